What follows belongs to an exercise in optimizing a design on an open flow for small area, a short achievable clock period and few clock cycles; a production flow would make more cautious choices. RTL that was checked went through simulation tests only; none was proved equivalent to the original. Runs are listed by start time; runs that overlapped did not see each other's results, and the first one shown may already differ from the original design. Not every run is shown, and edits may drop behaviour that the tests do not exercise. For runs 1, 3 to 7, 11, 12, 14, 19 to 23 and 25, only the layout was checked, not whether the RTL still works. Power is estimated from default activity; no workload was simulated.

## flow/run.sh

```bash
#!/bin/bash
# synth_recipe.tcl (not shown) runs the flow's synth.tcl, then flattens the netlist and writes it again
# the make line also repeats each setting of config.mk as NAME=value (left out here)
make -C /OpenROAD-flow-scripts/flow DESIGN_CONFIG=/design/flow/config.mk WORK_HOME=/design/flow/orfs CLKGATE_MAP_FILE= SYNTH_SCRIPT=/design/flow/synth_recipe.tcl finish
```

## flow/config.mk

```make
export PLATFORM = sky130hd
export DESIGN_NAME = alu
export DESIGN_NICKNAME = alu
export VERILOG_FILES = /design/flow/design.v
export SDC_FILE = /design/flow/constraint.sdc
export NUM_CORES = 4
export LEC_CHECK = 0
export CAP_MARGIN = 20
export CORE_MARGIN = 2
export CORE_UTILIZATION = 40
export SLEW_MARGIN = 20
```

## flow/constraint.sdc

```tcl
create_clock -name core_clock -period 9.0 [get_ports {i_clk}]
set_input_delay 1.8000 -clock core_clock [delete_from_list [all_inputs] [get_ports {i_clk}]]
set_output_delay 1.8000 -clock core_clock [all_outputs]
set_load 0.01 [all_outputs]
```

## flow/design.v

```verilog
module alu #(
    parameter INT_W  = 4,
    parameter FRAC_W = 6,
    parameter INST_W = 4,
    parameter DATA_W = INT_W + FRAC_W
)(
    input                     i_clk,
    input                     i_rst_n,
    input                     i_valid,
    input signed [DATA_W-1:0] i_data_a,
    input signed [DATA_W-1:0] i_data_b,
    input        [INST_W-1:0] i_inst,
    output                    o_valid,
    output       [DATA_W-1:0] o_data
);  
parameter INST_SIGN_ADD = 4'b0000;
parameter INST_SIGN_SUB = 4'b0001;
parameter INST_SIGN_MUL = 4'b0010;
parameter INST_MAC = 4'b0011;
parameter INST_TANH = 4'b0100;
parameter INST_ORN = 4'b0101;
parameter INST_CLZ = 4'b0110;
parameter INST_CTZ = 4'b0111;
parameter INST_CPOP = 4'b1000;
parameter INST_ROL = 4'b1001;
parameter TANH_INTERS_1_X = 10'sb11_1010_0000;  
parameter TANH_INTERS_2_X = 10'sb11_1110_0000;  
parameter TANH_INTERS_3_X = 10'sb00_0010_0000;  
parameter TANH_INTERS_4_X = 10'sb00_0110_0000;  
parameter TANH_INTERS_1_Y = 10'sb11_1100_0000;  
parameter TANH_INTERS_2_Y = 10'sb11_1110_0000;  
parameter TANH_INTERS_3_Y = 10'sb00_0010_0000;  
parameter TANH_INTERS_4_Y = 10'sb00_0100_0000;  
reg i_valid_w, i_valid_r;
reg signed [DATA_W-1:0] o_data_w, o_data_r;
reg signed o_valid_w, o_valid_r;
reg signed [DATA_W-1:0] input_a, input_b;
wire signed [3*DATA_W-1:0] mul_data_w, mul_data_rounded;
wire signed [DATA_W-1:0] mul_data_final;
integer i;
wire signed [3*DATA_W-1:0] mac_w, mac_round;
wire signed [DATA_W-1:0] mac_final;
assign mul_data_w = i_data_a * i_data_b;
assign mul_data_rounded = (mul_data_w[5])? (mul_data_w+'sb100_0000)>>>6: (mul_data_w)>>>6; 
assign mul_data_final = (mul_data_rounded>10'sb01_1111_1111)? (10'sb01_1111_1111): 
                            ((mul_data_rounded<10'sb10_0000_0000)? 10'sb10_0000_0000:mul_data_rounded[9:0]);
assign mac_w = $signed((o_data_r+'sb0)<<<6) + $signed(input_a)*$signed(input_b);
assign mac_round = (mac_w[5])? (mac_w+'sb100_0000)>>>6: (mac_w)>>>6; 
assign mac_final = (mac_round>10'sb01_1111_1111)? (10'sb01_1111_1111): 
                            ((mac_round<10'sb10_0000_0000)? 10'sb10_0000_0000:mac_round[9:0]);
assign o_valid = o_valid_r;
assign o_data = o_data_r;
always@(*) begin
    i_valid_w = i_valid;
    o_data_w = o_data_r;
    o_valid_w = o_valid_r;
    if(o_valid_r) begin
        o_valid_w = 0;
    end
    if(i_valid_r) begin
        case(i_inst)
            INST_SIGN_ADD: begin
                if(i_data_a + i_data_b + 'sb0 > 10'sb01_1111_1111) begin  
                    o_data_w = 10'sb01_1111_1111;
                end
                else if (i_data_a + i_data_b + 'sb0 < 10'sb10_0000_0000) begin
                    o_data_w = 10'sb10_0000_0000;
                end
                else begin
                    o_data_w = i_data_a + i_data_b;
                end
                o_valid_w = 1;
            end
            INST_SIGN_SUB: begin
                if(i_data_a - i_data_b + 'sb0 > 10'sb01_1111_1111) begin  
                    o_data_w = 10'sb01_1111_1111;
                end
                else if (i_data_a - i_data_b + 'sb0 < 10'sb10_0000_0000) begin
                    o_data_w = 10'sb10_0000_0000;
                end
                else begin
                    o_data_w = i_data_a - i_data_b;
                end
                o_valid_w = 1;
            end
            INST_SIGN_MUL: begin
                o_data_w = mul_data_final;
                o_valid_w = 1;
            end
            INST_MAC: begin
                o_data_w = mac_final;
                o_valid_w = 1;
            end
            INST_TANH: begin
                if(i_data_a <= TANH_INTERS_1_X) begin
                    o_data_w = TANH_INTERS_1_Y;
                end
                else if(i_data_a > TANH_INTERS_1_X && i_data_a <= TANH_INTERS_2_X) begin
                    o_data_w = i_data_a[0]? ((i_data_a >>> 1) - 'sd16 + 'sd1):((i_data_a >>> 1) - 'sd16);
                end
                else if(i_data_a > TANH_INTERS_2_X && i_data_a <= TANH_INTERS_3_X) begin
                    o_data_w = i_data_a;
                end
                else if(i_data_a > TANH_INTERS_3_X && i_data_a <= TANH_INTERS_4_X) begin
                    o_data_w = i_data_a[0]? ((i_data_a >>> 1) + 'sd16 + 'sd1):((i_data_a >>> 1) + 'sd16);
                end
                else begin  
                    o_data_w = TANH_INTERS_4_Y;
                end
                o_valid_w = 1;
            end
            INST_ORN: begin
                o_data_w = i_data_a | ~i_data_b;
                o_valid_w = 1;
            end
            INST_CLZ: begin
                if(i_data_a[9] == 1) o_data_w = 0;
                else if(i_data_a[8] == 1) o_data_w = 1;
                else if(i_data_a[7] == 1) o_data_w = 2;
                else if(i_data_a[6] == 1) o_data_w = 3;
                else if(i_data_a[5] == 1) o_data_w = 4;
                else if(i_data_a[4] == 1) o_data_w = 5;
                else if(i_data_a[3] == 1) o_data_w = 6;
                else if(i_data_a[2] == 1) o_data_w = 7;
                else if(i_data_a[1] == 1) o_data_w = 8;
                else if(i_data_a[0] == 1) o_data_w = 9;
                else o_data_w = 10;
                o_valid_w = 1;
            end
            INST_CTZ: begin
                if(i_data_a[0] == 1) o_data_w = 0;
                else if(i_data_a[1] == 1) o_data_w = 1;
                else if(i_data_a[2] == 1) o_data_w = 2;
                else if(i_data_a[3] == 1) o_data_w = 3;
                else if(i_data_a[4] == 1) o_data_w = 4;
                else if(i_data_a[5] == 1) o_data_w = 5;
                else if(i_data_a[6] == 1) o_data_w = 6;
                else if(i_data_a[7] == 1) o_data_w = 7;
                else if(i_data_a[8] == 1) o_data_w = 8;
                else if(i_data_a[9] == 1) o_data_w = 9;
                else o_data_w = 10;
                o_valid_w = 1;
            end
            INST_CPOP: begin
                o_data_w = ((i_data_a[0]+i_data_a[1])+(i_data_a[2]+i_data_a[3]))+
                    (i_data_a[4]+i_data_a[5])+
                    ((i_data_a[6]+i_data_a[7])+(i_data_a[8]+i_data_a[9]));
                o_valid_w = 1;
            end
            INST_ROL: begin
                for(i=0; i<DATA_W; i=i+1) begin
                    o_data_w[i] = i_data_a[(i-i_data_b+DATA_W)%DATA_W];
                end
                o_valid_w = 1;
            end
            default: begin
            end
        endcase
    end
end
always@(posedge i_clk or negedge i_rst_n) begin
    if (!i_rst_n) begin
        o_data_r <= 0;
        o_valid_r <= 0;
        i_valid_r <= 0;
        input_a <= 0;
        input_b <= 0;
    end else begin
        o_data_r <= o_data_w;
        o_valid_r <= o_valid_w;
        i_valid_r <= i_valid_w;
        input_a <= i_data_a;
        input_b <= i_data_b;
    end
end
endmodule
```

==> out/results.txt, run 1 <==
Final Cycle Share - 97.3%
DR DRC count - 0
PwrDens - 345 nW/µm²
Crit end category - register
Simple-gate area share of the yosys netlist - 22.9%
Clock transition at path regs - 60 ps
Largest net degree at the start of global routing - 57
Final Cell Area - 28,200 µm²
Bufs on Longest Clock Path - 2
Worst slack at placement - -6.04 ps
Number of max-cap violations - 0
Peak supply drop - 361 µV
Synth Area in Adders - 24.1%
Post-synthesis cell area - 26,100 µm²
Critical Path End - o_data_r[5]
Fin worst setup slack - 243 ps
Mapped Avg Cell Area - 7.37 µm²
Req. time, crit path - 9170 ps
Status - no timing/DRC/antenna violations
Smallest hold slack - 711 ps
Row Count - 93
Final wirelength - 91,600 µm
CP Class - primary input to register
Most common cell after layout, fill and taps aside - nand2_1
Worst r2r src - input_a[9]
CTS sink cnt - 32
# nets final - 3,980
Worst Setup SP - i_data_a[9]
Final setup fails - 0
First-pass GRT wire length - 145,000 µm
Most frequent cells in the layout - nand2_1, nor2_1, inv_1
Post-layout minimum cycle time - 8760 ps
Synth Area in XOR/XNOR - 10.7%
Ports - 38
Final Skew - 8.82 ps
GR Overflow Total - 0
CTS Hold Bufs - 0
First-pass detailed-route iteration total - 7
Share of layout cells above drive strength 1 - 8.67%
Compound-Gate Fraction of Synth Area - 29.4%
TritonCTS Buffers - 5
Final ANT Viol Nets - 0
P_leak - 11.7 nW
Reg-to-reg slack, setup - 1540 ps
Die Y - 259 µm
Fmax - 114 MHz
Area grow syn2layout - 8.15%
Max Slew Vio Count - 0
Synthesized instance count - 3,538
Post-route total power - 9.74 mW
Fin. Hold Viols - 0
Primary FF master, synth - dfrtp_1
Clk Latency, worst-skew pair - 290 ps
Post-synth EDFFs - 0
Startpoint types - primary input
Synthesis Warnings - 1
Hpwl dp - 73,100 µm
Share of synthesized registers carrying an async set or reset - 100%
Starting density of the core - 40.5%
Port Buffer Count - 37
Detailed-route via count - 27,500
H-Tree Level Count - 2
GPL Wtd Cong - 1.02
Slew at the pin closest to its max-slew limit - 919 ps
Vias/cell - 6.21
Crit path DAT - 8930 ps
Reg2reg path depth - 23
Overall global routing resource usage - 26.7%
Cell Area, Placed - 28,000 µm²
Reg2Reg Capture Point - o_data_r[8]
Routed WL per cell - 20.7 µm
Die footprint - 67,300 µm²
Post-layout util - 43.8%
Post-synth cell types - 123
Main combinational cell family by area after synthesis - compound AO/OA/AOI/OAI gates
Total core area - 64,500 µm²
Die width - 259 µm
Post-synthesis mux area share - 2.93%
CTS tree - yes
Slew headroom - 38.3%
Worst-path maximum fanout - 8
Worst Hold Class - register to register
Antenna violations before repair - 0
Clock Tree Root - clkbuf_16
Number of synthesized register bits - 32
Vias in the first global route - 25,400
Seq/Total Area, Yosys - 3.07%
Initial drt markers - 2,866
==> worst max-delay path: stages <==
cell	delay, ps
clkdlybuf4s50_1	540
buf_4	180
nand2_1	100
inv_1	140
fa_1	450
buf_4	180
fa_1	530
fa_1	440
fa_1	520
fa_1	520
ha_1	320
inv_1	130
o21bai_1	110
a21o_1	220
a21oi_1	180
nor2b_2	90
a211oi_4	290
mux2i_1	120
a31oi_1	150
o2111ai_1	130
a2111oi_2	480
a31oi_1	180
a211oi_1	430
a311oi_1	90
a2111o_1	400
a32o_1	210
==> layout make-up <==
| type | count | area, µm² |
|---|---|---|
| Multi-Input combinational cell | 3054 | 23500 |
| Clock buffer | 8 | 146 |
| Timing Repair Buffer | 205 | 1630 |
| Sequential cell | 32 | 801 |
| Fill cell | 6680 | 36200 |
| Tap cell | 855 | 1070 |
| Antenna cell | 1 | 2.50 |
| Inverter | 276 | 1040 |
==> worst min path at each step <==
stage	startpoint	endpoint	slack [ps]	cells after the start
finish	o_data_r[1]	o_data_r[1]	710	2
global route	o_data_r[1]	o_data_r[1]	730	2
CTS	o_data_r[1]	o_data_r[1]	700	2
detailed placement	o_data_r[1]	o_data_r[1]	690	2
global placement	o_data_r[1]	o_data_r[1]	700	2
floorplan	o_data_r[1]	o_data_r[1]	580	2
==> where the power goes <==
part	switching (mW)	internal [mW]	leakage (nW)
Combinational	5.52	3.80	11.3
Clock	0.0635	0.110	0.0712
Sequential	0.0816	0.170	0.378
Total	5.66	4.08	11.7
==> stage by stage <==
step	cells	setup TNS [ps]
global route	4430	-37.6
detailed placement	4421	-6.04
CTS	4429	0
global placement	4421	0
floorplan	3538	0
finish	4431	0
==> state kept, by name, indices dropped and copies added (netlist names) <==
register   cells
input_a       10
input_b       10
o_data_r      10
i_valid_r      1
o_valid_r      1
==> layer usage <==
metal | vias to the layer above | share of wire, % | track usage (%)
li1 | 12900 | - | -
met3 | 153 | 8.0 | 3.22
met1 | 13200 | 45 | 38.1
met2 | 1197 | 45 | 42.5
met5 | - | 0 | 0
met4 | 0 | 2.7 | 6.80
==> cells in the mapped netlist (34+ instances only) <==
library cell / instances / area share (%)
nand2_1: 331 / 4.8
nor2_1: 290 / 4.2
inv_1: 260 / 3.7
xnor2_1: 217 / 7.3
a21oi_1: 213 / 4.1
fa_1: 203 / 16
ha_1: 176 / 8.4
o21ai_0: 169 / 3.2
nor3_1: 115 / 2.2
nand3_1: 110 / 2.1
clkbuf_1: 108 / 1.6
xor2_1: 87 / 2.9
and2_1: 78 / 1.9
o211ai_1: 61 / 1.8
mux2i_1: 55 / 2.1
a31oi_1: 51 / 1.2
nand2b_1: 41 / 0.98
a211oi_1: 39 / 1.1
a21o_1: 39 / 1.1
buf_2: 38 / 0.73
and3_1: 37 / 0.89
nand4_1: 37 / 0.89
o21ai_1: 35 / 0.67
or3_1: 35 / 0.84
nor4_1: 34 / 0.82
==> cell families after synthesis <==
logic type,count (synthesis)
AND/OR/NAND/NOR,1224
AO/OA/AOI/OAI,1068
buffers and inverters,452
adder cells (fa/ha/maj),380
XOR/XNOR,312
multiplexers,70
flip-flops,32
==> repair_timing <==
| action | CTS | global route |
|---|---|---|
| resized for setup | 0 | 9 |
| setup endpoints to repair | 0 | 5 |
| buffers inserted | 0 | 1 |
==> run 2, diff against run 1 <==
==> flow/design.v (replaced) <==
module alu #(
    parameter INT_W  = 4,
    parameter FRAC_W = 6,
    parameter INST_W = 4,
    parameter DATA_W = INT_W + FRAC_W
)(
    input                     i_clk,
    input                     i_rst_n,
    input                     i_valid,
    input signed [DATA_W-1:0] i_data_a,
    input signed [DATA_W-1:0] i_data_b,
    input        [INST_W-1:0] i_inst,
    output                    o_valid,
    output       [DATA_W-1:0] o_data
);
reg              o_valid_r;
reg signed [9:0] o_data_r;
wire signed [9:0] a = i_data_a;
wire signed [9:0] b = i_data_b;
wire              is_sub = i_inst[0];
wire signed [10:0] addsub = {a[9], a} + (is_sub ? ~{b[9], b} : {b[9], b}) + is_sub;
wire        [9:0] addsub_sat = (addsub[10] != addsub[9]) ? {addsub[10], {9{~addsub[10]}}} : addsub[9:0];
wire              is_mac = i_inst[0];
wire signed [19:0] prod = a * b;
wire signed [19:0] macsum = prod + {{4{o_data_r[9] & is_mac}}, o_data_r & {10{is_mac}}, 6'b100000};
wire signed [13:0] rnd = macsum[19:6];
wire        [9:0] mul_sat = (rnd > 14'sd511) ? 10'h1ff : (rnd < -14'sd512) ? 10'h200 : rnd[9:0];
wire signed [9:0] half = (a + 10'sd1) >>> 1;
reg         [9:0] tanh;
always @(*) begin
    if (a <= -10'sd96)      tanh = -10'sd64;
    else if (a <= -10'sd32) tanh = half - 10'sd16;
    else if (a <= 10'sd32)  tanh = a;
    else if (a <= 10'sd96)  tanh = half + 10'sd16;
    else                    tanh = 10'sd64;
end
reg [3:0] clz, ctz;
integer k;
always @(*) begin
    clz = 4'd10;
    for (k = 0; k < 10; k = k + 1) if (a[k]) clz = 9 - k;
    ctz = 4'd10;
    for (k = 9; k >= 0; k = k - 1) if (a[k]) ctz = k;
end
wire [3:0] cpop = a[0] + a[1] + a[2] + a[3] + a[4] + a[5] + a[6] + a[7] + a[8] + a[9];
wire [19:0] rol2 = {a, a} << b[3:0];
wire [9:0]  rol  = rol2[19:10];
reg [9:0] result;
always @(*) begin
    case (i_inst)
        4'd0, 4'd1: result = addsub_sat;
        4'd2, 4'd3: result = mul_sat;
        4'd4:       result = tanh;
        4'd5:       result = a | ~b;
        4'd6:       result = {6'd0, clz};
        4'd7:       result = {6'd0, ctz};
        4'd8:       result = {6'd0, cpop};
        default:    result = rol;
    endcase
end
always @(posedge i_clk or negedge i_rst_n) begin
    if (!i_rst_n) begin
        o_valid_r <= 1'b0;
        o_data_r  <= 10'd0;
    end else begin
        o_valid_r <= i_valid;
        if (i_valid) o_data_r <= result;
    end
end
assign o_valid = o_valid_r;
assign o_data  = o_data_r;
endmodule
==> run 2 against run 1 <==
Still clean. Non-clock buffer count fell by 147. Core utilization is 0.95 points higher. Critical path depth shrank 7. First-iteration DRC count decreased by 82%. Combinational power is 66% lower. Global-route usage is 4.9 points lower. Largest power group unchanged.
==> out/results.txt, run 2 <==
Post-layout minimum cycle time - 8230 ps (-530 ps)
Primary FF master, synth - dfrtp_1
Crit path DAT - 8340 ps (-590 ps)
Largest net degree at the start of global routing - 23 (-60%)
Most common cell after layout, fill and taps aside - inv_1
Die Y - 140 µm (-46%)
CTS Hold Bufs - 0 (unchanged)
Register bank with the most flops - o_data_r
P_leak - 3.75 nW (-68%)
Regs by FF count - o_data_r (10), o_valid_r (1)
Synthesized instance count - 910 (-74%)
First-pass GRT wire length - 34,100 µm (-77%)
Postcts setup bufs - 0 (unchanged)
Worst-path maximum fanout - 11 (+3)
Synth Area in XOR/XNOR - 5.11% (-5.6 points)
Met3 Usage GRT - 2.51% (-0.71 points)
Met1 global-route usage - 31.9% (-6.1 points)
Area leader, netlist - fa_1
Cell Area, Placed - 7980 µm² (-72%)
Seq/Total Area, Yosys - 3.74% (+0.67 points)
# nets final - 1,122 (-72%)
Port Buffer Count - 37 (unchanged)
Share of layout cells above drive strength 1 - 7.14% (-1.5 points)
Fin. Hold Viols - 0 (unchanged)
Hold Startpoint - o_data_r[9]
GR Overflow Total - 0 (unchanged)
Post-synthesis mux area share - 3.86% (+0.93 points)
GPL Wtd Cong - 1.00 (-1.4%)
Bufs on Longest Clock Path - 2 (unchanged)
Synthesis Warnings - 1 (unchanged)
Crit end category - register
Peak supply drop - 402 µV (+11%)
Routed WL per cell - 18.4 µm (-11%)
Status - no timing/DRC/antenna violations
Top post-synthesis cells by area - fa_1, ha_1, inv_1
Area grow syn2layout - 9.44%
Share of synthesized registers carrying an async set or reset - 100% (unchanged)
Fmax - 122 MHz (+6.4%)
Vias/cell - 5.62 (-9.6%)
GR peak layer - met2
Final ANT Viol Nets - 0 (unchanged)
Synth Area in Adders - 39.8% (+16 points)
Detailed-route via count - 6,481 (-76%)
Clock Tree Root - clkbuf_16
Max Slew Vio Count - 0 (unchanged)
Mapped Avg Cell Area - 8.09 µm² (+9.8%)
Main combinational cell family by area after synthesis - adder cells
Clk Latency, worst-skew pair - 240 ps (-50 ps)
Post-synth cell types - 83 (-33%)
PwrDens - 411 nW/µm² (+19%)
TritonCTS Buffers - 3 (-2)
DR DRC count - 0 (unchanged)
CP Class - primary input to register
Worst Hold Class - register to register
Reg2reg path depth - 18 (-22%)
Post_cts resized - 0 (unchanged)
Max reg flops - 10
Number of synthesized register bits - 11 (-66%)
Compound-Gate Fraction of Synth Area - 18.0% (-11 points)
First-pass detailed-route iteration total - 5 (-2)
Initial drt markers - 515 (-82%)
Final wirelength - 21,200 µm (-77%)
Number of max-cap violations - 0 (unchanged)
Final Skew - 7.98 ps (-0.841 ps)
Overall global routing resource usage - 21.8% (-4.9 points)
Worst Setup SP - i_data_a[9]
Die width - 140 µm (-46%)
Top-area cell type share of the netlist area - 29.6% (+14 points)
Req. time, crit path - 9110 ps (-60 ps)
Setup TNS - 0 ps (unchanged)
Startpoint types - primary input
Ports - 38 (unchanged)
Slew at the pin closest to its max-slew limit - 828 ps (-90.5 ps)
Post-synth EDFFs - 0 (unchanged)
Die footprint - 19,500 µm² (-71%)
RSZ-0062 raised after global routing - false
Antenna diodes - 0 (-1)
Slew headroom - 43.3% (+5.0 points)
Row Count - 49 (-47%)
CTS tree - yes
Top post-synthesis cells by count - inv_1, fa_1, nand2_1, ha_1, nor2_1
CTS sink cnt - 11 (-66%)
Critical Path End - o_data_r[7]
GRT met2 Usage - 35.1% (-7.4 points)
Vias in the first global route - 6,312 (-75%)
Post-synthesis cell area - 7370 µm² (-72%)
H-Tree Level Count - 1 (-1)
Total core area - 18,000 µm² (-72%)
Simple-gate area share of the yosys netlist - 17.7% (-5.2 points)
Most frequent cells in the layout - inv_1, fa_1, nand2_1
Reg2Reg Capture Point - o_data_r[7]
Final Cycle Share - 91.4% (-5.9 points)
Count leader, synth - inv_1
Hpwl dp - 17,800 µm (-76%)
Worst r2r src - o_data_r[3]
Final setup fails - 0 (unchanged)
Clock transition at path regs - 50 ps (about the same)
Antenna violations before repair - 0 (unchanged)
Post-route total power - 3.31 mW (-66%)
Reg-to-reg slack, setup - 3670 ps (+2130 ps)
Final Cell Area - 8060 µm² (-71%)
Starting density of the core - 40.9% (+0.39 points)
==> run 2: per-stage QoR <==
step	worst slack, ps	cells	hold WS, ps	util (%)
after floorplan	1120	910	562	-
after global placement	555	1150	542	44.3
after detailed placement	553	1150	532	44.3
after CTS	793	1154	549	44.7
after global routing	344	1154	568	44.7
final	773	1154	545	44.7
==> run 2: power by group <==
group	switching (mW)	leakage [nW]	internal [mW]
clock	0.0253	0.0382	0.0598
sequential	0.0309	0.127	0.0730
combinational	1.85	3.58	1.27
==> run 2: critical path, stage by stage <==
cell and delay [ps]:
clkdlybuf4s50_1 830, nand2_1 310, fa_1 820, fa_1 480
inv_1 80, fa_1 430, fa_1 540, inv_1 50
fa_1 520, inv_1 50, ha_1 430, nand2_1 130
nor3_1 340, nand4_1 250, a211o_1 360, a21oi_1 260
nor2b_1 180, a2111oi_2 360, nor3_2 80
==> run 2: area by class of cell <==
cell class,count,area [µm²]
Clock buffer,4,78.8
Multi-Input combinational cell,673,6220
Fill cell,1851,9960
Timing Repair Buffer,58,528
Inverter,179,672
Tap cell,229,287
Sequential cell,11,275
==> run 2: worst min path at each step <==
stage	cells past startpoint	slack, ps	to
3_3_place_gp	1	540	o_data_r[9]
2_1_floorplan	1	560	o_data_r[9]
5_1_grt	1	570	o_data_r[9]
4_1_cts	1	550	o_data_r[9]
6_report	1	550	o_data_r[9]
3_5_place_dp	1	530	o_data_r[9]
==> run 2: cell families after synthesis <==
kind of cell	after synthesis
flip-flops	11
buffers and inverters	226
AO/OA/AOI/OAI	182
adder cells (fa/ha/maj)	169
AND/OR/NAND/NOR	258
multiplexers	21
XOR/XNOR	43
==> run 2: per-layer routing <==
layer | wire (µm) | vias up
met1 | 9470 | 3159
met2 | 9810 | 280
met4 | 383 | 0
met5 | 0 | -
met3 | 1580 | 28
li1 | - | 3014
Testbench counts for the RTL of run 2, summed over its fixed seeds: cycles 24,000.
==> run 3, diff against run 2 <==
==> flow/design.v (replaced) <==
module alu #(
    parameter INT_W  = 4,
    parameter FRAC_W = 6,
    parameter INST_W = 4,
    parameter DATA_W = INT_W + FRAC_W
)(
    input                     i_clk,
    input                     i_rst_n,
    input                     i_valid,
    input signed [DATA_W-1:0] i_data_a,
    input signed [DATA_W-1:0] i_data_b,
    input        [INST_W-1:0] i_inst,
    output                    o_valid,
    output       [DATA_W-1:0] o_data
);
wire signed [9:0] a = i_data_a;
wire signed [9:0] b = i_data_b;
wire               is_sub = i_inst[0];
wire signed [10:0] addsub = {a[9], a} + (is_sub ? ~{b[9], b} : {b[9], b}) + is_sub;
wire         [9:0] addsub_sat = (addsub[10] != addsub[9]) ? {addsub[10], {9{~addsub[10]}}} : addsub[9:0];
wire signed [9:0] half = (a + 10'sd1) >>> 1;
reg         [9:0] tanh;
always @(*) begin
    if (a <= -10'sd96)      tanh = -10'sd64;
    else if (a <= -10'sd32) tanh = half - 10'sd16;
    else if (a <= 10'sd32)  tanh = a;
    else if (a <= 10'sd96)  tanh = half + 10'sd16;
    else                    tanh = 10'sd64;
end
reg [3:0] clz, ctz;
integer k;
always @(*) begin
    clz = 4'd10;
    for (k = 0; k < 10; k = k + 1) if (a[k]) clz = 9 - k;
    ctz = 4'd10;
    for (k = 9; k >= 0; k = k - 1) if (a[k]) ctz = k;
end
wire [3:0] cpop = a[0] + a[1] + a[2] + a[3] + a[4] + a[5] + a[6] + a[7] + a[8] + a[9];
wire [19:0] rol2 = {a, a} << b[3:0];
wire [9:0]  rol  = rol2[19:10];
reg [9:0] simple;
always @(*) begin
    case (i_inst)
        4'd0, 4'd1: simple = addsub_sat;
        4'd4:       simple = tanh;
        4'd5:       simple = a | ~b;
        4'd6:       simple = {6'd0, clz};
        4'd7:       simple = {6'd0, ctz};
        4'd8:       simple = {6'd0, cpop};
        default:    simple = rol;
    endcase
end
wire ts1 = (a[1] & b[8]) ^ (a[2] & b[7]);
wire tc2 = (a[1] & b[8]) & (a[2] & b[7]);
wire ts3 = (a[2] & b[8]) ^ (a[3] & b[7]) ^ (a[4] & b[6]);
wire tc4 = ((a[2] & b[8]) & (a[3] & b[7])) | ((a[2] & b[8]) & (a[4] & b[6])) | ((a[3] & b[7]) & (a[4] & b[6]));
wire ts5 = (a[0] & b[5]) ^ (a[1] & b[4]);
wire tc6 = (a[0] & b[5]) & (a[1] & b[4]);
wire ts7 = (a[0] & b[6]) ^ (a[1] & b[5]) ^ (a[2] & b[4]);
wire tc8 = ((a[0] & b[6]) & (a[1] & b[5])) | ((a[0] & b[6]) & (a[2] & b[4])) | ((a[1] & b[5]) & (a[2] & b[4]));
wire ts9 = (a[0] & b[7]) ^ (a[1] & b[6]) ^ (a[2] & b[5]);
wire tc10 = ((a[0] & b[7]) & (a[1] & b[6])) | ((a[0] & b[7]) & (a[2] & b[5])) | ((a[1] & b[6]) & (a[2] & b[5]));
wire ts11 = (a[3] & b[4]) ^ (a[4] & b[3]);
wire tc12 = (a[3] & b[4]) & (a[4] & b[3]);
wire ts13 = (a[0] & b[8]) ^ (a[1] & b[7]) ^ (a[2] & b[6]);
wire tc14 = ((a[0] & b[8]) & (a[1] & b[7])) | ((a[0] & b[8]) & (a[2] & b[6])) | ((a[1] & b[7]) & (a[2] & b[6]));
wire ts15 = (a[3] & b[5]) ^ (a[4] & b[4]) ^ (a[5] & b[3]);
wire tc16 = ((a[3] & b[5]) & (a[4] & b[4])) | ((a[3] & b[5]) & (a[5] & b[3])) | ((a[4] & b[4]) & (a[5] & b[3]));
wire ts17 = (a[6] & b[2]) ^ (a[7] & b[1]);
wire tc18 = (a[6] & b[2]) & (a[7] & b[1]);
wire ts19 = (a[3] & b[6]) ^ (a[4] & b[5]) ^ (a[5] & b[4]);
wire tc20 = ((a[3] & b[6]) & (a[4] & b[5])) | ((a[3] & b[6]) & (a[5] & b[4])) | ((a[4] & b[5]) & (a[5] & b[4]));
wire ts21 = (a[6] & b[3]) ^ (a[7] & b[2]) ^ (a[8] & b[1]);
wire tc22 = ((a[6] & b[3]) & (a[7] & b[2])) | ((a[6] & b[3]) & (a[8] & b[1])) | ((a[7] & b[2]) & (a[8] & b[1]));
wire ts23 = ~(a[9] & b[0]) ^ ~(a[0] & b[9]) ^ ts1;
wire tc24 = (~(a[9] & b[0]) & ~(a[0] & b[9])) | (~(a[9] & b[0]) & ts1) | (~(a[0] & b[9]) & ts1);
wire ts25 = (a[5] & b[5]) ^ (a[6] & b[4]) ^ (a[7] & b[3]);
wire tc26 = ((a[5] & b[5]) & (a[6] & b[4])) | ((a[5] & b[5]) & (a[7] & b[3])) | ((a[6] & b[4]) & (a[7] & b[3]));
wire ts27 = (a[8] & b[2]) ^ ~(a[9] & b[1]) ^ ~(a[1] & b[9]);
wire tc28 = ((a[8] & b[2]) & ~(a[9] & b[1])) | ((a[8] & b[2]) & ~(a[1] & b[9])) | (~(a[9] & b[1]) & ~(a[1] & b[9]));
wire ts29 = 1'b1 ^ tc2 ^ ts3;
wire tc30 = (1'b1 & tc2) | (1'b1 & ts3) | (tc2 & ts3);
wire ts31 = (a[3] & b[8]) ^ (a[4] & b[7]) ^ (a[5] & b[6]);
wire tc32 = ((a[3] & b[8]) & (a[4] & b[7])) | ((a[3] & b[8]) & (a[5] & b[6])) | ((a[4] & b[7]) & (a[5] & b[6]));
wire ts33 = (a[6] & b[5]) ^ (a[7] & b[4]) ^ (a[8] & b[3]);
wire tc34 = ((a[6] & b[5]) & (a[7] & b[4])) | ((a[6] & b[5]) & (a[8] & b[3])) | ((a[7] & b[4]) & (a[8] & b[3]));
wire ts35 = ~(a[9] & b[2]) ^ ~(a[2] & b[9]) ^ tc4;
wire tc36 = (~(a[9] & b[2]) & ~(a[2] & b[9])) | (~(a[9] & b[2]) & tc4) | (~(a[2] & b[9]) & tc4);
wire ts37 = (a[4] & b[8]) ^ (a[5] & b[7]) ^ (a[6] & b[6]);
wire tc38 = ((a[4] & b[8]) & (a[5] & b[7])) | ((a[4] & b[8]) & (a[6] & b[6])) | ((a[5] & b[7]) & (a[6] & b[6]));
wire ts39 = (a[7] & b[5]) ^ (a[8] & b[4]) ^ ~(a[9] & b[3]);
wire tc40 = ((a[7] & b[5]) & (a[8] & b[4])) | ((a[7] & b[5]) & ~(a[9] & b[3])) | ((a[8] & b[4]) & ~(a[9] & b[3]));
wire ts41 = (a[5] & b[8]) ^ (a[6] & b[7]) ^ (a[7] & b[6]);
wire tc42 = ((a[5] & b[8]) & (a[6] & b[7])) | ((a[5] & b[8]) & (a[7] & b[6])) | ((a[6] & b[7]) & (a[7] & b[6]));
wire ts43 = (a[0] & b[4]) ^ (a[1] & b[3]);
wire tc44 = (a[0] & b[4]) & (a[1] & b[3]);
wire ts45 = (a[2] & b[3]) ^ (a[3] & b[2]) ^ (a[4] & b[1]);
wire tc46 = ((a[2] & b[3]) & (a[3] & b[2])) | ((a[2] & b[3]) & (a[4] & b[1])) | ((a[3] & b[2]) & (a[4] & b[1]));
wire ts47 = (a[5] & b[0]) ^ 1'b1;
wire tc48 = (a[5] & b[0]) & 1'b1;
wire ts49 = (a[3] & b[3]) ^ (a[4] & b[2]) ^ (a[5] & b[1]);
wire tc50 = ((a[3] & b[3]) & (a[4] & b[2])) | ((a[3] & b[3]) & (a[5] & b[1])) | ((a[4] & b[2]) & (a[5] & b[1]));
wire ts51 = (a[6] & b[0]) ^ tc6 ^ ts7;
wire tc52 = ((a[6] & b[0]) & tc6) | ((a[6] & b[0]) & ts7) | (tc6 & ts7);
wire ts53 = (a[5] & b[2]) ^ (a[6] & b[1]) ^ (a[7] & b[0]);
wire tc54 = ((a[5] & b[2]) & (a[6] & b[1])) | ((a[5] & b[2]) & (a[7] & b[0])) | ((a[6] & b[1]) & (a[7] & b[0]));
wire ts55 = tc8 ^ ts9 ^ ts11;
wire tc56 = (tc8 & ts9) | (tc8 & ts11) | (ts9 & ts11);
wire ts57 = (a[8] & b[0]) ^ tc10 ^ tc12;
wire tc58 = ((a[8] & b[0]) & tc10) | ((a[8] & b[0]) & tc12) | (tc10 & tc12);
wire ts59 = ts13 ^ ts15 ^ ts17;
wire tc60 = (ts13 & ts15) | (ts13 & ts17) | (ts15 & ts17);
wire ts61 = tc14 ^ tc16 ^ tc18;
wire tc62 = (tc14 & tc16) | (tc14 & tc18) | (tc16 & tc18);
wire ts63 = ts19 ^ ts21 ^ ts23;
wire tc64 = (ts19 & ts21) | (ts19 & ts23) | (ts21 & ts23);
wire ts65 = tc20 ^ tc22 ^ tc24;
wire tc66 = (tc20 & tc22) | (tc20 & tc24) | (tc22 & tc24);
wire ts67 = ts25 ^ ts27 ^ ts29;
wire tc68 = (ts25 & ts27) | (ts25 & ts29) | (ts27 & ts29);
wire ts69 = tc26 ^ tc28 ^ tc30;
wire tc70 = (tc26 & tc28) | (tc26 & tc30) | (tc28 & tc30);
wire ts71 = ts31 ^ ts33 ^ ts35;
wire tc72 = (ts31 & ts33) | (ts31 & ts35) | (ts33 & ts35);
wire ts73 = ~(a[3] & b[9]) ^ tc32 ^ tc34;
wire tc74 = (~(a[3] & b[9]) & tc32) | (~(a[3] & b[9]) & tc34) | (tc32 & tc34);
wire ts75 = tc36 ^ ts37 ^ ts39;
wire tc76 = (tc36 & ts37) | (tc36 & ts39) | (ts37 & ts39);
wire ts77 = (a[8] & b[5]) ^ ~(a[9] & b[4]) ^ ~(a[4] & b[9]);
wire tc78 = ((a[8] & b[5]) & ~(a[9] & b[4])) | ((a[8] & b[5]) & ~(a[4] & b[9])) | (~(a[9] & b[4]) & ~(a[4] & b[9]));
wire ts79 = tc38 ^ tc40 ^ ts41;
wire tc80 = (tc38 & tc40) | (tc38 & ts41) | (tc40 & ts41);
wire ts81 = (a[6] & b[8]) ^ (a[7] & b[7]) ^ (a[8] & b[6]);
wire tc82 = ((a[6] & b[8]) & (a[7] & b[7])) | ((a[6] & b[8]) & (a[8] & b[6])) | ((a[7] & b[7]) & (a[8] & b[6]));
wire ts83 = ~(a[9] & b[5]) ^ ~(a[5] & b[9]) ^ tc42;
wire tc84 = (~(a[9] & b[5]) & ~(a[5] & b[9])) | (~(a[9] & b[5]) & tc42) | (~(a[5] & b[9]) & tc42);
wire ts85 = (a[7] & b[8]) ^ (a[8] & b[7]) ^ ~(a[9] & b[6]);
wire tc86 = ((a[7] & b[8]) & (a[8] & b[7])) | ((a[7] & b[8]) & ~(a[9] & b[6])) | ((a[8] & b[7]) & ~(a[9] & b[6]));
wire ts87 = ~(a[6] & b[9]) ^ 1'b1;
wire tc88 = ~(a[6] & b[9]) & 1'b1;
wire ts89 = (a[8] & b[8]) ^ ~(a[9] & b[7]) ^ ~(a[7] & b[9]);
wire tc90 = ((a[8] & b[8]) & ~(a[9] & b[7])) | ((a[8] & b[8]) & ~(a[7] & b[9])) | (~(a[9] & b[7]) & ~(a[7] & b[9]));
wire ts91 = (a[0] & b[3]) ^ (a[1] & b[2]);
wire tc92 = (a[0] & b[3]) & (a[1] & b[2]);
wire ts93 = (a[2] & b[2]) ^ (a[3] & b[1]) ^ (a[4] & b[0]);
wire tc94 = ((a[2] & b[2]) & (a[3] & b[1])) | ((a[2] & b[2]) & (a[4] & b[0])) | ((a[3] & b[1]) & (a[4] & b[0]));
wire ts95 = ts5 ^ tc44 ^ ts45;
wire tc96 = (ts5 & tc44) | (ts5 & ts45) | (tc44 & ts45);
wire ts97 = tc46 ^ tc48 ^ ts49;
wire tc98 = (tc46 & tc48) | (tc46 & ts49) | (tc48 & ts49);
wire ts99 = tc50 ^ tc52 ^ ts53;
wire tc100 = (tc50 & tc52) | (tc50 & ts53) | (tc52 & ts53);
wire ts101 = tc54 ^ tc56 ^ ts57;
wire tc102 = (tc54 & tc56) | (tc54 & ts57) | (tc56 & ts57);
wire ts103 = tc58 ^ tc60 ^ ts61;
wire tc104 = (tc58 & tc60) | (tc58 & ts61) | (tc60 & ts61);
wire ts105 = tc62 ^ tc64 ^ ts65;
wire tc106 = (tc62 & tc64) | (tc62 & ts65) | (tc64 & ts65);
wire ts107 = tc66 ^ tc68 ^ ts69;
wire tc108 = (tc66 & tc68) | (tc66 & ts69) | (tc68 & ts69);
wire ts109 = tc70 ^ tc72 ^ ts73;
wire tc110 = (tc70 & tc72) | (tc70 & ts73) | (tc72 & ts73);
wire ts111 = tc74 ^ tc76 ^ ts77;
wire tc112 = (tc74 & tc76) | (tc74 & ts77) | (tc76 & ts77);
wire ts113 = tc78 ^ tc80 ^ ts81;
wire tc114 = (tc78 & tc80) | (tc78 & ts81) | (tc80 & ts81);
wire ts115 = tc82 ^ tc84 ^ ts85;
wire tc116 = (tc82 & tc84) | (tc82 & ts85) | (tc84 & ts85);
wire ts117 = 1'b1 ^ tc86 ^ tc88;
wire tc118 = (1'b1 & tc86) | (1'b1 & tc88) | (tc86 & tc88);
wire ts119 = ~(a[9] & b[8]) ^ ~(a[8] & b[9]) ^ 1'b1;
wire tc120 = (~(a[9] & b[8]) & ~(a[8] & b[9])) | (~(a[9] & b[8]) & 1'b1) | (~(a[8] & b[9]) & 1'b1);
wire ts121 = (a[0] & b[2]) ^ (a[1] & b[1]);
wire tc122 = (a[0] & b[2]) & (a[1] & b[1]);
wire ts123 = (a[2] & b[1]) ^ (a[3] & b[0]) ^ ts91;
wire tc124 = ((a[2] & b[1]) & (a[3] & b[0])) | ((a[2] & b[1]) & ts91) | ((a[3] & b[0]) & ts91);
wire ts125 = ts43 ^ tc92 ^ ts93;
wire tc126 = (ts43 & tc92) | (ts43 & ts93) | (tc92 & ts93);
wire ts127 = ts47 ^ tc94 ^ ts95;
wire tc128 = (ts47 & tc94) | (ts47 & ts95) | (tc94 & ts95);
wire ts129 = ts51 ^ tc96 ^ ts97;
wire tc130 = (ts51 & tc96) | (ts51 & ts97) | (tc96 & ts97);
wire ts131 = ts55 ^ tc98 ^ ts99;
wire tc132 = (ts55 & tc98) | (ts55 & ts99) | (tc98 & ts99);
wire ts133 = ts59 ^ tc100 ^ ts101;
wire tc134 = (ts59 & tc100) | (ts59 & ts101) | (tc100 & ts101);
wire ts135 = ts63 ^ tc102 ^ ts103;
wire tc136 = (ts63 & tc102) | (ts63 & ts103) | (tc102 & ts103);
wire ts137 = ts67 ^ tc104 ^ ts105;
wire tc138 = (ts67 & tc104) | (ts67 & ts105) | (tc104 & ts105);
wire ts139 = ts71 ^ tc106 ^ ts107;
wire tc140 = (ts71 & tc106) | (ts71 & ts107) | (tc106 & ts107);
wire ts141 = ts75 ^ tc108 ^ ts109;
wire tc142 = (ts75 & tc108) | (ts75 & ts109) | (tc108 & ts109);
wire ts143 = ts79 ^ tc110 ^ ts111;
wire tc144 = (ts79 & tc110) | (ts79 & ts111) | (tc110 & ts111);
wire ts145 = ts83 ^ tc112 ^ ts113;
wire tc146 = (ts83 & tc112) | (ts83 & ts113) | (tc112 & ts113);
wire ts147 = ts87 ^ tc114 ^ ts115;
wire tc148 = (ts87 & tc114) | (ts87 & ts115) | (tc114 & ts115);
wire ts149 = ts89 ^ tc116 ^ ts117;
wire tc150 = (ts89 & tc116) | (ts89 & ts117) | (tc116 & ts117);
wire ts151 = tc90 ^ tc118 ^ ts119;
wire tc152 = (tc90 & tc118) | (tc90 & ts119) | (tc118 & ts119);
wire ts153 = (a[9] & b[9]) ^ 1'b1 ^ tc120;
wire tc154 = ((a[9] & b[9]) & 1'b1) | ((a[9] & b[9]) & tc120) | (1'b1 & tc120);
wire [19:0] row0 = {tc154, tc152, tc150, tc148, tc146, tc144, tc142, tc140, tc138, tc136, tc134, tc132, tc130, tc128, tc126, tc124, tc122, (a[2] & b[0]), (a[0] & b[1]), (a[0] & b[0])};
wire [19:0] row1 = {1'b0, ts153, ts151, ts149, ts147, ts145, ts143, ts141, ts139, ts137, ts135, ts133, ts131, ts129, ts127, ts125, ts123, ts121, (a[1] & b[0]), 1'b0};
wire [6:0] lo = row0[5:0] + row1[5:0];
reg        o_valid_r;
reg  [9:0] acc_r;
reg [13:0] r0_r, r1_r;
reg        c6_r;
reg  [9:0] simple_r;
reg        is_mul_r, is_mac_r;
always @(posedge i_clk or negedge i_rst_n) begin
    if (!i_rst_n) begin
        o_valid_r <= 1'b0;
        acc_r     <= 10'd0;
    end else begin
        o_valid_r <= i_valid;
        if (o_valid_r) acc_r <= o_data;
    end
end
always @(posedge i_clk) begin
    r0_r     <= row0[19:6];
    r1_r     <= row1[19:6];
    c6_r     <= lo[6];
    simple_r <= simple;
    is_mul_r <= (i_inst[3:1] == 3'b001);
    is_mac_r <= i_inst[0];
end
wire [13:0] accrow = {4'b0000, ~(acc_r[9] & is_mac_r), acc_r[8:0] & {9{is_mac_r}}};
wire [13:0] xs = r0_r ^ r1_r ^ accrow;
wire [13:0] xc = (r0_r & r1_r) | (r0_r & accrow) | (r1_r & accrow);
wire [14:0] sum = {xs, 1'b1} + {xc[12:0], 1'b0, c6_r};
wire [13:0] S = sum[14:1];
wire        ovf = ~(&S[13:9] | ~|S[13:9]);
wire  [9:0] mul_sat = ovf ? {S[13], {9{~S[13]}}} : S[9:0];
assign o_valid = o_valid_r;
assign o_data  = is_mul_r ? mul_sat : simple_r;
endmodule
--- a/flow/config.mk
+++ b/flow/config.mk
@@ -9,3 +9,4 @@
 export CORE_MARGIN = 2
 export CORE_UTILIZATION = 40
+export SETUP_SLACK_MARGIN = 4
 export SLEW_MARGIN = 20
==> run 3 against run 2 <==
Register-to-register slack improved by 1800 ps. Sequential power rose to 3.2 times the previous value. Hold slack lost 13 ps. Highest routed layer unchanged. Core utilization rose by 5.4 points.
==> out/results.txt, run 3 <==
Status - no timing/DRC/antenna violations
DR DRC count - 0 (unchanged)
Cell Area, Placed - 7760 µm² (-2.8%)
Final wirelength - 20,500 µm (-3.5%)
Clock transition at path regs - 70 ps (+20 ps)
Initial drt markers - 631 (+23%)
CP Class - register to output port
Overall global routing resource usage - 22.6% (+0.79 points)
Total core area - 17,400 µm² (-3.7%)
Vias in the first global route - 6,304 (-0.13%)
Antenna violations before repair - 0 (unchanged)
Met1 global-route usage - 30.9% (-1.1 points)
CP top delay family - simple AND/OR/NAND/NOR gates
Slowest stage cell, crit path - or4_4
Die footprint - 19,000 µm² (-2.9%)
Top post-synthesis cells by area - fa_1, dfxtp_1, ha_1
TritonCTS Buffers - 5 (+2)
Fin. Hold Viols - 0 (unchanged)
Vias/cell - 5.53 (-1.6%)
Most frequent cells in the layout - inv_1, nand2_1, fa_1
Top-area cell type share of the netlist area - 22.7% (-6.9 points)
Post-layout minimum cycle time - 5480 ps (-2740 ps)
Synthesized instance count - 874 (-4.0%)
PwrDens - 283 nW/µm² (-31%)
Worst-path maximum fanout - 6 (-5)
Antenna diodes - 0 (unchanged)
Primary FF master, synth - dfxtp_1
Clk Latency, worst-skew pair - 300 ps (+60 ps)
Final Cycle Share - 60.9% (-30 points)
CTS sink cnt - 51 (+40)
CP bufs+invs - 6 (+2)
Largest net degree at the start of global routing - 33 (+43%)
Req. time, crit path - 7200 ps (-1910 ps)
GR Overflow Total - 0 (unchanged)
Regs by FF count - r0_r (14), r1_r (13)
Clock Tree Root - clkbuf_16
Routed WL per cell - 18.0 µm (-2.2%)
GPL Wtd Cong - 0.909 (-9.3%)
First-pass GRT wire length - 33,100 µm (-3.1%)
Area leader, netlist - fa_1
RSZ-0062 raised after global routing - true
GR peak layer - met2
Row Count - 48 (-2.0%)
Final Cell Area - 8700 µm² (+7.9%)
GRT met2 Usage - 36.7% (+1.6 points)
Largest stage delay, worst path - 580 ps (-250 ps)
Crit-path cells - buf_6, and2_4, fa_1, inv_2, ha_4, buf_6, inv_2, o21ai_1, a21oi_2, and3b_1, or4_4, nor3_4, buf_6, o21ai_2, a21oi_2, buf_2
CTS Hold Bufs - 0 (unchanged)
Crit path DAT - 3680 ps (-4660 ps)
Ports - 38 (unchanged)
Final ANT Viol Nets - 0 (unchanged)
Post-synthesis cell area - 7150 µm² (-3.0%)
Post-synth EDFFs - 0 (unchanged)
Fmax - 182 MHz (+50%)
Hpwl dp - 14,400 µm (-19%)
Detailed-route via count - 6,297 (-2.8%)
Die Y - 138 µm (-1.4%)
# nets final - 1,068 (-4.8%)
H-Tree Level Count - 2 (+1)
Mapped Avg Cell Area - 8.18 µm² (+1.0%)
CTS tree - yes
Top post-synthesis cells by count - inv_1, nand2_1, fa_1, nor2_1, and2_1
Setup TNS - 0 ps (unchanged)
Worst Hold Class - register to register
Area grow syn2layout - 21.7%
Count leader, synth - inv_1
Peak supply drop - 271 µV (-33%)
Final Skew - 8.02 ps (+0.0445 ps)
Reg-to-reg slack, setup - 5500 ps (+1830 ps)
P_leak - 3.93 nW (+4.9%)
Seq/Total Area, Yosys - 15.1% (+11 points)
Register bank with the most flops - r0_r
Port Buffer Count - 37 (unchanged)
Slew headroom - 23.9% (-19 points)
Synthesis Warnings - 1 (unchanged)
Most common cell after layout, fill and taps aside - inv_1
Crit end category - output port
Starting density of the core - 41.2% (+0.32 points)
First-pass detailed-route iteration total - 5 (unchanged)
Met3 Usage GRT - 2.65% (+0.14 points)
Slew at the pin closest to its max-slew limit - 1130 ps (+303 ps)
Number of max-cap violations - 0 (unchanged)
Share of layout cells above drive strength 1 - 18.4% (+11 points)
Post-synth cell types - 74 (-11%)
Die width - 138 µm (-1.4%)
Share of synthesized registers carrying an async set or reset - 21.6% (-78 points)
Startpoint types - register
Most Frequent Cell on Critical Path - buf_6
Number of synthesized register bits - 51 (+40)
Bufs on Longest Clock Path - 2 (unchanged)
Max Slew Vio Count - 0 (unchanged)
Max reg flops - 14 (+4)
Final setup fails - 0 (unchanged)
-- run 3: through the flow --
stage          power (mW)  instances  hold slack (ps)  setup slack (ps)  util, %
6_report             2.46       1139              532              3520     50.1
5_1_grt              2.66       1139              562              3380     50.1
4_1_cts              2.20       1131              532              3510     48.4
3_5_place_dp         1.68       1101              514              2880     44.7
3_3_place_gp         1.68       1101              512              2970     44.7
2_1_floorplan        1.38        874              472              3990        -
-- run 3: cell type report --
| type | instances | area, µm² |
|---|---|---|
| fill | 1671 | 8660 |
| multi-input combinational | 634 | 5810 |
| sequential | 51 | 1080 |
| timing repair buffer | 80 | 803 |
| inverter | 141 | 551 |
| tap | 225 | 282 |
| clock buffer | 5 | 125 |
| clock inverter | 3 | 47.5 |
-- run 3: final timing paths --
check	from	end	cells past startpoint
worst min register to register	acc_r[5]	acc_r[5]	2
max in group asynchronous	i_rst_n	acc_r[7]	1
worst max register to register	is_mac_r	acc_r[6]	14
worst max-delay path	is_mac_r	o_data[1]	16
worst min-delay path	acc_r[5]	acc_r[5]	2
min in group asynchronous	i_rst_n	acc_r[0]	1
-- run 3: what timing repair did --
item / in CTS / in global routing
pin swaps: 26 / 40
endpoints found under the setup margin: 20 / 20
resized for setup: 129 / 62
buffers inserted: 19 / 8
cloned: 3 / 0
-- run 3: worst register-to-register path, cell delays in order (launching register included) --
cell and delay [ps]:
dfxtp_4 410, nand2_2 60, fa_1 480, inv_1 60, ha_4 240, a211oi_4 260
a211oi_2 130, buf_4 160, nand4b_1 180, o2111a_2 190, or4_4 560, o21ai_4 170
buf_4 130, nand3_1 180, o21ai_1 210
-- run 3: where the power goes --
part           internal [mW]  total (mW)  switching, mW  leakage (nW)
Sequential             0.301       0.332         0.0307         0.467
Clock                  0.133       0.223         0.0905        0.0844
Combinational          0.869        1.91           1.04          3.38
-- run 3: cells by family after synthesis --
| group | count (synthesis) | share of synthesized area, % |
|---|---|---|
| buffers and inverters | 189 | 10.0 |
| AND/OR/NAND/NOR | 256 | 17.1 |
| multiplexers | 16 | 3.22 |
| adder cells (fa/ha/maj) | 130 | 31.2 |
| AO/OA/AOI/OAI | 194 | 18.7 |
| XOR/XNOR | 38 | 4.66 |
| flip-flops | 51 | 15.1 |
-- run 3: layer usage --
layer  vias to the layer above  wire, µm
met5                         -         0
met4                         0       662
met3                        54      1130
met2                       226      9390
met1                      3065      9330
li1                       2952         -
==> run 4, diff against run 3 <==
--- a/flow/config.mk
+++ b/flow/config.mk
@@ -9,4 +9,3 @@
 export CORE_MARGIN = 2
 export CORE_UTILIZATION = 40
-export SETUP_SLACK_MARGIN = 4
 export SLEW_MARGIN = 20
==> run 4 against run 3 <==
Still clean. Cell area is 9.0% lower. Register-to-register slack worse by 410 ps. Wire length is 8.1% lower. Hold slack better by 7.4 ps. Critical path type unchanged. Largest cell class unchanged.
==> out/results.txt, run 4 <==
Synthesis Warnings - 1 (unchanged)
Top post-synthesis cells by count - inv_1, nand2_1, fa_1, nor2_1, and2_1
PwrDens - 239 nW/µm² (-16%)
Final setup fails - 0 (unchanged)
Area grow syn2layout - 10.8%
Clock transition at path regs - 70 ps (about the same)
Most common cell after layout, fill and taps aside - inv_1
Status - no timing/DRC/antenna violations
Hpwl dp - 14,400 µm (+0.15%)
Met1 global-route usage - 29.9% (-0.92 points)
P_leak - 3.66 nW (-7.0%)
First-pass detailed-route iteration total - 5 (unchanged)
Final Cell Area - 7920 µm² (-9.0%)
Final Cycle Share - 72.1% (+11 points)
Max reg flops - 14 (unchanged)
Slowest stage cell, crit path - clkdlybuf4s50_1
Peak supply drop - 163 µV (-40%)
Crit-path cells - nand2_1, fa_1, inv_1, ha_1, a211oi_1, a211oi_1, a31o_1, a2111oi_0, o22ai_1, nor3_1, o21ai_1, a21oi_1, clkdlybuf4s50_1
Fin worst setup slack - 2510 ps (-1010 ps)
GPL Wtd Cong - 0.910 (+0.20%)
GR peak layer - met2
H-Tree Level Count - 2 (unchanged)
Most Frequent Cell on Critical Path - a211oi_1
Post-synthesis cell area - 7150 µm² (unchanged)
CTS Hold Bufs - 0 (unchanged)
Mapped Avg Cell Area - 8.18 µm² (unchanged)
Area leader, netlist - fa_1
Startpoint types - register
Initial drt markers - 520 (-18%)
Primary FF master, synth - dfxtp_1
TritonCTS Buffers - 5 (unchanged)
Clock Tree Root - clkbuf_16
Slew at the pin closest to its max-slew limit - 1000 ps (-131 ps)
Die footprint - 19,000 µm² (unchanged)
RSZ-0062 raised after global routing - false
Req. time, crit path - 7200 ps (about the same)
Seq/Total Area, Yosys - 15.1% (unchanged)
Cell Area, Placed - 7730 µm² (-0.35%)
# nets final - 1,041 (-2.5%)
GRT met2 Usage - 35.5% (-1.2 points)
Ports - 38 (unchanged)
Crit end category - output port
GR Overflow Total - 0 (unchanged)
Top-area cell type share of the netlist area - 22.7% (unchanged)
Setup TNS - 0 ps (unchanged)
Post-synth EDFFs - 0 (unchanged)
Reg2reg path depth - 12 (-2)
Post_cts resized - 0 (-100%)
Worst-path maximum fanout - 10 (+4)
Fin. Hold Viols - 0 (unchanged)
Met3 Usage GRT - 1.88% (-0.77 points)
Most frequent cells in the layout - inv_1, nand2_1, fa_1
Post-route total power - 1.89 mW (-23%)
Worst hold path depth - 2 (unchanged)
Detailed-route via count - 5,991 (-4.9%)
CP Class - register to output port
Share of layout cells above drive strength 1 - 5.30% (-13 points)
Final wirelength - 18,800 µm (-8.1%)
Max Slew Vio Count - 0 (unchanged)
Fmax - 154 MHz (-16%)
Bufs on Longest Clock Path - 2 (unchanged)
Synthesized instance count - 874 (unchanged)
Total core area - 17,400 µm² (unchanged)
Slew headroom - 32.8% (+8.8 points)
Die Y - 138 µm (unchanged)
Post-synth cell types - 74 (unchanged)
Worst Hold Class - register to register
Vias in the first global route - 6,052 (-4.0%)
Number of synthesized register bits - 51 (unchanged)
First-pass GRT wire length - 31,700 µm (-4.3%)
CTS tree - yes
Postcts setup bufs - 0 (-19)
Antenna diodes - 0 (unchanged)
Largest stage delay, worst path - 550 ps (-30 ps)
Number of max-cap violations - 0 (unchanged)
Smallest hold slack - 540 ps (+7.43 ps)
CTS sink cnt - 51 (unchanged)
Starting density of the core - 41.2% (unchanged)
Top post-synthesis cells by area - fa_1, dfxtp_1, ha_1
Count leader, synth - inv_1
Worst slack at placement - 2740 ps (-145 ps)
Largest net degree at the start of global routing - 33 (unchanged)
Clk Latency, worst-skew pair - 290 ps (about the same)
Post-layout minimum cycle time - 6490 ps (+1010 ps)
Share of synthesized registers carrying an async set or reset - 21.6% (unchanged)
Crit path DAT - 4690 ps (+1010 ps)
Die width - 138 µm (unchanged)
Port Buffer Count - 37 (unchanged)
Row Count - 48 (unchanged)
Vias/cell - 5.39 (-2.5%)
Overall global routing resource usage - 21.4% (-1.2 points)
DR DRC count - 0 (unchanged)
Antenna violations before repair - 0 (unchanged)
Final Skew - 7.28 ps (-0.744 ps)
Final ANT Viol Nets - 0 (unchanged)
Routed WL per cell - 16.9 µm (-5.9%)
Regs by FF count - r0_r (14), r1_r (13)
Register bank with the most flops - r0_r
-- run 4: cell counts after synthesis --
Identical to the previous run, type by type.
-- run 4: cell families after synthesis --
logic type | after synthesis | synth area share (%)
xor gates and xnor gates | 38 | 4.66
muxes | 16 | 3.22
DFF | 51 | 15.1
adders and majority gates | 130 | 31.2
and+or+nand+nor | 256 | 17.1
buffers and inverters | 189 | 10.0
AOI/OAI and AO/OA | 194 | 18.7
-- run 4: worst max-delay path, delay by kind of cell (launching register included) --
family | cells | cell delay, ps
buffers and inverters | 2 | 590
DFF | 1 | 540
and+or+nand+nor | 2 | 600
adders and majority gates | 2 | 860
AOI/OAI and AO/OA | 7 | 1790
-- run 4: area by class of cell --
class,count,area (µm²)
inverter,141,529
fill,1738,9440
clock buffer,6,150
clock inverter,2,36.3
multi-input combinational,634,5360
sequential,51,1080
tap,225,282
timing repair buffer,53,490
-- run 4: final timing paths --
check                         start   endpoint  slack, ps
max reg2reg                is_mac_r   acc_r[4]       5090
max in group asynchronous   i_rst_n   acc_r[6]       6800
min in group asynchronous   i_rst_n  o_valid_r       1850
min reg2reg                acc_r[2]   acc_r[2]        540
min                        acc_r[2]   acc_r[2]        540
max                        is_mac_r  o_data[7]       2510
-- run 4: power by group --
part           internal, mW  switching, mW  leakage [nW]
sequential            0.302         0.0321         0.467
clock                 0.148         0.0868        0.0925
combinational         0.552          0.770          3.10
-- run 4: metal layers --
| layer | vias up | share of wire (%) |
|---|---|---|
| li1 | 2889 | - |
| met1 | 2869 | 46 |
| met2 | 201 | 47 |
| met3 | 32 | 4.9 |
| met4 | 0 | 1.8 |
| met5 | - | 0 |
-- run 4: metrics by stage --
stage | util (%) | cells
final | 45.6 | 1112
after global routing | 45.6 | 1112
after CTS | 45.6 | 1112
after detailed placement | 44.6 | 1104
after global placement | 44.6 | 1104
after floorplan | - | 874
==> run 5, diff against run 4 <==
--- a/flow/config.mk
+++ b/flow/config.mk
@@ -8,4 +8,5 @@
 export CAP_MARGIN = 20
 export CORE_MARGIN = 2
-export CORE_UTILIZATION = 40
+export CORE_UTILIZATION = 60
+export SETUP_SLACK_MARGIN = 5
 export SLEW_MARGIN = 20
==> run 5 against run 4 <==
Core utilization up 40 points. Clock skew rose by 4.7 ps. Area after synthesis unchanged. Power grew 49%. Synthesized cell count unchanged. Flip-flop and latch count stayed put. Sequential share of layout area fell by 2.7 points. Register-to-register slack worse by 50 ps. Via count up 21%. Non-clock buffer count increased by 96. Count of clock-buffer cells in the layout down 1.
==> out/results.txt, run 5 <==
Final setup fails - 0 (unchanged)
Die Y - 113 µm (-18%)
CTS Hold Bufs - 0 (unchanged)
Worst slack at placement - 3100 ps (+367 ps)
Area grow syn2layout - 38.7%
Slew at the pin closest to its max-slew limit - 1300 ps (+301 ps)
Share of synthesized registers carrying an async set or reset - 21.6% (unchanged)
Vias/cell - 6.44 (+20%)
CTS sink cnt - 51 (unchanged)
Final Skew - 12.0 ps (+4.69 ps)
Bufs on Longest Clock Path - 2 (unchanged)
Top-area cell type share of the netlist area - 22.7% (unchanged)
Post-route insts no fill - 1,126 (+1.3%)
P_leak - 4.46 nW (+22%)
Worst-path maximum fanout - 6 (-4)
Post-synth EDFFs - 0 (unchanged)
Placed cells - 1,016 (-8.0%)
Die footprint - 12,800 µm² (-32%)
Reg-to-reg slack, setup - 5040 ps (-50 ps)
Peak supply drop - 246 µV (+51%)
Clk Latency, worst-skew pair - 290 ps (about the same)
Register bank with the most flops - r0_r
DR DRC count - 0 (unchanged)
Regs by FF count - r0_r (14), r1_r (13)
Worst Hold Class - register to register
Post-synth cell types - 74 (unchanged)
CP Class - register to output port
Synthesized instance count - 874 (unchanged)
Antenna violations before repair - 0 (unchanged)
Top post-synthesis cells by area - fa_1, dfxtp_1, ha_1
Number of synthesized register bits - 51 (unchanged)
Slowest stage cell, crit path - or4_4
Post-layout util - 86.1% (+40 points)
Post-synthesis cell area - 7150 µm² (unchanged)
Slew headroom - 12.4% (-20 points)
Final wirelength - 25,400 µm (+35%)
Number of max-cap violations - 0 (unchanged)
Primary FF master, synth - dfxtp_1
Clock Tree Root - clkbuf_16
Most frequent cells in the layout - inv_1, nand2_1, buf_4
GR Overflow Total - 0 (unchanged)
Fin worst setup slack - 3210 ps (+700 ps)
Worst Setup SP - is_mac_r
Max reg flops - 14 (unchanged)
Area leader, netlist - fa_1
H-Tree Level Count - 2 (unchanged)
Hpwl dp - 15,500 µm (+7.3%)
Antenna diodes - 0 (unchanged)
Startpoint types - register
Post-route total power - 2.82 mW (+49%)
TritonCTS Buffers - 5 (unchanged)
Fin. Hold Viols - 0 (unchanged)
Vias in the first global route - 7,192 (+19%)
Most common cell after layout, fill and taps aside - inv_1
Reg2reg path depth - 15 (+3)
WHS Endpoint - acc_r[9]
Final ANT Viol Nets - 0 (unchanged)
Routed WL per cell - 22.5 µm (+33%)
Ports - 38 (unchanged)
Crit-path cells - buf_6, nand2_4, fa_1, buf_4, nand4b_1, a211oi_2, a31o_1, a211oi_2, or4_4, nor3_4, buf_6, buf_4, o21ai_2, a21oi_2, buf_2
Seq/Total Area, Yosys - 15.1% (unchanged)
CP bufs+invs - 5 (+3)
GPL Wtd Cong - 0.972 (+6.8%)
Fmax - 173 MHz (+12%)
Reg2Reg Capture Point - acc_r[6]
Fill cell total of the finished layout - 603 (-65%)
Status - no timing/DRC/antenna violations
Worst r2r src - is_mac_r
Post-layout minimum cycle time - 5790 ps (-700 ps)
Top post-synthesis cells by count - inv_1, nand2_1, fa_1, nor2_1, and2_1
Final Cycle Share - 64.3% (-7.8 points)
Clock transition at path regs - 70 ps (about the same)
Mapped Avg Cell Area - 8.18 µm² (unchanged)
First-pass GRT wire length - 38,400 µm (+21%)
# nets final - 1,137 (+9.2%)
First-pass detailed-route iteration total - 25 (+20)
Largest stage delay, worst path - 550 ps (about the same)
Req. time, crit path - 7200 ps (about the same)
Initial drt markers - 835 (+61%)
Port Buffer Count - 37 (unchanged)
Largest net degree at the start of global routing - 22 (-33%)
Overall global routing resource usage - 38.5% (+17 points)
Row Count - 39 (-19%)
Starting density of the core - 62.1% (+21 points)
Setup TNS - 0 ps (unchanged)
Crit path DAT - 3990 ps (-700 ps)
Worst hold path depth - 1 (-1)
Share of layout cells above drive strength 1 - 36.0% (+31 points)
Max Slew Vio Count - 0 (unchanged)
CP top delay family - simple AND/OR/NAND/NOR gates
Synthesis Warnings - 1 (unchanged)
RSZ-0062 raised after global routing - true
PwrDens - 284 nW/µm² (+19%)
CTS tree - yes
Count leader, synth - inv_1
Total core area - 11,500 µm² (-34%)
Die width - 113 µm (-18%)
Detailed-route via count - 7,250 (+21%)
Crit end category - output port
Hold Startpoint - acc_r[9]
run 5: cell type report:
class                   instances  area [µm²]  share of cell area (%)
multi-input cells             634        6260                    63.1
inverters                     141         573                    5.78
repair buffers                149        1660                    16.7
flip-flops and latches         51        1080                    10.9
clock inverters                 3        43.8                   0.442
well taps                     143         179                    1.80
clock buffers                   5         125                    1.26
run 5: worst max-delay path by stage:
stage	end	cells past startpoint	slack, ps
5_1_grt	o_data[1]	16	3140
6_report	o_data[1]	15	3210
3_3_place_gp	simple_r[1]	16	3140
2_1_floorplan	o_data[4]	14	4080
3_5_place_dp	o_data[6]	13	3100
4_1_cts	o_data[3]	15	3450
run 5: kinds of logic (layout without fill, tap and decap cells):
kind of cell | Yosys count | after routing | share of synthesized area, %
xor+xnor | 38 | 38 | 4.66
flops | 51 | 51 | 15.1
buf+inv | 189 | 298 | 10.0
fa+ha+maj | 130 | 130 | 31.2
compound gates | 194 | 194 | 18.7
mux | 16 | 16 | 3.22
simple gates | 256 | 256 | 17.1
run 5: metrics by stage:
| stage | hold WS (ps) | cell area (µm²) |
|---|---|---|
| after floorplan | 473 | 7690 |
| after global placement | 508 | 7870 |
| after detailed placement | 504 | 7870 |
| after CTS | 523 | 9480 |
| after global routing | 537 | 9920 |
| final | 532 | 9920 |
run 5: what timing repair did:
item,CTS,global route
buffers inserted,72,22
endpoints found under the setup margin,46,35
pin swaps,54,57
gates cloned,8,0
gates resized for setup,311,67
run 5: worst register-to-register path: cells and delay by family (launching register included):
family / cells / cell delay, ps
adder cells (fa/ha/maj): 1 / 500
AO/OA/AOI/OAI: 5 / 1210
buffers and inverters: 5 / 700
flip-flops: 1 / 400
AND/OR/NAND/NOR: 4 / 1030
run 5: routing by layer:
layer	track usage, %	vias up	part of all wire (%)
met2	65.0	522	48
met5	0	-	0
met3	5.03	151	9.8
met4	19.8	0	6.5
met1	48.6	3482	36
li1	-	3095	-
run 5: power breakdown:
group	internal, mW	leakage, nW	switching (mW)	total [mW]
sequential	0.301	0.467	0.0332	0.335
clock	0.131	0.0838	0.0882	0.219
combinational	1.02	3.91	1.24	2.26
==> run 6, diff against run 5 <==
--- a/flow/config.mk
+++ b/flow/config.mk
@@ -6,7 +6,8 @@
 export NUM_CORES = 4
 export LEC_CHECK = 0
+export ABC_CLOCK_PERIOD_IN_PS = 2500
 export CAP_MARGIN = 20
 export CORE_MARGIN = 2
-export CORE_UTILIZATION = 60
-export SETUP_SLACK_MARGIN = 5
+export CORE_UTILIZATION = 40
+export SETUP_SLACK_MARGIN = 4
 export SLEW_MARGIN = 20
==> run 6 against run 5 <==
Still clean. Clock skew is 3.9 ps lower. Global-route usage is 16 points lower. Power is 13% lower. Critical path depth is 1 higher. Count of clock-buffer cells in the layout stayed put. Hold slack better by 0.56 ps. Non-clock buffer count is 69 lower. Via count is 13% lower. Sequential power hardly changed. Clock power is 2% higher. Area after synthesis stayed put. Combinational power is 15% lower. Largest power group unchanged. Highest routed layer unchanged.
==> out/results.txt, run 6 <==
Worst hold path depth - 2 (+1)
Slew headroom - 23.9% (+12 points)
Total core area - 17,400 µm² (+51%)
RSZ-0062 raised after global routing - true
PwrDens - 283 nW/µm² (-0.37%)
Number of synthesized register bits - 51 (unchanged)
Req. time, crit path - 7200 ps (about the same)
Setup TNS - 0 ps (unchanged)
Crit path DAT - 3680 ps (-310 ps)
CTS tree - yes
First-pass GRT wire length - 33,100 µm (-14%)
Fin. Hold Viols - 0 (unchanged)
Placed cells - 1,101 (+8.4%)
Die width - 138 µm (+22%)
Bufs on Longest Clock Path - 2 (unchanged)
Post-route insts no fill - 1,139 (+1.2%)
TritonCTS Buffers - 5 (unchanged)
Post-synth cell types - 74 (unchanged)
Final ANT Viol Nets - 0 (unchanged)
Synthesized instance count - 874 (unchanged)
Worst Setup SP - is_mac_r
Top post-synthesis cells by area - fa_1, dfxtp_1, ha_1
Antenna diodes - 0 (unchanged)
Overall global routing resource usage - 22.6% (-16 points)
Most frequent cells in the layout - inv_1, nand2_1, fa_1
Worst Hold Class - register to register
Hold Startpoint - acc_r[5]
Detailed-route via count - 6,297 (-13%)
Final Skew - 8.02 ps (-3.94 ps)
WHS Endpoint - acc_r[5]
DR DRC count - 0 (unchanged)
Seq/Total Area, Yosys - 15.1% (unchanged)
GPL Wtd Cong - 0.909 (-6.5%)
Top post-synthesis cells by count - inv_1, nand2_1, fa_1, nor2_1, and2_1
Final setup fails - 0 (unchanged)
Final wirelength - 20,500 µm (-19%)
Vias/cell - 5.53 (-14%)
CTS sink cnt - 51 (unchanged)
Primary FF master, synth - dfxtp_1
Row Count - 48 (+23%)
Area leader, netlist - fa_1
Share of synthesized registers carrying an async set or reset - 21.6% (unchanged)
Fmax - 182 MHz (+5.6%)
Reg2reg path depth - 14 (-1)
Clk Latency, worst-skew pair - 300 ps (about the same)
Die Y - 138 µm (+22%)
Starting density of the core - 41.2% (-21 points)
Final Cycle Share - 60.9% (-3.4 points)
P_leak - 3.93 nW (-12%)
Vias in the first global route - 6,304 (-12%)
Hpwl dp - 14,400 µm (-6.9%)
Synthesis Warnings - 1 (unchanged)
Reg2Reg Capture Point - acc_r[6]
Port Buffer Count - 37 (unchanged)
Slew at the pin closest to its max-slew limit - 1130 ps (-170 ps)
Count leader, synth - inv_1
CP Class - register to output port
Worst r2r src - is_mac_r
Post-synthesis cell area - 7150 µm² (unchanged)
H-Tree Level Count - 2 (unchanged)
Worst-path maximum fanout - 6 (unchanged)
# nets final - 1,068 (-6.1%)
Crit end category - output port
Top-area cell type share of the netlist area - 22.7% (unchanged)
Post-layout minimum cycle time - 5480 ps (-307 ps)
Most common cell after layout, fill and taps aside - inv_1
Routed WL per cell - 18.0 µm (-20%)
Initial drt markers - 631 (-24%)
Reg-to-reg slack, setup - 5500 ps (+460 ps)
Antenna violations before repair - 0 (unchanged)
Post-synth EDFFs - 0 (unchanged)
Mapped Avg Cell Area - 8.18 µm² (unchanged)
Startpoint types - register
Register bank with the most flops - r0_r
GR Overflow Total - 0 (unchanged)
Max reg flops - 14 (unchanged)
Clock transition at path regs - 70 ps (about the same)
First-pass detailed-route iteration total - 5 (-80%)
Peak supply drop - 271 µV (+10%)
Regs by FF count - r0_r (14), r1_r (13)
Ports - 38 (unchanged)
Area grow syn2layout - 21.7%
Number of max-cap violations - 0 (unchanged)
CTS Hold Bufs - 0 (unchanged)
Clock Tree Root - clkbuf_16
Status - no timing/DRC/antenna violations
Max Slew Vio Count - 0 (unchanged)
Die footprint - 19,000 µm² (+48%)
Share of layout cells above drive strength 1 - 18.4% (-18 points)
Largest net degree at the start of global routing - 33 (+50%)
[run 6: cells by family (layout without fill, tap and decap cells)]
kind of cell | after synthesis | after routing | synth area share, %
adder cells (fa/ha/maj) | 130 | 130 | 31.2
flip-flops | 51 | 51 | 15.1
multiplexers | 16 | 16 | 3.22
AND/OR/NAND/NOR | 256 | 256 | 17.1
buffers and inverters | 189 | 229 | 10.0
AO/OA/AOI/OAI | 194 | 194 | 18.7
XOR/XNOR | 38 | 38 | 4.66
[run 6: per-stage QoR]
stage | total power, mW | cell area, µm² | setup WS, ps | util, % | hold WS (ps)
after floorplan | 1.38 | 7210 | 3990 | - | 472
after global placement | 1.68 | 7760 | 2970 | 44.7 | 512
after detailed placement | 1.68 | 7760 | 2880 | 44.7 | 514
after CTS | 2.20 | 8400 | 3510 | 48.4 | 532
after global routing | 2.66 | 8700 | 3380 | 50.1 | 562
final | 2.46 | 8700 | 3520 | 50.1 | 532
[run 6: worst max path at each step]
stage | endpoint | slack (ps) | cells past startpoint
2_1_floorplan | simple_r[1] | 3990 | 15
3_3_place_gp | simple_r[1] | 2970 | 15
3_5_place_dp | simple_r[1] | 2880 | 15
4_1_cts | o_data[1] | 3510 | 15
5_1_grt | o_data[3] | 3380 | 14
6_report | o_data[1] | 3520 | 16
[run 6: report_power, final]
part | switching [mW] | leakage (nW) | internal, mW | total (mW)
combinational | 1.04 | 3.38 | 0.869 | 1.91
clock | 0.0905 | 0.0844 | 0.133 | 0.223
sequential | 0.0307 | 0.467 | 0.301 | 0.332
total | 1.16 | 3.93 | 1.30 | 2.46
[run 6: critical path, stage by stage (launching register included)]
cell and delay, ps:
dfxtp_4 390, buf_6 140, and2_4 160, fa_1 500
inv_2 50, ha_4 280, buf_6 100, inv_2 40
o21ai_1 190, a21oi_2 80, and3b_1 190, or4_4 580
nor3_4 200, buf_6 160, o21ai_2 70, a21oi_2 120
buf_2 140
[run 6: area by class of cell]
| type | count | area [µm²] |
|---|---|---|
| Clock buffer | 5 | 125 |
| Inverter | 141 | 551 |
| Tap cell | 225 | 282 |
| Timing Repair Buffer | 80 | 803 |
| Sequential cell | 51 | 1080 |
| Fill cell | 1671 | 8660 |
| Multi-Input combinational cell | 634 | 5810 |
| Clock inverter | 3 | 47.5 |
[run 6: routing by layer]
layer	track usage (%)	routed length [µm]	vias up
met5	0	0	-
met1	30.9	9330	3065
met2	36.7	9390	226
li1	-	-	2952
met3	2.65	1130	54
met4	8.59	662	0
[run 6: repair_timing]
action | 4_1_cts | 5_1_grt
resized for setup | 129 | 62
pin swaps | 26 | 40
cloned | 3 | 0
setup buffers | 19 | 8
setup endpoints to repair | 20 | 20
--- run 7: outline of the changes from run 6 ---
flow/design.v: 242 -> 240 lines; modules unchanged: 0
  alu: edited, 242 -> 240 lines, shown in part
==> module alu, changes in run 7, first 39 of 368 lines <==
@@ -16,7 +16,8 @@
 wire signed [9:0] a = i_data_a;
 wire signed [9:0] b = i_data_b;
-wire               is_sub = i_inst[0];
-wire signed [10:0] addsub = {a[9], a} + (is_sub ? ~{b[9], b} : {b[9], b}) + is_sub;
-wire         [9:0] addsub_sat = (addsub[10] != addsub[9]) ? {addsub[10], {9{~addsub[10]}}} : addsub[9:0];
+wire is_addsub = (i_inst[3:1] == 3'b000);
+wire is_mul    = (i_inst[3:1] == 3'b001);
+wire is_sub    = (i_inst == 4'd1);
+wire is_mac    = (i_inst == 4'd3);
 wire signed [9:0] half = (a + 10'sd1) >>> 1;
 reg         [9:0] tanh;
@@ -36,77 +37,87 @@
     for (k = 9; k >= 0; k = k - 1) if (a[k]) ctz = k;
 end
-wire [3:0] cpop = a[0] + a[1] + a[2] + a[3] + a[4] + a[5] + a[6] + a[7] + a[8] + a[9];
+wire p_s0 = a[0] ^ a[1] ^ a[2], p_c0 = (a[0] & a[1]) | (a[0] & a[2]) | (a[1] & a[2]);
+wire p_s1 = a[3] ^ a[4] ^ a[5], p_c1 = (a[3] & a[4]) | (a[3] & a[5]) | (a[4] & a[5]);
+wire p_s2 = a[6] ^ a[7] ^ a[8], p_c2 = (a[6] & a[7]) | (a[6] & a[8]) | (a[7] & a[8]);
+wire p_s3 = p_s0 ^ p_s1 ^ p_s2, p_c3 = (p_s0 & p_s1) | (p_s0 & p_s2) | (p_s1 & p_s2);
+wire p_s4 = p_c0 ^ p_c1 ^ p_c2, p_c4 = (p_c0 & p_c1) | (p_c0 & p_c2) | (p_c1 & p_c2);
+wire p_c5 = p_s3 & a[9];
+wire p_c6 = (p_s4 & p_c3) | (p_s4 & p_c5) | (p_c3 & p_c5);
+wire [3:0] cpop = {p_c4 & p_c6, p_c4 ^ p_c6, p_s4 ^ p_c3 ^ p_c5, p_s3 ^ a[9]};
 wire [19:0] rol2 = {a, a} << b[3:0];
 wire [9:0]  rol  = rol2[19:10];
-reg [9:0] simple;
+reg [9:0] x;
 always @(*) begin
     case (i_inst)
-        4'd0, 4'd1: simple = addsub_sat;
-        4'd4:       simple = tanh;
-        4'd5:       simple = a | ~b;
-        4'd6:       simple = {6'd0, clz};
-        4'd7:       simple = {6'd0, ctz};
-        4'd8:       simple = {6'd0, cpop};
-        default:    simple = rol;
+        4'd0:    x = b;
+        4'd1:    x = ~b;
--- a/flow/config.mk
+++ b/flow/config.mk
@@ -6,5 +6,4 @@
 export NUM_CORES = 4
 export LEC_CHECK = 0
-export ABC_CLOCK_PERIOD_IN_PS = 2500
 export CAP_MARGIN = 20
 export CORE_MARGIN = 2
==> run 7 against run 6 <==
Power increased by 4.4%. Non-clock buffer count up 17. Sequential power decreased by 26%. Largest power group unchanged. Wire length rose by 4.9%. Critical endpoint is now x_r[2]. Flip-flop and latch count fell by 13. Critical path type is now primary input to register. Maximum frequency up 6.1%. Area after synthesis decreased by 8.8%. First-iteration DRC count fell by 11%. Worst setup slack improved by 310 ps. Synthesized cell count is 11% lower.
==> out/results.txt, run 7 <==
Reg-to-reg slack, setup - 5550 ps (+50 ps)
Mapped Avg Cell Area - 8.40 µm² (+2.7%)
Final ANT Viol Nets - 0 (unchanged)
Crit-path cells - buf_8, buf_12, fa_1, inv_2, fa_1, inv_1, ha_2, fa_2, ha_4, mux2_4, a21oi_2, nor2_1, a221o_1, a311oi_1, a21oi_1, a311o_1
Worst hold path depth - 1 (-1)
Bufs on Longest Clock Path - 2 (unchanged)
Synthesis Warnings - 1 (unchanged)
P_leak - 3.78 nW (-3.8%)
Clock Tree Root - clkbuf_16
Slew at the pin closest to its max-slew limit - 834 ps (-297 ps)
Number of synthesized register bits - 38 (-25%)
Share of synthesized registers carrying an async set or reset - 28.9% (+7.4 points)
Post-synthesis cell area - 6520 µm² (-8.8%)
Largest stage delay, worst path - 540 ps (-40 ps)
Final Cycle Share - 57.4% (-3.5 points)
RSZ-0062 raised after global routing - true
Ports - 38 (unchanged)
Met1 global-route usage - 34.9% (+4.1 points)
Clock transition at path regs - 60 ps (about the same)
Post-route insts no fill - 1,038 (-8.9%)
Die Y - 132 µm (-4.4%)
Top post-synthesis cells by area - fa_1, dfxtp_1, ha_1
Worst Hold Class - register to register
Most frequent cells in the layout - nand2_1, inv_1, fa_1
Post-synth cell types - 77 (+4.1%)
PwrDens - 306 nW/µm² (+8.3%)
Largest net degree at the start of global routing - 36 (+9.1%)
Post-synth EDFFs - 0 (unchanged)
Regs by FF count - r0_r (13), r1_r (13), x_r (10)
Port Buffer Count - 37 (unchanged)
Placed cells - 984 (-11%)
TritonCTS Buffers - 5 (unchanged)
CP bufs+invs - 4 (-2)
CP Class - primary input to register
Slew headroom - 44.2% (+20 points)
Overall global routing resource usage - 24.8% (+2.2 points)
Crit end category - register
Reg2reg path depth - 12 (-2)
Number of max-cap violations - 0 (unchanged)
Detailed-route via count - 6,172 (-2.0%)
Antenna diodes - 0 (unchanged)
Die width - 132 µm (-4.4%)
Crit path DAT - 5330 ps (+1650 ps)
Hold Startpoint - x_r[6]
Top post-synthesis cells by count - nand2_1, inv_1, fa_1, and3_1, clkbuf_1
Slowest stage cell, crit path - fa_1
Startpoint types - primary input
Final wirelength - 21,500 µm (+4.9%)
Met3 Usage GRT - 2.66% (+0.013 points)
Fin. Hold Viols - 0 (unchanged)
Seq/Total Area, Yosys - 12.5% (-2.5 points)
Antenna violations before repair - 0 (unchanged)
Vias in the first global route - 6,260 (-0.70%)
Area grow syn2layout - 28.7%
Status - no timing/DRC/antenna violations
Share of layout cells above drive strength 1 - 21.0% (+2.7 points)
Synthesized instance count - 776 (-11%)
Peak supply drop - 408 µV (+50%)
GR Overflow Total - 0 (unchanged)
First-pass detailed-route iteration total - 6 (+1)
CTS sink cnt - 38 (-25%)
Vias/cell - 5.95 (+7.6%)
Worst r2r src - x_r[2]
Most Frequent Cell on Critical Path - fa_1
Reg2Reg Capture Point - x_r[6]
Primary FF master, synth - dfxtp_1
GRT met2 Usage - 40.2% (+3.5 points)
Routed WL per cell - 20.7 µm (+15%)
Starting density of the core - 41.0% (-0.16 points)
Req. time, crit path - 9160 ps (+1960 ps)
Final setup fails - 0 (unchanged)
Row Count - 46 (-4.2%)
GR peak layer - met2
Area leader, netlist - fa_1
CP top delay family - adder cells
Final Skew - 3.38 ps (-4.64 ps)
Clk Latency, worst-skew pair - 280 ps (-20 ps)
Hpwl dp - 14,300 µm (-0.78%)
H-Tree Level Count - 2 (unchanged)
Initial drt markers - 560 (-11%)
Post-layout minimum cycle time - 5170 ps (-314 ps)
WHS Endpoint - x_r[6]
Fmax - 193 MHz (+6.1%)
First-pass GRT wire length - 34,300 µm (+3.9%)
CTS Hold Bufs - 0 (unchanged)
GPL Wtd Cong - 0.984 (+8.3%)
Total core area - 15,900 µm² (-8.5%)
Top-area cell type share of the netlist area - 25.5% (+2.8 points)
# nets final - 969 (-9.3%)
Worst-path maximum fanout - 2 (-4)
CTS tree - yes
Setup TNS - 0 ps (unchanged)
Most common cell after layout, fill and taps aside - nand2_1
Count leader, synth - nand2_1
DR DRC count - 0 (unchanged)
Die footprint - 17,300 µm² (-8.6%)
Max Slew Vio Count - 0 (unchanged)
run 7: changes by cell type in the layout (fill, tap and decap cells not counted), moves of 30 or more:
| cell | previous run | this run |
|---|---|---|
| inv_1 | 125 | 81 |
| nor2_1 | 60 | 30 |
| and2_1 | 56 | 12 |
| and3_1 | 1 | 57 |
run 7: repair_timing:
action | 4_1_cts | 5_1_grt
endpoints found under the setup margin | 35 | 15
cloned | 11 | 1
buffers inserted | 22 | 12
pin swaps | 24 | 29
gates resized for setup | 169 | 44
run 7: layout make-up:
| type | count | area (µm²) |
|---|---|---|
| Fill cell | 1431 | 7500 |
| Multi-Input combinational cell | 593 | 5550 |
| Timing Repair Buffer | 97 | 1220 |
| Sequential cell | 38 | 818 |
| Inverter | 86 | 334 |
| Tap cell | 216 | 270 |
| Clock buffer | 5 | 125 |
| Clock inverter | 3 | 68.8 |
run 7: cell families after synthesis:
| family | synth area share, % |
|---|---|
| flip-flops | 12.5 |
| AO/OA/AOI/OAI | 16.5 |
| buffers and inverters | 8.83 |
| adder cells (fa/ha/maj) | 32.8 |
| multiplexers | 5.49 |
| AND/OR/NAND/NOR | 21.1 |
| XOR/XNOR | 2.82 |
run 7: worst max-delay path by stage:
stage,startpoint,to,slack (ps),cells after the start
after global placement,i_inst[2],r1_r[6],2900,13
after CTS,i_data_a[3],x_r[2],3790,16
final,i_data_a[8],x_r[2],3830,16
after detailed placement,i_inst[2],r1_r[6],2740,13
after floorplan,i_data_a[2],x_r[2],3890,16
after global routing,i_data_a[8],x_r[2],3740,16
run 7: report_power, final:
part	internal, mW	switching (mW)
clock	0.159	0.0682
combinational	1.03	1.06
sequential	0.209	0.0376
total	1.40	1.17
run 7: worst register-to-register path, cell delays in order, from the launching register on:
cell and delay [ps]:
dfrtp_1 410, fa_1 540, ha_4 230, o21ai_4 220
a22oi_2 180, a221oi_4 290, mux4_2 580, nand3_4 140
buf_12 130, nand2_8 70, buf_4 160, a2111oi_2 310
a211o_1 140
run 7: per-stage QoR:
step	setup slack [ps]	total power [mW]	utilization, %	cell area [µm²]	hold WS (ps)
after detailed placement	2740	1.59	44.5	7070	554
after floorplan	3890	1.15	-	6590	502
after global routing	3740	2.73	52.8	8390	566
final	3830	2.57	52.8	8390	551
after global placement	2900	1.56	44.5	7070	548
after CTS	3790	2.13	50.7	8050	566
run 7: per-layer routing:
layer	vias to the layer above	part of all wire [%]	wire, µm
met3	55	8.1	1750
met4	0	3.1	670
met1	3048	42	9080
met5	-	0	0
li1	2738	-	-
met2	331	47	10000
==> run 8, diff against run 7 <==
==> flow/design.v (replaced) <==
module alu #(
    parameter INT_W  = 4,
    parameter FRAC_W = 6,
    parameter INST_W = 4,
    parameter DATA_W = INT_W + FRAC_W
)(
    input                     i_clk,
    input                     i_rst_n,
    input                     i_valid,
    input signed [DATA_W-1:0] i_data_a,
    input signed [DATA_W-1:0] i_data_b,
    input        [INST_W-1:0] i_inst,
    output                    o_valid,
    output       [DATA_W-1:0] o_data
);
wire signed [9:0] a = i_data_a;
wire signed [9:0] b = i_data_b;
wire is_addsub = (i_inst[3:1] == 3'b000);
wire is_mul    = (i_inst[3:1] == 3'b001);
wire is_sub    = (i_inst == 4'd1);
wire is_mac    = (i_inst == 4'd3);
wire is_tanh   = (i_inst == 4'd4);
wire t_r1 = (a <= -10'sd96);
wire t_r2 = !t_r1 && (a <= -10'sd32);
wire t_r5 = (a > 10'sd96);
wire t_r4 = !t_r5 && (a > 10'sd32);
wire t_r3 = !(t_r1 || t_r2 || t_r4 || t_r5);
wire [9:0] tanh_x = t_r1 ? -10'sd64 : t_r2 ? -10'sd16 : t_r4 ? 10'sd16 : t_r5 ? 10'sd64 : 10'sd0;
reg [3:0] clz, ctz;
integer k;
always @(*) begin
    clz = 4'd10;
    for (k = 0; k < 10; k = k + 1) if (a[k]) clz = 9 - k;
    ctz = 4'd10;
    for (k = 9; k >= 0; k = k - 1) if (a[k]) ctz = k;
end
wire [3:0] cpop = a[0] + a[1] + a[2] + a[3] + a[4] + a[5] + a[6] + a[7] + a[8] + a[9];
wire [9:0] rol_1 = b[0] ? {a[8:0], a[9]} : a;
wire [9:0] rol_2 = b[1] ? {rol_1[7:0], rol_1[9:8]} : rol_1;
wire [9:0] rol_4 = b[2] ? {rol_2[5:0], rol_2[9:6]} : rol_2;
wire [9:0] rol   = b[3] ? {rol_4[1:0], rol_4[9:2]} : rol_4;
reg [9:0] x;
always @(*) begin
    case (i_inst)
        4'd0:    x = b;
        4'd1:    x = ~b;
        4'd4:    x = tanh_x;
        4'd5:    x = a | ~b;
        4'd6:    x = {6'd0, clz};
        4'd7:    x = {6'd0, ctz};
        4'd8:    x = {6'd0, cpop};
        4'd9:    x = rol;
        default: x = 10'd0;
    endcase
end
wire [9:0] m = {b[9:7] & {3{is_mul}}, (b[6] & is_mul) | is_addsub | (is_tanh & t_r3),
                (b[5] & is_mul) | (is_tanh & (t_r2 | t_r4)), b[4:0] & {5{is_mul}}};
wire ts1 = ~(a[0] & m[9]) ^ (a[1] & m[8]);
wire tc2 = ~(a[0] & m[9]) & (a[1] & m[8]);
wire ts3 = 1'b1 ^ ~(a[1] & m[9]) ^ (a[2] & m[8]);
wire tc4 = (1'b1 & ~(a[1] & m[9])) | (1'b1 & (a[2] & m[8])) | (~(a[1] & m[9]) & (a[2] & m[8]));
wire ts5 = 1'b1 ^ (a[1] & m[4]);
wire tc6 = 1'b1 & (a[1] & m[4]);
wire ts7 = (a[2] & m[4]) ^ (a[3] & m[3]) ^ (a[4] & m[2]);
wire tc8 = ((a[2] & m[4]) & (a[3] & m[3])) | ((a[2] & m[4]) & (a[4] & m[2])) | ((a[3] & m[3]) & (a[4] & m[2]));
wire ts9 = (a[0] & m[7]) ^ (a[3] & m[4]) ^ (a[4] & m[3]);
wire tc10 = ((a[0] & m[7]) & (a[3] & m[4])) | ((a[0] & m[7]) & (a[4] & m[3])) | ((a[3] & m[4]) & (a[4] & m[3]));
wire ts11 = (a[5] & m[2]) ^ (a[6] & m[1]);
wire tc12 = (a[5] & m[2]) & (a[6] & m[1]);
wire ts13 = (a[0] & m[8]) ^ (a[1] & m[7]) ^ (a[4] & m[4]);
wire tc14 = ((a[0] & m[8]) & (a[1] & m[7])) | ((a[0] & m[8]) & (a[4] & m[4])) | ((a[1] & m[7]) & (a[4] & m[4]));
wire ts15 = (a[5] & m[3]) ^ (a[6] & m[2]) ^ (a[7] & m[1]);
wire tc16 = ((a[5] & m[3]) & (a[6] & m[2])) | ((a[5] & m[3]) & (a[7] & m[1])) | ((a[6] & m[2]) & (a[7] & m[1]));
wire ts17 = (a[8] & m[0]) ^ (a[2] & m[6]);
wire tc18 = (a[8] & m[0]) & (a[2] & m[6]);
wire ts19 = (a[2] & m[7]) ^ (a[5] & m[4]) ^ (a[6] & m[3]);
wire tc20 = ((a[2] & m[7]) & (a[5] & m[4])) | ((a[2] & m[7]) & (a[6] & m[3])) | ((a[5] & m[4]) & (a[6] & m[3]));
wire ts21 = (a[7] & m[2]) ^ (a[8] & m[1]) ^ ~(a[9] & m[0]);
wire tc22 = ((a[7] & m[2]) & (a[8] & m[1])) | ((a[7] & m[2]) & ~(a[9] & m[0])) | ((a[8] & m[1]) & ~(a[9] & m[0]));
wire ts23 = ts1 ^ (a[3] & m[6]) ^ (a[4] & m[5]);
wire tc24 = (ts1 & (a[3] & m[6])) | (ts1 & (a[4] & m[5])) | ((a[3] & m[6]) & (a[4] & m[5]));
wire ts25 = (a[3] & m[7]) ^ (a[6] & m[4]) ^ (a[7] & m[3]);
wire tc26 = ((a[3] & m[7]) & (a[6] & m[4])) | ((a[3] & m[7]) & (a[7] & m[3])) | ((a[6] & m[4]) & (a[7] & m[3]));
wire ts27 = (a[8] & m[2]) ^ ~(a[9] & m[1]) ^ tc2;
wire tc28 = ((a[8] & m[2]) & ~(a[9] & m[1])) | ((a[8] & m[2]) & tc2) | (~(a[9] & m[1]) & tc2);
wire ts29 = ts3 ^ (a[4] & m[6]) ^ (a[5] & m[5]);
wire tc30 = (ts3 & (a[4] & m[6])) | (ts3 & (a[5] & m[5])) | ((a[4] & m[6]) & (a[5] & m[5]));
wire ts31 = ~(a[2] & m[9]) ^ (a[3] & m[8]) ^ (a[4] & m[7]);
wire tc32 = (~(a[2] & m[9]) & (a[3] & m[8])) | (~(a[2] & m[9]) & (a[4] & m[7])) | ((a[3] & m[8]) & (a[4] & m[7]));
wire ts33 = (a[7] & m[4]) ^ (a[8] & m[3]) ^ ~(a[9] & m[2]);
wire tc34 = ((a[7] & m[4]) & (a[8] & m[3])) | ((a[7] & m[4]) & ~(a[9] & m[2])) | ((a[8] & m[3]) & ~(a[9] & m[2]));
wire ts35 = tc4 ^ (a[5] & m[6]) ^ (a[6] & m[5]);
wire tc36 = (tc4 & (a[5] & m[6])) | (tc4 & (a[6] & m[5])) | ((a[5] & m[6]) & (a[6] & m[5]));
wire ts37 = ~(a[3] & m[9]) ^ (a[4] & m[8]) ^ (a[5] & m[7]);
wire tc38 = (~(a[3] & m[9]) & (a[4] & m[8])) | (~(a[3] & m[9]) & (a[5] & m[7])) | ((a[4] & m[8]) & (a[5] & m[7]));
wire ts39 = (a[8] & m[4]) ^ ~(a[9] & m[3]) ^ (a[6] & m[6]);
wire tc40 = ((a[8] & m[4]) & ~(a[9] & m[3])) | ((a[8] & m[4]) & (a[6] & m[6])) | (~(a[9] & m[3]) & (a[6] & m[6]));
wire ts41 = ~(a[4] & m[9]) ^ (a[5] & m[8]) ^ (a[6] & m[7]);
wire tc42 = (~(a[4] & m[9]) & (a[5] & m[8])) | (~(a[4] & m[9]) & (a[6] & m[7])) | ((a[5] & m[8]) & (a[6] & m[7]));
wire ts43 = (a[0] & m[4]) ^ (a[1] & m[3]);
wire tc44 = (a[0] & m[4]) & (a[1] & m[3]);
wire ts45 = (a[2] & m[3]) ^ (a[3] & m[2]) ^ (a[4] & m[1]);
wire tc46 = ((a[2] & m[3]) & (a[3] & m[2])) | ((a[2] & m[3]) & (a[4] & m[1])) | ((a[3] & m[2]) & (a[4] & m[1]));
wire ts47 = (a[5] & m[0]) ^ ts5;
wire tc48 = (a[5] & m[0]) & ts5;
wire ts49 = (a[5] & m[1]) ^ (a[6] & m[0]) ^ tc6;
wire tc50 = ((a[5] & m[1]) & (a[6] & m[0])) | ((a[5] & m[1]) & tc6) | ((a[6] & m[0]) & tc6);
wire ts51 = ts7 ^ (a[0] & m[6]) ^ (a[1] & m[5]);
wire tc52 = (ts7 & (a[0] & m[6])) | (ts7 & (a[1] & m[5])) | ((a[0] & m[6]) & (a[1] & m[5]));
wire ts53 = (a[7] & m[0]) ^ ts11 ^ tc8;
wire tc54 = ((a[7] & m[0]) & ts11) | ((a[7] & m[0]) & tc8) | (ts11 & tc8);
wire ts55 = ts9 ^ (a[1] & m[6]) ^ (a[2] & m[5]);
wire tc56 = (ts9 & (a[1] & m[6])) | (ts9 & (a[2] & m[5])) | ((a[1] & m[6]) & (a[2] & m[5]));
wire ts57 = tc12 ^ tc10 ^ ts13;
wire tc58 = (tc12 & tc10) | (tc12 & ts13) | (tc10 & ts13);
wire ts59 = ts15 ^ (a[3] & m[5]) ^ ts17;
wire tc60 = (ts15 & (a[3] & m[5])) | (ts15 & ts17) | ((a[3] & m[5]) & ts17);
wire ts61 = tc14 ^ tc16 ^ ts19;
wire tc62 = (tc14 & tc16) | (tc14 & ts19) | (tc16 & ts19);
wire ts63 = ts21 ^ tc18 ^ ts23;
wire tc64 = (ts21 & tc18) | (ts21 & ts23) | (tc18 & ts23);
wire ts65 = tc20 ^ tc22 ^ ts25;
wire tc66 = (tc20 & tc22) | (tc20 & ts25) | (tc22 & ts25);
wire ts67 = ts27 ^ tc24 ^ ts29;
wire tc68 = (ts27 & tc24) | (ts27 & ts29) | (tc24 & ts29);
wire ts69 = tc26 ^ ts31 ^ ts33;
wire tc70 = (tc26 & ts31) | (tc26 & ts33) | (ts31 & ts33);
wire ts71 = tc28 ^ tc30 ^ ts35;
wire tc72 = (tc28 & tc30) | (tc28 & ts35) | (tc30 & ts35);
wire ts73 = tc32 ^ tc34 ^ ts37;
wire tc74 = (tc32 & tc34) | (tc32 & ts37) | (tc34 & ts37);
wire ts75 = (a[7] & m[5]) ^ tc36 ^ ts39;
wire tc76 = ((a[7] & m[5]) & tc36) | ((a[7] & m[5]) & ts39) | (tc36 & ts39);
wire ts77 = ~(a[9] & m[4]) ^ tc38 ^ ts41;
wire tc78 = (~(a[9] & m[4]) & tc38) | (~(a[9] & m[4]) & ts41) | (tc38 & ts41);
wire ts79 = (a[7] & m[6]) ^ (a[8] & m[5]) ^ tc40;
wire tc80 = ((a[7] & m[6]) & (a[8] & m[5])) | ((a[7] & m[6]) & tc40) | ((a[8] & m[5]) & tc40);
wire ts81 = ~(a[5] & m[9]) ^ (a[6] & m[8]) ^ (a[7] & m[7]);
wire tc82 = (~(a[5] & m[9]) & (a[6] & m[8])) | (~(a[5] & m[9]) & (a[7] & m[7])) | ((a[6] & m[8]) & (a[7] & m[7]));
wire ts83 = tc42 ^ (a[8] & m[6]) ^ ~(a[9] & m[5]);
wire tc84 = (tc42 & (a[8] & m[6])) | (tc42 & ~(a[9] & m[5])) | ((a[8] & m[6]) & ~(a[9] & m[5]));
wire ts85 = ~(a[6] & m[9]) ^ (a[7] & m[8]) ^ (a[8] & m[7]);
wire tc86 = (~(a[6] & m[9]) & (a[7] & m[8])) | (~(a[6] & m[9]) & (a[8] & m[7])) | ((a[7] & m[8]) & (a[8] & m[7]));
wire ts87 = (a[0] & m[3]) ^ (a[1] & m[2]);
wire tc88 = (a[0] & m[3]) & (a[1] & m[2]);
wire ts89 = (a[2] & m[2]) ^ (a[3] & m[1]) ^ (a[4] & m[0]);
wire tc90 = ((a[2] & m[2]) & (a[3] & m[1])) | ((a[2] & m[2]) & (a[4] & m[0])) | ((a[3] & m[1]) & (a[4] & m[0]));
wire ts91 = tc44 ^ ts45 ^ (a[0] & m[5]);
wire tc92 = (tc44 & ts45) | (tc44 & (a[0] & m[5])) | (ts45 & (a[0] & m[5]));
wire ts93 = tc46 ^ tc48 ^ ts49;
wire tc94 = (tc46 & tc48) | (tc46 & ts49) | (tc48 & ts49);
wire ts95 = tc50 ^ ts53 ^ tc52;
wire tc96 = (tc50 & ts53) | (tc50 & tc52) | (ts53 & tc52);
wire ts97 = tc54 ^ ts57 ^ tc56;
wire tc98 = (tc54 & ts57) | (tc54 & tc56) | (ts57 & tc56);
wire ts99 = tc58 ^ ts61 ^ tc60;
wire tc100 = (tc58 & ts61) | (tc58 & tc60) | (ts61 & tc60);
wire ts101 = tc62 ^ ts65 ^ tc64;
wire tc102 = (tc62 & ts65) | (tc62 & tc64) | (ts65 & tc64);
wire ts103 = tc66 ^ ts69 ^ tc68;
wire tc104 = (tc66 & ts69) | (tc66 & tc68) | (ts69 & tc68);
wire ts105 = tc70 ^ ts73 ^ tc72;
wire tc106 = (tc70 & ts73) | (tc70 & tc72) | (ts73 & tc72);
wire ts107 = tc74 ^ ts77 ^ tc76;
wire tc108 = (tc74 & ts77) | (tc74 & tc76) | (ts77 & tc76);
wire ts109 = ts81 ^ tc78 ^ ts83;
wire tc110 = (ts81 & tc78) | (ts81 & ts83) | (tc78 & ts83);
wire ts111 = tc82 ^ ts85 ^ ~(a[9] & m[6]);
wire tc112 = (tc82 & ts85) | (tc82 & ~(a[9] & m[6])) | (ts85 & ~(a[9] & m[6]));
wire ts113 = ~(a[7] & m[9]) ^ (a[8] & m[8]) ^ ~(a[9] & m[7]);
wire tc114 = (~(a[7] & m[9]) & (a[8] & m[8])) | (~(a[7] & m[9]) & ~(a[9] & m[7])) | ((a[8] & m[8]) & ~(a[9] & m[7]));
wire ts115 = (a[0] & m[2]) ^ (a[1] & m[1]);
wire tc116 = (a[0] & m[2]) & (a[1] & m[1]);
wire ts117 = (a[2] & m[1]) ^ (a[3] & m[0]) ^ ts87;
wire tc118 = ((a[2] & m[1]) & (a[3] & m[0])) | ((a[2] & m[1]) & ts87) | ((a[3] & m[0]) & ts87);
wire ts119 = tc88 ^ ts43 ^ ts89;
wire tc120 = (tc88 & ts43) | (tc88 & ts89) | (ts43 & ts89);
wire ts121 = tc90 ^ ts47 ^ ts91;
wire tc122 = (tc90 & ts47) | (tc90 & ts91) | (ts47 & ts91);
wire ts123 = tc92 ^ ts51 ^ ts93;
wire tc124 = (tc92 & ts51) | (tc92 & ts93) | (ts51 & ts93);
wire ts125 = ts55 ^ tc94 ^ ts95;
wire tc126 = (ts55 & tc94) | (ts55 & ts95) | (tc94 & ts95);
wire ts127 = ts59 ^ tc96 ^ ts97;
wire tc128 = (ts59 & tc96) | (ts59 & ts97) | (tc96 & ts97);
wire ts129 = tc98 ^ ts63 ^ ts99;
wire tc130 = (tc98 & ts63) | (tc98 & ts99) | (ts63 & ts99);
wire ts131 = ts67 ^ tc100 ^ ts101;
wire tc132 = (ts67 & tc100) | (ts67 & ts101) | (tc100 & ts101);
wire ts133 = ts71 ^ tc102 ^ ts103;
wire tc134 = (ts71 & tc102) | (ts71 & ts103) | (tc102 & ts103);
wire ts135 = ts75 ^ tc104 ^ ts105;
wire tc136 = (ts75 & tc104) | (ts75 & ts105) | (tc104 & ts105);
wire ts137 = ts79 ^ tc106 ^ ts107;
wire tc138 = (ts79 & tc106) | (ts79 & ts107) | (tc106 & ts107);
wire ts139 = tc80 ^ ts109 ^ tc108;
wire tc140 = (tc80 & ts109) | (tc80 & tc108) | (ts109 & tc108);
wire ts141 = tc84 ^ ts111 ^ tc110;
wire tc142 = (tc84 & ts111) | (tc84 & tc110) | (ts111 & tc110);
wire ts143 = tc86 ^ ts113 ^ tc112;
wire tc144 = (tc86 & ts113) | (tc86 & tc112) | (ts113 & tc112);
wire ts145 = ~(a[8] & m[9]) ^ ~(a[9] & m[8]) ^ tc114;
wire tc146 = (~(a[8] & m[9]) & ~(a[9] & m[8])) | (~(a[8] & m[9]) & tc114) | (~(a[9] & m[8]) & tc114);
wire [19:0] row0 = {1'b1, (a[9] & m[9]), tc144, tc142, tc140, tc138, tc136, tc134, tc132, tc130, tc128, tc126, tc124, tc122, tc120, tc118, tc116, (a[2] & m[0]), (a[0] & m[1]), (a[0] & m[0])};
wire [19:0] row1 = {1'b0, tc146, ts145, ts143, ts141, ts139, ts137, ts135, ts133, ts131, ts129, ts127, ts125, ts123, ts121, ts119, ts117, ts115, (a[1] & m[0]), 1'b0};
wire [6:0] lo = row0[5:0] + row1[5:0];
reg        o_valid_r;
reg  [9:0] x_r;
reg [13:0] r0_r, r1_r;
reg        c6_r;
always @(posedge i_clk or negedge i_rst_n) begin
    if (!i_rst_n) begin
        o_valid_r <= 1'b0;
        x_r       <= 10'd0;
    end else begin
        o_valid_r <= i_valid;
        if (i_valid && !is_mac) x_r <= x;
        else if (o_valid_r)     x_r <= o_data;
    end
end
always @(posedge i_clk) begin
    r0_r <= row0[19:6];
    r1_r <= row1[19:6];
    c6_r <= lo[6] | is_sub;
end
wire [13:0] xrow = {{4{x_r[9]}}, x_r};
wire [13:0] xs = r0_r ^ r1_r ^ xrow;
wire [13:0] xc = (r0_r & r1_r) | (r0_r & xrow) | (r1_r & xrow);
wire [14:0] sum = {xs, 1'b1} + {xc[12:0], 1'b0, c6_r};
wire [13:0] S = sum[14:1];
wire        ovf = ~(&S[13:9] | ~|S[13:9]);
assign o_valid = o_valid_r;
assign o_data  = ovf ? {S[13], {9{~S[13]}}} : S[9:0];
endmodule
==> run 8 against run 7 <==
Clock power decreased by 8%. First-iteration DRC count decreased by 23%. Power is 23% higher. Sequential share of layout area rose by 0.65 points. Wire length is 9.6% lower. Worst setup slack worse by 18 ps. Core utilization grew 3.4 points. Cell area fell by 6.2%. Highest routed layer unchanged.
==> out/results.txt, run 8 <==
Status - no timing/DRC/antenna violations
Crit end category - output port
Overall global routing resource usage - 25.5% (+0.77 points)
Antenna diodes - 0 (unchanged)
Fill cell total of the finished layout - 1,214 (-15%)
Fin. Hold Viols - 0 (unchanged)
Clock Tree Root - clkbuf_16
Fmax - 193 MHz (-0.35%)
Most common cell after layout, fill and taps aside - inv_1
CTS tree - yes
Seq/Total Area, Yosys - 14.1% (+1.6 points)
Clock transition at path regs - 50 ps (about the same)
Req. time, crit path - 7200 ps (-1960 ps)
Top post-synthesis cells by area - fa_1, dfxtp_1, ha_1
Routed WL per cell - 20.7 µm (-0.30%)
Number of max-cap violations - 0 (unchanged)
Share of synthesized registers carrying an async set or reset - 28.9% (unchanged)
P_leak - 3.61 nW (-4.7%)
Smallest hold slack - 610 ps (+58.4 ps)
Final setup fails - 0 (unchanged)
Met3 Usage GRT - 2.84% (+0.18 points)
Final wirelength - 19,400 µm (-9.6%)
Final ANT Viol Nets - 0 (unchanged)
Regs by FF count - r0_r (13), r1_r (13), x_r (10)
Crit path DAT - 3390 ps (-1940 ps)
Top post-synthesis cells by count - inv_1, nand2_1, fa_1, clkbuf_1, and3_1
Worst-path maximum fanout - 3 (+1)
Placed cells - 855 (-13%)
Share of layout cells above drive strength 1 - 29.7% (+8.7 points)
Port Buffer Count - 37 (unchanged)
DR DRC count - 0 (unchanged)
TritonCTS Buffers - 5 (unchanged)
Number of synthesized register bits - 38 (unchanged)
Post-synth cell types - 60 (-22%)
Initial drt markers - 434 (-23%)
Worst Hold Class - register to register
# nets final - 899 (-7.2%)
Clk Latency, worst-skew pair - 280 ps (about the same)
Startpoint types - register
Vias in the first global route - 5,457 (-13%)
Most frequent cells in the layout - inv_1, nand2_1, fa_1
GR peak layer - met2
Primary FF master, synth - dfxtp_1
CTS sink cnt - 38 (unchanged)
Antenna violations before repair - 0 (unchanged)
Largest net degree at the start of global routing - 24 (-33%)
GR Overflow Total - 0 (unchanged)
Met1 global-route usage - 34.2% (-0.72 points)
Final Cycle Share - 57.6% (+0.20 points)
Peak supply drop - 295 µV (-28%)
Row Count - 43 (-6.5%)
First-pass GRT wire length - 29,800 µm (-13%)
Ports - 38 (unchanged)
Setup TNS - 0 ps (unchanged)
Max Slew Vio Count - 0 (unchanged)
Post-synthesis cell area - 5780 µm² (-11%)
Area leader, netlist - fa_1
Die footprint - 15,400 µm² (-11%)
CTS Hold Bufs - 0 (unchanged)
Vias/cell - 5.70 (-4.2%)
Hpwl dp - 13,200 µm (-7.4%)
Die Y - 124 µm (-5.7%)
Post-synth EDFFs - 0 (unchanged)
CP Class - register to output port
Post-layout minimum cycle time - 5190 ps (+18.0 ps)
Count leader, synth - inv_1
Slew at the pin closest to its max-slew limit - 811 ps (-22.9 ps)
GRT met2 Usage - 44.1% (+3.9 points)
Starting density of the core - 41.3% (+0.26 points)
First-pass detailed-route iteration total - 5 (-1)
Slew headroom - 45.7% (+1.5 points)
RSZ-0062 raised after global routing - true
Mapped Avg Cell Area - 8.59 µm² (+2.3%)
Top-area cell type share of the netlist area - 28.8% (+3.3 points)
Die width - 124 µm (-5.7%)
PwrDens - 401 nW/µm² (+31%)
Post-route insts no fill - 941 (-9.3%)
Bufs on Longest Clock Path - 2 (unchanged)
Synthesized instance count - 672 (-13%)
GPL Wtd Cong - 0.888 (-9.8%)
Total core area - 14,000 µm² (-12%)
Synthesis Warnings - 1 (unchanged)
Detailed-route via count - 5,359 (-13%)
H-Tree Level Count - 2 (unchanged)
Post-route total power - 3.16 mW (+23%)
Area grow syn2layout - 36.2%
Final Skew - 7.09 ps (+3.71 ps)
-- run 8: changes by cell type after synthesis, sizes merged, moves of 7 or more --
cell    before  now
mux2i       20    8
buf         15    3
a21oi       44   30
and3        57   36
ha          38   29
inv         86   96
nand3       22   13
nand2       92   84
o21ai       44   19
clkbuf      45   38
-- run 8: per-layer routing --
layer | up-vias | routed length [µm]
met5 | - | 0
met4 | 0 | 345
li1 | 2427 | -
met2 | 208 | 9720
met1 | 2696 | 8160
met3 | 28 | 1220
-- run 8: timing repair --
| item | CTS | global route |
|---|---|---|
| buffers inserted | 45 | 27 |
| endpoints found under the setup margin | 39 | 24 |
| pin swaps | 39 | 44 |
| resized for setup | 206 | 72 |
| cloned | 5 | 1 |
-- run 8: report_power, final --
group          internal (mW)  switching, mW  total, mW
clock                  0.144         0.0640      0.208
combinational           1.40           1.29       2.69
sequential             0.217         0.0406      0.258
total                   1.76           1.40       3.16
-- run 8: logic make-up (layout without fill, tap and decap cells) --
kind of cell | after synthesis | count (layout) | share of synthesized area [%]
DFF | 38 | 38 | 14.1
adders and majority gates | 112 | 112 | 35.1
buffers and inverters | 137 | 223 | 8.93
AOI/OAI and AO/OA | 125 | 126 | 14.9
and+or+nand+nor | 220 | 222 | 18.6
muxes | 23 | 23 | 5.87
xor gates and xnor gates | 17 | 17 | 2.58
-- run 8: per-stage QoR --
step	utilization, %	instance area (µm²)	worst slack (ps)
final	56.2	7870	3810
after global routing	56.2	7870	3730
after CTS	52.4	7330	3900
after detailed placement	44.9	6280	2330
after global placement	44.9	6280	2300
after floorplan	-	5800	3990
-- run 8: layout make-up --
cell class / count / area (µm²) / area share [%]
flip-flops and latches: 38 / 818 / 10.4
clock buffers: 8 / 189 / 2.40
multi-input cells: 500 / 5050 / 64.2
inverters: 96 / 378 / 4.80
repair buffers: 119 / 1210 / 15.3
well taps: 180 / 225 / 2.86
-- run 8: final timing paths --
| check | start | end | slack (ps) | cells after the start |
|---|---|---|---|---|
| max in group asynchronous | i_rst_n | x_r[9] | 6670 | 1 |
| max | x_r[0] | o_data[7] | 3810 | 14 |
| min reg2reg | o_valid_r | x_r[0] | 610 | 1 |
| max reg2reg | x_r[7] | x_r[2] | 5360 | 16 |
| min | o_valid_r | x_r[0] | 610 | 1 |
| min in group asynchronous | i_rst_n | x_r[5] | 1900 | 1 |
-- run 8: critical path: stages, from the launching register on --
cell and delay [ps]:
dfrtp_1 400, fa_2 640, ha_4 160, a21o_1 150
nand4_1 150, a21oi_2 280, a211oi_4 70, xor2_2 190
buf_4 150, buf_6 110, o41ai_4 370, buf_4 180
nand2_2 40, nand2_1 80, buf_2 130
Testbench counts for the RTL of run 8, summed over its fixed seeds: cycles 24,000.
==> run 9, diff against run 8 <==
--- a/flow/config.mk
+++ b/flow/config.mk
@@ -9,4 +9,4 @@
 export CORE_MARGIN = 2
 export CORE_UTILIZATION = 40
-export SETUP_SLACK_MARGIN = 4
+export SETUP_SLACK_MARGIN = 2.5
 export SLEW_MARGIN = 20
==> run 9 against run 8 <==
Highest routed layer unchanged. Flip-flop and latch count stayed put. Critical path depth up 2. Still clean on timing, DRC and antenna. Register-to-register slack worse by 50 ps. Critical path type is now primary input to register. Area after synthesis unchanged. Sequential power hardly changed. Clock skew is essentially flat. Non-clock buffer count fell by 76. Final cell count decreased by 8.4%. Clock power is 4% higher. Sequential share of layout area grew 2.2 points.
==> out/results.txt, run 9 <==
DR DRC count - 0 (unchanged)
Worst Setup SP - i_data_a[5]
Final setup fails - 0 (unchanged)
Overall global routing resource usage - 23.2% (-2.3 points)
Post-synthesis cell area - 5780 µm² (unchanged)
Startpoint types - primary input
CTS Hold Bufs - 0 (unchanged)
Share of layout cells above drive strength 1 - 5.72% (-24 points)
Status - no timing/DRC/antenna violations
Synth Area in XOR/XNOR - 2.58% (unchanged)
Slew headroom - 35.9% (-9.8 points)
RSZ-0062 raised after global routing - false
Clock Tree Root - clkbuf_16
P_leak - 3.05 nW (-15%)
Fin. Hold Viols - 0 (unchanged)
Vias/cell - 5.63 (-1.2%)
Mapped Avg Cell Area - 8.59 µm² (unchanged)
Most frequent cells in the layout - inv_1, nand2_1, fa_1
Cell Area, Placed - 6260 µm² (-0.34%)
Simple-gate area share of the yosys netlist - 18.6% (unchanged)
Synthesized instance count - 672 (unchanged)
Reg2Reg Capture Point - x_r[7]
First-pass detailed-route iteration total - 8 (+3)
Final Skew - 7.00 ps (-0.0911 ps)
Req. time, crit path - 9150 ps (+1950 ps)
Die footprint - 15,400 µm² (unchanged)
Crit end category - register
Starting density of the core - 41.3% (unchanged)
Worst Hold Class - register to register
Top post-synthesis cells by count - inv_1, nand2_1, fa_1, clkbuf_1, and3_1
TritonCTS Buffers - 5 (unchanged)
Total core area - 14,000 µm² (unchanged)
Hold Startpoint - o_valid_r
WHS Endpoint - x_r[0]
H-Tree Level Count - 2 (unchanged)
Vias in the first global route - 4,903 (-10%)
Final ANT Viol Nets - 0 (unchanged)
Largest net degree at the start of global routing - 43 (+79%)
# nets final - 820 (-8.8%)
Ports - 38 (unchanged)
Count leader, synth - inv_1
Initial drt markers - 401 (-7.6%)
Die width - 124 µm (unchanged)
Area grow syn2layout - 11.8%
Seq/Total Area, Yosys - 14.1% (unchanged)
Main combinational cell family by area after synthesis - adder cells
Worst-path maximum fanout - 17 (+14)
Post-synth EDFFs - 0 (unchanged)
Routed WL per cell - 19.5 µm (-5.7%)
CTS sink cnt - 38 (unchanged)
Peak supply drop - 198 µV (-33%)
Number of max-cap violations - 0 (unchanged)
Synthesis Warnings - 1 (unchanged)
Number of synthesized register bits - 38 (unchanged)
Worst r2r src - x_r[1]
Reg2reg path depth - 10 (-6)
Final Cell Area - 6450 µm² (-18%)
Slew at the pin closest to its max-slew limit - 958 ps (+147 ps)
Post-synthesis mux area share - 5.87% (unchanged)
Setup TNS - 0 ps (unchanged)
Reg-to-reg slack, setup - 5310 ps (-50 ps)
Detailed-route via count - 4,852 (-9.5%)
GPL Wtd Cong - 0.948 (+6.7%)
CP Class - primary input to register
Clock transition at path regs - 60 ps (about the same)
CTS tree - yes
Post-layout minimum cycle time - 6240 ps (+1060 ps)
Row Count - 43 (unchanged)
Hpwl dp - 13,100 µm (-0.88%)
GR Overflow Total - 0 (unchanged)
Compound-Gate Fraction of Synth Area - 14.9% (unchanged)
Top-area cell type share of the netlist area - 28.8% (unchanged)
Final Cycle Share - 69.4% (+12 points)
Fill cell total of the finished layout - 1,395 (+15%)
Bufs on Longest Clock Path - 2 (unchanged)
Antenna diodes - 0 (unchanged)
Regs by FF count - r0_r (13), r1_r (13), x_r (10)
PwrDens - 294 nW/µm² (-27%)
Antenna violations before repair - 0 (unchanged)
Post-route total power - 1.90 mW (-40%)
Die Y - 124 µm (unchanged)
Most common cell after layout, fill and taps aside - inv_1
Top post-synthesis cells by area - fa_1, dfxtp_1, ha_1
Max Slew Vio Count - 0 (unchanged)
First-pass GRT wire length - 27,100 µm (-9.0%)
Fmax - 160 MHz (-17%)
Primary FF master, synth - dfxtp_1
Port Buffer Count - 37 (unchanged)
Post-synth cell types - 60 (unchanged)
Synth Area in Adders - 35.1% (unchanged)
Final wirelength - 16,800 µm (-14%)
Clk Latency, worst-skew pair - 280 ps (about the same)
Crit path DAT - 6400 ps (+3010 ps)
Worst hold path depth - 1 (unchanged)
Area leader, netlist - fa_1
Share of synthesized registers carrying an async set or reset - 28.9% (unchanged)
==> run 9: cell counts after synthesis <==
Identical to the previous run, type by type.
==> run 9: metal layers <==
| metal | vias to the layer above | GRT usage (%) | wire length [µm] |
|---|---|---|---|
| met5 | - | 0 | 0 |
| met4 | 0 | 4.42 | 216 |
| met3 | 21 | 2.38 | 1060 |
| met2 | 173 | 36.4 | 7470 |
| met1 | 2397 | 34.8 | 8050 |
| li1 | 2261 | - | - |
==> run 9: worst max-delay path by stage <==
stage | end | slack, ps | cells past startpoint
after floorplan | r1_r[6] | 3710 | 16
after global placement | r1_r[6] | 2520 | 16
after detailed placement | r1_r[6] | 2460 | 16
after CTS | r1_r[6] | 2750 | 16
after global routing | r1_r[6] | 2530 | 16
final | r1_r[6] | 2760 | 16
==> run 9: area by class of cell <==
| class | count | area [µm²] | area share (%) |
|---|---|---|---|
| repair buffers | 43 | 418 | 6.47 |
| inverters | 96 | 360 | 5.58 |
| well taps | 180 | 225 | 3.49 |
| clock inverters | 2 | 38.8 | 0.601 |
| clock buffers | 6 | 150 | 2.33 |
| multi-input cells | 497 | 4450 | 68.9 |
| flip-flops and latches | 38 | 816 | 12.6 |
==> run 9: kinds of logic after synthesis <==
kind of cell             Yosys count
XOR/XNOR                          17
AO/OA/AOI/OAI                    125
flip-flops                        38
buffers and inverters            137
multiplexers                      23
adder cells (fa/ha/maj)          112
AND/OR/NAND/NOR                  220
==> run 9: repair_timing <==
item | in CTS | in global routing
setup buffers | 0 | 0
setup endpoints to repair | 0 | 1
gates resized for setup | 0 | 1
==> run 9: critical path, stage by stage <==
cell,delay [ps]
clkdlybuf4s50_1,970
inv_1,270
a211o_1,350
nor2_1,150
a31oi_1,50
o21ai_0,150
nand2b_1,70
a21oi_1,530
nand2_1,160
fa_1,530
inv_1,50
fa_1,340
inv_1,70
fa_1,400
inv_1,80
fa_1,410
==> run 9: per-stage QoR <==
step / util (%) / worst slack, ps / hold WS (ps) / cells
CTS: 46.1 / 2750 / 541 / 862
detailed placement: 44.8 / 2460 / 533 / 854
floorplan: - / 3710 / 547 / 672
global placement: 44.8 / 2520 / 538 / 854
finish: 46.1 / 2760 / 544 / 862
global route: 46.1 / 2530 / 582 / 862
==> run 9: report_power, final <==
group          switching, mW  internal (mW)  leakage (nW)
Combinational          0.786          0.640          2.60
Sequential            0.0410          0.216         0.359
Clock                 0.0684          0.148        0.0922
==> run 10, diff against run 9 <==
--- a/flow/config.mk
+++ b/flow/config.mk
@@ -9,4 +9,4 @@
 export CORE_MARGIN = 2
 export CORE_UTILIZATION = 40
-export SETUP_SLACK_MARGIN = 2.5
+export SETUP_SLACK_MARGIN = 4.5
 export SLEW_MARGIN = 20
==> run 10 against run 9 <==
Clock skew increased by 1.8 ps. Still clean on timing, DRC and antenna. Sequential share of layout area decreased by 2.9 points. Critical path type is now register to output port. Clock power decreased by 22%. Final cell count increased by 13%. Count of clock-buffer cells in the layout increased by 1. Synthesized cell count unchanged. Area after synthesis unchanged. Maximum frequency increased by 20%.
==> out/results.txt, run 10 <==
Status - no timing/DRC/antenna violations
Share of synthesized registers carrying an async set or reset - 28.9% (unchanged)
Seq/Total Area, Yosys - 14.1% (unchanged)
Clk Latency, worst-skew pair - 280 ps (about the same)
Slew headroom - 46.6% (+11 points)
CP Class - register to output port
Fill cell total of the finished layout - 1,139 (-18%)
Crit end category - output port
Largest stage delay, worst path - 530 ps (-440 ps)
CP top delay family - compound AO/OA/AOI/OAI gates
Detailed-route via count - 5,672 (+17%)
Final Skew - 8.78 ps (+1.78 ps)
Vias in the first global route - 5,692 (+16%)
Number of synthesized register bits - 38 (unchanged)
# nets final - 931 (+14%)
Max Slew Vio Count - 0 (unchanged)
RSZ-0062 raised after global routing - true
Crit path DAT - 3390 ps (-3010 ps)
Worst-path maximum fanout - 3 (-14)
Vias/cell - 5.83 (+3.6%)
PwrDens - 360 nW/µm² (+22%)
Area leader, netlist - fa_1
Crit-path cells - fa_1, ha_4, o21ai_4, a221oi_4, a31oi_4, o21bai_4, xnor2_2, buf_4, o41ai_4, buf_4, buf_6, a21oi_4, inv_2, buf_2
Synthesis Warnings - 1 (unchanged)
CTS tree - yes
Mapped Avg Cell Area - 8.59 µm² (unchanged)
H-Tree Level Count - 2 (unchanged)
GPL Wtd Cong - 0.982 (+3.6%)
Final ANT Viol Nets - 0 (unchanged)
Regs by FF count - r0_r (13), r1_r (13), x_r (10)
Primary FF master, synth - dfxtp_1
Post-synthesis cell area - 5780 µm² (unchanged)
Post-synth cell types - 60 (unchanged)
Post-layout util - 59.8% (+14 points)
TritonCTS Buffers - 5 (unchanged)
Smallest hold slack - 575 ps (+30.2 ps)
Ports - 38 (unchanged)
CP bufs+invs - 5 (unchanged)
Final wirelength - 20,100 µm (+20%)
Clock transition at path regs - 60 ps (about the same)
Post-route total power - 3.01 mW (+58%)
Die width - 124 µm (unchanged)
Largest net degree at the start of global routing - 25 (-42%)
Total core area - 14,000 µm² (unchanged)
Startpoint types - register
First-pass GRT wire length - 30,400 µm (+12%)
Final Cycle Share - 57.7% (-12 points)
DR DRC count - 0 (unchanged)
First-pass detailed-route iteration total - 8 (unchanged)
Setup TNS - 0 ps (unchanged)
Overall global routing resource usage - 26.2% (+3.0 points)
Top post-synthesis cells by count - inv_1, nand2_1, fa_1, clkbuf_1, and3_1
Clock Tree Root - clkbuf_16
Row Count - 43 (unchanged)
GR Overflow Total - 0 (unchanged)
Fmax - 193 MHz (+20%)
Worst slack at placement - 2680 ps (+225 ps)
Die footprint - 15,400 µm² (unchanged)
Number of max-cap violations - 0 (unchanged)
Port Buffer Count - 37 (unchanged)
Share of layout cells above drive strength 1 - 41.1% (+35 points)
Top post-synthesis cells by area - fa_1, dfxtp_1, ha_1
P_leak - 3.79 nW (+24%)
Most Frequent Cell on Critical Path - buf_4
Routed WL per cell - 20.7 µm (+6.1%)
Antenna diodes - 0 (unchanged)
Post-layout minimum cycle time - 5190 ps (-1050 ps)
Bufs on Longest Clock Path - 2 (unchanged)
Count leader, synth - inv_1
Slew at the pin closest to its max-slew limit - 798 ps (-160 ps)
Peak supply drop - 333 µV (+68%)
Initial drt markers - 600 (+50%)
Top-area cell type share of the netlist area - 28.8% (unchanged)
Antenna violations before repair - 0 (unchanged)
Starting density of the core - 41.3% (unchanged)
Slowest stage cell, crit path - fa_1
Worst Hold Class - register to register
Die Y - 124 µm (unchanged)
Area grow syn2layout - 44.8%
Fin. Hold Viols - 0 (unchanged)
Req. time, crit path - 7200 ps (-1950 ps)
Fin worst setup slack - 3810 ps (+1050 ps)
CTS sink cnt - 38 (unchanged)
CTS Hold Bufs - 0 (unchanged)
Most frequent cells in the layout - nand2_1, buf_4, inv_1
Hpwl dp - 12,900 µm (-1.2%)
Final setup fails - 0 (unchanged)
Synthesized instance count - 672 (unchanged)
Post-synth EDFFs - 0 (unchanged)
==> run 10: cell types whose count changed in the layout (fill, tap and decap cells not counted), moves of 15 or more <==
cell | previous run | this run
inv_1 | 96 | 67
inv_2 | 0 | 24
buf_4 | 6 | 71
and2_4 | 0 | 15
fa_1 | 83 | 55
and2_1 | 21 | 5
clkdlybuf4s50_1 | 36 | 9
buf_6 | 0 | 41
fa_2 | 0 | 28
ha_1 | 29 | 14
==> run 10: cells by family after synthesis <==
kind of cell,after synthesis,share of synthesized area (%)
AND/OR/NAND/NOR,220,18.6
buffers and inverters,137,8.93
flip-flops,38,14.1
multiplexers,23,5.87
adder cells (fa/ha/maj),112,35.1
XOR/XNOR,17,2.58
AO/OA/AOI/OAI,125,14.9
==> run 10: final timing paths <==
path                       startpoint        end  slack [ps]  cells after the start
min in group asynchronous     i_rst_n  o_valid_r        1900                      1
hold / removal              o_valid_r     x_r[0]         570                      1
setup / recovery               x_r[2]  o_data[5]        3810                     14
hold reg to reg             o_valid_r     x_r[0]         570                      1
max in group asynchronous     i_rst_n     x_r[9]        6680                      1
setup reg to reg               x_r[1]     x_r[7]        5350                     15
==> run 10: metrics by stage <==
| stage | area, µm² | std cells |
|---|---|---|
| final | 8360 | 973 |
| after global routing | 8360 | 973 |
| after CTS | 7910 | 952 |
| after detailed placement | 6540 | 858 |
| after global placement | 6540 | 858 |
| after floorplan | 6200 | 672 |
==> run 10: per-layer routing <==
metal / share of wire [%] / vias up / global-route usage, %
met1: 40 / 2777 / 34.7
li1: - / 2492 / -
met2: 47 / 327 / 43.2
met5: 0 / - / 0
met3: 8.5 / 76 / 4.12
met4: 3.7 / 0 / 9.90
==> run 10: repair_timing <==
item | 4_1_cts | 5_1_grt
resized for setup | 244 | 80
endpoints found under the setup margin | 40 | 36
cloned | 7 | 0
buffers inserted | 79 | 21
pin swaps | 70 | 57
==> run 10: layout make-up <==
cell class              instances  area, µm²  area share, %
multi-input cells             500       5260           62.9
repair buffers                151       1530           18.3
flip-flops and latches         38        818           9.79
inverters                      96        380           4.55
well taps                     180        225           2.69
clock buffers                   7        143           1.71
clock inverters                 1       5.00         0.0599
==> run 10: power breakdown <==
part           switching [mW]  total, mW  leakage (nW)  internal (mW)
Clock                  0.0594      0.169        0.0739          0.109
Combinational            1.30       2.58          3.36           1.29
Sequential             0.0428      0.260         0.356          0.217
==> run 11, diff against run 10 <==
==> flow/design.v (replaced) <==
module alu #(
    parameter INT_W  = 4,
    parameter FRAC_W = 6,
    parameter INST_W = 4,
    parameter DATA_W = INT_W + FRAC_W
)(
    input                     i_clk,
    input                     i_rst_n,
    input                     i_valid,
    input signed [DATA_W-1:0] i_data_a,
    input signed [DATA_W-1:0] i_data_b,
    input        [INST_W-1:0] i_inst,
    output                    o_valid,
    output       [DATA_W-1:0] o_data
);
wire signed [9:0] a = i_data_a;
wire signed [9:0] b = i_data_b;
wire is_addsub = (i_inst[3:1] == 3'b000);
wire is_mul    = (i_inst[3:1] == 3'b001);
wire is_sub    = (i_inst == 4'd1);
wire is_mac    = (i_inst == 4'd3);
wire is_tanh   = (i_inst == 4'd4);
wire t_r1 = (a <= -10'sd96);
wire t_r2 = !t_r1 && (a <= -10'sd32);
wire t_r5 = (a > 10'sd96);
wire t_r4 = !t_r5 && (a > 10'sd32);
wire t_r3 = !(t_r1 || t_r2 || t_r4 || t_r5);
wire [9:0] tanh_x = t_r1 ? -10'sd64 : t_r2 ? -10'sd16 : t_r4 ? 10'sd16 : t_r5 ? 10'sd64 : 10'sd0;
reg [3:0] clz, ctz;
integer k;
always @(*) begin
    clz = 4'd10;
    for (k = 0; k < 10; k = k + 1) if (a[k]) clz = 9 - k;
    ctz = 4'd10;
    for (k = 9; k >= 0; k = k - 1) if (a[k]) ctz = k;
end
wire [3:0] cpop = a[0] + a[1] + a[2] + a[3] + a[4] + a[5] + a[6] + a[7] + a[8] + a[9];
wire [9:0] rol_1 = b[0] ? {a[8:0], a[9]} : a;
wire [9:0] rol_2 = b[1] ? {rol_1[7:0], rol_1[9:8]} : rol_1;
wire [9:0] rol_4 = b[2] ? {rol_2[5:0], rol_2[9:6]} : rol_2;
wire [9:0] rol   = b[3] ? {rol_4[1:0], rol_4[9:2]} : rol_4;
reg [9:0] x;
always @(*) begin
    case (i_inst)
        4'd0:    x = b;
        4'd1:    x = ~b;
        4'd4:    x = tanh_x;
        4'd5:    x = a | ~b;
        4'd6:    x = {6'd0, clz};
        4'd7:    x = {6'd0, ctz};
        4'd8:    x = {6'd0, cpop};
        4'd9:    x = rol;
        default: x = 10'd0;
    endcase
end
wire [9:0] m = {b[9:7] & {3{is_mul}}, (b[6] & is_mul) | is_addsub | (is_tanh & t_r3),
                (b[5] & is_mul) | (is_tanh & (t_r2 | t_r4)), b[4:0] & {5{is_mul}}};
wire ts1, tc2;
alu_ha u_ts1 (.x(~(a[0] & m[9])), .y((a[1] & m[8])), .s(ts1), .c(tc2));
wire ts3, tc4;
alu_fa u_ts3 (.x(1'b1), .y(~(a[1] & m[9])), .z((a[2] & m[8])), .s(ts3), .c(tc4));
wire ts5, tc6;
alu_ha u_ts5 (.x(1'b1), .y((a[1] & m[4])), .s(ts5), .c(tc6));
wire ts7, tc8;
alu_fa u_ts7 (.x((a[2] & m[4])), .y((a[3] & m[3])), .z((a[4] & m[2])), .s(ts7), .c(tc8));
wire ts9, tc10;
alu_fa u_ts9 (.x((a[0] & m[7])), .y((a[3] & m[4])), .z((a[4] & m[3])), .s(ts9), .c(tc10));
wire ts11, tc12;
alu_ha u_ts11 (.x((a[5] & m[2])), .y((a[6] & m[1])), .s(ts11), .c(tc12));
wire ts13, tc14;
alu_fa u_ts13 (.x((a[0] & m[8])), .y((a[1] & m[7])), .z((a[4] & m[4])), .s(ts13), .c(tc14));
wire ts15, tc16;
alu_fa u_ts15 (.x((a[5] & m[3])), .y((a[6] & m[2])), .z((a[7] & m[1])), .s(ts15), .c(tc16));
wire ts17, tc18;
alu_ha u_ts17 (.x((a[8] & m[0])), .y((a[2] & m[6])), .s(ts17), .c(tc18));
wire ts19, tc20;
alu_fa u_ts19 (.x((a[2] & m[7])), .y((a[5] & m[4])), .z((a[6] & m[3])), .s(ts19), .c(tc20));
wire ts21, tc22;
alu_fa u_ts21 (.x((a[7] & m[2])), .y((a[8] & m[1])), .z(~(a[9] & m[0])), .s(ts21), .c(tc22));
wire ts23, tc24;
alu_fa u_ts23 (.x(ts1), .y((a[3] & m[6])), .z((a[4] & m[5])), .s(ts23), .c(tc24));
wire ts25, tc26;
alu_fa u_ts25 (.x((a[3] & m[7])), .y((a[6] & m[4])), .z((a[7] & m[3])), .s(ts25), .c(tc26));
wire ts27, tc28;
alu_fa u_ts27 (.x((a[8] & m[2])), .y(~(a[9] & m[1])), .z(tc2), .s(ts27), .c(tc28));
wire ts29, tc30;
alu_fa u_ts29 (.x(ts3), .y((a[4] & m[6])), .z((a[5] & m[5])), .s(ts29), .c(tc30));
wire ts31, tc32;
alu_fa u_ts31 (.x(~(a[2] & m[9])), .y((a[3] & m[8])), .z((a[4] & m[7])), .s(ts31), .c(tc32));
wire ts33, tc34;
alu_fa u_ts33 (.x((a[7] & m[4])), .y((a[8] & m[3])), .z(~(a[9] & m[2])), .s(ts33), .c(tc34));
wire ts35, tc36;
alu_fa u_ts35 (.x(tc4), .y((a[5] & m[6])), .z((a[6] & m[5])), .s(ts35), .c(tc36));
wire ts37, tc38;
alu_fa u_ts37 (.x(~(a[3] & m[9])), .y((a[4] & m[8])), .z((a[5] & m[7])), .s(ts37), .c(tc38));
wire ts39, tc40;
alu_fa u_ts39 (.x((a[8] & m[4])), .y(~(a[9] & m[3])), .z((a[6] & m[6])), .s(ts39), .c(tc40));
wire ts41, tc42;
alu_fa u_ts41 (.x(~(a[4] & m[9])), .y((a[5] & m[8])), .z((a[6] & m[7])), .s(ts41), .c(tc42));
wire ts43, tc44;
alu_ha u_ts43 (.x((a[0] & m[4])), .y((a[1] & m[3])), .s(ts43), .c(tc44));
wire ts45, tc46;
alu_fa u_ts45 (.x((a[2] & m[3])), .y((a[3] & m[2])), .z((a[4] & m[1])), .s(ts45), .c(tc46));
wire ts47, tc48;
alu_ha u_ts47 (.x((a[5] & m[0])), .y(ts5), .s(ts47), .c(tc48));
wire ts49, tc50;
alu_fa u_ts49 (.x((a[5] & m[1])), .y((a[6] & m[0])), .z(tc6), .s(ts49), .c(tc50));
wire ts51, tc52;
alu_fa u_ts51 (.x(ts7), .y((a[0] & m[6])), .z((a[1] & m[5])), .s(ts51), .c(tc52));
wire ts53, tc54;
alu_fa u_ts53 (.x((a[7] & m[0])), .y(ts11), .z(tc8), .s(ts53), .c(tc54));
wire ts55, tc56;
alu_fa u_ts55 (.x(ts9), .y((a[1] & m[6])), .z((a[2] & m[5])), .s(ts55), .c(tc56));
wire ts57, tc58;
alu_fa u_ts57 (.x(tc12), .y(tc10), .z(ts13), .s(ts57), .c(tc58));
wire ts59, tc60;
alu_fa u_ts59 (.x(ts15), .y((a[3] & m[5])), .z(ts17), .s(ts59), .c(tc60));
wire ts61, tc62;
alu_fa u_ts61 (.x(tc14), .y(tc16), .z(ts19), .s(ts61), .c(tc62));
wire ts63, tc64;
alu_fa u_ts63 (.x(ts21), .y(tc18), .z(ts23), .s(ts63), .c(tc64));
wire ts65, tc66;
alu_fa u_ts65 (.x(tc20), .y(tc22), .z(ts25), .s(ts65), .c(tc66));
wire ts67, tc68;
alu_fa u_ts67 (.x(ts27), .y(tc24), .z(ts29), .s(ts67), .c(tc68));
wire ts69, tc70;
alu_fa u_ts69 (.x(tc26), .y(ts31), .z(ts33), .s(ts69), .c(tc70));
wire ts71, tc72;
alu_fa u_ts71 (.x(tc28), .y(tc30), .z(ts35), .s(ts71), .c(tc72));
wire ts73, tc74;
alu_fa u_ts73 (.x(tc32), .y(tc34), .z(ts37), .s(ts73), .c(tc74));
wire ts75, tc76;
alu_fa u_ts75 (.x((a[7] & m[5])), .y(tc36), .z(ts39), .s(ts75), .c(tc76));
wire ts77, tc78;
alu_fa u_ts77 (.x(~(a[9] & m[4])), .y(tc38), .z(ts41), .s(ts77), .c(tc78));
wire ts79, tc80;
alu_fa u_ts79 (.x((a[7] & m[6])), .y((a[8] & m[5])), .z(tc40), .s(ts79), .c(tc80));
wire ts81, tc82;
alu_fa u_ts81 (.x(~(a[5] & m[9])), .y((a[6] & m[8])), .z((a[7] & m[7])), .s(ts81), .c(tc82));
wire ts83, tc84;
alu_fa u_ts83 (.x(tc42), .y((a[8] & m[6])), .z(~(a[9] & m[5])), .s(ts83), .c(tc84));
wire ts85, tc86;
alu_fa u_ts85 (.x(~(a[6] & m[9])), .y((a[7] & m[8])), .z((a[8] & m[7])), .s(ts85), .c(tc86));
wire ts87, tc88;
alu_ha u_ts87 (.x((a[0] & m[3])), .y((a[1] & m[2])), .s(ts87), .c(tc88));
wire ts89, tc90;
alu_fa u_ts89 (.x((a[2] & m[2])), .y((a[3] & m[1])), .z((a[4] & m[0])), .s(ts89), .c(tc90));
wire ts91, tc92;
alu_fa u_ts91 (.x(tc44), .y(ts45), .z((a[0] & m[5])), .s(ts91), .c(tc92));
wire ts93, tc94;
alu_fa u_ts93 (.x(tc46), .y(tc48), .z(ts49), .s(ts93), .c(tc94));
wire ts95, tc96;
alu_fa u_ts95 (.x(tc50), .y(ts53), .z(tc52), .s(ts95), .c(tc96));
wire ts97, tc98;
alu_fa u_ts97 (.x(tc54), .y(ts57), .z(tc56), .s(ts97), .c(tc98));
wire ts99, tc100;
alu_fa u_ts99 (.x(tc58), .y(ts61), .z(tc60), .s(ts99), .c(tc100));
wire ts101, tc102;
alu_fa u_ts101 (.x(tc62), .y(ts65), .z(tc64), .s(ts101), .c(tc102));
wire ts103, tc104;
alu_fa u_ts103 (.x(tc66), .y(ts69), .z(tc68), .s(ts103), .c(tc104));
wire ts105, tc106;
alu_fa u_ts105 (.x(tc70), .y(ts73), .z(tc72), .s(ts105), .c(tc106));
wire ts107, tc108;
alu_fa u_ts107 (.x(tc74), .y(ts77), .z(tc76), .s(ts107), .c(tc108));
wire ts109, tc110;
alu_fa u_ts109 (.x(ts81), .y(tc78), .z(ts83), .s(ts109), .c(tc110));
wire ts111, tc112;
alu_fa u_ts111 (.x(tc82), .y(ts85), .z(~(a[9] & m[6])), .s(ts111), .c(tc112));
wire ts113, tc114;
alu_fa u_ts113 (.x(~(a[7] & m[9])), .y((a[8] & m[8])), .z(~(a[9] & m[7])), .s(ts113), .c(tc114));
wire ts115, tc116;
alu_ha u_ts115 (.x((a[0] & m[2])), .y((a[1] & m[1])), .s(ts115), .c(tc116));
wire ts117, tc118;
alu_fa u_ts117 (.x((a[2] & m[1])), .y((a[3] & m[0])), .z(ts87), .s(ts117), .c(tc118));
wire ts119, tc120;
alu_fa u_ts119 (.x(tc88), .y(ts43), .z(ts89), .s(ts119), .c(tc120));
wire ts121, tc122;
alu_fa u_ts121 (.x(tc90), .y(ts47), .z(ts91), .s(ts121), .c(tc122));
wire ts123, tc124;
alu_fa u_ts123 (.x(tc92), .y(ts51), .z(ts93), .s(ts123), .c(tc124));
wire ts125, tc126;
alu_fa u_ts125 (.x(ts55), .y(tc94), .z(ts95), .s(ts125), .c(tc126));
wire ts127, tc128;
alu_fa u_ts127 (.x(ts59), .y(tc96), .z(ts97), .s(ts127), .c(tc128));
wire ts129, tc130;
alu_fa u_ts129 (.x(tc98), .y(ts63), .z(ts99), .s(ts129), .c(tc130));
wire ts131, tc132;
alu_fa u_ts131 (.x(ts67), .y(tc100), .z(ts101), .s(ts131), .c(tc132));
wire ts133, tc134;
alu_fa u_ts133 (.x(ts71), .y(tc102), .z(ts103), .s(ts133), .c(tc134));
wire ts135, tc136;
alu_fa u_ts135 (.x(ts75), .y(tc104), .z(ts105), .s(ts135), .c(tc136));
wire ts137, tc138;
alu_fa u_ts137 (.x(ts79), .y(tc106), .z(ts107), .s(ts137), .c(tc138));
wire ts139, tc140;
alu_fa u_ts139 (.x(tc80), .y(ts109), .z(tc108), .s(ts139), .c(tc140));
wire ts141, tc142;
alu_fa u_ts141 (.x(tc84), .y(ts111), .z(tc110), .s(ts141), .c(tc142));
wire ts143, tc144;
alu_fa u_ts143 (.x(tc86), .y(ts113), .z(tc112), .s(ts143), .c(tc144));
wire ts145, tc146;
alu_fa u_ts145 (.x(~(a[8] & m[9])), .y(~(a[9] & m[8])), .z(tc114), .s(ts145), .c(tc146));
wire [19:0] row0 = {1'b1, (a[9] & m[9]), tc144, tc142, tc140, tc138, tc136, tc134, tc132, tc130, tc128, tc126, tc124, tc122, tc120, tc118, tc116, (a[2] & m[0]), (a[0] & m[1]), (a[0] & m[0])};
wire [19:0] row1 = {1'b0, tc146, ts145, ts143, ts141, ts139, ts137, ts135, ts133, ts131, ts129, ts127, ts125, ts123, ts121, ts119, ts117, ts115, (a[1] & m[0]), 1'b0};
wire [6:0] lo = row0[5:0] + row1[5:0];
reg        o_valid_r;
reg  [9:0] x_r;
reg [13:0] r0_r, r1_r;
reg        c6_r;
always @(posedge i_clk or negedge i_rst_n) begin
    if (!i_rst_n) begin
        o_valid_r <= 1'b0;
        x_r       <= 10'd0;
    end else begin
        o_valid_r <= i_valid;
        if (i_valid && !is_mac) x_r <= x;
        else if (o_valid_r)     x_r <= o_data;
    end
end
always @(posedge i_clk) begin
    r0_r <= row0[19:6];
    r1_r <= row1[19:6];
    c6_r <= lo[6] | is_sub;
end
wire [13:0] xrow = {{4{x_r[9]}}, x_r};
wire [13:0] xs = r0_r ^ r1_r ^ xrow;
wire [13:0] xc = (r0_r & r1_r) | (r0_r & xrow) | (r1_r & xrow);
wire [14:0] sum = {xs, 1'b1} + {xc[12:0], 1'b0, c6_r};
wire [13:0] S = sum[14:1];
wire        ovf = ~(&S[13:9] | ~|S[13:9]);
assign o_valid = o_valid_r;
assign o_data  = ovf ? {S[13], {9{~S[13]}}} : S[9:0];
endmodule
module alu_fa (input x, input y, input z, output s, output c);
assign s = x ^ y ^ z;
assign c = (x & y) | (x & z) | (y & z);
endmodule
module alu_ha (input x, input y, output s, output c);
assign s = x ^ y;
assign c = x & y;
endmodule
--- a/flow/config.mk
+++ b/flow/config.mk
@@ -9,4 +9,6 @@
 export CORE_MARGIN = 2
 export CORE_UTILIZATION = 40
-export SETUP_SLACK_MARGIN = 4.5
+export SETUP_SLACK_MARGIN = 4
 export SLEW_MARGIN = 20
+export SYNTH_HIERARCHICAL = 1
+export SYNTH_MINIMUM_KEEP_SIZE = 0
==> run 11 against run 10 <==
Critical path depth decreased by 1. Global-route usage is 1.6 points lower. Critical path type unchanged. Final cell count decreased by 13%. Clock skew decreased by 3.6 ps. Register-to-register slack better by 120 ps. First-iteration DRC count shrank 37%.
==> out/results.txt, run 11 <==
Synthesized instance count - 606 (-9.8%)
Worst slack at placement - 2520 ps (-163 ps)
Post-route total power - 2.76 mW (-8.2%)
GR Overflow Total - 0 (unchanged)
Largest stage delay, worst path - 590 ps (+60 ps)
Clock Tree Root - clkbuf_16
DR DRC count - 0 (unchanged)
CP bufs+invs - 4 (-1)
H-Tree Level Count - 2 (unchanged)
Mapped Avg Cell Area - 9.40 µm² (+9.4%)
Total core area - 13,900 µm² (-0.77%)
CP Class - register to output port
Overall global routing resource usage - 24.6% (-1.6 points)
Share of layout cells above drive strength 1 - 29.0% (-12 points)
Final setup fails - 0 (unchanged)
Peak supply drop - 342 µV (+2.6%)
Reg power frac - 9.1% (+0.5 points)
Worst Hold Class - register to register
GPL Wtd Cong - 0.910 (-7.3%)
Post-synth EDFFs - 0 (unchanged)
Switching power - 1.28 mW (-8.8%)
Crit-path cells - fa_1, ha_4, and3_4, a2111oi_4, o21ai_2, a311o_1, xnor2_4, buf_12, o31ai_4, buf_4, buf_12, a21oi_4, buf_6
RSZ-0062 raised after global routing - true
Final wirelength - 18,200 µm (-9.4%)
Final Cycle Share - 58.8% (+1.1 points)
Vias in the first global route - 5,324 (-6.5%)
Most Frequent Cell on Critical Path - buf_12
Slew at the pin closest to its max-slew limit - 774 ps (-23.9 ps)
Bufs on Longest Clock Path - 2 (unchanged)
Req. time, crit path - 7200 ps (about the same)
Fmax - 189 MHz (-1.9%)
Routed WL per cell - 21.5 µm (+3.8%)
Top post-synthesis cells by area - fa_1, dfxtp_1, and3_1
Most common cell after layout, fill and taps aside - fa_1
Post-synth cell types - 68 (+13%)
Count leader, synth - fa_1
CTS sink cnt - 38 (unchanged)
First-pass GRT wire length - 28,600 µm (-5.9%)
Final Skew - 5.15 ps (-3.63 ps)
Final ANT Viol Nets - 0 (unchanged)
Reg-to-reg slack, setup - 5470 ps (+120 ps)
Slowest stage cell, crit path - fa_1
Area grow syn2layout - 29.8%
PwrDens - 374 nW/µm² (+3.8%)
CP top delay family - compound AO/OA/AOI/OAI gates
CTS Hold Bufs - 0 (unchanged)
Fin worst setup slack - 3710 ps (-101 ps)
Detailed-route via count - 5,131 (-9.5%)
Max Slew Vio Count - 0 (unchanged)
Startpoint types - register
Fin. Hold Viols - 0 (unchanged)
Hpwl dp - 12,700 µm (-1.9%)
Initial drt markers - 381 (-37%)
Primary FF master, synth - dfxtp_1
TritonCTS Buffers - 5 (unchanged)
Slew headroom - 48.2% (+1.6 points)
Antenna diodes - 0 (unchanged)
Post-synthesis cell area - 5700 µm² (-1.3%)
Synthesis Warnings - 7 (+6)
Die Y - 123 µm (-0.64%)
CTS tree - yes
# nets final - 809 (-13%)
P_leak - 3.30 nW (-13%)
Crit end category - output port
Die width - 123 µm (-0.64%)
Die footprint - 15,200 µm² (-1.3%)
Most frequent cells in the layout - fa_1, and3_1, nand2_1
First-pass detailed-route iteration total - 5 (-3)
Number of max-cap violations - 0 (unchanged)
Regs by FF count - r0_r (13), r1_r (13), x_r (10)
Vias/cell - 6.04 (+3.6%)
Comb power frac - 82.4% (-3.4 points)
Seq/Total Area, Yosys - 14.3% (+0.19 points)
Smallest hold slack - 549 ps (-25.6 ps)
Starting density of the core - 41.1% (-0.23 points)
Largest net degree at the start of global routing - 36 (+44%)
Setup TNS - 0 ps (unchanged)
Antenna violations before repair - 1 (+1)
Crit path DAT - 3490 ps (+100 ps)
Ports - 38 (unchanged)
Sw frac - 46.1% (-0.31 points)
Row Count - 43 (unchanged)
Worst-path maximum fanout - 6 (+3)
Post-layout minimum cycle time - 5290 ps (+101 ps)
Clock transition at path regs - 60 ps (about the same)
Clk Latency, worst-skew pair - 280 ps (about the same)
Top-area cell type share of the netlist area - 29.5% (+0.74 points)
Share of synthesized registers carrying an async set or reset - 28.9% (unchanged)
Status - no timing/DRC/antenna violations
Area leader, netlist - fa_1
Internal - 1.49 mW (-7.6%)
Number of synthesized register bits - 38 (unchanged)
Clk pwr share - 8.5% (+2.9 points)
Port Buffer Count - 37 (unchanged)
Top post-synthesis cells by count - fa_1, and3_1, nand2_1, clkbuf_1, a21oi_1
## run 11: cell types whose count changed after synthesis, moves of 4 or more
cell / delta
inv_1: -69
and3_1: +29
nand2_1: -27
and2_1: -14
o22ai_1: -9
a211oi_1: -6
a21oi_1: +6
nand2b_1: -5
o22a_1: +5
nor2b_1: +4
nor4_1: -4
o211ai_2: +4
xnor2_1: -4
## run 11: cell families after synthesis
logic type	count (synthesis)	share of synthesized area [%]
simple gates	215	19.5
compound gates	129	16.2
fa+ha+maj	113	35.9
buf+inv	73	5.12
flops	38	14.3
mux	24	6.56
xor+xnor	13	2.33
other cells	1	0.0658
## run 11: metrics by stage
step / utilization, % / instance area [µm²] / std cells
floorplan: - / 5800 / 607
global placement: 44.9 / 6230 / 785
detailed placement: 44.9 / 6230 / 785
CTS: 50.7 / 7040 / 832
global route: 53.3 / 7400 / 850
finish: 53.3 / 7400 / 850
## run 11: layout make-up
type	count	area [µm²]
clock buffers	6	139
clock inverters	2	60.1
fillers	1195	6480
inverters	27	118
multi-input cells	497	5050
flip-flops and latches	38	817
well taps	180	225
repair buffers	100	985
## run 11: what timing repair did
| item | in CTS | in global routing |
|---|---|---|
| setup endpoints to repair | 36 | 26 |
| gates cloned | 5 | 0 |
| resized for setup | 171 | 60 |
| pin swaps | 27 | 39 |
| buffers inserted | 34 | 18 |
## run 11: tightest hold or removal path: stages, from the launching register on
cell and delay, ps:
dfrtp_1 370, a21oi_1 90, o211ai_2 50
## run 11: routing by layer
metal | vias to the layer above | global-route usage (%) | wire (µm)
li1 | 2285 | - | -
met1 | 2579 | 32.5 | 7400
met2 | 221 | 42.1 | 9030
met3 | 46 | 3.37 | 1330
met4 | 0 | 7.32 | 467
met5 | - | 0 | 0
## run 11: worst paths after layout
path                               from   endpoint  depth (start not counted)
worst max-delay path             x_r[3]  o_data[6]                         13
worst min-delay path             x_r[0]     x_r[0]                          2
worst max register to register   x_r[3]     x_r[8]                         13
worst min register to register   x_r[0]     x_r[0]                          2
max in group asynchronous       i_rst_n     x_r[9]                          1
min in group asynchronous       i_rst_n     x_r[5]                          1
## run 11: power by group through the flow
stage | combinational (mW) | sequential, mW | clock, mW
floorplan | 1.02 | 0.244 | 0
global route | 2.44 | 0.256 | 0.246
detailed placement | 1.49 | 0.256 | 0
global placement | 1.45 | 0.255 | 0
finish | 2.28 | 0.251 | 0.235
CTS | 2.01 | 0.251 | 0.237
## run 11: per-module statistics from Yosys, one instance, submodules excluded
module / area (µm²) / flip-flops and latches
alu: 4300 / 38
alu_fa: 20.0 / 0
alu_ha: 12.5 / 0
==> run 12, diff against run 11 <==
--- a/flow/config.mk
+++ b/flow/config.mk
@@ -9,5 +9,5 @@
 export CORE_MARGIN = 2
 export CORE_UTILIZATION = 40
-export SETUP_SLACK_MARGIN = 4
+export SETUP_SLACK_MARGIN = 2.5
 export SLEW_MARGIN = 20
 export SYNTH_HIERARCHICAL = 1
==> run 12 against run 11 <==
Register-to-register slack got worse by 430 ps. Count of clock-buffer cells in the layout down 1. Power fell by 31%. Maximum frequency is 17% lower.
==> out/results.txt, run 12 <==
H-Tree Level Count - 2 (unchanged)
Worst-path maximum fanout - 15 (+9)
# nets final - 753 (-6.9%)
Total core area - 13,900 µm² (unchanged)
Area leader, netlist - fa_1
Most common cell after layout, fill and taps aside - fa_1
Slew at the pin closest to its max-slew limit - 1090 ps (+317 ps)
Top post-synthesis cells by area - fa_1, dfxtp_1, and3_1
Synth Area in Adders - 35.9% (unchanged)
Slowest stage cell, crit path - clkdlybuf4s50_1
Main combinational cell family by area after synthesis - adder cells
Primary FF master, synth - dfxtp_1
GR Overflow Total - 0 (unchanged)
First-pass GRT wire length - 27,800 µm (-3.0%)
Multi-input logic area - 4610 µm² (-8.8%)
Clk pwr share - 9.2% (+0.7 points)
GRT met2 Usage - 41.0% (-1.0 points)
Count leader, synth - fa_1
Clock transition at path regs - 60 ps (about the same)
Number of max-cap violations - 0 (unchanged)
Final Cycle Share - 70.9% (+12 points)
Worst r2r src - x_r[2]
Final Skew - 6.02 ps (+0.868 ps)
Comb power frac - 77.6% (-4.8 points)
CTS tree - yes
Crit end category - register
Synthesized instance count - 606 (unchanged)
Slew headroom - 27.0% (-21 points)
Antenna violations before repair - 1 (unchanged)
Largest net degree at the start of global routing - 70 (+94%)
Die footprint - 15,200 µm² (unchanged)
Bufs on Longest Clock Path - 2 (unchanged)
Reg2Reg Capture Point - x_r[7]
Clock Tree Root - clkbuf_16
Row Count - 43 (unchanged)
Simple-gate area share of the yosys netlist - 19.5% (unchanged)
First-pass detailed-route iteration total - 7 (+2)
GPL Wtd Cong - 0.978 (+7.4%)
CP Class - primary input to register
Synthesis Warnings - 7 (unchanged)
Final setup fails - 0 (unchanged)
Post-layout minimum cycle time - 6380 ps (+1090 ps)
Final wirelength - 17,200 µm (-5.9%)
Die width - 123 µm (unchanged)
Top-area cell type share of the netlist area - 29.5% (unchanged)
Reg-to-reg slack, setup - 5040 ps (-430 ps)
Starting density of the core - 41.1% (unchanged)
Antenna diodes - 0 (unchanged)
Top post-synthesis cells by count - fa_1, and3_1, nand2_1, clkbuf_1, a21oi_1
Vias in the first global route - 5,087 (-4.5%)
DR DRC count - 0 (unchanged)
Startpoint types - primary input
Reg power frac - 13.1% (+4.0 points)
Met3 Usage GRT - 3.46% (+0.092 points)
Hpwl dp - 12,700 µm (about the same)
Internal - 0.984 mW (-34%)
RSZ-0062 raised after global routing - true
Req. time, crit path - 9160 ps (+1960 ps)
Met1 global-route usage - 31.8% (-0.75 points)
Seq/Total Area, Yosys - 14.3% (unchanged)
Detailed-route via count - 4,804 (-6.4%)
Clk Latency, worst-skew pair - 290 ps (about the same)
Smallest hold slack - 546 ps (-3.04 ps)
Die Y - 123 µm (unchanged)
CTS Hold Bufs - 0 (unchanged)
TritonCTS Buffers - 5 (unchanged)
Critical Path End - x_r[1]
P_leak - 2.89 nW (-12%)
Reg2reg path depth - 10 (-3)
Post-synthesis mux area share - 6.56% (unchanged)
Area occupied by registers - 816 µm² (-0.15%)
Crit-path cells - clkdlybuf4s50_1, inv_1, fa_1, fa_1, fa_1, inv_1, ha_1, fa_1, mux2_2, a21oi_1, nor2_1, a221oi_1, a21oi_1, a21oi_1, o211ai_2
Initial drt markers - 420 (+10%)
Fmax - 157 MHz (-17%)
Routed WL per cell - 21.6 µm (+0.75%)
Share of synthesized registers carrying an async set or reset - 28.9% (unchanged)
Post-synth cell types - 68 (unchanged)
Crit path DAT - 6540 ps (+3050 ps)
Fill cell total of the finished layout - 1,303 (+9.0%)
Ports - 38 (unchanged)
Most Frequent Cell on Critical Path - fa_1
Fin. Hold Viols - 0 (unchanged)
Share of layout cells above drive strength 1 - 8.79% (-20 points)
Peak supply drop - 165 µV (-52%)
Number of synthesized register bits - 38 (unchanged)
Vias/cell - 6.05 (+0.23%)
Mapped Avg Cell Area - 9.40 µm² (unchanged)
Area grow syn2layout - 11.1%
GR peak layer - met2
Final ANT Viol Nets - 0 (unchanged)
Worst Hold Class - register to register
Synth Area in XOR/XNOR - 2.33% (unchanged)
PwrDens - 302 nW/µm² (-19%)
Largest stage delay, worst path - 870 ps (+280 ps)
CTS sink cnt - 38 (unchanged)
Switching power - 0.927 mW (-27%)
Compound-Gate Fraction of Synth Area - 16.2% (unchanged)
Overall global routing resource usage - 24.0% (-0.63 points)
Setup TNS - 0 ps (unchanged)
Sw frac - 48.5% (+2.4 points)
Port Buffer Count - 37 (unchanged)
Worst Setup SP - i_data_a[1]
Post-synth EDFFs - 0 (unchanged)
Regs by FF count - r0_r (13), r1_r (13), x_r (10)
Status - no timing/DRC/antenna violations
Post-synthesis cell area - 5700 µm² (unchanged)
Most frequent cells in the layout - fa_1, and3_1, nand2_1
Max Slew Vio Count - 0 (unchanged)
[run 12: cell count changes in the layout (fill, tap and decap cells not counted), moves of 8 or more]
cell	delta
buf_4	-42
buf_6	-11
ha_1	+10
buf_2	-10
fa_2	-8
clkdlybuf4s50_1	+24
o21ai_0	+8
fa_1	+8
[run 12: Yosys stat by module (local to each module, per instance)]
module  times used  cells inside  flip-flops and latches  area [µm²]
alu              1           533                      38        4300
alu_ha           8             1                       0        12.5
alu_fa          65             1                       0        20.0
[run 12: kinds of logic after synthesis]
logic type                 Yosys count
and+or+nand+nor                    215
AOI/OAI and AO/OA                  129
adders and majority gates          113
buffers and inverters               73
DFF                                 38
muxes                               24
xor gates and xnor gates            13
other                                1
[run 12: worst max-delay path, delay by kind of cell]
| family | cells | cell delay [ps] |
|---|---|---|
| adders and majority gates | 5 | 2190 |
| buffers and inverters | 3 | 1200 |
| AOI/OAI and AO/OA | 5 | 1000 |
| muxes | 1 | 270 |
| and+or+nand+nor | 1 | 70 |
[run 12: metrics by stage]
step           instances  setup slack (ps)  util (%)  total power [mW]  area, µm²
2_1_floorplan        607              3440         -              1.26       5700
3_3_place_gp         786              2340      44.5              1.70       6170
3_5_place_dp         786              2150      44.5              1.73       6170
4_1_cts              794              2680      45.6              1.92       6320
5_1_grt              794              2390      45.6              2.09       6330
6_report             794              2620      45.6              1.91       6330
[run 12: how the worst min path moves through the flow]
stage          startpoint  endpoint  slack [ps]  depth (start not counted)
2_1_floorplan      x_r[1]    x_r[1]         510                          2
3_3_place_gp       x_r[2]    x_r[2]         540                          2
3_5_place_dp       x_r[1]    x_r[1]         540                          2
4_1_cts            x_r[1]    x_r[1]         560                          2
5_1_grt            x_r[1]    x_r[1]         590                          2
6_report           x_r[1]    x_r[1]         550                          2
[run 12: cell type report]
type                       count  share of cell area (%)
multi-input combinational    496                    72.8
sequential                    38                    12.9
timing repair buffer          45                    6.88
inverter                      27                    1.60
clock inverter                 3                   0.336
tap                          180                    3.56
clock buffer                   5                    1.98
[run 12: repair_timing]
| action | 4_1_cts | 5_1_grt |
|---|---|---|
| resized for setup | 1 | 3 |
| endpoints found under the setup margin | 4 | 11 |
| setup buffers | 0 | 0 |
[run 12: layer usage]
layer	routed length (µm)	part of all wire (%)
met3	1060	6.2
met5	0	0
met1	7430	43
met2	8320	48
met4	344	2.0
[run 12: power groups by stage]
stage          clock network, mW  registers, mW  logic [mW]
2_1_floorplan                  0          0.244        1.02
3_3_place_gp                   0          0.254        1.45
3_5_place_dp                   0          0.255        1.48
4_1_cts                    0.180          0.251        1.48
5_1_grt                    0.186          0.258        1.65
6_report                   0.176          0.251        1.48
==> run 13, diff against run 12 <==
==> flow/design.v: back to that of run 8 <==
==> flow/flow/run.sh (new file) <==
#!/bin/bash
# The standard layout, except that the input and output ports are buffered
# with buf_2 cells (buffer_ports otherwise picks a slow delay buffer).
set -euo pipefail
bash standard.sh "BUFFER_PORTS_ARGS=-buffer_cell sky130_fd_sc_hd__buf_2" finish > standard_flow.log 2>&1
==> flow/standard.sh (new file) <==
#!/bin/bash
# synth_recipe.tcl (not shown) runs the flow's synth.tcl, then flattens the netlist and writes it again
# the make line also repeats each setting of config.mk as NAME=value (left out here)
make -C /OpenROAD-flow-scripts/flow DESIGN_CONFIG=/design/flow/config.mk WORK_HOME=/design/flow/orfs CLKGATE_MAP_FILE= SYNTH_SCRIPT=/design/flow/synth_recipe.tcl "${@:-finish}"
--- a/flow/config.mk
+++ b/flow/config.mk
@@ -11,4 +11,2 @@
 export SETUP_SLACK_MARGIN = 2.5
 export SLEW_MARGIN = 20
-export SYNTH_HIERARCHICAL = 1
-export SYNTH_MINIMUM_KEEP_SIZE = 0
removed: flow/run.sh
==> run 13 against run 12 <==
Final cell count up 7.9%. Wire length down 6.2%. Flip-flop and latch count unchanged. Highest routed layer unchanged. Cell area down 2.0%.
==> out/results.txt, run 13 <==
Status - no timing/DRC/antenna violations
Count leader, synth - inv_1
Reg-to-reg slack, setup - 5190 ps (+150 ps)
Primary FF master, synth - dfxtp_1
Final Cycle Share - 63.7% (-7.2 points)
DR DRC count - 0 (unchanged)
Fmax - 175 MHz (+11%)
Area leader, netlist - fa_1
Final wirelength - 16,100 µm (-6.2%)
Hpwl dp - 12,600 µm (-1.1%)
GR Overflow Total - 0 (unchanged)
Most common cell after layout, fill and taps aside - inv_1
Fill cell total of the finished layout - 1,413 (+8.4%)
Post-synth cell types - 60 (-12%)
Met1 WL - 7410 µm (-0.36%)
Vias in the first global route - 4,893 (-3.8%)
Hold Startpoint - o_valid_r
Worst hold path depth - 1 (-1)
TritonCTS Buffers - 5 (unchanged)
Bufs on Longest Clock Path - 2 (unchanged)
Detailed-route via count - 4,852 (+1.0%)
Seq/Total Area, Yosys - 14.1% (-0.19 points)
Starting density of the core - 41.3% (+0.23 points)
Most Frequent Cell on Critical Path - a21oi_1
Largest net degree at the start of global routing - 49 (-30%)
Slew at the pin closest to its max-slew limit - 953 ps (-138 ps)
Postcts setup bufs - 0 (unchanged)
PwrDens - 282 nW/µm² (-6.6%)
Reg2reg path depth - 10 (unchanged)
WHS Endpoint - x_r[0]
Setup TNS - 0 ps (unchanged)
First-pass GRT wire length - 26,400 µm (-4.9%)
Overall global routing resource usage - 22.4% (-1.6 points)
Most frequent cells in the layout - inv_1, nand2_1, fa_1
Post-layout minimum cycle time - 5730 ps (-651 ps)
Comb power frac - 73.8% (-3.8 points)
Row Count - 43 (unchanged)
Crit path DAT - 3930 ps (-2610 ps)
Crit end category - output port
Mapped Avg Cell Area - 8.59 µm² (-8.6%)
Die width - 124 µm (+0.64%)
CTS Hold Bufs - 0 (unchanged)
H-Tree Level Count - 2 (unchanged)
Crit-path cells - fa_1, ha_1, a21oi_1, o21ai_0, o21a_1, a311oi_1, xnor2_1, o41ai_4, a21oi_1, inv_1, buf_2
Port Buffer Count - 37 (unchanged)
Slew headroom - 36.3% (+9.2 points)
Post-synth EDFFs - 0 (unchanged)
Synthesized instance count - 672 (+11%)
Slowest stage cell, crit path - xnor2_1
Top sig layer - met4
P_leak - 3.00 nW (+3.7%)
Clock transition at path regs - 60 ps (about the same)
Post_cts resized - 0 (-1)
Final ANT Viol Nets - 0 (unchanged)
Final Skew - 9.80 ps (+3.78 ps)
Fin. Hold Viols - 0 (unchanged)
Post-synthesis cell area - 5780 µm² (+1.3%)
Met2 WL - 7470 µm (-10%)
Worst-path maximum fanout - 10 (-5)
Total core area - 14,000 µm² (+0.78%)
Smallest hold slack - 537 ps (-9.34 ps)
CTS tree - yes
Antenna violations before repair - 0 (-1)
Worst r2r src - x_r[9]
Synthesis Warnings - 1 (-6)
Antenna diodes - 0 (unchanged)
Startpoint types - register
Sw frac - 51.9% (+3.4 points)
Area grow syn2layout - 7.47%
GPL Wtd Cong - 1.00 (+2.3%)
Vias/cell - 5.66 (-6.4%)
First-pass detailed-route iteration total - 5 (-2)
Regs by FF count - r0_r (13), r1_r (13), x_r (10)
Initial drt markers - 502 (+20%)
Die Y - 124 µm (+0.64%)
Share of synthesized registers carrying an async set or reset - 28.9% (unchanged)
Peak supply drop - 195 µV (+18%)
Clk Latency, worst-skew pair - 280 ps (about the same)
Max Slew Vio Count - 0 (unchanged)
Clock Tree Root - clkbuf_16
Top post-synthesis cells by count - inv_1, nand2_1, fa_1, clkbuf_1, and3_1
RSZ-0062 raised after global routing - false
Share of layout cells above drive strength 1 - 10.3% (+1.5 points)
Ports - 38 (unchanged)
Worst slack at placement - 3250 ps (+1100 ps)
Routed WL per cell - 18.8 µm (-13%)
Top-area cell type share of the netlist area - 28.8% (-0.74 points)
CTS sink cnt - 38 (unchanged)
Worst Hold Class - register to register
Largest stage delay, worst path - 750 ps (-120 ps)
Clk pwr share - 11.2% (+2.0 points)
Reg power frac - 15.0% (+1.9 points)
Internal - 0.842 mW (-14%)
# nets final - 815 (+8.2%)
Number of synthesized register bits - 38 (unchanged)
Switching power - 0.908 mW (-2.1%)
Final setup fails - 0 (unchanged)
Die footprint - 15,400 µm² (+1.3%)
Req. time, crit path - 7200 ps (-1960 ps)
Top post-synthesis cells by area - fa_1, dfxtp_1, ha_1
Reg2Reg Capture Point - x_r[2]
CP Class - register to output port
DR WL met3 - 1010 µm (-5.0%)
Number of max-cap violations - 0 (unchanged)
Fin worst setup slack - 3270 ps (+651 ps)
[run 13: cell count changes after synthesis, sizes merged, moves of 4 or more]
| cell | previous run | this run |
|---|---|---|
| a211oi | 0 | 6 |
| a21oi | 37 | 30 |
| and2 | 7 | 21 |
| and3 | 66 | 36 |
| buf | 7 | 3 |
| inv | 27 | 96 |
| nand2 | 57 | 84 |
| nand2b | 5 | 10 |
| nor2b | 6 | 2 |
| nor4 | 2 | 6 |
| o21ai | 26 | 19 |
| o22a | 5 | 0 |
| o22ai | 1 | 10 |
[run 13: worst max path at each step]
stage                start   endpoint  slack (ps)  depth (start not counted)
6_report            x_r[9]  o_data[5]        3270                         11
5_1_grt             x_r[9]  o_data[5]        2980                         11
4_1_cts             x_r[9]  o_data[5]        3260                         11
3_5_place_dp   i_data_a[7]     x_r[2]        3250                         15
3_3_place_gp   i_data_a[7]     x_r[2]        3260                         15
2_1_floorplan  i_data_a[6]    r1_r[6]        3710                         16
[run 13: metal layers]
metal | vias to the layer above | global-route usage, %
met4 | 0 | 4.14
met1 | 2388 | 32.8
met3 | 21 | 2.20
li1 | 2250 | -
met2 | 193 | 36.3
met5 | - | 0
[run 13: area by class of cell]
class / count / area, µm² / area share, %
Multi-Input combinational cell: 497 / 4450 / 71.6
Sequential cell: 38 / 816 / 13.1
Inverter: 96 / 360 / 5.81
Tap cell: 180 / 225 / 3.63
Timing Repair Buffer: 38 / 193 / 3.10
Clock buffer: 6 / 129 / 2.08
Clock inverter: 2 / 37.5 / 0.605
[run 13: cells by family (layout without fill, tap and decap cells)]
group,after synthesis,count (layout),share of synthesized area [%]
xor+xnor,17,17,2.58
compound gates,125,125,14.9
fa+ha+maj,112,112,35.1
buf+inv,137,142,8.93
simple gates,220,220,18.6
mux,23,23,5.87
flops,38,38,14.1
[run 13: critical path, delay by kind of cell, from the launching register on]
kind | cells | cell delay [ps]
AOI/OAI and AO/OA | 6 | 1220
adders and majority gates | 2 | 940
xor gates and xnor gates | 1 | 750
DFF | 1 | 510
buffers and inverters | 2 | 210
[run 13: stage by stage]
stage	instance area [µm²]	instances	utilization [%]	power, mW
final	6210	857	44.4	1.75
after global routing	6210	857	44.4	1.93
after CTS	6210	857	44.4	1.76
after detailed placement	6040	849	43.2	1.56
after global placement	6040	849	43.2	1.53
after floorplan	5780	672	-	1.16
[run 13: power by group through the flow]
stage	sequential, mW	clock (mW)	combinational, mW
after global routing	0.268	0.205	1.45
after CTS	0.264	0.199	1.30
final	0.262	0.196	1.29
after floorplan	0.248	0	0.911
after detailed placement	0.267	0	1.29
after global placement	0.267	0	1.26
Testbench counts for the RTL of run 13, summed over its fixed seeds: cycles 24,000.
==> run 14, diff against run 13 <==
==> flow/design.v: back to that of run 11 <==
--- a/flow/config.mk
+++ b/flow/config.mk
@@ -11,2 +11,4 @@
 export SETUP_SLACK_MARGIN = 2.5
 export SLEW_MARGIN = 20
+export SYNTH_HIERARCHICAL = 1
+export SYNTH_MINIMUM_KEEP_SIZE = 0
==> run 14 against run 13 <==
Core utilization shrank 0.40 points. Global-route usage is 0.68 points higher. Non-clock buffer count is 1 higher. Count of clock-buffer cells in the layout increased by 1. Sequential power fell by 4%.
==> out/results.txt, run 14 <==
Status - no timing/DRC/antenna violations
Placed cells - 780 (-8.1%)
Fin. Hold Viols - 0 (unchanged)
Crit-path cells - buf_2, nor2_1, a41oi_1, a31o_2, nor3b_1, a31o_2, a21oi_1, nor2_1, fa_1, fa_1, fa_1, fa_1
Primary FF master, synth - dfxtp_1
Post-synth cell types - 68 (+13%)
Top post-synthesis cells by area - fa_1, dfxtp_1, and3_1
Largest stage delay, worst path - 630 ps (-120 ps)
CTS Hold Bufs - 0 (unchanged)
Number of max-cap violations - 0 (unchanged)
Top post-synthesis cells by count - fa_1, and3_1, nand2_1, clkbuf_1, a21oi_1
PwrDens - 292 nW/µm² (+3.5%)
Hpwl dp - 12,600 µm (+0.49%)
Crit end category - register
Setup TNS - 0 ps (unchanged)
Share of synthesized registers carrying an async set or reset - 28.9% (unchanged)
Synthesized instance count - 606 (-9.8%)
Final ANT Viol Nets - 0 (unchanged)
Peak supply drop - 140 µV (-28%)
Total core area - 13,900 µm² (-0.77%)
Initial drt markers - 487 (-3.0%)
Final Cycle Share - 65.0% (+1.3 points)
Post-synth EDFFs - 0 (unchanged)
Post-route insts no fill - 788 (-8.1%)
RSZ-0062 raised after global routing - false
Final Skew - 13.1 ps (+3.31 ps)
Most Frequent Cell on Critical Path - fa_1
# nets final - 747 (-8.3%)
Vias/cell - 5.89 (+4.0%)
Clock Tree Root - clkbuf_16
Worst Hold Class - register to register
Vias in the first global route - 4,845 (-0.98%)
Antenna diodes - 0 (unchanged)
GR Overflow Total - 0 (unchanged)
Regs by FF count - r0_r (13), r1_r (13), x_r (10)
Most frequent cells in the layout - fa_1, and3_1, nand2_1
Fill cell total of the finished layout - 1,353 (-4.2%)
Crit path DAT - 6010 ps (+2080 ps)
Post-synthesis cell area - 5700 µm² (-1.3%)
First-pass GRT wire length - 26,600 µm (+0.76%)
Area grow syn2layout - 7.09%
Ports - 38 (unchanged)
Number of synthesized register bits - 38 (unchanged)
Slew at the pin closest to its max-slew limit - 831 ps (-121 ps)
Count leader, synth - fa_1
H-Tree Level Count - 2 (unchanged)
Worst-path maximum fanout - 20 (+10)
Post-layout minimum cycle time - 5850 ps (+119 ps)
CTS tree - yes
Top-area cell type share of the netlist area - 29.5% (+0.74 points)
Final setup fails - 0 (unchanged)
GPL Wtd Cong - 0.959 (-4.1%)
Postcts setup bufs - 0 (unchanged)
Antenna violations before repair - 0 (unchanged)
Final wirelength - 16,400 µm (+1.9%)
Post-route total power - 1.78 mW (+1.8%)
Share of layout cells above drive strength 1 - 13.5% (+3.1 points)
Synthesis Warnings - 7 (+6)
Bufs on Longest Clock Path - 2 (unchanged)
Row Count - 43 (unchanged)
CP Class - primary input to register
Slowest stage cell, crit path - a21oi_1
P_leak - 2.85 nW (-4.9%)
Mapped Avg Cell Area - 9.40 µm² (+9.4%)
Area leader, netlist - fa_1
Worst slack at placement - 2890 ps (-352 ps)
Fmax - 171 MHz (-2.0%)
Largest net degree at the start of global routing - 71 (+45%)
Routed WL per cell - 20.8 µm (+11%)
Die width - 123 µm (-0.64%)
Overall global routing resource usage - 23.1% (+0.68 points)
Most common cell after layout, fill and taps aside - fa_1
Worst r2r src - x_r[2]
Post_cts resized - 0 (unchanged)
Die Y - 123 µm (-0.64%)
Starting density of the core - 41.1% (-0.23 points)
DR DRC count - 0 (unchanged)
First-pass detailed-route iteration total - 5 (unchanged)
Die footprint - 15,200 µm² (-1.3%)
Slew headroom - 44.4% (+8.1 points)
Worst Setup SP - i_data_a[2]
TritonCTS Buffers - 5 (unchanged)
Clk Latency, worst-skew pair - 290 ps (about the same)
Seq/Total Area, Yosys - 14.3% (+0.19 points)
Detailed-route via count - 4,641 (-4.3%)
CTS sink cnt - 38 (unchanged)
Startpoint types - primary input
Hold Startpoint - x_r[2]
Clock transition at path regs - 70 ps (about the same)
Req. time, crit path - 9160 ps (+1960 ps)
Port Buffer Count - 37 (unchanged)
Max Slew Vio Count - 0 (unchanged)
Fin worst setup slack - 3150 ps (-119 ps)
run 14: cell count changes after synthesis, moves of 5 or more:
cell and change:
inv_1 -69, and3_1 +29, nand2_1 -27, and2_1 -14, o22ai_1 -9, a211oi_1 -6, a21oi_1 +6, nand2b_1 -5
o22a_1 +5
run 14: kinds of logic (layout without fill, tap and decap cells):
family | after synthesis | after routing | synth area share (%)
buf+inv | 73 | 74 | 5.12
flops | 38 | 38 | 14.3
compound gates | 129 | 129 | 16.2
mux | 24 | 24 | 6.56
xor+xnor | 13 | 13 | 2.33
fa+ha+maj | 113 | 113 | 35.9
other cells | 1 | 2 | 0.0658
simple gates | 215 | 215 | 19.5
run 14: worst max-delay path, delay by kind of cell:
family,cells,cell delay (ps)
adder cells (fa/ha/maj),4,1900
AO/OA/AOI/OAI,4,1590
AND/OR/NAND/NOR,3,400
buffers and inverters,1,310
run 14: worst paths after layout:
path                                end  slack (ps)  depth (start not counted)
worst max-delay path            r1_r[5]        3150                         12
worst min-delay path             x_r[2]         560                          2
worst max register to register   x_r[7]        5100                         10
worst min register to register   x_r[2]         560                          2
max in group asynchronous        x_r[5]        7390                          1
min in group asynchronous        x_r[0]        1380                          1
run 14: layout make-up:
class | count | area [µm²] | area share [%]
Sequential cell | 38 | 816 | 13.4
Timing Repair Buffer | 39 | 200 | 3.28
Clock buffer | 7 | 154 | 2.52
Clock inverter | 1 | 6.26 | 0.103
Multi-Input combinational cell | 496 | 4600 | 75.4
Tap cell | 180 | 225 | 3.69
Inverter | 27 | 101 | 1.66
run 14: where the power goes:
group / total [mW] / internal, mW / switching, mW
Clock: 0.190 / 0.120 / 0.0698
Combinational: 1.34 / 0.528 / 0.813
Sequential: 0.251 / 0.215 / 0.0364
run 14: per-module statistics from Yosys (local to each module, per instance):
module / copies in the design / flip-flops and latches
alu_ha: 8 / 0
alu: 1 / 38
alu_fa: 65 / 0
run 14: per-layer routing:
layer	global-route usage [%]	vias up	wire, µm
met4	5.26	0	200
met3	3.27	14	1040
met2	38.6	174	7890
met1	31.7	2306	7280
li1	-	2147	-
met5	0	-	0
run 14: per-stage QoR:
stage / hold WS (ps) / util [%] / cell area (µm²)
6_report: 562 / 44.0 / 6100
5_1_grt: 586 / 44.0 / 6100
4_1_cts: 565 / 44.0 / 6100
3_5_place_dp: 552 / 42.8 / 5940
3_3_place_gp: 535 / 42.8 / 5940
2_1_floorplan: 509 / - / 5700
==> run 15, diff against run 14 <==
==> flow/design.v: back to that of run 8 <==
--- a/flow/config.mk
+++ b/flow/config.mk
@@ -9,6 +9,4 @@
 export CORE_MARGIN = 2
 export CORE_UTILIZATION = 40
-export SETUP_SLACK_MARGIN = 2.5
+export SETUP_SLACK_MARGIN = 3.5
 export SLEW_MARGIN = 20
-export SYNTH_HIERARCHICAL = 1
-export SYNTH_MINIMUM_KEEP_SIZE = 0
==> run 15 against run 14 <==
Combinational power is 19% higher. Clock power is 3% higher. Synthesized cell count is 11% higher. Count of clock-buffer cells in the layout is 1 lower. First-iteration DRC count is 10% higher. Register-to-register slack better by 460 ps. Final cell count is 9.6% higher. Area after synthesis is 1.3% higher. Via count is 5.9% higher.
==> out/results.txt, run 15 <==
Status - no timing/DRC/antenna violations
PwrDens - 318 nW/µm² (+8.9%)
Clock Tree Root - clkbuf_16
Largest net degree at the start of global routing - 49 (-31%)
TritonCTS Buffers - 5 (unchanged)
Post-synth cell types - 60 (-12%)
Regs by FF count - r0_r (13), r1_r (13), x_r (10)
Synth Area in Adders - 35.1% (-0.82 points)
Share of layout cells above drive strength 1 - 14.5% (+0.99 points)
Worst Hold Class - register to register
Worst r2r src - x_r[9]
RSZ-0062 raised after global routing - true
Max Slew Vio Count - 0 (unchanged)
Share of synthesized registers carrying an async set or reset - 28.9% (unchanged)
Worst hold path depth - 1 (-1)
Final Cell Area - 6430 µm² (+5.4%)
Die width - 124 µm (+0.64%)
Main combinational cell family by area after synthesis - adder cells
Hold Startpoint - o_valid_r
CTS tree - yes
Synth Area in XOR/XNOR - 2.58% (+0.25 points)
Cell Area, Placed - 6040 µm² (+1.6%)
Number of synthesized register bits - 38 (unchanged)
Slew headroom - 35.0% (-9.4 points)
Fin. Hold Viols - 0 (unchanged)
Vias in the first global route - 4,910 (+1.3%)
GR Overflow Total - 0 (unchanged)
Most common cell after layout, fill and taps aside - inv_1
GPL Wtd Cong - 1.00 (+4.3%)
Final wirelength - 16,300 µm (-0.77%)
Reg2Reg Capture Point - x_r[3]
Overall global routing resource usage - 22.4% (-0.70 points)
Clock transition at path regs - 60 ps (about the same)
Post-synth EDFFs - 0 (unchanged)
Top post-synthesis cells by count - inv_1, nand2_1, fa_1, clkbuf_1, and3_1
Slew at the pin closest to its max-slew limit - 971 ps (+140 ps)
Post-synthesis mux area share - 5.87% (-0.69 points)
Simple-gate area share of the yosys netlist - 18.6% (-0.97 points)
Startpoint types - register
P_leak - 3.05 nW (+7.2%)
Number of max-cap violations - 0 (unchanged)
Top-area cell type share of the netlist area - 28.8% (-0.74 points)
Final setup fails - 0 (unchanged)
Detailed-route via count - 4,916 (+5.9%)
Row Count - 43 (unchanged)
Total core area - 14,000 µm² (+0.78%)
Most frequent cells in the layout - inv_1, nand2_1, fa_1
Final Skew - 11.5 ps (-1.66 ps)
Req. time, crit path - 7200 ps (-1960 ps)
Reg2reg path depth - 11 (+1)
Bufs on Longest Clock Path - 2 (unchanged)
Vias/cell - 5.69 (-3.4%)
First-pass detailed-route iteration total - 5 (unchanged)
Final Cycle Share - 59.8% (-5.2 points)
Clk Latency, worst-skew pair - 280 ps (about the same)
Reg-to-reg slack, setup - 5560 ps (+460 ps)
Die footprint - 15,400 µm² (+1.3%)
Antenna diodes - 0 (unchanged)
Top post-synthesis cells by area - fa_1, dfxtp_1, ha_1
Crit end category - output port
Primary FF master, synth - dfxtp_1
Compound-Gate Fraction of Synth Area - 14.9% (-1.3 points)
Area leader, netlist - fa_1
Post-synthesis cell area - 5780 µm² (+1.3%)
First-pass GRT wire length - 26,400 µm (-0.86%)
Area grow syn2layout - 11.4%
Die Y - 124 µm (+0.64%)
Initial drt markers - 536 (+10%)
Synthesis Warnings - 1 (-6)
Antenna violations before repair - 0 (unchanged)
Worst-path maximum fanout - 4 (-80%)
Crit path DAT - 3580 ps (-2430 ps)
# nets final - 822 (+10%)
CP Class - register to output port
Peak supply drop - 211 µV (+51%)
Port Buffer Count - 37 (unchanged)
Fmax - 186 MHz (+8.7%)
CTS sink cnt - 38 (unchanged)
Ports - 38 (unchanged)
Final ANT Viol Nets - 0 (unchanged)
Starting density of the core - 41.3% (+0.23 points)
Post-layout minimum cycle time - 5380 ps (-466 ps)
Setup TNS - 0 ps (unchanged)
Routed WL per cell - 18.8 µm (-9.5%)
H-Tree Level Count - 2 (unchanged)
WHS Endpoint - x_r[0]
Hpwl dp - 12,600 µm (-0.48%)
Count leader, synth - inv_1
Synthesized instance count - 672 (+11%)
DR DRC count - 0 (unchanged)
Mapped Avg Cell Area - 8.59 µm² (-8.6%)
Seq/Total Area, Yosys - 14.1% (-0.19 points)
run 15: cell count changes in the layout (fill, tap and decap cells not counted), moves of 9 or more:
cell	previous run	this run
a21oi_1	36	26
inv_1	27	96
and2_1	7	21
and3_1	65	36
o22ai_1	1	10
nand2_1	57	84
run 15: layout make-up:
class	instances	area, µm²
Multi-Input combinational cell	497	4610
Tap cell	180	225
Inverter	96	360
Clock buffer	6	129
Timing Repair Buffer	45	259
Fill cell	1368	7550
Clock inverter	2	37.5
Sequential cell	38	817
run 15: cells by family after synthesis:
| group | after synthesis |
|---|---|
| AOI/OAI and AO/OA | 125 |
| xor gates and xnor gates | 17 |
| adders and majority gates | 112 |
| buffers and inverters | 137 |
| DFF | 38 |
| muxes | 23 |
| and+or+nand+nor | 220 |
run 15: layer usage:
metal,routed length (µm),up-vias,track usage (%)
met5,0,-,0
met4,289,0,5.13
met3,891,30,2.34
met2,7520,184,35.8
met1,7590,2435,32.7
li1,-,2267,-
run 15: worst max-delay path, cell delays in order (launching register included):
cell      delay [ps]
dfrtp_1          420
fa_1             510
ha_4             320
o21ai_2           70
a221oi_2         360
a31oi_2          210
buf_4            180
a21oi_2          160
xnor2_2          140
o41a_1           480
o21ai_2          260
buf_2            180
run 15: timing repair:
action / 4_1_cts / 5_1_grt
endpoints found under the setup margin: 8 / 21
pin swaps: 1 / 10
gates cloned: 0 / 0
resized for setup: 3 / 32
buffers inserted: 2 / 5
hold buffers: 0 / 0
run 15: worst max-delay path by stage:
stage | cells after the start | endpoint | startpoint
global route | 13 | o_data[3] | x_r[2]
CTS | 10 | o_data[6] | x_r[6]
global placement | 15 | x_r[2] | i_data_a[7]
detailed placement | 15 | x_r[2] | i_data_a[7]
finish | 11 | o_data[6] | x_r[2]
floorplan | 16 | r1_r[6] | i_data_a[6]
run 15: per-stage QoR:
| stage | power (mW) | std cells | setup slack [ps] | util (%) | hold slack, ps |
|---|---|---|---|---|---|
| floorplan | 1.16 | 672 | 3710 | - | 547 |
| global placement | 1.53 | 849 | 3260 | 43.2 | 527 |
| detailed placement | 1.56 | 849 | 3250 | 43.2 | 529 |
| CTS | 1.82 | 859 | 3490 | 44.6 | 538 |
| global route | 2.21 | 864 | 3450 | 46.0 | 572 |
| finish | 2.04 | 864 | 3620 | 46.0 | 534 |
run 15: report_power, final:
part | switching (mW) | internal, mW
combinational | 0.920 | 0.666
sequential | 0.0459 | 0.216
clock | 0.0649 | 0.131
total | 1.03 | 1.01
Testbench counts for the RTL of run 15, summed over its fixed seeds: cycles 24,000.
==> run 16, diff against run 15 <==
--- a/flow/config.mk
+++ b/flow/config.mk
@@ -9,4 +9,4 @@
 export CORE_MARGIN = 2
 export CORE_UTILIZATION = 40
-export SETUP_SLACK_MARGIN = 3.5
+export SETUP_SLACK_MARGIN = 4.5
 export SLEW_MARGIN = 20
==> run 16 against run 15 <==
Count of clock-buffer cells in the layout increased by 1. Flip-flop and latch count unchanged. Register-to-register slack worse by 230 ps. Largest cell class unchanged. Critical path depth is 2 higher. Die area unchanged. Core utilization grew 12 points. Still clean. Largest power group unchanged. Power increased by 44%.
==> out/results.txt, run 16 <==
Regs by FF count - r0_r (13), r1_r (13), x_r (10)
PwrDens - 362 nW/µm² (+14%)
Multi-input logic area - 5220 µm² (+13%)
First-pass detailed-route iteration total - 5 (unchanged)
Clk pwr share - 7.5% (-2.1 points)
Placed cells - 848 (-0.12%)
CTS sink cnt - 38 (unchanged)
Final wirelength - 20,100 µm (+24%)
Synthesized instance count - 672 (unchanged)
Worst-path maximum fanout - 4 (unchanged)
Post-layout minimum cycle time - 5220 ps (-163 ps)
Number of synthesized register bits - 38 (unchanged)
CP Class - register to output port
Hpwl dp - 13,600 µm (+8.4%)
Area occupied by registers - 817 µm² (unchanged)
Sw frac - 45.7% (-4.7 points)
Internal - 1.60 mW (+58%)
Most frequent cells in the layout - nand2_1, inv_1, buf_4
Final Skew - 7.09 ps (-4.37 ps)
Post-synth EDFFs - 0 (unchanged)
Bufs on Longest Clock Path - 2 (unchanged)
Top post-synthesis cells by count - inv_1, nand2_1, fa_1, clkbuf_1, and3_1
First-pass GRT wire length - 31,400 µm (+19%)
Routed WL per cell - 21.1 µm (+12%)
Port Buffer Count - 37 (unchanged)
Die Y - 124 µm (unchanged)
GPL Wtd Cong - 0.988 (-1.2%)
TritonCTS Buffers - 5 (unchanged)
Slew at the pin closest to its max-slew limit - 779 ps (-192 ps)
Area leader, netlist - fa_1
Share of synthesized registers carrying an async set or reset - 28.9% (unchanged)
Total core area - 14,000 µm² (unchanged)
Reg2reg path depth - 14 (+3)
CP Depth - 13 (+2)
# nets final - 912 (+11%)
Crit-path cells - fa_1, ha_4, o21ai_4, a221oi_4, a31oi_4, o21bai_2, xnor2_2, buf_6, buf_12, o41ai_4, nand2_1, nand2_1, buf_2
Die footprint - 15,400 µm² (unchanged)
H-Tree Level Count - 2 (unchanged)
Cell Area, Placed - 6280 µm² (+3.9%)
Antenna diodes - 0 (unchanged)
Fin. Hold Viols - 0 (unchanged)
Worst Hold Class - register to register
Max Slew Vio Count - 0 (unchanged)
Status - no timing/DRC/antenna violations
Clock transition at path regs - 60 ps (about the same)
Seq/Total Area, Yosys - 14.1% (unchanged)
Peak supply drop - 358 µV (+70%)
Area grow syn2layout - 40.7%
Final setup fails - 0 (unchanged)
DR DRC count - 0 (unchanged)
Vias in the first global route - 5,764 (+17%)
Share of layout cells above drive strength 1 - 39.4% (+25 points)
Most common cell after layout, fill and taps aside - nand2_1
Antenna violations before repair - 0 (unchanged)
RSZ-0062 raised after global routing - true
Fin worst setup slack - 3780 ps (+163 ps)
GR Overflow Total - 0 (unchanged)
Overall global routing resource usage - 27.3% (+4.9 points)
Switching power - 1.35 mW (+31%)
Primary FF master, synth - dfxtp_1
Mapped Avg Cell Area - 8.59 µm² (unchanged)
Most Frequent Cell on Critical Path - nand2_1
P_leak - 3.69 nW (+21%)
Fmax - 192 MHz (+3.1%)
Starting density of the core - 41.3% (unchanged)
Final ANT Viol Nets - 0 (unchanged)
Slowest stage cell, crit path - fa_1
Crit path DAT - 3420 ps (-160 ps)
Reg power frac - 8.8% (-4.0 points)
Ports - 38 (unchanged)
Largest net degree at the start of global routing - 31 (-37%)
Detailed-route via count - 5,517 (+12%)
Worst slack at placement - 3200 ps (-42.7 ps)
Final Cell Area - 8130 µm² (+26%)
Vias/cell - 5.78 (+1.6%)
CTS Hold Bufs - 0 (unchanged)
Setup TNS - 0 ps (unchanged)
Die width - 124 µm (unchanged)
Row Count - 43 (unchanged)
Post-synthesis cell area - 5780 µm² (unchanged)
CP top delay family - compound AO/OA/AOI/OAI gates
Final Cycle Share - 58.0% (-1.8 points)
Top-area cell type share of the netlist area - 28.8% (unchanged)
Number of max-cap violations - 0 (unchanged)
Req. time, crit path - 7200 ps (about the same)
Fill cell total of the finished layout - 1,186 (-13%)
Clk Latency, worst-skew pair - 280 ps (about the same)
Clock Tree Root - clkbuf_16
Largest stage delay, worst path - 530 ps (+20 ps)
Synthesis Warnings - 1 (unchanged)
Crit end category - output port
Post-synth cell types - 60 (unchanged)
Top post-synthesis cells by area - fa_1, dfxtp_1, ha_1
Count leader, synth - inv_1
Startpoint types - register
CTS tree - yes
Slew headroom - 47.9% (+13 points)
Comb power frac - 83.7% (+6.1 points)
Initial drt markers - 553 (+3.2%)
Worst hold path depth - 1 (unchanged)
CP bufs+invs - 3 (+1)
Post-route insts no fill - 954 (+10%)
## run 16: metrics by stage
stage	utilization, %	total power, mW	hold slack [ps]
3_5_place_dp	44.9	1.71	564
4_1_cts	55.7	2.65	572
3_3_place_gp	44.9	1.67	548
2_1_floorplan	-	1.29	529
5_1_grt	58.1	3.13	611
6_report	58.1	2.94	568
## run 16: area by class of cell
class | count | share of cell area [%]
clock buffer | 7 | 2.02
clock inverter | 1 | 0.370
inverter | 96 | 4.73
multi-input combinational | 503 | 64.3
sequential | 38 | 10.1
tap | 180 | 2.77
timing repair buffer | 129 | 15.8
## run 16: path summary, 6_finish.rpt
path / start / slack (ps) / end
setup / recovery: x_r[3] / 3780 / o_data[7]
hold / removal: o_valid_r / 570 / x_r[0]
setup reg to reg: x_r[3] / 5330 / x_r[3]
hold reg to reg: o_valid_r / 570 / x_r[0]
max in group asynchronous: i_rst_n / 7380 / x_r[9]
min in group asynchronous: i_rst_n / 1390 / x_r[8]
## run 16: metal layers
metal / wire [µm] / vias up / global-route usage [%]
met5: 0 / - / 0
met3: 1500 / 40 / 5.68
li1: - / 2461 / -
met2: 9860 / 261 / 46.2
met4: 520 / 0 / 9.69
met1: 8250 / 2755 / 34.4
## run 16: timing repair
action,in CTS,in global routing
gates cloned,8,0
pin swaps,69,48
buffers inserted,73,17
resized for setup,150,53
endpoints found under the setup margin,38,32
## run 16: cell families (layout without fill, tap and decap cells)
| logic type | Yosys count | in the layout | share of synthesized area [%] |
|---|---|---|---|
| buffers and inverters | 137 | 233 | 8.93 |
| and+or+nand+nor | 220 | 225 | 18.6 |
| AOI/OAI and AO/OA | 125 | 126 | 14.9 |
| DFF | 38 | 38 | 14.1 |
| adders and majority gates | 112 | 112 | 35.1 |
| xor gates and xnor gates | 17 | 17 | 2.58 |
| muxes | 23 | 23 | 5.87 |
## run 16: power groups by stage
stage               Sequential [mW]  Combinational (mW)  Clock (mW)
floorplan                     0.247                1.05           0
global placement              0.262                1.41           0
detailed placement            0.263                1.45           0
CTS                           0.260                2.17       0.223
global route                  0.265                2.63       0.233
finish                        0.260                2.46       0.220
==> run 17, diff against run 16 <==
--- a/flow/config.mk
+++ b/flow/config.mk
@@ -6,7 +6,8 @@
 export NUM_CORES = 4
 export LEC_CHECK = 0
+export ABC_AREA = 1
 export CAP_MARGIN = 20
 export CORE_MARGIN = 2
 export CORE_UTILIZATION = 40
-export SETUP_SLACK_MARGIN = 4.5
+export SETUP_SLACK_MARGIN = 3.5
 export SLEW_MARGIN = 20
==> run 17 against run 16 <==
Critical path type is now primary input to register. Non-clock buffer count is 92 lower. Still clean. Sequential power down 2%. Combinational power is 39% lower.
==> out/results.txt, run 17 <==
Overall global routing resource usage - 21.6% (-5.6 points)
Cell Area, Placed - 6270 µm² (-0.14%)
Area grow syn2layout - 8.29%
Peak supply drop - 180 µV (-50%)
Post-layout minimum cycle time - 5340 ps (+123 ps)
Worst-path maximum fanout - 15 (+11)
PwrDens - 301 nW/µm² (-17%)
RSZ-0062 raised after global routing - false
TritonCTS Buffers - 5 (unchanged)
Top post-synthesis cells by count - nand2_1, inv_1, nor2_1, fa_1, nand3_1
Fill cell total of the finished layout - 1,567 (+32%)
Smallest hold slack - 562 ps (-6.03 ps)
Ports - 38 (unchanged)
GPL Wtd Cong - 0.972 (-1.6%)
Synthesis Warnings - 1 (unchanged)
Clk Latency, worst-skew pair - 280 ps (about the same)
Final wirelength - 16,700 µm (-17%)
Most common cell after layout, fill and taps aside - nand2_1
Final ANT Viol Nets - 0 (unchanged)
Slew at the pin closest to its max-slew limit - 793 ps (+13.6 ps)
Area leader, netlist - fa_1
Final setup fails - 0 (unchanged)
Die width - 126 µm (+1.5%)
Vias in the first global route - 5,334 (-7.5%)
Status - no timing/DRC/antenna violations
Die Y - 126 µm (+1.5%)
Total core area - 14,500 µm² (+3.9%)
P_leak - 3.39 nW (-8.4%)
Hpwl dp - 13,900 µm (+1.9%)
Post-synth cell types - 39 (-35%)
Die footprint - 15,900 µm² (+3.1%)
Top-area cell type share of the netlist area - 27.9% (-0.89 points)
Antenna diodes - 0 (unchanged)
Bufs on Longest Clock Path - 2 (unchanged)
Startpoint types - primary input
Clock transition at path regs - 60 ps (about the same)
Antenna violations before repair - 0 (unchanged)
First-pass detailed-route iteration total - 5 (unchanged)
Fin. Hold Viols - 0 (unchanged)
Regs by FF count - r0_r (13), r1_r (13), x_r (10)
Final Cycle Share - 59.4% (+1.4 points)
Fin worst setup slack - 3660 ps (-123 ps)
Seq/Total Area, Yosys - 13.7% (-0.44 points)
Post-layout util - 44.4% (-14 points)
Post_cts resized - 0 (-100%)
Largest net degree at the start of global routing - 22 (-29%)
Number of synthesized register bits - 38 (unchanged)
Detailed-route via count - 5,296 (-4.0%)
GR Overflow Total - 0 (unchanged)
Vias/cell - 5.08 (-12%)
First-pass GRT wire length - 27,500 µm (-13%)
Mapped Avg Cell Area - 7.15 µm² (-17%)
Primary FF master, synth - dfxtp_1
Number of max-cap violations - 0 (unchanged)
Count leader, synth - nand2_1
Slew headroom - 47.1% (-0.72 points)
H-Tree Level Count - 2 (unchanged)
Setup TNS - 0 ps (unchanged)
Worst Hold Class - register to register
Synthesized instance count - 834 (+24%)
Final Skew - 5.79 ps (-1.29 ps)
Crit end category - register
CP Class - primary input to register
Routed WL per cell - 16.0 µm (-24%)
Max Slew Vio Count - 0 (unchanged)
CTS sink cnt - 38 (unchanged)
Post-synth EDFFs - 0 (unchanged)
Final Cell Area - 6450 µm² (-21%)
Crit path DAT - 5510 ps (+2090 ps)
Port Buffer Count - 37 (unchanged)
Req. time, crit path - 9170 ps (+1970 ps)
Row Count - 44 (+2.3%)
Initial drt markers - 277 (-50%)
CTS tree - yes
Fmax - 187 MHz (-2.3%)
Starting density of the core - 41.0% (-0.28 points)
# nets final - 996 (+9.2%)
CTS Hold Bufs - 0 (unchanged)
Share of layout cells above drive strength 1 - 13.4% (-26 points)
Share of synthesized registers carrying an async set or reset - 28.9% (unchanged)
Most frequent cells in the layout - nand2_1, inv_1, nor2_1
Clock Tree Root - clkbuf_16
Post-synthesis cell area - 5960 µm² (+3.2%)
DR DRC count - 0 (unchanged)
Postcts setup bufs - 0 (-100%)
Top post-synthesis cells by area - fa_1, nand2_1, inv_1
Worst slack at placement - 3450 ps (+247 ps)
==> run 17: final timing paths <==
check | start | to | slack, ps | cells past startpoint
min in group asynchronous | i_rst_n | o_valid_r | 1390 | 1
max in group asynchronous | i_rst_n | x_r[4] | 7380 | 1
min reg2reg | x_r[5] | x_r[5] | 560 | 2
max | i_data_a[5] | x_r[2] | 3660 | 16
min | x_r[5] | x_r[5] | 560 | 2
max reg2reg | x_r[9] | x_r[7] | 6250 | 15
==> run 17: metrics by stage <==
stage / std cells / power, mW
final: 1042 / 1.95
after global routing: 1042 / 2.16
after CTS: 1042 / 1.97
after detailed placement: 1034 / 1.76
after global placement: 1034 / 1.74
after floorplan: 834 / 1.40
==> run 17: layout make-up <==
cell class                      count  area, µm²  area share, %
Multi-Input combinational cell    608       4410           68.3
Clock buffer                        7        175           2.71
Sequential cell                    38        816           12.6
Timing Repair Buffer               37        185           2.87
Tap cell                          184        230           3.57
Clock inverter                      1       8.76          0.136
Inverter                          167        629           9.75
==> run 17: metal layers <==
metal	wire [µm]	GRT usage (%)
met3	1010	3.31
met5	0	0
met4	226	5.11
met2	7710	35.5
met1	7770	30.2
==> run 17: power breakdown <==
group | leakage, nW | total (mW) | switching, mW | internal (mW)
combinational | 2.94 | 1.49 | 0.927 | 0.558
sequential | 0.354 | 0.256 | 0.0383 | 0.218
clock | 0.0904 | 0.203 | 0.0666 | 0.137
total | 3.39 | 1.95 | 1.03 | 0.913
==> run 17: logic make-up (layout without fill, tap and decap cells) <==
group | count (synthesis) | count (layout) | synth area share, %
XOR/XNOR | 9 | 9 | 1.32
AND/OR/NAND/NOR | 392 | 392 | 29.0
multiplexers | 2 | 2 | 0.336
buffers and inverters | 188 | 212 | 12.3
flip-flops | 38 | 38 | 13.7
adder cells (fa/ha/maj) | 112 | 112 | 34.0
AO/OA/AOI/OAI | 93 | 93 | 9.41
==> run 17: worst max-delay path, cell delays in order <==
cell,delay (ps)
buf_2,290
inv_1,270
fa_1,610
fa_1,430
fa_1,430
inv_1,60
ha_1,170
inv_1,60
fa_1,370
or2_2,300
nand3_1,80
nand4_1,90
nor2_1,130
nand2_1,120
a21oi_1,210
a21oi_2,80
==> run 18, diff against run 17 <==
--- a/flow/config.mk
+++ b/flow/config.mk
@@ -6,8 +6,7 @@
 export NUM_CORES = 4
 export LEC_CHECK = 0
-export ABC_AREA = 1
 export CAP_MARGIN = 20
 export CORE_MARGIN = 2
 export CORE_UTILIZATION = 40
-export SETUP_SLACK_MARGIN = 3.5
+export SETUP_SLACK_MARGIN = 3.0
 export SLEW_MARGIN = 20
==> run 18 against run 17 <==
Area after synthesis shrank 3.1%. Largest power group unchanged. Global-route usage is 0.74 points higher. Still clean. Sequential share of layout area up 0.49 points.
==> out/results.txt, run 18 <==
Die Y - 124 µm (-1.5%)
Switching power - 0.910 mW (-12%)
Max Slew Vio Count - 0 (unchanged)
Post_cts resized - 0 (unchanged)
Synthesis Warnings - 1 (unchanged)
CP Class - register to output port
PwrDens - 283 nW/µm² (-6.2%)
Worst-path maximum fanout - 7 (-8)
Antenna violations before repair - 0 (unchanged)
Number of max-cap violations - 0 (unchanged)
Synth Area in Adders - 35.1% (+1.1 points)
Fmax - 179 MHz (-4.5%)
Port Buffer Count - 37 (unchanged)
Most Frequent Cell on Critical Path - a21oi_1
Reg power frac - 14.9% (+1.7 points)
# nets final - 815 (-18%)
Setup TNS - 0 ps (unchanged)
DR DRC count - 0 (unchanged)
Primary FF master, synth - dfxtp_1
Reg2reg path depth - 10 (-5)
Share of synthesized registers carrying an async set or reset - 28.9% (unchanged)
Row Count - 43 (-2.3%)
Clock Tree Root - clkbuf_16
Worst Setup SP - x_r[9]
Worst hold path depth - 1 (-1)
Internal - 0.847 mW (-7.3%)
Peak supply drop - 202 µV (+12%)
Clock transition at path regs - 60 ps (about the same)
Crit path DAT - 3800 ps (-1710 ps)
Fin. Hold Viols - 0 (unchanged)
Post-route total power - 1.76 mW (-9.7%)
Clk Latency, worst-skew pair - 280 ps (about the same)
Top post-synthesis cells by area - fa_1, dfxtp_1, ha_1
Vias in the first global route - 4,893 (-8.3%)
Most frequent cells in the layout - inv_1, nand2_1, fa_1
Starting density of the core - 41.3% (+0.28 points)
Post-synth EDFFs - 0 (unchanged)
Total core area - 14,000 µm² (-3.8%)
Clk pwr share - 11.1% (+0.6 points)
Worst r2r src - x_r[6]
Number of synthesized register bits - 38 (unchanged)
First-pass detailed-route iteration total - 5 (unchanged)
Most common cell after layout, fill and taps aside - inv_1
Post-layout minimum cycle time - 5600 ps (+254 ps)
Count leader, synth - inv_1
Detailed-route via count - 4,910 (-7.3%)
Regs by FF count - r0_r (13), r1_r (13), x_r (10)
Die footprint - 15,400 µm² (-3.0%)
Startpoint types - register
GR Overflow Total - 0 (unchanged)
Final ANT Viol Nets - 0 (unchanged)
Reg-to-reg slack, setup - 5420 ps (-830 ps)
Die width - 124 µm (-1.5%)
First-pass GRT wire length - 26,400 µm (-3.8%)
Antenna diodes - 0 (unchanged)
RSZ-0062 raised after global routing - false
Worst Hold Class - register to register
Area leader, netlist - fa_1
Postcts setup bufs - 0 (unchanged)
Comb power frac - 73.9% (-2.5 points)
Ports - 38 (unchanged)
Post-synth cell types - 60 (+54%)
Final wirelength - 16,000 µm (-4.0%)
Final setup fails - 0 (unchanged)
Top post-synthesis cells by count - inv_1, nand2_1, fa_1, clkbuf_1, and3_1
Post-synthesis mux area share - 5.87% (+5.5 points)
Reg2Reg Capture Point - x_r[2]
Main combinational cell family by area after synthesis - adder cells
Synth Area in XOR/XNOR - 2.58% (+1.3 points)
TritonCTS Buffers - 5 (unchanged)
Req. time, crit path - 7200 ps (-1970 ps)
Sw frac - 51.8% (-1.3 points)
Crit end category - output port
Area grow syn2layout - 7.60%
CTS sink cnt - 38 (unchanged)
Slew at the pin closest to its max-slew limit - 918 ps (+125 ps)
Post-layout util - 44.4% (about the same)
P_leak - 3.00 nW (-11%)
GPL Wtd Cong - 1.00 (+2.8%)
Crit-path cells - fa_1, ha_1, a21oi_1, o21ai_0, o21a_1, a311oi_1, xnor2_2, a31oi_1, a21oi_1, inv_1, buf_2
Initial drt markers - 601 (+120%)
Top-area cell type share of the netlist area - 28.8% (+0.89 points)
Hpwl dp - 12,600 µm (-9.5%)
Bufs on Longest Clock Path - 2 (unchanged)
Routed WL per cell - 18.7 µm (+17%)
Post-synthesis cell area - 5780 µm² (-3.1%)
Slew headroom - 38.6% (-8.5 points)
Final Cycle Share - 62.2% (+2.8 points)
Share of layout cells above drive strength 1 - 10.5% (-2.9 points)
CTS tree - yes
Largest net degree at the start of global routing - 49 (+120%)
CTS Hold Bufs - 0 (unchanged)
Slowest stage cell, crit path - a31oi_1
Status - no timing/DRC/antenna violations
Final Skew - 9.30 ps (+3.50 ps)
Vias/cell - 5.73 (+13%)
Seq/Total Area, Yosys - 14.1% (+0.44 points)
Mapped Avg Cell Area - 8.59 µm² (+20%)
Synthesized instance count - 672 (-19%)
H-Tree Level Count - 2 (unchanged)
Largest stage delay, worst path - 590 ps (-20 ps)
Overall global routing resource usage - 22.4% (+0.74 points)
Critical Path End - o_data[5]
Simple-gate area share of the yosys netlist - 18.6% (-10 points)
Compound-Gate Fraction of Synth Area - 14.9% (+5.5 points)
[run 18: changes by cell type after synthesis, sizes merged, moves of 10 or more]
| cell | before | now |
|---|---|---|
| nand2 | 217 | 84 |
| inv | 166 | 96 |
| nor2 | 99 | 29 |
| nand3 | 58 | 13 |
| and3 | 0 | 36 |
| clkbuf | 5 | 38 |
| and2 | 0 | 21 |
| a21oi | 45 | 30 |
| buf | 16 | 3 |
| nand2b | 0 | 10 |
| o22ai | 0 | 10 |
[run 18: cells by family after synthesis]
family | count (synthesis)
buffers and inverters | 137
AND/OR/NAND/NOR | 220
AO/OA/AOI/OAI | 125
adder cells (fa/ha/maj) | 112
flip-flops | 38
multiplexers | 23
XOR/XNOR | 17
[run 18: final cells by class]
type | count | area [µm²]
fillers | 1410 | 7770
multi-input cells | 497 | 4450
flip-flops and latches | 38 | 816
inverters | 96 | 360
well taps | 180 | 225
repair buffers | 38 | 193
clock buffers | 6 | 129
clock inverters | 2 | 37.5
[run 18: how the worst min path moves through the flow]
stage                          from  endpoint  slack [ps]
after floorplan           o_valid_r    x_r[0]         550
after global placement    o_valid_r    x_r[0]         530
after detailed placement  o_valid_r    x_r[0]         530
after CTS                 o_valid_r    x_r[0]         540
after global routing      o_valid_r    x_r[0]         570
final                     o_valid_r    x_r[0]         530
[run 18: per-layer routing]
metal,GRT usage [%],wire (µm),up-vias
met5,0,0,-
met4,4.14,209,0
met3,2.20,797,23
met2,36.3,7430,183
met1,32.8,7590,2453
li1,-,-,2251
[run 18: power groups by stage]
stage / sequential, mW / clock [mW] / combinational (mW)
detailed placement: 0.267 / 0 / 1.29
floorplan: 0.248 / 0 / 0.911
CTS: 0.264 / 0.199 / 1.30
finish: 0.262 / 0.195 / 1.30
global route: 0.268 / 0.205 / 1.46
global placement: 0.267 / 0 / 1.26
[run 18: critical path, delay by kind of cell (launching register included)]
kind	cells	cell delay (ps)
xor+xnor	1	240
fa+ha+maj	2	910
compound gates	6	1630
buf+inv	2	210
flops	1	510
[run 18: through the flow]
| stage | hold WS [ps] | setup WS [ps] | cell area [µm²] | instances |
|---|---|---|---|---|
| final | 532 | 3400 | 6210 | 857 |
| after CTS | 538 | 3260 | 6210 | 857 |
| after global placement | 527 | 3260 | 6040 | 849 |
| after global routing | 572 | 3120 | 6210 | 857 |
| after detailed placement | 529 | 3250 | 6040 | 849 |
| after floorplan | 547 | 3710 | 5780 | 672 |
--- run 19: outline of the changes from run 18 ---
flow/design.v: 234 -> 243 lines; modules unchanged: 0
  alu: edited, 234 -> 243 lines, shown in part
==> module alu, changes in run 19, first 43 of 346 lines <==
@@ -16,9 +16,10 @@
 wire signed [9:0] a = i_data_a;
 wire signed [9:0] b = i_data_b;
-wire is_addsub = (i_inst[3:1] == 3'b000);
-wire is_mul    = (i_inst[3:1] == 3'b001);
-wire is_sub    = (i_inst == 4'd1);
-wire is_mac    = (i_inst == 4'd3);
-wire is_tanh   = (i_inst == 4'd4);
+wire s_mul  = (i_inst[3:1] == 3'b001);
+wire s_add  = (i_inst[3:1] == 3'b000);
+wire is_sub = (i_inst == 4'd1);
+wire is_mac = (i_inst == 4'd3);
+wire s_tanh = (i_inst == 4'd4);
+wire s_cpop = (i_inst == 4'd8);
 wire t_r1 = (a <= -10'sd96);
 wire t_r2 = !t_r1 && (a <= -10'sd32);
@@ -35,5 +36,7 @@
     for (k = 9; k >= 0; k = k - 1) if (a[k]) ctz = k;
 end
-wire [3:0] cpop = a[0] + a[1] + a[2] + a[3] + a[4] + a[5] + a[6] + a[7] + a[8] + a[9];
+wire [1:0] cp0 = a[0] + a[1] + a[2];
+wire [1:0] cp1 = a[3] + a[4] + a[5];
+wire [1:0] cp2 = a[6] + a[7] + a[8];
 wire [9:0] rol_1 = b[0] ? {a[8:0], a[9]} : a;
 wire [9:0] rol_2 = b[1] ? {rol_1[7:0], rol_1[9:8]} : rol_1;
@@ -49,164 +52,170 @@
         4'd6:    x = {6'd0, clz};
         4'd7:    x = {6'd0, ctz};
-        4'd8:    x = {6'd0, cpop};
+        4'd8:    x = {8'd0, cp2};
         4'd9:    x = rol;
         default: x = 10'd0;
     endcase
 end
-wire [9:0] m = {b[9:7] & {3{is_mul}}, (b[6] & is_mul) | is_addsub | (is_tanh & t_r3),
-                (b[5] & is_mul) | (is_tanh & (t_r2 | t_r4)), b[4:0] & {5{is_mul}}};
-wire ts1 = ~(a[0] & m[9]) ^ (a[1] & m[8]);
-wire tc2 = ~(a[0] & m[9]) & (a[1] & m[8]);
-wire ts3 = 1'b1 ^ ~(a[1] & m[9]) ^ (a[2] & m[8]);
-wire tc4 = (1'b1 & ~(a[1] & m[9])) | (1'b1 & (a[2] & m[8])) | (~(a[1] & m[9]) & (a[2] & m[8]));
-wire ts5 = 1'b1 ^ (a[1] & m[4]);
-wire tc6 = 1'b1 & (a[1] & m[4]);
-wire ts7 = (a[2] & m[4]) ^ (a[3] & m[3]) ^ (a[4] & m[2]);
--- a/flow/config.mk
+++ b/flow/config.mk
@@ -6,7 +6,8 @@
 export NUM_CORES = 4
 export LEC_CHECK = 0
+export ABC_AREA = 1
 export CAP_MARGIN = 20
 export CORE_MARGIN = 2
 export CORE_UTILIZATION = 40
-export SETUP_SLACK_MARGIN = 3.0
+export SETUP_SLACK_MARGIN = 3.5
 export SLEW_MARGIN = 20
==> run 19 against run 18 <==
Maximum frequency rose by 18%. Non-clock buffer count unchanged. Largest cell class unchanged. Flip-flop and latch count grew 1. Wire length rose by 7.9%. Cell area increased by 6.0%. First-iteration DRC count decreased by 40%. Global-route usage decreased by 0.058 points.
==> out/results.txt, run 19 <==
Status - no timing/DRC/antenna violations
Post-synthesis cell area - 6170 µm² (+6.8%)
Worst-path maximum fanout - 9 (+2)
Slew at the pin closest to its max-slew limit - 737 ps (-181 ps)
Regs by FF count - p_r (14), q_r (13), x_r (10)
Slew headroom - 50.9% (+12 points)
Post_cts resized - 0 (unchanged)
Antenna diodes - 0 (unchanged)
Port Buffer Count - 37 (unchanged)
Bufs on Longest Clock Path - 2 (unchanged)
Req. time, crit path - 7200 ps (about the same)
Most common cell after layout, fill and taps aside - nand2_1
Area grow syn2layout - 6.86%
Initial drt markers - 363 (-40%)
Startpoint types - register
Fmax - 212 MHz (+18%)
Crit end category - output port
Top post-synthesis cells by area - fa_1, nand2_1, inv_1
Post-synth EDFFs - 0 (unchanged)
Max Slew Vio Count - 0 (unchanged)
Primary FF master, synth - dfxtp_1
Top post-synthesis cells by count - nand2_1, inv_1, fa_1, nand3_1, nor2_1
Post-route insts no fill - 1,083 (+26%)
Fill cell total of the finished layout - 1,598 (+13%)
Most frequent cells in the layout - nand2_1, inv_1, fa_1
CTS tree - yes
Register bank with the most flops - p_r
Final wirelength - 17,300 µm (+7.9%)
Routed WL per cell - 16.0 µm (-15%)
First-pass detailed-route iteration total - 7 (+2)
PwrDens - 206 nW/µm² (-27%)
Final setup fails - 0 (unchanged)
CTS sink cnt - 39 (+2.6%)
Post-layout util - 43.5% (-0.92 points)
Detailed-route via count - 5,525 (+13%)
Number of max-cap violations - 0 (unchanged)
Die Y - 128 µm (+3.2%)
Top-area cell type share of the netlist area - 26.0% (-2.8 points)
Placed cells - 1,075 (+27%)
Cell Area, Placed - 6440 µm² (+6.6%)
Reg-to-reg slack, setup - 6260 ps (+840 ps)
Die footprint - 16,400 µm² (+6.5%)
Hpwl dp - 13,800 µm (+9.7%)
Vias in the first global route - 5,518 (+13%)
Peak supply drop - 132 µV (-35%)
Postcts setup bufs - 0 (unchanged)
Post-layout minimum cycle time - 4730 ps (-870 ps)
Count leader, synth - nand2_1
Ports - 38 (unchanged)
Smallest hold slack - 561 ps (+29.1 ps)
Crit path DAT - 2930 ps (-870 ps)
# nets final - 1,026 (+26%)
Clock Tree Root - clkbuf_16
Vias/cell - 5.10 (-11%)
Setup TNS - 0 ps (unchanged)
Overall global routing resource usage - 22.3% (-0.058 points)
GPL Wtd Cong - 0.978 (-2.2%)
GR Overflow Total - 0 (unchanged)
Antenna violations before repair - 1 (+1)
Fin. Hold Viols - 0 (unchanged)
Area occupied by registers - 836 µm² (+2.5%)
Final ANT Viol Nets - 0 (unchanged)
Final Skew - 13.5 ps (+4.17 ps)
CTS Hold Bufs - 0 (unchanged)
TritonCTS Buffers - 5 (unchanged)
Max reg flops - 14
Seq/Total Area, Yosys - 13.6% (-0.57 points)
Final Cell Area - 6590 µm² (+6.0%)
Clk Latency, worst-skew pair - 290 ps (about the same)
Post-synth cell types - 47 (-22%)
Worst Hold Class - register to register
Largest net degree at the start of global routing - 23 (-53%)
Starting density of the core - 40.7% (-0.58 points)
Number of synthesized register bits - 39 (+2.6%)
Synthesized instance count - 884 (+32%)
Area leader, netlist - fa_1
Row Count - 45 (+4.7%)
CP Class - register to output port
Total core area - 15,100 µm² (+8.3%)
DR DRC count - 0 (unchanged)
Clock transition at path regs - 60 ps (about the same)
RSZ-0062 raised after global routing - false
Share of layout cells above drive strength 1 - 12.6% (+2.1 points)
Die width - 128 µm (+3.2%)
H-Tree Level Count - 2 (unchanged)
Final Cycle Share - 52.5% (-9.7 points)
Share of synthesized registers carrying an async set or reset - 28.2% (-0.74 points)
Mapped Avg Cell Area - 6.98 µm² (-19%)
First-pass GRT wire length - 28,700 µm (+8.8%)
P_leak - 3.58 nW (+19%)
Multi-input logic area - 4520 µm² (+1.4%)
Synthesis Warnings - 1 (unchanged)
-- run 19: layout make-up --
type                            count  share of cell area [%]
Clock buffer                        7                    2.16
Tap cell                          188                    3.57
Clock inverter                      1                  0.0760
Sequential cell                    39                    12.7
Multi-Input combinational cell    635                    68.6
Timing Repair Buffer               38                    2.92
Inverter                          175                    10.0
-- run 19: worst paths after layout --
kind                          from   endpoint  cells past startpoint
hold reg to reg             x_r[3]     x_r[3]                      2
hold / removal              x_r[3]     x_r[3]                      2
min in group asynchronous  i_rst_n     x_r[5]                      1
setup / recovery            x_r[9]  o_data[5]                     14
setup reg to reg            x_r[9]     x_r[6]                     15
max in group asynchronous  i_rst_n     x_r[8]                      1
-- run 19: cell families (layout without fill, tap and decap cells) --
| kind of cell | after synthesis | in the layout | synth area share (%) |
|---|---|---|---|
| AND/OR/NAND/NOR | 426 | 426 | 30.6 |
| XOR/XNOR | 10 | 10 | 1.42 |
| flip-flops | 39 | 39 | 13.6 |
| AO/OA/AOI/OAI | 93 | 93 | 10.0 |
| multiplexers | 1 | 1 | 0.162 |
| buffers and inverters | 210 | 221 | 13.2 |
| adder cells (fa/ha/maj) | 105 | 105 | 31.0 |
-- run 19: worst max-delay path, stage by stage, from the launching register on --
cell,delay (ps)
dfrtp_1,500
fa_1,520
ha_1,370
nand2_1,100
inv_1,80
nand2_1,70
nor2_1,120
nand2_2,70
nand3_1,60
nand2_1,50
nand2_1,100
nand4_1,110
nand2_2,240
nand2_2,120
buf_2,150
-- run 19: power breakdown --
group | internal, mW | switching (mW) | total, mW | leakage, nW
clock network | 0.110 | 0.0685 | 0.178 | 0.0739
logic | 0.356 | 0.581 | 0.938 | 3.15
registers | 0.210 | 0.0308 | 0.241 | 0.358
-- run 19: layer usage --
metal	wire [µm]	GRT usage (%)
met1	8140	31.4
met2	7570	35.6
met3	1150	3.05
met4	435	7.30
met5	8	0
-- run 19: per-stage QoR --
step	worst slack [ps]	total power, mW
floorplan	4410	0.952
global placement	4420	1.18
detailed placement	4380	1.19
CTS	4250	1.37
global route	4030	1.50
finish	4270	1.36
==> run 20, diff against run 19 <==
--- a/flow/config.mk
+++ b/flow/config.mk
@@ -6,5 +6,4 @@
 export NUM_CORES = 4
 export LEC_CHECK = 0
-export ABC_AREA = 1
 export CAP_MARGIN = 20
 export CORE_MARGIN = 2
==> run 20 against run 19 <==
Still clean on timing, DRC and antenna. Sequential share of layout area up 0.32 points. Wire length down 3.5%. Critical path depth down 4. Maximum frequency down 12%. First-iteration DRC count up 7.2%. Combinational power down 26%. Non-clock buffer count up 6. Cell area down 2.3%. Count of clock-buffer cells in the layout unchanged. Critical path type unchanged. Critical endpoint is now o_data[6]. Largest cell class unchanged.
==> out/results.txt, run 20 <==
Status - no timing/DRC/antenna violations
Detailed-route via count - 5,004 (-9.4%)
Clock Tree Root - clkbuf_16
Post-layout minimum cycle time - 5360 ps (+628 ps)
Max reg flops - 14 (unchanged)
Overall global routing resource usage - 21.5% (-0.80 points)
Post-route total power - 1.10 mW (-19%)
Ports - 38 (unchanged)
Final Skew - 8.50 ps (-4.96 ps)
Mapped Avg Cell Area - 8.66 µm² (+24%)
Crit end category - output port
Final Cell Area - 6440 µm² (-2.3%)
RSZ-0062 raised after global routing - true
WHS Endpoint - x_r[0]
Slew headroom - 44.5% (-6.3 points)
Worst-path maximum fanout - 5 (-4)
Startpoint types - register
Share of layout cells above drive strength 1 - 14.2% (+1.5 points)
TritonCTS Buffers - 5 (unchanged)
Most frequent cells in the layout - nand2_1, fa_1, inv_1
Post-layout util - 44.5% (+0.97 points)
Req. time, crit path - 7200 ps (about the same)
CTS tree - yes
DR DRC count - 0 (unchanged)
Slew at the pin closest to its max-slew limit - 829 ps (+92.0 ps)
Area occupied by registers - 837 µm² (+0.15%)
Smallest hold slack - 546 ps (-15.7 ps)
Clock transition at path regs - 60 ps (about the same)
Post-synth cell types - 65 (+38%)
Largest net degree at the start of global routing - 27 (+17%)
# nets final - 816 (-20%)
Share of synthesized registers carrying an async set or reset - 28.2% (unchanged)
Hold Startpoint - x_r[0]
Crit path DAT - 3560 ps (+630 ps)
Bufs on Longest Clock Path - 2 (unchanged)
CP Class - register to output port
Vias in the first global route - 5,182 (-6.1%)
Die footprint - 15,800 µm² (-4.0%)
Area leader, netlist - fa_1
Multi-input logic area - 4700 µm² (+4.0%)
Top post-synthesis cells by area - fa_1, dfxtp_1, and2_1
Seq/Total Area, Yosys - 14.1% (+0.58 points)
Most common cell after layout, fill and taps aside - nand2_1
Top post-synthesis cells by count - nand2_1, fa_1, inv_1, and2_1, nor2_1
PwrDens - 171 nW/µm² (-17%)
Fill cell total of the finished layout - 1,438 (-10%)
Die width - 126 µm (-2.0%)
Regs by FF count - p_r (14), q_r (13), x_r (10)
Total core area - 14,500 µm² (-4.4%)
Clk Latency, worst-skew pair - 290 ps (about the same)
Reg2reg path depth - 12 (-3)
Post-synthesis cell area - 5910 µm² (-4.1%)
Synthesized instance count - 683 (-23%)
GR Overflow Total - 0 (unchanged)
Worst r2r src - x_r[4]
Final setup fails - 0 (unchanged)
Max Slew Vio Count - 0 (unchanged)
Reg-to-reg slack, setup - 5370 ps (-890 ps)
Final Cycle Share - 59.5% (+7.0 points)
Post-synth EDFFs - 0 (unchanged)
Count leader, synth - nand2_1
Primary FF master, synth - dfxtp_1
Routed WL per cell - 19.2 µm (+20%)
Top-area cell type share of the netlist area - 27.1% (+1.1 points)
Row Count - 44 (-2.2%)
Worst hold path depth - 2 (unchanged)
Setup TNS - 0 ps (unchanged)
Antenna diodes - 0 (unchanged)
GPL Wtd Cong - 0.938 (-4.1%)
CTS sink cnt - 39 (unchanged)
Post-route insts no fill - 869 (-20%)
Vias/cell - 5.76 (+13%)
H-Tree Level Count - 2 (unchanged)
Number of max-cap violations - 0 (unchanged)
Fin. Hold Viols - 0 (unchanged)
Placed cells - 854 (-21%)
Peak supply drop - 72.5 µV (-45%)
P_leak - 2.88 nW (-20%)
Synthesis Warnings - 1 (unchanged)
Register bank with the most flops - p_r
First-pass detailed-route iteration total - 5 (-2)
Hpwl dp - 12,500 µm (-9.5%)
First-pass GRT wire length - 27,400 µm (-4.7%)
Number of synthesized register bits - 39 (unchanged)
Die Y - 126 µm (-2.0%)
Port Buffer Count - 37 (unchanged)
Final wirelength - 16,700 µm (-3.5%)
Fin worst setup slack - 3640 ps (-628 ps)
Reg2Reg Capture Point - x_r[1]
Final ANT Viol Nets - 0 (unchanged)
CTS Hold Bufs - 0 (unchanged)
Initial drt markers - 389 (+7.2%)
Worst slack at placement - 3600 ps (-782 ps)
Cell Area, Placed - 6120 µm² (-5.0%)
Worst Hold Class - register to register
Fmax - 187 MHz (-12%)
Antenna violations before repair - 0 (-1)
Area grow syn2layout - 8.86%
Starting density of the core - 40.8% (+0.14 points)
[run 20: logic make-up (layout without fill, tap and decap cells)]
logic type / Yosys count / count (layout) / synth area share, %
AO/OA/AOI/OAI: 138 / 138 / 16.8
XOR/XNOR: 12 / 12 / 1.78
adder cells (fa/ha/maj): 105 / 105 / 32.4
buffers and inverters: 123 / 125 / 8.14
flip-flops: 39 / 39 / 14.1
multiplexers: 23 / 23 / 7.17
AND/OR/NAND/NOR: 243 / 243 / 19.6
[run 20: worst max path at each step]
stage	cells past startpoint	slack, ps	to	start
after floorplan	10	4070	p_r[6]	i_data_b[3]
after global placement	11	3780	o_data[0]	x_r[4]
after detailed placement	11	3600	o_data[1]	x_r[3]
after CTS	12	3510	o_data[7]	x_r[9]
after global routing	11	3480	o_data[7]	x_r[1]
final	10	3640	o_data[6]	x_r[4]
[run 20: timing repair]
item | in CTS | in global routing
resized for setup | 3 | 18
buffers inserted | 0 | 7
endpoints found under the setup margin | 9 | 9
pin swaps | 0 | 4
[run 20: critical path, cell delays in order (launching register included)]
cell	delay, ps
dfrtp_1	400
fa_1	550
ha_2	310
and2_4	170
a221oi_4	310
a21oi_4	120
o21a_1	240
or3_4	420
a2111oi_2	380
o22a_2	240
buf_2	130
[run 20: area by class of cell]
class	instances	share of cell area [%]
Multi-Input combinational cell	521	73.0
Sequential cell	39	13.0
Inverter	73	4.26
Timing Repair Buffer	44	3.69
Tap cell	184	3.58
Clock buffer	7	2.37
Clock inverter	1	0.117
[run 20: power breakdown]
part / switching [mW] / leakage [nW] / total [mW] / internal [mW]
clock: 0.0669 / 0.0761 / 0.185 / 0.118
combinational: 0.406 / 2.43 / 0.694 / 0.288
sequential: 0.0219 / 0.372 / 0.222 / 0.201
[run 20: layer usage]
metal	wire length (µm)	vias to the layer above	GRT usage (%)
met5	0	-	0
met4	312	0	6.86
met1	7440	2473	29.9
met2	7840	207	35.3
met3	1100	31	2.48
li1	-	2293	-
==> run 21, diff against run 20 <==
--- a/flow/config.mk
+++ b/flow/config.mk
@@ -6,7 +6,8 @@
 export NUM_CORES = 4
 export LEC_CHECK = 0
+export ABC_AREA = 1
 export CAP_MARGIN = 20
 export CORE_MARGIN = 2
 export CORE_UTILIZATION = 40
-export SETUP_SLACK_MARGIN = 3.5
+export SETUP_SLACK_MARGIN = 4.5
 export SLEW_MARGIN = 20
==> run 21 against run 20 <==
Power increased by 66%. Area after synthesis is 4.3% higher. Register-to-register slack improved by 890 ps. Wire length rose by 9.2%. Count of clock-buffer cells in the layout decreased by 1. Worst setup slack improved by 800 ps. Critical path type unchanged. Still clean. Clock skew shrank 4.1 ps. Critical path depth increased by 2. Largest power group unchanged. Combinational power up 100%. Sequential share of layout area is 1.4 points lower. Synthesized cell count grew 29%. Clock power down 7%.
==> out/results.txt, run 21 <==
Status - no timing/DRC/antenna violations
Fill cell total of the finished layout - 1,529 (+6.3%)
Die footprint - 16,400 µm² (+4.1%)
Synthesized instance count - 884 (+29%)
Vias/cell - 5.13 (-11%)
Final Skew - 4.36 ps (-4.14 ps)
Req. time, crit path - 7200 ps (about the same)
Peak supply drop - 168 µV (+130%)
Seq/Total Area, Yosys - 13.6% (-0.58 points)
Max reg flops - 14 (unchanged)
CTS Hold Bufs - 0 (unchanged)
Fin. Hold Viols - 0 (unchanged)
Share of layout cells above drive strength 1 - 21.6% (+7.4 points)
Reg2reg path depth - 14 (+2)
Fmax - 220 MHz (+18%)
Post-layout util - 47.5% (+3.0 points)
Startpoint types - register
Die Y - 128 µm (+2.0%)
Clock Tree Root - clkbuf_16
Reg2Reg Capture Point - x_r[6]
Register bank with the most flops - p_r
Number of synthesized register bits - 39 (unchanged)
Smallest hold slack - 547 ps (+1.23 ps)
Vias in the first global route - 5,638 (+8.8%)
Crit path DAT - 2750 ps (-810 ps)
H-Tree Level Count - 2 (unchanged)
Internal - 0.955 mW (+57%)
Fin worst setup slack - 4450 ps (+801 ps)
Setup TNS - 0 ps (unchanged)
Routed WL per cell - 16.5 µm (-14%)
Row Count - 45 (+2.3%)
Final ANT Viol Nets - 0 (unchanged)
Worst hold path depth - 2 (unchanged)
Area leader, netlist - fa_1
Top post-synthesis cells by area - fa_1, nand2_1, inv_1
Final setup fails - 0 (unchanged)
Slew headroom - 49.3% (+4.8 points)
Share of synthesized registers carrying an async set or reset - 28.2% (unchanged)
Antenna violations before repair - 1 (+1)
Reg power frac - 13.1% (-7.1 points)
Clk pwr share - 9.4% (-7.4 points)
Top-area cell type share of the netlist area - 26.0% (-1.1 points)
Hold Startpoint - x_r[2]
CP Class - register to output port
Post-synth EDFFs - 0 (unchanged)
Final Cycle Share - 50.6% (-8.9 points)
Most frequent cells in the layout - nand2_1, inv_1, fa_1
RSZ-0062 raised after global routing - true
Switching power - 0.868 mW (+75%)
Worst Setup SP - x_r[4]
Largest net degree at the start of global routing - 23 (-15%)
CTS sink cnt - 39 (unchanged)
Sw frac - 47.6% (+2.7 points)
Reg-to-reg slack, setup - 6260 ps (+890 ps)
Primary FF master, synth - dfxtp_1
Synthesis Warnings - 1 (unchanged)
Port Buffer Count - 37 (unchanged)
Final wirelength - 18,200 µm (+9.2%)
Number of max-cap violations - 0 (unchanged)
GR Overflow Total - 0 (unchanged)
Overall global routing resource usage - 23.2% (+1.7 points)
Die width - 128 µm (+2.0%)
# nets final - 1,049 (+29%)
Bufs on Longest Clock Path - 2 (unchanged)
CTS tree - yes
Final Cell Area - 7200 µm² (+12%)
Comb power frac - 77.5% (+15 points)
Detailed-route via count - 5,675 (+13%)
Top post-synthesis cells by count - nand2_1, inv_1, fa_1, nand3_1, nor2_1
Crit end category - output port
Regs by FF count - p_r (14), q_r (13), x_r (10)
Clk Latency, worst-skew pair - 280 ps (about the same)
Mapped Avg Cell Area - 6.98 µm² (-19%)
Count leader, synth - nand2_1
First-pass GRT wire length - 29,800 µm (+8.9%)
Initial drt markers - 448 (+15%)
DR DRC count - 0 (unchanged)
GPL Wtd Cong - 0.964 (+2.7%)
TritonCTS Buffers - 5 (unchanged)
Slew at the pin closest to its max-slew limit - 760 ps (-68.8 ps)
Total core area - 15,100 µm² (+4.6%)
Area grow syn2layout - 16.7%
Worst r2r src - x_r[4]
Ports - 38 (unchanged)
Max Slew Vio Count - 0 (unchanged)
Most common cell after layout, fill and taps aside - nand2_1
Cell Area, Placed - 6440 µm² (+5.2%)
Worst Hold Class - register to register
Post-layout minimum cycle time - 4550 ps (-801 ps)
Post-synthesis cell area - 6170 µm² (+4.3%)
Hpwl dp - 13,900 µm (+11%)
Worst-path maximum fanout - 4 (-1)
Post-synth cell types - 47 (-28%)
PwrDens - 253 nW/µm² (+48%)
Starting density of the core - 40.7% (-0.14 points)
Critical Path End - o_data[6]
Worst slack at placement - 4350 ps (+744 ps)
Clock transition at path regs - 60 ps (about the same)
First-pass detailed-route iteration total - 5 (unchanged)
Antenna diodes - 0 (unchanged)
P_leak - 3.76 nW (+31%)
-- run 21: cell types whose count changed in the layout (fill, tap and decap cells not counted), sizes merged, moves of 12 or more --
| cell | before | now |
|---|---|---|
| inv | 73 | 174 |
| and2 | 58 | 0 |
| nand2 | 93 | 282 |
| nand3 | 6 | 72 |
| buf | 44 | 56 |
| mux4 | 15 | 0 |
-- run 21: worst min-delay path by stage --
stage,slack (ps),end
global route,580,x_r[5]
finish,550,x_r[2]
global placement,540,x_r[4]
detailed placement,550,x_r[1]
floorplan,530,x_r[1]
CTS,550,x_r[5]
-- run 21: cell type report --
| cell class | instances | area (µm²) | share of cell area, % |
|---|---|---|---|
| clock buffers | 6 | 129 | 1.79 |
| repair buffers | 59 | 418 | 5.81 |
| well taps | 188 | 235 | 3.27 |
| clock inverters | 2 | 12.5 | 0.174 |
| multi-input cells | 637 | 4900 | 68.1 |
| inverters | 175 | 662 | 9.20 |
| flip-flops and latches | 39 | 837 | 11.6 |
-- run 21: logic make-up (layout without fill, tap and decap cells) --
logic type      after synthesis  count (layout)  synth area share [%]
mux                           1               1                 0.162
xor+xnor                     10              10                  1.42
buf+inv                     210             242                  13.2
fa+ha+maj                   105             105                  31.0
flops                        39              39                  13.6
compound gates               93              93                  10.0
simple gates                426             428                  30.6
-- run 21: power by group through the flow --
| stage | Combinational [mW] | Clock, mW | Sequential [mW] |
|---|---|---|---|
| global route | 1.55 | 0.181 | 0.245 |
| detailed placement | 0.942 | 0 | 0.245 |
| CTS | 1.34 | 0.175 | 0.239 |
| finish | 1.41 | 0.172 | 0.239 |
| floorplan | 0.714 | 0 | 0.239 |
| global placement | 0.934 | 0 | 0.245 |
-- run 21: metrics by stage --
step           cells  total power, mW
2_1_floorplan    884            0.952
3_3_place_gp    1075             1.18
3_5_place_dp    1075             1.19
4_1_cts         1102             1.76
5_1_grt         1106             1.98
6_report        1106             1.82
-- run 21: timing repair --
action,in CTS,in global routing
pin swaps,40,25
setup endpoints to repair,9,10
cloned,2,0
endpoints found under the hold margin,0,0
resized for setup,70,23
setup buffers,17,4
-- run 21: critical path, cell delays in order, from the launching register on --
cell and delay, ps:
dfrtp_1 400, fa_1 520, ha_4 320, nand2_2 70, nor2_2 180, nand3_2 100
nand3_1 90, nand2_1 60, nand2_2 70, nand4_1 220, nand2_2 220, nand2_2 80
buf_6 120
-- run 21: per-layer routing --
layer  up-vias  routed length (µm)  GRT usage, %
met2       199                8400          38.5
met5         -                  10             0
met1      2664                8240          32.3
met3        27                1260          3.09
met4         2                 310          5.37
li1       2783                   -             -
==> run 22, diff against run 21 <==
--- a/flow/config.mk
+++ b/flow/config.mk
@@ -10,4 +10,4 @@
 export CORE_MARGIN = 2
 export CORE_UTILIZATION = 40
-export SETUP_SLACK_MARGIN = 4.5
+export SETUP_SLACK_MARGIN = 4.0
 export SLEW_MARGIN = 20
==> run 22 against run 21 <==
Combinational power decreased by 33%. First-iteration DRC count decreased by 19%. Area after synthesis unchanged. Core utilization decreased by 4.0 points. Maximum frequency decreased by 3.7%. Power decreased by 26%. Clock skew increased by 9.1 ps. Count of clock-buffer cells in the layout increased by 1. Critical path type unchanged.
==> out/results.txt, run 22 <==
Post_cts resized - 0 (-100%)
Synthesized instance count - 884 (unchanged)
GRT met2 Usage - 35.6% (-2.9 points)
Count leader, synth - nand2_1
Top post-synthesis cells by count - nand2_1, inv_1, fa_1, nand3_1, nor2_1
Most frequent cells in the layout - nand2_1, inv_1, fa_1
Register bank with the most flops - p_r
CTS sink cnt - 39 (unchanged)
First-pass detailed-route iteration total - 7 (+2)
Post-route total power - 1.36 mW (-26%)
Port Buffer Count - 37 (unchanged)
Final Skew - 13.5 ps (+9.10 ps)
GR peak layer - met2
Antenna violations before repair - 1 (unchanged)
Slew headroom - 50.9% (+1.5 points)
Starting density of the core - 40.7% (unchanged)
Overall global routing resource usage - 22.3% (-0.89 points)
Seq/Total Area, Yosys - 13.6% (unchanged)
Hpwl dp - 13,800 µm (-0.84%)
Fmax - 212 MHz (-3.7%)
Vias in the first global route - 5,518 (-2.1%)
Top-area cell type share of the netlist area - 26.0% (unchanged)
# nets final - 1,026 (-2.2%)
Die footprint - 16,400 µm² (unchanged)
Die Y - 128 µm (unchanged)
Total core area - 15,100 µm² (unchanged)
CTS Hold Bufs - 0 (unchanged)
Bufs on Longest Clock Path - 2 (unchanged)
Post-synth cell types - 47 (unchanged)
Clock Tree Root - clkbuf_16
Ports - 38 (unchanged)
Max Slew Vio Count - 0 (unchanged)
Number of max-cap violations - 0 (unchanged)
Final ANT Viol Nets - 0 (unchanged)
H-Tree Level Count - 2 (unchanged)
Largest net degree at the start of global routing - 23 (unchanged)
Share of layout cells above drive strength 1 - 12.6% (-8.9 points)
Slew at the pin closest to its max-slew limit - 737 ps (-23.1 ps)
PwrDens - 206 nW/µm² (-19%)
Hold Startpoint - x_r[3]
Crit path DAT - 2930 ps (+180 ps)
Peak supply drop - 132 µV (-21%)
Setup TNS - 0 ps (unchanged)
Crit end category - output port
Postcts setup bufs - 0 (-17)
Max reg flops - 14 (unchanged)
Clock transition at path regs - 60 ps (about the same)
TritonCTS Buffers - 5 (unchanged)
Final wirelength - 17,300 µm (-5.1%)
Worst-path maximum fanout - 9 (+5)
DR DRC count - 0 (unchanged)
Final Cycle Share - 52.5% (+1.9 points)
Final setup fails - 0 (unchanged)
Worst r2r src - x_r[9]
Clk Latency, worst-skew pair - 290 ps (about the same)
Initial drt markers - 363 (-19%)
GPL Wtd Cong - 0.978 (+1.5%)
Post-layout util - 43.5% (-4.0 points)
CP Class - register to output port
CTS tree - yes
Most common cell after layout, fill and taps aside - nand2_1
Detailed-route via count - 5,525 (-2.6%)
Die width - 128 µm (unchanged)
Smallest hold slack - 561 ps (+14.5 ps)
Regs by FF count - p_r (14), q_r (13), x_r (10)
Mapped Avg Cell Area - 6.98 µm² (unchanged)
RSZ-0062 raised after global routing - false
Worst Hold Class - register to register
First-pass GRT wire length - 28,700 µm (-3.7%)
Req. time, crit path - 7200 ps (about the same)
Fin. Hold Viols - 0 (unchanged)
Synthesis Warnings - 1 (unchanged)
Row Count - 45 (unchanged)
Primary FF master, synth - dfxtp_1
Post-layout minimum cycle time - 4730 ps (+173 ps)
Top post-synthesis cells by area - fa_1, nand2_1, inv_1
Number of synthesized register bits - 39 (unchanged)
Area leader, netlist - fa_1
Share of synthesized registers carrying an async set or reset - 28.2% (unchanged)
Post-synth EDFFs - 0 (unchanged)
Area grow syn2layout - 6.86%
Met3 Usage GRT - 3.05% (-0.042 points)
Antenna diodes - 0 (unchanged)
Startpoint types - register
Met1 global-route usage - 31.4% (-0.96 points)
Status - no timing/DRC/antenna violations
Worst Setup SP - x_r[9]
GR Overflow Total - 0 (unchanged)
Routed WL per cell - 16.0 µm (-3.1%)
P_leak - 3.58 nW (-4.8%)
Post-synthesis cell area - 6170 µm² (unchanged)
Vias/cell - 5.10 (-0.58%)
run 22: path summary, 6_finish.rpt:
path	endpoint	slack [ps]	depth (start not counted)
setup / recovery	o_data[5]	4270	14
hold / removal	x_r[3]	560	2
setup reg to reg	x_r[6]	6260	15
hold reg to reg	x_r[3]	560	2
max in group asynchronous	x_r[8]	7400	1
min in group asynchronous	x_r[5]	1370	1
run 22: kinds of logic after synthesis:
logic type / synth area share (%)
flops: 13.6
xor+xnor: 1.42
fa+ha+maj: 31.0
mux: 0.162
compound gates: 10.0
buf+inv: 13.2
simple gates: 30.6
run 22: layer usage:
| layer | vias up | routed length [µm] |
|---|---|---|
| met2 | 192 | 7570 |
| met3 | 36 | 1150 |
| li1 | 2739 | - |
| met1 | 2556 | 8140 |
| met5 | - | 8 |
| met4 | 2 | 435 |
run 22: report_power, final:
group / switching (mW) / internal (mW)
clock: 0.0685 / 0.110
combinational: 0.581 / 0.356
sequential: 0.0308 / 0.210
total: 0.681 / 0.676
run 22: final cells by class:
type,count,area [µm²]
sequential,39,836
clock inverter,1,5.00
tap,188,235
fill,1598,8560
timing repair buffer,38,193
multi-input combinational,635,4520
inverter,175,659
clock buffer,7,143
run 22: critical path: stages, from the launching register on:
cell and delay, ps:
dfrtp_1 500, fa_1 520, ha_1 370, nand2_1 100, inv_1 80, nand2_1 70, nor2_1 120, nand2_2 70
nand3_1 60, nand2_1 50, nand2_1 100, nand4_1 110, nand2_2 240, nand2_2 120, buf_2 150
run 22: per-stage QoR:
| stage | std cells | instance area (µm²) | setup slack, ps |
|---|---|---|---|
| 2_1_floorplan | 884 | 6170 | 4410 |
| 3_3_place_gp | 1075 | 6440 | 4420 |
| 3_5_place_dp | 1075 | 6440 | 4380 |
| 4_1_cts | 1083 | 6590 | 4250 |
| 5_1_grt | 1083 | 6590 | 4030 |
| 6_report | 1083 | 6590 | 4270 |
==> run 23, diff against run 22 <==
--- a/flow/config.mk
+++ b/flow/config.mk
@@ -10,4 +10,6 @@
 export CORE_MARGIN = 2
 export CORE_UTILIZATION = 40
-export SETUP_SLACK_MARGIN = 4.0
+export CTS_CLUSTER_DIAMETER = 300
+export CTS_CLUSTER_SIZE = 60
+export SETUP_SLACK_MARGIN = 3.5
 export SLEW_MARGIN = 20
==> run 23 against run 22 <==
Cell area stayed put. Combinational power hardly changed. Die area did not move. Worst setup slack did not move. Sequential share of layout area is the same. First-iteration DRC count is the same. Power unchanged. Count of clock-buffer cells in the layout did not move. Area after synthesis is the same. Clock skew stayed put. Sequential power about the same.
==> out/results.txt, run 23 <==
Status - no timing/DRC/antenna violations
Routed WL per cell - 16.0 µm (unchanged)
Clock transition at path regs - 60 ps (about the same)
Die width - 128 µm (unchanged)
# nets final - 1,026 (unchanged)
RSZ-0062 raised after global routing - false
Top-area cell type share of the netlist area - 26.0% (unchanged)
Final Cell Area - 6590 µm² (unchanged)
Number of max-cap violations - 0 (unchanged)
Die Y - 128 µm (unchanged)
Bufs on Longest Clock Path - 2 (unchanged)
Synthesis Warnings - 1 (unchanged)
Register bank with the most flops - p_r
Worst r2r src - x_r[9]
Total core area - 15,100 µm² (unchanged)
Max reg flops - 14 (unchanged)
Final ANT Viol Nets - 0 (unchanged)
Detailed-route via count - 5,525 (unchanged)
Post_cts resized - 0 (unchanged)
Post-synthesis cell area - 6170 µm² (unchanged)
Vias in the first global route - 5,518 (unchanged)
Largest net degree at the start of global routing - 23 (unchanged)
Fin. Hold Viols - 0 (unchanged)
Count leader, synth - nand2_1
Row Count - 45 (unchanged)
Fmax - 212 MHz (unchanged)
Top post-synthesis cells by count - nand2_1, inv_1, fa_1, nand3_1, nor2_1
Peak supply drop - 132 µV (unchanged)
Area leader, netlist - fa_1
P_leak - 3.58 nW (unchanged)
Number of synthesized register bits - 39 (unchanged)
Fin worst setup slack - 4270 ps (unchanged)
Crit-path cells - fa_1, ha_1, nand2_1, inv_1, nand2_1, nor2_1, nand2_2, nand3_1, nand2_1, nand2_1, nand4_1, nand2_2, nand2_2, buf_2
Req. time, crit path - 7200 ps (about the same)
Max Slew Vio Count - 0 (unchanged)
Postcts setup bufs - 0 (unchanged)
Post-layout util - 43.5% (unchanged)
Regs by FF count - p_r (14), q_r (13), x_r (10)
Share of layout cells above drive strength 1 - 12.6% (unchanged)
PwrDens - 206 nW/µm² (unchanged)
CTS sink cnt - 39 (unchanged)
Seq/Total Area, Yosys - 13.6% (unchanged)
Die footprint - 16,400 µm² (unchanged)
Final wirelength - 17,300 µm (unchanged)
First-pass GRT wire length - 28,700 µm (unchanged)
Reg2Reg Capture Point - x_r[6]
Mapped Avg Cell Area - 6.98 µm² (unchanged)
Hold Startpoint - x_r[3]
Reg2reg path depth - 15 (unchanged)
Antenna violations before repair - 1 (unchanged)
Slowest stage cell, crit path - fa_1
Vias/cell - 5.10 (unchanged)
Crit path DAT - 2930 ps (about the same)
Most common cell after layout, fill and taps aside - nand2_1
Clk Latency, worst-skew pair - 290 ps (about the same)
Reg-to-reg slack, setup - 6260 ps (about the same)
Primary FF master, synth - dfxtp_1
Overall global routing resource usage - 22.3% (unchanged)
Area occupied by registers - 836 µm² (unchanged)
Final Cycle Share - 52.5% (unchanged)
Crit end category - output port
Placed cells - 1,075 (unchanged)
Most Frequent Cell on Critical Path - nand2_1
Worst hold path depth - 2 (unchanged)
H-Tree Level Count - 2 (unchanged)
Final Skew - 13.5 ps (unchanged)
Fill cell total of the finished layout - 1,598 (unchanged)
Slew headroom - 50.9% (unchanged)
Initial drt markers - 363 (unchanged)
Startpoint types - register
Share of synthesized registers carrying an async set or reset - 28.2% (unchanged)
Port Buffer Count - 37 (unchanged)
Antenna diodes - 0 (unchanged)
Post-route insts no fill - 1,083 (unchanged)
CP Class - register to output port
Ports - 38 (unchanged)
CTS Hold Bufs - 0 (unchanged)
Setup TNS - 0 ps (unchanged)
Post-synth cell types - 47 (unchanged)
Hpwl dp - 13,800 µm (unchanged)
CP Depth - 14 (unchanged)
Clock Tree Root - clkbuf_16
Final setup fails - 0 (unchanged)
Worst-path maximum fanout - 9 (unchanged)
Worst slack at placement - 4380 ps (unchanged)
GPL Wtd Cong - 0.978 (unchanged)
CP bufs+invs - 2 (unchanged)
Multi-input logic area - 4520 µm² (unchanged)
WHS Endpoint - x_r[3]
CP top delay family - simple AND/OR/NAND/NOR gates
Area grow syn2layout - 6.86% (unchanged)
Synthesized instance count - 884 (unchanged)
Post-synth EDFFs - 0 (unchanged)
Starting density of the core - 40.7% (unchanged)
Worst Hold Class - register to register
TritonCTS Buffers - 5 (unchanged)
Cell Area, Placed - 6440 µm² (unchanged)
Most frequent cells in the layout - nand2_1, inv_1, fa_1
Post-layout minimum cycle time - 4730 ps (unchanged)
First-pass detailed-route iteration total - 7 (unchanged)
Slew at the pin closest to its max-slew limit - 737 ps (unchanged)
Top post-synthesis cells by area - fa_1, nand2_1, inv_1
Largest stage delay, worst path - 520 ps (about the same)
CTS tree - yes
GR Overflow Total - 0 (unchanged)
DR DRC count - 0 (unchanged)
run 23: worst min-delay path, stage by stage, from the launching register on:
cell,delay (ps)
dfrtp_1,370
nor2_1,60
a21oi_2,90
run 23: final cells by class:
| type | count | share of cell area [%] |
|---|---|---|
| clock inverter | 1 | 0.0760 |
| sequential | 39 | 12.7 |
| clock buffer | 7 | 2.16 |
| tap | 188 | 3.57 |
| inverter | 175 | 10.0 |
| multi-input combinational | 635 | 68.6 |
| timing repair buffer | 38 | 2.92 |
run 23: kinds of logic (layout without fill, tap and decap cells):
| logic type | count (synthesis) | after routing | share of synthesized area (%) |
|---|---|---|---|
| compound gates | 93 | 93 | 10.0 |
| flops | 39 | 39 | 13.6 |
| mux | 1 | 1 | 0.162 |
| fa+ha+maj | 105 | 105 | 31.0 |
| simple gates | 426 | 426 | 30.6 |
| buf+inv | 210 | 221 | 13.2 |
| xor+xnor | 10 | 10 | 1.42 |
run 23: how the worst max path moves through the flow:
stage / start / to / slack (ps)
3_3_place_gp: i_data_a[5] / c_r / 4420
2_1_floorplan: i_data_a[0] / q_r[4] / 4410
3_5_place_dp: i_data_a[5] / c_r / 4380
4_1_cts: x_r[9] / o_data[5] / 4250
5_1_grt: x_r[9] / o_data[2] / 4030
6_report: x_r[9] / o_data[5] / 4270
run 23: stage by stage:
stage / hold WS, ps / power (mW)
after floorplan: 532 / 0.952
after global placement: 547 / 1.18
after detailed placement: 551 / 1.19
after CTS: 564 / 1.37
after global routing: 594 / 1.50
final: 561 / 1.36
run 23: metal layers:
layer  global-route usage [%]  up-vias  routed length, µm
li1                         -     2739                  -
met1                     31.4     2556               8140
met2                     35.6      192               7570
met3                     3.05       36               1150
met4                     7.30        2                435
met5                        0        -                  8
run 23: where the power goes:
| part | switching (mW) | internal [mW] | total, mW |
|---|---|---|---|
| clock | 0.0685 | 0.110 | 0.178 |
| sequential | 0.0308 | 0.210 | 0.241 |
| combinational | 0.581 | 0.356 | 0.938 |
==> run 24, diff against run 23 <==
--- a/flow/design.v
+++ b/flow/design.v
@@ -141,75 +141,84 @@
 wire ts83 = (a[8] & b[6]) ^ ~(a[9] & b[5]) ^ tc42;
 wire tc84 = ((a[8] & b[6]) & ~(a[9] & b[5])) | ((a[8] & b[6]) & tc42) | (~(a[9] & b[5]) & tc42);
-wire ts85 = ~(a[6] & b[9]) ^ (a[7] & b[8]) ^ (a[8] & b[7]);
-wire tc86 = (~(a[6] & b[9]) & (a[7] & b[8])) | (~(a[6] & b[9]) & (a[8] & b[7])) | ((a[7] & b[8]) & (a[8] & b[7]));
-wire ts87 = (a[0] & b[3]) ^ (a[1] & b[2]);
-wire tc88 = (a[0] & b[3]) & (a[1] & b[2]);
-wire ts89 = (a[2] & b[2]) ^ (a[3] & b[1]) ^ (a[4] & b[0]);
-wire tc90 = ((a[2] & b[2]) & (a[3] & b[1])) | ((a[2] & b[2]) & (a[4] & b[0])) | ((a[3] & b[1]) & (a[4] & b[0]));
-wire ts91 = tc44 ^ ts5 ^ ts47;
-wire tc92 = (tc44 & ts5) | (tc44 & ts47) | (ts5 & ts47);
-wire ts93 = tc48 ^ tc46 ^ ts49;
-wire tc94 = (tc48 & tc46) | (tc48 & ts49) | (tc46 & ts49);
-wire ts95 = tc50 ^ ts53 ^ tc52;
-wire tc96 = (tc50 & ts53) | (tc50 & tc52) | (ts53 & tc52);
-wire ts97 = tc54 ^ ts57 ^ tc56;
-wire tc98 = (tc54 & ts57) | (tc54 & tc56) | (ts57 & tc56);
-wire ts99 = tc58 ^ tc60 ^ ts61;
-wire tc100 = (tc58 & tc60) | (tc58 & ts61) | (tc60 & ts61);
-wire ts101 = tc62 ^ ts65 ^ tc64;
-wire tc102 = (tc62 & ts65) | (tc62 & tc64) | (ts65 & tc64);
-wire ts103 = tc66 ^ ts69 ^ ts71;
-wire tc104 = (tc66 & ts69) | (tc66 & ts71) | (ts69 & ts71);
-wire ts105 = tc70 ^ ts73 ^ tc72;
-wire tc106 = (tc70 & ts73) | (tc70 & tc72) | (ts73 & tc72);
-wire ts107 = ts77 ^ tc74 ^ ts79;
-wire tc108 = (ts77 & tc74) | (ts77 & ts79) | (tc74 & ts79);
-wire ts109 = tc78 ^ ts81 ^ tc80;
-wire tc110 = (tc78 & ts81) | (tc78 & tc80) | (ts81 & tc80);
-wire ts111 = ~(a[9] & b[6]) ^ tc82 ^ ts85;
-wire tc112 = (~(a[9] & b[6]) & tc82) | (~(a[9] & b[6]) & ts85) | (tc82 & ts85);
-wire ts113 = ~(a[7] & b[9]) ^ (a[8] & b[8]) ^ ~(a[9] & b[7]);
-wire tc114 = (~(a[7] & b[9]) & (a[8] & b[8])) | (~(a[7] & b[9]) & ~(a[9] & b[7])) | ((a[8] & b[8]) & ~(a[9] & b[7]));
-wire ts115 = (a[0] & b[2]) ^ (a[1] & b[1]);
-wire tc116 = (a[0] & b[2]) & (a[1] & b[1]);
-wire ts117 = (a[2] & b[1]) ^ (a[3] & b[0]) ^ ts87;
-wire tc118 = ((a[2] & b[1]) & (a[3] & b[0])) | ((a[2] & b[1]) & ts87) | ((a[3] & b[0]) & ts87);
-wire ts119 = tc88 ^ ts43 ^ ts89;
-wire tc120 = (tc88 & ts43) | (tc88 & ts89) | (ts43 & ts89);
-wire ts121 = tc90 ^ ts45 ^ ts91;
-wire tc122 = (tc90 & ts45) | (tc90 & ts91) | (ts45 & ts91);
-wire ts123 = tc92 ^ ts51 ^ ts93;
-wire tc124 = (tc92 & ts51) | (tc92 & ts93) | (ts51 & ts93);
-wire ts125 = tc94 ^ ts55 ^ ts95;
-wire tc126 = (tc94 & ts55) | (tc94 & ts95) | (ts55 & ts95);
-wire ts127 = ts59 ^ tc96 ^ ts97;
-wire tc128 = (ts59 & tc96) | (ts59 & ts97) | (tc96 & ts97);
-wire ts129 = ts63 ^ tc98 ^ ts99;
-wire tc130 = (ts63 & tc98) | (ts63 & ts99) | (tc98 & ts99);
-wire ts131 = tc100 ^ ts67 ^ ts101;
-wire tc132 = (tc100 & ts67) | (tc100 & ts101) | (ts67 & ts101);
-wire ts133 = tc68 ^ tc102 ^ ts103;
-wire tc134 = (tc68 & tc102) | (tc68 & ts103) | (tc102 & ts103);
-wire ts135 = ts75 ^ ts105 ^ tc104;
-wire tc136 = (ts75 & ts105) | (ts75 & tc104) | (ts105 & tc104);
-wire ts137 = tc76 ^ ts107 ^ tc106;
-wire tc138 = (tc76 & ts107) | (tc76 & tc106) | (ts107 & tc106);
-wire ts139 = ts83 ^ ts109 ^ tc108;
-wire tc140 = (ts83 & ts109) | (ts83 & tc108) | (ts109 & tc108);
-wire ts141 = tc84 ^ ts111 ^ tc110;
-wire tc142 = (tc84 & ts111) | (tc84 & tc110) | (ts111 & tc110);
-wire ts143 = tc86 ^ ts113 ^ tc112;
-wire tc144 = (tc86 & ts113) | (tc86 & tc112) | (ts113 & tc112);
-wire ts145 = ~(a[8] & b[9]) ^ ~(a[9] & b[8]) ^ tc114;
-wire tc146 = (~(a[8] & b[9]) & ~(a[9] & b[8])) | (~(a[8] & b[9]) & tc114) | (~(a[9] & b[8]) & tc114);
-wire [19:0] row0 = {1'b1, (a[9] & b[9]), tc144, tc142, tc140, tc138, tc136, tc134, tc132, tc130, tc128, tc126, tc124, tc122, tc120, tc118, tc116, (a[2] & b[0]), (a[0] & b[1]), (a[0] & b[0])};
-wire [19:0] row1 = {1'b0, tc146, ts145, ts143, ts141, ts139, ts137, ts135, ts133, ts131, ts129, ts127, ts125, ts123, ts121, ts119, ts117, ts115, (a[1] & b[0]), 1'b0};
+wire ts85 = 1'b1 ^ ~(a[6] & b[9]) ^ (a[7] & b[8]);
+wire tc86 = (1'b1 & ~(a[6] & b[9])) | (1'b1 & (a[7] & b[8])) | (~(a[6] & b[9]) & (a[7] & b[8]));
+wire ts87 = (a[8] & b[7]) ^ ~(a[9] & b[6]);
+wire tc88 = (a[8] & b[7]) & ~(a[9] & b[6]);
+wire ts89 = 1'b1 ^ ~(a[7] & b[9]) ^ (a[8] & b[8]);
+wire tc90 = (1'b1 & ~(a[7] & b[9])) | (1'b1 & (a[8] & b[8])) | (~(a[7] & b[9]) & (a[8] & b[8]));
+wire ts91 = (a[0] & b[3]) ^ (a[1] & b[2]);
+wire tc92 = (a[0] & b[3]) & (a[1] & b[2]);
+wire ts93 = (a[2] & b[2]) ^ (a[3] & b[1]) ^ (a[4] & b[0]);
+wire tc94 = ((a[2] & b[2]) & (a[3] & b[1])) | ((a[2] & b[2]) & (a[4] & b[0])) | ((a[3] & b[1]) & (a[4] & b[0]));
+wire ts95 = tc44 ^ ts5 ^ ts47;
+wire tc96 = (tc44 & ts5) | (tc44 & ts47) | (ts5 & ts47);
+wire ts97 = tc48 ^ tc46 ^ ts49;
+wire tc98 = (tc48 & tc46) | (tc48 & ts49) | (tc46 & ts49);
+wire ts99 = tc50 ^ ts53 ^ tc52;
+wire tc100 = (tc50 & ts53) | (tc50 & tc52) | (ts53 & tc52);
+wire ts101 = tc54 ^ ts57 ^ tc56;
+wire tc102 = (tc54 & ts57) | (tc54 & tc56) | (ts57 & tc56);
+wire ts103 = tc58 ^ tc60 ^ ts61;
+wire tc104 = (tc58 & tc60) | (tc58 & ts61) | (tc60 & ts61);
+wire ts105 = tc62 ^ ts65 ^ tc64;
+wire tc106 = (tc62 & ts65) | (tc62 & tc64) | (ts65 & tc64);
+wire ts107 = tc66 ^ ts69 ^ ts71;
+wire tc108 = (tc66 & ts69) | (tc66 & ts71) | (ts69 & ts71);
+wire ts109 = tc70 ^ ts73 ^ tc72;
+wire tc110 = (tc70 & ts73) | (tc70 & tc72) | (ts73 & tc72);
+wire ts111 = ts77 ^ tc74 ^ ts79;
+wire tc112 = (ts77 & tc74) | (ts77 & ts79) | (tc74 & ts79);
+wire ts113 = tc78 ^ ts81 ^ tc80;
+wire tc114 = (tc78 & ts81) | (tc78 & tc80) | (ts81 & tc80);
+wire ts115 = ts87 ^ tc82 ^ ts85;
+wire tc116 = (ts87 & tc82) | (ts87 & ts85) | (tc82 & ts85);
+wire ts117 = ~(a[9] & b[7]) ^ tc88 ^ tc86;
+wire tc118 = (~(a[9] & b[7]) & tc88) | (~(a[9] & b[7]) & tc86) | (tc88 & tc86);
+wire ts119 = 1'b1 ^ ~(a[8] & b[9]) ^ ~(a[9] & b[8]);
+wire tc120 = (1'b1 & ~(a[8] & b[9])) | (1'b1 & ~(a[9] & b[8])) | (~(a[8] & b[9]) & ~(a[9] & b[8]));
+wire ts121 = (a[0] & b[2]) ^ (a[1] & b[1]);
+wire tc122 = (a[0] & b[2]) & (a[1] & b[1]);
+wire ts123 = (a[2] & b[1]) ^ (a[3] & b[0]) ^ ts91;
+wire tc124 = ((a[2] & b[1]) & (a[3] & b[0])) | ((a[2] & b[1]) & ts91) | ((a[3] & b[0]) & ts91);
+wire ts125 = tc92 ^ ts43 ^ ts93;
+wire tc126 = (tc92 & ts43) | (tc92 & ts93) | (ts43 & ts93);
+wire ts127 = tc94 ^ ts45 ^ ts95;
+wire tc128 = (tc94 & ts45) | (tc94 & ts95) | (ts45 & ts95);
+wire ts129 = tc96 ^ ts51 ^ ts97;
+wire tc130 = (tc96 & ts51) | (tc96 & ts97) | (ts51 & ts97);
+wire ts131 = tc98 ^ ts55 ^ ts99;
+wire tc132 = (tc98 & ts55) | (tc98 & ts99) | (ts55 & ts99);
+wire ts133 = ts59 ^ tc100 ^ ts101;
+wire tc134 = (ts59 & tc100) | (ts59 & ts101) | (tc100 & ts101);
+wire ts135 = ts63 ^ tc102 ^ ts103;
+wire tc136 = (ts63 & tc102) | (ts63 & ts103) | (tc102 & ts103);
+wire ts137 = tc104 ^ ts67 ^ ts105;
+wire tc138 = (tc104 & ts67) | (tc104 & ts105) | (ts67 & ts105);
+wire ts139 = tc68 ^ tc106 ^ ts107;
+wire tc140 = (tc68 & tc106) | (tc68 & ts107) | (tc106 & ts107);
+wire ts141 = ts75 ^ ts109 ^ tc108;
+wire tc142 = (ts75 & ts109) | (ts75 & tc108) | (ts109 & tc108);
+wire ts143 = tc76 ^ ts111 ^ tc110;
+wire tc144 = (tc76 & ts111) | (tc76 & tc110) | (ts111 & tc110);
+wire ts145 = ts83 ^ ts113 ^ tc112;
+wire tc146 = (ts83 & ts113) | (ts83 & tc112) | (ts113 & tc112);
+wire ts147 = tc84 ^ ts115 ^ tc114;
+wire tc148 = (tc84 & ts115) | (tc84 & tc114) | (ts115 & tc114);
+wire ts149 = ts89 ^ tc116 ^ ts117;
+wire tc150 = (ts89 & tc116) | (ts89 & ts117) | (tc116 & ts117);
+wire ts151 = tc90 ^ ts119 ^ tc118;
+wire tc152 = (tc90 & ts119) | (tc90 & tc118) | (ts119 & tc118);
+wire ts153 = 1'b1 ^ (a[9] & b[9]) ^ tc120;
+wire tc154 = (1'b1 & (a[9] & b[9])) | (1'b1 & tc120) | ((a[9] & b[9]) & tc120);
+wire [19:0] row0 = {tc154, tc152, tc150, tc148, tc146, tc144, tc142, tc140, tc138, tc136, tc134, tc132, tc130, tc128, tc126, tc124, tc122, (a[2] & b[0]), (a[0] & b[1]), (a[0] & b[0])};
+wire [19:0] row1 = {1'b0, ts153, ts151, ts149, ts147, ts145, ts143, ts141, ts139, ts137, ts135, ts133, ts131, ts129, ts127, ts125, ts123, ts121, (a[1] & b[0]), 1'b0};
 wire [6:0] lo = row0[5:0] + row1[5:0];
 wire s_a  = s_add | (s_tanh & t_r3);
 wire s_ah = s_tanh & (t_r2 | t_r4);
-wire [13:0] a_ext  = {{4{a[9]}}, a};
-wire [13:0] ah_ext = {{5{a[9]}}, a[9:1]};
+wire [13:0] a_ext  = {4'b1111, ~a[9], a[8:0]};
+wire [13:0] ah_ext = {4'b1111, ~a[9], a[9:1]};
+wire        s_none = !(s_mul | s_a | s_ah);
 wire [13:0] p = ({14{s_mul}} & row0[19:6]) | ({14{s_a}} & a_ext) | ({14{s_ah}} & ah_ext)
-              | ({14{s_cpop}} & {12'd0, cp0});
+              | ({14{s_none}} & {5'b11111, 7'd0, cp0 & {2{s_cpop}}});
 wire [13:0] q = ({14{s_mul}} & row1[19:6]) | ({14{s_cpop}} & {12'd0, cp1});
 wire        c = s_mul ? lo[6] : (is_sub | (s_ah & a[0]) | (s_cpop & a[9]));
@@ -233,5 +242,5 @@
     c_r <= c;
 end
-wire [13:0] xrow = {{4{x_r[9]}}, x_r};
+wire [13:0] xrow = {4'b0000, ~x_r[9], x_r[8:0]};
 wire [13:0] xs = p_r ^ q_r ^ xrow;
 wire [13:0] xc = (p_r & q_r) | (p_r & xrow) | (q_r & xrow);
--- a/flow/config.mk
+++ b/flow/config.mk
@@ -10,6 +10,4 @@
 export CORE_MARGIN = 2
 export CORE_UTILIZATION = 40
-export CTS_CLUSTER_DIAMETER = 300
-export CTS_CLUSTER_SIZE = 60
 export SETUP_SLACK_MARGIN = 3.5
 export SLEW_MARGIN = 20
==> run 24 against run 23 <==
Still clean. Clock skew shrank 7.9 ps. Hold slack is essentially flat. Maximum frequency grew 0.56%. Die area shrank 2.3%. Clock power grew 8%. Worst setup slack gained 26 ps. Wire length shrank 1.2%. Combinational power shrank 21%. First-iteration DRC count grew 16%. Critical endpoint is now o_data[8].
==> out/results.txt, run 24 <==
Status - no timing/DRC/antenna violations
Mapped Avg Cell Area - 6.73 µm² (-3.5%)
Comb power frac - 63.8% (-5.3 points)
Req. time, crit path - 7200 ps (about the same)
Post-synth cell types - 35 (-26%)
Clk Latency, worst-skew pair - 280 ps (about the same)
Row Count - 44 (-2.2%)
Setup TNS - 0 ps (unchanged)
Reg power frac - 19.6% (+1.8 points)
Max Slew Vio Count - 0 (unchanged)
Post-synth EDFFs - 0 (unchanged)
Synthesis Warnings - 1 (unchanged)
Slew headroom - 46.9% (-4.0 points)
Top post-synthesis cells by count - nand2_1, inv_1, fa_1, nand3_1, nor2_1
Worst-path maximum fanout - 9 (unchanged)
Area grow syn2layout - 7.38%
Initial drt markers - 421 (+16%)
Clock transition at path regs - 60 ps (about the same)
Seq/Total Area, Yosys - 13.9% (+0.32 points)
Hpwl dp - 13,600 µm (-0.84%)
Overall global routing resource usage - 22.4% (+0.051 points)
Regs by FF count - p_r (14), q_r (13), x_r (10)
Post_cts resized - 0 (unchanged)
Detailed-route via count - 5,541 (+0.29%)
Final wirelength - 17,100 µm (-1.2%)
Number of synthesized register bits - 39 (unchanged)
GR Overflow Total - 0 (unchanged)
Crit end category - output port
Number of max-cap violations - 0 (unchanged)
Top post-synthesis cells by area - fa_1, nand2_1, inv_1
Total core area - 14,600 µm² (-3.3%)
Primary FF master, synth - dfxtp_1
Port Buffer Count - 37 (unchanged)
Starting density of the core - 41.1% (+0.41 points)
CTS sink cnt - 39 (unchanged)
Worst Setup SP - x_r[7]
Clk pwr share - 16.6% (+3.5 points)
Internal - 0.600 mW (-11%)
First-pass GRT wire length - 28,600 µm (-0.38%)
Fill cell total of the finished layout - 1,555 (-2.7%)
Final ANT Viol Nets - 0 (unchanged)
Count leader, synth - nand2_1
Fmax - 213 MHz (+0.56%)
Die Y - 127 µm (-1.1%)
Post-layout minimum cycle time - 4700 ps (-26.3 ps)
Postcts setup bufs - 0 (unchanged)
Final Cycle Share - 52.2% (-0.29 points)
Die footprint - 16,100 µm² (-2.3%)
First-pass detailed-route iteration total - 6 (-1)
Final setup fails - 0 (unchanged)
Ports - 38 (unchanged)
Top-area cell type share of the netlist area - 25.3% (-0.71 points)
Routed WL per cell - 15.7 µm (-1.8%)
Share of layout cells above drive strength 1 - 7.51% (-5.1 points)
CP Class - register to output port
Area occupied by registers - 836 µm² (unchanged)
Antenna diodes - 0 (unchanged)
Share of synthesized registers carrying an async set or reset - 28.2% (unchanged)
Most frequent cells in the layout - nand2_1, inv_1, fa_1
Crit path DAT - 2900 ps (-30 ps)
Smallest hold slack - 561 ps (+0.0180 ps)
Fin. Hold Viols - 0 (unchanged)
Peak supply drop - 96.8 µV (-27%)
Most common cell after layout, fill and taps aside - nand2_1
# nets final - 1,041 (+1.5%)
Die width - 127 µm (-1.1%)
Largest net degree at the start of global routing - 25 (+8.7%)
Sw frac - 48.6% (-1.6 points)
DR DRC count - 0 (unchanged)
Vias in the first global route - 5,393 (-2.3%)
Bufs on Longest Clock Path - 2 (unchanged)
Vias/cell - 5.08 (-0.35%)
Final Skew - 5.53 ps (-7.93 ps)
CTS Hold Bufs - 0 (unchanged)
P_leak - 3.63 nW (+1.3%)
Hold Startpoint - x_r[0]
GPL Wtd Cong - 0.902 (-7.8%)
Multi-input logic area - 4340 µm² (-3.9%)
CTS tree - yes
Synthesized instance count - 895 (+1.2%)
H-Tree Level Count - 2 (unchanged)
Max reg flops - 14 (unchanged)
Worst r2r src - x_r[7]
RSZ-0062 raised after global routing - false
Switching power - 0.566 mW (-17%)
TritonCTS Buffers - 5 (unchanged)
Slew at the pin closest to its max-slew limit - 792 ps (+55.0 ps)
Clock Tree Root - clkbuf_16
Register bank with the most flops - p_r
Startpoint types - register
Area leader, netlist - fa_1
PwrDens - 180 nW/µm² (-12%)
Worst Hold Class - register to register
Antenna violations before repair - 1 (unchanged)
Post-synthesis cell area - 6020 µm² (-2.3%)
[run 24: changes by cell type in the layout (fill, tap and decap cells not counted), moves of 4 or more]
cell	previous run	this run
nand2_2	34	7
nand2_1	243	268
inv_1	167	181
ha_1	25	33
nor2_1	49	57
a21oi_1	28	34
fa_1	80	76
nand3_1	70	66
nor2_2	6	2
o211ai_1	16	12
o21ai_0	20	24
[run 24: area by class of cell]
cell class | count | area share [%]
well taps | 184 | 3.56
repair buffers | 38 | 2.98
multi-input cells | 634 | 67.1
clock buffers | 6 | 2.32
flip-flops and latches | 39 | 12.9
inverters | 187 | 10.9
clock inverters | 2 | 0.213
[run 24: worst max-delay path: stages (launching register included)]
cell	delay (ps)
dfrtp_1	420
fa_1	490
ha_1	380
nand2_1	130
nor2_2	180
nand3_1	130
nand3_1	100
nand2_1	50
nand2_1	80
nand4_1	100
nand2_1	250
nand2_1	150
buf_2	160
[run 24: routing by layer]
layer  part of all wire (%)  GRT usage [%]  up-vias
met4                    1.8           5.82        2
met2                     45           35.9      192
met5                  0.064              0        -
li1                       -              -     2762
met3                    6.0           2.61       30
met1                     47           32.3     2555
[run 24: logic make-up (layout without fill, tap and decap cells)]
| group | after synthesis | in the layout | synth area share, % |
|---|---|---|---|
| buf+inv | 222 | 233 | 14.0 |
| fa+ha+maj | 109 | 109 | 32.1 |
| flops | 39 | 39 | 13.9 |
| mux | 1 | 1 | 0.166 |
| xor+xnor | 9 | 9 | 1.31 |
| compound gates | 95 | 95 | 9.68 |
| simple gates | 420 | 420 | 28.8 |
[run 24: metrics by stage]
step	total power, mW	util, %	setup WS [ps]	instances	instance area [µm²]
2_1_floorplan	0.767	-	4450	895	6020
5_1_grt	1.30	44.2	4060	1090	6470
3_3_place_gp	0.966	43.0	4400	1082	6300
3_5_place_dp	0.973	43.0	4370	1082	6300
4_1_cts	1.17	44.2	4270	1090	6470
6_report	1.17	44.2	4300	1090	6470
[run 24: path summary, 6_finish.rpt]
kind	end	slack, ps	cells after the start
setup / recovery	o_data[8]	4300	12
min in group asynchronous	x_r[0]	1380	1
hold reg to reg	x_r[0]	560	2
max in group asynchronous	x_r[8]	7400	1
setup reg to reg	x_r[5]	6200	13
hold / removal	x_r[0]	560	2
[run 24: power by group through the flow]
stage | clock, mW | sequential (mW) | combinational (mW)
after global placement | 0 | 0.233 | 0.732
after floorplan | 0 | 0.227 | 0.541
after global routing | 0.206 | 0.234 | 0.855
final | 0.193 | 0.229 | 0.744
after CTS | 0.197 | 0.230 | 0.744
after detailed placement | 0 | 0.233 | 0.740
Testbench counts for the RTL of run 24, summed over its fixed seeds: cycles 24,000.
==> run 25, diff against run 24 <==
--- a/flow/design.v
+++ b/flow/design.v
@@ -141,84 +141,75 @@
 wire ts83 = (a[8] & b[6]) ^ ~(a[9] & b[5]) ^ tc42;
 wire tc84 = ((a[8] & b[6]) & ~(a[9] & b[5])) | ((a[8] & b[6]) & tc42) | (~(a[9] & b[5]) & tc42);
-wire ts85 = 1'b1 ^ ~(a[6] & b[9]) ^ (a[7] & b[8]);
-wire tc86 = (1'b1 & ~(a[6] & b[9])) | (1'b1 & (a[7] & b[8])) | (~(a[6] & b[9]) & (a[7] & b[8]));
-wire ts87 = (a[8] & b[7]) ^ ~(a[9] & b[6]);
-wire tc88 = (a[8] & b[7]) & ~(a[9] & b[6]);
-wire ts89 = 1'b1 ^ ~(a[7] & b[9]) ^ (a[8] & b[8]);
-wire tc90 = (1'b1 & ~(a[7] & b[9])) | (1'b1 & (a[8] & b[8])) | (~(a[7] & b[9]) & (a[8] & b[8]));
-wire ts91 = (a[0] & b[3]) ^ (a[1] & b[2]);
-wire tc92 = (a[0] & b[3]) & (a[1] & b[2]);
-wire ts93 = (a[2] & b[2]) ^ (a[3] & b[1]) ^ (a[4] & b[0]);
-wire tc94 = ((a[2] & b[2]) & (a[3] & b[1])) | ((a[2] & b[2]) & (a[4] & b[0])) | ((a[3] & b[1]) & (a[4] & b[0]));
-wire ts95 = tc44 ^ ts5 ^ ts47;
-wire tc96 = (tc44 & ts5) | (tc44 & ts47) | (ts5 & ts47);
-wire ts97 = tc48 ^ tc46 ^ ts49;
-wire tc98 = (tc48 & tc46) | (tc48 & ts49) | (tc46 & ts49);
-wire ts99 = tc50 ^ ts53 ^ tc52;
-wire tc100 = (tc50 & ts53) | (tc50 & tc52) | (ts53 & tc52);
-wire ts101 = tc54 ^ ts57 ^ tc56;
-wire tc102 = (tc54 & ts57) | (tc54 & tc56) | (ts57 & tc56);
-wire ts103 = tc58 ^ tc60 ^ ts61;
-wire tc104 = (tc58 & tc60) | (tc58 & ts61) | (tc60 & ts61);
-wire ts105 = tc62 ^ ts65 ^ tc64;
-wire tc106 = (tc62 & ts65) | (tc62 & tc64) | (ts65 & tc64);
-wire ts107 = tc66 ^ ts69 ^ ts71;
-wire tc108 = (tc66 & ts69) | (tc66 & ts71) | (ts69 & ts71);
-wire ts109 = tc70 ^ ts73 ^ tc72;
-wire tc110 = (tc70 & ts73) | (tc70 & tc72) | (ts73 & tc72);
-wire ts111 = ts77 ^ tc74 ^ ts79;
-wire tc112 = (ts77 & tc74) | (ts77 & ts79) | (tc74 & ts79);
-wire ts113 = tc78 ^ ts81 ^ tc80;
-wire tc114 = (tc78 & ts81) | (tc78 & tc80) | (ts81 & tc80);
-wire ts115 = ts87 ^ tc82 ^ ts85;
-wire tc116 = (ts87 & tc82) | (ts87 & ts85) | (tc82 & ts85);
-wire ts117 = ~(a[9] & b[7]) ^ tc88 ^ tc86;
-wire tc118 = (~(a[9] & b[7]) & tc88) | (~(a[9] & b[7]) & tc86) | (tc88 & tc86);
-wire ts119 = 1'b1 ^ ~(a[8] & b[9]) ^ ~(a[9] & b[8]);
-wire tc120 = (1'b1 & ~(a[8] & b[9])) | (1'b1 & ~(a[9] & b[8])) | (~(a[8] & b[9]) & ~(a[9] & b[8]));
-wire ts121 = (a[0] & b[2]) ^ (a[1] & b[1]);
-wire tc122 = (a[0] & b[2]) & (a[1] & b[1]);
-wire ts123 = (a[2] & b[1]) ^ (a[3] & b[0]) ^ ts91;
-wire tc124 = ((a[2] & b[1]) & (a[3] & b[0])) | ((a[2] & b[1]) & ts91) | ((a[3] & b[0]) & ts91);
-wire ts125 = tc92 ^ ts43 ^ ts93;
-wire tc126 = (tc92 & ts43) | (tc92 & ts93) | (ts43 & ts93);
-wire ts127 = tc94 ^ ts45 ^ ts95;
-wire tc128 = (tc94 & ts45) | (tc94 & ts95) | (ts45 & ts95);
-wire ts129 = tc96 ^ ts51 ^ ts97;
-wire tc130 = (tc96 & ts51) | (tc96 & ts97) | (ts51 & ts97);
-wire ts131 = tc98 ^ ts55 ^ ts99;
-wire tc132 = (tc98 & ts55) | (tc98 & ts99) | (ts55 & ts99);
-wire ts133 = ts59 ^ tc100 ^ ts101;
-wire tc134 = (ts59 & tc100) | (ts59 & ts101) | (tc100 & ts101);
-wire ts135 = ts63 ^ tc102 ^ ts103;
-wire tc136 = (ts63 & tc102) | (ts63 & ts103) | (tc102 & ts103);
-wire ts137 = tc104 ^ ts67 ^ ts105;
-wire tc138 = (tc104 & ts67) | (tc104 & ts105) | (ts67 & ts105);
-wire ts139 = tc68 ^ tc106 ^ ts107;
-wire tc140 = (tc68 & tc106) | (tc68 & ts107) | (tc106 & ts107);
-wire ts141 = ts75 ^ ts109 ^ tc108;
-wire tc142 = (ts75 & ts109) | (ts75 & tc108) | (ts109 & tc108);
-wire ts143 = tc76 ^ ts111 ^ tc110;
-wire tc144 = (tc76 & ts111) | (tc76 & tc110) | (ts111 & tc110);
-wire ts145 = ts83 ^ ts113 ^ tc112;
-wire tc146 = (ts83 & ts113) | (ts83 & tc112) | (ts113 & tc112);
-wire ts147 = tc84 ^ ts115 ^ tc114;
-wire tc148 = (tc84 & ts115) | (tc84 & tc114) | (ts115 & tc114);
-wire ts149 = ts89 ^ tc116 ^ ts117;
-wire tc150 = (ts89 & tc116) | (ts89 & ts117) | (tc116 & ts117);
-wire ts151 = tc90 ^ ts119 ^ tc118;
-wire tc152 = (tc90 & ts119) | (tc90 & tc118) | (ts119 & tc118);
-wire ts153 = 1'b1 ^ (a[9] & b[9]) ^ tc120;
-wire tc154 = (1'b1 & (a[9] & b[9])) | (1'b1 & tc120) | ((a[9] & b[9]) & tc120);
-wire [19:0] row0 = {tc154, tc152, tc150, tc148, tc146, tc144, tc142, tc140, tc138, tc136, tc134, tc132, tc130, tc128, tc126, tc124, tc122, (a[2] & b[0]), (a[0] & b[1]), (a[0] & b[0])};
-wire [19:0] row1 = {1'b0, ts153, ts151, ts149, ts147, ts145, ts143, ts141, ts139, ts137, ts135, ts133, ts131, ts129, ts127, ts125, ts123, ts121, (a[1] & b[0]), 1'b0};
+wire ts85 = ~(a[6] & b[9]) ^ (a[7] & b[8]) ^ (a[8] & b[7]);
+wire tc86 = (~(a[6] & b[9]) & (a[7] & b[8])) | (~(a[6] & b[9]) & (a[8] & b[7])) | ((a[7] & b[8]) & (a[8] & b[7]));
+wire ts87 = (a[0] & b[3]) ^ (a[1] & b[2]);
+wire tc88 = (a[0] & b[3]) & (a[1] & b[2]);
+wire ts89 = (a[2] & b[2]) ^ (a[3] & b[1]) ^ (a[4] & b[0]);
+wire tc90 = ((a[2] & b[2]) & (a[3] & b[1])) | ((a[2] & b[2]) & (a[4] & b[0])) | ((a[3] & b[1]) & (a[4] & b[0]));
+wire ts91 = tc44 ^ ts5 ^ ts47;
+wire tc92 = (tc44 & ts5) | (tc44 & ts47) | (ts5 & ts47);
+wire ts93 = tc48 ^ tc46 ^ ts49;
+wire tc94 = (tc48 & tc46) | (tc48 & ts49) | (tc46 & ts49);
+wire ts95 = tc50 ^ ts53 ^ tc52;
+wire tc96 = (tc50 & ts53) | (tc50 & tc52) | (ts53 & tc52);
+wire ts97 = tc54 ^ ts57 ^ tc56;
+wire tc98 = (tc54 & ts57) | (tc54 & tc56) | (ts57 & tc56);
+wire ts99 = tc58 ^ tc60 ^ ts61;
+wire tc100 = (tc58 & tc60) | (tc58 & ts61) | (tc60 & ts61);
+wire ts101 = tc62 ^ ts65 ^ tc64;
+wire tc102 = (tc62 & ts65) | (tc62 & tc64) | (ts65 & tc64);
+wire ts103 = tc66 ^ ts69 ^ ts71;
+wire tc104 = (tc66 & ts69) | (tc66 & ts71) | (ts69 & ts71);
+wire ts105 = tc70 ^ ts73 ^ tc72;
+wire tc106 = (tc70 & ts73) | (tc70 & tc72) | (ts73 & tc72);
+wire ts107 = ts77 ^ tc74 ^ ts79;
+wire tc108 = (ts77 & tc74) | (ts77 & ts79) | (tc74 & ts79);
+wire ts109 = tc78 ^ ts81 ^ tc80;
+wire tc110 = (tc78 & ts81) | (tc78 & tc80) | (ts81 & tc80);
+wire ts111 = ~(a[9] & b[6]) ^ tc82 ^ ts85;
+wire tc112 = (~(a[9] & b[6]) & tc82) | (~(a[9] & b[6]) & ts85) | (tc82 & ts85);
+wire ts113 = ~(a[7] & b[9]) ^ (a[8] & b[8]) ^ ~(a[9] & b[7]);
+wire tc114 = (~(a[7] & b[9]) & (a[8] & b[8])) | (~(a[7] & b[9]) & ~(a[9] & b[7])) | ((a[8] & b[8]) & ~(a[9] & b[7]));
+wire ts115 = (a[0] & b[2]) ^ (a[1] & b[1]);
+wire tc116 = (a[0] & b[2]) & (a[1] & b[1]);
+wire ts117 = (a[2] & b[1]) ^ (a[3] & b[0]) ^ ts87;
+wire tc118 = ((a[2] & b[1]) & (a[3] & b[0])) | ((a[2] & b[1]) & ts87) | ((a[3] & b[0]) & ts87);
+wire ts119 = tc88 ^ ts43 ^ ts89;
+wire tc120 = (tc88 & ts43) | (tc88 & ts89) | (ts43 & ts89);
+wire ts121 = tc90 ^ ts45 ^ ts91;
+wire tc122 = (tc90 & ts45) | (tc90 & ts91) | (ts45 & ts91);
+wire ts123 = tc92 ^ ts51 ^ ts93;
+wire tc124 = (tc92 & ts51) | (tc92 & ts93) | (ts51 & ts93);
+wire ts125 = tc94 ^ ts55 ^ ts95;
+wire tc126 = (tc94 & ts55) | (tc94 & ts95) | (ts55 & ts95);
+wire ts127 = ts59 ^ tc96 ^ ts97;
+wire tc128 = (ts59 & tc96) | (ts59 & ts97) | (tc96 & ts97);
+wire ts129 = ts63 ^ tc98 ^ ts99;
+wire tc130 = (ts63 & tc98) | (ts63 & ts99) | (tc98 & ts99);
+wire ts131 = tc100 ^ ts67 ^ ts101;
+wire tc132 = (tc100 & ts67) | (tc100 & ts101) | (ts67 & ts101);
+wire ts133 = tc68 ^ tc102 ^ ts103;
+wire tc134 = (tc68 & tc102) | (tc68 & ts103) | (tc102 & ts103);
+wire ts135 = ts75 ^ ts105 ^ tc104;
+wire tc136 = (ts75 & ts105) | (ts75 & tc104) | (ts105 & tc104);
+wire ts137 = tc76 ^ ts107 ^ tc106;
+wire tc138 = (tc76 & ts107) | (tc76 & tc106) | (ts107 & tc106);
+wire ts139 = ts83 ^ ts109 ^ tc108;
+wire tc140 = (ts83 & ts109) | (ts83 & tc108) | (ts109 & tc108);
+wire ts141 = tc84 ^ ts111 ^ tc110;
+wire tc142 = (tc84 & ts111) | (tc84 & tc110) | (ts111 & tc110);
+wire ts143 = tc86 ^ ts113 ^ tc112;
+wire tc144 = (tc86 & ts113) | (tc86 & tc112) | (ts113 & tc112);
+wire ts145 = ~(a[8] & b[9]) ^ ~(a[9] & b[8]) ^ tc114;
+wire tc146 = (~(a[8] & b[9]) & ~(a[9] & b[8])) | (~(a[8] & b[9]) & tc114) | (~(a[9] & b[8]) & tc114);
+wire [19:0] row0 = {1'b1, (a[9] & b[9]), tc144, tc142, tc140, tc138, tc136, tc134, tc132, tc130, tc128, tc126, tc124, tc122, tc120, tc118, tc116, (a[2] & b[0]), (a[0] & b[1]), (a[0] & b[0])};
+wire [19:0] row1 = {1'b0, tc146, ts145, ts143, ts141, ts139, ts137, ts135, ts133, ts131, ts129, ts127, ts125, ts123, ts121, ts119, ts117, ts115, (a[1] & b[0]), 1'b0};
 wire [6:0] lo = row0[5:0] + row1[5:0];
 wire s_a  = s_add | (s_tanh & t_r3);
 wire s_ah = s_tanh & (t_r2 | t_r4);
-wire [13:0] a_ext  = {4'b1111, ~a[9], a[8:0]};
-wire [13:0] ah_ext = {4'b1111, ~a[9], a[9:1]};
-wire        s_none = !(s_mul | s_a | s_ah);
+wire [13:0] a_ext  = {{4{a[9]}}, a};
+wire [13:0] ah_ext = {{5{a[9]}}, a[9:1]};
 wire [13:0] p = ({14{s_mul}} & row0[19:6]) | ({14{s_a}} & a_ext) | ({14{s_ah}} & ah_ext)
-              | ({14{s_none}} & {5'b11111, 7'd0, cp0 & {2{s_cpop}}});
+              | ({14{s_cpop}} & {12'd0, cp0});
 wire [13:0] q = ({14{s_mul}} & row1[19:6]) | ({14{s_cpop}} & {12'd0, cp1});
 wire        c = s_mul ? lo[6] : (is_sub | (s_ah & a[0]) | (s_cpop & a[9]));
@@ -246,7 +237,8 @@
 wire [13:0] xc = (p_r & q_r) | (p_r & xrow) | (q_r & xrow);
 wire [14:0] sum = {xs, 1'b1} + {xc[12:0], 1'b0, c_r};
-wire [13:0] S = sum[14:1];
-wire        ovf = ~(&S[13:9] | ~|S[13:9]);
+wire [13:0] U = sum[14:1];
+wire        neg = U[13];                   
+wire        big = !U[13] && |U[12:10];      
 assign o_valid = o_valid_r;
-assign o_data  = ovf ? {S[13], {9{~S[13]}}} : S[9:0];
+assign o_data  = {neg | (!big & ~U[9]), {9{!neg}} & ({9{big}} | U[8:0])};
 endmodule
==> run 25 against run 24 <==
Combinational power down 8.6%. Critical path type unchanged. Cell area increased by 0.29%. Power decreased by 4.7%. Wire length down 1.6%.
==> out/results.txt, run 25 <==
Final Skew - 13.4 ps (+7.87 ps)
Initial drt markers - 540 (+28%)
Final setup fails - 0 (unchanged)
Die width - 127 µm (+0.19%)
Primary FF master, synth - dfxtp_1
Overall global routing resource usage - 22.0% (-0.37 points)
Synthesized instance count - 898 (+0.34%)
P_leak - 3.64 nW (+0.36%)
Post-synth cell types - 41 (+17%)
PwrDens - 171 nW/µm² (-5.0%)
Antenna violations before repair - 0 (-1)
Final ANT Viol Nets - 0 (unchanged)
Clock transition at path regs - 60 ps (about the same)
Status - no timing/DRC/antenna violations
Detailed-route via count - 5,532 (-0.16%)
Share of synthesized registers carrying an async set or reset - 28.2% (unchanged)
GPL Wtd Cong - 0.904 (+0.27%)
Share of layout cells above drive strength 1 - 7.15% (-0.35 points)
Routed WL per cell - 15.4 µm (-1.8%)
Post-synth EDFFs - 0 (unchanged)
Synthesis Warnings - 1 (unchanged)
Startpoint types - register
Starting density of the core - 41.3% (+0.16 points)
Number of synthesized register bits - 39 (unchanged)
GR Overflow Total - 0 (unchanged)
Setup TNS - 0 ps (unchanged)
Fill cell total of the finished layout - 1,576 (+1.4%)
Largest stage delay, worst path - 550 ps (+60 ps)
Row Count - 44 (unchanged)
Hold Startpoint - x_r[0]
Post_cts resized - 0 (unchanged)
Hpwl dp - 13,400 µm (-2.1%)
First-pass detailed-route iteration total - 5 (-1)
Slowest stage cell, crit path - fa_1
CTS tree - yes
Top post-synthesis cells by area - fa_1, nand2_1, inv_1
Max Slew Vio Count - 0 (unchanged)
Placed cells - 1,085 (+0.28%)
Fmax - 209 MHz (-1.7%)
Die Y - 127 µm (+0.19%)
Postcts setup bufs - 0 (unchanged)
Area grow syn2layout - 7.26%
Bufs on Longest Clock Path - 2 (unchanged)
# nets final - 1,040 (-0.096%)
Vias/cell - 5.06 (-0.44%)
Post-route insts no fill - 1,093 (+0.28%)
Reg2reg path depth - 15 (+2)
Count leader, synth - nand2_1
Regs by FF count - p_r (14), q_r (13), x_r (10)
Worst Hold Class - register to register
Register bank with the most flops - p_r
H-Tree Level Count - 2 (unchanged)
Fin. Hold Viols - 0 (unchanged)
Total core area - 14,600 µm² (unchanged)
Worst r2r src - x_r[9]
WHS Endpoint - x_r[0]
Final wirelength - 16,800 µm (-1.6%)
Final Cycle Share - 53.1% (+0.92 points)
Vias in the first global route - 5,525 (+2.4%)
Slew at the pin closest to its max-slew limit - 871 ps (+78.7 ps)
Seq/Total Area, Yosys - 13.8% (-0.055 points)
Most common cell after layout, fill and taps aside - nand2_1
Most frequent cells in the layout - nand2_1, inv_1, nand3_1
CTS Hold Bufs - 0 (unchanged)
Ports - 38 (unchanged)
Area occupied by registers - 836 µm² (unchanged)
Worst-path maximum fanout - 10 (+1)
Port Buffer Count - 37 (unchanged)
Req. time, crit path - 7200 ps (about the same)
Largest net degree at the start of global routing - 27 (+8.0%)
Multi-input logic area - 4320 µm² (-0.40%)
Area leader, netlist - fa_1
Reg-to-reg slack, setup - 6200 ps (about the same)
Post-synthesis cell area - 6050 µm² (+0.39%)
Worst hold path depth - 2 (unchanged)
Top post-synthesis cells by count - nand2_1, inv_1, nand3_1, fa_1, nor2_1
Max reg flops - 14 (unchanged)
Crit-path cells - fa_1, inv_1, ha_1, nand2_1, nor2_1, nand3_1, nand3_1, nand2_1, nand2_1, inv_1, nor2_4, nand3b_1, nand2_1, inv_1, buf_2
Slew headroom - 41.8% (-5.0 points)
CP Class - register to output port
Top-area cell type share of the netlist area - 25.5% (+0.23 points)
Crit path DAT - 2980 ps (+80 ps)
DR DRC count - 0 (unchanged)
Number of max-cap violations - 0 (unchanged)
First-pass GRT wire length - 28,300 µm (-1.3%)
Post-layout util - 44.3% (+0.13 points)
Post-layout minimum cycle time - 4780 ps (+82.4 ps)
CTS sink cnt - 39 (unchanged)
Peak supply drop - 79.3 µV (-18%)
Most Frequent Cell on Critical Path - nand2_1
Clk Latency, worst-skew pair - 290 ps (about the same)
Antenna diodes - 0 (unchanged)
Crit end category - output port
Clock Tree Root - clkbuf_16
RSZ-0062 raised after global routing - false
Mapped Avg Cell Area - 6.73 µm² (about the same)
Die footprint - 16,100 µm² (+0.38%)
TritonCTS Buffers - 5 (unchanged)
Reg2Reg Capture Point - x_r[9]
## run 25: cell families after synthesis
group / share of synthesized area [%]
AND/OR/NAND/NOR: 30.1
buffers and inverters: 14.7
adder cells (fa/ha/maj): 31.3
AO/OA/AOI/OAI: 8.84
flip-flops: 13.8
XOR/XNOR: 1.30
## run 25: routing by layer
metal	GRT usage [%]	part of all wire [%]	vias to the layer above	wire, µm
li1	-	-	2775	-
met1	30.1	46	2571	7740
met2	36.7	47	169	7860
met3	3.67	5.9	17	993
met4	5.11	1.4	0	235
met5	0	0	-	0
## run 25: critical path: cells and delay by family, from the launching register on
| family | cells | cell delay [ps] |
|---|---|---|
| adders and majority gates | 2 | 900 |
| buffers and inverters | 4 | 260 |
| and+or+nand+nor | 9 | 1110 |
| DFF | 1 | 430 |
## run 25: final cells by class
class                      count  share of cell area (%)
clock buffer                   6                    2.14
clock inverter                 2                   0.540
inverter                     196                    11.3
multi-input combinational    629                    66.7
sequential                    39                    12.9
tap                          184                    3.55
timing repair buffer          37                    2.86
## run 25: per-stage QoR
step	cell area [µm²]	worst slack (ps)	power, mW	hold slack (ps)
4_1_cts	6480	4180	1.12	540
3_5_place_dp	6310	4040	0.911	527
5_1_grt	6480	3950	1.24	595
2_1_floorplan	6050	4420	0.723	490
6_report	6480	4220	1.11	537
3_3_place_gp	6310	4140	0.904	549
## run 25: worst max-delay path by stage
stage	cells after the start	endpoint	startpoint	slack [ps]
3_3_place_gp	9	x_r[8]	i_inst[3]	4140
6_report	15	o_data[8]	x_r[9]	4220
2_1_floorplan	10	p_r[6]	i_data_b[3]	4420
5_1_grt	15	o_data[8]	x_r[9]	3950
3_5_place_dp	9	x_r[8]	i_inst[3]	4040
4_1_cts	15	o_data[8]	x_r[9]	4180
## run 25: power breakdown
group          total [mW]  internal (mW)  switching (mW)
sequential          0.228          0.203          0.0244
combinational       0.680          0.263           0.416
clock               0.204          0.138          0.0660
==> run 26, diff against run 25 <==
==> flow/design.v: back to that of run 24 <==
--- a/flow/config.mk
+++ b/flow/config.mk
@@ -9,5 +9,5 @@
 export CAP_MARGIN = 20
 export CORE_MARGIN = 2
-export CORE_UTILIZATION = 40
+export CORE_UTILIZATION = 55
 export SETUP_SLACK_MARGIN = 3.5
 export SLEW_MARGIN = 20
==> run 26 against run 25 <==
Still clean on timing, DRC and antenna. Sequential share of layout area rose by 0.26 points. Area after synthesis decreased by 0.39%. Cell area decreased by 2.0%. Clock power is 29% lower. Hold slack improved by 57 ps. Critical path depth decreased by 2. Critical path type unchanged.
==> out/results.txt, run 26 <==
Status - no timing/DRC/antenna violations
CP Class - register to output port
Bufs on Longest Clock Path - 2 (unchanged)
Share of layout cells above drive strength 1 - 7.40% (+0.24 points)
Met3 Usage GRT - 5.20% (+1.5 points)
Final ANT Viol Nets - 0 (unchanged)
Startpoint types - register
Most common cell after layout, fill and taps aside - nand2_1
Post-synth cell types - 35 (-15%)
RSZ-0062 raised after global routing - false
Top-area cell type share of the netlist area - 25.3% (-0.23 points)
Crit end category - output port
Largest net degree at the start of global routing - 25 (-7.4%)
Clock transition at path regs - 80 ps (+20 ps)
Number of max-cap violations - 0 (unchanged)
Antenna violations before repair - 0 (unchanged)
Number of synthesized register bits - 39 (unchanged)
Total core area - 10,700 µm² (-27%)
P_leak - 3.60 nW (-1.1%)
GRT met2 Usage - 50.3% (+14 points)
GPL Wtd Cong - 1.04 (+14%)
Fin. Hold Viols - 0 (unchanged)
Area grow syn2layout - 5.53%
Synthesis Warnings - 1 (unchanged)
Detailed-route via count - 5,841 (+5.6%)
Postcts setup bufs - 0 (unchanged)
Port Buffer Count - 37 (unchanged)
GR peak layer - met2
Post-route insts no fill - 1,046 (-4.3%)
Crit path DAT - 2990 ps (about the same)
Post_cts resized - 0 (unchanged)
Placed cells - 1,038 (-4.3%)
Fmax - 209 MHz (about the same)
Initial drt markers - 717 (+33%)
Post-layout minimum cycle time - 4790 ps (+2.54 ps)
Clock Tree Root - clkbuf_8
Final Cycle Share - 53.2% (about the same)
Share of synthesized registers carrying an async set or reset - 28.2% (unchanged)
Clk Latency, worst-skew pair - 300 ps (about the same)
GR Overflow Total - 0 (unchanged)
Starting density of the core - 56.0% (+15 points)
Antenna diodes - 0 (unchanged)
Slew headroom - 49.4% (+7.6 points)
First-pass detailed-route iteration total - 8 (+3)
Final setup fails - 0 (unchanged)
Peak supply drop - 131 µV (+65%)
Hpwl dp - 14,000 µm (+5.2%)
DR DRC count - 0 (unchanged)
Top post-synthesis cells by count - nand2_1, inv_1, fa_1, nand3_1, nor2_1
Slew at the pin closest to its max-slew limit - 755 ps (-115 ps)
Vias/cell - 5.58 (+10%)
Req. time, crit path - 7200 ps (about the same)
TritonCTS Buffers - 5 (unchanged)
Routed WL per cell - 16.7 µm (+8.7%)
Final Skew - 20.0 ps (+6.57 ps)
Regs by FF count - p_r (14), q_r (13), x_r (10)
Ports - 38 (unchanged)
Setup TNS - 0 ps (unchanged)
Post-synthesis cell area - 6020 µm² (-0.39%)
Final wirelength - 17,500 µm (+4.0%)
Synthesized instance count - 895 (-0.33%)
Die footprint - 11,800 µm² (-27%)
Register bank with the most flops - p_r
Max reg flops - 14 (unchanged)
PwrDens - 177 nW/µm² (+3.4%)
H-Tree Level Count - 2 (unchanged)
First-pass GRT wire length - 28,500 µm (+0.98%)
Met1 global-route usage - 45.3% (+15 points)
CTS tree - yes
Post-synth EDFFs - 0 (unchanged)
Vias in the first global route - 5,582 (+1.0%)
CTS sink cnt - 39 (unchanged)
Primary FF master, synth - dfxtp_1
Die width - 109 µm (-14%)
Most frequent cells in the layout - nand2_1, inv_1, fa_1
Die Y - 109 µm (-14%)
Top post-synthesis cells by area - fa_1, nand2_1, inv_1
Max Slew Vio Count - 0 (unchanged)
Mapped Avg Cell Area - 6.73 µm² (about the same)
Overall global routing resource usage - 31.6% (+9.6 points)
Count leader, synth - nand2_1
CTS Hold Bufs - 0 (unchanged)
Row Count - 38 (-14%)
Worst-path maximum fanout - 9 (-1)
Fill cell total of the finished layout - 1,053 (-33%)
Area leader, netlist - fa_1
Worst Hold Class - register to register
Post-route total power - 1.13 mW (+1.3%)
Seq/Total Area, Yosys - 13.9% (+0.055 points)
# nets final - 1,041 (+0.096%)
[run 26: final cells by class]
class | count | area [µm²] | area share (%)
clock buffer | 5 | 68.8 | 1.08
clock inverter | 3 | 38.8 | 0.610
inverter | 187 | 702 | 11.0
multi-input combinational | 634 | 4340 | 68.3
sequential | 39 | 836 | 13.2
tap | 140 | 175 | 2.76
timing repair buffer | 38 | 193 | 3.03
[run 26: path summary, 6_finish.rpt]
check,start,slack [ps],end,cells past startpoint
worst max register to register,x_r[9],6200,x_r[1],14
worst min-delay path,x_r[2],590,x_r[2],2
worst min register to register,x_r[2],590,x_r[2],2
worst max-delay path,x_r[9],4210,o_data[0],13
min in group asynchronous,i_rst_n,1360,x_r[0],1
max in group asynchronous,i_rst_n,7430,x_r[8],1
[run 26: cells by family after synthesis]
family | count (synthesis) | synth area share [%]
and+or+nand+nor | 420 | 28.8
adders and majority gates | 109 | 32.1
DFF | 39 | 13.9
AOI/OAI and AO/OA | 95 | 9.68
buffers and inverters | 222 | 14.0
muxes | 1 | 0.166
xor gates and xnor gates | 9 | 1.31
[run 26: worst max-delay path: stages, from the launching register on]
cell	delay (ps)
dfrtp_1	450
fa_1	550
inv_1	40
ha_1	360
nand2_1	100
nor2_1	150
nand3_1	130
nand3_1	80
nand2_1	50
nand2_1	90
nand4_1	90
nand2_1	270
nand2_1	170
buf_2	170
[run 26: through the flow]
stage / worst slack (ps) / area (µm²) / hold WS [ps] / util [%]
floorplan: 4450 / 6020 / 532 / -
global placement: 4440 / 6250 / 567 / 58.1
detailed placement: 4360 / 6250 / 582 / 58.1
CTS: 4240 / 6350 / 603 / 59.1
global route: 4030 / 6350 / 645 / 59.1
finish: 4210 / 6350 / 594 / 59.1
[run 26: per-layer routing]
| metal | up-vias | part of all wire (%) |
|---|---|---|
| met5 | - | 0 |
| met4 | 0 | 2.2 |
| met3 | 39 | 8.4 |
| met2 | 294 | 46 |
| met1 | 2747 | 44 |
| li1 | 2761 | - |
[run 26: power by group]
part | switching [mW] | internal [mW] | total (mW) | leakage, nW
Combinational | 0.472 | 0.273 | 0.745 | 3.19
Clock | 0.0632 | 0.0813 | 0.144 | 0.0556
Sequential | 0.0312 | 0.204 | 0.236 | 0.360
Total | 0.567 | 0.559 | 1.13 | 3.60
Testbench counts for the RTL of run 26, summed over its fixed seeds: cycles 24,000.
==> run 27, diff against run 26 <==
--- a/flow/config.mk
+++ b/flow/config.mk
@@ -9,5 +9,5 @@
 export CAP_MARGIN = 20
 export CORE_MARGIN = 2
-export CORE_UTILIZATION = 55
+export CORE_UTILIZATION = 30
 export SETUP_SLACK_MARGIN = 3.5
 export SLEW_MARGIN = 20
==> run 27 against run 26 <==
Non-clock buffer count unchanged. Synthesized cell count unchanged. Count of clock-buffer cells in the layout increased by 1. Global-route usage decreased by 14 points. Die area increased by 80%. Clock power increased by 33%. Sequential power decreased by 3%. Highest routed layer unchanged.
==> out/results.txt, run 27 <==
Post-synth EDFFs - 0 (unchanged)
Antenna diodes - 0 (unchanged)
GR Overflow Total - 0 (unchanged)
Register bank with the most flops - p_r
CTS tree - yes
Primary FF master, synth - dfxtp_1
Post-layout minimum cycle time - 4670 ps (-121 ps)
Starting density of the core - 30.7% (-25 points)
Count leader, synth - nand2_1
Fill cell total of the finished layout - 2,186 (+110%)
Fmax - 214 MHz (+2.6%)
Total core area - 19,600 µm² (+82%)
Smallest hold slack - 566 ps (-28.9 ps)
Multi-input logic area - 4340 µm² (unchanged)
Max Slew Vio Count - 0 (unchanged)
Crit end category - output port
Vias in the first global route - 5,658 (+1.4%)
Worst Setup SP - x_r[9]
Crit path DAT - 2870 ps (-120 ps)
Seq/Total Area, Yosys - 13.9% (unchanged)
Ports - 38 (unchanged)
Regs by FF count - p_r (14), q_r (13), x_r (10)
Area occupied by registers - 836 µm² (unchanged)
Synthesis Warnings - 1 (unchanged)
Area leader, netlist - fa_1
Vias/cell - 4.80 (-14%)
WHS Endpoint - x_r[1]
Reg2reg path depth - 13 (-1)
Detailed-route via count - 5,615 (-3.9%)
Postcts setup bufs - 0 (unchanged)
Number of synthesized register bits - 39 (unchanged)
Slew at the pin closest to its max-slew limit - 780 ps (+24.3 ps)
Startpoint types - register
Slew headroom - 47.7% (-1.8 points)
Worst hold path depth - 2 (unchanged)
Bufs on Longest Clock Path - 2 (unchanged)
Overall global routing resource usage - 17.3% (-14 points)
Final ANT Viol Nets - 0 (unchanged)
Clock transition at path regs - 60 ps (-20 ps)
Post-synth cell types - 35 (unchanged)
H-Tree Level Count - 2 (unchanged)
Antenna violations before repair - 0 (unchanged)
Setup TNS - 0 ps (unchanged)
CP Class - register to output port
Final Skew - 8.26 ps (-11.7 ps)
Reg2Reg Capture Point - x_r[7]
PwrDens - 178 nW/µm² (+0.29%)
First-pass detailed-route iteration total - 5 (-3)
Port Buffer Count - 37 (unchanged)
Worst-path maximum fanout - 9 (unchanged)
P_leak - 3.63 nW (+0.73%)
Share of layout cells above drive strength 1 - 7.51% (+0.11 points)
Most common cell after layout, fill and taps aside - nand2_1
CTS sink cnt - 39 (unchanged)
Worst slack at placement - 4360 ps (+2.16 ps)
Die footprint - 21,200 µm² (+80%)
Final wirelength - 17,500 µm (-0.24%)
Post-route total power - 1.17 mW (+3.6%)
Peak supply drop - 86.1 µV (-34%)
Final setup fails - 0 (unchanged)
Fin. Hold Viols - 0 (unchanged)
Hpwl dp - 14,100 µm (+0.14%)
Worst Hold Class - register to register
Worst r2r src - x_r[1]
Number of max-cap violations - 0 (unchanged)
Top post-synthesis cells by count - nand2_1, inv_1, fa_1, nand3_1, nor2_1
Hold Startpoint - x_r[1]
Most frequent cells in the layout - nand2_1, inv_1, fa_1
Area grow syn2layout - 9.06%
Reg-to-reg slack, setup - 6270 ps (+70 ps)
First-pass GRT wire length - 29,800 µm (+4.5%)
Final Cycle Share - 51.8% (-1.3 points)
Status - no timing/DRC/antenna violations
Max reg flops - 14 (unchanged)
Row Count - 51 (+34%)
Die Y - 146 µm (+34%)
Placed cells - 1,163 (+12%)
Clk Latency, worst-skew pair - 280 ps (-20 ps)
Top post-synthesis cells by area - fa_1, nand2_1, inv_1
Post_cts resized - 0 (unchanged)
Mapped Avg Cell Area - 6.73 µm² (unchanged)
Share of synthesized registers carrying an async set or reset - 28.2% (unchanged)
Synthesized instance count - 895 (unchanged)
Routed WL per cell - 14.9 µm (-11%)
RSZ-0062 raised after global routing - false
CTS Hold Bufs - 0 (unchanged)
Top-area cell type share of the netlist area - 25.3% (unchanged)
Req. time, crit path - 7200 ps (about the same)
Largest net degree at the start of global routing - 25 (unchanged)
Post-route insts no fill - 1,171 (+12%)
# nets final - 1,041 (unchanged)
Fin worst setup slack - 4330 ps (+121 ps)
Post-synthesis cell area - 6020 µm² (unchanged)
DR DRC count - 0 (unchanged)
TritonCTS Buffers - 5 (unchanged)
Die width - 146 µm (+34%)
GPL Wtd Cong - 0.935 (-9.7%)
Clock Tree Root - clkbuf_16
Initial drt markers - 432 (-40%)
run 27: cell counts after synthesis:
Identical to the previous run, type by type.
run 27: layer usage:
layer  GRT usage [%]  share of wire, %  vias up
li1                -                 -     2760
met1            24.9                46     2622
met2            27.3                44      221
met3            3.48               8.5       12
met4            3.04              0.86        0
met5               0                 0        -
run 27: final cells by class:
class	count	area share, %
Timing Repair Buffer	38	2.93
Clock buffer	6	2.29
Clock inverter	2	0.210
Inverter	187	10.7
Sequential cell	39	12.7
Tap cell	265	5.05
Multi-Input combinational cell	634	66.1
run 27: kinds of logic after synthesis:
group,Yosys count,share of synthesized area [%]
xor+xnor,9,1.31
compound gates,95,9.68
flops,39,13.9
mux,1,0.166
simple gates,420,28.8
buf+inv,222,14.0
fa+ha+maj,109,32.1
run 27: worst max-delay path by stage:
| stage | endpoint | depth (start not counted) |
|---|---|---|
| 2_1_floorplan | q_r[4] | 10 |
| 3_3_place_gp | x_r[1] | 10 |
| 3_5_place_dp | c_r | 13 |
| 4_1_cts | o_data[7] | 13 |
| 5_1_grt | o_data[8] | 15 |
| 6_report | o_data[8] | 13 |
run 27: worst max-delay path, stage by stage, from the launching register on:
cell	delay, ps
dfrtp_1	420
fa_1	550
inv_1	40
ha_1	340
nand2_1	90
nor2_1	150
nand3_1	120
nand3_1	100
nand2_1	50
nand2_1	80
nand4_1	90
nand2_1	250
nand2_1	160
buf_2	170
run 27: power by group:
part           internal [mW]  leakage [nW]  switching [mW]
clock network          0.120        0.0820          0.0726
logic                  0.275          3.19           0.469
registers              0.205         0.360          0.0251
run 27: stage by stage:
step / instance area (µm²) / util (%)
after floorplan: 6020 / -
after global placement: 6400 / 32.7
after detailed placement: 6400 / 32.7
after CTS: 6570 / 33.5
after global routing: 6570 / 33.5
final: 6570 / 33.5
==> run 28, diff against run 27 <==
--- a/flow/config.mk
+++ b/flow/config.mk
@@ -9,5 +9,5 @@
 export CAP_MARGIN = 20
 export CORE_MARGIN = 2
-export CORE_UTILIZATION = 30
-export SETUP_SLACK_MARGIN = 3.5
+export CORE_UTILIZATION = 40
+export SETUP_SLACK_MARGIN = 4.6
 export SLEW_MARGIN = 20
==> run 28 against run 27 <==
Worst setup slack better by 95 ps. Via count increased by 1.4%. Clock power is 8% higher. Synthesized cell count unchanged. Final cell count is 5.2% lower. Maximum frequency is 2.1% higher. Global-route usage is 5.0 points higher. Sequential power is essentially flat. Core utilization is 15 points higher. Die area down 24%. Register-to-register slack worse by 30 ps. Power grew 31%.
==> out/results.txt, run 28 <==
Status - no timing/DRC/antenna violations
TritonCTS Buffers - 5 (unchanged)
Ports - 38 (unchanged)
Count leader, synth - nand2_1
Final ANT Viol Nets - 0 (unchanged)
Crit path DAT - 2770 ps (-100 ps)
Mapped Avg Cell Area - 6.73 µm² (unchanged)
Sw frac - 45.8% (-2.8 points)
Top-area cell type share of the netlist area - 25.3% (unchanged)
Setup TNS - 0 ps (unchanged)
Fill cell total of the finished layout - 1,472 (-33%)
Top post-synthesis cells by area - fa_1, nand2_1, inv_1
Slew at the pin closest to its max-slew limit - 668 ps (-112 ps)
Port Buffer Count - 37 (unchanged)
Internal - 0.830 mW (+38%)
Vias/cell - 5.13 (+7.0%)
Antenna violations before repair - 1 (+1)
DR WL met3 - 978 µm (-34%)
Final setup fails - 0 (unchanged)
Post-synthesis cell area - 6020 µm² (unchanged)
Routed WL per cell - 15.8 µm (+6.0%)
Met2 WL - 8200 µm (+6.1%)
CTS sink cnt - 39 (unchanged)
Final Skew - 4.15 ps (-4.11 ps)
CTS tree - yes
Max reg flops - 14 (unchanged)
Worst hold path depth - 2 (unchanged)
Peak supply drop - 130 µV (+51%)
Number of synthesized register bits - 39 (unchanged)
Comb power frac - 71.5% (+7.7 points)
Register bank with the most flops - p_r
Multi-input logic area - 4690 µm² (+8.1%)
Fmax - 219 MHz (+2.1%)
Seq/Total Area, Yosys - 13.9% (unchanged)
Vias in the first global route - 5,446 (-3.7%)
Placed cells - 1,082 (-7.0%)
PwrDens - 217 nW/µm² (+22%)
Reg2reg path depth - 16 (+3)
Post-synth EDFFs - 0 (unchanged)
Top sig layer - met4
Clk Latency, worst-skew pair - 280 ps (about the same)
Post-layout util - 48.1% (+15 points)
Slew headroom - 55.3% (+7.6 points)
Clk pwr share - 13.6% (-2.9 points)
CTS Hold Bufs - 0 (unchanged)
Number of max-cap violations - 0 (unchanged)
GR Overflow Total - 0 (unchanged)
Clock transition at path regs - 60 ps (about the same)
Initial drt markers - 336 (-22%)
Worst Hold Class - register to register
Final Cell Area - 7040 µm² (+7.2%)
Area grow syn2layout - 17.0%
Worst-path maximum fanout - 4 (-5)
Reg power frac - 14.9% (-4.8 points)
Overall global routing resource usage - 22.3% (+5.0 points)
Post-layout minimum cycle time - 4570 ps (-95.4 ps)
Synthesized instance count - 895 (unchanged)
Hold Startpoint - x_r[3]
Clock Tree Root - clkbuf_16
Switching power - 0.701 mW (+24%)
Die Y - 127 µm (-13%)
Worst r2r src - x_r[6]
Primary FF master, synth - dfxtp_1
First-pass GRT wire length - 28,600 µm (-4.3%)
Regs by FF count - p_r (14), q_r (13), x_r (10)
Worst Setup SP - x_r[6]
Largest net degree at the start of global routing - 25 (unchanged)
Die width - 127 µm (-13%)
Starting density of the core - 41.1% (+10 points)
First-pass detailed-route iteration total - 5 (unchanged)
Hpwl dp - 13,400 µm (-4.7%)
Bufs on Longest Clock Path - 2 (unchanged)
Post-route insts no fill - 1,110 (-5.2%)
DR DRC count - 0 (unchanged)
Area leader, netlist - fa_1
Met1 WL - 8010 µm (-1.1%)
Final wirelength - 17,500 µm (+0.49%)
Most common cell after layout, fill and taps aside - nand2_1
Top post-synthesis cells by count - nand2_1, inv_1, fa_1, nand3_1, nor2_1
Detailed-route via count - 5,693 (+1.4%)
# nets final - 1,060 (+1.8%)
P_leak - 3.78 nW (+4.1%)
Share of synthesized registers carrying an async set or reset - 28.2% (unchanged)
Die footprint - 16,100 µm² (-24%)
Synthesis Warnings - 1 (unchanged)
Req. time, crit path - 7200 ps (about the same)
Most frequent cells in the layout - nand2_1, inv_1, fa_1
RSZ-0062 raised after global routing - true
Final Cycle Share - 50.8% (-1.1 points)
Startpoint types - register
Area occupied by registers - 836 µm² (unchanged)
Share of layout cells above drive strength 1 - 17.3% (+9.8 points)
CP Class - register to output port
GPL Wtd Cong - 0.914 (-2.3%)
Total core area - 14,600 µm² (-25%)
Row Count - 44 (-14%)
Fin. Hold Viols - 0 (unchanged)
H-Tree Level Count - 2 (unchanged)
Crit end category - output port
Post-synth cell types - 35 (unchanged)
Max Slew Vio Count - 0 (unchanged)
Cell Area, Placed - 6300 µm² (-1.6%)
-- run 28: cell counts after synthesis --
Identical to the previous run, type by type.
-- run 28: what timing repair did --
item	4_1_cts	5_1_grt
pin swaps	34	40
cloned	1	0
setup buffers	10	8
gates resized for setup	45	64
endpoints found under the setup margin	10	25
-- run 28: path summary, 6_finish.rpt --
path | endpoint | slack [ps]
max in group asynchronous | x_r[8] | 7400
min in group asynchronous | x_r[0] | 1380
max | o_data[3] | 4430
min | x_r[3] | 550
min reg2reg | x_r[3] | 550
max reg2reg | x_r[5] | 6240
-- run 28: worst max-delay path: stages (launching register included) --
cell	delay, ps
dfrtp_1	410
fa_1	510
ha_4	360
nand2_4	70
inv_2	60
nand2_1	80
nand2_2	90
nand2_2	70
nand3_2	70
nand2_1	50
nand2_1	80
nand4_1	220
nand2_2	220
nand2_2	80
buf_6	120
-- run 28: cell families after synthesis --
kind of cell             after synthesis  share of synthesized area (%)
adder cells (fa/ha/maj)              109                           32.1
multiplexers                           1                          0.166
AND/OR/NAND/NOR                      420                           28.8
buffers and inverters                222                           14.0
AO/OA/AOI/OAI                         95                           9.68
flip-flops                            39                           13.9
XOR/XNOR                               9                           1.31
-- run 28: layer usage --
layer / global-route usage [%] / up-vias
met5: 0 / -
met4: 5.37 / 0
met3: 3.33 / 32
met2: 36.6 / 192
met1: 31.3 / 2661
li1: - / 2808
-- run 28: area by class of cell --
| cell class | count | share of cell area (%) |
|---|---|---|
| Sequential cell | 39 | 11.9 |
| Timing Repair Buffer | 56 | 5.67 |
| Multi-Input combinational cell | 635 | 66.6 |
| Inverter | 187 | 10.1 |
| Tap cell | 184 | 3.27 |
| Antenna cell | 1 | 0.0355 |
| Clock inverter | 2 | 0.497 |
| Clock buffer | 6 | 1.97 |
-- run 28: power groups by stage --
stage                     clock network [mW]  registers, mW  logic [mW]
after floorplan                            0          0.227       0.541
after global placement                     0          0.233       0.731
after detailed placement                   0          0.234       0.737
after CTS                              0.212          0.228       0.914
after global routing                   0.218          0.232        1.21
final                                  0.208          0.229        1.09
-- run 28: per-stage QoR --
| step | setup WS [ps] | power (mW) | hold WS (ps) |
|---|---|---|---|
| 6_report | 4430 | 1.53 | 545 |
| 2_1_floorplan | 4600 | 0.768 | 532 |
| 3_3_place_gp | 4350 | 0.964 | 551 |
| 3_5_place_dp | 4270 | 0.970 | 553 |
| 5_1_grt | 4310 | 1.66 | 567 |
| 4_1_cts | 4480 | 1.35 | 550 |
==> run 29, diff against run 28 <==
--- a/flow/config.mk
+++ b/flow/config.mk
@@ -9,5 +9,5 @@
 export CAP_MARGIN = 20
 export CORE_MARGIN = 2
-export CORE_UTILIZATION = 40
-export SETUP_SLACK_MARGIN = 4.6
+export CORE_UTILIZATION = 30
+export SETUP_SLACK_MARGIN = 4.3
 export SLEW_MARGIN = 20
==> run 29 against run 28 <==
Still clean. Core utilization decreased by 13 points. Maximum frequency increased by 0.49%. Sequential share of layout area increased by 0.37 points. Wire length increased by 1.8%. Global-route usage decreased by 5.0 points. Final cell count increased by 6.4%. First-iteration DRC count increased by 15%. Area after synthesis unchanged. Critical endpoint is now o_data[1]. Largest power group unchanged. Highest routed layer unchanged.
==> out/results.txt, run 29 <==
Crit path DAT - 2750 ps (-20 ps)
Crit end category - output port
Synthesis Warnings - 1 (unchanged)
Clock Tree Root - clkbuf_16
Synth Area in Adders - 32.1% (unchanged)
Worst Hold Class - register to register
Vias in the first global route - 5,658 (+3.9%)
Synth Area in XOR/XNOR - 1.31% (unchanged)
Hpwl dp - 14,100 µm (+5.0%)
Post-synthesis cell area - 6020 µm² (unchanged)
Main combinational cell family by area after synthesis - adder cells
Seq/Total Area, Yosys - 13.9% (unchanged)
Top-area cell type share of the netlist area - 25.3% (unchanged)
Slowest stage cell, crit path - fa_1
Synthesized instance count - 895 (unchanged)
Fin. Hold Viols - 0 (unchanged)
Overall global routing resource usage - 17.3% (-5.0 points)
Post-route insts no fill - 1,181 (+6.4%)
Setup TNS - 0 ps (unchanged)
Most common cell after layout, fill and taps aside - nand2_1
Share of synthesized registers carrying an async set or reset - 28.2% (unchanged)
Starting density of the core - 30.7% (-10 points)
Clock transition at path regs - 60 ps (about the same)
Clk Latency, worst-skew pair - 280 ps (about the same)
Post-layout minimum cycle time - 4550 ps (-22.3 ps)
CP bufs+invs - 1 (-1)
Die width - 146 µm (+15%)
Die Y - 146 µm (+15%)
Top post-synthesis cells by area - fa_1, nand2_1, inv_1
Most frequent cells in the layout - nand2_1, inv_1, fa_1
Slew at the pin closest to its max-slew limit - 809 ps (+141 ps)
Antenna violations before repair - 0 (-1)
Final Skew - 6.00 ps (+1.85 ps)
Final ANT Viol Nets - 0 (unchanged)
RSZ-0062 raised after global routing - false
# nets final - 1,051 (-0.85%)
Fill cell total of the finished layout - 2,143 (+46%)
Total core area - 19,600 µm² (+34%)
Ports - 38 (unchanged)
Primary FF master, synth - dfxtp_1
DR DRC count - 0 (unchanged)
H-Tree Level Count - 2 (unchanged)
Register bank with the most flops - p_r
CTS sink cnt - 39 (unchanged)
Routed WL per cell - 15.1 µm (-4.4%)
Compound-Gate Fraction of Synth Area - 9.68% (unchanged)
Area grow syn2layout - 13.5%
Largest stage delay, worst path - 500 ps (about the same)
Simple-gate area share of the yosys netlist - 28.8% (unchanged)
GPL Wtd Cong - 0.935 (+2.4%)
Post-synth cell types - 35 (unchanged)
Number of synthesized register bits - 39 (unchanged)
Share of layout cells above drive strength 1 - 12.4% (-4.9 points)
Most Frequent Cell on Critical Path - nand2_1
Crit-path cells - fa_1, ha_4, nand2_1, nor2_1, nand3_1, nand3_1, nand2_1, nand2_1, nand4_1, nand2_2, nand2_2, buf_2
Placed cells - 1,163 (+7.5%)
Row Count - 51 (+16%)
CTS Hold Bufs - 0 (unchanged)
Antenna diodes - 0 (-1)
CTS tree - yes
Final Cycle Share - 50.5% (-0.25 points)
Detailed-route via count - 5,729 (+0.63%)
TritonCTS Buffers - 5 (unchanged)
Regs by FF count - p_r (14), q_r (13), x_r (10)
Final setup fails - 0 (unchanged)
CP Class - register to output port
Vias/cell - 4.85 (-5.4%)
Max Slew Vio Count - 0 (unchanged)
Mapped Avg Cell Area - 6.73 µm² (unchanged)
Post-synthesis mux area share - 0.166% (unchanged)
Worst-path maximum fanout - 4 (unchanged)
Final wirelength - 17,900 µm (+1.8%)
Req. time, crit path - 7200 ps (about the same)
Port Buffer Count - 37 (unchanged)
PwrDens - 196 nW/µm² (-9.9%)
Peak supply drop - 92.2 µV (-29%)
P_leak - 3.67 nW (-3.1%)
Startpoint types - register
Count leader, synth - nand2_1
Bufs on Longest Clock Path - 2 (unchanged)
Post-synth EDFFs - 0 (unchanged)
CP top delay family - simple AND/OR/NAND/NOR gates
First-pass GRT wire length - 29,800 µm (+4.4%)
Post-route total power - 1.34 mW (-13%)
Die footprint - 21,200 µm² (+32%)
Top post-synthesis cells by count - nand2_1, inv_1, fa_1, nand3_1, nor2_1
Status - no timing/DRC/antenna violations
Reg-to-reg slack, setup - 6270 ps (+30 ps)
First-pass detailed-route iteration total - 5 (unchanged)
Slew headroom - 45.7% (-9.6 points)
Number of max-cap violations - 0 (unchanged)
GR Overflow Total - 0 (unchanged)
Area leader, netlist - fa_1
Initial drt markers - 386 (+15%)
Max reg flops - 14 (unchanged)
Largest net degree at the start of global routing - 25 (unchanged)
Fmax - 220 MHz (+0.49%)
-- run 29: cell type report --
cell class / count / area (µm²) / area share [%]
multi-input combinational: 636 / 4540 / 66.3
sequential: 39 / 837 / 12.2
inverter: 187 / 704 / 10.3
tap: 265 / 332 / 4.85
timing repair buffer: 46 / 265 / 3.88
clock buffer: 6 / 150 / 2.20
clock inverter: 2 / 13.8 / 0.201
-- run 29: worst paths after layout --
| path | cells past startpoint | start | to |
|---|---|---|---|
| min in group asynchronous | 1 | i_rst_n | x_r[3] |
| hold reg to reg | 2 | x_r[3] | x_r[3] |
| setup / recovery | 12 | x_r[5] | o_data[1] |
| hold / removal | 2 | x_r[3] | x_r[3] |
| setup reg to reg | 14 | x_r[5] | x_r[7] |
| max in group asynchronous | 1 | i_rst_n | x_r[8] |
-- run 29: logic make-up after synthesis --
logic type | after synthesis
fa+ha+maj | 109
compound gates | 95
xor+xnor | 9
mux | 1
buf+inv | 222
flops | 39
simple gates | 420
-- run 29: metrics by stage --
stage	area, µm²	setup WS [ps]	hold slack, ps	util [%]
after floorplan	6020	4450	532	-
after global placement	6400	4380	547	32.7
after detailed placement	6400	4360	556	32.7
after CTS	6570	4310	570	33.5
after global routing	6840	4280	589	34.9
final	6840	4450	548	34.9
-- run 29: report_power, final --
| part | internal (mW) | total [mW] | leakage, nW | switching (mW) |
|---|---|---|---|---|
| Sequential | 0.205 | 0.229 | 0.360 | 0.0240 |
| Combinational | 0.383 | 0.918 | 3.22 | 0.535 |
| Clock | 0.120 | 0.192 | 0.0820 | 0.0723 |
| Total | 0.707 | 1.34 | 3.67 | 0.631 |
-- run 29: tightest hold or removal path, stage by stage, from the launching register on --
cell and delay [ps]:
dfrtp_1 360, nor2_1 60, a21oi_2 90
-- run 29: what timing repair did --
item / CTS / global route
resized for setup: 0 / 44
endpoints found under the setup margin: 0 / 9
buffers inserted: 0 / 8
-- run 29: routing by layer --
layer / global-route usage (%) / vias up / part of all wire, %
met5: 0 / - / 0
met1: 24.9 / 2682 / 46
met3: 3.48 / 21 / 8.3
met2: 27.3 / 240 / 44
met4: 3.04 / 0 / 1.0
li1: - / 2786 / -
==> run 30, diff against run 29 <==
--- a/flow/config.mk
+++ b/flow/config.mk
@@ -9,5 +9,6 @@
 export CAP_MARGIN = 20
 export CORE_MARGIN = 2
-export CORE_UTILIZATION = 30
+export CORE_UTILIZATION = 40
+export CTS_BUF_LIST = sky130_fd_sc_hd__clkbuf_4 sky130_fd_sc_hd__clkbuf_8
 export SETUP_SLACK_MARGIN = 4.3
 export SLEW_MARGIN = 20
==> run 30 against run 29 <==
Count of clock-buffer cells in the layout shrank 1. Clock skew is 1.0 ps higher. Final cell count decreased by 6.8%. Register-to-register slack worse by 100 ps. Critical path type unchanged. Flip-flop and latch count stayed put. Still clean. Via count down 1.4%. Largest power group unchanged.
==> out/results.txt, run 30 <==
Post-synth EDFFs - 0 (unchanged)
Req. time, crit path - 7200 ps (about the same)
Primary FF master, synth - dfxtp_1
Status - no timing/DRC/antenna violations
Mapped Avg Cell Area - 6.73 µm² (unchanged)
Post-layout minimum cycle time - 4660 ps (+113 ps)
Vias/cell - 5.13 (+5.7%)
Final Cell Area - 6800 µm² (-0.59%)
Initial drt markers - 424 (+9.8%)
Fin. Hold Viols - 0 (unchanged)
First-pass GRT wire length - 28,600 µm (-4.2%)
RSZ-0062 raised after global routing - true
Fill cell total of the finished layout - 1,502 (-30%)
Area grow syn2layout - 12.9%
Register bank with the most flops - p_r
Die Y - 127 µm (-13%)
Number of max-cap violations - 0 (unchanged)
Most frequent cells in the layout - nand2_1, inv_1, fa_1
CP Class - register to output port
Slew headroom - 47.0% (+1.3 points)
Synthesized instance count - 895 (unchanged)
Share of layout cells above drive strength 1 - 14.1% (+1.6 points)
Sw frac - 48.2% (+1.1 points)
Comb power frac - 72.3% (+3.7 points)
Post-synthesis cell area - 6020 µm² (unchanged)
Reg power frac - 16.7% (-0.4 points)
Overall global routing resource usage - 22.3% (+5.0 points)
Port Buffer Count - 37 (unchanged)
Internal - 0.706 mW (-0.10%)
Antenna diodes - 0 (unchanged)
Regs by FF count - p_r (14), q_r (13), x_r (10)
Top post-synthesis cells by area - fa_1, nand2_1, inv_1
CTS sink cnt - 39 (unchanged)
Die width - 127 µm (-13%)
Simple-gate area share of the yosys netlist - 28.8% (unchanged)
Top-area cell type share of the netlist area - 25.3% (unchanged)
Final Cycle Share - 51.8% (+1.3 points)
GR Overflow Total - 0 (unchanged)
Clk pwr share - 11.1% (-3.2 points)
Startpoint types - register
Detailed-route via count - 5,646 (-1.4%)
Hpwl dp - 13,600 µm (-3.0%)
Setup TNS - 0 ps (unchanged)
Bufs on Longest Clock Path - 2 (unchanged)
Most common cell after layout, fill and taps aside - nand2_1
Synthesis Warnings - 1 (unchanged)
Top post-synthesis cells by count - nand2_1, inv_1, fa_1, nand3_1, nor2_1
GPL Wtd Cong - 0.902 (-3.6%)
# nets final - 1,052 (+0.095%)
CTS tree - yes
Max reg flops - 14 (unchanged)
Post-synthesis mux area share - 0.166% (unchanged)
Count leader, synth - nand2_1
Clock transition at path regs - 90 ps (+30 ps)
Fmax - 215 MHz (-2.4%)
Final setup fails - 0 (unchanged)
Starting density of the core - 41.1% (+10 points)
PwrDens - 201 nW/µm² (+2.5%)
Synth Area in Adders - 32.1% (unchanged)
First-pass detailed-route iteration total - 5 (unchanged)
Seq/Total Area, Yosys - 13.9% (unchanged)
DR DRC count - 0 (unchanged)
Total core area - 14,600 µm² (-25%)
Post-synth cell types - 35 (unchanged)
Compound-Gate Fraction of Synth Area - 9.68% (unchanged)
P_leak - 3.68 nW (+0.44%)
Main combinational cell family by area after synthesis - adder cells
Switching power - 0.658 mW (+4.2%)
Vias in the first global route - 5,392 (-4.7%)
Ports - 38 (unchanged)
Area leader, netlist - fa_1
Number of synthesized register bits - 39 (unchanged)
Max Slew Vio Count - 0 (unchanged)
Die footprint - 16,100 µm² (-24%)
Slew at the pin closest to its max-slew limit - 789 ps (-19.6 ps)
TritonCTS Buffers - 5 (unchanged)
Final Skew - 7.05 ps (+1.05 ps)
Final wirelength - 17,600 µm (-1.1%)
H-Tree Level Count - 2 (unchanged)
Crit end category - output port
Worst Hold Class - register to register
Row Count - 44 (-14%)
Post-route total power - 1.36 mW (+1.9%)
Peak supply drop - 103 µV (+12%)
Final ANT Viol Nets - 0 (unchanged)
Share of synthesized registers carrying an async set or reset - 28.2% (unchanged)
Clk Latency, worst-skew pair - 290 ps (about the same)
CTS Hold Bufs - 0 (unchanged)
Synth Area in XOR/XNOR - 1.31% (unchanged)
Antenna violations before repair - 1 (+1)
Routed WL per cell - 16.0 µm (+6.0%)
Cell Area, Placed - 6300 µm² (-1.6%)
Crit path DAT - 2860 ps (+110 ps)
Worst-path maximum fanout - 5 (+1)
Largest net degree at the start of global routing - 25 (unchanged)
Clock Tree Root - clkbuf_8
-- run 30: changes by cell type in the layout (fill, tap and decap cells not counted), moves of 5 or more --
| cell | previous run | this run |
|---|---|---|
| nand2_4 | 3 | 8 |
| buf_6 | 0 | 5 |
| clkbuf_8 | 0 | 5 |
| nand2_1 | 253 | 242 |
| clkbuf_16 | 6 | 0 |
| buf_2 | 37 | 32 |
| nand2_2 | 22 | 28 |
-- run 30: worst max-delay path, stage by stage, from the launching register on --
cell,delay (ps)
dfrtp_1,430
fa_1,520
ha_4,350
nand2_4,60
inv_2,60
nand2_1,50
nor2_1,140
nand2_2,80
nand3_2,70
nand2_2,50
nand2_2,80
nand4_1,230
nand2_4,240
nand2_2,80
buf_6,120
-- run 30: layer usage --
metal	global-route usage, %	up-vias	part of all wire (%)
met5	0	-	0.062
met4	5.82	2	2.1
met3	2.61	35	5.4
met2	35.6	188	45
met1	32.4	2635	47
li1	-	2786	-
-- run 30: final timing paths --
check	start	end	slack, ps	cells after the start
max	x_r[7]	o_data[2]	4340	14
min	x_r[2]	x_r[2]	560	2
max reg2reg	x_r[7]	x_r[6]	6170	16
min reg2reg	x_r[2]	x_r[2]	560	2
max in group asynchronous	i_rst_n	x_r[8]	7410	1
min in group asynchronous	i_rst_n	x_r[2]	1370	1
-- run 30: per-stage QoR --
| stage | utilization (%) | cells | hold slack, ps | setup WS, ps |
|---|---|---|---|---|
| 2_1_floorplan | - | 895 | 532 | 4450 |
| 3_3_place_gp | 43.0 | 1082 | 550 | 4400 |
| 3_5_place_dp | 43.0 | 1082 | 556 | 4370 |
| 4_1_cts | 43.8 | 1090 | 575 | 4320 |
| 5_1_grt | 46.4 | 1101 | 584 | 4230 |
| 6_report | 46.4 | 1101 | 557 | 4340 |
-- run 30: area by class of cell --
class	count	area [µm²]	area share [%]
clock buffers	5	68.8	1.01
clock inverters	3	43.8	0.644
inverters	187	707	10.4
multi-input cells	636	4620	68.0
flip-flops and latches	39	837	12.3
well taps	184	230	3.39
repair buffers	47	292	4.29
-- run 30: logic make-up after synthesis --
| kind of cell | Yosys count |
|---|---|
| adders and majority gates | 109 |
| muxes | 1 |
| buffers and inverters | 222 |
| xor gates and xnor gates | 9 |
| AOI/OAI and AO/OA | 95 |
| DFF | 39 |
| and+or+nand+nor | 420 |
-- run 30: what timing repair did --
action / in CTS / in global routing
pin swaps: 0 / 35
setup endpoints to repair: 9 / 9
gates resized for setup: 1 / 70
buffers inserted: 0 / 9
cloned: 0 / 2
-- run 30: power groups by stage --
stage	registers, mW	logic, mW	clock network [mW]
CTS	0.229	0.744	0.154
global route	0.231	1.10	0.163
global placement	0.233	0.732	0
detailed placement	0.233	0.740	0
finish	0.227	0.986	0.151
floorplan	0.227	0.541	0
==> run 31, diff against run 30 <==
--- a/flow/config.mk
+++ b/flow/config.mk
@@ -10,5 +10,5 @@
 export CORE_MARGIN = 2
 export CORE_UTILIZATION = 40
-export CTS_BUF_LIST = sky130_fd_sc_hd__clkbuf_4 sky130_fd_sc_hd__clkbuf_8
+export CTS_BUF_LIST = sky130_fd_sc_hd__clkbuf_8
 export SETUP_SLACK_MARGIN = 4.3
 export SLEW_MARGIN = 20
==> run 31 against run 30 <==
Area after synthesis is the same. Largest power group unchanged. Hold slack is the same. Still clean on timing, DRC and antenna. Via count is the same.
==> out/results.txt, run 31 <==
Post-layout minimum cycle time - 4660 ps (unchanged)
Worst-path maximum fanout - 5 (unchanged)
CTS sink cnt - 39 (unchanged)
Final Skew - 7.05 ps (unchanged)
Req. time, crit path - 7200 ps (about the same)
Setup TNS - 0 ps (unchanged)
Reg-to-reg slack, setup - 6170 ps (about the same)
Hold Startpoint - x_r[2]
Fin. Hold Viols - 0 (unchanged)
Most common cell after layout, fill and taps aside - nand2_1
Vias in the first global route - 5,392 (unchanged)
Crit end category - output port
Worst r2r src - x_r[7]
CTS Hold Bufs - 0 (unchanged)
Number of synthesized register bits - 39 (unchanged)
Post-synth cell types - 35 (unchanged)
Starting density of the core - 41.1% (unchanged)
DR DRC count - 0 (unchanged)
Peak supply drop - 103 µV (unchanged)
Die footprint - 16,100 µm² (unchanged)
Area grow syn2layout - 12.9% (unchanged)
WHS Endpoint - x_r[2]
Hpwl dp - 13,600 µm (unchanged)
Fill cell total of the finished layout - 1,502 (unchanged)
Fmax - 215 MHz (unchanged)
Routed WL per cell - 16.0 µm (unchanged)
Clk Latency, worst-skew pair - 290 ps (about the same)
Area leader, netlist - fa_1
Final setup fails - 0 (unchanged)
Antenna diodes - 0 (unchanged)
Most frequent cells in the layout - nand2_1, inv_1, fa_1
Initial drt markers - 424 (unchanged)
Largest net degree at the start of global routing - 25 (unchanged)
Top-area cell type share of the netlist area - 25.3% (unchanged)
Fin worst setup slack - 4340 ps (unchanged)
Final wirelength - 17,600 µm (unchanged)
Synthesized instance count - 895 (unchanged)
Status - no timing/DRC/antenna violations
Top post-synthesis cells by area - fa_1, nand2_1, inv_1
Row Count - 44 (unchanged)
Final Cycle Share - 51.8% (unchanged)
Worst hold path depth - 2 (unchanged)
Post-synth EDFFs - 0 (unchanged)
Final Cell Area - 6800 µm² (unchanged)
Reg2Reg Capture Point - x_r[6]
Vias/cell - 5.13 (unchanged)
CP Class - register to output port
Bufs on Longest Clock Path - 2 (unchanged)
Reg2reg path depth - 16 (unchanged)
Total core area - 14,600 µm² (unchanged)
Worst slack at placement - 4370 ps (unchanged)
GR Overflow Total - 0 (unchanged)
Crit path DAT - 2860 ps (about the same)
Port Buffer Count - 37 (unchanged)
Slew headroom - 47.0% (unchanged)
Max reg flops - 14 (unchanged)
Synthesis Warnings - 1 (unchanged)
PwrDens - 201 nW/µm² (unchanged)
Register bank with the most flops - p_r
Cell Area, Placed - 6300 µm² (unchanged)
Overall global routing resource usage - 22.3% (unchanged)
Post-synthesis cell area - 6020 µm² (unchanged)
Startpoint types - register
Die width - 127 µm (unchanged)
Smallest hold slack - 557 ps (unchanged)
Seq/Total Area, Yosys - 13.9% (unchanged)
Detailed-route via count - 5,646 (unchanged)
RSZ-0062 raised after global routing - true
Ports - 38 (unchanged)
Share of synthesized registers carrying an async set or reset - 28.2% (unchanged)
Die Y - 127 µm (unchanged)
TritonCTS Buffers - 5 (unchanged)
Mapped Avg Cell Area - 6.73 µm² (unchanged)
Antenna violations before repair - 1 (unchanged)
H-Tree Level Count - 2 (unchanged)
Clock transition at path regs - 90 ps (about the same)
Max Slew Vio Count - 0 (unchanged)
P_leak - 3.68 nW (unchanged)
Final ANT Viol Nets - 0 (unchanged)
Top post-synthesis cells by count - nand2_1, inv_1, fa_1, nand3_1, nor2_1
First-pass detailed-route iteration total - 5 (unchanged)
# nets final - 1,052 (unchanged)
Worst Hold Class - register to register
Clock Tree Root - clkbuf_8
Slew at the pin closest to its max-slew limit - 789 ps (unchanged)
First-pass GRT wire length - 28,600 µm (unchanged)
Worst Setup SP - x_r[7]
Number of max-cap violations - 0 (unchanged)
Share of layout cells above drive strength 1 - 14.1% (unchanged)
CTS tree - yes
GPL Wtd Cong - 0.902 (unchanged)
Count leader, synth - nand2_1
Regs by FF count - p_r (14), q_r (13), x_r (10)
Primary FF master, synth - dfxtp_1
-- run 31: how the worst max path moves through the flow --
stage / endpoint / slack, ps / cells past startpoint
floorplan: q_r[4] / 4450 / 10
global placement: x_r[3] / 4400 / 10
detailed placement: x_r[7] / 4370 / 10
CTS: o_data[8] / 4320 / 15
global route: o_data[0] / 4230 / 14
finish: o_data[2] / 4340 / 14
-- run 31: per-layer routing --
metal | up-vias | track usage [%] | wire length (µm) | share of wire [%]
met1 | 2635 | 32.4 | 8300 | 47
li1 | 2786 | - | - | -
met2 | 188 | 35.6 | 8010 | 45
met5 | - | 0 | 11 | 0.062
met4 | 2 | 5.82 | 374 | 2.1
met3 | 35 | 2.61 | 950 | 5.4
-- run 31: kinds of logic after synthesis --
family / count (synthesis) / share of synthesized area (%)
XOR/XNOR: 9 / 1.31
multiplexers: 1 / 0.166
flip-flops: 39 / 13.9
adder cells (fa/ha/maj): 109 / 32.1
buffers and inverters: 222 / 14.0
AND/OR/NAND/NOR: 420 / 28.8
AO/OA/AOI/OAI: 95 / 9.68
-- run 31: area by class of cell --
| cell class | count | area (µm²) | share of cell area (%) |
|---|---|---|---|
| Timing Repair Buffer | 47 | 292 | 4.29 |
| Clock buffer | 5 | 68.8 | 1.01 |
| Sequential cell | 39 | 837 | 12.3 |
| Tap cell | 184 | 230 | 3.39 |
| Inverter | 187 | 707 | 10.4 |
| Multi-Input combinational cell | 636 | 4620 | 68.0 |
| Clock inverter | 3 | 43.8 | 0.644 |
-- run 31: timing repair --
| item | in CTS | in global routing |
|---|---|---|
| pin swaps | 0 | 35 |
| setup buffers | 0 | 9 |
| resized for setup | 1 | 70 |
| cloned | 0 | 2 |
| endpoints found under the hold margin | 0 | 0 |
| setup endpoints to repair | 9 | 9 |
-- run 31: power by group --
| part | switching [mW] | internal, mW |
|---|---|---|
| sequential | 0.0227 | 0.205 |
| clock | 0.0682 | 0.0827 |
| combinational | 0.567 | 0.419 |
-- run 31: worst max-delay path, stage by stage (launching register included) --
cell     delay, ps
dfrtp_1        430
fa_1           520
ha_4           350
nand2_4         60
inv_2           60
nand2_1         50
nor2_1         140
nand2_2         80
nand3_2         70
nand2_2         50
nand2_2         80
nand4_1        230
nand2_4        240
nand2_2         80
buf_6          120
-- run 31: metrics by stage --
stage	power [mW]	utilization, %	std cells
after floorplan	0.767	-	895
after global placement	0.966	43.0	1082
after detailed placement	0.973	43.0	1082
after CTS	1.13	43.8	1090
after global routing	1.49	46.4	1101
final	1.36	46.4	1101
==> run 32, diff against run 31 <==
--- a/flow/config.mk
+++ b/flow/config.mk
@@ -10,5 +10,4 @@
 export CORE_MARGIN = 2
 export CORE_UTILIZATION = 40
-export CTS_BUF_LIST = sky130_fd_sc_hd__clkbuf_8
 export SETUP_SLACK_MARGIN = 4.3
 export SLEW_MARGIN = 20
==> run 32 against run 31 <==
Count of clock-buffer cells in the layout up 1. Global-route usage about the same. Clock skew about the same. Worst setup slack better by 120 ps. Cell area down 2.0%. Sequential share of layout area up 0.24 points. Critical path type unchanged. Largest power group unchanged.
==> out/results.txt, run 32 <==
Number of max-cap violations - 0 (unchanged)
Max Slew Vio Count - 0 (unchanged)
Most frequent cells in the layout - nand2_1, inv_1, fa_1
Post-route total power - 1.28 mW (-6.0%)
Vias/cell - 5.14 (+0.25%)
# nets final - 1,045 (-0.67%)
Post-layout minimum cycle time - 4540 ps (-121 ps)
Fin worst setup slack - 4460 ps (+121 ps)
Regs by FF count - p_r (14), q_r (13), x_r (10)
Die footprint - 16,100 µm² (unchanged)
Bufs on Longest Clock Path - 2 (unchanged)
Startpoint types - register
Port Buffer Count - 37 (unchanged)
Area grow syn2layout - 10.6%
Most common cell after layout, fill and taps aside - nand2_1
CTS tree - yes
Crit end category - output port
Count leader, synth - nand2_1
Fill cell total of the finished layout - 1,519 (+1.1%)
Max reg flops - 14 (unchanged)
Seq/Total Area, Yosys - 13.9% (unchanged)
Worst Setup SP - x_r[6]
RSZ-0062 raised after global routing - true
GR Overflow Total - 0 (unchanged)
Setup TNS - 0 ps (unchanged)
Post-synthesis cell area - 6020 µm² (unchanged)
Row Count - 44 (unchanged)
DR DRC count - 0 (unchanged)
Post-route insts no fill - 1,094 (-0.64%)
Top-area cell type share of the netlist area - 25.3% (unchanged)
Vias in the first global route - 5,396 (+0.074%)
CTS sink cnt - 39 (unchanged)
Final ANT Viol Nets - 0 (unchanged)
Simple-gate area share of the yosys netlist - 28.8% (unchanged)
PwrDens - 193 nW/µm² (-4.0%)
Mapped Avg Cell Area - 6.73 µm² (unchanged)
Final Cycle Share - 50.4% (-1.3 points)
Number of synthesized register bits - 39 (unchanged)
Clk Latency, worst-skew pair - 280 ps (about the same)
Worst-path maximum fanout - 5 (unchanged)
Share of layout cells above drive strength 1 - 10.5% (-3.5 points)
TritonCTS Buffers - 5 (unchanged)
Share of synthesized registers carrying an async set or reset - 28.2% (unchanged)
Area leader, netlist - fa_1
Primary FF master, synth - dfxtp_1
Final setup fails - 0 (unchanged)
Initial drt markers - 427 (+0.71%)
Starting density of the core - 41.1% (unchanged)
Req. time, crit path - 7200 ps (about the same)
Fmax - 220 MHz (+2.7%)
Main combinational cell family by area after synthesis - adder cells
Worst r2r src - x_r[6]
Hold Startpoint - x_r[3]
GPL Wtd Cong - 0.902 (unchanged)
First-pass detailed-route iteration total - 5 (unchanged)
Hpwl dp - 13,600 µm (unchanged)
Ports - 38 (unchanged)
Antenna violations before repair - 1 (unchanged)
Slew headroom - 47.1% (+0.090 points)
Crit path DAT - 2740 ps (-120 ps)
Antenna diodes - 0 (unchanged)
Synthesized instance count - 895 (unchanged)
Post-synthesis mux area share - 0.166% (unchanged)
First-pass GRT wire length - 28,600 µm (+0.19%)
Top post-synthesis cells by area - fa_1, nand2_1, inv_1
Synth Area in Adders - 32.1% (unchanged)
Compound-Gate Fraction of Synth Area - 9.68% (unchanged)
Final Cell Area - 6660 µm² (-2.0%)
Clock transition at path regs - 60 ps (-30 ps)
P_leak - 3.65 nW (-0.77%)
Clock Tree Root - clkbuf_16
Largest net degree at the start of global routing - 25 (unchanged)
Total core area - 14,600 µm² (unchanged)
Fin. Hold Viols - 0 (unchanged)
Detailed-route via count - 5,624 (-0.39%)
Top post-synthesis cells by count - nand2_1, inv_1, fa_1, nand3_1, nor2_1
Status - no timing/DRC/antenna violations
CP Class - register to output port
Final wirelength - 17,300 µm (-1.8%)
Worst Hold Class - register to register
Register bank with the most flops - p_r
Peak supply drop - 97.7 µV (-5.4%)
Overall global routing resource usage - 22.4% (+0.045 points)
Slew at the pin closest to its max-slew limit - 788 ps (-1.34 ps)
Synth Area in XOR/XNOR - 1.31% (unchanged)
Post-synth EDFFs - 0 (unchanged)
Placed cells - 1,082 (unchanged)
Die Y - 127 µm (unchanged)
Worst slack at placement - 4370 ps (unchanged)
Final Skew - 6.99 ps (-0.0592 ps)
Routed WL per cell - 15.8 µm (-1.1%)
Die width - 127 µm (unchanged)
Synthesis Warnings - 1 (unchanged)
Cell Area, Placed - 6300 µm² (unchanged)
Post-synth cell types - 35 (unchanged)
H-Tree Level Count - 2 (unchanged)
run 32: cell type report:
type | count | area (µm²) | share of cell area [%]
sequential | 39 | 836 | 12.5
tap | 184 | 230 | 3.46
inverter | 187 | 704 | 10.6
clock buffer | 6 | 150 | 2.25
clock inverter | 2 | 13.8 | 0.207
timing repair buffer | 41 | 215 | 3.23
multi-input combinational | 635 | 4510 | 67.7
run 32: path summary, 6_finish.rpt:
kind | slack, ps | depth (start not counted) | to
worst max-delay path | 4460 | 14 | o_data[8]
worst max register to register | 6330 | 15 | x_r[8]
max in group asynchronous | 7390 | 1 | x_r[8]
worst min register to register | 550 | 2 | x_r[3]
worst min-delay path | 550 | 2 | x_r[3]
min in group asynchronous | 1390 | 1 | x_r[2]
run 32: power by group:
group	leakage, nW	total, mW	internal, mW	switching [mW]
combinational	3.21	0.861	0.345	0.516
clock	0.0820	0.193	0.120	0.0737
sequential	0.360	0.229	0.205	0.0241
run 32: critical path: stages (launching register included):
cell     delay (ps)
dfrtp_1         410
fa_1            590
ha_4            230
nand2_1          60
nand2_1          70
a21oi_2         200
nand3_1         100
nand2_1          60
nand2_1          70
nor2_1          140
nand2_2         110
nand2_4         110
nand2_1          50
nand2_1         100
buf_2           140
run 32: logic make-up (layout without fill, tap and decap cells):
kind of cell / after synthesis / in the layout
flip-flops: 39 / 39
multiplexers: 1 / 1
AO/OA/AOI/OAI: 95 / 95
buffers and inverters: 222 / 236
AND/OR/NAND/NOR: 420 / 421
XOR/XNOR: 9 / 9
adder cells (fa/ha/maj): 109 / 109
run 32: repair_timing:
item / in CTS / in global routing
gates cloned: 0 / 1
setup buffers: 0 / 3
pin swaps: 0 / 8
gates resized for setup: 1 / 32
endpoints found under the setup margin: 3 / 9
hold buffers: 0 / 0
run 32: through the flow:
| step | utilization [%] | hold slack [ps] |
|---|---|---|
| after global placement | 43.0 | 550 |
| after CTS | 44.2 | 570 |
| final | 45.5 | 552 |
| after global routing | 45.5 | 599 |
| after floorplan | - | 532 |
| after detailed placement | 43.0 | 556 |
run 32: metal layers:
metal	track usage, %	vias up	routed length [µm]
li1	-	2777	-
met3	2.61	38	1050
met1	32.4	2616	8080
met4	5.82	2	382
met5	0	-	11
met2	35.9	191	7810
==> run 33, diff against run 32 <==
==> flow/flow/run.sh (replaced) <==
#!/bin/bash
# The standard layout with two changes:
#  - the input and output ports are buffered with buf_2 cells (buffer_ports
#    otherwise picks a slow delay buffer);
#  - synthesis is the standard one except for ABC's mapping: the logic from
#    the registers to o_data keeps ORFS's area script (abc_area.script), the
#    logic from the inputs to the registers, which has timing to spare, is
#    mapped for area only (abc_s1.script). flow/abc_split.tcl replaces the
#    single abc call of ORFS's synth.tcl.
set -euo pipefail
W=$PWD
awk -v blk="$W/flow/abc_split.tcl" '{
  if ($0 == "  log_cmd abc {*}$abc_args") { while ((getline l < blk) > 0) print l; close(blk) }
  else print
}' "$FLOW_HOME/scripts/synth.tcl" > synth_split.tcl
grep -q 'ABC_S1' synth_split.tcl
sed "s#source \$::env(SCRIPTS_DIR)/synth.tcl#source $W/synth_split.tcl#" synth_recipe.tcl > synth_top.tcl
grep -q 'synth_split.tcl' synth_top.tcl
bash standard.sh "BUFFER_PORTS_ARGS=-buffer_cell sky130_fd_sc_hd__buf_2" \
  "SYNTH_SCRIPT=$W/synth_top.tcl" \
  "ABC_S1=$W/flow/abc_s1.script" \
  "ABC_S2=$FLOW_HOME/scripts/abc_area.script" \
  finish > standard_flow.log 2>&1
==> flow/flow/abc_s1.script (new file) <==
strash
dch
map -a
topo
stime -c
buffer -c
upsize -c
dnsize -c
==> flow/flow/abc_split.tcl (new file) <==
  # Map the logic in the cone of the outputs (from the registers to o_data)
  # and the rest (from the inputs to the registers) with separate ABC scripts.
  set abc_rest [lrange $abc_args 2 end]
  select -set s2 o:o_data {%ci*:-sky130_fd_sc_hd__dfxtp_1[D,CLK]:-sky130_fd_sc_hd__dfrtp_1[D,CLK,RESET_B]}
  select -set s1 * @s2 %d
  log_cmd abc -script $::env(ABC_S1) {*}$abc_rest @s1
  log_cmd abc -script $::env(ABC_S2) {*}$abc_rest @s2
  select -clear
==> run 33 against run 32 <==
Critical path depth stayed put. Power decreased by 1.7%. Synthesized cell count shrank 9.3%. Worst setup slack worse by 56 ps. Sequential power down 5%. Flip-flop and latch count did not move. First-iteration DRC count up 7.3%. Area after synthesis shrank 2.4%. Critical path type unchanged. Critical endpoint is now o_data[6].
==> out/results.txt, run 33 <==
Final ANT Viol Nets - 0 (unchanged)
Final Cycle Share - 51.1% (+0.63 points)
Clock Tree Root - clkbuf_16
Bufs on Longest Clock Path - 2 (unchanged)
Fmax - 218 MHz (-1.2%)
Most frequent cells in the layout - nand2_1, inv_1, nor2_1
Reg-to-reg slack, setup - 6060 ps (-270 ps)
Worst slack at placement - 4150 ps (-227 ps)
Placed cells - 1,005 (-7.1%)
Area leader, netlist - fa_1
Number of synthesized register bits - 39 (unchanged)
Hold Startpoint - x_r[5]
CTS tree - yes
Synthesized instance count - 812 (-9.3%)
Clk pwr share - 14.2% (-0.9 points)
Worst hold path depth - 2 (unchanged)
Row Count - 44 (unchanged)
Internal - 0.678 mW (+1.3%)
Post-synth cell types - 50 (+43%)
PwrDens - 187 nW/µm² (-3.1%)
Max reg flops - 14 (unchanged)
Worst Hold Class - register to register
Die width - 125 µm (-1.2%)
Antenna violations before repair - 0 (-1)
Port Buffer Count - 37 (unchanged)
Top post-synthesis cells by count - nand2_1, inv_1, nor2_1, fa_1, a21oi_1
Crit path DAT - 2800 ps (+60 ps)
# nets final - 986 (-5.6%)
First-pass GRT wire length - 29,300 µm (+2.3%)
Initial drt markers - 458 (+7.3%)
Worst-path maximum fanout - 5 (unchanged)
RSZ-0062 raised after global routing - true
Synthesis Warnings - 1 (unchanged)
Detailed-route via count - 5,568 (-1.0%)
Reg2Reg Capture Point - x_r[7]
Number of max-cap violations - 0 (unchanged)
Top-area cell type share of the netlist area - 25.9% (+0.62 points)
CP Class - register to output port
Post-layout minimum cycle time - 4600 ps (+56.3 ps)
WHS Endpoint - x_r[5]
H-Tree Level Count - 2 (unchanged)
Reg power frac - 17.2% (-0.6 points)
P_leak - 3.20 nW (-13%)
Hpwl dp - 14,400 µm (+5.6%)
Most common cell after layout, fill and taps aside - nand2_1
Worst Setup SP - x_r[2]
Top post-synthesis cells by area - fa_1, nand2_1, dfxtp_1
Startpoint types - register
Comb power frac - 68.5% (+1.4 points)
Post-synthesis cell area - 5880 µm² (-2.4%)
Final wirelength - 18,800 µm (+8.3%)
Largest net degree at the start of global routing - 22 (-12%)
GR Overflow Total - 0 (unchanged)
Clk Latency, worst-skew pair - 290 ps (about the same)
Count leader, synth - nand2_1
Area grow syn2layout - 15.0%
Max Slew Vio Count - 0 (unchanged)
GPL Wtd Cong - 0.931 (+3.2%)
Primary FF master, synth - dfxtp_1
Fin. Hold Viols - 0 (unchanged)
Slew headroom - 57.5% (+10 points)
Clock transition at path regs - 60 ps (about the same)
Ports - 38 (unchanged)
Post-route insts no fill - 1,035 (-5.4%)
CTS sink cnt - 39 (unchanged)
First-pass detailed-route iteration total - 5 (unchanged)
Seq/Total Area, Yosys - 14.2% (+0.34 points)
Routed WL per cell - 18.1 µm (+14%)
Req. time, crit path - 7200 ps (about the same)
Share of synthesized registers carrying an async set or reset - 28.2% (unchanged)
Switching power - 0.584 mW (-4.9%)
Peak supply drop - 81.5 µV (-17%)
Final setup fails - 0 (unchanged)
Vias/cell - 5.38 (+4.6%)
Setup TNS - 0 ps (unchanged)
Reg2reg path depth - 16 (+1)
Die footprint - 15,700 µm² (-2.3%)
Post-route total power - 1.26 mW (-1.7%)
Register bank with the most flops - p_r
Antenna diodes - 0 (unchanged)
Regs by FF count - p_r (14), q_r (13), x_r (10)
Final Skew - 9.47 ps (+2.47 ps)
Total core area - 14,400 µm² (-1.5%)
Share of layout cells above drive strength 1 - 18.4% (+7.9 points)
CTS Hold Bufs - 0 (unchanged)
Sw frac - 46.3% (-1.6 points)
DR DRC count - 0 (unchanged)
TritonCTS Buffers - 5 (unchanged)
Mapped Avg Cell Area - 7.24 µm² (+7.6%)
Worst r2r src - x_r[2]
Vias in the first global route - 5,464 (+1.3%)
Starting density of the core - 40.8% (-0.37 points)
Crit end category - output port
Slew at the pin closest to its max-slew limit - 634 ps (-154 ps)
Status - no timing/DRC/antenna violations
Post-synth EDFFs - 0 (unchanged)
Fin worst setup slack - 4400 ps (-56.3 ps)
Overall global routing resource usage - 23.7% (+1.4 points)
Die Y - 125 µm (-1.2%)
-- run 33: per-stage QoR --
stage	instance area, µm²	util [%]	hold WS [ps]
after CTS	6300	43.7	587
after global routing	6760	46.9	593
after detailed placement	6150	42.7	574
final	6760	46.9	561
after floorplan	5880	-	542
after global placement	6150	42.7	562
-- run 33: logic make-up (layout without fill, tap and decap cells) --
family	after synthesis	count (layout)	synth area share (%)
AOI/OAI and AO/OA	134	134	14.3
xor gates and xnor gates	9	9	1.34
adders and majority gates	109	109	32.9
buffers and inverters	169	206	11.5
DFF	39	39	14.2
muxes	2	2	0.341
and+or+nand+nor	350	352	25.5
-- run 33: worst max path at each step --
| stage | depth (start not counted) | end | slack, ps |
|---|---|---|---|
| after floorplan | 10 | q_r[5] | 4500 |
| after global placement | 13 | c_r | 4200 |
| after detailed placement | 12 | p_r[5] | 4150 |
| after CTS | 14 | o_data[1] | 4340 |
| after global routing | 16 | o_data[6] | 4270 |
| final | 14 | o_data[6] | 4400 |
-- run 33: critical path, stage by stage, from the launching register on --
cell     delay [ps]
dfrtp_1         400
fa_1            510
ha_4            330
nand2_4          70
nor2_2          100
nand2_1          60
nand2_2         100
nand2_2          70
nand3_1          60
nand2_1          60
nand2_2          90
nand4_1         220
nand2_4         240
nand2_4          60
buf_2           140
-- run 33: what timing repair did --
action,CTS,global route
buffers inserted,0,19
resized for setup,0,66
setup endpoints to repair,0,12
-- run 33: power groups by stage --
stage	sequential (mW)	combinational [mW]	clock [mW]
global route	0.221	0.952	0.190
floorplan	0.216	0.469	0
finish	0.217	0.865	0.180
global placement	0.222	0.645	0
detailed placement	0.222	0.652	0
CTS	0.219	0.657	0.183
-- run 33: per-layer routing --
metal | share of wire [%] | vias to the layer above | GRT usage (%)
met3 | 8.0 | 42 | 4.49
met2 | 46 | 243 | 38.3
met1 | 43 | 2650 | 31.9
met5 | 0 | - | 0
met4 | 3.1 | 0 | 8.63
li1 | - | 2633 | -
-- run 33: layout make-up --
class                           instances  area (µm²)
Clock inverter                          1        5.00
Fill cell                            1492        7660
Clock buffer                            7         143
Timing Repair inverter                  1        5.00
Tap cell                              184         230
Multi-Input combinational cell        606        4630
Sequential cell                        39         836
Inverter                              141         547
Timing Repair Buffer                   56         368
==> run 34, diff against run 33 <==
--- a/flow/config.mk
+++ b/flow/config.mk
@@ -10,4 +10,4 @@
 export CORE_MARGIN = 2
 export CORE_UTILIZATION = 40
-export SETUP_SLACK_MARGIN = 4.3
+export SETUP_SLACK_MARGIN = 3.5
 export SLEW_MARGIN = 20
==> run 34 against run 33 <==
Highest routed layer unchanged. Worst setup slack got worse by 47 ps. Die area did not move. Still clean. Critical endpoint is now o_data[8]. Flip-flop and latch count did not move.
==> out/results.txt, run 34 <==
# nets final - 964 (-2.2%)
CTS Hold Bufs - 0 (unchanged)
Vias/cell - 5.33 (-0.89%)
Row Count - 44 (unchanged)
Antenna violations before repair - 0 (unchanged)
Detailed-route via count - 5,401 (-3.0%)
Bufs on Longest Clock Path - 2 (unchanged)
Slew at the pin closest to its max-slew limit - 630 ps (-3.48 ps)
Share of synthesized registers carrying an async set or reset - 28.2% (unchanged)
Post_cts resized - 0 (unchanged)
Most frequent cells in the layout - nand2_1, inv_1, nor2_1
Worst-path maximum fanout - 9 (+4)
Crit end category - output port
CTS tree - yes
Post-synth EDFFs - 0 (unchanged)
Max reg flops - 14 (unchanged)
RSZ-0062 raised after global routing - false
Worst slack at placement - 4150 ps (unchanged)
Req. time, crit path - 7200 ps (about the same)
Fin. Hold Viols - 0 (unchanged)
Final Cell Area - 6300 µm² (-6.8%)
Synthesized instance count - 812 (unchanged)
Regs by FF count - p_r (14), q_r (13), x_r (10)
Final ANT Viol Nets - 0 (unchanged)
First-pass detailed-route iteration total - 5 (unchanged)
DR DRC count - 0 (unchanged)
Crit path DAT - 2840 ps (+40 ps)
PwrDens - 167 nW/µm² (-10%)
Share of layout cells above drive strength 1 - 11.0% (-7.5 points)
CP Class - register to output port
Number of synthesized register bits - 39 (unchanged)
Startpoint types - register
GPL Wtd Cong - 0.931 (unchanged)
Slew headroom - 57.7% (+0.23 points)
Fmax - 215 MHz (-1.0%)
Post-synthesis cell area - 5880 µm² (unchanged)
Mapped Avg Cell Area - 7.24 µm² (unchanged)
Fin worst setup slack - 4360 ps (-46.7 ps)
Die width - 125 µm (unchanged)
Register bank with the most flops - p_r
Hpwl dp - 14,400 µm (unchanged)
Status - no timing/DRC/antenna violations
Initial drt markers - 439 (-4.1%)
Cell Area, Placed - 6150 µm² (unchanged)
TritonCTS Buffers - 5 (unchanged)
Peak supply drop - 70.7 µV (-13%)
CTS sink cnt - 39 (unchanged)
Post-synth cell types - 50 (unchanged)
Top post-synthesis cells by area - fa_1, nand2_1, dfxtp_1
GR Overflow Total - 0 (unchanged)
Primary FF master, synth - dfxtp_1
Final wirelength - 18,000 µm (-4.0%)
Overall global routing resource usage - 23.7% (unchanged)
Clk Latency, worst-skew pair - 290 ps (about the same)
Post-layout minimum cycle time - 4640 ps (+46.7 ps)
Top post-synthesis cells by count - nand2_1, inv_1, nor2_1, fa_1, a21oi_1
Final setup fails - 0 (unchanged)
Die Y - 125 µm (unchanged)
Vias in the first global route - 5,464 (unchanged)
Hold Startpoint - x_r[5]
Clock transition at path regs - 60 ps (about the same)
Seq/Total Area, Yosys - 14.2% (unchanged)
P_leak - 3.09 nW (-3.4%)
Area grow syn2layout - 7.17%
Count leader, synth - nand2_1
Setup TNS - 0 ps (unchanged)
Synthesis Warnings - 1 (unchanged)
Antenna diodes - 0 (unchanged)
Final Cycle Share - 51.6% (+0.52 points)
Worst Setup SP - x_r[9]
Most common cell after layout, fill and taps aside - nand2_1
Die footprint - 15,700 µm² (unchanged)
Routed WL per cell - 17.8 µm (-1.9%)
Final Skew - 7.62 ps (-1.85 ps)
Port Buffer Count - 37 (unchanged)
Worst Hold Class - register to register
Worst r2r src - x_r[9]
Max Slew Vio Count - 0 (unchanged)
Number of max-cap violations - 0 (unchanged)
Top-area cell type share of the netlist area - 25.9% (unchanged)
Area leader, netlist - fa_1
Total core area - 14,400 µm² (unchanged)
First-pass GRT wire length - 29,300 µm (unchanged)
Postcts setup bufs - 0 (unchanged)
Largest net degree at the start of global routing - 22 (unchanged)
Clock Tree Root - clkbuf_16
Starting density of the core - 40.8% (unchanged)
H-Tree Level Count - 2 (unchanged)
Ports - 38 (unchanged)
## run 34: cell counts after synthesis
Identical to the previous run, type by type.
## run 34: cell families after synthesis
logic type	share of synthesized area (%)
simple gates	25.5
flops	14.2
buf+inv	11.5
fa+ha+maj	32.9
xor+xnor	1.34
compound gates	14.3
mux	0.341
## run 34: per-stage QoR
stage	hold slack, ps	instances	util, %	total power [mW]
floorplan	542	812	-	0.685
global placement	562	1005	42.7	0.867
detailed placement	574	1005	42.7	0.874
CTS	587	1013	43.7	1.06
global route	625	1013	43.7	1.16
finish	576	1013	43.7	1.05
## run 34: layout make-up
cell class / instances / area [µm²]
inverters: 141 / 532
flip-flops and latches: 39 / 836
well taps: 184 / 230
clock inverters: 1 / 5.00
repair buffers: 37 / 185
clock buffers: 7 / 143
fillers: 1537 / 8120
multi-input cells: 604 / 4370
## run 34: path summary, 6_finish.rpt
check,to,slack [ps],cells past startpoint
max,o_data[8],4360,14
min,x_r[5],580,2
max reg2reg,x_r[7],6160,14
min reg2reg,x_r[5],580,2
max in group asynchronous,x_r[7],7400,1
min in group asynchronous,x_r[3],1380,1
## run 34: power by group
group          internal (mW)  switching [mW]  total (mW)  leakage [nW]
clock                  0.110          0.0691       0.179        0.0739
sequential             0.199          0.0193       0.218         0.363
combinational          0.244           0.413       0.657          2.65
total                  0.553           0.501        1.05          3.09
## run 34: worst max-delay path, stage by stage (launching register included)
cell and delay [ps]:
dfrtp_1 410, fa_1 540, inv_1 40, ha_1 360
nand2_1 130, nor2_1 160, nand3_1 140, nand4_1 100
nand2_1 70, nor2_1 100, nand2_1 90, nand2_4 120
nand2_1 60, nand2_1 100, buf_2 140
## run 34: per-layer routing
| layer | global-route usage, % | vias to the layer above | part of all wire [%] |
|---|---|---|---|
| met3 | 4.49 | 45 | 7.5 |
| li1 | - | 2591 | - |
| met1 | 31.9 | 2550 | 44 |
| met4 | 8.63 | 0 | 3.4 |
| met2 | 38.3 | 215 | 45 |
| met5 | 0 | - | 0 |
==> run 35, diff against run 34 <==
--- a/flow/config.mk
+++ b/flow/config.mk
@@ -10,4 +10,4 @@
 export CORE_MARGIN = 2
 export CORE_UTILIZATION = 40
-export SETUP_SLACK_MARGIN = 3.5
+export SETUP_SLACK_MARGIN = 4.0
 export SLEW_MARGIN = 20
==> run 35 against run 34 <==
Count of clock-buffer cells in the layout unchanged. Core utilization unchanged. Register-to-register slack about the same. Combinational power about the same. Area after synthesis unchanged. Maximum frequency unchanged. Clock power about the same. Hold slack unchanged. Die area unchanged. Power unchanged.
==> out/results.txt, run 35 <==
Detailed-route via count - 5,401 (unchanged)
CP Class - register to output port
Top post-synthesis cells by area - fa_1, nand2_1, dfxtp_1
Area grow syn2layout - 7.17% (unchanged)
Postcts setup bufs - 0 (unchanged)
Overall global routing resource usage - 23.7% (unchanged)
First-pass GRT wire length - 29,300 µm (unchanged)
Post_cts resized - 0 (unchanged)
Max Slew Vio Count - 0 (unchanged)
Synthesis Warnings - 1 (unchanged)
Clk pwr share - 17.0% (about the same)
Ports - 38 (unchanged)
Synthesized instance count - 812 (unchanged)
CTS sink cnt - 39 (unchanged)
Starting density of the core - 40.8% (unchanged)
Vias/cell - 5.33 (unchanged)
Antenna diodes - 0 (unchanged)
Status - no timing/DRC/antenna violations
CTS tree - yes
Comb power frac - 62.3% (about the same)
Final Cycle Share - 51.6% (unchanged)
Die width - 125 µm (unchanged)
Final Skew - 7.62 ps (unchanged)
Top-area cell type share of the netlist area - 25.9% (unchanged)
Fin. Hold Viols - 0 (unchanged)
Fmax - 215 MHz (unchanged)
Primary FF master, synth - dfxtp_1
Final wirelength - 18,000 µm (unchanged)
Crit path DAT - 2840 ps (about the same)
Post-synthesis cell area - 5880 µm² (unchanged)
Clk Latency, worst-skew pair - 290 ps (about the same)
RSZ-0062 raised after global routing - false
Largest net degree at the start of global routing - 22 (unchanged)
Share of synthesized registers carrying an async set or reset - 28.2% (unchanged)
Switching power - 0.501 mW (unchanged)
Number of max-cap violations - 0 (unchanged)
CP top delay family - simple AND/OR/NAND/NOR gates
DR DRC count - 0 (unchanged)
Slowest stage cell, crit path - fa_1
Final setup fails - 0 (unchanged)
Post-layout util - 43.7% (unchanged)
Largest stage delay, worst path - 540 ps (about the same)
Fill cell total of the finished layout - 1,537 (unchanged)
Crit end category - output port
Seq/Total Area, Yosys - 14.2% (unchanged)
CP bufs+invs - 2 (unchanged)
Crit-path cells - fa_1, inv_1, ha_1, nand2_1, nor2_1, nand3_1, nand4_1, nand2_1, nor2_1, nand2_1, nand2_4, nand2_1, nand2_1, buf_2
Top post-synthesis cells by count - nand2_1, inv_1, nor2_1, fa_1, a21oi_1
Clock transition at path regs - 60 ps (about the same)
Count leader, synth - nand2_1
Post-layout minimum cycle time - 4640 ps (unchanged)
Worst Hold Class - register to register
Slew headroom - 57.7% (unchanged)
Mapped Avg Cell Area - 7.24 µm² (unchanged)
Most Frequent Cell on Critical Path - nand2_1
Vias in the first global route - 5,464 (unchanged)
Hpwl dp - 14,400 µm (unchanged)
Most common cell after layout, fill and taps aside - nand2_1
Share of layout cells above drive strength 1 - 11.0% (unchanged)
Peak supply drop - 70.7 µV (unchanged)
Internal - 0.553 mW (unchanged)
Post-synth cell types - 50 (unchanged)
Req. time, crit path - 7200 ps (about the same)
Clock Tree Root - clkbuf_16
Most frequent cells in the layout - nand2_1, inv_1, nor2_1
First-pass detailed-route iteration total - 5 (unchanged)
GR Overflow Total - 0 (unchanged)
Regs by FF count - p_r (14), q_r (13), x_r (10)
Number of synthesized register bits - 39 (unchanged)
PwrDens - 167 nW/µm² (unchanged)
GPL Wtd Cong - 0.931 (unchanged)
H-Tree Level Count - 2 (unchanged)
Port Buffer Count - 37 (unchanged)
Antenna violations before repair - 0 (unchanged)
Routed WL per cell - 17.8 µm (unchanged)
Die footprint - 15,700 µm² (unchanged)
Startpoint types - register
P_leak - 3.09 nW (unchanged)
Worst-path maximum fanout - 9 (unchanged)
TritonCTS Buffers - 5 (unchanged)
# nets final - 964 (unchanged)
Initial drt markers - 439 (unchanged)
Bufs on Longest Clock Path - 2 (unchanged)
Row Count - 44 (unchanged)
Final ANT Viol Nets - 0 (unchanged)
Slew at the pin closest to its max-slew limit - 630 ps (unchanged)
Setup TNS - 0 ps (unchanged)
Register bank with the most flops - p_r
Post-synth EDFFs - 0 (unchanged)
Sw frac - 47.5% (unchanged)
Total core area - 14,400 µm² (unchanged)
CTS Hold Bufs - 0 (unchanged)
Die Y - 125 µm (unchanged)
Max reg flops - 14 (unchanged)
Area leader, netlist - fa_1
Reg power frac - 20.7% (about the same)
run 35: cell counts after synthesis:
No cell type changed its count.
run 35: kinds of logic (layout without fill, tap and decap cells):
| group | after synthesis | in the layout | share of synthesized area [%] |
|---|---|---|---|
| compound gates | 134 | 134 | 14.3 |
| xor+xnor | 9 | 9 | 1.34 |
| flops | 39 | 39 | 14.2 |
| fa+ha+maj | 109 | 109 | 32.9 |
| buf+inv | 169 | 186 | 11.5 |
| mux | 2 | 2 | 0.341 |
| simple gates | 350 | 350 | 25.5 |
run 35: path summary, 6_finish.rpt:
check,to,cells past startpoint,from,slack [ps]
worst max-delay path,o_data[8],14,x_r[9],4360
worst min-delay path,x_r[5],2,x_r[5],580
worst max register to register,x_r[7],14,x_r[9],6160
worst min register to register,x_r[5],2,x_r[5],580
max in group asynchronous,x_r[7],1,i_rst_n,7400
min in group asynchronous,x_r[3],1,i_rst_n,1380
run 35: power groups by stage:
stage	combinational, mW	clock (mW)	sequential (mW)
after floorplan	0.469	0	0.216
after global placement	0.645	0	0.222
after detailed placement	0.652	0	0.222
after CTS	0.657	0.183	0.219
after global routing	0.747	0.190	0.222
final	0.657	0.179	0.218
run 35: layout make-up:
type,count,area (µm²),area share (%)
tap,184,230,3.65
clock buffer,7,143,2.26
sequential,39,836,13.3
inverter,141,532,8.44
timing repair buffer,37,185,2.94
clock inverter,1,5.00,0.0794
multi-input combinational,604,4370,69.4
run 35: metrics by stage:
stage               total power [mW]  setup slack, ps  hold slack (ps)  std cells  cell area [µm²]
floorplan                      0.685             4500              542        812             5880
global placement               0.867             4200              562       1005             6150
detailed placement             0.874             4150              574       1005             6150
CTS                             1.06             4340              587       1013             6300
global route                    1.16             4090              625       1013             6300
finish                          1.05             4360              576       1013             6300
run 35: routing by layer:
metal,up-vias,GRT usage [%],routed length (µm)
li1,2591,-,-
met2,215,38.3,8160
met4,0,8.63,613
met1,2550,31.9,7900
met5,-,0,0
met3,45,4.49,1360
run 35: worst reg2reg max path, stage by stage (launching register included):
cell     delay, ps
dfrtp_1        410
fa_1           540
inv_1           40
ha_1           360
nand2_1        130
nor2_1         160
nand3_1        140
nand3_1        100
nand2_1         50
nand2_1         70
nand4_1        150
nand2_4        150
nand2_1         90
o21ai_0        230
a21oi_1        100
==> run 36, diff against run 35 <==
==> flow/flow/abc_s1.script (replaced) <==
strash
dch
map -a
topo
--- a/flow/config.mk
+++ b/flow/config.mk
@@ -10,4 +10,4 @@
 export CORE_MARGIN = 2
 export CORE_UTILIZATION = 40
-export SETUP_SLACK_MARGIN = 4.0
+export SETUP_SLACK_MARGIN = 3.5
 export SLEW_MARGIN = 20
==> run 36 against run 35 <==
Sequential share of layout area increased by 0.14 points. Hold slack improved by 2.6 ps. Critical path depth shrank 5. Largest power group unchanged.
==> out/results.txt, run 36 <==
Worst Hold Class - register to register
Most frequent cells in the layout - nand2_1, nor2_1, clkinv_1
Crit-path cells - buf_2, nor2_1, clkinv_1, nor2_1, clkinv_1, o21ai_1, clkinv_1, nor3_1, a21oi_1
Status - no timing/DRC/antenna violations
Slew at the pin closest to its max-slew limit - 810 ps (+180 ps)
Synthesis Warnings - 1 (unchanged)
Ports - 38 (unchanged)
Startpoint types - primary input
CTS Hold Bufs - 0 (unchanged)
Count leader, synth - nand2_1
Largest net degree at the start of global routing - 22 (unchanged)
DR DRC count - 0 (unchanged)
Most Frequent Cell on Critical Path - clkinv_1
Crit end category - register
Fmax - 197 MHz (-8.3%)
Crit path DAT - 5220 ps (+2380 ps)
RSZ-0062 raised after global routing - false
First-pass detailed-route iteration total - 6 (+1)
Final setup fails - 0 (unchanged)
Final Skew - 3.89 ps (-3.72 ps)
Seq/Total Area, Yosys - 14.8% (+0.61 points)
Share of synthesized registers carrying an async set or reset - 28.2% (unchanged)
Slew headroom - 45.7% (-12 points)
Starting density of the core - 40.8% (about the same)
Cell Area, Placed - 6050 µm² (-1.6%)
Peak supply drop - 77.5 µV (+9.5%)
PwrDens - 175 nW/µm² (+4.8%)
Slowest stage cell, crit path - clkinv_1
Clk Latency, worst-skew pair - 280 ps (about the same)
Post-layout minimum cycle time - 5060 ps (+422 ps)
H-Tree Level Count - 2 (unchanged)
Antenna violations before repair - 0 (unchanged)
First-pass GRT wire length - 27,800 µm (-5.1%)
Area leader, netlist - fa_1
Req. time, crit path - 9150 ps (+1950 ps)
CP top delay family - buffers and inverters
Post-synthesis cell area - 5640 µm² (-4.1%)
Register bank with the most flops - p_r
Number of synthesized register bits - 39 (unchanged)
Worst-path maximum fanout - 21 (+12)
Fin. Hold Viols - 0 (unchanged)
Post-synth cell types - 38 (-24%)
Max Slew Vio Count - 0 (unchanged)
Share of layout cells above drive strength 1 - 8.19% (-2.8 points)
Number of max-cap violations - 0 (unchanged)
Post-layout util - 45.1% (+1.4 points)
Detailed-route via count - 5,349 (-0.96%)
TritonCTS Buffers - 5 (unchanged)
Final Cell Area - 6240 µm² (-1.0%)
Vias in the first global route - 5,317 (-2.7%)
Total core area - 13,800 µm² (-4.1%)
CTS tree - yes
Final Cycle Share - 56.3% (+4.7 points)
Routed WL per cell - 16.7 µm (-6.2%)
Port Buffer Count - 37 (unchanged)
Final ANT Viol Nets - 0 (unchanged)
Row Count - 43 (-2.3%)
Final wirelength - 16,900 µm (-6.5%)
Mapped Avg Cell Area - 7.19 µm² (-0.71%)
Primary FF master, synth - dfxtp_1
Die footprint - 15,100 µm² (-4.0%)
Max reg flops - 14 (unchanged)
CP bufs+invs - 4 (+2)
Antenna diodes - 0 (unchanged)
Post-synth EDFFs - 0 (unchanged)
CTS sink cnt - 39 (unchanged)
GPL Wtd Cong - 0.932 (+0.18%)
Post-route total power - 1.09 mW (+3.8%)
P_leak - 2.73 nW (-11%)
Top post-synthesis cells by area - fa_1, nand2_1, dfxtp_1
Regs by FF count - p_r (14), q_r (13), x_r (10)
Bufs on Longest Clock Path - 2 (unchanged)
Hpwl dp - 13,800 µm (-4.5%)
GR Overflow Total - 0 (unchanged)
Top post-synthesis cells by count - nand2_1, nor2_1, clkinv_1, fa_1, o21ai_0
Die Y - 123 µm (-2.0%)
Most common cell after layout, fill and taps aside - nand2_1
Setup TNS - 0 ps (unchanged)
Vias/cell - 5.30 (-0.67%)
Die width - 123 µm (-2.0%)
Overall global routing resource usage - 24.1% (+0.36 points)
Clock transition at path regs - 50 ps (about the same)
Synthesized instance count - 784 (-3.4%)
Largest stage delay, worst path - 710 ps (+170 ps)
Top-area cell type share of the netlist area - 27.0% (+1.1 points)
# nets final - 965 (+0.10%)
Initial drt markers - 312 (-29%)
CP Class - primary input to register
Clock Tree Root - clkbuf_16
Area grow syn2layout - 10.7%
==> run 36: layout make-up <==
class / instances / area, µm²
flip-flops and latches: 39 / 836
well taps: 180 / 225
inverters: 141 / 529
clock buffers: 7 / 175
multi-input cells: 604 / 4270
clock inverters: 1 / 7.51
fillers: 1509 / 7590
repair buffers: 38 / 193
==> run 36: worst paths after layout <==
kind | slack [ps] | start | end | cells after the start
max | 3940 | i_inst[3] | x_r[4] | 9
min | 580 | x_r[3] | x_r[3] | 2
max reg2reg | 6130 | x_r[9] | x_r[5] | 14
min reg2reg | 580 | x_r[3] | x_r[3] | 2
max in group asynchronous | 7420 | i_rst_n | o_valid_r | 1
min in group asynchronous | 1370 | i_rst_n | x_r[2] | 1
==> run 36: logic make-up (layout without fill, tap and decap cells) <==
kind of cell               count (synthesis)  count (layout)  share of synthesized area [%]
AOI/OAI and AO/OA                        134             134                           14.0
DFF                                       39              39                           14.8
and+or+nand+nor                          350             350                           25.7
buffers and inverters                    141             187                           9.39
muxes                                      2               2                          0.355
xor gates and xnor gates                   9               9                           1.40
adders and majority gates                109             109                           34.3
==> run 36: what timing repair did <==
item,in CTS,in global routing
resized for setup,0,1
endpoints found under the hold margin,0,0
setup endpoints to repair,0,10
buffers inserted,0,0
==> run 36: metrics by stage <==
stage,cells,hold WS [ps],setup WS (ps)
after floorplan,784,542,4550
after global placement,1002,574,3590
after detailed placement,1002,576,3300
after CTS,1010,585,3580
after global routing,1010,619,3550
final,1010,579,3940
==> run 36: where the power goes <==
part	leakage (nW)	switching, mW	internal [mW]
registers	0.363	0.0194	0.199
logic	2.28	0.420	0.252
clock network	0.0864	0.0672	0.136
total	2.73	0.507	0.587
==> run 36: layer usage <==
layer  global-route usage [%]  wire length [µm]
met1                     33.6              7500
met2                     40.5              8010
met3                     2.28              1090
met4                     5.53               259
met5                        0                 0
==> run 36: tightest hold or removal path, stage by stage, from the launching register on <==
cell	delay, ps
dfrtp_1	370
nor3_1	60
a21oi_1	100
==> run 37, diff against run 36 <==
==> flow/flow/abc_s1.script (replaced) <==
strash
dc2
dch -f
map -a
topo
stime -c
buffer -c
upsize -c
dnsize -c
==> run 37 against run 36 <==
Clock power fell by 17%. Final cell count is 0.30% lower. Power rose by 2.9%. Wire length increased by 2.2%. Sequential share of layout area hardly changed. Flip-flop and latch count is the same. Cell area hardly changed. Area after synthesis up 3.2%. Still clean on timing, DRC and antenna. Critical path type is now register to output port. Synthesized cell count is 2.4% higher. Non-clock buffer count down 1. Sequential power is 5% higher. Die area increased by 3.0%.
==> out/results.txt, run 37 <==
CTS tree - yes
H-Tree Level Count - 2 (unchanged)
Slew headroom - 32.3% (-13 points)
Ports - 38 (unchanged)
Fin. Hold Viols - 0 (unchanged)
Post_cts resized - 0 (unchanged)
CTS sink cnt - 39 (unchanged)
Port Buffer Count - 37 (unchanged)
Post-route insts no fill - 1,007 (-0.30%)
Most common cell after layout, fill and taps aside - nand2_1
Share of layout cells above drive strength 1 - 11.7% (+3.5 points)
Clk Latency, worst-skew pair - 280 ps (about the same)
Share of synthesized registers carrying an async set or reset - 28.2% (unchanged)
GPL Wtd Cong - 0.908 (-2.6%)
Number of max-cap violations - 0 (unchanged)
Synthesis Warnings - 1 (unchanged)
Most frequent cells in the layout - nand2_1, inv_1, nor2_1
Worst slack at placement - 4130 ps (+824 ps)
Startpoint types - register
Clock Tree Root - clkbuf_16
Mapped Avg Cell Area - 7.24 µm² (+0.71%)
Antenna violations before repair - 0 (unchanged)
P_leak - 3.12 nW (+14%)
Req. time, crit path - 7200 ps (-1950 ps)
Worst Hold Class - register to register
# nets final - 958 (-0.73%)
Max reg flops - 14 (unchanged)
Starting density of the core - 40.5% (-0.30 points)
Peak supply drop - 69.6 µV (-10%)
Top post-synthesis cells by count - nand2_1, inv_1, nor2_1, fa_1, a21oi_1
Largest net degree at the start of global routing - 23 (+4.5%)
Routed WL per cell - 17.1 µm (+2.5%)
Top-area cell type share of the netlist area - 26.2% (-0.83 points)
Bufs on Longest Clock Path - 2 (unchanged)
Final Cycle Share - 51.1% (-5.2 points)
Most Frequent Cell on Critical Path - nand2_1
Number of synthesized register bits - 39 (unchanged)
Synthesized instance count - 803 (+2.4%)
Post-layout util - 43.4% (-1.7 points)
Cell Area, Placed - 6100 µm² (+0.81%)
GR Overflow Total - 0 (unchanged)
Post-synth EDFFs - 0 (unchanged)
Worst-path maximum fanout - 9 (-57%)
Register bank with the most flops - p_r
Largest stage delay, worst path - 490 ps (-220 ps)
DR DRC count - 0 (unchanged)
Max Slew Vio Count - 0 (unchanged)
Post-layout minimum cycle time - 4600 ps (-464 ps)
Die footprint - 15,500 µm² (+3.0%)
Area leader, netlist - fa_1
CP Class - register to output port
Vias/cell - 5.24 (-1.0%)
CP bufs+invs - 1 (-3)
Seq/Total Area, Yosys - 14.4% (-0.45 points)
Final wirelength - 17,200 µm (+2.2%)
Die Y - 125 µm (+1.5%)
Status - no timing/DRC/antenna violations
Post-route total power - 1.13 mW (+2.9%)
First-pass GRT wire length - 28,400 µm (+2.2%)
First-pass detailed-route iteration total - 5 (-1)
Count leader, synth - nand2_1
Row Count - 44 (+2.3%)
Fin worst setup slack - 4400 ps (+464 ps)
Die width - 125 µm (+1.5%)
Hpwl dp - 13,900 µm (+0.71%)
CTS Hold Bufs - 0 (unchanged)
CP top delay family - simple AND/OR/NAND/NOR gates
Placed cells - 999 (-0.30%)
Slowest stage cell, crit path - fa_1
Area grow syn2layout - 7.34%
Regs by FF count - p_r (14), q_r (13), x_r (10)
Post-synthesis cell area - 5810 µm² (+3.2%)
Antenna diodes - 0 (unchanged)
Crit path DAT - 2800 ps (-2420 ps)
Fmax - 217 MHz (+10%)
Initial drt markers - 488 (+56%)
Final ANT Viol Nets - 0 (unchanged)
TritonCTS Buffers - 5 (unchanged)
Vias in the first global route - 5,346 (+0.55%)
Setup TNS - 0 ps (unchanged)
Post-synth cell types - 51 (+34%)
Final setup fails - 0 (unchanged)
Postcts setup bufs - 0 (unchanged)
Final Cell Area - 6240 µm² (about the same)
Final Skew - 6.36 ps (+2.47 ps)
Overall global routing resource usage - 22.9% (-1.2 points)
Primary FF master, synth - dfxtp_1
Crit end category - output port
Crit-path cells - fa_1, ha_1, nand2_1, nand2_1, nor2_1, nand2_2, nand2_2, nand3_1, nand2_1, nand2_1, nor2_1, nand2_1, nand2_4, nand2_1, nand2_1, buf_2
Slew at the pin closest to its max-slew limit - 1010 ps (+198 ps)
Clock transition at path regs - 60 ps (about the same)
PwrDens - 180 nW/µm² (+2.8%)
RSZ-0062 raised after global routing - false
Smallest hold slack - 572 ps (-7.33 ps)
Total core area - 14,400 µm² (+3.9%)
Detailed-route via count - 5,278 (-1.3%)
Top post-synthesis cells by area - fa_1, nand2_1, dfxtp_1
==> run 37: cell types whose count changed after synthesis, moves of 16 or more <==
cell | before | now
o21ai_0 | 57 | 26
nand2_1 | 187 | 168
o21ai_1 | 0 | 18
clkinv_1 | 107 | 1
inv_1 | 31 | 125
inv_2 | 3 | 19
==> run 37: cell type report <==
cell class / instances / area (µm²)
clock buffers: 7 / 133
clock inverters: 1 / 5.00
fillers: 1494 / 8130
inverters: 146 / 551
multi-input cells: 593 / 4300
flip-flops and latches: 39 / 836
well taps: 184 / 230
repair buffers: 37 / 185
==> run 37: power breakdown <==
part	internal, mW	switching (mW)	leakage (nW)
clock network	0.102	0.0652	0.0679
logic	0.274	0.455	2.69
registers	0.205	0.0237	0.362
==> run 37: kinds of logic (layout without fill, tap and decap cells) <==
logic type	Yosys count	in the layout	share of synthesized area, %
adders and majority gates	109	109	33.3
DFF	39	39	14.4
muxes	1	1	0.172
buffers and inverters	171	191	11.6
xor gates and xnor gates	9	9	1.36
and+or+nand+nor	336	336	24.3
AOI/OAI and AO/OA	138	138	14.9
==> run 37: worst reg2reg max path, delay by kind of cell (launching register included) <==
family          cells  cell delay (ps)
flops               1              400
buf+inv             1               50
simple gates       11             1030
compound gates      2              260
fa+ha+maj           2              850
==> run 37: per-layer routing <==
| layer | routed length, µm | share of wire (%) | global-route usage (%) |
|---|---|---|---|
| met5 | 0 | 0 | 0 |
| met4 | 307 | 1.8 | 6.41 |
| met3 | 1030 | 6.0 | 1.68 |
| met2 | 7920 | 46 | 37.5 |
| met1 | 7970 | 46 | 32.7 |
==> run 37: worst paths after layout <==
| path | start | endpoint | slack [ps] | cells past startpoint |
|---|---|---|---|---|
| min reg2reg | x_r[3] | x_r[3] | 570 | 2 |
| max | x_r[3] | o_data[1] | 4400 | 16 |
| max in group asynchronous | i_rst_n | x_r[8] | 7390 | 1 |
| min | x_r[3] | x_r[3] | 570 | 2 |
| max reg2reg | x_r[2] | x_r[3] | 6250 | 16 |
| min in group asynchronous | i_rst_n | x_r[0] | 1390 | 1 |
==> run 38, diff against run 37 <==
--- a/flow/config.mk
+++ b/flow/config.mk
@@ -10,4 +10,4 @@
 export CORE_MARGIN = 2
 export CORE_UTILIZATION = 40
-export SETUP_SLACK_MARGIN = 3.5
+export SETUP_SLACK_MARGIN = 4.7
 export SLEW_MARGIN = 20
==> run 38 against run 37 <==
First-iteration DRC count increased by 4.7%. Flip-flop and latch count unchanged. Sequential power hardly changed. Global-route usage increased by 0.68 points. Via count grew 4.9%. Final cell count increased by 4.2%. Maximum frequency rose by 2.5%. Critical endpoint is now o_data[0]. Count of clock-buffer cells in the layout decreased by 1. Die area did not move. Register-to-register slack got worse by 30 ps. Core utilization is 6.0 points higher.
==> out/results.txt, run 38 <==
Smallest hold slack - 556 ps (-16.0 ps)
Final Cell Area - 7110 µm² (+14%)
Slew at the pin closest to its max-slew limit - 1020 ps (+14.3 ps)
Starting density of the core - 40.5% (unchanged)
Regs by FF count - p_r (14), q_r (13), x_r (10)
Die footprint - 15,500 µm² (unchanged)
Port Buffer Count - 37 (unchanged)
Slowest stage cell, crit path - fa_1
Slew headroom - 31.3% (-0.96 points)
Antenna violations before repair - 0 (unchanged)
Final Cycle Share - 49.9% (-1.2 points)
Post-route insts no fill - 1,049 (+4.2%)
Post-synth EDFFs - 0 (unchanged)
# nets final - 1,000 (+4.4%)
Top post-synthesis cells by count - nand2_1, inv_1, nor2_1, fa_1, a21oi_1
Worst Hold Class - register to register
CTS tree - yes
Cell Area, Placed - 6110 µm² (+0.18%)
Synthesized instance count - 803 (unchanged)
Top-area cell type share of the netlist area - 26.2% (unchanged)
Antenna diodes - 0 (unchanged)
Worst-path maximum fanout - 4 (-5)
Hold Startpoint - x_r[5]
Max Slew Vio Count - 0 (unchanged)
Fin. Hold Viols - 0 (unchanged)
Primary FF master, synth - dfxtp_1
Clock transition at path regs - 60 ps (about the same)
Reg2Reg Capture Point - x_r[1]
Final Skew - 5.58 ps (-0.781 ps)
Max reg flops - 14 (unchanged)
Bufs on Longest Clock Path - 2 (unchanged)
Crit-path cells - fa_1, ha_4, nand2_4, nor2_1, nand3_1, nand4_1, nand2_2, nor2_2, nand2_2, nand2_4, nand2_1, nand2_1, buf_2
Final wirelength - 18,300 µm (+6.2%)
Most frequent cells in the layout - nand2_1, inv_1, nor2_1
Overall global routing resource usage - 23.6% (+0.68 points)
Post-synth cell types - 51 (unchanged)
First-pass GRT wire length - 29,200 µm (+2.8%)
Startpoint types - register
Reg-to-reg slack, setup - 6220 ps (-30 ps)
Vias/cell - 5.28 (+0.74%)
DR DRC count - 0 (unchanged)
TritonCTS Buffers - 5 (unchanged)
Detailed-route via count - 5,539 (+4.9%)
CTS Hold Bufs - 0 (unchanged)
Crit path DAT - 2690 ps (-110 ps)
Register bank with the most flops - p_r
GR Overflow Total - 0 (unchanged)
Ports - 38 (unchanged)
CP Class - register to output port
Vias in the first global route - 5,530 (+3.4%)
Final ANT Viol Nets - 0 (unchanged)
Number of max-cap violations - 0 (unchanged)
Routed WL per cell - 17.4 µm (+1.9%)
Synthesis Warnings - 1 (unchanged)
Req. time, crit path - 7200 ps (about the same)
PwrDens - 211 nW/µm² (+17%)
Final setup fails - 0 (unchanged)
Setup TNS - 0 ps (unchanged)
Fmax - 223 MHz (+2.5%)
Number of synthesized register bits - 39 (unchanged)
Total core area - 14,400 µm² (unchanged)
Peak supply drop - 95.8 µV (+38%)
Status - no timing/DRC/antenna violations
RSZ-0062 raised after global routing - true
Worst hold path depth - 2 (unchanged)
Row Count - 44 (unchanged)
Largest stage delay, worst path - 510 ps (+20 ps)
Seq/Total Area, Yosys - 14.4% (unchanged)
Largest net degree at the start of global routing - 23 (unchanged)
Share of synthesized registers carrying an async set or reset - 28.2% (unchanged)
Hpwl dp - 14,100 µm (+1.5%)
Area grow syn2layout - 22.2%
Reg2reg path depth - 18 (+2)
Share of layout cells above drive strength 1 - 26.0% (+14 points)
Placed cells - 999 (unchanged)
First-pass detailed-route iteration total - 6 (+1)
Post-layout minimum cycle time - 4490 ps (-112 ps)
Top post-synthesis cells by area - fa_1, nand2_1, dfxtp_1
Initial drt markers - 511 (+4.7%)
H-Tree Level Count - 2 (unchanged)
Worst Setup SP - x_r[3]
Post-synthesis cell area - 5810 µm² (unchanged)
Clk Latency, worst-skew pair - 280 ps (about the same)
Crit end category - output port
Area leader, netlist - fa_1
P_leak - 3.34 nW (+7.1%)
Worst r2r src - x_r[3]
Die width - 125 µm (unchanged)
Mapped Avg Cell Area - 7.24 µm² (unchanged)
Die Y - 125 µm (unchanged)
Most common cell after layout, fill and taps aside - nand2_1
WHS Endpoint - x_r[5]
CTS sink cnt - 39 (unchanged)
GPL Wtd Cong - 0.916 (+0.90%)
Clock Tree Root - clkbuf_16
Count leader, synth - nand2_1
Fill cell total of the finished layout - 1,416 (-5.2%)
## run 38: cell counts after synthesis
No cell type changed its count.
## run 38: timing repair
action                                  4_1_cts  5_1_grt
setup buffers                                19       20
endpoints found under the setup margin       20       35
pin swaps                                    18       45
resized for setup                            45       94
cloned                                        1        2
## run 38: per-stage QoR
stage          total power, mW  util, %  worst slack [ps]
6_report                  1.50     49.5              4510
5_1_grt                   1.62     49.5              4390
4_1_cts                   1.38     46.5              4520
3_5_place_dp             0.954     42.5              4240
3_3_place_gp             0.946     42.5              4270
2_1_floorplan            0.764        -              4700
## run 38: cell families after synthesis
| group | Yosys count | synth area share, % |
|---|---|---|
| buffers and inverters | 171 | 11.6 |
| muxes | 1 | 0.172 |
| DFF | 39 | 14.4 |
| xor gates and xnor gates | 9 | 1.36 |
| AOI/OAI and AO/OA | 138 | 14.9 |
| adders and majority gates | 109 | 33.3 |
| and+or+nand+nor | 336 | 24.3 |
## run 38: area by class of cell
| cell class | instances | area, µm² | share of cell area, % |
|---|---|---|---|
| multi-input combinational | 595 | 4620 | 65.0 |
| sequential | 39 | 836 | 11.8 |
| inverter | 146 | 627 | 8.82 |
| timing repair buffer | 76 | 603 | 8.49 |
| tap | 184 | 230 | 3.24 |
| clock buffer | 6 | 129 | 1.81 |
| clock inverter | 2 | 60.1 | 0.845 |
| timing repair inverter | 1 | 5.00 | 0.0704 |
## run 38: worst max path at each step
stage                end  slack, ps
6_report       o_data[0]       4510
3_5_place_dp      q_r[4]       4240
3_3_place_gp      q_r[4]       4270
5_1_grt        o_data[0]       4390
2_1_floorplan     q_r[4]       4700
4_1_cts        o_data[0]       4520
## run 38: power by group
group / internal, mW / switching [mW] / total, mW
sequential: 0.205 / 0.0248 / 0.230
combinational: 0.469 / 0.567 / 1.04
clock: 0.159 / 0.0716 / 0.231
## run 38: critical path: cells and delay by family, from the launching register on
kind	cells	cell delay [ps]
buffers and inverters	1	130
and+or+nand+nor	10	1010
DFF	1	400
adders and majority gates	2	850
## run 38: routing by layer
layer	vias up	global-route usage [%]	routed length, µm
met5	-	0	0
li1	2648	-	-
met3	40	2.62	1170
met2	210	38.8	8610
met4	0	7.14	502
met1	2641	32.7	8020
==> run 39, diff against run 38 <==
--- a/flow/config.mk
+++ b/flow/config.mk
@@ -10,4 +10,4 @@
 export CORE_MARGIN = 2
 export CORE_UTILIZATION = 40
-export SETUP_SLACK_MARGIN = 4.7
+export SETUP_SLACK_MARGIN = 4.4
 export SLEW_MARGIN = 20
==> run 39 against run 38 <==
Core utilization decreased by 3.1 points. Register-to-register slack worse by 190 ps. Count of clock-buffer cells in the layout grew 1. First-iteration DRC count fell by 14%. Global-route usage decreased by 0.60 points. Synthesized cell count is the same. Die area is the same. Combinational power down 5%. Worst setup slack worse by 170 ps. Largest power group unchanged. Still clean on timing, DRC and antenna. Maximum frequency shrank 3.6%. Clock skew increased by 2.5 ps.
==> out/results.txt, run 39 <==
Worst Setup SP - x_r[3]
Clk Latency, worst-skew pair - 280 ps (about the same)
Primary FF master, synth - dfxtp_1
Slew headroom - 36.5% (+5.2 points)
CTS tree - yes
Post-layout minimum cycle time - 4660 ps (+170 ps)
Worst-path maximum fanout - 5 (+1)
Post-route insts no fill - 1,026 (-2.2%)
Top-area cell type share of the netlist area - 26.2% (unchanged)
Antenna diodes - 0 (unchanged)
First-pass GRT wire length - 28,400 µm (-2.5%)
Fin. Hold Viols - 0 (unchanged)
Detailed-route via count - 5,462 (-1.4%)
DR DRC count - 0 (unchanged)
# nets final - 977 (-2.3%)
Critical Path End - o_data[0]
Mapped Avg Cell Area - 7.24 µm² (unchanged)
Count leader, synth - nand2_1
First-pass detailed-route iteration total - 5 (-1)
CTS sink cnt - 39 (unchanged)
P_leak - 3.22 nW (-3.6%)
Final ANT Viol Nets - 0 (unchanged)
Max Slew Vio Count - 0 (unchanged)
Vias/cell - 5.32 (+0.82%)
Final Cycle Share - 51.8% (+1.9 points)
Die Y - 125 µm (unchanged)
Worst Hold Class - register to register
RSZ-0062 raised after global routing - true
Reg2Reg Capture Point - x_r[3]
Die footprint - 15,500 µm² (unchanged)
Port Buffer Count - 37 (unchanged)
Share of layout cells above drive strength 1 - 18.5% (-7.5 points)
Register bank with the most flops - p_r
Crit-path cells - fa_1, ha_4, nand2_4, nor2_1, nand2_1, nand2_2, nand2_2, nand3_2, nand2_2, nand2_2, nand4_1, nand2_4, nand2_4, buf_6
Share of synthesized registers carrying an async set or reset - 28.2% (unchanged)
Reg-to-reg slack, setup - 6030 ps (-190 ps)
Clock Tree Root - clkbuf_16
Largest stage delay, worst path - 520 ps (about the same)
CP top delay family - simple AND/OR/NAND/NOR gates
Initial drt markers - 440 (-14%)
Final Skew - 8.12 ps (+2.55 ps)
Reg2reg path depth - 16 (-2)
Synthesis Warnings - 1 (unchanged)
Slowest stage cell, crit path - fa_1
Antenna violations before repair - 0 (unchanged)
Peak supply drop - 94.7 µV (-1.1%)
CP Depth - 14 (+1)
Seq/Total Area, Yosys - 14.4% (unchanged)
Most Frequent Cell on Critical Path - nand2_2
Number of synthesized register bits - 39 (unchanged)
Top post-synthesis cells by area - fa_1, nand2_1, dfxtp_1
Slew at the pin closest to its max-slew limit - 945 ps (-77.4 ps)
Placed cells - 999 (unchanged)
Final setup fails - 0 (unchanged)
Total core area - 14,400 µm² (unchanged)
Final Cell Area - 6660 µm² (-6.2%)
Status - no timing/DRC/antenna violations
Row Count - 44 (unchanged)
Cell Area, Placed - 6100 µm² (-0.18%)
Post-synthesis cell area - 5810 µm² (unchanged)
GPL Wtd Cong - 0.908 (-0.89%)
TritonCTS Buffers - 5 (unchanged)
Crit end category - output port
Overall global routing resource usage - 23.0% (-0.60 points)
Area leader, netlist - fa_1
Die width - 125 µm (unchanged)
CP Class - register to output port
Area grow syn2layout - 14.6%
Vias in the first global route - 5,359 (-3.1%)
Clock transition at path regs - 60 ps (about the same)
Number of max-cap violations - 0 (unchanged)
Regs by FF count - p_r (14), q_r (13), x_r (10)
Starting density of the core - 40.5% (unchanged)
Hpwl dp - 13,900 µm (-1.5%)
Final wirelength - 18,100 µm (-0.84%)
CP bufs+invs - 1 (unchanged)
Fmax - 215 MHz (-3.6%)
Req. time, crit path - 7200 ps (about the same)
Top post-synthesis cells by count - nand2_1, inv_1, nor2_1, fa_1, a21oi_1
CTS Hold Bufs - 0 (unchanged)
Bufs on Longest Clock Path - 2 (unchanged)
Post-synth cell types - 51 (unchanged)
Most frequent cells in the layout - nand2_1, inv_1, nor2_1
H-Tree Level Count - 2 (unchanged)
Startpoint types - register
Ports - 38 (unchanged)
Most common cell after layout, fill and taps aside - nand2_1
Crit path DAT - 2860 ps (+170 ps)
Routed WL per cell - 17.7 µm (+1.4%)
Setup TNS - 0 ps (unchanged)
Largest net degree at the start of global routing - 23 (unchanged)
Max reg flops - 14 (unchanged)
Synthesized instance count - 803 (unchanged)
PwrDens - 208 nW/µm² (-1.3%)
Post-synth EDFFs - 0 (unchanged)
Worst r2r src - x_r[3]
GR Overflow Total - 0 (unchanged)
[run 39: cell counts after synthesis]
Identical to the previous run, type by type.
[run 39: report_power, final]
| group | switching [mW] | internal, mW |
|---|---|---|
| combinational | 0.555 | 0.436 |
| sequential | 0.0219 | 0.205 |
| clock | 0.0648 | 0.102 |
[run 39: cell type report]
| cell class | count | area (µm²) |
|---|---|---|
| multi-input cells | 595 | 4540 |
| well taps | 184 | 230 |
| flip-flops and latches | 39 | 837 |
| clock inverters | 1 | 5.00 |
| repair buffers | 53 | 349 |
| fillers | 1462 | 7710 |
| clock buffers | 7 | 133 |
| repair inverters | 1 | 5.00 |
| inverters | 146 | 562 |
[run 39: what timing repair did]
item,in CTS,in global routing
buffers inserted,0,16
gates resized for setup,5,58
cloned,0,3
hold endpoints to repair,0,0
pin swaps,0,37
endpoints found under the setup margin,9,11
[run 39: per-stage QoR]
step | utilization, % | power (mW) | setup WS (ps) | hold WS [ps]
2_1_floorplan | - | 0.762 | 4440 | 537
3_3_place_gp | 42.5 | 0.951 | 4160 | 569
6_report | 46.4 | 1.39 | 4340 | 553
4_1_cts | 43.7 | 1.15 | 4400 | 578
3_5_place_dp | 42.5 | 0.958 | 4130 | 566
5_1_grt | 46.4 | 1.51 | 4220 | 586
[run 39: cell families after synthesis]
kind of cell	Yosys count	synth area share, %
fa+ha+maj	109	33.3
mux	1	0.172
simple gates	336	24.3
buf+inv	171	11.6
compound gates	138	14.9
flops	39	14.4
xor+xnor	9	1.36
[run 39: worst min path at each step]
stage / start / endpoint / slack [ps] / cells past startpoint
global placement: x_r[2] / x_r[2] / 570 / 2
floorplan: x_r[2] / x_r[2] / 540 / 2
CTS: x_r[3] / x_r[3] / 580 / 2
global route: x_r[5] / x_r[5] / 590 / 2
detailed placement: x_r[3] / x_r[3] / 570 / 2
finish: x_r[9] / x_r[9] / 550 / 2
[run 39: worst reg2reg max path, stage by stage, from the launching register on]
cell	delay, ps
dfrtp_1	400
fa_1	520
ha_4	330
nand2_4	70
nor2_1	100
nand2_1	80
nand2_2	110
nand2_2	90
nand3_2	70
nand2_2	50
nand2_2	90
nand4_1	230
nand2_2	210
nand2_2	80
buf_4	140
a22oi_1	180
a21oi_1	90
[run 39: layer usage]
metal | GRT usage [%] | share of wire (%)
met2 | 37.7 | 47
met3 | 1.68 | 6.8
met5 | 0 | 0
met4 | 6.41 | 2.0
met1 | 32.8 | 44
==> run 40, diff against run 39 <==
--- a/flow/config.mk
+++ b/flow/config.mk
@@ -9,5 +9,5 @@
 export CAP_MARGIN = 20
 export CORE_MARGIN = 2
-export CORE_UTILIZATION = 40
-export SETUP_SLACK_MARGIN = 4.4
+export CORE_UTILIZATION = 30
+export SETUP_SLACK_MARGIN = 3.5
 export SLEW_MARGIN = 20
==> run 40 against run 39 <==
Clock power is 23% higher. Area after synthesis unchanged. Combinational power shrank 26%. Still clean. Die area up 32%. Critical path type is now primary input to register. Hold slack improved by 12 ps. Flip-flop and latch count unchanged.
==> out/results.txt, run 40 <==
Number of max-cap violations - 0 (unchanged)
Post-synth cell types - 51 (unchanged)
CTS Hold Bufs - 0 (unchanged)
Antenna diodes - 0 (unchanged)
Crit-path cells - buf_2, inv_1, nor2_1, fa_1, inv_1, fa_1, inv_1, fa_1, fa_1, a22oi_1, o21ai_0
Die Y - 143 µm (+15%)
Final ANT Viol Nets - 0 (unchanged)
Largest net degree at the start of global routing - 23 (unchanged)
Primary FF master, synth - dfxtp_1
Regs by FF count - p_r (14), q_r (13), x_r (10)
Fmax - 214 MHz (-0.42%)
Max Slew Vio Count - 0 (unchanged)
Starting density of the core - 30.9% (-9.6 points)
Slowest stage cell, crit path - fa_1
Most Frequent Cell on Critical Path - fa_1
Status - no timing/DRC/antenna violations
GR Overflow Total - 0 (unchanged)
Post-synth EDFFs - 0 (unchanged)
P_leak - 3.13 nW (-2.6%)
Overall global routing resource usage - 18.1% (-4.8 points)
Peak supply drop - 70.4 µV (-26%)
Total core area - 18,800 µm² (+31%)
Most common cell after layout, fill and taps aside - nand2_1
Clk Latency, worst-skew pair - 280 ps (about the same)
Worst hold path depth - 2 (unchanged)
TritonCTS Buffers - 5 (unchanged)
Slew at the pin closest to its max-slew limit - 1000 ps (+58.6 ps)
Clock transition at path regs - 70 ps (about the same)
Post_cts resized - 0 (-5)
Final setup fails - 0 (unchanged)
Area grow syn2layout - 9.51%
CTS tree - yes
Die width - 143 µm (+15%)
DR DRC count - 0 (unchanged)
GPL Wtd Cong - 0.904 (-0.42%)
Area occupied by registers - 836 µm² (-0.15%)
Vias in the first global route - 5,161 (-3.7%)
Register bank with the most flops - p_r
Synthesized instance count - 803 (unchanged)
Share of layout cells above drive strength 1 - 11.9% (-6.6 points)
Bufs on Longest Clock Path - 2 (unchanged)
Smallest hold slack - 566 ps (+12.5 ps)
H-Tree Level Count - 2 (unchanged)
Ports - 38 (unchanged)
Number of synthesized register bits - 39 (unchanged)
Setup TNS - 0 ps (unchanged)
Top post-synthesis cells by count - nand2_1, inv_1, nor2_1, fa_1, a21oi_1
Mapped Avg Cell Area - 7.24 µm² (unchanged)
Slew headroom - 32.5% (-3.9 points)
Postcts setup bufs - 0 (unchanged)
# nets final - 958 (-1.9%)
CTS sink cnt - 39 (unchanged)
Count leader, synth - nand2_1
PwrDens - 183 nW/µm² (-12%)
Post-layout minimum cycle time - 4680 ps (+19.7 ps)
Crit path DAT - 4840 ps (+1980 ps)
Hpwl dp - 14,400 µm (+3.7%)
Reg2reg path depth - 14 (-2)
Die footprint - 20,500 µm² (+32%)
First-pass GRT wire length - 28,600 µm (+0.53%)
Clock Tree Root - clkbuf_16
Initial drt markers - 441 (+0.23%)
Startpoint types - primary input
Final Skew - 10.2 ps (+2.08 ps)
Row Count - 50 (+14%)
Synthesis Warnings - 1 (unchanged)
Top post-synthesis cells by area - fa_1, nand2_1, dfxtp_1
Detailed-route via count - 5,272 (-3.5%)
Worst-path maximum fanout - 20 (+15)
Routed WL per cell - 16.4 µm (-7.5%)
Seq/Total Area, Yosys - 14.4% (unchanged)
Vias/cell - 4.87 (-8.6%)
Req. time, crit path - 9160 ps (+1960 ps)
Post-synthesis cell area - 5810 µm² (unchanged)
First-pass detailed-route iteration total - 5 (unchanged)
Crit end category - register
Top-area cell type share of the netlist area - 26.2% (unchanged)
Area leader, netlist - fa_1
CP Class - primary input to register
Most frequent cells in the layout - nand2_1, inv_1, nor2_1
Worst Hold Class - register to register
Share of synthesized registers carrying an async set or reset - 28.2% (unchanged)
Final Cycle Share - 52.0% (+0.22 points)
Max reg flops - 14 (unchanged)
Antenna violations before repair - 0 (unchanged)
Multi-input logic area - 4300 µm² (-5.3%)
Port Buffer Count - 37 (unchanged)
Fill cell total of the finished layout - 2,033 (+39%)
RSZ-0062 raised after global routing - false
Fin. Hold Viols - 0 (unchanged)
Post-route total power - 1.17 mW (-16%)
Largest stage delay, worst path - 570 ps (+50 ps)
Final wirelength - 17,700 µm (-2.4%)
## run 40: final timing paths
kind	start	end	slack (ps)
worst max-delay path	i_data_b[1]	p_r[5]	4320
worst min-delay path	x_r[9]	x_r[9]	570
worst max register to register	x_r[9]	x_r[3]	6220
worst min register to register	x_r[9]	x_r[9]	570
max in group asynchronous	i_rst_n	x_r[4]	7400
min in group asynchronous	i_rst_n	x_r[3]	1380
## run 40: where the power goes
group	leakage [nW]	total, mW	switching (mW)	internal (mW)
registers	0.362	0.229	0.0243	0.205
clock network	0.0838	0.205	0.0741	0.131
logic	2.69	0.733	0.459	0.274
total	3.13	1.17	0.557	0.609
## run 40: cell families after synthesis
| group | after synthesis | synth area share [%] |
|---|---|---|
| AOI/OAI and AO/OA | 138 | 14.9 |
| xor gates and xnor gates | 9 | 1.36 |
| adders and majority gates | 109 | 33.3 |
| buffers and inverters | 171 | 11.6 |
| DFF | 39 | 14.4 |
| muxes | 1 | 0.172 |
| and+or+nand+nor | 336 | 24.3 |
## run 40: critical path, delay by kind of cell
family,cells,cell delay (ps)
fa+ha+maj,4,1790
buf+inv,4,810
compound gates,2,270
simple gates,1,150
## run 40: cell type report
cell class,count,area share [%]
clock buffers,5,1.97
well taps,260,5.11
multi-input cells,593,67.6
inverters,146,8.65
clock inverters,3,0.688
flip-flops and latches,39,13.1
repair buffers,37,2.91
## run 40: metrics by stage
stage / area [µm²] / cells / worst slack, ps / util (%)
floorplan: 5810 / 803 / 4440 / -
global placement: 6200 / 1075 / 4100 / 32.9
detailed placement: 6200 / 1075 / 4060 / 32.9
CTS: 6370 / 1083 / 4320 / 33.8
global route: 6370 / 1083 / 4060 / 33.8
finish: 6370 / 1083 / 4320 / 33.8
## run 40: routing by layer
| metal | up-vias | wire length (µm) | global-route usage, % |
|---|---|---|---|
| li1 | 2561 | - | - |
| met1 | 2470 | 8250 | 25.8 |
| met2 | 211 | 7830 | 28.9 |
| met3 | 30 | 1140 | 2.08 |
| met4 | 0 | 485 | 5.47 |
| met5 | - | 0 | 0 |
==> run 41, diff against run 40 <==
--- a/flow/config.mk
+++ b/flow/config.mk
@@ -9,5 +9,5 @@
 export CAP_MARGIN = 20
 export CORE_MARGIN = 2
-export CORE_UTILIZATION = 30
+export CORE_UTILIZATION = 50
 export SETUP_SLACK_MARGIN = 3.5
 export SLEW_MARGIN = 20
==> run 41 against run 40 <==
Register-to-register slack worse by 90 ps. Maximum frequency down 1.2%. Sequential power up 2%. Via count up 4.1%. Core utilization up 21 points.
==> out/results.txt, run 41 <==
Smallest hold slack - 602 ps (+36.3 ps)
Max reg flops - 14 (unchanged)
Hpwl dp - 14,900 µm (+3.6%)
Seq/Total Area, Yosys - 14.4% (unchanged)
Fmax - 211 MHz (-1.2%)
Area leader, netlist - fa_1
Worst r2r src - x_r[9]
CP Class - register to output port
Worst-path maximum fanout - 9 (-55%)
Reg-to-reg slack, setup - 6130 ps (-90 ps)
Die width - 112 µm (-22%)
Detailed-route via count - 5,487 (+4.1%)
Post_cts resized - 0 (unchanged)
# nets final - 958 (unchanged)
GR Overflow Total - 0 (unchanged)
First-pass detailed-route iteration total - 7 (+2)
Area grow syn2layout - 6.91%
Clock transition at path regs - 60 ps (about the same)
TritonCTS Buffers - 5 (unchanged)
CTS sink cnt - 39 (unchanged)
Top post-synthesis cells by area - fa_1, nand2_1, dfxtp_1
Peak supply drop - 135 µV (+92%)
Antenna violations before repair - 1 (+1)
Max Slew Vio Count - 0 (unchanged)
Share of synthesized registers carrying an async set or reset - 28.2% (unchanged)
Slew at the pin closest to its max-slew limit - 1040 ps (+40.1 ps)
Postcts setup bufs - 0 (unchanged)
Worst Hold Class - register to register
Number of max-cap violations - 0 (unchanged)
Starting density of the core - 51.1% (+20 points)
Regs by FF count - p_r (14), q_r (13), x_r (10)
Die footprint - 12,500 µm² (-39%)
Crit end category - output port
Cell Area, Placed - 6050 µm² (-2.4%)
Antenna diodes - 0 (unchanged)
Reg2reg path depth - 14 (unchanged)
Mapped Avg Cell Area - 7.24 µm² (unchanged)
Initial drt markers - 486 (+10%)
Post-route insts no fill - 966 (-11%)
Synthesized instance count - 803 (unchanged)
Reg2Reg Capture Point - x_r[3]
Startpoint types - register
Largest net degree at the start of global routing - 23 (unchanged)
Ports - 38 (unchanged)
First-pass GRT wire length - 29,700 µm (+3.7%)
GPL Wtd Cong - 0.994 (+10%)
Status - no timing/DRC/antenna violations
Final wirelength - 18,500 µm (+4.3%)
Die Y - 112 µm (-22%)
Vias in the first global route - 5,539 (+7.3%)
Register bank with the most flops - p_r
Critical Path End - o_data[3]
Final Skew - 9.06 ps (-1.14 ps)
Post-synthesis cell area - 5810 µm² (unchanged)
Final ANT Viol Nets - 0 (unchanged)
Final Cell Area - 6210 µm² (-2.4%)
Clock Tree Root - clkbuf_16
DR DRC count - 0 (unchanged)
Bufs on Longest Clock Path - 2 (unchanged)
Req. time, crit path - 7200 ps (-1960 ps)
Fin. Hold Viols - 0 (unchanged)
Top-area cell type share of the netlist area - 26.2% (unchanged)
Post-layout minimum cycle time - 4730 ps (+55.9 ps)
Synthesis Warnings - 1 (unchanged)
Count leader, synth - nand2_1
Placed cells - 958 (-11%)
Number of synthesized register bits - 39 (unchanged)
Final setup fails - 0 (unchanged)
Primary FF master, synth - dfxtp_1
H-Tree Level Count - 2 (unchanged)
Vias/cell - 5.68 (+17%)
Routed WL per cell - 19.1 µm (+17%)
Total core area - 11,400 µm² (-40%)
Top post-synthesis cells by count - nand2_1, inv_1, nor2_1, fa_1, a21oi_1
PwrDens - 189 nW/µm² (+3.0%)
Port Buffer Count - 37 (unchanged)
CTS tree - yes
Slew headroom - 29.9% (-2.7 points)
RSZ-0062 raised after global routing - false
Clk Latency, worst-skew pair - 290 ps (about the same)
P_leak - 3.13 nW (about the same)
CTS Hold Bufs - 0 (unchanged)
Crit path DAT - 2930 ps (-1910 ps)
Share of layout cells above drive strength 1 - 11.9% (unchanged)
Post-synth cell types - 51 (unchanged)
Most common cell after layout, fill and taps aside - nand2_1
Setup TNS - 0 ps (unchanged)
Row Count - 39 (-22%)
Worst Setup SP - x_r[9]
Final Cycle Share - 52.6% (+0.62 points)
Post-route total power - 1.17 mW (+0.60%)
Most frequent cells in the layout - nand2_1, inv_1, nor2_1
Post-synth EDFFs - 0 (unchanged)
Overall global routing resource usage - 30.6% (+12 points)
## run 41: critical path, cell delays in order, from the launching register on
cell	delay [ps]
dfrtp_1	410
fa_1	540
inv_1	40
ha_1	380
nand2_1	150
nor2_1	170
nand3_1	150
nand4_1	100
nand2_1	80
nor2_1	100
nand2_1	90
nand2_4	120
nand2_1	70
nand2_1	100
buf_2	140
## run 41: worst min-delay path by stage
stage                 from     end  slack [ps]  depth (start not counted)
global placement    x_r[5]  x_r[5]         580                          2
global route        x_r[4]  x_r[4]         630                          2
floorplan           x_r[2]  x_r[2]         540                          2
finish              x_r[9]  x_r[9]         600                          2
CTS                 x_r[7]  x_r[7]         610                          2
detailed placement  x_r[7]  x_r[7]         600                          2
## run 41: kinds of logic (layout without fill, tap and decap cells)
kind of cell | after synthesis | count (layout) | share of synthesized area (%)
and+or+nand+nor | 336 | 336 | 24.3
buffers and inverters | 171 | 191 | 11.6
AOI/OAI and AO/OA | 138 | 138 | 14.9
adders and majority gates | 109 | 109 | 33.3
DFF | 39 | 39 | 14.4
xor gates and xnor gates | 9 | 9 | 1.36
muxes | 1 | 1 | 0.172
## run 41: layout make-up
cell class | instances | area (µm²)
clock buffers | 6 | 150
clock inverters | 2 | 13.8
repair buffers | 37 | 185
fillers | 1144 | 5150
multi-input cells | 593 | 4300
flip-flops and latches | 39 | 836
well taps | 143 | 179
inverters | 146 | 551
## run 41: report_power, final
part / internal, mW / switching, mW / leakage, nW
Clock: 0.120 / 0.0758 / 0.0820
Sequential: 0.205 / 0.0289 / 0.362
Combinational: 0.276 / 0.469 / 2.69
Total: 0.601 / 0.573 / 3.13
## run 41: metrics by stage
stage               utilization (%)  setup WS (ps)
finish                         54.7           4270
global placement               53.2           4180
global route                   54.7           4070
detailed placement             53.2           4150
floorplan                         -           4440
CTS                            54.7           4270
## run 41: routing by layer
metal	up-vias	part of all wire, %	wire (µm)	GRT usage (%)
li1	2572	-	-	-
met1	2616	43	7920	41.4
met2	243	47	8650	49.7
met3	54	6.8	1260	4.14
met4	2	3.4	631	12.4
met5	-	0.076	14	0
==> run 42, diff against run 41 <==
--- a/flow/flow/run.sh
+++ b/flow/flow/run.sh
@@ -7,5 +7,8 @@
 #    logic from the inputs to the registers, which has timing to spare, is
 #    mapped for area only (abc_s1.script). flow/abc_split.tcl replaces the
-#    single abc call of ORFS's synth.tcl.
+#    single abc call of ORFS's synth.tcl;
+#  - flow/fixpol.py then rebuilds the inverters of the synthesised netlist,
+#    choosing for each full adder whether it works on true or complemented
+#    signals (a full adder is self-dual) so that fewer inverters are needed.
 set -euo pipefail
 W=$PWD
@@ -17,4 +20,6 @@
 sed "s#source \$::env(SCRIPTS_DIR)/synth.tcl#source $W/synth_split.tcl#" synth_recipe.tcl > synth_top.tcl
 grep -q 'synth_split.tcl' synth_top.tcl
+# after synthesis writes the netlist, re-polarise its full adders
+echo "exec python3 $W/flow/fixpol.py \$::env(RESULTS_DIR)/1_2_yosys.v 2>@ stdout >@ stdout" >> synth_top.tcl
 bash standard.sh "BUFFER_PORTS_ARGS=-buffer_cell sky130_fd_sc_hd__buf_2" \
   "SYNTH_SCRIPT=$W/synth_top.tcl" \
==> flow/flow/fixpol.py (new file) <==
#!/usr/bin/env python3
"""Re-polarise the full adders of a mapped sky130 netlist (yosys write_verilog).

A full adder is self-dual: FA(~a, ~b, ~c) = (~sum, ~carry). Synthesis leaves
inverters between full adders; this script rebuilds every inverter of the
netlist from scratch and picks, for each sky130 fa cell, whether it works on
true or complemented signals so that as few inverters as possible are needed.
The function of the netlist does not change.

usage: fixpol.py netlist.v [out.v]   (rewrites netlist.v in place without out.v)
"""
import re, sys

OUT_PINS = {"X", "Y", "Q", "Q_N", "SUM", "COUT", "HI", "LO"}
FA_IN = ("A", "B", "CIN")
FA_OUT = ("SUM", "COUT")

def main():
    src_path = sys.argv[1]
    dst_path = sys.argv[2] if len(sys.argv) > 2 else src_path
    text = open(src_path).read()
    mods = list(re.finditer(r"^module\s+(\S+)\s*\(", text, re.M))
    if len(mods) != 1:
        sys.stderr.write("fixpol: expected one module, leaving the netlist unchanged\n")
        if dst_path != src_path: open(dst_path, "w").write(text)
        return
    cell_re = re.compile(r"^(\s*)(sky130_fd_sc_hd__\w+)\s+(\S+)\s*\((.*?)\);\s*$", re.M | re.S)
    pin_re = re.compile(r"\.(\w+)\(\s*(.*?)\s*\)\s*(?:,|$)", re.S)
    cells = []
    for m in cell_re.finditer(text):
        pins = {p: n.strip() for p, n in pin_re.findall(m.group(4))}
        cells.append(dict(span=m.span(), indent=m.group(1), type=m.group(2), name=m.group(3), pins=pins))
    assign_re = re.compile(r"^\s*assign\s+(.*?)\s*=\s*(.*?)\s*;\s*$", re.M)
    assigns = [dict(span=m.span(), lhs=m.group(1), rhs=m.group(2)) for m in assign_re.finditer(text)]

    def is_inv(c):
        return re.match(r"sky130_fd_sc_hd__(clk)?inv_\d+$", c["type"]) is not None
    def is_fa(c):
        return re.match(r"sky130_fd_sc_hd__fa_\d+$", c["type"]) is not None

    driver = {}
    for i, c in enumerate(cells):
        for p, n in c["pins"].items():
            if p in OUT_PINS:
                driver[n] = (i, p)
    invs = [i for i, c in enumerate(cells) if is_inv(c)]
    inv_out = {cells[i]["pins"]["Y"]: i for i in invs}

    def root(n):
        par = 0
        seen = 0
        while n in inv_out and seen < 64:
            n = cells[inv_out[n]]["pins"]["A"]
            par ^= 1
            seen += 1
        return n, par

    # sinks: (kind, index, pin) with their root net and parity
    sinks = []   # (root, parity, ('cell', i, pin) | ('assign', j))
    for i, c in enumerate(cells):
        if is_inv(c):
            continue
        for p, n in c["pins"].items():
            if p in OUT_PINS or not n or n.startswith("1'"):
                continue
            r, par = root(n)
            if par == 0 and n not in inv_out:
                sinks.append((r, 0, ("cell", i, p)))
            else:
                sinks.append((r, par, ("cell", i, p)))
    for j, a in enumerate(assigns):
        r, par = root(a["rhs"])
        sinks.append((r, par, ("assign", j)))
    # inverters whose output is not used anywhere simply go away
    if any(r == "i_clk" and par for r, par, _ in sinks):
        sys.stderr.write("fixpol: inverted clock found, leaving the netlist unchanged\n")
        if dst_path != src_path: open(dst_path, "w").write(text)
        return

    fa = [i for i, c in enumerate(cells) if is_fa(c)]
    x = {i: 0 for i in fa}
    def src_flip(r):
        d = driver.get(r)
        if d and d[0] in x and d[1] in FA_OUT:
            return x[d[0]]
        return 0
    def sink_flip(s):
        if s[0] == "cell" and s[1] in x and s[2] in FA_IN:
            return x[s[1]]
        return 0
    by_root = {}
    for r, par, s in sinks:
        by_root.setdefault(r, []).append((par, s))
    def root_cost(r):
        sf = src_flip(r)
        return 1 if any(par ^ sf ^ sink_flip(s) for par, s in by_root[r]) else 0
    # roots touched by each fa
    touch = {i: set() for i in fa}
    for r, lst in by_root.items():
        d = driver.get(r)
        if d and d[0] in x and d[1] in FA_OUT:
            touch[d[0]].add(r)
        for par, s in lst:
            if s[0] == "cell" and s[1] in x and s[2] in FA_IN:
                touch[s[1]].add(r)
    before = sum(root_cost(r) for r in by_root)
    import random, math
    rng = random.Random(1)
    def total():
        return sum(root_cost(r) for r in by_root)
    def descend():
        improved = True
        while improved:
            improved = False
            for i in fa:
                old = sum(root_cost(r) for r in touch[i])
                x[i] ^= 1
                new = sum(root_cost(r) for r in touch[i])
                if new < old:
                    improved = True
                else:
                    x[i] ^= 1
    descend()
    best = total(); best_x = dict(x)
    # simulated annealing from the descended point
    cur = best
    T = 2.0
    for step in range(40000):
        i = fa[rng.randrange(len(fa))]
        old = sum(root_cost(r) for r in touch[i])
        x[i] ^= 1
        new = sum(root_cost(r) for r in touch[i])
        d = new - old
        if d <= 0 or rng.random() < math.exp(-d / T):
            cur += d
            if cur < best:
                best = cur; best_x = dict(x)
        else:
            x[i] ^= 1
        T = max(0.05, T * 0.9998)
    x.update(best_x)
    descend()
    after = total()

    # rebuild: one inverter per root that has complemented sinks
    newpin = {}      # (i, pin) -> net
    newassign = {}   # j -> rhs
    new_cells = []
    new_wires = []
    k = 0
    for r, lst in by_root.items():
        sf = src_flip(r)
        comp = None
        for par, s in lst:
            need = par ^ sf ^ sink_flip(s)
            if need:
                if comp is None:
                    comp = f"_pol{k}_"
                    new_wires.append(comp)
                    new_cells.append(f"  sky130_fd_sc_hd__inv_1 _polinv{k}_ (\n    .A({r}),\n    .Y({comp})\n  );\n")
                    k += 1
                net = comp
            else:
                net = r
            if s[0] == "cell":
                newpin[(s[1], s[2])] = net
            else:
                newassign[s[1]] = net
    # write out
    edits = []   # (start, end, replacement)
    for i, c in enumerate(cells):
        if is_inv(c):
            edits.append((c["span"][0], c["span"][1], ""))
            continue
        pins = dict(c["pins"])
        changed = False
        for p in pins:
            if (i, p) in newpin and newpin[(i, p)] != pins[p]:
                pins[p] = newpin[(i, p)]
                changed = True
        if changed:
            body = ",\n".join(f"    .{p}({n})" for p, n in pins.items())
            edits.append((c["span"][0], c["span"][1], f"{c['indent']}{c['type']} {c['name']} (\n{body}\n  );"))
    for j, a in enumerate(assigns):
        if j in newassign and newassign[j] != a["rhs"]:
            edits.append((a["span"][0], a["span"][1], f"  assign {a['lhs']} = {newassign[j]};"))
    edits.sort()
    out = []
    pos = 0
    for s, e, rep in edits:
        out.append(text[pos:s]); out.append(rep); pos = e
    out.append(text[pos:])
    res = "".join(out)
    endm = res.rindex("endmodule")
    decl = "".join(f"  wire {w};\n" for w in new_wires)
    res = res[:endm] + decl + "".join(new_cells) + res[endm:]
    res = re.sub(r"\n\s*\n(\s*\n)+", "\n\n", res)
    open(dst_path, "w").write(res)
    sys.stderr.write(f"fixpol: {len(invs)} inverters before, {k} after "
                     f"({before} -> {after} inverted roots, {sum(x.values())} of {len(fa)} full adders flipped)\n")

main()
--- a/flow/config.mk
+++ b/flow/config.mk
@@ -9,5 +9,5 @@
 export CAP_MARGIN = 20
 export CORE_MARGIN = 2
-export CORE_UTILIZATION = 50
+export CORE_UTILIZATION = 40
 export SETUP_SLACK_MARGIN = 3.5
 export SLEW_MARGIN = 20
==> run 42 against run 41 <==
The flow now stops in 1_synth.
==> out/results.txt, run 42 <==
Status - stopped before the end
Failing step - 1_synth
Run-stopping error - [ERROR STA-0171] /design/flow/orfs/results/sky130hd/alu/base/1_2_yosys.v line 1275, syntax error
Synthesis Warnings - 1 (unchanged)
==> run 43, diff against run 42 <==
--- a/flow/flow/fixpol.py
+++ b/flow/flow/fixpol.py
@@ -15,4 +15,8 @@
 FA_IN = ("A", "B", "CIN")
 FA_OUT = ("SUM", "COUT")
+
+def esc(n):
+    # escaped identifiers end at white space
+    return n + " " if n.startswith("\\") else n
 
 def main():
@@ -158,5 +162,5 @@
                     comp = f"_pol{k}_"
                     new_wires.append(comp)
-                    new_cells.append(f"  sky130_fd_sc_hd__inv_1 _polinv{k}_ (\n    .A({r}),\n    .Y({comp})\n  );\n")
+                    new_cells.append(f"  sky130_fd_sc_hd__inv_1 _polinv{k}_ (\n    .A({esc(r)}),\n    .Y({comp})\n  );\n")
                     k += 1
                 net = comp
@@ -180,9 +184,9 @@
                 changed = True
         if changed:
-            body = ",\n".join(f"    .{p}({n})" for p, n in pins.items())
+            body = ",\n".join(f"    .{p}({esc(n)})" for p, n in pins.items())
             edits.append((c["span"][0], c["span"][1], f"{c['indent']}{c['type']} {c['name']} (\n{body}\n  );"))
     for j, a in enumerate(assigns):
         if j in newassign and newassign[j] != a["rhs"]:
-            edits.append((a["span"][0], a["span"][1], f"  assign {a['lhs']} = {newassign[j]};"))
+            edits.append((a["span"][0], a["span"][1], f"  assign {a['lhs']} = {esc(newassign[j])};"))
     edits.sort()
     out = []
==> run 43 against run 42 <==
Now clean on timing, DRC and antenna.
==> out/results.txt, run 43 <==
PwrDens - 190 nW/µm²
Starting density of the core - 41.0%
Row Count - 43
Die Y - 123 µm
CP Class - register to output port
Fin worst setup slack - 4380 ps
Most frequent cells in the layout - nand2_1, nor2_1, inv_1
Switching power - 0.534 mW
Clk Latency, worst-skew pair - 280 ps
Final Cycle Share - 51.4%
Post-synthesis cell area - 5700 µm²
Worst slack at placement - 4170 ps
Post-layout minimum cycle time - 4620 ps
TritonCTS Buffers - 5
Slew at the pin closest to its max-slew limit - 910 ps
Detailed-route via count - 5,203
Regs by FF count - p_r (14), q_r (13), x_r (10)
Final setup fails - 0
Slew headroom - 38.9%
Clk pwr share - 19.2%
Max reg flops - 14
Vias in the first global route - 5,030
Post_cts resized - 0
Internal - 0.639 mW
Synthesized instance count - 773
Number of max-cap violations - 0
Total core area - 13,900 µm²
Largest net degree at the start of global routing - 23
Synthesis Warnings - 1 (unchanged)
Antenna diodes - 0
Final ANT Viol Nets - 0
Initial drt markers - 485
Crit end category - output port
Req. time, crit path - 7200 ps
Final Cell Area - 6180 µm²
Worst hold path depth - 2
Vias/cell - 5.34
Startpoint types - register
GR Overflow Total - 0
GPL Wtd Cong - 0.939
Ports - 38
RSZ-0062 raised after global routing - false
Hpwl dp - 13,800 µm
CTS Hold Bufs - 0
Sw frac - 45.5%
Die width - 123 µm
First-pass detailed-route iteration total - 8
Share of layout cells above drive strength 1 - 9.82%
Reg2reg path depth - 15
Routed WL per cell - 17.2 µm
Post-route total power - 1.17 mW
Clock Tree Root - clkbuf_16
Crit path DAT - 2820 ps
Most common cell after layout, fill and taps aside - nand2_1
Final Skew - 9.83 ps
Die footprint - 15,200 µm²
Final wirelength - 16,800 µm
Fill cell total of the finished layout - 1,492
Worst Hold Class - register to register
Postcts setup bufs - 0
Comb power frac - 61.3%
Fmax - 216 MHz
H-Tree Level Count - 2
Fin. Hold Viols - 0
Multi-input logic area - 4300 µm²
CTS tree - yes
Antenna violations before repair - 0
Overall global routing resource usage - 23.4%
First-pass GRT wire length - 27,100 µm
Peak supply drop - 86.6 µV
Reg power frac - 19.5%
WHS Endpoint - x_r[9]
Mapped Avg Cell Area - 7.37 µm²
Reg-to-reg slack, setup - 6220 ps
Port Buffer Count - 37
Worst r2r src - x_r[8]
Clock transition at path regs - 60 ps
Status - no timing/DRC/antenna violations
Area occupied by registers - 836 µm²
Register bank with the most flops - p_r
Reg2Reg Capture Point - x_r[3]
# nets final - 929
Bufs on Longest Clock Path - 2
Cell Area, Placed - 5990 µm²
Setup TNS - 0 ps
Worst-path maximum fanout - 9
CTS sink cnt - 39
Area grow syn2layout - 8.43%
Hold Startpoint - x_r[9]
Max Slew Vio Count - 0
DR DRC count - 0
P_leak - 3.01 nW
[run 43: power by group through the flow]
stage	clock network, mW	logic (mW)	registers (mW)
floorplan	0	0.526	0.227
global placement	0	0.708	0.233
detailed placement	0	0.714	0.233
CTS	0.228	0.720	0.230
global route	0.236	0.827	0.234
finish	0.225	0.719	0.229
[run 43: worst max-delay path by stage]
| stage | end | cells past startpoint | start |
|---|---|---|---|
| 6_report | o_data[3] | 16 | x_r[3] |
| 2_1_floorplan | q_r[5] | 10 | i_data_b[3] |
| 3_5_place_dp | q_r[5] | 9 | i_data_b[3] |
| 3_3_place_gp | p_r[6] | 11 | i_data_b[3] |
| 4_1_cts | o_data[3] | 16 | x_r[3] |
| 5_1_grt | o_data[3] | 16 | x_r[6] |
[run 43: layout make-up]
type / count / share of cell area, %
timing repair buffer: 38 / 3.12
multi-input combinational: 593 / 69.6
sequential: 39 / 13.5
clock inverter: 2 / 0.972
tap: 180 / 3.65
inverter: 116 / 7.05
clock buffer: 6 / 2.09
[run 43: per-stage QoR]
stage               hold slack (ps)  cells  utilization [%]
floorplan                       495    773                -
global placement                531    966             43.1
detailed placement              562    966             43.1
CTS                             579    974             44.5
global route                    600    974             44.5
finish                          571    974             44.5
[run 43: layer usage]
metal	GRT usage, %	share of wire, %	vias up
li1	-	-	2502
met1	34.4	45	2432
met2	37.1	44	240
met3	1.15	7.9	29
met4	7.53	2.5	0
met5	0	0	-
[run 43: worst max-delay path, stage by stage, from the launching register on]
cell	delay, ps
dfrtp_1	410
fa_1	480
ha_1	360
nand2_1	90
nand2_1	70
nor2_1	130
nand2_2	100
nand2_2	80
nand3_1	70
nand2_1	60
nand2_1	70
nor2_1	90
nand2_1	90
nand2_4	110
nand2_1	60
nand2_1	110
buf_2	150
==> run 44, diff against run 43 <==
--- a/flow/flow/run.sh
+++ b/flow/flow/run.sh
@@ -26,3 +26,4 @@
   "ABC_S1=$W/flow/abc_s1.script" \
   "ABC_S2=$FLOW_HOME/scripts/abc_area.script" \
+  "SETUP_MOVE_SEQUENCE=sizeup,swap" \
   finish > standard_flow.log 2>&1
--- a/flow/config.mk
+++ b/flow/config.mk
@@ -10,4 +10,4 @@
 export CORE_MARGIN = 2
 export CORE_UTILIZATION = 40
-export SETUP_SLACK_MARGIN = 3.5
+export SETUP_SLACK_MARGIN = 4.6
 export SLEW_MARGIN = 20
==> run 44 against run 43 <==
Sequential power is essentially flat. First-iteration DRC count is 13% lower. Global-route usage increased by 1.1 points. Critical path depth is 3 lower. Count of clock-buffer cells in the layout decreased by 1. Register-to-register slack better by 120 ps. Cell area is 7.7% higher. Non-clock buffer count unchanged. Sequential share of layout area fell by 0.93 points. Hold slack lost 24 ps. Critical endpoint is now o_data[7].
==> out/results.txt, run 44 <==
Req. time, crit path - 7200 ps (about the same)
Hpwl dp - 13,900 µm (+1.2%)
Status - no timing/DRC/antenna violations
First-pass detailed-route iteration total - 5 (-3)
Met1 global-route usage - 33.3% (-1.1 points)
Setup TNS - 0 ps (unchanged)
RSZ-0062 raised after global routing - true
First-pass GRT wire length - 28,300 µm (+4.2%)
Mapped Avg Cell Area - 7.37 µm² (unchanged)
Crit-path cells - fa_1, ha_4, nand2_2, nand2_2, nor2_2, nand2_2, nand2_2, nand4_1, nand2_2, nand4_1, nand2_4, nand2_2, buf_6
CTS tree - yes
Clock transition at path regs - 70 ps (about the same)
CTS sink cnt - 39 (unchanged)
Total core area - 13,900 µm² (unchanged)
Die footprint - 15,200 µm² (unchanged)
Port Buffer Count - 37 (unchanged)
Share of layout cells above drive strength 1 - 20.3% (+10 points)
Antenna violations before repair - 0 (unchanged)
Fin. Hold Viols - 0 (unchanged)
GPL Wtd Cong - 0.937 (-0.26%)
Fill cell total of the finished layout - 1,406 (-5.8%)
H-Tree Level Count - 2 (unchanged)
Crit end category - output port
Final ANT Viol Nets - 0 (unchanged)
Post-synthesis cell area - 5700 µm² (unchanged)
P_leak - 2.97 nW (-1.2%)
Number of max-cap violations - 0 (unchanged)
Clk Latency, worst-skew pair - 290 ps (about the same)
Largest stage delay, worst path - 490 ps (about the same)
Regs by FF count - p_r (14), q_r (13), x_r (10)
Most common cell after layout, fill and taps aside - nand2_1
Row Count - 43 (unchanged)
Final Skew - 15.0 ps (+5.13 ps)
Postcts setup bufs - 0 (unchanged)
Bufs on Longest Clock Path - 2 (unchanged)
GR peak layer - met2
Vias/cell - 5.38 (+0.69%)
Max Slew Vio Count - 0 (unchanged)
Antenna diodes - 0 (unchanged)
Starting density of the core - 41.0% (unchanged)
Smallest hold slack - 547 ps (-24.4 ps)
DR DRC count - 0 (unchanged)
CP Class - register to output port
Slew headroom - 31.7% (-7.2 points)
Synthesized instance count - 773 (unchanged)
Final wirelength - 17,500 µm (+4.2%)
Crit path DAT - 2710 ps (-110 ps)
Slew at the pin closest to its max-slew limit - 1020 ps (+108 ps)
Peak supply drop - 91.1 µV (+5.2%)
CTS Hold Bufs - 0 (unchanged)
TritonCTS Buffers - 5 (unchanged)
Startpoint types - register
Most Frequent Cell on Critical Path - nand2_2
Max reg flops - 14 (unchanged)
Synthesis Warnings - 1 (unchanged)
Worst Hold Class - register to register
Post-layout minimum cycle time - 4510 ps (-118 ps)
Clock Tree Root - clkbuf_16
Most frequent cells in the layout - nand2_1, nor2_1, inv_1
PwrDens - 206 nW/µm² (+8.6%)
Routed WL per cell - 17.9 µm (+4.2%)
Slowest stage cell, crit path - fa_1
Final Cycle Share - 50.1% (-1.3 points)
GR Overflow Total - 0 (unchanged)
GRT met2 Usage - 39.9% (+2.8 points)
Die width - 123 µm (unchanged)
Initial drt markers - 422 (-13%)
Detailed-route via count - 5,239 (+0.69%)
Final setup fails - 0 (unchanged)
Fmax - 222 MHz (+2.6%)
Vias in the first global route - 5,316 (+5.7%)
Worst-path maximum fanout - 9 (unchanged)
Overall global routing resource usage - 24.5% (+1.1 points)
Area grow syn2layout - 16.8%
Largest net degree at the start of global routing - 23 (unchanged)
# nets final - 929 (unchanged)
Register bank with the most flops - p_r
Die Y - 123 µm (unchanged)
Met3 Usage GRT - 4.84% (+3.7 points)
Ports - 38 (unchanged)
[run 44: cell count changes in the layout (fill, tap and decap cells not counted), sizes merged]
cell,before,now
bufinv,2,1
clkinvlp,0,15
clkbuf,6,10
inv,116,101
clkinv,0,2
buf,38,33
[run 44: final cells by class]
| cell class | instances | area (µm²) | area share [%] |
|---|---|---|---|
| Tap cell | 180 | 225 | 3.38 |
| Inverter | 116 | 492 | 7.39 |
| Timing Repair Buffer | 38 | 320 | 4.81 |
| Multi-Input combinational cell | 593 | 4610 | 69.3 |
| Sequential cell | 39 | 838 | 12.6 |
| Clock inverter | 3 | 43.8 | 0.658 |
| Clock buffer | 5 | 125 | 1.88 |
[run 44: routing by layer]
metal | wire (µm) | up-vias
met1 | 7740 | 2491
met2 | 8040 | 215
met5 | 0 | -
li1 | - | 2504
met4 | 333 | 0
met3 | 1360 | 29
[run 44: per-stage QoR]
step / power (mW) / util, % / setup WS (ps) / cells / area (µm²)
final: 1.37 / 47.9 / 4490 / 974 / 6650
after global routing: 1.49 / 47.9 / 4350 / 974 / 6650
after CTS: 1.33 / 46.6 / 4500 / 974 / 6460
after detailed placement: 0.950 / 43.1 / 4070 / 966 / 5990
after global placement: 0.946 / 43.1 / 4050 / 966 / 5990
after floorplan: 0.753 / - / 4580 / 773 / 5700
[run 44: what timing repair did]
action / 4_1_cts / 5_1_grt
setup endpoints to repair: 20 / 26
gates resized for setup: 62 / 62
pin swaps: 18 / 14
[run 44: worst max-delay path, delay by kind of cell (launching register included)]
kind,cells,cell delay [ps]
AND/OR/NAND/NOR,10,1100
adder cells (fa/ha/maj),2,780
flip-flops,1,400
buffers and inverters,1,130
[run 44: worst paths after layout]
kind | start | endpoint | slack [ps] | depth (start not counted)
max reg2reg | x_r[3] | x_r[5] | 6340 | 14
min in group asynchronous | i_rst_n | x_r[3] | 1370 | 1
max in group asynchronous | i_rst_n | x_r[8] | 7410 | 1
min | x_r[9] | x_r[9] | 550 | 2
min reg2reg | x_r[9] | x_r[9] | 550 | 2
max | x_r[3] | o_data[7] | 4490 | 13
[run 44: power breakdown]
group,total [mW],leakage [nW],switching (mW),internal (mW)
Combinational,0.936,2.53,0.529,0.407
Clock,0.209,0.0838,0.0777,0.131
Sequential,0.228,0.363,0.0226,0.205
Total,1.37,2.97,0.630,0.743
==> run 45, diff against run 44 <==
--- a/flow/config.mk
+++ b/flow/config.mk
@@ -10,4 +10,4 @@
 export CORE_MARGIN = 2
 export CORE_UTILIZATION = 40
-export SETUP_SLACK_MARGIN = 4.6
+export SETUP_SLACK_MARGIN = 5.0
 export SLEW_MARGIN = 20
==> run 45 against run 44 <==
Core utilization up 2.0 points. Area after synthesis unchanged. Highest routed layer unchanged. Combinational power is 1% higher. Still clean. Largest power group unchanged.
==> out/results.txt, run 45 <==
Slew at the pin closest to its max-slew limit - 925 ps (-92.3 ps)
Max reg flops - 14 (unchanged)
Most frequent cells in the layout - nand2_1, nor2_1, inv_1
Slew headroom - 37.9% (+6.2 points)
Detailed-route via count - 5,272 (+0.63%)
Final wirelength - 17,700 µm (+1.4%)
Fmax - 217 MHz (-2.2%)
CP top delay family - simple AND/OR/NAND/NOR gates
Mapped Avg Cell Area - 7.37 µm² (unchanged)
Total core area - 13,900 µm² (unchanged)
Critical Path End - o_data[1]
Ports - 38 (unchanged)
Antenna violations before repair - 0 (unchanged)
Synthesis Warnings - 1 (unchanged)
GR Overflow Total - 0 (unchanged)
Post-route total power - 1.40 mW (+2.2%)
Peak supply drop - 95.5 µV (+4.8%)
Crit path DAT - 2810 ps (+100 ps)
Clk Latency, worst-skew pair - 280 ps (about the same)
Vias/cell - 5.42 (+0.73%)
First-pass detailed-route iteration total - 5 (unchanged)
Final Skew - 5.88 ps (-9.08 ps)
Regs by FF count - p_r (14), q_r (13), x_r (10)
CP Class - register to output port
Most common cell after layout, fill and taps aside - nand2_1
Startpoint types - register
TritonCTS Buffers - 5 (unchanged)
Reg2reg path depth - 15 (+1)
Post-synthesis cell area - 5700 µm² (unchanged)
Crit-path cells - fa_1, ha_4, nand2_4, nor2_1, nand2_1, nand2_2, nand2_2, nand3_2, nand2_2, nand2_2, nand4_1, nand2_8, nand2_2, buf_6
Antenna diodes - 0 (unchanged)
Clock transition at path regs - 60 ps (about the same)
Worst Setup SP - x_r[2]
Starting density of the core - 41.0% (unchanged)
H-Tree Level Count - 2 (unchanged)
CP Depth - 14 (+1)
CTS tree - yes
Port Buffer Count - 37 (unchanged)
Postcts setup bufs - 0 (unchanged)
Area grow syn2layout - 21.7%
Die Y - 123 µm (unchanged)
Initial drt markers - 316 (-25%)
Fin. Hold Viols - 0 (unchanged)
PwrDens - 202 nW/µm² (-1.9%)
Hpwl dp - 14,200 µm (+1.7%)
Die width - 123 µm (unchanged)
Cell Area, Placed - 6090 µm² (+1.7%)
First-pass GRT wire length - 28,300 µm (+0.17%)
Number of max-cap violations - 0 (unchanged)
Routed WL per cell - 18.2 µm (+1.5%)
Die footprint - 15,200 µm² (unchanged)
Overall global routing resource usage - 24.5% (-0.027 points)
GPL Wtd Cong - 0.907 (-3.2%)
DR DRC count - 0 (unchanged)
Row Count - 43 (unchanged)
Final setup fails - 0 (unchanged)
Post-layout minimum cycle time - 4610 ps (+99.4 ps)
Max Slew Vio Count - 0 (unchanged)
Setup TNS - 0 ps (unchanged)
Largest net degree at the start of global routing - 23 (unchanged)
Clock Tree Root - clkbuf_16
Share of layout cells above drive strength 1 - 25.9% (+5.6 points)
Worst-path maximum fanout - 9 (unchanged)
Slowest stage cell, crit path - fa_1
Reg-to-reg slack, setup - 6230 ps (-110 ps)
Reg2Reg Capture Point - x_r[3]
Crit end category - output port
Req. time, crit path - 7200 ps (about the same)
CTS Hold Bufs - 0 (unchanged)
Bufs on Longest Clock Path - 2 (unchanged)
Final Cell Area - 6930 µm² (+4.2%)
P_leak - 2.99 nW (+0.70%)
Register bank with the most flops - p_r
CTS sink cnt - 39 (unchanged)
Worst Hold Class - register to register
Synthesized instance count - 773 (unchanged)
Vias in the first global route - 5,349 (+0.62%)
Status - no timing/DRC/antenna violations
Largest stage delay, worst path - 540 ps (+50 ps)
Final Cycle Share - 51.2% (+1.1 points)
CP bufs+invs - 1 (unchanged)
Final ANT Viol Nets - 0 (unchanged)
# nets final - 928 (-0.11%)
Post-layout util - 50.0% (+2.0 points)
Worst r2r src - x_r[2]
Most Frequent Cell on Critical Path - nand2_2
RSZ-0062 raised after global routing - true
[run 45: power breakdown]
group | internal, mW | switching, mW | leakage (nW)
Clock | 0.159 | 0.0672 | 0.0911
Combinational | 0.410 | 0.537 | 2.54
Sequential | 0.205 | 0.0246 | 0.362
Total | 0.774 | 0.629 | 2.99
[run 45: through the flow]
| stage | worst slack (ps) | cells | hold slack, ps |
|---|---|---|---|
| 6_report | 4390 | 973 | 553 |
| 5_1_grt | 4300 | 973 | 598 |
| 4_1_cts | 4470 | 973 | 562 |
| 3_5_place_dp | 4150 | 965 | 549 |
| 3_3_place_gp | 4230 | 965 | 547 |
| 2_1_floorplan | 4690 | 773 | 495 |
[run 45: worst register-to-register path: stages, from the launching register on]
cell,delay [ps]
dfrtp_1,400
fa_1,540
ha_4,350
nand2_4,80
nor2_1,90
nand2_1,60
nand2_2,130
nand2_2,90
nand3_2,60
nand2_2,50
nand2_2,50
nand4_1,200
nand2_8,200
nand2_2,100
a22oi_1,180
a21oi_1,80
[run 45: what timing repair did]
item | 4_1_cts | 5_1_grt
resized for setup | 112 | 55
endpoints found under the setup margin | 42 | 41
pin swaps | 54 | 43
[run 45: worst min-delay path by stage]
| stage | to | depth (start not counted) | startpoint | slack [ps] |
|---|---|---|---|---|
| after CTS | x_r[9] | 2 | x_r[9] | 560 |
| after floorplan | x_r[9] | 2 | x_r[9] | 490 |
| final | x_r[9] | 2 | x_r[9] | 550 |
| after detailed placement | x_r[9] | 2 | x_r[9] | 550 |
| after global placement | x_r[9] | 2 | x_r[9] | 550 |
| after global routing | x_r[9] | 2 | x_r[9] | 600 |
[run 45: layer usage]
layer	GRT usage, %	part of all wire, %	vias to the layer above
met5	0	0	-
met3	2.86	5.3	36
met1	32.9	44	2551
met4	8.66	3.1	0
met2	40.9	47	173
li1	-	-	2512
[run 45: cell type report]
type | count | area (µm²)
clock buffer | 6 | 129
sequential | 39 | 836
multi-input combinational | 593 | 4790
clock inverter | 2 | 60.1
fill | 1368 | 6950
inverter | 116 | 523
tap | 180 | 225
timing repair buffer | 37 | 374

[separate check: timing with driven ports]
How much do the figures lean on ideal ports? The routed layouts below were timed once more, with nothing changed but the port constraints.
Step 1 (the two cells are an assumption about what drives the block):
set clk [get_ports {i_clk}]
set_driving_cell -lib_cell sky130_fd_sc_hd__clkbuf_16 $clk
set_driving_cell -lib_cell sky130_fd_sc_hd__buf_2 [delete_from_list [all_inputs] $clk]
Step 2, shift: input delay + t, output delay - t, t = (earliest + latest rising clock arrival at the registers) / 2. This alone moves slack from input paths to output paths.
Three values: ideal ports, drivers, drivers and shift; two values: the first two.
run	t (ns)	setup slack, ns	worst register clock-pin slew, ns
run 1	0.328	0.243 / 0.264 / -0.063	0.06 / 0.06
run 2	0.272	0.773 / 0.783 / 0.511	0.05 / 0.05
run 3	0.332	3.517 / 3.481 / 3.666	0.08 / 0.08
run 4	0.325	2.510 / 2.476 / 2.656	0.07 / 0.07
run 5	0.325	3.210 / 3.172 / 3.497	0.07 / 0.07
run 6	0.332	3.517 / 3.481 / 3.666	0.08 / 0.08
run 7	0.315	3.832 / 3.829 / 3.514	0.06 / 0.06
run 8	0.310	3.814 / 3.780 / 3.680	0.06 / 0.06
run 9	0.310	2.755 / 2.769 / 2.458	0.06 / 0.06
run 10	0.314	3.806 / 3.767 / 3.520	0.06 / 0.06
run 11	0.316	3.705 / 3.670 / 3.577	0.06 / 0.06
run 12	0.317	2.619 / 2.626 / 2.309	0.06 / 0.06
run 13	0.313	3.270 / 3.235 / 3.219	0.06 / 0.06
run 14	0.320	3.151 / 3.156 / 2.848	0.07 / 0.07
run 15	0.312	3.617 / 3.583 / 3.377	0.06 / 0.06
run 16	0.319	3.780 / 3.739 / 3.785	0.06 / 0.06
run 17	0.309	3.656 / 3.667 / 3.358	0.06 / 0.06
run 18	0.312	3.402 / 3.368 / 3.206	0.06 / 0.06
run 19	0.317	4.273 / 4.238 / 4.339	0.07 / 0.07
run 20	0.317	3.645 / 3.611 / 3.928	0.06 / 0.06
run 21	0.315	4.446 / 4.411 / 4.384	0.06 / 0.06
run 22	0.317	4.273 / 4.238 / 4.339	0.07 / 0.07
run 23	0.317	4.273 / 4.238 / 4.339	0.07 / 0.07
run 24	0.316	4.299 / 4.263 / 4.354	0.06 / 0.06
run 25	0.315	4.217 / 4.181 / 4.028	0.06 / 0.06
run 26	0.316	4.214 / 4.185 / 4.362	0.09 / 0.09
run 27	0.314	4.335 / 4.300 / 4.339	0.06 / 0.06
run 28	0.316	4.430 / 4.395 / 4.385	0.06 / 0.06
run 29	0.314	4.453 / 4.418 / 4.348	0.06 / 0.06
run 30	0.323	4.339 / 4.307 / 4.349	0.09 / 0.09
run 31	0.323	4.339 / 4.307 / 4.349	0.09 / 0.09
run 32	0.316	4.461 / 4.424 / 4.333	0.06 / 0.06
run 33	0.320	4.404 / 4.370 / 4.128	0.06 / 0.06
run 34	0.319	4.358 / 4.324 / 4.103	0.06 / 0.06
run 35	0.319	4.358 / 4.324 / 4.103	0.06 / 0.06
run 36	0.310	3.935 / 3.947 / 3.637	0.06 / 0.06
run 37	0.312	4.400 / 4.361 / 4.107	0.06 / 0.06
run 38	0.321	4.512 / 4.472 / 4.398	0.06 / 0.06
run 39	0.312	4.342 / 4.302 / 4.195	0.06 / 0.06
run 40	0.317	4.322 / 4.339 / 4.022	0.07 / 0.07
run 41	0.322	4.266 / 4.233 / 4.120	0.07 / 0.07
run 43	0.311	4.376 / 4.340 / 4.104	0.06 / 0.06
run 44	0.324	4.494 / 4.458 / 4.179	0.07 / 0.07
run 45	0.316	4.394 / 4.357 / 4.288	0.06 / 0.06
With both steps, setup timing fails in run 1, where it was met with ideal ports. For run 7, which loses most, drivers alone change the setup slack by -0.003 ns; drivers and shift together by -0.318 ns.
